What follows belongs to an exercise in optimizing a design on an open flow for small area, a short achievable clock period and few clock cycles; a production flow would make more cautious choices.
At most, simulation tests tie the RTL to the original design; equivalence was not proved.
Order is by start time. A run may have started before the one above it ended, and the first run may already hold edits.
The series may have gaps, and a smaller design here may also do less where the tests do not look.
For runs 2, 10, 17, 18, 20, 22 and 25, only the layout was checked, not whether the RTL still works.
Power figures rest on the tool's default switching activity, not on a simulated workload.

<file path="flow/run.sh">
#!/bin/bash
# synth_recipe.tcl (not shown) runs the flow's synth.tcl, then flattens the netlist and writes it again
# the make line also repeats each setting of config.mk as NAME=value (left out here)
make -C /OpenROAD-flow-scripts/flow DESIGN_CONFIG=/design/flow/config.mk WORK_HOME=/design/flow/orfs CLKGATE_MAP_FILE= SYNTH_SCRIPT=/design/flow/synth_recipe.tcl finish
</file>
<file path="flow/config.mk">
export PLATFORM = sky130hd
export DESIGN_NAME = top
export DESIGN_NICKNAME = top
export VERILOG_FILES = /design/flow/design.v
export SDC_FILE = /design/flow/constraint.sdc
export NUM_CORES = 8
export LEC_CHECK = 0
export CAP_MARGIN = 20
export CORE_MARGIN = 2
export CORE_UTILIZATION = 40
export SLEW_MARGIN = 20
</file>
<file path="flow/constraint.sdc">
create_clock -name core_clock -period 6.5 [get_ports {clk_i}]
set_input_delay 1.3000 -clock core_clock [delete_from_list [all_inputs] [get_ports {clk_i}]]
set_output_delay 1.3000 -clock core_clock [all_outputs]
set_load 0.01 [all_outputs]
</file>
<file path="flow/design.v">
module PE #(
    parameter x_w = 9,
    parameter w_w = 9,
    parameter mac_w = 32 
)
(
    input clk_i,
    input rst_i,
    input signed [x_w-1:0] x_i, 
    input x_v_i, 
    input signed [mac_w-1:0] mac_i, 
    input mac_v_i, 
    input signed [w_w-1:0] w_i, 
    input wr_en_i,
    output reg [x_w-1:0] x_o,
    output reg x_v_o,
    output reg signed [mac_w-1:0] mac_o,
    output reg mac_v_o
);
reg signed [w_w-1:0] w_r;
always_ff @(posedge clk_i or negedge rst_i)begin
    if (!rst_i)begin
        w_r <= 0;
    end
    else if (wr_en_i) begin
        w_r <= w_i;
    end
end
always_ff @(posedge clk_i or negedge rst_i)
    if (!rst_i) begin
        x_o <= '0;
    end
    else begin
        if (x_v_i) x_o <= x_i;
    end
always_ff @(posedge clk_i or negedge rst_i) begin
     if (!rst_i) begin
        x_v_o <= 0;
        mac_v_o <= 0;
    end 
    else begin
        x_v_o <= x_v_i;
        mac_v_o <= mac_v_i && x_v_i;
    end
end
always_ff @(posedge clk_i or negedge rst_i) begin
     if (!rst_i) begin
       mac_o <= '0;
    end
    else begin
        if(x_v_i && mac_v_i) mac_o <= x_i*w_r + mac_i;
    end
end
endmodule
module read_buf#(
    parameter x_w = 9,
    parameter depth = 8
)(
    input clk_i,
    input rst_i,
    input start_vi,
    output reg [x_w-1:0] d_o,
    output reg v_vo,
    input [$clog2(depth)-1:0] addr_w_i,
    input [x_w-1:0] data_w_i,
    input w_vi
);
logic [$clog2(depth):0] cnt_n;
reg [$clog2(depth):0] cnt_r;
always_comb begin
    if(cnt_r != depth) begin
        cnt_n = cnt_r + 1; 
    end
    else if(start_vi) begin
        cnt_n = 0; 
    end
    else cnt_n = cnt_r; 
end
always_ff @(posedge clk_i or negedge rst_i) begin
    if (!rst_i) begin
        cnt_r <= depth;
    end
    else cnt_r <= cnt_n;
end
reg [depth-1:0][x_w-1:0] data_r;
always_ff @(posedge clk_i or negedge rst_i)
    if(!rst_i) d_o <= '0;
    else d_o <= data_r[cnt_n[$clog2(depth)-1:0]];
always_ff @(posedge clk_i or negedge rst_i)
    if(!rst_i) v_vo <= '0;
    else v_vo <= cnt_n != depth;
always_ff @(posedge clk_i) 
    if(w_vi) data_r[addr_w_i] <= data_w_i;
endmodule
module o_buf #(
  parameter width = 32,
  parameter depth = 8
)(
  input clk_i,
  input rst_i,
  input [width-1:0] wdata_i,
  input wdata_vi,
  input [$clog2(depth)-1:0] raddr_i,
  output reg [width-1:0] rdata_o, 
  input [width-1:0] cdata_i,  
  input cw_vi  
);
reg [$clog2(depth)-1:0] cnt_r;
always_ff @(posedge clk_i or negedge rst_i) begin
  if(!rst_i) cnt_r <= '0;
  else if(wdata_vi) cnt_r <= cnt_r + 1;
end
reg [depth-1:0][width-1:0] data_r; 
always_ff @(posedge clk_i or negedge rst_i) begin
  if(!rst_i) data_r <= '0;
  else begin
    if(wdata_vi) data_r[cnt_r] <= wdata_i + data_r[cnt_r];
    else if(cw_vi) data_r[raddr_i] <= cdata_i; 
    end
end
always_ff @(posedge clk_i or negedge rst_i) begin
  if(!rst_i) rdata_o <= '0;
  else rdata_o <= data_r[raddr_i]; 
end
endmodule
module pe_array #(
    parameter array_width = 8,
    parameter array_height = 8,
    parameter x_w = 9,
    parameter w_w = 9,
    parameter mac_w = 32,
    parameter rbuf_depth = 8
)
(
    input clk_i,
    input rst_i,
    input [w_w-1:0] w_i,
    input [$clog2(array_width*array_height)-1:0] w_addr_i,
    input w_en_i,
    input [$clog2(array_height) + $clog2(rbuf_depth)-1:0] rbuf_waddr_i,
    input [x_w-1:0] rbuf_wdata_i,
    input rbuf_w_vi,
    input start_vi,
    output [array_width-1:0][mac_w-1:0] mac_o,
    output [array_width-1:0] mac_v_o
);
wire [array_height:0] start_v;
wire [array_height:0][array_width-1:0][mac_w-1:0] pe_mac;
wire [array_height:0][array_width-1:0] pe_mac_v;
for(genvar i = 0; i < array_height; ++i) begin: pe_column
    wire cc_to_pe;
    wire [x_w-1:0] rdata;
    wire [array_width:0][x_w-1:0] pe_x;
    wire [array_width:0] pe_x_v;
    read_buf #(
        .x_w(x_w)
        ,.depth(rbuf_depth)
    ) rbuf (
        .clk_i(clk_i),
        .rst_i(rst_i),
        .start_vi(start_v[i]),
        .d_o(pe_x[0]), 
        .v_vo(pe_x_v[0]), 
        .addr_w_i(rbuf_waddr_i[$clog2(rbuf_depth)-1:0]),
        .data_w_i(rbuf_wdata_i),
        .w_vi(rbuf_waddr_i[$clog2(array_height) + $clog2(rbuf_depth)-1:$clog2(rbuf_depth)] == i && rbuf_w_vi)
    );
    assign start_v[i + 1] = pe_x_v[0]; 
    for(genvar j = 0; j < array_width; ++j) begin: pe_row
        PE #(
            .x_w(x_w)
            ,.w_w(w_w)
            ,.mac_w(mac_w)
        ) pe (
            .clk_i(clk_i)
            ,.rst_i(rst_i)
            ,.x_i(pe_x[j])
            ,.x_v_i(pe_x_v[j])
            ,.mac_i(pe_mac[i][j])
            ,.mac_v_i(pe_mac_v[i][j])
            ,.w_i(w_i)
            ,.wr_en_i(w_addr_i == j+i*array_width && w_en_i)
            ,.x_o(pe_x[j+1])
            ,.x_v_o(pe_x_v[j+1])
            ,.mac_o(pe_mac[i+1][j])
            ,.mac_v_o(pe_mac_v[i+1][j])
        );
    end
end
assign start_v[0] = start_vi;
assign pe_mac[0] = '0;
assign pe_mac_v[0] = '1;
assign mac_o = pe_mac[array_height];
assign mac_v_o = pe_mac_v[array_height];
endmodule
module top #(
    parameter mac_w = 32,
    parameter x_w = 9,
    parameter array_width = 4,
    parameter array_height = 4
)(
    input clk_i,
    input rst_i,
    input [7:0] addr_i,
    input [31:0] data_i,
    input wr_vi,
    output [mac_w-1:0] data_o 
);
localparam ib = $clog2(array_width);
localparam lat = array_height + 2 * array_width;
wire [array_width-1:0][mac_w-1:0] mac;
wire [array_width-1:0] mac_v;
reg [5:0] cnt_24_r;
always_ff @(posedge clk_i or negedge rst_i)begin
    if (!rst_i)begin
         cnt_24_r <= lat;
    end
    else if(cnt_24_r < lat) cnt_24_r <= cnt_24_r + 1;
    else if(addr_i[7:6] == 2'b11 && wr_vi) cnt_24_r <= 0; 
end
pe_array #(
    .array_width(array_width),
    .array_height(array_height),
    .rbuf_depth(array_width)
) i1(
    .clk_i(clk_i),
    .rst_i(rst_i),
    .w_i(data_i[x_w-1:0]),
    .w_addr_i(addr_i[2*ib-1:0]),
    .w_en_i(addr_i[7:6] == 0 && addr_i[5:2*ib] == 0 && wr_vi),
    .rbuf_waddr_i(addr_i[2*ib-1:0]),
    .rbuf_wdata_i(data_i[x_w-1:0]),
    .rbuf_w_vi(addr_i[7:6] == 2'b01 && addr_i[5:2*ib] == 0 && wr_vi),
    .start_vi(addr_i[7:6] == 2'b11 && wr_vi), 
    .mac_o(mac),
    .mac_v_o(mac_v)
);
wire [array_width-1:0][mac_w-1:0] rdata;
for(genvar i = 0; i < array_width; i++) begin: o_buf_gen
    o_buf #(
        .width(mac_w),
        .depth(array_width)
    ) obuf(
        .clk_i(clk_i),
        .rst_i(rst_i),
        .wdata_i(mac[i]),
        .wdata_vi(mac_v[i]),
        .raddr_i(addr_i[ib-1:0]),
        .rdata_o(rdata[i]), 
        .cdata_i(data_i[mac_w-1:0]),
        .cw_vi(addr_i[7:6] == 2'b10 && addr_i[5:2*ib] == 0 && addr_i[2*ib-1:ib] == i && wr_vi)
    );
end
reg [1:0] addr_76_r;
reg [ib-1:0] addr_53_r;
always_ff @(posedge clk_i)begin
    addr_76_r <= addr_i[7:6];
    addr_53_r <= addr_i[2*ib-1:ib];
end
assign data_o = addr_76_r == 2'b10 ? rdata[addr_53_r] : {31'b0, cnt_24_r == lat};
endmodule
</file>
==> results of run 1 <==
-- what timing repair did --
item,in CTS,in global routing
gates resized for setup,0,17
buffers inserted,0,4
setup endpoints to repair,0,37
-- per-layer routing --
metal  vias up  track usage  wire length, um
met3      1272      0.07799            54840
met4        32       0.1341            30210
met2      5711       0.3873           212500
li1      52234            -                -
met5         -            0              292
met1     59138       0.3449           201700
-- power by group through the flow --
stage	Clock (uW)	Sequential (uW)	Combinational [uW]
final	11700	19400	49700
after global routing	12100	19800	54800
after CTS	11800	19200	48700
after detailed placement	0	19400	48400
after global placement	0	19300	48000
after floorplan	0	15800	36100
-- path summary, 6_finish.rpt --
check / to / slack [ns]
setup / recovery: i1.pe_column[2].pe_row[3].pe.mac_o[23]$_DFFE_PN0P_ / 0.31
hold / removal: i1.pe_column[2].pe_row[3].pe.mac_o[31]$_DFFE_PN0P_ / 0.36
setup reg to reg: i1.pe_column[2].pe_row[3].pe.mac_o[23]$_DFFE_PN0P_ / 0.31
hold reg to reg: i1.pe_column[2].pe_row[1].pe.mac_o[8]$_DFFE_PN0P_ / 0.48
max in group asynchronous: i1.pe_column[0].pe_row[1].pe.mac_o[3]$_DFFE_PN0P_ / 4.40
min in group core_clock: i1.pe_column[2].pe_row[1].pe.mac_o[8]$_DFFE_PN0P_ / 0.48
-- cells by family after synthesis --
| family | count (synthesis) | synth area share |
|---|---|---|
| compound gates | 3313 | 0.1386 |
| simple gates | 3529 | 0.1061 |
| buf+inv | 3458 | 0.08573 |
| mux | 690 | 0.07376 |
| flops | 1587 | 0.2668 |
| xor+xnor | 478 | 0.02763 |
| fa+ha+maj | 2709 | 0.3014 |
-- cells in the mapped netlist (all sizes together), types with 60 or more instances --
library cell / number / area, um2
nor2: 554 / 2079
dfrtp: 1433 / 35860
o21a: 80 / 600.6
buf: 81 / 310.3
fa: 1568 / 31390
nand2: 1748 / 6561
xnor2: 315 / 2759
a21o: 220 / 1652
nand2b: 86 / 538.0
edfxtp: 144 / 4324
mux2: 352 / 3964
xor2: 163 / 1428
nor3: 115 / 575.6
nor2b: 89 / 556.8
mux4: 306 / 6892
clkbuf: 734 / 2758
ha: 1141 / 14280
and2: 521 / 3259
o31ai: 73 / 548.0
a31oi: 154 / 975.9
a211oi: 88 / 680.7
inv: 2619 / 9831
a22oi: 60 / 450.4
and3: 65 / 406.6
nand3: 165 / 825.8
a221oi: 224 / 1962
o21ai: 996 / 4992
o21bai: 82 / 615.6
a21oi: 857 / 4297
-- registers in the layout, indices dropped and copies added (netlist names) --
register and flops:
i1.pe_column.pe_row.pe.w_r 144, i1.pe_column.rbuf.data_r 144, cnt_24_r 6, addr_76_r 2, i1.pe_column.rbuf.v_vo 4, i1.pe_column.pe_row.pe.mac_o 456
i1.pe_column.pe_row.pe.x_v_o 12, o_buf_gen.obuf.data_r 512, i1.pe_column.pe_row.pe.mac_v_o 13, i1.pe_column.pe_row.pe.x_o 108, addr_53_r 2, o_buf_gen.obuf.cnt_r 8
i1.pe_column.rbuf.cnt_r 12, i1.pe_column.rbuf.d_o 36, o_buf_gen.obuf.rdata_o 128
-- through the flow --
| stage | cell area (um2) | cells |
|---|---|---|
| 5_1_grt | 165200 | 20761 |
| 3_3_place_gp | 158500 | 20394 |
| 4_1_cts | 165100 | 20745 |
| 6_report | 165300 | 20805 |
| 2_1_floorplan | 151500 | 15764 |
| 3_5_place_dp | 158500 | 20394 |
-- area by class of cell --
type / instances / share of cell area
repair buffers: 433 / 0.02200
well taps: 5016 / 0.03796
multi-input cells: 10719 / 0.5947
flip-flops and latches: 1587 / 0.2447
inverters: 2643 / 0.06004
clock inverters: 91 / 0.007637
diodes: 56 / 0.0008477
clock buffers: 260 / 0.03213
==> metrics.md, run 1 <==
| Metric | Value |
|---|---|
| Most frequent CP cell | `fa_1` |
| Max Cap Viol | `0` |
| Net Sw Frac | `0.5065` |
| Largest net degree at the start of global routing | `141` |
| Total wire length | `roughly 500 mm` |
| Number of primary I/O pins | `75` |
| Initial antenna violation count | `77` |
| Root buffer cell | `clkbuf_16` |
| VDD IR-drop max | `0.0003535 V` |
| Setup slack after layout | `0.3098 ns` |
| Clock Path Buffers | `4` |
| RePlAce Congestion | `around 0.99` |
| Port Buffers | `74` |
| DP HPWL | `~370 mm` |
| WP data required | `slightly above 7 ns` |
| WL per Instance | `around 24 um` |
| Yosys synthesis warning count | `4` |
| Area grow syn2layout | `9.110%` |
| Async set-reset flop share out of synthesis | `0.9067` |
| Cts bufs inserted | `around 190` |
| Core area | `0.3781 mm2` |
| Share of layout cells above drive strength 1 | `0.09401` |
| Internal power | `about 40000 uW` |
| Worst slew margin | `0.09973` |
| Hold buffers post-CTS | `0` |
| Total grt overflow | `0` |
| Clock period minus worst slack | `6.190 ns` |
| Area of the die | `0.3837 mm2` |
| DRC | `0` |
| Synthesized area | `~0.15 mm2` |
| CP Cell Sequence | `and2_1, fa_1, inv_1, fa_1, inv_1, fa_1, fa_1, inv_1, fa_1, inv_1, ha_1, a21o_1, a21oi_1, o21ai_0, or3_1, o221a_2, and4_1, a2111oi_0, nor3_1, o31ai_1` |
| Peak Freq | `161.5 MHz` |
| Most frequent cells in the layout | `inv_1 (2612), nand2_1 (1742), fa_1 (1566), dfrtp_1 (1418), ha_1 (1137)` |
| Antenna Nets Post-Route | `0` |
| WP depth | `20` |
| Starting Density | `0.4007` |
| CP top delay family | `adder cells` |
| First-pass GRT wire length | `roughly 760 mm` |
| CTS tree | `built` |
| Final nets | `about 18000` |
| HP Class | `primary input to async pin` |
| Mapped Cells | `15764` |
| Vias/cell | `5.690` |
| R2R cell count | `20` |
| Crit path DAT | `~6.9 ns` |
| Area of the multi-input gates | `0.09831 mm2` |
| Slew at the pin with the worst max-slew slack | `1.344 ns` |
| FF+latch count, synth | `1587` |
| Setup TNS | `0 ns` |
| First-pass DRT Iterations | `9` |
| Htree depth | `4` |
| Startpoint Class | `flip-flop` |
| Die Wd | `619.4 um` |
| Row count | `226` |
| Crit end category | `flip-flop` |
| Final Hold Fails | `0` |
| Hold slack | `0.3573 ns` |
| Synth cell types | `97` |
| DIE HEIGHT | `619.4 um` |
| EDFF count, synth | `144` |
| Crit path kind | `flip-flop to flip-flop` |
| Vias | `118387` |
| Sum of buffers and inverters on the critical path | `4` |
| RSZ-0062 raised after global routing | `false` |
| Dominant synthesized flop cell | `dfrtp_1` |
| Worst clock skew | `0.1318 ns` |
| Static Leakage | `0.07939 uW` |
| PwrDens | `488.6 mW/mm2` |
| Sequential power share | `0.241` |
| Switching pwr | `40910 uW` |
| Pre-CTS setup slack | `0.09542 ns` |
| Clock Sinks | `1587` |
| Critical path peak fanout | `10` |
| All-Layer GR Usage | `0.2612` |
| Max-slew violation count | `0` |
| Status | `timing/DRC/antenna clean` |
| Max stage delay cell, worst path | `a2111oi_0` |
| Filler instances | `36154` |
| Sequential area share after synthesis | `0.2668` |
| Commonest non-fill, non-tap cell in the layout | `inv_1` |
| Fin util | `0.4373` |
| Reg2Reg Launch Point | `i1.pe_column[2].pe_row[2].pe.x_o[5]$_DFFE_PN0P_` |
| Part of the power in the clock network | `0.144` |
| Clk Latency, worst-skew pair | `0.97 ns` |
| Clock Pin Slew Worst Setup and Hold Paths | `0.07 ns` |
| Crit. Startpoint | `i1.pe_column[2].pe_row[2].pe.x_o[5]$_DFFE_PN0P_` |
| Power share of the combinational group | `0.615` |
| Register area | `0.04045 mm2` |
| DRC violation total after the first TritonRoute iteration | `between 10000 and 15000` |
| Worst stage delay on the critical path | `between 0.7 and 0.8 ns` |
| Final Cycle Share | `0.9523` |
| Syn avg cell area | `9.611 um2` |
| Power, Total | `80770 uW` |
| Final setup vio count | `0` |
| Number of global-route vias before repair | `roughly 120k` |
Testbench counts, summed over its fixed seeds: cycles 14,136.
==> inputs of run 2 (changes only) <==
==> flow/design.v (replaced) <==
module top (
    input         clk_i,
    input         rst_i,
    input  [7:0]  addr_i,
    input  [31:0] data_i,
    input         wr_vi,
    output [31:0] data_o
);
reg        s0_wx;       
reg        s0_c;        
reg        s0_isx;      
reg        s0_rd;       
reg [3:0]  s0_idx;      
reg [31:0] s0_d;
always_ff @(posedge clk_i or negedge rst_i)
    if (!rst_i) begin
        s0_wx <= 1'b0;
        s0_c  <= 1'b0;
    end else begin
        s0_wx <= wr_vi & ~addr_i[7];
        s0_c  <= wr_vi & addr_i[7] & ~addr_i[6];
    end
always_ff @(posedge clk_i) begin
    s0_isx <= addr_i[6];
    s0_rd  <= addr_i[7] & ~addr_i[6];
    s0_idx <= addr_i[3:0];
    s0_d   <= data_i;
end
reg st0, st1, st2;
always_ff @(posedge clk_i or negedge rst_i)
    if (!rst_i) begin
        st0 <= 1'b0;
        st1 <= 1'b0;
        st2 <= 1'b0;
    end else begin
        st0 <= wr_vi & addr_i[7] & addr_i[6];
        st1 <= st0;
        st2 <= st1;
    end
wire idle = ~(st0 | st1);
reg [8:0] W [16];
reg [8:0] X [16];
always_ff @(posedge clk_i or negedge rst_i)
    if (!rst_i) begin
        for (int a = 0; a < 16; a++) begin
            W[a] <= '0;
            X[a] <= '0;
        end
    end else if (s0_wx) begin
        if (s0_isx) X[s0_idx] <= s0_d[8:0];
        else        W[s0_idx] <= s0_d[8:0];
    end
wire [1:0] row = s0_idx[3:2];
wire [8:0] oldv = s0_isx ? X[s0_idx] : W[s0_idx];
wire [9:0] delta = {s0_d[8], s0_d[8:0]} - {oldv[8], oldv};
reg        sa_v;
reg        sa_isx;
reg [1:0]  sa_sel;
reg [9:0]  sa_delta;
reg [8:0]  sa_b [4];
always_ff @(posedge clk_i or negedge rst_i)
    if (!rst_i) sa_v <= 1'b0;
    else        sa_v <= s0_wx;
always_ff @(posedge clk_i) begin
    sa_isx   <= s0_isx;
    sa_sel   <= s0_idx[1:0];
    sa_delta <= delta;
    for (int m = 0; m < 4; m++)
        sa_b[m] <= s0_isx ? W[{row, m[1:0]}] : X[{row, m[1:0]}];
end
reg        sb_v;
reg        sb_isx;
reg [1:0]  sb_sel;
reg [17:0] sb_p [4];
always_ff @(posedge clk_i or negedge rst_i)
    if (!rst_i) sb_v <= 1'b0;
    else        sb_v <= sa_v;
always_ff @(posedge clk_i) begin
    sb_isx <= sa_isx;
    sb_sel <= sa_sel;
    for (int m = 0; m < 4; m++)
        sb_p[m] <= 18'($signed(sa_delta) * $signed(sa_b[m]));
end
reg [19:0] P [16];
always_ff @(posedge clk_i or negedge rst_i)
    if (!rst_i) begin
        for (int a = 0; a < 16; a++) P[a] <= '0;
    end else begin
        for (int j = 0; j < 4; j++)
            for (int k = 0; k < 4; k++) begin
                logic [17:0] add;
                add = (sb_v &  sb_isx & (sb_sel == k[1:0])) ? sb_p[j] :
                      (sb_v & ~sb_isx & (sb_sel == j[1:0])) ? sb_p[k] : 18'd0;
                P[4*j+k] <= P[4*j+k] + {{2{add[17]}}, add};
            end
    end
reg [31:0] C [16];
always_ff @(posedge clk_i or negedge rst_i)
    if (!rst_i) begin
        for (int a = 0; a < 16; a++) C[a] <= '0;
    end else begin
        for (int a = 0; a < 16; a++) begin
            logic [31:0] base;
            logic [19:0] inc;
            base = (s0_c && s0_idx == a[3:0]) ? s0_d : C[a];
            inc  = st2 ? P[a] : 20'd0;
            C[a] <= base + {{12{inc[19]}}, inc};
        end
    end
assign data_o = s0_rd ? C[s0_idx] : {31'd0, idle};
endmodule
==> run 2 against run 1 <==
Effect of this change: core utilization increased by 0.86 points; wire length is 28% lower; largest cell class unchanged; combinational power down 59%; still clean; first-iteration DRC count decreased by 42%.
==> metrics.md, run 2 <==
| Metric | Value |
|---|---|
| Cell with the most instances after synthesis | `dfrtp_1` |
| Setup TNS | `0 ns (unchanged)` |
| Crit. Startpoint | `s0_idx[2]$_DFF_P_` |
| Post-Layout Inst Area | `0.1111 mm2 (-33%)` |
| Syn avg cell area | `9.837 um2 (+2.3%)` |
| Root buffer cell | `clkbuf_16` |
| Top flop regs | `C x512, P x320` |
| Antenna Nets Post-Route | `0 (unchanged)` |
| Largest net degree at the start of global routing | `148 (+5.0%)` |
| Net Sw Frac | `0.4263 (-0.08023)` |
| Cts bufs inserted | `155 (-19%)` |
| Static Leakage | `0.05310 uW (-33%)` |
| Worst clock skew | `0.05516 ns (-0.07666 ns)` |
| EDFF count, synth | `0 (-100%)` |
| DP Area | `0.1058 mm2 (-33%)` |
| Crit path DAT | `5.10 ns (-1.83 ns)` |
| Clk Latency, worst-skew pair | `0.87 ns (-0.10 ns)` |
| Slew at the pin with the worst max-slew slack | `1.216 ns (-0.1284 ns)` |
| Status | `timing/DRC/antenna clean` |
| Final Cycle Share | `0.9848 (+0.03249)` |
| Synth cell types | `90 (-7.2%)` |
| Critical path peak fanout | `24 (+14)` |
| Synthesized area | `0.1004 mm2 (-34%)` |
| Reg2Reg Launch Point | `s0_idx[2]$_DFF_P_` |
| Metal2 WL | `152.2 mm (-28%)` |
| Final Non-Filler Cells | `13690 (-34%)` |
| Worst stage delay on the critical path | `0.74 ns (+0.03 ns)` |
| Clock Sinks | `1289 (-19%)` |
| Dominant synthesized flop cell | `dfrtp_1` |
| Core area | `0.2491 mm2 (-34%)` |
| Top cell type's share of synthesized area | `0.2808 (+0.04412)` |
| Startpoint Class | `flip-flop` |
| Clock Path Buffers | `3 (-1)` |
| Most common library cells after synthesis | `dfrtp_1 (1127), ha_1 (957), mux2_2 (757)` |
| DRC | `0 (unchanged)` |
| Final nets | `11561 (-37%)` |
| All-Layer GR Usage | `0.2764 (+0.01526)` |
| Share of layout cells above drive strength 1 | `0.1344 (+0.04042)` |
| Max-slew violation count | `0 (unchanged)` |
| RSZ-0062 raised after global routing | `false` |
| Clock Pin Slew Worst Setup and Hold Paths | `0.06 ns (about the same)` |
| Max stage delay cell, worst path | `buf_4` |
| Internal power | `25630 uW (-36%)` |
| Switching pwr | `19040 uW (-53%)` |
| Vias/cell | `5.915 (+3.9%)` |
| Row count | `183 (-19%)` |
| Crit path kind | `flip-flop to primary output` |
| Total grt overflow | `0 (unchanged)` |
| Top post-synthesis cells by area | `dfrtp_1 (28%), ha_1 (12%), mux2_2 (8.5%)` |
| Commonest non-fill, non-tap cell in the layout | `dfrtp_1` |
| Part of the power in the clock network | `0.207 (+0.063)` |
| DIE HEIGHT | `505.1 um (-18%)` |
| Area grow syn2layout | `10.58%` |
| WL per Instance | `26.30 um (+9.5%)` |
| Number of global-route vias before repair | `79350 (-33%)` |
| Met1 wire length | `153.4 mm (-24%)` |
| Port Buffers | `72 (-2.7%)` |
| Number of primary I/O pins | `75 (unchanged)` |
| Metal3 WL | `27.63 mm (-50%)` |
| Dpl cells | `13405 (-34%)` |
| CTS tree | `built` |
| CP Cell Sequence | `inv_2, nand2_1, nor3_2, buf_4, buf_4, a21oi_1, and3_1, a31oi_1, clkdlybuf4s50_1` |
| First-pass GRT wire length | `529.0 mm (-30%)` |
| Sequential area share after synthesis | `0.3131 (+0.04630)` |
| VDD IR-drop max | `0.0003537 V (about the same)` |
| DP HPWL | `273.2 mm (-26%)` |
| Sequential power share | `0.341 (+0.100)` |
| Most flops, register | `C` |
| Max Cap Viol | `0 (unchanged)` |
| Hold Crit Start | `sa_sel[0]$_DFF_P_` |
| Max FFs per register | `512 (unchanged)` |
| First-pass DRT Iterations | `8 (-1)` |
| Worst slew margin | `0.1865 (+0.08682)` |
| HP Class | `flip-flop to flip-flop` |
| Htree depth | `4 (unchanged)` |
| Most frequent CP cell | `buf_4` |
| Vias | `80977 (-32%)` |
| WP data required | `5.20 ns (-2.04 ns)` |
| Power share of the combinational group | `0.453 (-0.162)` |
| Final setup vio count | `0 (unchanged)` |
| # resized after CTS | `0 (unchanged)` |
| RePlAce Congestion | `0.9735 (-2.1%)` |
| Async set-reset flop share out of synthesis | `0.8743 (-0.03242)` |
| Peak Freq | `156.2 MHz (-3.3%)` |
| Most frequent cells in the layout | `dfrtp_1 (1126), ha_1 (957), mux2_2 (757), a21oi_1 (642), xnor2_1 (621)` |
| DRC violation total after the first TritonRoute iteration | `7715 (-42%)` |
| Final Hold Fails | `0 (unchanged)` |
| Yosys synthesis warning count | `7 (+3)` |
| Total wire length | `360.1 mm (-28%)` |
| Setup bufs post-CTS | `0 (unchanged)` |
| FF+latch count, synth | `1289 (-19%)` |
| Starting Density | `0.4032 (+0.002413)` |
| Leading area contributor after synthesis | `dfrtp_1` |
| Mapped Cells | `10210 (-35%)` |
| Clock period minus worst slack | `6.401 ns (+0.2112 ns)` |
| Crit end category | `primary output` |
| Initial antenna violation count | `22 (-71%)` |
| Max Used Layer | `met5` |
| Die Wd | `505.1 um (-18%)` |
| PwrDens | `402.2 mW/mm2 (-18%)` |
| Hold buffers post-CTS | `0 (unchanged)` |
| Area of the die | `0.2551 mm2 (-34%)` |
==> run 2: path summary, 6_finish.rpt <==
kind	endpoint	slack (ns)	cells after the start
worst max-delay path	data_o[14]	0.1	9
worst min-delay path	sb_sel[0]$_DFF_P_	0.33	0
worst max register to register	C[8][31]$_DFF_PN0_	0.41	17
worst min register to register	sb_sel[0]$_DFF_P_	0.33	0
max in group asynchronous	P[2][5]$_DFF_PN0_	4.48	2
min in group asynchronous	X[14][3]$_DFFE_PN0P_	0.42	1
==> run 2: area by class of cell <==
cell class | count | area, um2
fillers | 23807 | 138100
clock buffers | 230 | 4566
flip-flops and latches | 1289 | 31470
repair buffers | 291 | 2537
clock inverters | 50 | 713.2
multi-input cells | 7968 | 65620
inverters | 527 | 1978
diodes | 5 | 12.51
well taps | 3330 | 4167
==> run 2: worst max-delay path: cells and delay by family, from the launching register on <==
| kind | cells | cell delay, ns |
|---|---|---|
| DFF | 1 | 0.48 |
| AOI/OAI and AO/OA | 2 | 0.82 |
| buffers and inverters | 4 | 1.96 |
| and+or+nand+nor | 3 | 0.93 |
==> run 2: kinds of logic after synthesis <==
group / Yosys count / share of synthesized area
flops: 1289 / 0.3131
buf+inv: 953 / 0.03573
simple gates: 2469 / 0.1225
fa+ha+maj: 1286 / 0.1848
mux: 865 / 0.09975
xor+xnor: 802 / 0.07062
compound gates: 2546 / 0.1735
==> run 2: through the flow <==
step	power, uW	hold WS (ns)	worst slack [ns]	util
2_1_floorplan	27960	0.3096	1.106	-
3_3_place_gp	34450	0.3134	0.5383	0.4246
3_5_place_dp	35120	0.3182	0.5655	0.4246
4_1_cts	44490	0.3325	0.2184	0.4458
5_1_grt	47470	0.3431	0.1764	0.4458
6_report	44670	0.3301	0.09856	0.4458
==> run 2: layer usage <==
| layer | vias to the layer above | global-route usage |
|---|---|---|
| li1 | 36653 | - |
| met1 | 40209 | 0.3693 |
| met2 | 3233 | 0.4103 |
| met3 | 870 | 0.05390 |
| met4 | 12 | 0.1725 |
| met5 | - | 0 |
==> run 2: power by group through the flow <==
| stage | sequential (uW) | clock (uW) | combinational (uW) |
|---|---|---|---|
| after floorplan | 12700 | 0 | 15300 |
| after global placement | 15200 | 0 | 19300 |
| after detailed placement | 15300 | 0 | 19800 |
| after CTS | 15100 | 9360 | 20000 |
| after global routing | 15300 | 9680 | 22400 |
| final | 15200 | 9230 | 20200 |
==> inputs of run 3 (changes only) <==
==> flow/design.v (replaced) <==
module top (
    input         clk_i,
    input         rst_i,
    input  [7:0]  addr_i,
    input  [31:0] data_i,
    input         wr_vi,
    output [31:0] data_o
);
wire       op_wx = wr_vi & ~addr_i[7];              
wire       op_c  = wr_vi &  addr_i[7] & ~addr_i[6];  
wire       op_st = wr_vi &  addr_i[7] &  addr_i[6];  
wire       op_rd = addr_i[7] & ~addr_i[6];           
wire       isx   = addr_i[6];
wire [3:0] a     = addr_i[3:0];
wire [1:0] sel   = a[1:0];                           
wire [1:0] row   = a[3:2];                           
wire [8:0] dnew  = data_i[8:0];
reg       b0;
reg [3:0] g;
always_ff @(posedge clk_i or negedge rst_i)
    if (!rst_i) begin
        b0 <= 1'b0;
        g  <= '0;
    end else begin
        b0 <= op_st;
        g  <= {g[2:0], b0};
    end
wire commit = |g;
wire idle_next = ~(op_st | b0 | g[0] | g[1] | g[2]);
reg [8:0] W [16];
reg [8:0] X [16];
always_ff @(posedge clk_i or negedge rst_i)
    if (!rst_i) begin
        for (int q = 0; q < 16; q++) begin
            W[q] <= '0;
            X[q] <= '0;
        end
    end else if (op_wx) begin
        if (isx) X[a] <= dnew;
        else     W[a] <= dnew;
    end
wire [8:0] oldv  = isx ? X[a] : W[a];
wire [9:0] delta = {dnew[8], dnew} - {oldv[8], oldv};
reg       sa_v;
reg [9:0] sa_d;
reg [8:0] sa_b  [4];
reg [3:0] sa_oh [4];      
always_ff @(posedge clk_i or negedge rst_i)
    if (!rst_i) sa_v <= 1'b0;
    else        sa_v <= op_wx;
always_ff @(posedge clk_i) begin
    sa_d <= delta;
    for (int m = 0; m < 4; m++) begin
        logic [1:0] r;
        r = 2'(m) - sel;
        sa_b[m]  <= isx ? W[{row, r}] : X[{row, r}];
        sa_oh[m] <= 4'b1 << (isx ? sel : r);
    end
end
function automatic logic [41:0] mul_cs(input logic [9:0] d, input logic [8:0] b);
    logic [10:0] bx;
    logic [20:0] rows [5];
    logic [20:0] nk;
    logic [20:0] s1, c1, s2, c2, s3, c3, s4, c4;
    bx = {b[8], b, 1'b0};                  
    nk = 21'h0AAC00 | 21'h100000;          
    for (int t = 0; t < 5; t++) begin
        logic neg, one, two;
        logic [10:0] xm, rw;
        neg = bx[2*t+2];
        one = bx[2*t+1] ^ bx[2*t];
        two = (bx[2*t+2] & ~bx[2*t+1] & ~bx[2*t]) | (~bx[2*t+2] & bx[2*t+1] & bx[2*t]);
        xm  = one ? {d[9], d} : two ? {d, 1'b0} : 11'd0;
        rw  = xm ^ {11{neg}};
        rw[10] = ~rw[10];
        rows[t] = 21'(rw) << (2*t);
        nk[2*t] = neg;
    end
    s1 = rows[0] ^ rows[1] ^ rows[2];
    c1 = ((rows[0] & rows[1]) | (rows[0] & rows[2]) | (rows[1] & rows[2])) << 1;
    s2 = rows[3] ^ rows[4] ^ nk;
    c2 = ((rows[3] & rows[4]) | (rows[3] & nk) | (rows[4] & nk)) << 1;
    s3 = s1 ^ c1 ^ s2;
    c3 = ((s1 & c1) | (s1 & s2) | (c1 & s2)) << 1;
    s4 = s3 ^ c3 ^ c2;
    c4 = ((s3 & c3) | (s3 & c2) | (c3 & c2)) << 1;
    mul_cs = {s4, c4};
endfunction
reg        sb_v;
reg [20:0] sb_s  [4];
reg [20:0] sb_c  [4];
reg [3:0]  sb_oh [4];
always_ff @(posedge clk_i or negedge rst_i)
    if (!rst_i) sb_v <= 1'b0;
    else        sb_v <= sa_v;
always_ff @(posedge clk_i)
    for (int m = 0; m < 4; m++) begin
        logic [41:0] sc;
        sc = mul_cs(sa_d, sa_b[m]);
        sb_s[m]  <= sc[41:21];
        sb_c[m]  <= sc[20:0];
        sb_oh[m] <= sa_oh[m];
    end
function automatic logic [3:0] lane_addr(input int m, input int e);
    lane_addr = 4'(4 * ((m - e) & 3) + e);
endfunction
reg [19:0] P [16];      
reg [31:0] C [16];
logic [19:0] lsum [4];   
logic [11:0] lhi  [4];   
logic [3:0]  lsel [4];   
always_comb
    for (int m = 0; m < 4; m++) begin
        logic [19:0] pv, cl;
        logic [11:0] ch;
        logic [20:0] x1, x2, x3, s, cc;
        logic [20:0] tot;
        lsel[m] = commit ? g : sb_oh[m];
        pv = '0; cl = '0; ch = '0;
        for (int e = 0; e < 4; e++)
            if (lsel[m][e]) begin
                pv = pv | P[lane_addr(m, e)];
                cl = cl | C[lane_addr(m, e)][19:0];
                ch = ch | C[lane_addr(m, e)][31:20];
            end
        x1 = {1'b0, pv};
        x2 = commit ? {1'b0, cl} : sb_s[m];
        x3 = commit ? 21'd0 : sb_c[m];
        s  = x1 ^ x2 ^ x3;
        cc = ((x1 & x2) | (x1 & x3) | (x2 & x3)) << 1;
        tot = s + cc;
        lsum[m] = tot[19:0];
        if (tot[20] & ~pv[19])      lhi[m] = ch + 12'd1;
        else if (~tot[20] & pv[19]) lhi[m] = ch - 12'd1;
        else                        lhi[m] = ch;
    end
always_ff @(posedge clk_i or negedge rst_i)
    if (!rst_i) begin
        for (int q = 0; q < 16; q++) P[q] <= '0;
    end else if (sb_v & ~commit) begin
        for (int m = 0; m < 4; m++)
            for (int e = 0; e < 4; e++)
                if (lsel[m][e]) P[lane_addr(m, e)] <= lsum[m];
    end
always_ff @(posedge clk_i or negedge rst_i)
    if (!rst_i) begin
        for (int q = 0; q < 16; q++) C[q] <= '0;
    end else begin
        for (int m = 0; m < 4; m++)
            for (int e = 0; e < 4; e++) begin
                if (commit & g[e])
                    C[lane_addr(m, e)] <= {lhi[m], lsum[m]};
                else if (op_c && a == lane_addr(m, e))
                    C[lane_addr(m, e)] <= data_i;
            end
    end
reg [31:0] dout;
always_ff @(posedge clk_i)
    dout <= op_rd ? C[a] : {31'd0, idle_next};
assign data_o = dout;
endmodule
--- a/flow/config.mk
+++ b/flow/config.mk
@@ -8,4 +8,5 @@
 export CAP_MARGIN = 20
 export CORE_MARGIN = 2
 export CORE_UTILIZATION = 40
+export SETUP_SLACK_MARGIN = 3.5
 export SLEW_MARGIN = 20
==> run 3 against run 2 <==
Effect of this change: clock power is 2% higher; synthesized cell count is 8.5% lower; clock-buffer cell count is 15 higher; global-route usage is 9.7 points higher; total power is 43% higher.
==> metrics.md, run 3 <==
| Metric | Value |
|---|---|
| PwrDens | `557.9 mW/mm2 (+39%)` |
| Root buffer cell | `clkbuf_16` |
| Synthesized area | `0.08585 mm2 (-15%)` |
| Crit path DAT | `6.03 ns (+0.93 ns)` |
| WL per Instance | `33.39 um (+27%)` |
| Yosys synthesis warning count | `17 (+10)` |
| Final Cycle Share | `0.8162 (-0.1687)` |
| Cell with the most instances after synthesis | `dfrtp_1` |
| Final setup vio count | `0 (unchanged)` |
| Crit end category | `flip-flop` |
| First-pass DRT Iterations | `19 (+11)` |
| HP Class | `flip-flop to flip-flop` |
| Max Cap Viol | `0 (unchanged)` |
| DIE HEIGHT | `467.3 um (-7.5%)` |
| VDD IR-drop max | `0.0005259 V (+49%)` |
| Static Leakage | `0.04563 uW (-14%)` |
| Cts bufs inserted | `160 (+3.2%)` |
| Top cell type's share of synthesized area | `0.3285 (+0.04772)` |
| CP Cell Sequence | `nor4b_4, or2_4, buf_12, buf_4, a22oi_1, a31oi_2, ha_1, ha_4, o21ai_1, o21ai_2, nand4_1, and3_1, buf_6, a211oi_4, buf_6, buf_12, mux2_4, buf_6, o22ai_2, nor3_2` |
| Clock period minus worst slack | `5.305 ns (-1.096 ns)` |
| Leading area contributor after synthesis | `dfrtp_1` |
| Clk Latency, worst-skew pair | `0.87 ns (about the same)` |
| Worst clock skew | `0.07874 ns (+0.02359 ns)` |
| Syn avg cell area | `9.184 um2 (-6.6%)` |
| Vias | `88388 (+9.2%)` |
| Vias/cell | `6.880 (+16%)` |
| Max-slew violation count | `0 (unchanged)` |
| Dominant synthesized flop cell | `dfrtp_1` |
| DP HPWL | `261.2 mm (-4.4%)` |
| Max stage delay cell, worst path | `dfxtp_1` |
| Starting Density | `0.4012 (-0.001968)` |
| DRC | `0 (unchanged)` |
| DRC violation total after the first TritonRoute iteration | `14696 (+90%)` |
| Power, Total | `64020 uW (+43%)` |
| Worst slew margin | `0.09967 (-0.08687)` |
| Core area | `0.2140 mm2 (-14%)` |
| Post-Layout Inst Area | `0.1147 mm2 (+3.3%)` |
| Startpoint Class | `flip-flop` |
| Clock Pin Slew Worst Setup and Hold Paths | `0.06 ns (about the same)` |
| All-Layer GR Usage | `0.3731 (+0.09672)` |
| Total grt overflow | `0 (unchanged)` |
| Top post-synthesis cells by area | `dfrtp_1 (33%), a22oi_1 (6.4%), dfxtp_1 (5.7%)` |
| RSZ-0062 raised after global routing | `true` |
| DP Area | `0.09207 mm2 (-13%)` |
| Status | `timing/DRC/antenna clean` |
| Area of the die | `0.2183 mm2 (-14%)` |
| Final Hold Fails | `0 (unchanged)` |
| Initial antenna violation count | `41 (+86%)` |
| Setup TNS | `0 ns (unchanged)` |
| Crit path kind | `flip-flop to flip-flop` |
| Final nets | `10269 (-11%)` |
| Clock Sinks | `1373 (+6.5%)` |
| Most flops, register | `C` |
| Die Wd | `467.3 um (-7.5%)` |
| Commonest non-fill, non-tap cell in the layout | `dfrtp_1` |
| Number of global-route vias before repair | `82911 (+4.5%)` |
| Critical path peak fanout | `8 (-67%)` |
| WP data required | `7.22 ns (+2.02 ns)` |
| Mapped Cells | `9347 (-8.5%)` |
| Row count | `170 (-7.1%)` |
| Peak Freq | `188.5 MHz (+21%)` |
| Number of primary I/O pins | `75 (unchanged)` |
| Most frequent cells in the layout | `dfrtp_1 (1123), nand2_1 (873), a22oi_1 (661), buf_4 (623), o21ai_0 (408)` |
| Slew at the pin with the worst max-slew slack | `1.346 ns (+0.1306 ns)` |
| First-pass GRT wire length | `599.4 mm (+13%)` |
| Area grow syn2layout | `33.66%` |
| Top flop regs | `C x512, P x320` |
| EDFF count, synth | `0 (unchanged)` |
| Clock Path Buffers | `3 (unchanged)` |
| Filler instances | `18318 (-23%)` |
| Htree depth | `4 (unchanged)` |
| Port Buffers | `72 (unchanged)` |
| Async set-reset flop share out of synthesis | `0.8208 (-0.05349)` |
| Pre-CTS setup slack | `0.4458 ns (-0.1197 ns)` |
| R2r setup slk | `1.19 ns (+0.78 ns)` |
| Largest net degree at the start of global routing | `135 (-8.8%)` |
| Max FFs per register | `512 (unchanged)` |
| Worst stage delay on the critical path | `0.75 ns (about the same)` |
| Setup slack after layout | `1.195 ns (+1.096 ns)` |
| Sequential area share after synthesis | `0.3859 (+0.07279)` |
| Most frequent CP cell | `buf_6` |
| Most common library cells after synthesis | `dfrtp_1 (1127), nand2_1 (919), o21ai_0 (833)` |
| Antenna Nets Post-Route | `0 (unchanged)` |
| FF+latch count, synth | `1373 (+6.5%)` |
| Synth cell types | `88 (-2.2%)` |
| RePlAce Congestion | `0.9851 (+1.2%)` |
| Share of layout cells above drive strength 1 | `0.3137 (+0.1792)` |
| Total wire length | `429.0 mm (+19%)` |
| CTS tree | `built` |
## run 3: cell count changes after synthesis, moves of 357 or more
cell,change
a22oi_1,+676
and2_1,-452
clkbuf_1,+357
ha_1,-739
mux2_2,-362
o21ai_0,+449
xnor2_1,-529
## run 3: critical path, delay by kind of cell (launching register included)
family	cells	cell delay [ns]
multiplexers	1	0.39
flip-flops	1	0.75
adder cells (fa/ha/maj)	2	0.73
AND/OR/NAND/NOR	5	1.05
AO/OA/AOI/OAI	6	1.30
buffers and inverters	6	0.90
## run 3: power by group
part / switching (uW) / internal [uW] / total (uW)
sequential: 3430 / 11700 / 15100
clock: 4070 / 5320 / 9390
combinational: 21800 / 17700 / 39500
total: 29300 / 34700 / 64000
## run 3: cell type report
class	count	area, um2	area share
clock inverter	53	680.7	0.005932
clock buffer	245	4668	0.04068
antenna	30	75.07	0.0006542
tap	2838	3551	0.03095
inverter	226	903.4	0.007873
timing repair buffer	1202	13340	0.1163
sequential	1373	33220	0.2895
multi-input combinational	6880	58310	0.5082
## run 3: cell families after synthesis
group	after synthesis	share of synthesized area
flops	1373	0.3859
mux	691	0.08676
buf+inv	1119	0.04929
simple gates	2206	0.1242
compound gates	3349	0.2598
xor+xnor	190	0.01960
fa+ha+maj	419	0.07445
## run 3: final timing paths
check	cells after the start	to	from
setup reg to reg	20	C[3][30]$_DFFE_PN0P_	sb_oh[3][1]$_DFF_P_
min in group asynchronous	1	C[7][25]$_DFFE_PN0P_	rst_i
setup / recovery	20	C[3][30]$_DFFE_PN0P_	sb_oh[3][1]$_DFF_P_
hold / removal	0	sb_oh[2][2]$_DFF_P_	sa_oh[2][2]$_SDFF_PN0_
hold reg to reg	0	sb_oh[2][2]$_DFF_P_	sa_oh[2][2]$_SDFF_PN0_
max in group asynchronous	2	W[12][1]$_DFFE_PN0P_	rst_i
## run 3: routing by layer
metal,vias up,global-route usage,part of all wire
met5,-,0,0.00038
met4,22,0.2541,0.089
met3,2029,0.1378,0.14
met2,7014,0.5277,0.41
met1,43340,0.4714,0.36
li1,35983,-,-
## run 3: repair_timing
action / in CTS / in global routing
gates resized for setup: 1321 / 809
endpoints found under the setup margin: 1316 / 999
hold buffers: 0 / 0
gates cloned: 44 / 9
endpoints found under the hold margin: 0 / 0
pin swaps: 511 / 478
buffers inserted: 564 / 187
## run 3: metrics by stage
step	cells	utilization	hold WS [ns]
after floorplan	9347	-	0.3096
after global placement	11712	0.4302	0.3125
after detailed placement	11714	0.4303	0.3121
after CTS	12620	0.5118	0.3193
after global routing	12839	0.5362	0.3259
final	12847	0.5362	0.3248
Testbench counts for the RTL of run 3, summed over its fixed seeds: cycles 12,624.
==> inputs of run 4 (changes only) <==
==> flow/design.v (replaced) <==
module top (
    input         clk_i,
    input         rst_i,
    input  [7:0]  addr_i,
    input  [31:0] data_i,
    input         wr_vi,
    output [31:0] data_o
);
wire       op_wx = wr_vi & ~addr_i[7];               
wire       op_c  = wr_vi &  addr_i[7] & ~addr_i[6];  
wire       op_st = wr_vi &  addr_i[7] &  addr_i[6];  
wire       op_rd = addr_i[7] & ~addr_i[6];           
wire [3:0] a     = addr_i[3:0];
wire       clr   = ~rst_i;                           
reg [7:1] q;
always_ff @(posedge clk_i or negedge rst_i)
    if (!rst_i) q <= '0;
    else        q <= {q[6:1], op_st};
wire [3:0] crd = q[6:3];    
wire [3:0] cwr = q[7:4];    
wire       crd_any = |crd;
wire       cwr_any = |cwr;
wire idle_next = ~(op_st | q[1] | q[2] | q[3] | q[4] | q[5] | q[6]);
reg        s0_v;
reg        s0_isx;
reg [3:0]  s0_a;
reg [15:0] s0_oh;
reg [8:0]  s0_new;
always_ff @(posedge clk_i or negedge rst_i)
    if (!rst_i) s0_v <= 1'b0;
    else        s0_v <= op_wx;
always_ff @(posedge clk_i) begin
    s0_isx <= addr_i[6];
    s0_a   <= a;
    s0_oh  <= 16'b1 << a;
    s0_new <= data_i[8:0];
end
wire [1:0] sel = s0_a[1:0];     
wire [1:0] row = s0_a[3:2];     
reg [8:0] W [16];
reg [8:0] X [16];
always_ff @(posedge clk_i)
    for (int n = 0; n < 16; n++) begin
        if (clr | (s0_v & ~s0_isx & s0_oh[n])) W[n] <= s0_new & {9{rst_i}};
        if (clr | (s0_v &  s0_isx & s0_oh[n])) X[n] <= s0_new & {9{rst_i}};
    end
logic [8:0] oldw, oldx;
always_comb begin
    oldw = '0;
    oldx = '0;
    for (int n = 0; n < 16; n++) begin
        oldw = oldw | (W[n] & {9{s0_oh[n]}});
        oldx = oldx | (X[n] & {9{s0_oh[n]}});
    end
end
wire [8:0] oldv  = s0_isx ? oldx : oldw;
wire [9:0] delta = {s0_new[8], s0_new} - {oldv[8], oldv};
function automatic logic [14:0] booth_enc(input logic [8:0] b);
    logic [10:0] bx;
    logic [14:0] r;
    bx = {b[8], b, 1'b0};
    for (int t = 0; t < 5; t++) begin
        r[3*t+2] = bx[2*t+2];
        r[3*t+1] = bx[2*t+1] ^ bx[2*t];
        r[3*t]   = (bx[2*t+2] & ~bx[2*t+1] & ~bx[2*t]) | (~bx[2*t+2] & bx[2*t+1] & bx[2*t]);
    end
    booth_enc = r;
endfunction
reg        sa_v;
reg [9:0]  sa_d;
reg [14:0] sa_bd [4];      
reg [3:0]  sa_oh [4];      
always_ff @(posedge clk_i or negedge rst_i)
    if (!rst_i) sa_v <= 1'b0;
    else        sa_v <= s0_v;
always_ff @(posedge clk_i) begin
    sa_d <= delta;
    for (int m = 0; m < 4; m++) begin
        logic [1:0] r;
        r = 2'(m) - sel;
        sa_bd[m] <= booth_enc(s0_isx ? W[{row, r}] : X[{row, r}]) & {15{s0_v}};
        sa_oh[m] <= 4'b1 << (s0_isx ? sel : r);
    end
end
function automatic logic [39:0] mul_cs(input logic [9:0] d, input logic [14:0] bd);
    logic [19:0] rows [5];
    logic [19:0] nk;
    logic [19:0] s1, c1, s2, c2, s3, c3, s4, c4;
    nk = 20'hAAC00;                        
    for (int t = 0; t < 5; t++) begin
        logic [10:0] xm, rw;
        xm = bd[3*t+1] ? {d[9], d} : bd[3*t] ? {d, 1'b0} : 11'd0;
        rw = xm ^ {11{bd[3*t+2]}};
        rw[10] = ~rw[10];
        rows[t] = 20'(rw) << (2*t);
        nk[2*t] = bd[3*t+2];
    end
    s1 = rows[0] ^ rows[1] ^ rows[2];
    c1 = ((rows[0] & rows[1]) | (rows[0] & rows[2]) | (rows[1] & rows[2])) << 1;
    s2 = rows[3] ^ rows[4] ^ nk;
    c2 = ((rows[3] & rows[4]) | (rows[3] & nk) | (rows[4] & nk)) << 1;
    s3 = s1 ^ c1 ^ s2;
    c3 = ((s1 & c1) | (s1 & s2) | (c1 & s2)) << 1;
    s4 = s3 ^ c3 ^ c2;
    c4 = ((s3 & c3) | (s3 & c2) | (c3 & c2)) << 1;
    mul_cs = {s4, c4};
endfunction
function automatic logic [3:0] lane_addr(input int m, input int e);
    lane_addr = 4'(4 * ((m - e) & 3) + e);
endfunction
reg [19:0] P [16];
reg [31:0] C [16];
reg        sb_v, sc_v;
reg [19:0] sb_s  [4];
reg [19:0] sb_c  [4];
reg [3:0]  sb_oh [4];
reg [31:0] sc_p  [4];     
reg [3:0]  sc_oh [4];
reg [19:0] pr    [4];     
logic [31:0] lsum [4];    
always_ff @(posedge clk_i or negedge rst_i)
    if (!rst_i) begin
        sb_v <= 1'b0;
        sc_v <= 1'b0;
    end else begin
        sb_v <= sa_v;
        sc_v <= sb_v;
    end
always_ff @(posedge clk_i)
    for (int m = 0; m < 4; m++) begin
        logic [39:0] sc;
        logic [3:0]  ri;
        logic [19:0] pv;
        logic [31:0] cv;
        sc = mul_cs(sa_d, sa_bd[m]);
        sb_s[m]  <= sc[39:20];
        sb_c[m]  <= sc[19:0];
        sb_oh[m] <= sa_oh[m];
        ri = crd_any ? crd : sb_oh[m];
        pv = '0;
        cv = '0;
        for (int e = 0; e < 4; e++) begin
            pv = pv | (P[lane_addr(m, e)] & {20{ri[e]}});
            cv = cv | (C[lane_addr(m, e)] & {32{crd[e]}});
        end
        sc_p[m]  <= crd_any ? cv : {12'd0, sb_s[m] + sb_c[m]};
        sc_oh[m] <= sb_oh[m];
        pr[m]    <= (sc_v && ri == sc_oh[m]) ? lsum[m][19:0] : pv;
    end
always_comb
    for (int m = 0; m < 4; m++)
        lsum[m] = {{12{pr[m][19]}}, pr[m]} + sc_p[m];
always_ff @(posedge clk_i or negedge rst_i)
    if (!rst_i) begin
        for (int n = 0; n < 16; n++) P[n] <= '0;
    end else if (sc_v) begin
        for (int m = 0; m < 4; m++)
            for (int e = 0; e < 4; e++)
                if (sc_oh[m][e]) P[lane_addr(m, e)] <= lsum[m][19:0];
    end
always_ff @(posedge clk_i)
    for (int m = 0; m < 4; m++) begin
        logic [31:0] din;
        din = cwr_any ? lsum[m] : data_i & {32{rst_i}};
        for (int e = 0; e < 4; e++)
            if (clr | cwr[e] | (op_c && a == lane_addr(m, e)))
                C[lane_addr(m, e)] <= din;
    end
reg [31:0] dout;
always_ff @(posedge clk_i)
    dout <= op_rd ? C[a] : {31'd0, idle_next};
assign data_o = dout;
endmodule
--- a/flow/config.mk
+++ b/flow/config.mk
@@ -8,5 +8,5 @@
 export CAP_MARGIN = 20
 export CORE_MARGIN = 2
 export CORE_UTILIZATION = 40
-export SETUP_SLACK_MARGIN = 3.5
+export SETUP_SLACK_MARGIN = 3.3
 export SLEW_MARGIN = 20
==> run 4 against run 3 <==
Effect of this change: now fails the layout checks on antenna violations; core utilization shrank 4.3 points; sequential share of layout area grew 13 points; maximum frequency grew 48%; clock power grew 17%; clock-buffer cell count shrank 5; wire length shrank 15%; first-iteration DRC count shrank 15%; non-clock buffer count shrank 516; critical path depth shrank 4; highest routed layer unchanged.
==> metrics.md, run 4 <==
| Metric | Value |
|---|---|
| Internal power | `27620 uW (-20%)` |
| Max Cap Viol | `0 (unchanged)` |
| R2R cell count | `16 (-20%)` |
| Fin util | `0.4934 (-0.04285)` |
| Layout Check Failures | `antenna violations` |
| Cell with the most instances after synthesis | `nand2_1` |
| Area of the multi-input gates | `0.04060 mm2 (-30%)` |
| RePlAce Congestion | `1.020 (+3.6%)` |
| Leading area contributor after synthesis | `edfxtp_1` |
| Peak Freq | `279.3 MHz (+48%)` |
| Share of layout cells above drive strength 1 | `0.1957 (-0.1179)` |
| Crit path kind | `flip-flop to flip-flop` |
| Setup TNS | `0 ns (unchanged)` |
| Top flop regs | `C x512, P x320` |
| FF-to-FF End | `sa_bd[0][6]$_DFF_P_` |
| Top post-synthesis cells by area | `edfxtp_1 (29%), dfxtp_1 (13%), dfrtp_1 (10%)` |
| RSZ-0062 raised after global routing | `true` |
| DRC | `0 (unchanged)` |
| Critical path peak fanout | `6 (-2)` |
| Worst clock skew | `0.1037 ns (+0.02499 ns)` |
| Top cell type's share of synthesized area | `0.2904 (-0.03812)` |
| Switching pwr | `18690 uW (-36%)` |
| R2r setup slk | `2.92 ns (+1.72 ns)` |
| Starting Density | `0.4035 (+0.002348)` |
| VDD IR-drop max | `0.0003311 V (-37%)` |
| Final Non-Filler Cells | `10889 (-15%)` |
| DRC violation total after the first TritonRoute iteration | `12420 (-15%)` |
| DIE HEIGHT | `458.8 um (-1.8%)` |
| Port Buffers | `72 (unchanged)` |
| Final Cycle Share | `0.5508 (-0.2654)` |
| Pre-CTS setup slack | `1.679 ns (+1.233 ns)` |
| Synth cell types | `92 (+4.5%)` |
| CP Cell Sequence | `buf_12, clkinvlp_4, buf_12, buf_6, ha_4, buf_16, and2_4, buf_12, a222oi_1, o2111ai_2, a211o_1, a21oi_4, buf_12, nand2_1, or2_0, a21oi_2` |
| Number of primary I/O pins | `75 (unchanged)` |
| PwrDens | `457.8 mW/mm2 (-18%)` |
| Crit end category | `flip-flop` |
| Slew at the pin with the worst max-slew slack | `1.226 ns (-0.1200 ns)` |
| HP Class | `primary input to async pin` |
| CTS tree | `built` |
| Async set-reset flop share out of synthesis | `0.2005 (-0.6203)` |
| Static Leakage | `0.04019 uW (-12%)` |
| Synthesized area | `0.08273 mm2 (-3.6%)` |
| EDFF count, synth | `800 (+800)` |
| Mapped Cells | `7694 (-18%)` |
| Most common library cells after synthesis | `nand2_1 (952), edfxtp_1 (800), o21ai_0 (656)` |
| Sequential power share | `0.371 (+0.135)` |
| Final Hold Fails | `0 (unchanged)` |
| Vias | `72765 (-18%)` |
| FF+latch count, synth | `1651 (+20%)` |
| Worst slew margin | `0.1797 (+0.08001)` |
| First-pass GRT wire length | `502.3 mm (-16%)` |
| Reg2Reg Launch Point | `s0_a[1]$_DFF_P_` |
| Clock Pin Slew Worst Setup and Hold Paths | `0.06 ns (about the same)` |
| Antenna Nets Post-Route | `1 (+1)` |
| Clk Latency, worst-skew pair | `0.89 ns (+0.02 ns)` |
| Dpl cells | `10140 (-13%)` |
| Clock Path Buffers | `3 (unchanged)` |
| Max stage delay cell, worst path | `a211o_1` |
| Final nets | `8470 (-18%)` |
| Max-slew violation count | `0 (unchanged)` |
| All-Layer GR Usage | `0.3307 (-0.04247)` |
| Setup slack after layout | `2.920 ns (+1.725 ns)` |
| Cts bufs inserted | `178 (+11%)` |
| Hold slack | `0.3164 ns (-0.008412 ns)` |
| Total wire length | `364.7 mm (-15%)` |
| Startpoint Class | `flip-flop` |
| Area grow syn2layout | `22.27%` |
| Sequential area share after synthesis | `0.5164 (+0.1305)` |
| Most frequent cells in the layout | `nand2_1 (936), edfxtp_1 (800), a22oi_1 (610), o21ai_0 (605), dfxtp_1 (458)` |
| Htree depth | `4 (unchanged)` |
| WL per Instance | `33.49 um (+0.30%)` |
| Vias/cell | `6.682 (-2.9%)` |
| CP top delay family | `compound AO/OA/AOI/OAI gates` |
| Status | `finished with violations` |
| Hold buffers post-CTS | `0 (unchanged)` |
| Yosys synthesis warning count | `18 (+1)` |
| Commonest non-fill, non-tap cell in the layout | `nand2_1` |
| Most frequent CP cell | `buf_12` |
| Part of the power in the clock network | `0.238 (+0.091)` |
| Sum of buffers and inverters on the critical path | `7 (+1)` |
| Root buffer cell | `clkbuf_16` |
| Net Sw Frac | `0.4036 (-0.05437)` |
| Filler instances | `18010 (-1.7%)` |
| Most flops, register | `C` |
| Number of global-route vias before repair | `67581 (-18%)` |
| Max FFs per register | `512 (unchanged)` |
| Crit path DAT | `4.33 ns (-1.70 ns)` |
| Dominant synthesized flop cell | `edfxtp_1` |
| Worst stage delay on the critical path | `0.47 ns (-0.28 ns)` |
| Row count | `166 (-2.4%)` |
| Core area | `0.2050 mm2 (-4.2%)` |
| Die Wd | `458.8 um (-1.8%)` |
| Clock Sinks | `1651 (+20%)` |
| Final setup vio count | `0 (unchanged)` |
| Area of the die | `0.2105 mm2 (-3.6%)` |
| Register area | `0.04287 mm2 (+29%)` |
| Power share of the combinational group | `0.390 (-0.227)` |
| WP data required | `7.25 ns (+0.03 ns)` |
| Syn avg cell area | `10.75 um2 (+17%)` |
| Total grt overflow | `0 (unchanged)` |
| Initial antenna violation count | `41 (unchanged)` |
| DP HPWL | `230.1 mm (-12%)` |
| First-pass DRT Iterations | `14 (-5)` |
| Largest net degree at the start of global routing | `105 (-22%)` |
| Clock period minus worst slack | `3.580 ns (-1.725 ns)` |
[run 4: cell count changes in the layout (fill, tap and decap cells not counted), moves of 145 or more]
cell,delta
edfxtp_1,+800
dfrtp_1,-796
mux2_2,-302
a211oi_1,-282
o21ai_1,-250
dfxtp_1,+243
nor2b_1,-241
buf_4,-207
o21ai_0,+197
mux2i_1,-164
buf_6,-163
a21oi_1,-145
xor2_1,+145
[run 4: cells by family (layout without fill, tap and decap cells)]
group,Yosys count,in the layout,synth area share
compound gates,2581,2581,0.2190
simple gates,1673,1680,0.08871
flops,1651,1651,0.5164
buf+inv,764,1238,0.03530
xor+xnor,414,414,0.04383
fa+ha+maj,408,408,0.07087
mux,203,203,0.02594
other cells,0,26,0
[run 4: repair_timing]
action                                  4_1_cts  5_1_grt
endpoints found under the setup margin      849      472
resized for setup                           498      377
gates cloned                                 11        9
setup buffers                               213      151
pin swaps                                   141      228
[run 4: power groups by stage]
stage          Sequential, uW  Clock (uW)  Combinational [uW]
6_report                17200       11000               18100
5_1_grt                 17500       11500               19200
4_1_cts                 17100       11100               16500
3_5_place_dp            17200           0               15200
3_3_place_gp            17100           0               14800
2_1_floorplan           16200           0                9350
[run 4: worst register-to-register path: stages (launching register included)]
cell	delay (ns)
dfxtp_2	0.35
buf_12	0.11
clkinvlp_4	0.11
buf_12	0.15
buf_6	0.12
ha_4	0.23
buf_16	0.19
and2_4	0.22
buf_12	0.16
a222oi_1	0.36
o2111ai_2	0.21
a211o_1	0.47
a21oi_4	0.26
buf_12	0.15
nand2_1	0.07
or2_0	0.21
a21oi_2	0.12
[run 4: metrics by stage]
stage,area [um2],total power (uW)
6_report,101100,46310
5_1_grt,101100,48130
4_1_cts,97720,44600
3_5_place_dp,87040,32410
3_3_place_gp,87010,31950
2_1_floorplan,82930,25590
[run 4: metal layers]
layer / global-route usage / wire length (um) / vias to the layer above
met3: 0.1318 / 53530 / 1648
met2: 0.4675 / 148000 / 5853
met5: 0.003904 / 359 / -
li1: - / - / 29818
met4: 0.2015 / 28690 / 22
met1: 0.4216 / 134000 / 35424
[run 4: how the worst max path moves through the flow]
stage	start	to	slack, ns	cells past startpoint
global route	s0_a[1]$_DFF_P_	sa_bd[0][6]$_DFF_P_	2.94	16
CTS	sc_p[0][0]$_DFF_P_	C[7][30]$_DFFE_PP_	3.03	13
floorplan	addr_i[1]	C[1][0]$_DFFE_PP_	3.00	7
detailed placement	addr_i[2]	C[4][24]$_DFFE_PP_	1.68	5
finish	s0_a[1]$_DFF_P_	sa_bd[0][6]$_DFF_P_	2.92	16
global placement	addr_i[2]	C[4][28]$_DFFE_PP_	1.70	5
[run 4: layout make-up]
type                            instances  area share
Inverter                              216    0.008127
Clock inverter                         96     0.01263
Multi-Input combinational cell       5286      0.4014
Timing Repair Buffer                  686     0.06867
Sequential cell                      1651      0.4239
Tap cell                             2688     0.03325
Clock buffer                          240     0.05140
Antenna cell                           26   0.0006433
Testbench counts for the RTL of run 4, summed over its fixed seeds: cycles 13,056.
==> inputs of run 5 (changes only) <==
--- a/flow/design.v
+++ b/flow/design.v
@@ -23,20 +23,20 @@
 wire idle_next = ~(op_st | q[1] | q[2] | q[3] | q[4] | q[5] | q[6]);
 reg        s0_v;
 reg        s0_isx;
-reg [3:0]  s0_a;
-reg [15:0] s0_oh;
+reg [15:0] s0_oh;       
+reg [3:0]  s0_row;      
+reg [3:0]  s0_sel;      
 reg [8:0]  s0_new;
 always_ff @(posedge clk_i or negedge rst_i)
     if (!rst_i) s0_v <= 1'b0;
     else        s0_v <= op_wx;
 always_ff @(posedge clk_i) begin
     s0_isx <= addr_i[6];
-    s0_a   <= a;
     s0_oh  <= 16'b1 << a;
+    s0_row <= 4'b1 << a[3:2];
+    s0_sel <= 4'b1 << a[1:0];
     s0_new <= data_i[8:0];
 end
-wire [1:0] sel = s0_a[1:0];     
-wire [1:0] row = s0_a[3:2];     
 reg [8:0] W [16];
 reg [8:0] X [16];
 always_ff @(posedge clk_i)
@@ -44,16 +44,24 @@
         if (clr | (s0_v & ~s0_isx & s0_oh[n])) W[n] <= s0_new & {9{rst_i}};
         if (clr | (s0_v &  s0_isx & s0_oh[n])) X[n] <= s0_new & {9{rst_i}};
     end
-logic [8:0] oldw, oldx;
+logic [8:0] rowv [4];
+logic [8:0] rowo [4];
+logic [8:0] oldv;
 always_comb begin
-    oldw = '0;
-    oldx = '0;
-    for (int n = 0; n < 16; n++) begin
-        oldw = oldw | (W[n] & {9{s0_oh[n]}});
-        oldx = oldx | (X[n] & {9{s0_oh[n]}});
+    oldv = '0;
+    for (int e = 0; e < 4; e++) begin
+        logic [8:0] rw, rx;
+        rw = '0;
+        rx = '0;
+        for (int r = 0; r < 4; r++) begin
+            rw = rw | (W[4*r+e] & {9{s0_row[r]}});
+            rx = rx | (X[4*r+e] & {9{s0_row[r]}});
+        end
+        rowv[e] = s0_isx ? rx : rw;
+        rowo[e] = s0_isx ? rw : rx;
+        oldv = oldv | (rowv[e] & {9{s0_sel[e]}});
     end
 end
-wire [8:0] oldv  = s0_isx ? oldx : oldw;
 wire [9:0] delta = {s0_new[8], s0_new} - {oldv[8], oldv};
 function automatic logic [14:0] booth_enc(input logic [8:0] b);
     logic [10:0] bx;
@@ -76,10 +84,15 @@
 always_ff @(posedge clk_i) begin
     sa_d <= delta;
     for (int m = 0; m < 4; m++) begin
-        logic [1:0] r;
-        r = 2'(m) - sel;
-        sa_bd[m] <= booth_enc(s0_isx ? W[{row, r}] : X[{row, r}]) & {15{s0_v}};
-        sa_oh[m] <= 4'b1 << (s0_isx ? sel : r);
+        logic [3:0] rot;
+        logic [8:0] b;
+        b = '0;
+        for (int e = 0; e < 4; e++) begin
+            rot[e] = s0_sel[(m - e) & 3];
+            b = b | (rowo[e] & {9{rot[e]}});
+        end
+        sa_bd[m] <= booth_enc(b) & {15{s0_v}};
+        sa_oh[m] <= s0_isx ? s0_sel : rot;
     end
 end
 function automatic logic [39:0] mul_cs(input logic [9:0] d, input logic [14:0] bd);
@@ -150,14 +163,11 @@
 always_comb
     for (int m = 0; m < 4; m++)
         lsum[m] = {{12{pr[m][19]}}, pr[m]} + sc_p[m];
-always_ff @(posedge clk_i or negedge rst_i)
-    if (!rst_i) begin
-        for (int n = 0; n < 16; n++) P[n] <= '0;
-    end else if (sc_v) begin
-        for (int m = 0; m < 4; m++)
-            for (int e = 0; e < 4; e++)
-                if (sc_oh[m][e]) P[lane_addr(m, e)] <= lsum[m][19:0];
-    end
+always_ff @(posedge clk_i)
+    for (int m = 0; m < 4; m++)
+        for (int e = 0; e < 4; e++)
+            if (clr | (sc_v & sc_oh[m][e]))
+                P[lane_addr(m, e)] <= lsum[m][19:0] & {20{rst_i}};
 always_ff @(posedge clk_i)
     for (int m = 0; m < 4; m++) begin
         logic [31:0] din;
--- a/flow/config.mk
+++ b/flow/config.mk
@@ -7,6 +7,6 @@
 export LEC_CHECK = 0
 export CAP_MARGIN = 20
 export CORE_MARGIN = 2
-export CORE_UTILIZATION = 40
-export SETUP_SLACK_MARGIN = 3.3
+export CORE_UTILIZATION = 30
+export SETUP_SLACK_MARGIN = 3.6
 export SLEW_MARGIN = 20
==> run 5 against run 4 <==
Effect of this change: the run now finishes clean; synthesized area fell by 7.4%; via count is 21% lower; maximum frequency grew 13%; highest routed layer unchanged; first-iteration DRC count is 33% lower; sequential power is 3% higher; critical endpoint is now C[5][28]$_DFFE_PP_; largest power group unchanged; clock power about the same; worst setup slack improved by 0.40 ns.
==> metrics.md, run 5 <==
| Metric | Value |
|---|---|
| Area grow syn2layout | `21.55%` |
| Htree depth | `4 (unchanged)` |
| Most frequent cells in the layout | `edfxtp_1 (1120), a22oi_1 (637), nand2_1 (621), dfxtp_1 (453), ha_1 (252)` |
| Syn avg cell area | `11.89 um2 (+11%)` |
| PwrDens | `511.6 mW/mm2 (+12%)` |
| Area of the multi-input gates | `0.03340 mm2 (-18%)` |
| Starting Density | `0.3017 (-0.1019)` |
| Area of the die | `0.2594 mm2 (+23%)` |
| FF-to-FF End | `C[5][28]$_DFFE_PP_` |
| Initial antenna violation count | `19 (-54%)` |
| Top post-synthesis cells by area | `edfxtp_1 (44%), dfxtp_1 (14%), a22oi_1 (6.4%)` |
| Pre-CTS setup slack | `1.987 ns (+0.3079 ns)` |
| CP Cell Sequence | `ha_4, fa_2, a21o_1, a21oi_4, o211ai_1, and4_4, o22ai_4, o21ai_4, a221oi_2, xor2_2, o21ai_2` |
| Hold path endpoint | `sb_oh[0][1]$_DFF_P_` |
| DP Area | `0.08139 mm2 (-6.5%)` |
| Synth cell types | `83 (-9.8%)` |
| Max stage delay cell, worst path | `xor2_2` |
| Worst clock skew | `0.05940 ns (-0.04434 ns)` |
| Power share of the combinational group | `0.401 (+0.011)` |
| Crit end category | `flip-flop` |
| Final Hold Fails | `0 (unchanged)` |
| Slew at the pin with the worst max-slew slack | `1.219 ns (-0.006908 ns)` |
| CTS tree | `built` |
| HP Class | `flip-flop to flip-flop` |
| WP data required | `7.06 ns (-0.19 ns)` |
| Setup TNS | `0 ns (unchanged)` |
| Worst slew margin | `0.1812 (+0.001536)` |
| Async set-reset flop share out of synthesis | `0.006647 (-0.1938)` |
| Total grt overflow | `0 (unchanged)` |
| Clock Sinks | `1655 (+0.24%)` |
| Sequential power share | `0.374 (+0.003)` |
| Status | `timing/DRC/antenna clean` |
| DRC | `0 (unchanged)` |
| Crit path kind | `flip-flop to flip-flop` |
| R2R cell count | `11 (-5)` |
| Max FFs per register | `512 (unchanged)` |
| Largest net degree at the start of global routing | `65 (-38%)` |
| DP HPWL | `193.0 mm (-16%)` |
| First-pass GRT wire length | `402.6 mm (-20%)` |
| RSZ-0062 raised after global routing | `true` |
| Number of primary I/O pins | `75 (unchanged)` |
| Crit path DAT | `3.74 ns (-0.59 ns)` |
| R2r setup slk | `3.32 ns (+0.40 ns)` |
| RePlAce Congestion | `0.9925 (-2.7%)` |
| Crit. Startpoint | `pr[2][0]$_DFF_P_` |
| Cts bufs inserted | `178 (unchanged)` |
| Critical path peak fanout | `4 (-2)` |
| Row count | `185 (+11%)` |
| Worst stage delay on the critical path | `0.34 ns (-0.13 ns)` |
| All-Layer GR Usage | `0.2150 (-0.1157)` |
| WL per Instance | `28.64 um (-14%)` |
| Sum of buffers and inverters on the critical path | `0 (-7)` |
| Yosys synthesis warning count | `20 (+2)` |
| Vias | `57822 (-21%)` |
| Internal power | `28820 uW (+4.4%)` |
| Dominant synthesized flop cell | `edfxtp_1` |
| Port Buffers | `72 (unchanged)` |
| Hold Crit Start | `sa_oh[0][1]$_DFF_P_` |
| Most common library cells after synthesis | `edfxtp_1 (1120), nand2_1 (653), a22oi_1 (650)` |
| Hold path cells | `0` |
| VDD IR-drop max | `0.0003326 V (+0.45%)` |
| Startpoint Class | `flip-flop` |
| Clock Path Buffers | `3 (unchanged)` |
| Cell with the most instances after synthesis | `edfxtp_1` |
| Net Sw Frac | `0.3950 (-0.008551)` |
| FF+latch count, synth | `1655 (+0.24%)` |
| Max-slew violation count | `0 (unchanged)` |
| Register area | `0.04454 mm2 (+3.9%)` |
| Commonest non-fill, non-tap cell in the layout | `edfxtp_1` |
| Setup slack after layout | `3.322 ns (+0.4016 ns)` |
| Mapped Cells | `6443 (-16%)` |
| Most flops, register | `C` |
| Die Wd | `509.3 um (+11%)` |
| CP top delay family | `compound AO/OA/AOI/OAI gates` |
| Post-Layout Inst Area | `0.09312 mm2 (-7.9%)` |
| Peak Freq | `314.6 MHz (+13%)` |
| Core area | `0.2539 mm2 (+24%)` |
| Final Cycle Share | `0.4890 (-0.06179)` |
| Vias/cell | `5.706 (-15%)` |
| Antenna Nets Post-Route | `0 (-1)` |
| Clk Latency, worst-skew pair | `0.85 ns (-0.04 ns)` |
| Clock period minus worst slack | `3.178 ns (-0.4016 ns)` |
| Switching pwr | `18820 uW (+0.70%)` |
| DIE HEIGHT | `509.3 um (+11%)` |
| Final nets | `7045 (-17%)` |
| Reg2Reg Launch Point | `pr[2][0]$_DFF_P_` |
| Total wire length | `290.2 mm (-20%)` |
| Number of global-route vias before repair | `54632 (-19%)` |
| First-pass DRT Iterations | `9 (-5)` |
| EDFF count, synth | `1120 (+40%)` |
| Top cell type's share of synthesized area | `0.4390 (+0.1486)` |
| Final setup vio count | `0 (unchanged)` |
| DRC violation total after the first TritonRoute iteration | `8357 (-33%)` |
| Top flop regs | `C x512, P x320` |
| Sequential area share after synthesis | `0.5796 (+0.06321)` |
| Part of the power in the clock network | `0.225 (-0.013)` |
| Clock Pin Slew Worst Setup and Hold Paths | `0.06 ns (about the same)` |
| Hold slack | `0.3225 ns (+0.006160 ns)` |
| Synthesized area | `0.07660 mm2 (-7.4%)` |
| Share of layout cells above drive strength 1 | `0.1764 (-0.01931)` |
| Filler instances | `24184 (+34%)` |
| Max Cap Viol | `0 (unchanged)` |
| Static Leakage | `0.03497 uW (-13%)` |
| Root buffer cell | `clkbuf_16` |
| Leading area contributor after synthesis | `edfxtp_1` |
-- run 5: cell count changes after synthesis, moves of 69 or more --
cell / change
nand4_1: -84
and2_1: +98
dfrtp_1: -320
edfxtp_1: +320
mux2i_1: -102
clkbuf_1: -115
a31oi_1: +69
nand2_1: -299
a222oi_1: -78
a221oi_1: -129
o21ai_0: -352
-- run 5: area by class of cell --
type / instances / area share
Tap cell: 3366 / 0.04523
Timing Repair Buffer: 385 / 0.04239
Clock buffer: 248 / 0.05519
Inverter: 188 / 0.007861
Clock inverter: 89 / 0.01209
Sequential cell: 1655 / 0.4783
Multi-Input combinational cell: 4192 / 0.3587
Antenna cell: 10 / 0.0002687
-- run 5: repair_timing --
action / CTS / global route
buffers inserted: 107 / 71
gates resized for setup: 421 / 396
gates cloned: 13 / 2
hold buffers: 0 / 0
endpoints found under the setup margin: 1048 / 730
pin swaps: 106 / 145
-- run 5: power by group through the flow --
stage          Clock, uW  Sequential [uW]  Combinational [uW]
2_1_floorplan          0            16900                9170
3_3_place_gp           0            17800               14900
3_5_place_dp           0            17900               15200
4_1_cts            10800            17700               16900
5_1_grt            11200            18100               20000
6_report           10700            17800               19100
-- run 5: worst reg2reg max path: cells and delay by family, from the launching register on --
family / cells / cell delay, ns
AO/OA/AOI/OAI: 7 / 1.47
XOR/XNOR: 1 / 0.34
AND/OR/NAND/NOR: 1 / 0.29
adder cells (fa/ha/maj): 2 / 0.49
flip-flops: 1 / 0.33
-- run 5: cell families after synthesis --
kind of cell / Yosys count / synth area share
fa+ha+maj: 402 / 0.07556
simple gates: 1327 / 0.07780
mux: 34 / 0.004835
buf+inv: 602 / 0.02991
compound gates: 1999 / 0.1839
flops: 1655 / 0.5796
xor+xnor: 424 / 0.04848
-- run 5: metal layers --
metal	vias up	track usage	share of wire
li1	24667	-	-
met4	14	0.1416	0.078
met1	28702	0.2815	0.38
met3	799	0.05349	0.11
met2	3640	0.3145	0.42
met5	-	0	0.00033
-- run 5: how the worst max path moves through the flow --
stage	to	slack, ns	cells past startpoint
after global placement	dout[17]$_SDFF_PN0_	1.99	9
after CTS	C[15][30]$_DFFE_PP_	3.23	10
after global routing	sa_d[9]$_DFF_P_	3.28	16
after floorplan	C[4][0]$_DFFE_PP_	3.35	4
after detailed placement	C[0][24]$_DFFE_PP_	1.99	7
final	C[5][28]$_DFFE_PP_	3.32	11
-- run 5: stage by stage --
stage | std cells | utilization | total power, uW
2_1_floorplan | 6443 | - | 26060
3_3_place_gp | 9591 | 0.3204 | 32720
3_5_place_dp | 9592 | 0.3205 | 33060
4_1_cts | 10049 | 0.3568 | 45390
5_1_grt | 10125 | 0.3666 | 49290
6_report | 10133 | 0.3667 | 47640
Testbench counts for the RTL of run 5, summed over its fixed seeds: cycles 13,056.
==> inputs of run 6 (changes only) <==
--- a/flow/design.v
+++ b/flow/design.v
@@ -23,7 +23,6 @@
 wire idle_next = ~(op_st | q[1] | q[2] | q[3] | q[4] | q[5] | q[6]);
 reg        s0_v;
 reg        s0_isx;
-reg [15:0] s0_oh;       
 reg [3:0]  s0_row;      
 reg [3:0]  s0_sel;      
 reg [8:0]  s0_new;
@@ -32,7 +31,6 @@
     else        s0_v <= op_wx;
 always_ff @(posedge clk_i) begin
     s0_isx <= addr_i[6];
-    s0_oh  <= 16'b1 << a;
     s0_row <= 4'b1 << a[3:2];
     s0_sel <= 4'b1 << a[1:0];
     s0_new <= data_i[8:0];
@@ -41,8 +39,8 @@
 reg [8:0] X [16];
 always_ff @(posedge clk_i)
     for (int n = 0; n < 16; n++) begin
-        if (clr | (s0_v & ~s0_isx & s0_oh[n])) W[n] <= s0_new & {9{rst_i}};
-        if (clr | (s0_v &  s0_isx & s0_oh[n])) X[n] <= s0_new & {9{rst_i}};
+        if (clr | (s0_v & ~s0_isx & s0_row[n/4] & s0_sel[n%4])) W[n] <= s0_new & {9{rst_i}};
+        if (clr | (s0_v &  s0_isx & s0_row[n/4] & s0_sel[n%4])) X[n] <= s0_new & {9{rst_i}};
     end
 logic [8:0] rowv [4];
 logic [8:0] rowo [4];
@@ -77,7 +75,14 @@
 reg        sa_v;
 reg [9:0]  sa_d;
 reg [14:0] sa_bd [4];      
-reg [3:0]  sa_oh [4];      
+reg        sa_isx;
+reg [3:0]  sa_sel;
+function automatic logic [3:0] lane_oh(input int m, input logic isx, input logic [3:0] sel);
+    logic [3:0] r;
+    for (int e = 0; e < 4; e++)
+        r[e] = isx ? sel[e] : sel[(m - e) & 3];
+    lane_oh = r;
+endfunction
 always_ff @(posedge clk_i or negedge rst_i)
     if (!rst_i) sa_v <= 1'b0;
     else        sa_v <= s0_v;
@@ -92,8 +97,9 @@
             b = b | (rowo[e] & {9{rot[e]}});
         end
         sa_bd[m] <= booth_enc(b) & {15{s0_v}};
-        sa_oh[m] <= s0_isx ? s0_sel : rot;
     end
+    sa_isx <= s0_isx;
+    sa_sel <= s0_sel;
 end
 function automatic logic [39:0] mul_cs(input logic [9:0] d, input logic [14:0] bd);
     logic [19:0] rows [5];
@@ -126,9 +132,9 @@
 reg        sb_v, sc_v;
 reg [19:0] sb_s  [4];
 reg [19:0] sb_c  [4];
-reg [3:0]  sb_oh [4];
+reg        sb_isx, sc_isx;
+reg [3:0]  sb_sel, sc_sel;
 reg [31:0] sc_p  [4];     
-reg [3:0]  sc_oh [4];
 reg [19:0] pr    [4];     
 logic [31:0] lsum [4];    
 always_ff @(posedge clk_i or negedge rst_i)
@@ -148,8 +154,7 @@
         sc = mul_cs(sa_d, sa_bd[m]);
         sb_s[m]  <= sc[39:20];
         sb_c[m]  <= sc[19:0];
-        sb_oh[m] <= sa_oh[m];
-        ri = crd_any ? crd : sb_oh[m];
+        ri = crd_any ? crd : lane_oh(m, sb_isx, sb_sel);
         pv = '0;
         cv = '0;
         for (int e = 0; e < 4; e++) begin
@@ -157,17 +162,25 @@
             cv = cv | (C[lane_addr(m, e)] & {32{crd[e]}});
         end
         sc_p[m]  <= crd_any ? cv : {12'd0, sb_s[m] + sb_c[m]};
-        sc_oh[m] <= sb_oh[m];
-        pr[m]    <= (sc_v && ri == sc_oh[m]) ? lsum[m][19:0] : pv;
+        pr[m]    <= (sc_v && ri == lane_oh(m, sc_isx, sc_sel)) ? lsum[m][19:0] : pv;
     end
+always_ff @(posedge clk_i) begin
+    sb_isx <= sa_isx;
+    sb_sel <= sa_sel;
+    sc_isx <= sb_isx;
+    sc_sel <= sb_sel;
+end
 always_comb
     for (int m = 0; m < 4; m++)
         lsum[m] = {{12{pr[m][19]}}, pr[m]} + sc_p[m];
 always_ff @(posedge clk_i)
-    for (int m = 0; m < 4; m++)
+    for (int m = 0; m < 4; m++) begin
+        logic [3:0] wo;
+        wo = lane_oh(m, sc_isx, sc_sel);
         for (int e = 0; e < 4; e++)
-            if (clr | (sc_v & sc_oh[m][e]))
+            if (clr | (sc_v & wo[e]))
                 P[lane_addr(m, e)] <= lsum[m][19:0] & {20{rst_i}};
+    end
 always_ff @(posedge clk_i)
     for (int m = 0; m < 4; m++) begin
         logic [31:0] din;
==> run 6 against run 5 <==
Effect of this change: still clean on timing, DRC and antenna; via count decreased by 2.4%; wire length shrank 5.2%; clock skew is 0.020 ns higher; clock-buffer cell count decreased by 39; global-route usage shrank 1.2 points; register-to-register slack lost 0.15 ns; clock power is 11% lower; total power decreased by 5.9%; core utilization decreased by 0.074 points; design area down 1.0%; critical path type unchanged; critical endpoint is now C[8][28]$_DFFE_PP_; largest cell class unchanged.
==> metrics.md, run 6 <==
| Metric | Value |
|---|---|
| Area grow syn2layout | `21.16%` |
| Final Hold Fails | `0 (unchanged)` |
| Starting Density | `0.3021 (+0.0003700)` |
| Slew at the pin with the worst max-slew slack | `1.155 ns (-0.06459 ns)` |
| Sequential power share | `0.394 (+0.020)` |
| Max-slew violation count | `0 (unchanged)` |
| DIE HEIGHT | `507.6 um (-0.34%)` |
| DRC violation total after the first TritonRoute iteration | `7295 (-13%)` |
| Share of layout cells above drive strength 1 | `0.1819 (+0.005462)` |
| Part of the power in the clock network | `0.213 (-0.012)` |
| FF+latch count, synth | `1606 (-3.0%)` |
| Switching pwr | `17250 uW (-8.3%)` |
| Pre-CTS setup slack | `1.885 ns (-0.1022 ns)` |
| CP top delay family | `compound AO/OA/AOI/OAI gates` |
| Yosys synthesis warning count | `17 (-15%)` |
| Hold slack | `0.3441 ns (+0.02152 ns)` |
| Status | `timing/DRC/antenna clean` |
| Htree depth | `4 (unchanged)` |
| XOR/XNOR Fraction of Synth Area | `0.04824 (-0.0002384)` |
| Complex-gate fraction of the synthesized area | `0.1785 (-0.005365)` |
| R2R cell count | `11 (unchanged)` |
| Crit. Startpoint | `sc_p[2][0]$_DFF_P_` |
| Async set-reset flop share out of synthesis | `0.006849 (+0.0002028)` |
| Sum of buffers and inverters on the critical path | `0 (unchanged)` |
| Clock period minus worst slack | `3.333 ns (+0.1548 ns)` |
| CTS tree | `built` |
| Number of primary I/O pins | `75 (unchanged)` |
| FF-to-FF End | `C[8][28]$_DFFE_PP_` |
| Hold buffers post-CTS | `0 (unchanged)` |
| Worst setup path end | `C[8][28]$_DFFE_PP_` |
| Syn avg cell area | `11.86 um2 (-0.24%)` |
| Synthesized area | `0.07608 mm2 (-0.69%)` |
| Final Non-Filler Cells | `10107 (-0.26%)` |
| Max stage delay cell, worst path | `a2111oi_4` |
| Final Cycle Share | `0.5128 (+0.02382)` |
| Net Sw Frac | `0.3849 (-0.01006)` |
| Vias | `56419 (-2.4%)` |
| Cts bufs inserted | `161 (-9.6%)` |
| Initial antenna violation count | `16 (-3)` |
| Port Buffers | `72 (unchanged)` |
| Top cell type's share of synthesized area | `0.4421 (+0.003054)` |
| Row count | `184 (-0.54%)` |
| Total wire length | `275.1 mm (-5.2%)` |
| Clock Path Buffers | `3 (unchanged)` |
| Post-Synth Simple-Gate Area | `0.08177 (+0.003979)` |
| Critical path peak fanout | `4 (unchanged)` |
| Area of the die | `0.2576 mm2 (-0.69%)` |
| Die Wd | `507.6 um (-0.34%)` |
| Setup slack after layout | `3.167 ns (-0.1548 ns)` |
| R2r setup slk | `3.17 ns (-0.15 ns)` |
| First-pass DRT Iterations | `7 (-2)` |
| Vias/cell | `5.582 (-2.2%)` |
| WP depth | `11 (unchanged)` |
| RSZ-0062 raised after global routing | `true` |
| RePlAce Congestion | `0.9678 (-2.5%)` |
| Sequential area share after synthesis | `0.5707 (-0.008862)` |
| Largest family of logic cells by synthesized area | `compound AO/OA/AOI/OAI gates` |
| Crit path DAT | `3.87 ns (+0.13 ns)` |
| Leading area contributor after synthesis | `edfxtp_1` |
| Adder-Cell Fraction of Synth Area | `0.07608 (+0.0005257)` |
| EDFF count, synth | `1120 (unchanged)` |
| Setup TNS | `0 ns (unchanged)` |
| Cell with the most instances after synthesis | `edfxtp_1` |
| Max FFs per register | `512 (unchanged)` |
| Total grt overflow | `0 (unchanged)` |
| Largest net degree at the start of global routing | `59 (-9.2%)` |
| HP Class | `flip-flop to flip-flop` |
| Filler instances | `24187 (+0.012%)` |
| Most common library cells after synthesis | `edfxtp_1 (1120), nand2_1 (664), a22oi_1 (610)` |
| Top flop regs | `C x512, P x320` |
| Peak Freq | `300.0 MHz (-4.6%)` |
| Static Leakage | `0.03477 uW (-0.56%)` |
| Commonest non-fill, non-tap cell in the layout | `edfxtp_1` |
| Internal power | `27560 uW (-4.4%)` |
| Worst clock skew | `0.07924 ns (+0.01984 ns)` |
| Synth cell types | `91 (+9.6%)` |
| Mapped Cells | `6414 (-0.45%)` |
| Most frequent cells in the layout | `edfxtp_1 (1120), nand2_1 (642), a22oi_1 (585), dfxtp_1 (422), o21ai_0 (285)` |
| Crit path kind | `flip-flop to flip-flop` |
| Worst slew margin | `0.2301 (+0.04890)` |
| Worst stage delay on the critical path | `0.39 ns (+0.05 ns)` |
| WL per Instance | `27.22 um (-5.0%)` |
| Clk Latency, worst-skew pair | `0.85 ns (about the same)` |
| Number of global-route vias before repair | `54165 (-0.85%)` |
| Reg2Reg Launch Point | `sc_p[2][0]$_DFF_P_` |
| Mux cell area share after synthesis | `0.01414 (+0.009310)` |
| All-Layer GR Usage | `0.2028 (-0.01217)` |
| DP HPWL | `177.8 mm (-7.9%)` |
| Dominant synthesized flop cell | `edfxtp_1` |
| PwrDens | `486.1 mW/mm2 (-5.0%)` |
| Antenna Nets Post-Route | `0 (unchanged)` |
| Power share of the combinational group | `0.393 (-0.008)` |
| Power, Total | `44810 uW (-5.9%)` |
| Top post-synthesis cells by area | `edfxtp_1 (44%), dfxtp_1 (12%), a22oi_1 (6.0%)` |
| Root buffer cell | `clkbuf_16` |
| Startpoint Class | `flip-flop` |
| Core area | `0.2519 mm2 (-0.81%)` |
| Crit end category | `flip-flop` |
| Final setup vio count | `0 (unchanged)` |
| Max Cap Viol | `0 (unchanged)` |
| DRC | `0 (unchanged)` |
| WP data required | `7.04 ns (-0.02 ns)` |
| First-pass GRT wire length | `383.1 mm (-4.8%)` |
| VDD IR-drop max | `0.0002745 V (-17%)` |
| Clock Pin Slew Worst Setup and Hold Paths | `0.06 ns (about the same)` |
| Most flops, register | `C` |
| Clock Sinks | `1606 (-3.0%)` |
| Final nets | `7061 (+0.23%)` |
| Dpl cells | `9568 (-0.25%)` |
| CP Cell Sequence | `ha_4, fa_2, a211o_1, a21oi_4, a22oi_2, o31a_4, a2111oi_4, nor2_2, a221oi_2, xor2_1, o21ai_2` |
==> run 6: cell count changes in the layout (fill, tap and decap cells not counted), moves of 20 or more <==
cell      change
xnor2_1      +24
a222oi_1     +33
nand3_1      +38
inv_1        +20
mux2_2       +67
a22oi_1      -52
buf_4        +28
dfxtp_1      -31
o21ai_0      +51
nand2_1      +21
nor2_1       -49
a31oi_1      -77
==> run 6: per-layer routing <==
| metal | up-vias | global-route usage | share of wire |
|---|---|---|---|
| li1 | 24607 | - | - |
| met1 | 27999 | 0.2576 | 0.39 |
| met2 | 3059 | 0.3169 | 0.45 |
| met3 | 744 | 0.04660 | 0.095 |
| met4 | 10 | 0.1163 | 0.066 |
| met5 | - | 0 | 0.00033 |
==> run 6: cell families after synthesis <==
kind of cell / Yosys count
AO/OA/AOI/OAI: 1921
XOR/XNOR: 419
adder cells (fa/ha/maj): 402
buffers and inverters: 609
flip-flops: 1606
multiplexers: 97
AND/OR/NAND/NOR: 1360
==> run 6: per-stage QoR <==
stage            util  area, um2
6_report       0.3660      92170
2_1_floorplan       -      76590
3_5_place_dp   0.3218      81060
3_3_place_gp   0.3217      81030
5_1_grt        0.3659      92160
4_1_cts        0.3568      89860
==> run 6: layout make-up <==
cell class                 instances  area (um2)  area share
antenna                            7       17.52   0.0001900
clock buffer                     209        4456     0.04834
clock inverter                    90       952.2     0.01033
inverter                         201       765.7    0.008308
multi-input combinational       4207       33460      0.3630
sequential                      1606       43530      0.4723
tap                             3348        4189     0.04545
timing repair buffer             439        4800     0.05207
==> run 6: worst register-to-register path: stages (launching register included) <==
cell       delay [ns]
dfxtp_2          0.34
ha_4             0.17
fa_2             0.36
a211o_1          0.32
a21oi_4          0.16
a22oi_2          0.10
o31a_4           0.33
a2111oi_4        0.39
nor2_2           0.09
a221oi_2         0.31
xor2_1           0.32
o21ai_2          0.14
==> run 6: power by group through the flow <==
stage	sequential, uW	clock, uW	combinational [uW]
5_1_grt	17800	10100	18800
4_1_cts	17600	9620	16000
3_5_place_dp	17700	0	14300
2_1_floorplan	16600	0	9300
6_report	17600	9550	17600
3_3_place_gp	17600	0	14000
==> run 6: repair_timing <==
action	4_1_cts	5_1_grt
setup buffers	128	69
endpoints found under the setup margin	1453	572
pin swaps	140	135
gates cloned	22	12
gates resized for setup	441	303
==> run 6: worst min-delay path by stage <==
stage | end | cells past startpoint | from
6_report | sb_isx$_DFF_P_ | 0 | sa_isx$_DFF_P_
2_1_floorplan | sb_isx$_DFF_P_ | 0 | sa_isx$_DFF_P_
3_5_place_dp | sb_sel[0]$_DFF_P_ | 0 | sa_sel[0]$_DFF_P_
4_1_cts | sb_sel[0]$_DFF_P_ | 0 | sa_sel[0]$_DFF_P_
5_1_grt | sb_isx$_DFF_P_ | 0 | sa_isx$_DFF_P_
3_3_place_gp | sb_isx$_DFF_P_ | 0 | sa_isx$_DFF_P_
Testbench counts for the RTL of run 6, summed over its fixed seeds: cycles 13,056.
==> inputs of run 7 (changes only) <==
==> flow/design.v (replaced) <==
module top (
    input         clk_i,
    input         rst_i,
    input  [7:0]  addr_i,
    input  [31:0] data_i,
    input         wr_vi,
    output [31:0] data_o
);
wire       op_wx = wr_vi & ~addr_i[7];               
wire       op_c  = wr_vi &  addr_i[7] & ~addr_i[6];  
wire       op_st = wr_vi &  addr_i[7] &  addr_i[6];  
wire       op_rd = addr_i[7] & ~addr_i[6];           
wire [3:0] a     = addr_i[3:0];
wire       clr   = ~rst_i;                           
reg [8:1] q;
always_ff @(posedge clk_i or negedge rst_i)
    if (!rst_i) q <= '0;
    else        q <= {q[7:1], op_st};
wire [3:0] cwr = q[7:4];    
wire [3:0] chi = q[8:5];    
wire idle_next = ~(op_st | q[1] | q[2] | q[3] | q[4] | q[5] | q[6] | q[7]);
reg [8:0] W [16];
reg [8:0] X [16];
reg        s0_v;
reg        s0_isx;
reg [3:0]  s0_row;      
reg [3:0]  s0_a;
reg [8:0]  s0_old;      
reg [3:0]  s0_sel;      
reg [8:0]  s0_new;
always_ff @(posedge clk_i or negedge rst_i)
    if (!rst_i) s0_v <= 1'b0;
    else        s0_v <= op_wx;
always_ff @(posedge clk_i) begin
    s0_isx <= addr_i[6];
    s0_row <= 4'b1 << a[3:2];
    s0_a   <= a;
    if (s0_v && s0_isx == addr_i[6] && s0_a == a) s0_old <= s0_new;
    else s0_old <= addr_i[6] ? X[a] : W[a];
    s0_sel <= 4'b1 << a[1:0];
    s0_new <= data_i[8:0];
end
always_ff @(posedge clk_i)
    for (int n = 0; n < 16; n++) begin
        if (clr | (s0_v & ~s0_isx & s0_row[n/4] & s0_sel[n%4])) W[n] <= s0_new & {9{rst_i}};
        if (clr | (s0_v &  s0_isx & s0_row[n/4] & s0_sel[n%4])) X[n] <= s0_new & {9{rst_i}};
    end
logic [8:0] rowo [4];
always_comb begin
    for (int e = 0; e < 4; e++) begin
        logic [8:0] rw, rx;
        rw = '0;
        rx = '0;
        for (int r = 0; r < 4; r++) begin
            rw = rw | (W[4*r+e] & {9{s0_row[r]}});
            rx = rx | (X[4*r+e] & {9{s0_row[r]}});
        end
        rowo[e] = s0_isx ? rw : rx;
    end
end
wire [9:0] delta = {s0_new[8], s0_new} - {s0_old[8], s0_old};
function automatic logic [14:0] booth_enc(input logic [8:0] b);
    logic [10:0] bx;
    logic [14:0] r;
    bx = {b[8], b, 1'b0};
    for (int t = 0; t < 5; t++) begin
        r[3*t+2] = bx[2*t+2];
        r[3*t+1] = bx[2*t+1] ^ bx[2*t];
        r[3*t]   = (bx[2*t+2] & ~bx[2*t+1] & ~bx[2*t]) | (~bx[2*t+2] & bx[2*t+1] & bx[2*t]);
    end
    booth_enc = r;
endfunction
reg        sa_v;
reg [9:0]  sa_d;
reg [14:0] sa_bd [4];      
reg [3:0]  sa_oh [4];      
always_ff @(posedge clk_i or negedge rst_i)
    if (!rst_i) sa_v <= 1'b0;
    else        sa_v <= s0_v;
always_ff @(posedge clk_i) begin
    sa_d <= delta;
    for (int m = 0; m < 4; m++) begin
        logic [3:0] rot;
        logic [8:0] b;
        b = '0;
        for (int e = 0; e < 4; e++) begin
            rot[e] = s0_sel[(m - e) & 3];
            b = b | (rowo[e] & {9{rot[e]}});
        end
        sa_bd[m] <= booth_enc(b) & {15{s0_v}};
        sa_oh[m] <= s0_isx ? s0_sel : rot;
    end
end
function automatic logic [39:0] mul_cs(input logic [9:0] d, input logic [14:0] bd);
    logic [19:0] rows [5];
    logic [19:0] nk;
    logic [19:0] s1, c1, s2, c2, s3, c3, s4, c4;
    nk = 20'hAAC00;                        
    for (int t = 0; t < 5; t++) begin
        logic [10:0] xm, rw;
        xm = bd[3*t+1] ? {d[9], d} : bd[3*t] ? {d, 1'b0} : 11'd0;
        rw = xm ^ {11{bd[3*t+2]}};
        rw[10] = ~rw[10];
        rows[t] = 20'(rw) << (2*t);
        nk[2*t] = bd[3*t+2];
    end
    s1 = rows[0] ^ rows[1] ^ rows[2];
    c1 = ((rows[0] & rows[1]) | (rows[0] & rows[2]) | (rows[1] & rows[2])) << 1;
    s2 = rows[3] ^ rows[4] ^ nk;
    c2 = ((rows[3] & rows[4]) | (rows[3] & nk) | (rows[4] & nk)) << 1;
    s3 = s1 ^ c1 ^ s2;
    c3 = ((s1 & c1) | (s1 & s2) | (c1 & s2)) << 1;
    s4 = s3 ^ c3 ^ c2;
    c4 = ((s3 & c3) | (s3 & c2) | (c3 & c2)) << 1;
    mul_cs = {s4, c4};
endfunction
function automatic logic [3:0] lane_addr(input int m, input int e);
    lane_addr = 4'(4 * ((m - e) & 3) + e);
endfunction
reg [19:0] P [16];
reg [31:0] C [16];
reg        sb_v, sc_v;
reg [19:0] sb_s  [4];
reg [19:0] sb_c  [4];
reg [3:0]  sb_oh [4];
reg [19:0] sc_p  [4];     
reg [3:0]  sc_oh [4];
reg [19:0] pr    [4];     
logic [20:0] lsum [4];    
reg   [1:0]  adj  [4];    
reg [3:0]  rsel  [4];
reg        fwd   [4];
reg        crdl  [4];
reg        cwrl  [4];
reg        chil  [4];
reg [3:0]  chiv  [4];
reg [3:0]  crdv  [4];
always_ff @(posedge clk_i or negedge rst_i)
    if (!rst_i) begin
        sb_v <= 1'b0;
        sc_v <= 1'b0;
    end else begin
        sb_v <= sa_v;
        sc_v <= sb_v;
    end
always_ff @(posedge clk_i)
    for (int m = 0; m < 4; m++) begin
        logic [39:0] sc;
        logic [3:0]  ri;
        logic [19:0] pv;
        logic [19:0] cv;
        sc = mul_cs(sa_d, sa_bd[m]);
        sb_s[m]  <= sc[39:20];
        sb_c[m]  <= sc[19:0];
        sb_oh[m] <= sa_oh[m];
        ri = |q[5:2] ? q[5:2] : sa_oh[m];
        rsel[m] <= ri;
        fwd[m]  <= sb_v && ri == sb_oh[m];
        crdl[m] <= |q[5:2];
        crdv[m] <= q[5:2];
        cwrl[m] <= |q[6:3];
        chil[m] <= |q[7:4];
        chiv[m] <= q[7:4];
        pv = '0;
        cv = '0;
        for (int e = 0; e < 4; e++) begin
            pv = pv | (P[lane_addr(m, e)] & {20{rsel[m][e]}});
            cv = cv | (C[lane_addr(m, e)][19:0] & {20{crdv[m][e]}});
        end
        sc_p[m]  <= crdl[m] ? cv : sb_s[m] + sb_c[m];
        sc_oh[m] <= sb_oh[m];
        pr[m]    <= fwd[m] ? lsum[m][19:0] : pv;
    end
always_comb
    for (int m = 0; m < 4; m++)
        lsum[m] = {1'b0, pr[m]} + {1'b0, sc_p[m]};
always_ff @(posedge clk_i)
    for (int m = 0; m < 4; m++)
        adj[m] <= {~lsum[m][20] & pr[m][19], lsum[m][20] & ~pr[m][19]};
always_ff @(posedge clk_i)
    for (int m = 0; m < 4; m++)
        for (int e = 0; e < 4; e++)
            if (clr | (sc_v & sc_oh[m][e]))
                P[lane_addr(m, e)] <= lsum[m][19:0] & {20{rst_i}};
always_ff @(posedge clk_i)
    for (int m = 0; m < 4; m++) begin
        logic [19:0] dlo;
        logic [11:0] dhi, ch;
        ch = '0;
        for (int e = 0; e < 4; e++)
            ch = ch | (C[lane_addr(m, e)][31:20] & {12{chiv[m][e]}});
        dlo = cwrl[m] ? lsum[m][19:0] : data_i[19:0] & {20{rst_i}};
        dhi = chil[m] ? (adj[m][1] ? ch - 12'd1 : adj[m][0] ? ch + 12'd1 : ch) : data_i[31:20] & {12{rst_i}};
        for (int e = 0; e < 4; e++) begin
            if (clr | cwr[e] | (op_c && a == lane_addr(m, e)))
                C[lane_addr(m, e)][19:0] <= dlo;
            if (clr | chi[e] | (op_c && a == lane_addr(m, e)))
                C[lane_addr(m, e)][31:20] <= dhi;
        end
    end
reg [31:0] dout;
always_ff @(posedge clk_i)
    dout <= op_rd ? C[a] : {31'd0, idle_next};
assign data_o = dout;
endmodule
--- a/flow/config.mk
+++ b/flow/config.mk
@@ -8,5 +8,7 @@
 export CAP_MARGIN = 20
 export CORE_MARGIN = 2
 export CORE_UTILIZATION = 30
-export SETUP_SLACK_MARGIN = 3.6
+export CTS_CLUSTER_DIAMETER = 80
+export CTS_CLUSTER_SIZE = 30
+export SETUP_SLACK_MARGIN = 3.7
 export SLEW_MARGIN = 20
==> run 7 against run 6 <==
Effect of this change: via count increased by 8.3%; register-to-register slack gained 0.33 ns; die area up 1.7%; synthesized cell count grew 2.8%; synthesized area is 1.7% higher; design area down 0.81%.
==> metrics.md, run 7 <==
| Metric | Value |
|---|---|
| Clock Path Buffers | `3 (unchanged)` |
| Number of global-route vias before repair | `57524 (+6.2%)` |
| Filler instances | `24651 (+1.9%)` |
| Hold path cells | `0 (unchanged)` |
| Sum of buffers and inverters on the critical path | `1 (+1)` |
| XOR/XNOR Fraction of Synth Area | `0.04662 (-0.001618)` |
| Final setup vio count | `0 (unchanged)` |
| Mux cell area share after synthesis | `0.01026 (-0.003879)` |
| R2R cell count | `11 (unchanged)` |
| Top post-synthesis cells by area | `edfxtp_1 (43%), dfxtp_1 (13%), a22oi_1 (6.6%)` |
| Area grow syn2layout | `18.12%` |
| Hold slack | `0.3581 ns (+0.01400 ns)` |
| Critical path peak fanout | `4 (unchanged)` |
| First-pass DRT Iterations | `7 (unchanged)` |
| First-pass GRT wire length | `435.9 mm (+14%)` |
| Final Cycle Share | `0.4621 (-0.05074)` |
| Crit end category | `flip-flop` |
| Most common library cells after synthesis | `edfxtp_1 (1120), a22oi_1 (681), nand2_1 (567)` |
| Top flop regs | `C x512, P x320` |
| Metal2 WL | `134.7 mm (+9.1%)` |
| Most flops, register | `C` |
| DRC | `0 (unchanged)` |
| DP HPWL | `206.9 mm (+16%)` |
| Largest family of logic cells by synthesized area | `compound AO/OA/AOI/OAI gates` |
| Max Cap Viol | `0 (unchanged)` |
| Adder-Cell Fraction of Synth Area | `0.06896 (-0.007122)` |
| Core area | `0.2567 mm2 (+1.9%)` |
| Setup TNS | `0 ns (unchanged)` |
| Max-slew violation count | `0 (unchanged)` |
| Worst stage delay on the critical path | `0.41 ns (+0.02 ns)` |
| Startpoint Class | `flip-flop` |
| RSZ-0062 raised after global routing | `true` |
| Cts bufs inserted | `89 (-45%)` |
| Total grt overflow | `0 (unchanged)` |
| Area of the multi-input gates | `0.03397 mm2 (+1.5%)` |
| Root buffer cell | `clkbuf_16` |
| Row count | `186 (+1.1%)` |
| Dominant synthesized flop cell | `edfxtp_1` |
| Fin util | `0.3562 (-0.009809)` |
| Slew at the pin with the worst max-slew slack | `1.233 ns (+0.07823 ns)` |
| CP top delay family | `compound AO/OA/AOI/OAI gates` |
| Syn avg cell area | `11.74 um2 (-0.99%)` |
| HP Class | `flip-flop to flip-flop` |
| DRC violation total after the first TritonRoute iteration | `9462 (+30%)` |
| Status | `timing/DRC/antenna clean` |
| Port Buffers | `72 (unchanged)` |
| Peak Freq | `333.0 MHz (+11%)` |
| Worst slew margin | `0.1771 (-0.05304)` |
| Complex-gate fraction of the synthesized area | `0.1902 (+0.01169)` |
| Final nets | `7108 (+0.67%)` |
| Vias | `61119 (+8.3%)` |
| R2r setup slk | `3.50 ns (+0.33 ns)` |
| Async set-reset flop share out of synthesis | `0.007308 (+0.0004588)` |
| Worst clock skew | `0.08011 ns (+0.0008757 ns)` |
| EDFF count, synth | `1120 (unchanged)` |
| All-Layer GR Usage | `0.2305 (+0.02763)` |
| Die Wd | `511.9 um (+0.86%)` |
| Synthesized area | `0.07740 mm2 (+1.7%)` |
| Area of the die | `0.2621 mm2 (+1.7%)` |
| Top cell type's share of synthesized area | `0.4345 (-0.007568)` |
| Share of layout cells above drive strength 1 | `0.1668 (-0.01511)` |
| WP depth | `11 (unchanged)` |
| WL per Instance | `31.20 um (+15%)` |
| Final Hold Fails | `0 (unchanged)` |
| Post-Layout Inst Area | `0.09142 mm2 (-0.81%)` |
| Final Non-Filler Cells | `10197 (+0.89%)` |
| Clock Pin Slew Worst Setup and Hold Paths | `0.12 ns (+0.06 ns)` |
| DIE HEIGHT | `511.9 um (+0.86%)` |
| Register area | `0.04434 mm2 (+1.9%)` |
| Clock Sinks | `1642 (+2.2%)` |
| Mapped Cells | `6591 (+2.8%)` |
| Htree depth | `3 (-1)` |
| Synth cell types | `93 (+2.2%)` |
| Number of primary I/O pins | `75 (unchanged)` |
| RePlAce Congestion | `0.9676 (about the same)` |
| CP Cell Sequence | `ha_4, fa_2, a211oi_2, o21a_1, o21ai_2, a211o_4, a2111o_1, a31oi_4, xor2_2, buf_6, o21ai_4` |
| Total wire length | `318.1 mm (+16%)` |
| Vias/cell | `5.994 (+7.4%)` |
| Leading area contributor after synthesis | `edfxtp_1` |
| Crit path kind | `flip-flop to flip-flop` |
| Initial antenna violation count | `52 (+36)` |
| Largest net degree at the start of global routing | `94 (+59%)` |
| Max FFs per register | `512 (unchanged)` |
| Dpl cells | `9753 (+1.9%)` |
| Max Used Layer | `met5` |
| VDD IR-drop max | `0.0003230 V (+18%)` |
| DP Area | `0.08240 mm2 (+1.7%)` |
| Static Leakage | `0.03348 uW (-3.7%)` |
| Crit path DAT | `3.58 ns (-0.29 ns)` |
| Commonest non-fill, non-tap cell in the layout | `edfxtp_1` |
| Yosys synthesis warning count | `27 (+10)` |
| Max stage delay cell, worst path | `a2111o_1` |
| FF+latch count, synth | `1642 (+2.2%)` |
| WP data required | `7.07 ns (+0.03 ns)` |
| Starting Density | `0.3015 (-0.0005241)` |
| Most frequent cells in the layout | `edfxtp_1 (1120), a22oi_1 (670), nand2_1 (521), dfxtp_1 (428), o21ai_0 (273)` |
| Cell with the most instances after synthesis | `edfxtp_1` |
| Clk Latency, worst-skew pair | `0.86 ns (about the same)` |
| Metal3 WL | `42.39 mm (+61%)` |
| Post-Synth Simple-Gate Area | `0.08265 (+0.0008794)` |
| CTS tree | `built` |
| Sequential area share after synthesis | `0.5703 (about the same)` |
| Antenna Nets Post-Route | `0 (unchanged)` |
| Clock period minus worst slack | `3.003 ns (-0.3298 ns)` |
| Met1 wire length | `113.8 mm (+6.3%)` |
| PwrDens | `441.5 mW/mm2 (-9.2%)` |
run 7: cell count changes in the layout (fill, tap and decap cells not counted), sizes merged, moves of 30 or more:
cell,delta
clkbuf,-115
diode,+30
dfxtp,+35
clkinv,-30
ha,-36
nand2,-102
a22oi,+70
a21oi,+44
mux2,-57
nor3,+52
a31oi,+111
o211ai,-40
a22o,+79
nor2,+84
run 7: cell type report:
cell class	instances	share of cell area
Sequential cell	1642	0.4850
Tap cell	3384	0.04631
Antenna cell	37	0.001013
Inverter	171	0.007650
Clock buffer	99	0.02511
Multi-Input combinational cell	4365	0.3716
Clock inverter	69	0.01099
Timing Repair Buffer	430	0.05232
run 7: worst register-to-register path, stage by stage, from the launching register on:
cell	delay [ns]
dfxtp_2	0.35
ha_4	0.16
fa_2	0.37
a211oi_2	0.22
o21a_1	0.17
o21ai_2	0.10
a211o_4	0.36
a2111o_1	0.41
a31oi_4	0.19
xor2_2	0.16
buf_6	0.18
o21ai_4	0.09
run 7: metal layers:
metal  GRT usage  vias up
li1            -    25283
met1      0.2824    30131
met2      0.3362     4551
met3     0.07713     1142
met4      0.1700       12
met5           0        -
run 7: what timing repair did:
item                        CTS  global route
resized for setup           469           315
pin swaps                    95            86
hold buffers                  0             0
hold endpoints to repair      0             0
cloned                       22             7
setup endpoints to repair  1198           773
buffers inserted            143            63
run 7: power by group:
| group | internal [uW] | switching, uW | leakage, uW | total [uW] |
|---|---|---|---|---|
| sequential | 15200 | 1890 | 0.0158 | 17100 |
| clock | 2920 | 4070 | 0.00157 | 6990 |
| combinational | 5740 | 10500 | 0.0161 | 16300 |
| total | 23900 | 16500 | 0.0335 | 40400 |
run 7: final timing paths:
kind	from	endpoint
setup / recovery	sc_p[1][0]$_DFF_P_	C[1][16]$_DFFE_PP_
hold / removal	sa_oh[2][3]$_DFF_P_	sb_oh[2][3]$_DFF_P_
setup reg to reg	sc_p[1][0]$_DFF_P_	C[1][16]$_DFFE_PP_
hold reg to reg	sa_oh[2][3]$_DFF_P_	sb_oh[2][3]$_DFF_P_
max in group asynchronous	rst_i	s0_v$_DFF_PN0_
min in group asynchronous	rst_i	q[5]$_DFF_PN0_
run 7: kinds of logic (layout without fill, tap and decap cells):
group / count (synthesis) / in the layout
AOI/OAI and AO/OA: 2105 / 2120
DFF: 1642 / 1642
xor gates and xnor gates: 412 / 412
other: 0 / 37
muxes: 71 / 71
and+or+nand+nor: 1392 / 1396
buffers and inverters: 603 / 769
adders and majority gates: 366 / 366
run 7: metrics by stage:
step / power (uW) / setup slack [ns]
after floorplan: 24490 / 3.545
after global placement: 30230 / 1.855
after detailed placement: 30500 / 1.857
after CTS: 38620 / 3.537
after global routing: 41860 / 3.387
final: 40370 / 3.497
Testbench counts for the RTL of run 7, summed over its fixed seeds: cycles 13,272.
==> inputs of run 8 (changes only) <==
--- a/flow/config.mk
+++ b/flow/config.mk
@@ -9,6 +9,7 @@
 export CORE_MARGIN = 2
 export CORE_UTILIZATION = 30
 export CTS_CLUSTER_DIAMETER = 80
-export CTS_CLUSTER_SIZE = 30
+export CTS_CLUSTER_SIZE = 25
+export PLACE_DENSITY = 0.7
 export SETUP_SLACK_MARGIN = 3.7
 export SLEW_MARGIN = 20
==> run 8 against run 7 <==
Effect of this change: non-clock buffer count decreased by 14; via count increased by 1.9%; clock-buffer cell count is 24 higher.
==> metrics.md, run 8 <==
| Metric | Value |
|---|---|
| Status | `timing/DRC/antenna clean` |
| Share of layout cells above drive strength 1 | `0.1515 (-0.01526)` |
| Crit path kind | `primary input to flip-flop` |
| RSZ-0062 raised after global routing | `true` |
| Max-slew violation count | `0 (unchanged)` |
| Crit path DAT | `3.74 ns (+0.16 ns)` |
| Clock Path Buffers | `3 (unchanged)` |
| Complex-gate fraction of the synthesized area | `0.1902 (unchanged)` |
| CP Cell Sequence | `buf_6, buf_6, and2_0, buf_4, a22oi_1, o22a_1, nand4_1, o221ai_1, o311ai_0` |
| Most flops, register | `C` |
| Most frequent CP cell | `buf_6` |
| XOR/XNOR Fraction of Synth Area | `0.04662 (unchanged)` |
| Max FFs per register | `512 (unchanged)` |
| Peak Freq | `329.8 MHz (-0.94%)` |
| VDD IR-drop max | `0.0004044 V (+25%)` |
| Top post-synthesis cells by area | `edfxtp_1 (43%), dfxtp_1 (13%), a22oi_1 (6.6%)` |
| Worst stage delay on the critical path | `0.70 ns (+0.29 ns)` |
| Total grt overflow | `0 (unchanged)` |
| Final Non-Filler Cells | `10175 (-0.22%)` |
| Setup TNS | `0 ns (unchanged)` |
| CTS tree | `built` |
| Clock period minus worst slack | `3.032 ns (+0.02858 ns)` |
| Clock Sinks | `1642 (unchanged)` |
| Total wire length | `310.2 mm (-2.5%)` |
| Crit end category | `flip-flop` |
| Synthesized area | `0.07740 mm2 (unchanged)` |
| HP Class | `flip-flop to flip-flop` |
| Max stage delay cell, worst path | `and2_0` |
| Number of global-route vias before repair | `57820 (+0.51%)` |
| Sequential area share after synthesis | `0.5703 (unchanged)` |
| DRC | `0 (unchanged)` |
| Clk Latency, worst-skew pair | `0.80 ns (-0.06 ns)` |
| Top flop regs | `C x512, P x320` |
| Slew at the pin with the worst max-slew slack | `1.174 ns (-0.05906 ns)` |
| Antenna Nets Post-Route | `0 (unchanged)` |
| Port Buffers | `72 (unchanged)` |
| Core area | `0.2567 mm2 (unchanged)` |
| Max Cap Viol | `0 (unchanged)` |
| Most frequent cells in the layout | `edfxtp_1 (1120), a22oi_1 (678), nand2_1 (533), dfxtp_1 (435), o21ai_0 (268)` |
| WP data required | `7.21 ns (+0.14 ns)` |
| Syn avg cell area | `11.74 um2 (unchanged)` |
| Async set-reset flop share out of synthesis | `0.007308 (unchanged)` |
| Area of the die | `0.2621 mm2 (unchanged)` |
| EDFF count, synth | `1120 (unchanged)` |
| Worst slew margin | `0.2173 (+0.04026)` |
| Die Wd | `511.9 um (unchanged)` |
| Clock Pin Slew Worst Setup and Hold Paths | `0.11 ns (about the same)` |
| Cell with the most instances after synthesis | `edfxtp_1` |
| First-pass GRT wire length | `427.1 mm (-2.0%)` |
| Hold buffers post-CTS | `0 (unchanged)` |
| Adder-Cell Fraction of Synth Area | `0.06896 (unchanged)` |
| Critical path peak fanout | `23 (+19)` |
| All-Layer GR Usage | `0.2232 (-0.007245)` |
| Largest net degree at the start of global routing | `73 (-22%)` |
| Static Leakage | `0.03317 uW (-0.93%)` |
| Most common library cells after synthesis | `edfxtp_1 (1120), a22oi_1 (681), nand2_1 (567)` |
| Startpoint Class | `primary input` |
| Commonest non-fill, non-tap cell in the layout | `edfxtp_1` |
| Dpl cells | `9751 (-0.021%)` |
| Vias | `62254 (+1.9%)` |
| Final Hold Fails | `0 (unchanged)` |
| Starting Density | `0.3015 (unchanged)` |
| Cts bufs inserted | `88 (-1.1%)` |
| Root buffer cell | `clkbuf_16` |
| Final setup vio count | `0 (unchanged)` |
| Htree depth | `3 (unchanged)` |
| Filler instances | `24560 (-0.37%)` |
| DIE HEIGHT | `511.9 um (unchanged)` |
| Largest family of logic cells by synthesized area | `compound AO/OA/AOI/OAI gates` |
| Post-Synth Simple-Gate Area | `0.08265 (unchanged)` |
| Dominant synthesized flop cell | `edfxtp_1` |
| Row count | `186 (unchanged)` |
| WL per Instance | `30.49 um (-2.3%)` |
| Number of primary I/O pins | `75 (unchanged)` |
| Final Cycle Share | `0.4665 (+0.004397)` |
| Final nets | `7092 (-0.23%)` |
| Vias/cell | `6.118 (+2.1%)` |
| DP HPWL | `202.3 mm (-2.3%)` |
| Yosys synthesis warning count | `27 (unchanged)` |
| Initial antenna violation count | `47 (-9.6%)` |
| Leading area contributor after synthesis | `edfxtp_1` |
| PwrDens | `443.0 mW/mm2 (+0.34%)` |
| Area grow syn2layout | `17.03%` |
| Top cell type's share of synthesized area | `0.4345 (unchanged)` |
| DRC violation total after the first TritonRoute iteration | `10328 (+9.2%)` |
| Mapped Cells | `6591 (unchanged)` |
| FF+latch count, synth | `1642 (unchanged)` |
| RePlAce Congestion | `1.033 (+6.7%)` |
| Synth cell types | `93 (unchanged)` |
| First-pass DRT Iterations | `11 (+4)` |
| Mux cell area share after synthesis | `0.01026 (unchanged)` |
| Worst clock skew | `0.05531 ns (-0.02481 ns)` |
## run 8: layout make-up
type / instances / area, um2 / area share
sequential: 1642 / 44340 / 0.4895
multi-input combinational: 4364 / 33740 / 0.3725
timing repair buffer: 416 / 4576 / 0.05052
tap: 3384 / 4234 / 0.04674
clock buffer: 123 / 2386 / 0.02634
inverter: 171 / 703.2 / 0.007763
clock inverter: 43 / 521.8 / 0.005760
antenna: 32 / 80.08 / 0.0008841
## run 8: final timing paths
check | from | to | slack [ns] | cells past startpoint
max | addr_i[1] | s0_old[0]$_DFF_P_ | 3.47 | 9
min | sa_oh[3][2]$_DFF_P_ | sb_oh[3][2]$_DFF_P_ | 0.33 | 0
max reg2reg | pr[1][0]$_DFF_P_ | C[11][16]$_DFFE_PP_ | 3.53 | 11
min reg2reg | sa_oh[3][2]$_DFF_P_ | sb_oh[3][2]$_DFF_P_ | 0.33 | 0
max in group asynchronous | rst_i | s0_v$_DFF_PN0_ | 5.12 | 2
min in group asynchronous | rst_i | q[5]$_DFF_PN0_ | 0.45 | 1
## run 8: metrics by stage
| stage | hold WS (ns) | instance area [um2] | total power, uW | util | worst slack, ns |
|---|---|---|---|---|---|
| after floorplan | 0.3312 | 78160 | 24490 | - | 3.545 |
| after global placement | 0.3378 | 82310 | 30020 | 0.3206 | 1.978 |
| after detailed placement | 0.3407 | 82380 | 30450 | 0.3209 | 1.950 |
| after CTS | 0.3376 | 88550 | 38030 | 0.3450 | 3.489 |
| after global routing | 0.3473 | 90540 | 41390 | 0.3527 | 3.472 |
| final | 0.3305 | 90580 | 40130 | 0.3529 | 3.468 |
## run 8: critical path: cells and delay by family
kind	cells	cell delay, ns
AO/OA/AOI/OAI	4	0.54
buffers and inverters	3	1.04
AND/OR/NAND/NOR	2	0.79
## run 8: power breakdown
| group | switching, uW | internal [uW] | leakage, uW | total, uW |
|---|---|---|---|---|
| Combinational | 10700 | 5780 | 0.0160 | 16400 |
| Clock | 3750 | 2790 | 0.00140 | 6540 |
| Sequential | 1920 | 15200 | 0.0158 | 17200 |
## run 8: timing repair
action	in CTS	in global routing
gates resized for setup	413	287
setup buffers	135	60
gates cloned	20	9
setup endpoints to repair	1570	673
pin swaps	91	76
## run 8: cells by family (layout without fill, tap and decap cells)
logic type      after synthesis  in the layout
mux                          71             71
fa+ha+maj                   366            366
xor+xnor                    412            412
simple gates               1392           1395
flops                      1642           1642
compound gates             2105           2120
other cells                   0             32
buf+inv                     603            753
## run 8: routing by layer
metal	up-vias	part of all wire	global-route usage
met5	-	0.0015	0.001644
met2	5229	0.41	0.3205
met3	1403	0.15	0.08584
li1	25231	-	-
met4	30	0.094	0.1721
met1	30361	0.34	0.2677
==> inputs of run 9 (changes only) <==
==> flow/design.v (replaced) <==
module top (
    input         clk_i,
    input         rst_i,
    input  [7:0]  addr_i,
    input  [31:0] data_i,
    input         wr_vi,
    output [31:0] data_o
);
wire       op_w  = wr_vi & ~addr_i[7] & ~addr_i[6];  
wire       op_x  = wr_vi & ~addr_i[7] &  addr_i[6];  
wire       op_c  = wr_vi &  addr_i[7] & ~addr_i[6];  
wire       op_st = wr_vi &  addr_i[7] &  addr_i[6];  
wire       op_rd = addr_i[7] & ~addr_i[6];           
wire [3:0] a     = addr_i[3:0];
wire       clr   = ~rst_i;                           
reg [8:0] W [16];
reg [8:0] X [16];
reg [15:0] xv;
reg        pok;
wire       fast = pok & (&xv);
reg        rc;
reg [4:0]  rn;
reg        rc_op;           
wire       rc_clr = rc & (rn == 5'd2);
wire       vst    = rc & (rn == 5'd19);
reg [7:1] q;
always_ff @(posedge clk_i or negedge rst_i)
    if (!rst_i) begin
        q   <= '0;
        rc  <= 1'b0;
        rn  <= '0;
        xv  <= '0;
        pok <= 1'b1;
    end else begin
        q <= {q[6:1], (op_st & fast) | vst};
        if (op_st & ~fast) begin
            rc <= 1'b1;
            rn <= '0;
        end else if (rc) begin
            rn <= rn + 5'd1;
            if (vst) rc <= 1'b0;
        end
        if (q[1]) begin
            xv  <= '0;
            pok <= 1'b1;
        end else if (op_x) begin
            xv[a] <= 1'b1;
            if (xv[a]) pok <= 1'b0;
        end else if (op_w) begin
            if (|(xv & (16'hF << {a[3:2], 2'b00}))) pok <= 1'b0;
        end
    end
wire idle_next = ~(op_st | rc | q[1] | q[2] | q[3] | q[4] | q[5] | q[6]);
always_ff @(posedge clk_i)
    for (int n = 0; n < 16; n++) begin
        if (clr | (op_w & a == n)) W[n] <= data_i[8:0] & {9{rst_i}};
        if (clr | (op_x & a == n)) X[n] <= data_i[8:0] & {9{rst_i}};
    end
reg [3:0] ri_oh, rk_oh;         
always_ff @(posedge clk_i or negedge rst_i)
    if (!rst_i) begin
        rc_op <= 1'b0;
        ri_oh <= '0;
        rk_oh <= '0;
    end else begin
        logic [3:0] n;
        logic       nx;
        n  = 4'(rn - 5'd2);         
        nx = rc & (rn >= 5'd2) & (rn <= 5'd17);
        rc_op <= nx;
        ri_oh <= nx ? 4'b1 << n[3:2] : 4'd0;
        rk_oh <= nx ? 4'b1 << n[1:0] : 4'd0;
    end
function automatic logic [14:0] booth_enc(input logic [8:0] b);
    logic [10:0] bx;
    logic [14:0] r;
    bx = {b[8], b, 1'b0};
    for (int t = 0; t < 5; t++) begin
        r[3*t+2] = bx[2*t+2];
        r[3*t+1] = bx[2*t+1] ^ bx[2*t];
        r[3*t]   = (bx[2*t+2] & ~bx[2*t+1] & ~bx[2*t]) | (~bx[2*t+2] & bx[2*t+1] & bx[2*t]);
    end
    booth_enc = r;
endfunction
wire [3:0] oh_i = (op_x ? 4'b1 << a[3:2] : 4'd0) | ri_oh;
wire [3:0] oh_k = (op_x ? 4'b1 << a[1:0] : 4'd0) | rk_oh;
logic [8:0] roww [4];
logic [8:0] xval;
always_comb begin
    xval = '0;
    for (int e = 0; e < 4; e++) begin
        logic [8:0] rx;
        roww[e] = '0;
        rx = '0;
        for (int r = 0; r < 4; r++) begin
            roww[e] = roww[e] | (W[4*r+e] & {9{oh_i[r]}});
            rx = rx | (X[4*r+e] & {9{ri_oh[r]}});
        end
        xval = xval | (rx & {9{rk_oh[e]}});
    end
end
reg        sa_v;
reg [9:0]  sa_d;
reg [14:0] sa_bd [4];      
reg [3:0]  sa_k;           
always_ff @(posedge clk_i or negedge rst_i)
    if (!rst_i) sa_v <= 1'b0;
    else        sa_v <= op_x | rc_op;
always_ff @(posedge clk_i) begin
    logic [8:0] d;
    d = rc_op ? xval : data_i[8:0];
    sa_d <= {d[8], d};
    sa_k <= oh_k;
    for (int m = 0; m < 4; m++) begin
        logic [8:0] b;
        b = '0;
        for (int e = 0; e < 4; e++)
            b = b | (roww[e] & {9{oh_k[(m - e) & 3]}});
        sa_bd[m] <= booth_enc(b);
    end
end
function automatic logic [39:0] mul_cs(input logic [9:0] d, input logic [14:0] bd);
    logic [19:0] rows [5];
    logic [19:0] nk;
    logic [19:0] s1, c1, s2, c2, s3, c3, s4, c4;
    nk = 20'hAAC00;                        
    for (int t = 0; t < 5; t++) begin
        logic [10:0] xm, rw;
        xm = bd[3*t+1] ? {d[9], d} : bd[3*t] ? {d, 1'b0} : 11'd0;
        rw = xm ^ {11{bd[3*t+2]}};
        rw[10] = ~rw[10];
        rows[t] = 20'(rw) << (2*t);
        nk[2*t] = bd[3*t+2];
    end
    s1 = rows[0] ^ rows[1] ^ rows[2];
    c1 = ((rows[0] & rows[1]) | (rows[0] & rows[2]) | (rows[1] & rows[2])) << 1;
    s2 = rows[3] ^ rows[4] ^ nk;
    c2 = ((rows[3] & rows[4]) | (rows[3] & nk) | (rows[4] & nk)) << 1;
    s3 = s1 ^ c1 ^ s2;
    c3 = ((s1 & c1) | (s1 & s2) | (c1 & s2)) << 1;
    s4 = s3 ^ c3 ^ c2;
    c4 = ((s3 & c3) | (s3 & c2) | (c3 & c2)) << 1;
    mul_cs = {s4, c4};
endfunction
function automatic logic [3:0] lane_addr(input int m, input int e);
    lane_addr = 4'(4 * ((m - e) & 3) + e);
endfunction
reg [19:0] P [16];
reg [31:0] C [16];
reg        sb_v, sc_v;
reg [19:0] sb_s  [4];
reg [19:0] sb_c  [4];
reg [3:0]  sb_k;
reg [19:0] sc_p  [4];     
reg [3:0]  sc_k;
reg [19:0] pr    [4];     
logic [20:0] lsum [4];    
reg   [1:0]  adj  [4];    
logic [11:0] chsel [4];   
reg [3:0]  rsel;
reg        fwd;
reg        crdl, cwrl, chil, pzl;
reg [3:0]  crdv, cwrv, chiv;
always_ff @(posedge clk_i or negedge rst_i)
    if (!rst_i) begin
        sb_v <= 1'b0;
        sc_v <= 1'b0;
    end else begin
        sb_v <= sa_v;
        sc_v <= sb_v;
    end
always_ff @(posedge clk_i) begin
    logic [3:0] ri;
    ri = |q[4:1] ? q[4:1] : sa_k;
    rsel <= ri;
    fwd  <= sb_v && ri == sb_k;
    crdl <= |q[4:1];
    crdv <= q[4:1];
    cwrl <= |q[5:2];
    cwrv <= q[5:2];
    chil <= |q[6:3];
    chiv <= q[6:3];
    pzl  <= |q[5:2] | rc_clr;
    sb_k <= sa_k;
    sc_k <= sb_k;
end
wire [39:0] msc [4];
wire [19:0] bsum [4];
wire [20:0] lsw [4];
wire [11:0] hiw [4];
for (genvar g = 0; g < 4; g++) begin : g_lane
    mul_cs_m u_mul (.d(sa_d), .bd(sa_bd[g]), .sc(msc[g]));
    add20_m  u_b2  (.a(sb_s[g]), .b(sb_c[g]), .s(bsum[g]));
    add21_m  u_l   (.a(pr[g]), .b(sc_p[g]), .s(lsw[g]));
    hiadj_m  u_h   (.ch(chsel[g]), .adj(adj[g]), .s(hiw[g]));
end
always_ff @(posedge clk_i)
    for (int m = 0; m < 4; m++) begin
        logic [39:0] sc;
        logic [19:0] pv, cv;
        sc = msc[m];
        sb_s[m] <= sc[39:20];
        sb_c[m] <= sc[19:0];
        pv = '0;
        cv = '0;
        for (int e = 0; e < 4; e++) begin
            pv = pv | (P[lane_addr(m, e)] & {20{rsel[e]}});
            cv = cv | (C[lane_addr(m, e)][19:0] & {20{crdv[e]}});
        end
        sc_p[m] <= crdl ? cv : bsum[m];
        pr[m]   <= fwd ? lsum[m][19:0] : pv;
    end
always_comb
    for (int m = 0; m < 4; m++)
        lsum[m] = lsw[m];
always_ff @(posedge clk_i)
    for (int m = 0; m < 4; m++)
        adj[m] <= {~lsum[m][20] & pr[m][19], lsum[m][20] & ~pr[m][19]};
always_ff @(posedge clk_i)
    for (int m = 0; m < 4; m++)
        for (int e = 0; e < 4; e++)
            if (clr | pzl & (cwrv[e] | ~cwrl) | (sc_v & sc_k[e]))
                P[lane_addr(m, e)] <= lsum[m][19:0] & {20{rst_i & ~pzl}};
always_ff @(posedge clk_i)
    for (int m = 0; m < 4; m++) begin
        logic [19:0] dlo;
        logic [11:0] dhi;
        dlo = cwrl ? lsum[m][19:0] : data_i[19:0] & {20{rst_i}};
        dhi = chil ? hiw[m] : data_i[31:20] & {12{rst_i}};
        for (int e = 0; e < 4; e++) begin
            if (clr | cwrv[e] | (op_c && a == lane_addr(m, e)))
                C[lane_addr(m, e)][19:0] <= dlo;
            if (clr | chiv[e] | (op_c && a == lane_addr(m, e)))
                C[lane_addr(m, e)][31:20] <= dhi;
        end
    end
always_comb
    for (int m = 0; m < 4; m++) begin
        chsel[m] = '0;
        for (int e = 0; e < 4; e++)
            chsel[m] = chsel[m] | (C[lane_addr(m, e)][31:20] & {12{chiv[e]}});
    end
reg [31:0] dout;
always_ff @(posedge clk_i)
    dout <= op_rd ? C[a] : {31'd0, idle_next};
assign data_o = dout;
endmodule
module mul_cs_m (input [9:0] d, input [14:0] bd, output [39:0] sc);
    logic [19:0] rows [5];
    logic [19:0] nk;
    logic [19:0] s1, c1, s2, c2, s3, c3, s4, c4;
    always_comb begin
        nk = 20'hAAC00;                    
        for (int t = 0; t < 5; t++) begin
            logic [10:0] xm, rw;
            xm = bd[3*t+1] ? {d[9], d} : bd[3*t] ? {d, 1'b0} : 11'd0;
            rw = xm ^ {11{bd[3*t+2]}};
            rw[10] = ~rw[10];
            rows[t] = 20'(rw) << (2*t);
            nk[2*t] = bd[3*t+2];
        end
        s1 = rows[0] ^ rows[1] ^ rows[2];
        c1 = ((rows[0] & rows[1]) | (rows[0] & rows[2]) | (rows[1] & rows[2])) << 1;
        s2 = rows[3] ^ rows[4] ^ nk;
        c2 = ((rows[3] & rows[4]) | (rows[3] & nk) | (rows[4] & nk)) << 1;
        s3 = s1 ^ c1 ^ s2;
        c3 = ((s1 & c1) | (s1 & s2) | (c1 & s2)) << 1;
        s4 = s3 ^ c3 ^ c2;
        c4 = ((s3 & c3) | (s3 & c2) | (c3 & c2)) << 1;
    end
    assign sc = {s4, c4};
endmodule
module add20_m (input [19:0] a, input [19:0] b, output [19:0] s);
    assign s = a + b;
endmodule
module add21_m (input [19:0] a, input [19:0] b, output [20:0] s);
    assign s = {1'b0, a} + {1'b0, b};
endmodule
module hiadj_m (input [11:0] ch, input [1:0] adj, output [11:0] s);
    assign s = adj[1] ? ch - 12'd1 : adj[0] ? ch + 12'd1 : ch;
endmodule
--- a/flow/config.mk
+++ b/flow/config.mk
@@ -13,3 +13,5 @@
 export PLACE_DENSITY = 0.7
 export SETUP_SLACK_MARGIN = 3.7
 export SLEW_MARGIN = 20
+export SYNTH_HIERARCHICAL = 1
+export SYNTH_MINIMUM_KEEP_SIZE = 0
==> run 9 against run 8 <==
Effect of this change: still clean on timing, DRC and antenna; register-to-register slack better by 0.17 ns; cell count up 0.19%; sequential share of layout area shrank 0.75 points; sequential cell count decreased by 29; maximum frequency increased by 0.80%; largest power group is now combinational logic; highest routed layer unchanged.
==> metrics.md, run 9 <==
| Metric | Value |
|---|---|
| Status | `timing/DRC/antenna clean` |
| Top post-synthesis cells by area | `edfxtp_1 (43%), dfxtp_1 (12%), a22oi_1 (7.3%)` |
| Final setup vio count | `0 (unchanged)` |
| Clock Pin Slew Worst Setup and Hold Paths | `0.10 ns (about the same)` |
| Starting Density | `0.3023 (+0.0007428)` |
| Root buffer cell | `clkbuf_16` |
| CTS tree | `built` |
| VDD IR-drop max | `0.0002904 V (-28%)` |
| Cts bufs inserted | `91 (+3.4%)` |
| GR Util met3 | `0.06679 (-0.01906)` |
| Initial antenna violation count | `19 (-60%)` |
| Cell with the most instances after synthesis | `edfxtp_1` |
| Critical path peak fanout | `46 (+100%)` |
| Largest net degree at the start of global routing | `68 (-6.8%)` |
| Row count | `187 (+0.54%)` |
| Clock Path Buffers | `3 (unchanged)` |
| Reg2Reg Launch Point | `sa_d[8]$_DFF_P_` |
| R2r setup slk | `3.70 ns (+0.17 ns)` |
| HP Class | `flip-flop to flip-flop` |
| M2 GR Usage | `0.3036 (-0.01698)` |
| DIE HEIGHT | `515.8 um (+0.75%)` |
| Share of layout cells above drive strength 1 | `0.1583 (+0.006818)` |
| Final nets | `7042 (-0.71%)` |
| Sequential area share after synthesis | `0.5563 (-0.01404)` |
| PwrDens | `546.2 mW/mm2 (+23%)` |
| Syn avg cell area | `11.96 um2 (+1.9%)` |
| Top cell type's share of synthesized area | `0.4280 (-0.006490)` |
| Synthesized area | `0.07857 mm2 (+1.5%)` |
| RePlAce Congestion | `0.9847 (-4.6%)` |
| Static Leakage | `0.03341 uW (+0.74%)` |
| Worst clock skew | `0.07755 ns (+0.02224 ns)` |
| Async set-reset flop share out of synthesis | `0.02542 (+0.01811)` |
| Max-slew violation count | `0 (unchanged)` |
| Fin util | `0.3504 (-0.002456)` |
| Area of the die | `0.2660 mm2 (+1.5%)` |
| Number of primary I/O pins | `75 (unchanged)` |
| EDFF count, synth | `1120 (unchanged)` |
| Total grt overflow | `0 (unchanged)` |
| FF-to-FF End | `sb_s[0][11]$_DFF_P_` |
| Clock period minus worst slack | `3.008 ns (-0.02414 ns)` |
| Vias | `59822 (-3.9%)` |
| Leading area contributor after synthesis | `edfxtp_1` |
| Htree depth | `3 (unchanged)` |
| Clk Latency, worst-skew pair | `0.79 ns (about the same)` |
| First-pass DRT Iterations | `9 (-2)` |
| Top flop regs | `C x512, P x320` |
| Hold path cells | `0 (unchanged)` |
| Peak Freq | `332.5 MHz (+0.80%)` |
| Crit path kind | `primary input to flip-flop` |
| First-pass GRT wire length | `399.3 mm (-6.5%)` |
| GRT busiest layer | `met2` |
| Antenna Nets Post-Route | `0 (unchanged)` |
| Most frequent cells in the layout | `edfxtp_1 (1120), a22oi_1 (746), nand2_1 (530), dfxtp_1 (380), ha_1 (270)` |
| Vias/cell | `5.868 (-4.1%)` |
| Hold path endpoint | `sc_k[0]$_DFF_P_` |
| DRC violation total after the first TritonRoute iteration | `8436 (-18%)` |
| Crit end category | `flip-flop` |
| Most flops, register | `C` |
| Mapped Cells | `6568 (-0.35%)` |
| Area grow syn2layout | `15.93%` |
| Final Cycle Share | `0.4627 (-0.003714)` |
| FF+latch count, synth | `1613 (-1.8%)` |
| Worst slew margin | `0.2001 (-0.01721)` |
| WL per Instance | `28.28 um (-7.2%)` |
| Core area | `0.2599 mm2 (+1.3%)` |
| All-Layer GR Usage | `0.2039 (-0.01934)` |
| Total wire length | `288.3 mm (-7.1%)` |
| Hold Crit Start | `sb_k[0]$_DFF_P_` |
| WP data required | `6.94 ns (-0.27 ns)` |
| Max FFs per register | `512 (unchanged)` |
| Startpoint Class | `primary input` |
| Met1 usage | `0.2508 (-0.01690)` |
| R2R cell count | `9 (-2)` |
| Die Wd | `515.8 um (+0.75%)` |
| Crit path DAT | `3.45 ns (-0.29 ns)` |
| Final Hold Fails | `0 (unchanged)` |
| DRC | `0 (unchanged)` |
| Dominant synthesized flop cell | `edfxtp_1` |
| RSZ-0062 raised after global routing | `true` |
| DP HPWL | `180.2 mm (-11%)` |
| Setup TNS | `0 ns (unchanged)` |
| Yosys synthesis warning count | `35 (+30%)` |
| Hold buffers post-CTS | `0 (unchanged)` |
| Slew at the pin with the worst max-slew slack | `1.197 ns (+0.02291 ns)` |
| Number of global-route vias before repair | `56493 (-2.3%)` |
| Synth cell types | `93 (unchanged)` |
| Commonest non-fill, non-tap cell in the layout | `edfxtp_1` |
| Max Cap Viol | `0 (unchanged)` |
| Most common library cells after synthesis | `edfxtp_1 (1120), a22oi_1 (759), nand2_1 (565)` |
| Clock Sinks | `1613 (-1.8%)` |
| Port Buffers | `72 (unchanged)` |
[run 9: cell types whose count changed after synthesis, sizes merged, moves of 58 or more]
cell	change
a22oi	+78
dfxtp	-58
mux2	+81
nor2	-64
nor3	-82
xnor2	+67
xor2	-74
[run 9: metrics by stage]
step	total power (uW)	instance area [um2]	setup slack (ns)	std cells	hold WS, ns
after floorplan	31950	80150	3.390	6595	0.3312
after global placement	39860	83680	1.294	9821	0.3465
after detailed placement	40480	83690	1.218	9821	0.3461
after CTS	48030	89380	3.695	10122	0.3665
after global routing	52330	91070	3.642	10188	0.3840
final	49750	91090	3.492	10194	0.3591
[run 9: final cells by class]
type,count,area (um2)
multi-input combinational,4368,34960
sequential,1613,43910
inverter,198,775.7
clock inverter,45,601.8
timing repair inverter,4,30.03
clock buffer,127,2495
timing repair buffer,334,3926
fill,24933,168900
tap,3496,4374
antenna,9,22.52
[run 9: worst max-delay path, cell delays in order]
cell,delay (ns)
buf_16,0.19
nor2_4,0.49
buf_4,0.35
nand2_2,0.38
o21ai_4,0.62
[run 9: worst max-delay path by stage]
stage / startpoint / to / cells past startpoint
floorplan: addr_i[2] / C[15][0]$_DFFE_PP_ / 9
global placement: addr_i[1] / sa_bd[2][3]$_DFF_P_ / 9
detailed placement: addr_i[1] / sa_bd[3][9]$_DFF_P_ / 10
CTS: pr[2][0]$_DFF_P_ / C[2][12]$_DFFE_PP_ / 9
global route: addr_i[2] / sa_bd[3][4]$_DFF_P_ / 9
finish: addr_i[3] / C[3][10]$_DFFE_PP_ / 5
[run 9: cells by family after synthesis]
| family | after synthesis | synth area share |
|---|---|---|
| and+or+nand+nor | 1269 | 0.07707 |
| AOI/OAI and AO/OA | 2058 | 0.1862 |
| DFF | 1613 | 0.5563 |
| muxes | 186 | 0.02908 |
| adders and majority gates | 389 | 0.07188 |
| xor gates and xnor gates | 405 | 0.04514 |
| other | 9 | 0.0004299 |
| buffers and inverters | 639 | 0.03389 |
[run 9: what timing repair did]
action / in CTS / in global routing
pin swaps: 58 / 51
setup endpoints to repair: 2125 / 584
cloned: 33 / 15
gates resized for setup: 391 / 202
setup buffers: 96 / 48
[run 9: modules after synthesis (local to each module, per instance)]
module | times used | cell area, um2 | cells | flops+latches
mul_cs_m | 4 | 2090 | 262 | 0
add21_m | 4 | 1012 | 142 | 0
top | 1 | 60560 | 4180 | 1613
hiadj_m | 4 | 400.4 | 61 | 0
add20_m | 4 | 1001 | 132 | 0
[run 9: metal layers]
metal	vias up	share of wire
met5	-	0.00075
met3	976	0.14
met2	4215	0.43
met4	16	0.078
li1	25147	-
met1	29468	0.36
[run 9: where the power goes]
part / internal, uW / switching [uW]
clock: 2880 / 3780
combinational: 9390 / 16000
sequential: 15200 / 2500
total: 27500 / 22300
Testbench counts for the RTL of run 9, summed over its fixed seeds: cycles 13,056.
==> inputs of run 10 (changes only) <==
--- a/flow/design.v
+++ b/flow/design.v
@@ -50,7 +50,8 @@
             if (|(xv & (16'hF << {a[3:2], 2'b00}))) pok <= 1'b0;
         end
     end
-wire idle_next = ~(op_st | rc | q[1] | q[2] | q[3] | q[4] | q[5] | q[6]);
+wire idle_next = ~(op_st | rc | q[1] | q[2] | q[3] | q[4] | q[5]);
+wire qin = (op_st & fast) | vst;
 always_ff @(posedge clk_i)
     for (int n = 0; n < 16; n++) begin
         if (clr | (op_w & a == n)) W[n] <= data_i[8:0] & {9{rst_i}};
@@ -100,7 +101,7 @@
     end
 end
 reg        sa_v;
-reg [9:0]  sa_d;
+reg [8:0]  sa_d;
 reg [14:0] sa_bd [4];      
 reg [3:0]  sa_k;           
 always_ff @(posedge clk_i or negedge rst_i)
@@ -109,105 +110,73 @@
 always_ff @(posedge clk_i) begin
     logic [8:0] d;
     d = rc_op ? xval : data_i[8:0];
-    sa_d <= {d[8], d};
+    sa_d <= d;
     sa_k <= oh_k;
     for (int m = 0; m < 4; m++) begin
         logic [8:0] b;
         b = '0;
         for (int e = 0; e < 4; e++)
             b = b | (roww[e] & {9{oh_k[(m - e) & 3]}});
-        sa_bd[m] <= booth_enc(b);
-    end
-end
-function automatic logic [39:0] mul_cs(input logic [9:0] d, input logic [14:0] bd);
-    logic [19:0] rows [5];
-    logic [19:0] nk;
-    logic [19:0] s1, c1, s2, c2, s3, c3, s4, c4;
-    nk = 20'hAAC00;                        
-    for (int t = 0; t < 5; t++) begin
-        logic [10:0] xm, rw;
-        xm = bd[3*t+1] ? {d[9], d} : bd[3*t] ? {d, 1'b0} : 11'd0;
-        rw = xm ^ {11{bd[3*t+2]}};
-        rw[10] = ~rw[10];
-        rows[t] = 20'(rw) << (2*t);
-        nk[2*t] = bd[3*t+2];
-    end
-    s1 = rows[0] ^ rows[1] ^ rows[2];
-    c1 = ((rows[0] & rows[1]) | (rows[0] & rows[2]) | (rows[1] & rows[2])) << 1;
-    s2 = rows[3] ^ rows[4] ^ nk;
-    c2 = ((rows[3] & rows[4]) | (rows[3] & nk) | (rows[4] & nk)) << 1;
-    s3 = s1 ^ c1 ^ s2;
-    c3 = ((s1 & c1) | (s1 & s2) | (c1 & s2)) << 1;
-    s4 = s3 ^ c3 ^ c2;
-    c4 = ((s3 & c3) | (s3 & c2) | (c3 & c2)) << 1;
-    mul_cs = {s4, c4};
-endfunction
+        sa_bd[m] <= booth_enc(b) & {15{op_x | rc_op}};
+    end
+end
 function automatic logic [3:0] lane_addr(input int m, input int e);
     lane_addr = 4'(4 * ((m - e) & 3) + e);
 endfunction
 reg [19:0] P [16];
 reg [31:0] C [16];
-reg        sb_v, sc_v;
-reg [19:0] sb_s  [4];
+reg        sb_v;
+reg [19:0] sb_s  [4];     
 reg [19:0] sb_c  [4];
 reg [3:0]  sb_k;
-reg [19:0] sc_p  [4];     
-reg [3:0]  sc_k;
 reg [19:0] pr    [4];     
 logic [20:0] lsum [4];    
 reg   [1:0]  adj  [4];    
 logic [11:0] chsel [4];   
 reg [3:0]  rsel;
 reg        fwd;
-reg        crdl, cwrl, chil, pzl;
+reg        cwrl, chil, pzl;
 reg [3:0]  crdv, cwrv, chiv;
 always_ff @(posedge clk_i or negedge rst_i)
-    if (!rst_i) begin
-        sb_v <= 1'b0;
-        sc_v <= 1'b0;
-    end else begin
-        sb_v <= sa_v;
-        sc_v <= sb_v;
-    end
+    if (!rst_i) sb_v <= 1'b0;
+    else        sb_v <= sa_v;
 always_ff @(posedge clk_i) begin
-    logic [3:0] ri;
-    ri = |q[4:1] ? q[4:1] : sa_k;
+    logic [3:0] ri, nq;
+    nq = {q[3:1], qin};       
+    ri = |nq ? nq : oh_k;
     rsel <= ri;
-    fwd  <= sb_v && ri == sb_k;
-    crdl <= |q[4:1];
-    crdv <= q[4:1];
-    cwrl <= |q[5:2];
-    cwrv <= q[5:2];
-    chil <= |q[6:3];
-    chiv <= q[6:3];
-    pzl  <= |q[5:2] | rc_clr;
+    fwd  <= sa_v && ri == sa_k;
+    crdv <= nq;
+    cwrl <= |q[4:1];
+    cwrv <= q[4:1];
+    chil <= |q[5:2];
+    chiv <= q[5:2];
+    pzl  <= |q[4:1] | rc_clr;
     sb_k <= sa_k;
-    sc_k <= sb_k;
 end
 wire [39:0] msc [4];
-wire [19:0] bsum [4];
 wire [20:0] lsw [4];
 wire [11:0] hiw [4];
+logic [19:0] cin [4];     
 for (genvar g = 0; g < 4; g++) begin : g_lane
-    mul_cs_m u_mul (.d(sa_d), .bd(sa_bd[g]), .sc(msc[g]));
-    add20_m  u_b2  (.a(sb_s[g]), .b(sb_c[g]), .s(bsum[g]));
-    add21_m  u_l   (.a(pr[g]), .b(sc_p[g]), .s(lsw[g]));
+    mul_cs_m u_mul (.d(sa_d), .bd(sa_bd[g]), .v(sa_v), .e(cin[g]), .sc(msc[g]));
+    add3_m   u_l   (.a(pr[g]), .b(sb_s[g]), .c(sb_c[g]), .s(lsw[g]));
     hiadj_m  u_h   (.ch(chsel[g]), .adj(adj[g]), .s(hiw[g]));
 end
-always_ff @(posedge clk_i)
-    for (int m = 0; m < 4; m++) begin
-        logic [39:0] sc;
-        logic [19:0] pv, cv;
-        sc = msc[m];
-        sb_s[m] <= sc[39:20];
-        sb_c[m] <= sc[19:0];
+always_comb
+    for (int m = 0; m < 4; m++) begin
+        cin[m] = '0;
+        for (int e = 0; e < 4; e++)
+            cin[m] = cin[m] | (C[lane_addr(m, e)][19:0] & {20{crdv[e]}});
+    end
+always_ff @(posedge clk_i)
+    for (int m = 0; m < 4; m++) begin
+        logic [19:0] pv;
+        sb_s[m] <= msc[m][39:20];
+        sb_c[m] <= msc[m][19:0];
         pv = '0;
-        cv = '0;
-        for (int e = 0; e < 4; e++) begin
+        for (int e = 0; e < 4; e++)
             pv = pv | (P[lane_addr(m, e)] & {20{rsel[e]}});
-            cv = cv | (C[lane_addr(m, e)][19:0] & {20{crdv[e]}});
-        end
-        sc_p[m] <= crdl ? cv : bsum[m];
         pr[m]   <= fwd ? lsum[m][19:0] : pv;
     end
 always_comb
@@ -219,7 +188,7 @@
 always_ff @(posedge clk_i)
     for (int m = 0; m < 4; m++)
         for (int e = 0; e < 4; e++)
-            if (clr | pzl & (cwrv[e] | ~cwrl) | (sc_v & sc_k[e]))
+            if (clr | pzl & (cwrv[e] | ~cwrl) | (sb_v & sb_k[e]))
                 P[lane_addr(m, e)] <= lsum[m][19:0] & {20{rst_i & ~pzl}};
 always_ff @(posedge clk_i)
     for (int m = 0; m < 4; m++) begin
@@ -245,17 +214,17 @@
     dout <= op_rd ? C[a] : {31'd0, idle_next};
 assign data_o = dout;
 endmodule
-module mul_cs_m (input [9:0] d, input [14:0] bd, output [39:0] sc);
+module mul_cs_m (input [8:0] d, input [14:0] bd, input v, input [19:0] e, output [39:0] sc);
     logic [19:0] rows [5];
     logic [19:0] nk;
     logic [19:0] s1, c1, s2, c2, s3, c3, s4, c4;
     always_comb begin
-        nk = 20'hAAC00;                    
+        nk = 20'hD5600 & {20{v}};          
         for (int t = 0; t < 5; t++) begin
-            logic [10:0] xm, rw;
-            xm = bd[3*t+1] ? {d[9], d} : bd[3*t] ? {d, 1'b0} : 11'd0;
-            rw = xm ^ {11{bd[3*t+2]}};
-            rw[10] = ~rw[10];
+            logic [9:0] xm, rw;
+            xm = bd[3*t+1] ? {d[8], d} : bd[3*t] ? {d, 1'b0} : 10'd0;
+            rw = xm ^ {10{bd[3*t+2]}};
+            rw[9] = rw[9] ^ v;
             rows[t] = 20'(rw) << (2*t);
             nk[2*t] = bd[3*t+2];
         end
@@ -265,16 +234,14 @@
         c2 = ((rows[3] & rows[4]) | (rows[3] & nk) | (rows[4] & nk)) << 1;
         s3 = s1 ^ c1 ^ s2;
         c3 = ((s1 & c1) | (s1 & s2) | (c1 & s2)) << 1;
+        c2 = v ? c2 : e;
         s4 = s3 ^ c3 ^ c2;
         c4 = ((s3 & c3) | (s3 & c2) | (c3 & c2)) << 1;
     end
     assign sc = {s4, c4};
 endmodule
-module add20_m (input [19:0] a, input [19:0] b, output [19:0] s);
-    assign s = a + b;
-endmodule
-module add21_m (input [19:0] a, input [19:0] b, output [20:0] s);
-    assign s = {1'b0, a} + {1'b0, b};
+module add3_m (input [19:0] a, input [19:0] b, input [19:0] c, output [20:0] s);
+    assign s = {1'b0, a} + {1'b0, b} + {1'b0, c};
 endmodule
 module hiadj_m (input [11:0] ch, input [1:0] adj, output [11:0] s);
     assign s = adj[1] ? ch - 12'd1 : adj[0] ? ch + 12'd1 : ch;
==> run 10 against run 9 <==
Effect of this change: still clean; wire length increased by 0.53%; via count shrank 4.2%; first-iteration DRC count up 7.0%; die area shrank 5.1%; clock-buffer cell count is 14 lower; sequential cell count shrank 87; design area about the same; total power rose by 16%; critical endpoint is now C[9][19]$_DFFE_PP_; largest power group unchanged; highest routed layer unchanged.
==> metrics.md, run 10 <==
| Metric | Value |
|---|---|
| Status | `timing/DRC/antenna clean` |
| Most frequent cells in the layout | `edfxtp_1 (1120), a22oi_1 (695), nand2_1 (503), dfxtp_1 (263), buf_4 (245)` |
| Startpoint Class | `flip-flop` |
| Max-slew violation count | `0 (unchanged)` |
| Starting Density | `0.3025 (about the same)` |
| VDD IR-drop max | `0.0004773 V (+64%)` |
| Largest net degree at the start of global routing | `82 (+21%)` |
| Crit path kind | `flip-flop to flip-flop` |
| WP data required | `7.02 ns (+0.08 ns)` |
| First-pass DRT Iterations | `14 (+5)` |
| Power, Total | `57850 uW (+16%)` |
| Peak Freq | `306.3 MHz (-7.9%)` |
| Row count | `182 (-2.7%)` |
| Clock Sinks | `1526 (-5.4%)` |
| Worst clock skew | `0.07085 ns (-0.006701 ns)` |
| DP HPWL | `167.2 mm (-7.2%)` |
| Max stage delay cell, worst path | `fa_2` |
| Top flop regs | `C x512, P x320` |
| CTS tree | `built` |
| Metal3 WL | `44.70 mm (+13%)` |
| PwrDens | `634.9 mW/mm2 (+16%)` |
| Clock Path Buffers | `3 (unchanged)` |
| FF+latch count, synth | `1526 (-5.4%)` |
| Root buffer cell | `clkbuf_16` |
| Final setup vio count | `0 (unchanged)` |
| Clk Latency, worst-skew pair | `0.80 ns (about the same)` |
| Vias | `57335 (-4.2%)` |
| EDFF count, synth | `1120 (unchanged)` |
| Max FFs per register | `512 (unchanged)` |
| Initial antenna violation count | `34 (+15)` |
| Clock Pin Slew Worst Setup and Hold Paths | `0.11 ns (about the same)` |
| Met1 wire length | `96.62 mm (-6.0%)` |
| Metal2 WL | `121.3 mm (-1.4%)` |
| R2r setup slk | `3.23 ns (-0.47 ns)` |
| Crit end category | `flip-flop` |
| Post-Layout Inst Area | `0.09111 mm2 (about the same)` |
| WL per Instance | `30.24 um (+6.9%)` |
| Commonest non-fill, non-tap cell in the layout | `edfxtp_1` |
| Mapped Cells | `5958 (-9.3%)` |
| Hold buffers post-CTS | `0 (unchanged)` |
| Die Wd | `502.4 um (-2.6%)` |
| Yosys synthesis warning count | `35 (unchanged)` |
| Top post-synthesis cells by area | `edfxtp_1 (45%), dfxtp_1 (9.9%), a22oi_1 (7.3%)` |
| Area grow syn2layout | `22.25%` |
| Core area | `0.2464 mm2 (-5.2%)` |
| RSZ-0062 raised after global routing | `true` |
| Critical path peak fanout | `4 (-91%)` |
| Synthesized area | `0.07453 mm2 (-5.1%)` |
| Hold path cells | `0 (unchanged)` |
| Syn avg cell area | `12.51 um2 (+4.6%)` |
| Crit path DAT | `3.78 ns (+0.33 ns)` |
| Htree depth | `3 (unchanged)` |
| Cell with the most instances after synthesis | `edfxtp_1` |
| Worst slew margin | `0.1127 (-0.08744)` |
| Number of primary I/O pins | `75 (unchanged)` |
| Hold Crit Start | `q[4]$_DFF_PN0_` |
| Sequential area share after synthesis | `0.5629 (+0.006679)` |
| Max Cap Viol | `0 (unchanged)` |
| R2R cell count | `11 (+2)` |
| DP Area | `0.07972 mm2 (-4.8%)` |
| All-Layer GR Usage | `0.2160 (+0.01206)` |
| Clock period minus worst slack | `3.265 ns (+0.2575 ns)` |
| CP Cell Sequence | `fa_2, ha_4, fa_2, a211oi_4, o21ai_4, a311oi_4, buf_6, nor2_4, mux2i_4, buf_12, a22o_1` |
| Async set-reset flop share out of synthesis | `0.02556 (+0.0001385)` |
| Reg2Reg Launch Point | `pr[3][1]$_DFF_P_` |
| Top cell type's share of synthesized area | `0.4513 (+0.02322)` |
| Antenna Nets Post-Route | `0 (unchanged)` |
| Cts bufs inserted | `80 (-12%)` |
| Port Buffers | `72 (unchanged)` |
| Final Hold Fails | `0 (unchanged)` |
| Total grt overflow | `0 (unchanged)` |
| Leading area contributor after synthesis | `edfxtp_1` |
| Vias/cell | `5.982 (+1.9%)` |
| Static Leakage | `0.03374 uW (+0.98%)` |
| Number of global-route vias before repair | `54285 (-3.9%)` |
| Hold path endpoint | `chiv[3]$_DFF_P_` |
| Synth cell types | `92 (-1.1%)` |
| Most flops, register | `C` |
| Area of the die | `0.2524 mm2 (-5.1%)` |
| Most frequent CP cell | `fa_2` |
| Final nets | `6601 (-6.3%)` |
| DRC violation total after the first TritonRoute iteration | `9025 (+7.0%)` |
| Dominant synthesized flop cell | `edfxtp_1` |
| DIE HEIGHT | `502.4 um (-2.6%)` |
| Slew at the pin with the worst max-slew slack | `1.331 ns (+0.1341 ns)` |
| Most common library cells after synthesis | `edfxtp_1 (1120), a22oi_1 (722), nand2_1 (564)` |
| Worst stage delay on the critical path | `0.51 ns (-0.11 ns)` |
| First-pass GRT wire length | `394.2 mm (-1.3%)` |
| Max Used Layer | `met5` |
| Setup TNS | `0 ns (unchanged)` |
| Share of layout cells above drive strength 1 | `0.2569 (+0.09856)` |
| HP Class | `flip-flop to flip-flop` |
| Total wire length | `289.8 mm (+0.53%)` |
| FF-to-FF End | `C[9][19]$_DFFE_PP_` |
| DRC | `0 (unchanged)` |
| Final Cycle Share | `0.5024 (+0.03961)` |
| RePlAce Congestion | `0.9530 (-3.2%)` |
run 10: cell count changes in the layout (fill, tap and decap cells not counted), sizes merged, moves of 61 or more:
cell | before | now
nor2 | 217 | 156
ha | 285 | 169
dfxtp | 452 | 367
o21ai | 362 | 262
a31oi | 125 | 31
buf | 257 | 437
fa | 104 | 208
run 10: timing repair:
action | 4_1_cts | 5_1_grt
cloned | 43 | 8
resized for setup | 706 | 476
buffers inserted | 194 | 113
setup endpoints to repair | 2000 | 726
pin swaps | 213 | 202
run 10: how the worst max path moves through the flow:
stage / cells past startpoint / startpoint / slack [ns] / to
detailed placement: 9 / addr_i[1] / 1.38 / dout[16]$_SDFF_PN0_
CTS: 10 / pr[1][1]$_DFF_P_ / 3.26 / C[11][17]$_DFFE_PP_
finish: 11 / pr[3][1]$_DFF_P_ / 3.23 / C[9][19]$_DFFE_PP_
global route: 10 / pr[1][1]$_DFF_P_ / 3.19 / C[4][19]$_DFFE_PP_
floorplan: 9 / addr_i[3] / 3.37 / sa_bd[0][3]$_DFF_P_
global placement: 9 / addr_i[1] / 1.44 / dout[16]$_SDFF_PN0_
run 10: modules after synthesis, one instance, submodules excluded:
| module | copies in the design | cell area, um2 | cells inside |
|---|---|---|---|
| top | 1 | 58210 | 4014 |
| hiadj_m | 4 | 400.4 | 61 |
| mul_cs_m | 4 | 2262 | 273 |
| add3_m | 4 | 1418 | 152 |
run 10: kinds of logic (layout without fill, tap and decap cells):
| kind of cell | after synthesis | count (layout) | share of synthesized area |
|---|---|---|---|
| buffers and inverters | 604 | 844 | 0.03403 |
| XOR/XNOR | 356 | 356 | 0.04184 |
| adder cells (fa/ha/maj) | 377 | 377 | 0.08424 |
| AO/OA/AOI/OAI | 1721 | 1740 | 0.1706 |
| multiplexers | 187 | 187 | 0.03052 |
| flip-flops | 1526 | 1526 | 0.5629 |
| other | 5 | 57 | 0.0002518 |
| AND/OR/NAND/NOR | 1182 | 1186 | 0.07555 |
run 10: layer usage:
layer,track usage,vias to the layer above
met5,0.02037,-
met1,0.2470,28212
met4,0.1525,29
li1,-,22976
met3,0.09849,1422
met2,0.3176,4696
run 10: cell type report:
cell class	count	area [um2]
Antenna cell	25	62.56
Clock buffer	113	2188
Clock inverter	36	489.2
Fill cell	23010	155300
Inverter	186	735.7
Multi-Input combinational cell	3878	35370
Sequential cell	1526	42190
Tap cell	3312	4144
Timing Repair Buffer	509	5926
run 10: worst max-delay path, delay by kind of cell (launching register included):
family / cells / cell delay (ns)
muxes: 1 / 0.20
buffers and inverters: 2 / 0.33
adders and majority gates: 3 / 1.12
DFF: 1 / 0.39
and+or+nand+nor: 1 / 0.06
AOI/OAI and AO/OA: 4 / 0.91
run 10: power breakdown:
part | switching, uW | internal (uW)
logic | 19900 | 14700
clock network | 3470 | 2580
registers | 2620 | 14600
run 10: stage by stage:
stage | setup WS, ns | utilization | cells | hold slack [ns]
2_1_floorplan | 3.373 | - | 5985 | 0.3481
3_3_place_gp | 1.439 | 0.3233 | 9051 | 0.3591
3_5_place_dp | 1.385 | 0.3235 | 9053 | 0.3750
4_1_cts | 3.265 | 0.3566 | 9439 | 0.3706
5_1_grt | 3.194 | 0.3696 | 9570 | 0.3814
6_report | 3.235 | 0.3698 | 9585 | 0.3588
==> inputs of run 11 (changes only) <==
==> flow/design.v: back to that of run 9 <==
--- a/flow/config.mk
+++ b/flow/config.mk
@@ -7,7 +7,7 @@
 export LEC_CHECK = 0
 export CAP_MARGIN = 20
 export CORE_MARGIN = 2
-export CORE_UTILIZATION = 30
+export CORE_UTILIZATION = 45
 export CTS_CLUSTER_DIAMETER = 80
 export CTS_CLUSTER_SIZE = 25
 export PLACE_DENSITY = 0.7
==> run 11 against run 10 <==
Effect of this change: still clean; core utilization rose by 14 points; cell count shrank 6.5%; synthesized area grew 5.4%; clock skew down 0.013 ns; wire length down 5.2%; non-clock buffer count shrank 205; register-to-register slack better by 0.41 ns; global-route usage grew 7.5 points; design area fell by 2.8%; total power fell by 15%; clock-buffer cell count rose by 9; critical endpoint is now C[0][13]$_DFFE_PP_.
==> metrics.md, run 11 <==
| Metric | Value |
|---|---|
| Status | `timing/DRC/antenna clean` |
| Max-slew violation count | `0 (unchanged)` |
| DIE HEIGHT | `421.9 um (-16%)` |
| WP data required | `6.84 ns (-0.18 ns)` |
| Final Cycle Share | `0.4504 (-0.05195)` |
| Final setup vio count | `0 (unchanged)` |
| Final nets | `6997 (+6.0%)` |
| Htree depth | `3 (unchanged)` |
| PwrDens | `553.9 mW/mm2 (-13%)` |
| Async set-reset flop share out of synthesis | `0.02542 (-0.0001385)` |
| All-Layer GR Usage | `0.2913 (+0.07536)` |
| FF+latch count, synth | `1613 (+5.7%)` |
| Hold buffers post-CTS | `0 (unchanged)` |
| Hold path cells | `0 (unchanged)` |
| Number of primary I/O pins | `75 (unchanged)` |
| Clk Latency, worst-skew pair | `0.75 ns (-0.05 ns)` |
| Crit end category | `flip-flop` |
| Clock period minus worst slack | `2.928 ns (-0.3377 ns)` |
| HP Class | `flip-flop to flip-flop` |
| Startpoint Class | `primary input` |
| R2R cell count | `7 (-4)` |
| Peak Freq | `341.6 MHz (+12%)` |
| Largest net degree at the start of global routing | `90 (+9.8%)` |
| Static Leakage | `0.03300 uW (-2.2%)` |
| Synthesized area | `0.07857 mm2 (+5.4%)` |
| Starting Density | `0.4525 (+0.1500)` |
| Cell with the most instances after synthesis | `edfxtp_1` |
| Pre-CTS setup slack | `1.448 ns (+0.06341 ns)` |
| Register area | `0.04388 mm2 (+4.0%)` |
| Mapped Cells | `6568 (+10%)` |
| DRC violation total after the first TritonRoute iteration | `8649 (-4.2%)` |
| Top cell type's share of synthesized area | `0.4280 (-0.02322)` |
| CTS tree | `built` |
| Die Wd | `421.9 um (-16%)` |
| Leading area contributor after synthesis | `edfxtp_1` |
| Slew at the pin with the worst max-slew slack | `1.219 ns (-0.1121 ns)` |
| Root buffer cell | `clkbuf_16` |
| Setup slack after layout | `3.572 ns (+0.3377 ns)` |
| Top post-synthesis cells by area | `edfxtp_1 (43%), dfxtp_1 (12%), a22oi_1 (7.3%)` |
| Crit path kind | `primary input to flip-flop` |
| Vias/cell | `6.587 (+10%)` |
| Max FFs per register | `512 (unchanged)` |
| First-pass DRT Iterations | `7 (-7)` |
| Final Hold Fails | `0 (unchanged)` |
| RePlAce Congestion | `0.9678 (+1.6%)` |
| Clock Pin Slew Worst Setup and Hold Paths | `0.11 ns (about the same)` |
| Total grt overflow | `0 (unchanged)` |
| Top flop regs | `C x512, P x320` |
| DP HPWL | `171.9 mm (+2.8%)` |
| Vias | `59053 (+3.0%)` |
| Port Buffers | `72 (unchanged)` |
| Core area | `0.1736 mm2 (-30%)` |
| Number of global-route vias before repair | `54733 (+0.83%)` |
| Area grow syn2layout | `12.72%` |
| Max Cap Viol | `0 (unchanged)` |
| Setup TNS | `0 ns (unchanged)` |
| Cts bufs inserted | `82 (+2.5%)` |
| Initial antenna violation count | `10 (-71%)` |
| Net Sw Frac | `0.4466 (-0.003358)` |
| Power share of the combinational group | `0.516 (-0.082)` |
| Crit path DAT | `3.27 ns (-0.51 ns)` |
| Clock Sinks | `1613 (+5.7%)` |
| Antenna Nets Post-Route | `0 (unchanged)` |
| WL per Instance | `30.65 um (+1.4%)` |
| Internal power | `27150 uW (-15%)` |
| Hold slack | `0.3688 ns (+0.01003 ns)` |
| Row count | `153 (-16%)` |
| Area of the multi-input gates | `0.03487 mm2 (-1.4%)` |
| EDFF count, synth | `1120 (unchanged)` |
| Sequential power share | `0.359 (+0.062)` |
| Most frequent cells in the layout | `edfxtp_1 (1120), a22oi_1 (738), nand2_1 (529), dfxtp_1 (379), ha_1 (277)` |
| Filler instances | `14640 (-36%)` |
| Worst slew margin | `0.1874 (+0.07470)` |
| Syn avg cell area | `11.96 um2 (-4.4%)` |
| Part of the power in the clock network | `0.125 (+0.020)` |
| Most common library cells after synthesis | `edfxtp_1 (1120), a22oi_1 (759), nand2_1 (565)` |
| Yosys synthesis warning count | `35 (unchanged)` |
| Sequential area share after synthesis | `0.5563 (-0.006679)` |
| Power, Total | `49060 uW (-15%)` |
| Total wire length | `274.8 mm (-5.2%)` |
| Switching pwr | `21910 uW (-16%)` |
| Synth cell types | `93 (+1.1%)` |
| Critical path peak fanout | `43 (+39)` |
| Area of the die | `0.1780 mm2 (-30%)` |
| Dominant synthesized flop cell | `edfxtp_1` |
| RSZ-0062 raised after global routing | `true` |
| Clock Path Buffers | `3 (unchanged)` |
| Commonest non-fill, non-tap cell in the layout | `edfxtp_1` |
| Worst clock skew | `0.05761 ns (-0.01324 ns)` |
| First-pass GRT wire length | `381.7 mm (-3.2%)` |
| VDD IR-drop max | `0.0003072 V (-36%)` |
| Share of layout cells above drive strength 1 | `0.1476 (-0.1092)` |
| DRC | `0 (unchanged)` |
| Most flops, register | `C` |
[run 11: timing repair]
item | CTS | global route
endpoints found under the setup margin | 1777 | 701
setup buffers | 75 | 50
cloned | 24 | 13
gates resized for setup | 335 | 184
pin swaps | 39 | 45
[run 11: final cells by class]
class / instances / share of cell area
flip-flops and latches: 1613 / 0.4954
multi-input cells: 4363 / 0.3938
repair buffers: 304 / 0.03836
well taps: 2325 / 0.03285
clock buffers: 122 / 0.02591
inverters: 198 / 0.008731
clock inverters: 28 / 0.004478
diodes: 9 / 0.0002543
repair inverters: 3 / 0.0002260
[run 11: path summary, 6_finish.rpt]
kind                                 start  slack [ns]            endpoint
max in group asynchronous            rst_i        5.32  ri_oh[3]$_DFF_PN0_
min reg2reg                 q[5]$_DFF_PN0_        0.37     chiv[3]$_DFF_P_
min in group asynchronous            rst_i        0.42      q[2]$_DFF_PN0_
max                              addr_i[3]        3.57  C[0][13]$_DFFE_PP_
min                         q[5]$_DFF_PN0_        0.37     chiv[3]$_DFF_P_
max reg2reg                chiv[0]$_DFF_P_        3.64  C[2][23]$_DFFE_PP_
[run 11: Yosys stat by module (local to each module, per instance)]
module | flops+latches | area [um2] | cells inside
hiadj_m | 0 | 400.4 | 61
mul_cs_m | 0 | 2090 | 262
add21_m | 0 | 1012 | 142
top | 1613 | 60560 | 4180
add20_m | 0 | 1001 | 132
[run 11: cell families after synthesis]
logic type	Yosys count	share of synthesized area
xor gates and xnor gates	405	0.04514
other	9	0.0004299
DFF	1613	0.5563
muxes	186	0.02908
buffers and inverters	639	0.03389
AOI/OAI and AO/OA	2058	0.1862
and+or+nand+nor	1269	0.07707
adders and majority gates	389	0.07188
[run 11: through the flow]
stage | cells | utilization | cell area [um2]
finish | 8965 | 0.5101 | 88570
CTS | 8893 | 0.5016 | 87090
floorplan | 6595 | - | 80150
global route | 8959 | 0.5100 | 88550
detailed placement | 8644 | 0.4734 | 82200
global placement | 8643 | 0.4732 | 82170
[run 11: worst max-delay path, stage by stage]
cell and delay (ns):
buf_16 0.18, buf_16 0.23, nor2_4 0.36, nand2_4 0.27
o21ai_4 0.82
[run 11: power groups by stage]
stage / Combinational, uW / Clock, uW / Sequential [uW]
final: 25300 / 6140 / 17600
after global routing: 27200 / 6490 / 17900
after CTS: 24000 / 6150 / 17400
after detailed placement: 22900 / 0 / 17600
after global placement: 22500 / 0 / 17500
after floorplan: 15700 / 0 / 16200
[run 11: routing by layer]
layer	vias to the layer above	global-route usage	wire length, um
li1	25001	-	-
met1	29037	0.3688	98400
met2	4123	0.4345	119100
met3	884	0.09085	37440
met4	8	0.1806	19660
met5	-	0	154
Testbench counts for the RTL of run 11, summed over its fixed seeds: cycles 13,056.
==> inputs of run 12 (changes only) <==
--- a/flow/config.mk
+++ b/flow/config.mk
@@ -12,6 +12,6 @@
 export CTS_CLUSTER_SIZE = 25
 export PLACE_DENSITY = 0.7
 export SETUP_SLACK_MARGIN = 3.7
-export SLEW_MARGIN = 20
+export SLEW_MARGIN = 60
 export SYNTH_HIERARCHICAL = 1
 export SYNTH_MINIMUM_KEEP_SIZE = 0
==> run 12 against run 11 <==
Effect of this change: largest cell class unchanged; non-clock buffer count up 95; synthesized area unchanged; clock skew down 0.0035 ns; synthesized cell count unchanged; highest routed layer unchanged; via count down 0.41%; worst hold slack better by 0.0070 ns; critical endpoint is now C[3][16]$_DFFE_PP_.
==> metrics.md, run 12 <==
| Metric | Value |
|---|---|
| Vias/cell | `6.503 (-1.3%)` |
| Sequential power share | `0.352 (-0.007)` |
| Clk Latency, worst-skew pair | `0.76 ns (about the same)` |
| CTS tree | `built` |
| Filler instances | `14511 (-0.88%)` |
| Port Buffers | `72 (unchanged)` |
| Most flops, register | `C` |
| Number of primary I/O pins | `75 (unchanged)` |
| Power share of the combinational group | `0.523 (+0.007)` |
| Syn avg cell area | `11.96 um2 (unchanged)` |
| Top cell type's share of synthesized area | `0.4280 (unchanged)` |
| Status | `timing/DRC/antenna clean` |
| Leading area contributor after synthesis | `edfxtp_1` |
| Htree depth | `3 (unchanged)` |
| Crit end category | `flip-flop` |
| Total grt overflow | `0 (unchanged)` |
| Critical path peak fanout | `43 (unchanged)` |
| Static Leakage | `0.03372 uW (+2.2%)` |
| VDD IR-drop max | `0.0003384 V (+10%)` |
| RePlAce Congestion | `0.9678 (unchanged)` |
| DP HPWL | `180.7 mm (+5.1%)` |
| Final nets | `7071 (+1.1%)` |
| Synthesized area | `0.07857 mm2 (unchanged)` |
| Cell with the most instances after synthesis | `edfxtp_1` |
| Register area | `0.04390 mm2 (about the same)` |
| Initial antenna violation count | `14 (+4)` |
| Startpoint Class | `primary input` |
| RSZ-0062 raised after global routing | `true` |
| WP data required | `6.96 ns (+0.12 ns)` |
| Area of the multi-input gates | `0.03501 mm2 (+0.40%)` |
| Area grow syn2layout | `14.61%` |
| First-pass GRT wire length | `371.4 mm (-2.7%)` |
| Crit path kind | `primary input to flip-flop` |
| Clock Pin Slew Worst Setup and Hold Paths | `0.11 ns (about the same)` |
| Antenna Nets Post-Route | `0 (unchanged)` |
| Starting Density | `0.4525 (unchanged)` |
| Crit path DAT | `3.34 ns (+0.07 ns)` |
| HP Class | `flip-flop to flip-flop` |
| Async set-reset flop share out of synthesis | `0.02542 (unchanged)` |
| WL per Instance | `29.50 um (-3.7%)` |
| Core area | `0.1736 mm2 (unchanged)` |
| Post-Layout Inst Area | `0.09005 mm2 (+1.7%)` |
| PwrDens | `548.1 mW/mm2 (-1.1%)` |
| Clock period minus worst slack | `2.883 ns (-0.04472 ns)` |
| Peak Freq | `346.9 MHz (+1.6%)` |
| EDFF count, synth | `1120 (unchanged)` |
| All-Layer GR Usage | `0.2808 (-0.01048)` |
| Clock Sinks | `1613 (unchanged)` |
| Max Cap Viol | `0 (unchanged)` |
| Final Cycle Share | `0.4435 (-0.006880)` |
| Most frequent cells in the layout | `edfxtp_1 (1120), a22oi_1 (732), nand2_1 (517), dfxtp_1 (371), ha_1 (276)` |
| Number of global-route vias before repair | `54461 (-0.50%)` |
| Yosys synthesis warning count | `35 (unchanged)` |
| Largest net degree at the start of global routing | `90 (unchanged)` |
| Vias | `58811 (-0.41%)` |
| Top flop regs | `C x512, P x320` |
| Worst clock skew | `0.05414 ns (-0.003466 ns)` |
| Power, Total | `49350 uW (+0.60%)` |
| Dominant synthesized flop cell | `edfxtp_1` |
| FF+latch count, synth | `1613 (unchanged)` |
| Top post-synthesis cells by area | `edfxtp_1 (43%), dfxtp_1 (12%), a22oi_1 (7.3%)` |
| DIE HEIGHT | `421.9 um (unchanged)` |
| Clock Path Buffers | `3 (unchanged)` |
| Most common library cells after synthesis | `edfxtp_1 (1120), a22oi_1 (759), nand2_1 (565)` |
| Part of the power in the clock network | `0.125 (about the same)` |
| Area of the die | `0.1780 mm2 (unchanged)` |
| Mapped Cells | `6568 (unchanged)` |
| Net Sw Frac | `0.4437 (-0.002909)` |
| Max-slew violation count | `0 (unchanged)` |
| Row count | `153 (unchanged)` |
| Total wire length | `266.8 mm (-2.9%)` |
| Sequential area share after synthesis | `0.5563 (unchanged)` |
| First-pass DRT Iterations | `8 (+1)` |
| Cts bufs inserted | `82 (unchanged)` |
| Setup TNS | `0 ns (unchanged)` |
| DRC violation total after the first TritonRoute iteration | `8753 (+1.2%)` |
| Internal power | `27450 uW (+1.1%)` |
| DRC | `0 (unchanged)` |
| Synth cell types | `93 (unchanged)` |
| Commonest non-fill, non-tap cell in the layout | `edfxtp_1` |
| Share of layout cells above drive strength 1 | `0.1680 (+0.02037)` |
| R2r setup slk | `3.67 ns (+0.03 ns)` |
| Final setup vio count | `0 (unchanged)` |
| Final Hold Fails | `0 (unchanged)` |
| Switching pwr | `21900 uW (about the same)` |
| Die Wd | `421.9 um (unchanged)` |
| Slew at the pin with the worst max-slew slack | `0.6313 ns (-0.5876 ns)` |
| DP Area | `0.08408 mm2 (+2.3%)` |
| Worst slew margin | `0.5791 (+0.3917)` |
| Root buffer cell | `clkbuf_16` |
| Max FFs per register | `512 (unchanged)` |
[run 12: through the flow]
| step | utilization | setup WS (ns) | instances | hold WS (ns) |
|---|---|---|---|---|
| after detailed placement | 0.4842 | 1.851 | 8733 | 0.3432 |
| after global placement | 0.4732 | 1.490 | 8643 | 0.3391 |
| after global routing | 0.5185 | 3.641 | 9034 | 0.3815 |
| after floorplan | - | 3.390 | 6595 | 0.3312 |
| final | 0.5186 | 3.617 | 9044 | 0.3758 |
| after CTS | 0.5077 | 3.664 | 8941 | 0.3727 |
[run 12: power groups by stage]
| stage | clock network (uW) | logic [uW] | registers, uW |
|---|---|---|---|
| after floorplan | 0 | 15700 | 16200 |
| after global placement | 0 | 22500 | 17500 |
| after detailed placement | 0 | 23800 | 17400 |
| after CTS | 6170 | 24500 | 17200 |
| after global routing | 6520 | 27800 | 17600 |
| final | 6180 | 25800 | 17400 |
[run 12: cells by family after synthesis]
family / Yosys count / share of synthesized area
AO/OA/AOI/OAI: 2058 / 0.1862
flip-flops: 1613 / 0.5563
AND/OR/NAND/NOR: 1269 / 0.07707
buffers and inverters: 639 / 0.03389
XOR/XNOR: 405 / 0.04514
adder cells (fa/ha/maj): 389 / 0.07188
multiplexers: 186 / 0.02908
other: 9 / 0.0004299
[run 12: worst paths after layout]
kind,cells past startpoint,to,start
worst max-delay path,7,C[3][16]$_DFFE_PP_,addr_i[3]
worst min-delay path,0,sb_v$_DFF_PN0_,sa_v$_DFF_PN0_
worst max register to register,8,sc_p[2][17]$_DFF_P_,sb_s[2][6]$_DFF_P_
worst min register to register,0,sb_v$_DFF_PN0_,sa_v$_DFF_PN0_
max in group asynchronous,2,ri_oh[1]$_DFF_PN0_,rst_i
min in group asynchronous,1,q[2]$_DFF_PN0_,rst_i
[run 12: timing repair]
item,in CTS,in global routing
resized for setup,252,169
endpoints found under the setup margin,1133,376
hold buffers,0,0
pin swaps,30,59
cloned,7,15
setup buffers,48,74
[run 12: metal layers]
layer	up-vias	part of all wire	track usage
li1	25107	-	-
met5	-	0.00027	0
met4	10	0.070	0.1692
met3	784	0.12	0.06825
met1	29007	0.37	0.3620
met2	3903	0.44	0.4285
[run 12: per-module statistics from Yosys (local to each module, per instance)]
module	times used	flops+latches	cell area, um2
add20_m	4	0	1001
top	1	1613	60560
mul_cs_m	4	0	2090
hiadj_m	4	0	400.4
add21_m	4	0	1012
[run 12: cell type report]
class | instances | share of cell area
inverters | 198 | 0.008503
well taps | 2325 | 0.03230
repair buffers | 399 | 0.05203
flip-flops and latches | 1613 | 0.4875
diodes | 11 | 0.0003057
clock buffers | 125 | 0.02586
clock inverters | 28 | 0.004710
multi-input cells | 4345 | 0.3888
[run 12: worst max-delay path, cell delays in order]
cell and delay, ns:
buf_16 0.17, buf_16 0.26, nor2_4 0.37, nand2_2 0.29, o21ai_4 0.44, buf_6 0.22, buf_6 0.18
==> inputs of run 13 (changes only) <==
--- a/flow/config.mk
+++ b/flow/config.mk
@@ -7,11 +7,11 @@
 export LEC_CHECK = 0
 export CAP_MARGIN = 20
 export CORE_MARGIN = 2
-export CORE_UTILIZATION = 45
+export CORE_UTILIZATION = 65
 export CTS_CLUSTER_DIAMETER = 80
 export CTS_CLUSTER_SIZE = 25
-export PLACE_DENSITY = 0.7
+export PLACE_DENSITY = 0.75
 export SETUP_SLACK_MARGIN = 3.7
-export SLEW_MARGIN = 60
+export SLEW_MARGIN = 20
 export SYNTH_HIERARCHICAL = 1
 export SYNTH_MINIMUM_KEEP_SIZE = 0
==> run 13 against run 12 <==
Effect of this change: still clean on timing, DRC and antenna; worst hold slack worse by 0.013 ns; synthesized cell count unchanged; cell count down 8.8%; first-iteration DRC count up 11%; wire length increased by 0.37%; critical path depth grew 3; sequential share of layout area grew 1.4 points; clock-buffer cell count rose by 1; critical path type unchanged; critical endpoint is now dout[6]$_SDFF_PN0_; largest power group unchanged; highest routed layer unchanged.
==> metrics.md, run 13 <==
| Metric | Value |
|---|---|
| Clk Latency, worst-skew pair | `0.73 ns (-0.03 ns)` |
| WP data required | `7.10 ns (+0.14 ns)` |
| Share of layout cells above drive strength 1 | `0.1457 (-0.02231)` |
| Vias/cell | `7.272 (+12%)` |
| RSZ-0062 raised after global routing | `true` |
| Clock period minus worst slack | `2.998 ns (+0.1151 ns)` |
| Cts bufs inserted | `79 (-3.7%)` |
| Antenna Nets Post-Route | `0 (unchanged)` |
| Largest net degree at the start of global routing | `82 (-8.9%)` |
| Row count | `127 (-17%)` |
| Number of primary I/O pins | `75 (unchanged)` |
| Leading area contributor after synthesis | `edfxtp_1` |
| Total grt overflow | `0 (unchanged)` |
| Max-slew violation count | `0 (unchanged)` |
| Static Leakage | `0.03293 uW (-2.3%)` |
| Hold Crit Start | `sb_k[3]$_DFF_P_` |
| Syn avg cell area | `11.96 um2 (unchanged)` |
| Filler instances | `8010 (-45%)` |
| Status | `timing/DRC/antenna clean` |
| Slew at the pin with the worst max-slew slack | `1.175 ns (+0.5441 ns)` |
| Initial antenna violation count | `15 (+1)` |
| DRC violation total after the first TritonRoute iteration | `9710 (+11%)` |
| Port Buffers | `72 (unchanged)` |
| Number of global-route vias before repair | `54803 (+0.63%)` |
| Top cell type's share of synthesized area | `0.4280 (unchanged)` |
| Crit path DAT | `3.60 ns (+0.26 ns)` |
| Crit. Startpoint | `addr_i[3]` |
| Area of the die | `0.1237 mm2 (-31%)` |
| Synth cell types | `93 (unchanged)` |
| Final setup vio count | `0 (unchanged)` |
| Crit end category | `flip-flop` |
| Synthesized area | `0.07857 mm2 (unchanged)` |
| DP HPWL | `167.5 mm (-7.3%)` |
| Worst slew margin | `0.2128 (-0.3663)` |
| DRC | `0 (unchanged)` |
| Die Wd | `351.7 um (-17%)` |
| Root buffer cell | `clkbuf_16` |
| Async set-reset flop share out of synthesis | `0.02542 (unchanged)` |
| Most flops, register | `C` |
| Hold buffers post-CTS | `0 (unchanged)` |
| Commonest non-fill, non-tap cell in the layout | `edfxtp_1` |
| Max Cap Viol | `0 (unchanged)` |
| First-pass GRT wire length | `370.9 mm (-0.14%)` |
| Final nets | `6996 (-1.1%)` |
| VDD IR-drop max | `0.0003361 V (-0.69%)` |
| Starting Density | `0.6549 (+0.2024)` |
| WL per Instance | `32.45 um (+10%)` |
| Setup TNS | `0 ns (unchanged)` |
| Worst clock skew | `0.04875 ns (-0.005387 ns)` |
| Mapped Cells | `6568 (unchanged)` |
| Crit path kind | `primary input to flip-flop` |
| Startpoint Class | `primary input` |
| Critical path peak fanout | `29 (-33%)` |
| Yosys synthesis warning count | `35 (unchanged)` |
| Total wire length | `267.8 mm (+0.37%)` |
| Htree depth | `3 (unchanged)` |
| Cell with the most instances after synthesis | `edfxtp_1` |
| Core area | `0.1200 mm2 (-31%)` |
| Top flop regs | `C x512, P x320` |
| First-pass DRT Iterations | `15 (+7)` |
| DIE HEIGHT | `351.7 um (-17%)` |
| Area grow syn2layout | `11.35%` |
| Most frequent cells in the layout | `edfxtp_1 (1120), a22oi_1 (749), nand2_1 (522), dfxtp_1 (384), ha_1 (277)` |
| Final Cycle Share | `0.4612 (+0.01771)` |
| Most common library cells after synthesis | `edfxtp_1 (1120), a22oi_1 (759), nand2_1 (565)` |
| CTS tree | `built` |
| PwrDens | `552.5 mW/mm2 (+0.80%)` |
| EDFF count, synth | `1120 (unchanged)` |
| HP Class | `flip-flop to flip-flop` |
| All-Layer GR Usage | `0.4166 (+0.1358)` |
| Max FFs per register | `512 (unchanged)` |
| Top post-synthesis cells by area | `edfxtp_1 (43%), dfxtp_1 (12%), a22oi_1 (7.3%)` |
| Clock Pin Slew Worst Setup and Hold Paths | `0.10 ns (about the same)` |
| Clock Sinks | `1613 (unchanged)` |
| FF+latch count, synth | `1613 (unchanged)` |
| RePlAce Congestion | `0.9912 (+2.4%)` |
| DP Area | `0.08125 mm2 (-3.4%)` |
| Peak Freq | `333.6 MHz (-3.8%)` |
| Dominant synthesized flop cell | `edfxtp_1` |
| Clock Path Buffers | `3 (unchanged)` |
| Final Hold Fails | `0 (unchanged)` |
| Vias | `59999 (+2.0%)` |
| Reg2Reg Launch Point | `pr[3][2]$_DFF_P_` |
| Sequential area share after synthesis | `0.5563 (unchanged)` |
| Post-Layout Inst Area | `0.08750 mm2 (-2.8%)` |
-- run 13: through the flow --
| stage | power [uW] | std cells | util | hold WS, ns | worst slack (ns) |
|---|---|---|---|---|---|
| 2_1_floorplan | 31950 | 6595 | - | 0.3312 | 3.390 |
| 3_3_place_gp | 39300 | 7924 | 0.6772 | 0.3338 | 1.550 |
| 3_5_place_dp | 40030 | 7924 | 0.6772 | 0.3508 | 1.496 |
| 4_1_cts | 46730 | 8177 | 0.7168 | 0.3562 | 3.538 |
| 5_1_grt | 50790 | 8245 | 0.7292 | 0.3704 | 3.505 |
| 6_report | 48340 | 8251 | 0.7293 | 0.3626 | 3.502 |
-- run 13: kinds of logic (layout without fill, tap and decap cells) --
kind of cell	Yosys count	after routing	share of synthesized area
simple gates	1269	1274	0.07707
compound gates	2058	2072	0.1862
flops	1613	1613	0.5563
fa+ha+maj	389	389	0.07188
xor+xnor	405	405	0.04514
mux	186	186	0.02908
buf+inv	639	655	0.03389
other cells	9	45	0.0004299
-- run 13: Yosys stat by module (local to each module, per instance) --
module / flops+latches / cells inside
top: 1613 / 4180
mul_cs_m: 0 / 262
add21_m: 0 / 142
add20_m: 0 / 132
hiadj_m: 0 / 61
-- run 13: report_power, final --
group / switching (uW) / total [uW] / internal [uW]
clock: 3360 / 5980 / 2620
combinational: 15700 / 24800 / 9110
sequential: 2370 / 17600 / 15200
total: 21400 / 48300 / 26900
-- run 13: final cells by class --
cell class,count,area [um2],share of cell area
Sequential cell,1613,43870,0.5014
Timing Repair Buffer,304,3493,0.03993
Antenna cell,9,22.52,0.0002574
Clock buffer,126,2311,0.02641
Clock inverter,21,240.2,0.002746
Inverter,198,770.7,0.008809
Timing Repair inverter,6,37.54,0.0004290
Multi-Input combinational cell,4362,34730,0.3969
Tap cell,1612,2017,0.02305
-- run 13: worst paths after layout --
kind                                       to  slack (ns)  depth (start not counted)
setup / recovery           dout[6]$_SDFF_PN0_        3.50                         10
setup reg to reg           C[3][13]$_DFFE_PP_        3.62                          7
hold / removal                sc_k[3]$_DFF_P_        0.36                          0
hold reg to reg               sc_k[3]$_DFF_P_        0.36                          0
min in group asynchronous      q[1]$_DFF_PN0_        0.59                          1
max in group asynchronous     pok$_DFFE_PN1P_        5.14                          2
-- run 13: critical path, cell delays in order --
cell	delay, ns
buf_12	0.18
buf_16	0.24
inv_4	0.22
buf_12	0.24
nor2_1	0.07
buf_4	0.26
a222oi_1	0.51
nand3_1	0.16
a2111oi_2	0.25
a21oi_1	0.12
-- run 13: per-layer routing --
metal  global-route usage  wire length, um  up-vias  share of wire
li1                     -                -    24992              -
met1               0.5500            94070    29146           0.35
met2               0.5948           112300     4745           0.42
met3               0.1471            41140     1100           0.15
met4               0.2461            19890       16          0.074
met5                    0              416        -         0.0016
-- run 13: repair_timing --
item / CTS / global route
pin swaps: 51 / 40
endpoints found under the hold margin: 0 / 0
cloned: 26 / 9
gates resized for setup: 323 / 194
endpoints found under the setup margin: 2100 / 798
buffers inserted: 80 / 56
==> inputs of run 14 (changes only) <==
--- a/flow/config.mk
+++ b/flow/config.mk
@@ -7,10 +7,10 @@
 export LEC_CHECK = 0
 export CAP_MARGIN = 20
 export CORE_MARGIN = 2
-export CORE_UTILIZATION = 65
+export CORE_UTILIZATION = 55
 export CTS_CLUSTER_DIAMETER = 80
 export CTS_CLUSTER_SIZE = 25
-export PLACE_DENSITY = 0.75
+export PLACE_DENSITY = 0.7
 export SETUP_SLACK_MARGIN = 3.7
 export SLEW_MARGIN = 20
 export SYNTH_HIERARCHICAL = 1
==> run 14 against run 13 <==
Effect of this change: combinational power fell by 2%; sequential cell count did not move; still clean on timing, DRC and antenna; first-iteration DRC count fell by 7.6%; sequential share of layout area fell by 0.11 points; largest power group unchanged; synthesized cell count did not move; highest routed layer unchanged.
==> metrics.md, run 14 <==
| Metric | Value |
|---|---|
| Htree depth | `3 (unchanged)` |
| Crit path kind | `primary input to flip-flop` |
| Sequential area share after synthesis | `0.5563 (unchanged)` |
| Top flop regs | `C x512, P x320` |
| CTS tree | `built` |
| Cts bufs inserted | `86 (+8.9%)` |
| Synth cell types | `93 (unchanged)` |
| Clk Latency, worst-skew pair | `0.76 ns (+0.03 ns)` |
| Peak Freq | `345.0 MHz (+3.4%)` |
| Antenna Nets Post-Route | `0 (unchanged)` |
| Most flops, register | `C` |
| Final nets | `6972 (-0.34%)` |
| First-pass GRT wire length | `374.1 mm (+0.87%)` |
| Total grt overflow | `0 (unchanged)` |
| Status | `timing/DRC/antenna clean` |
| EDFF count, synth | `1120 (unchanged)` |
| Vias | `59208 (-1.3%)` |
| Startpoint Class | `primary input` |
| Dpl cells | `8202 (+3.5%)` |
| Cell with the most instances after synthesis | `edfxtp_1` |
| Total wire length | `266.5 mm (-0.48%)` |
| Initial antenna violation count | `18 (+3)` |
| Synthesized area | `0.07857 mm2 (unchanged)` |
| Yosys synthesis warning count | `35 (unchanged)` |
| Dominant synthesized flop cell | `edfxtp_1` |
| Clock period minus worst slack | `2.899 ns (-0.09936 ns)` |
| Crit end category | `flip-flop` |
| Top cell type's share of synthesized area | `0.4280 (unchanged)` |
| Crit path DAT | `3.25 ns (-0.35 ns)` |
| Most frequent cells in the layout | `edfxtp_1 (1120), a22oi_1 (749), nand2_1 (529), dfxtp_1 (386), ha_1 (278)` |
| Crit. Startpoint | `addr_i[3]` |
| RePlAce Congestion | `0.9690 (-2.2%)` |
| R2r setup slk | `3.70 ns (+0.08 ns)` |
| First-pass DRT Iterations | `9 (-6)` |
| Share of layout cells above drive strength 1 | `0.1386 (-0.007144)` |
| Final Cycle Share | `0.4460 (-0.01529)` |
| Die Wd | `382.0 um (+8.6%)` |
| Hold path cells | `0 (unchanged)` |
| WL per Instance | `31.32 um (-3.5%)` |
| Power share of the combinational group | `0.505 (-0.007)` |
| Most common library cells after synthesis | `edfxtp_1 (1120), a22oi_1 (759), nand2_1 (565)` |
| Net Sw Frac | `0.4410 (-0.001634)` |
| Async set-reset flop share out of synthesis | `0.02542 (unchanged)` |
| Top post-synthesis cells by area | `edfxtp_1 (43%), dfxtp_1 (12%), a22oi_1 (7.3%)` |
| Commonest non-fill, non-tap cell in the layout | `edfxtp_1` |
| FF+latch count, synth | `1613 (unchanged)` |
| Static Leakage | `0.03289 uW (-0.12%)` |
| Clock Sinks | `1613 (unchanged)` |
| Area of the die | `0.1459 mm2 (+18%)` |
| Max-slew violation count | `0 (unchanged)` |
| HP Class | `flip-flop to flip-flop` |
| Mapped Cells | `6568 (unchanged)` |
| Setup TNS | `0 ns (unchanged)` |
| Final setup vio count | `0 (unchanged)` |
| DRC | `0 (unchanged)` |
| Number of global-route vias before repair | `54653 (-0.27%)` |
| FF-to-FF End | `C[15][14]$_DFFE_PP_` |
| RSZ-0062 raised after global routing | `true` |
| Row count | `138 (+8.7%)` |
| Hold buffers post-CTS | `0 (unchanged)` |
| Port Buffers | `72 (unchanged)` |
| Starting Density | `0.5543 (-0.1007)` |
| Number of primary I/O pins | `75 (unchanged)` |
| Worst clock skew | `0.07288 ns (+0.02412 ns)` |
| VDD IR-drop max | `0.0003070 V (-8.7%)` |
| Filler instances | `10847 (+35%)` |
| R2R cell count | `8 (+1)` |
| Reg2Reg Launch Point | `pr[2][0]$_DFF_P_` |
| Final Hold Fails | `0 (unchanged)` |
| Clock Pin Slew Worst Setup and Hold Paths | `0.10 ns (about the same)` |
| Worst setup path end | `C[4][0]$_DFFE_PP_` |
| Core area | `0.1418 mm2 (+18%)` |
| Leading area contributor after synthesis | `edfxtp_1` |
| WP data required | `6.85 ns (-0.25 ns)` |
| Syn avg cell area | `11.96 um2 (unchanged)` |
| Switching pwr | `21290 uW (-0.51%)` |
| Max Cap Viol | `0 (unchanged)` |
| Root buffer cell | `clkbuf_16` |
| Vias/cell | `6.957 (-4.3%)` |
| All-Layer GR Usage | `0.3490 (-0.06760)` |
| DRC violation total after the first TritonRoute iteration | `8971 (-7.6%)` |
| Sequential power share | `0.364 (about the same)` |
| Max FFs per register | `512 (unchanged)` |
| Largest net degree at the start of global routing | `84 (+2.4%)` |
| Internal power | `26980 uW (+0.15%)` |
| DIE HEIGHT | `382.0 um (+8.6%)` |
| Critical path peak fanout | `10 (-66%)` |
| Part of the power in the clock network | `0.131 (+0.007)` |
| PwrDens | `550.8 mW/mm2 (-0.31%)` |
| Clock Path Buffers | `3 (unchanged)` |
| Worst slew margin | `0.1787 (-0.03411)` |
| Slew at the pin with the worst max-slew slack | `1.232 ns (+0.05649 ns)` |
| DP HPWL | `170.3 mm (+1.7%)` |
| Area grow syn2layout | `11.55%` |
| Final Non-Filler Cells | `8510 (+3.1%)` |
## run 14: layer usage
layer,part of all wire,global-route usage,vias to the layer above
met5,0.00010,0.0003307,-
met4,0.065,0.1883,4
met3,0.14,0.1058,866
met2,0.43,0.5176,4435
met1,0.36,0.4602,28964
li1,-,-,24939
## run 14: Yosys stat by module, one instance, submodules excluded
module    area [um2]  flip-flops and latches  cells inside
add21_m         1012                       0           142
mul_cs_m        2090                       0           262
add20_m         1001                       0           132
hiadj_m        400.4                       0            61
top            60560                    1613          4180
## run 14: worst max-delay path, stage by stage
cell and delay, ns:
buf_8 0.16, buf_16 0.18, nor2b_4 0.42, buf_4 0.27
nand2_4 0.19, o21ai_4 0.68
## run 14: logic make-up (layout without fill, tap and decap cells)
| group | after synthesis | after routing | synth area share |
|---|---|---|---|
| compound gates | 2058 | 2071 | 0.1862 |
| flops | 1613 | 1613 | 0.5563 |
| simple gates | 1269 | 1274 | 0.07707 |
| buf+inv | 639 | 637 | 0.03389 |
| xor+xnor | 405 | 405 | 0.04514 |
| fa+ha+maj | 389 | 389 | 0.07188 |
| mux | 186 | 186 | 0.02908 |
| other cells | 9 | 45 | 0.0004299 |
## run 14: cell type report
| class | count | area [um2] | share of cell area |
|---|---|---|---|
| well taps | 1890 | 2365 | 0.02698 |
| clock buffers | 121 | 2376 | 0.02711 |
| repair inverters | 3 | 20.02 | 0.0002284 |
| clock inverters | 38 | 470.5 | 0.005368 |
| inverters | 198 | 773.2 | 0.008822 |
| multi-input cells | 4361 | 34590 | 0.3946 |
| repair buffers | 277 | 3174 | 0.03622 |
| diodes | 9 | 22.52 | 0.0002570 |
| flip-flops and latches | 1613 | 43860 | 0.5004 |
## run 14: worst min path at each step
stage | start | end | slack, ns
2_1_floorplan | sa_v$_DFF_PN0_ | sb_v$_DFF_PN0_ | 0.33
3_3_place_gp | sa_v$_DFF_PN0_ | sb_v$_DFF_PN0_ | 0.33
3_5_place_dp | sa_v$_DFF_PN0_ | sb_v$_DFF_PN0_ | 0.34
4_1_cts | sa_v$_DFF_PN0_ | sb_v$_DFF_PN0_ | 0.36
5_1_grt | q[5]$_DFF_PN0_ | chiv[3]$_DFF_P_ | 0.38
6_report | q[5]$_DFF_PN0_ | chiv[3]$_DFF_P_ | 0.37
## run 14: repair_timing
action | 4_1_cts | 5_1_grt
pin swaps | 43 | 23
gates cloned | 24 | 10
setup buffers | 67 | 39
gates resized for setup | 298 | 156
setup endpoints to repair | 1755 | 424
## run 14: power by group through the flow
stage,sequential [uW],clock [uW],combinational (uW)
2_1_floorplan,16200,0,15700
3_3_place_gp,17500,0,22100
3_5_place_dp,17600,0,22500
4_1_cts,17400,6340,23300
5_1_grt,17800,6680,26300
6_report,17600,6350,24400
## run 14: stage by stage
stage | util | hold slack [ns] | total power, uW | cell area [um2] | setup slack [ns]
2_1_floorplan | - | 0.3312 | 31950 | 80150 | 3.390
3_3_place_gp | 0.5755 | 0.3337 | 39630 | 81580 | 1.434
3_5_place_dp | 0.5755 | 0.3373 | 40170 | 81580 | 1.456
4_1_cts | 0.6096 | 0.3592 | 47090 | 86420 | 3.610
5_1_grt | 0.6181 | 0.3810 | 50840 | 87620 | 3.636
6_report | 0.6183 | 0.3688 | 48270 | 87650 | 3.601
==> inputs of run 15 (changes only) <==
--- a/flow/config.mk
+++ b/flow/config.mk
@@ -11,7 +11,7 @@
 export CTS_CLUSTER_DIAMETER = 80
 export CTS_CLUSTER_SIZE = 25
 export PLACE_DENSITY = 0.7
-export SETUP_SLACK_MARGIN = 3.7
+export SETUP_SLACK_MARGIN = 3.5
 export SLEW_MARGIN = 20
 export SYNTH_HIERARCHICAL = 1
 export SYNTH_MINIMUM_KEEP_SIZE = 0
==> run 15 against run 14 <==
Effect of this change: synthesized cell count stayed put; clock-buffer cell count decreased by 4; critical path type unchanged; global-route usage barely moved; sequential share of layout area grew 0.81 points; non-clock buffer count decreased by 30; worst hold slack better by 0.0073 ns; cell count fell by 0.45%; total power down 1.5%; still clean on timing, DRC and antenna; clock power is 2% lower; synthesized area is the same.
==> metrics.md, run 15 <==
| Metric | Value |
|---|---|
| Metal2 WL | `111.7 mm (-2.4%)` |
| Total grt overflow | `0 (unchanged)` |
| Synth cell types | `93 (unchanged)` |
| Final setup vio count | `0 (unchanged)` |
| Max Cap Viol | `0 (unchanged)` |
| R2R cell count | `4 (-4)` |
| Slew at the pin with the worst max-slew slack | `1.073 ns (-0.1584 ns)` |
| Root buffer cell | `clkbuf_16` |
| Reg2Reg Launch Point | `chiv[1]$_DFF_P_` |
| Setup TNS | `0 ns (unchanged)` |
| RSZ-0062 raised after global routing | `true` |
| Max stage delay cell, worst path | `and2_2` |
| Largest net degree at the start of global routing | `145 (+73%)` |
| Peak Freq | `321.7 MHz (-6.8%)` |
| Critical path peak fanout | `36 (+26)` |
| Clock Path Buffers | `3 (unchanged)` |
| Htree depth | `3 (unchanged)` |
| Yosys synthesis warning count | `35 (unchanged)` |
| Clock Pin Slew Worst Setup and Hold Paths | `0.10 ns (about the same)` |
| Status | `timing/DRC/antenna clean` |
| Top cell type's share of synthesized area | `0.4280 (unchanged)` |
| HP Class | `flip-flop to flip-flop` |
| Most frequent CP cell | `a22oi_1` |
| First-pass GRT wire length | `374.2 mm (about the same)` |
| PwrDens | `552.2 mW/mm2 (+0.27%)` |
| DIE HEIGHT | `382.0 um (unchanged)` |
| Filler instances | `11030 (+1.7%)` |
| Synthesized area | `0.07857 mm2 (unchanged)` |
| Syn avg cell area | `11.96 um2 (unchanged)` |
| Antenna Nets Post-Route | `0 (unchanged)` |
| FF-to-FF End | `sc_p[0][1]$_DFF_P_` |
| Clk Latency, worst-skew pair | `0.77 ns (about the same)` |
| Worst stage delay on the critical path | `0.49 ns (-0.19 ns)` |
| Starting Density | `0.5543 (unchanged)` |
| Clock period minus worst slack | `3.109 ns (+0.2103 ns)` |
| Worst slew margin | `0.2844 (+0.1056)` |
| Area of the die | `0.1459 mm2 (unchanged)` |
| Post-Layout Inst Area | `0.08614 mm2 (-1.7%)` |
| CTS tree | `built` |
| Crit path kind | `primary input to flip-flop` |
| FF+latch count, synth | `1613 (unchanged)` |
| Final Cycle Share | `0.4783 (+0.03235)` |
| Core area | `0.1418 mm2 (unchanged)` |
| Worst clock skew | `0.06161 ns (-0.01127 ns)` |
| Hold path cells | `0 (unchanged)` |
| Initial antenna violation count | `14 (-4)` |
| Max FFs per register | `512 (unchanged)` |
| Max Used Layer | `met5` |
| Sequential area share after synthesis | `0.5563 (unchanged)` |
| Top post-synthesis cells by area | `edfxtp_1 (43%), dfxtp_1 (12%), a22oi_1 (7.3%)` |
| Met1 wire length | `95.96 mm (-1.2%)` |
| Hold path endpoint | `sc_k[0]$_DFF_P_` |
| Port Buffers | `72 (unchanged)` |
| R2r setup slk | `3.44 ns (-0.26 ns)` |
| Most flops, register | `C` |
| Metal3 WL | `35.96 mm (-4.2%)` |
| Cell with the most instances after synthesis | `edfxtp_1` |
| Mapped Cells | `6568 (unchanged)` |
| DRC | `0 (unchanged)` |
| Die Wd | `382.0 um (unchanged)` |
| DP HPWL | `169.5 mm (-0.46%)` |
| Clock Sinks | `1613 (unchanged)` |
| Hold Crit Start | `sb_k[0]$_DFF_P_` |
| Crit path DAT | `3.74 ns (+0.49 ns)` |
| Final nets | `6941 (-0.44%)` |
| Top flop regs | `C x512, P x320` |
| DP Area | `0.08131 mm2 (-0.33%)` |
| Number of primary I/O pins | `75 (unchanged)` |
| Leading area contributor after synthesis | `edfxtp_1` |
| WP data required | `7.13 ns (+0.28 ns)` |
| EDFF count, synth | `1120 (unchanged)` |
| Total wire length | `261.5 mm (-1.9%)` |
| Vias | `58176 (-1.7%)` |
| First-pass DRT Iterations | `13 (+4)` |
| Dominant synthesized flop cell | `edfxtp_1` |
| Share of layout cells above drive strength 1 | `0.1180 (-0.02053)` |
| Crit end category | `flip-flop` |
| Final Hold Fails | `0 (unchanged)` |
| Startpoint Class | `primary input` |
| All-Layer GR Usage | `0.3487 (about the same)` |
| Vias/cell | `6.867 (-1.3%)` |
| Max-slew violation count | `0 (unchanged)` |
| Number of global-route vias before repair | `54937 (+0.52%)` |
| Most common library cells after synthesis | `edfxtp_1 (1120), a22oi_1 (759), nand2_1 (565)` |
| Area grow syn2layout | `9.631%` |
| CP Cell Sequence | `buf_8, and2_2, buf_4, a21o_1, a22oi_1, nand2_1, a22oi_1, and3_1` |
| Row count | `138 (unchanged)` |
| DRC violation total after the first TritonRoute iteration | `7916 (-12%)` |
| WL per Instance | `30.87 um (-1.4%)` |
| RePlAce Congestion | `0.9986 (+3.1%)` |
| Cts bufs inserted | `84 (-2.3%)` |
| Most frequent cells in the layout | `edfxtp_1 (1120), a22oi_1 (758), nand2_1 (546), dfxtp_1 (409), ha_1 (280)` |
| Static Leakage | `0.03231 uW (-1.8%)` |
| VDD IR-drop max | `0.0003075 V (+0.16%)` |
| Async set-reset flop share out of synthesis | `0.02542 (unchanged)` |
| Commonest non-fill, non-tap cell in the layout | `edfxtp_1` |
[run 15: cell types whose count changed in the layout (fill, tap and decap cells not counted), moves of 11 or more]
cell and delta:
nand2_1 +17, buf_4 -15, nor2b_4 -11, nand2_2 -13, clkdlybuf4s50_1 +12, o21ai_4 -11
dfxtp_1 +23, dfxtp_2 -14, dlygate4sd2_1 -12, o21ai_2 +11
[run 15: repair_timing]
item                       in CTS  in global routing
cloned                         19                  5
setup endpoints to repair    1329                514
pin swaps                      34                  8
hold buffers                    0                  0
buffers inserted               49                 25
resized for setup             183                 86
[run 15: report_power, final]
part,switching [uW],total (uW),leakage (uW),internal [uW]
clock network,3540,6200,0.00132,2660
logic,15400,24000,0.0153,8560
registers,2220,17400,0.0157,15200
[run 15: cell type report]
type                    count  area (um2)  area share
diodes                      7       17.52   0.0002033
clock buffers             117        2308     0.02680
clock inverters            35       440.4    0.005113
inverters                 198       762.0    0.008846
multi-input cells        4360       33850      0.3929
flip-flops and latches   1613       43800      0.5084
well taps                1890        2365     0.02745
repair buffers            247        2569     0.02982
repair inverters            5       37.54   0.0004357
[run 15: Yosys stat by module (local to each module, per instance)]
module,cell area [um2],cells inside
add20_m,1001,132
top,60560,4180
add21_m,1012,142
mul_cs_m,2090,262
hiadj_m,400.4,61
[run 15: cell families (layout without fill, tap and decap cells)]
family,after synthesis,count (layout),share of synthesized area
buf+inv,639,602,0.03389
mux,186,186,0.02908
compound gates,2058,2073,0.1862
simple gates,1269,1271,0.07707
xor+xnor,405,405,0.04514
fa+ha+maj,389,389,0.07188
flops,1613,1613,0.5563
other cells,9,43,0.0004299
[run 15: worst max path at each step]
stage | slack [ns] | startpoint | to | cells past startpoint
6_report | 3.39 | addr_i[2] | sa_bd[0][0]$_DFF_P_ | 8
5_1_grt | 3.44 | wr_vi | sa_bd[0][0]$_DFF_P_ | 8
4_1_cts | 3.38 | rst_i | P[7][13]$_DFFE_PP_ | 5
3_5_place_dp | 1.45 | addr_i[1] | dout[10]$_SDFF_PN0_ | 9
3_3_place_gp | 1.45 | addr_i[1] | dout[10]$_SDFF_PN0_ | 9
2_1_floorplan | 3.34 | addr_i[2] | C[7][0]$_DFFE_PP_ | 9
[run 15: metrics by stage]
stage	util	total power [uW]	setup slack [ns]	instances	hold WS, ns
floorplan	-	31900	3.340	6595	0.3312
global placement	0.5734	39790	1.455	8213	0.3328
detailed placement	0.5736	40350	1.448	8215	0.3450
CTS	0.6028	46790	3.384	8435	0.3671
global route	0.6076	50280	3.439	8466	0.3782
finish	0.6077	47570	3.391	8472	0.3760
[run 15: critical path, delay by kind of cell]
kind	cells	cell delay [ns]
compound gates	3	0.69
buf+inv	2	0.69
simple gates	3	0.94
[run 15: per-layer routing]
layer  vias to the layer above  global-route usage
met1                     28403              0.4550
met3                       829              0.1176
met5                         -                   0
met2                      4030              0.5104
met4                        14              0.1953
li1                      24900                   -
==> inputs of run 16 (changes only) <==
--- a/flow/config.mk
+++ b/flow/config.mk
@@ -11,7 +11,7 @@
 export CTS_CLUSTER_DIAMETER = 80
 export CTS_CLUSTER_SIZE = 25
 export PLACE_DENSITY = 0.7
-export SETUP_SLACK_MARGIN = 3.5
+export SETUP_SLACK_MARGIN = 3.9
 export SLEW_MARGIN = 20
 export SYNTH_HIERARCHICAL = 1
 export SYNTH_MINIMUM_KEEP_SIZE = 0
==> run 16 against run 15 <==
Effect of this change: still clean on timing, DRC and antenna; die area unchanged; sequential power increased by 2%; maximum frequency increased by 8.9%; combinational power increased by 17%; synthesized cell count unchanged; non-clock buffer count increased by 222; core utilization increased by 4.4 points; sequential share of layout area decreased by 3.2 points; first-iteration DRC count increased by 17%; synthesized area unchanged; wire length increased by 9.0%; critical path type is now flip-flop to flip-flop; largest cell class unchanged; largest power group unchanged.
==> metrics.md, run 16 <==
| Metric | Value |
|---|---|
| Number of global-route vias before repair | `56393 (+2.7%)` |
| First-pass DRT Iterations | `9 (-4)` |
| Status | `timing/DRC/antenna clean` |
| RePlAce Congestion | `1.041 (+4.3%)` |
| Sequential area share after synthesis | `0.5563 (unchanged)` |
| Htree depth | `3 (unchanged)` |
| Fin util | `0.6516 (+0.04394)` |
| Max FFs per register | `512 (unchanged)` |
| Area of the die | `0.1459 mm2 (unchanged)` |
| First-pass GRT wire length | `393.2 mm (+5.1%)` |
| PwrDens | `567.6 mW/mm2 (+2.8%)` |
| Max stage delay cell, worst path | `fa_2` |
| RSZ-0062 raised after global routing | `true` |
| Port Buffers | `72 (unchanged)` |
| Dominant synthesized flop cell | `edfxtp_1` |
| Top cell type's share of synthesized area | `0.4280 (unchanged)` |
| Setup TNS | `0 ns (unchanged)` |
| Crit path kind | `flip-flop to flip-flop` |
| Hold slack | `0.3414 ns (-0.03463 ns)` |
| Area of the multi-input gates | `0.03663 mm2 (+8.2%)` |
| Slew at the pin with the worst max-slew slack | `1.189 ns (+0.1160 ns)` |
| Async set-reset flop share out of synthesis | `0.02542 (unchanged)` |
| Most frequent cells in the layout | `edfxtp_1 (1120), a22oi_1 (679), nand2_1 (497), dfxtp_1 (352), ha_1 (250)` |
| Cts bufs inserted | `86 (+2.4%)` |
| Largest net degree at the start of global routing | `85 (-41%)` |
| FF-to-FF End | `sb_s[2][10]$_DFF_P_` |
| Core area | `0.1418 mm2 (unchanged)` |
| Die Wd | `382.0 um (unchanged)` |
| CTS tree | `built` |
| Final setup vio count | `0 (unchanged)` |
| Number of primary I/O pins | `75 (unchanged)` |
| Crit end category | `flip-flop` |
| Most flops, register | `C` |
| Total grt overflow | `0 (unchanged)` |
| Leading area contributor after synthesis | `edfxtp_1` |
| Final nets | `7163 (+3.2%)` |
| Peak Freq | `350.3 MHz (+8.9%)` |
| R2R cell count | `11 (+7)` |
| Worst slew margin | `0.2035 (-0.08089)` |
| Hold buffers post-CTS | `0 (unchanged)` |
| Worst stage delay on the critical path | `0.59 ns (+0.10 ns)` |
| Most frequent CP cell | `fa_2` |
| Crit path DAT | `3.56 ns (-0.18 ns)` |
| Max-slew violation count | `0 (unchanged)` |
| Commonest non-fill, non-tap cell in the layout | `edfxtp_1` |
| Starting Density | `0.5543 (unchanged)` |
| R2r setup slk | `3.65 ns (+0.21 ns)` |
| Row count | `138 (unchanged)` |
| DRC violation total after the first TritonRoute iteration | `9285 (+17%)` |
| DIE HEIGHT | `382.0 um (unchanged)` |
| EDFF count, synth | `1120 (unchanged)` |
| Clock Sinks | `1613 (unchanged)` |
| Filler instances | `10218 (-7.4%)` |
| Cell with the most instances after synthesis | `edfxtp_1` |
| Clk Latency, worst-skew pair | `0.78 ns (about the same)` |
| WP data required | `7.21 ns (+0.08 ns)` |
| Final Hold Fails | `0 (unchanged)` |
| Synth cell types | `93 (unchanged)` |
| HP Class | `flip-flop to flip-flop` |
| Vias | `60860 (+4.6%)` |
| Clock period minus worst slack | `2.855 ns (-0.2541 ns)` |
| Most common library cells after synthesis | `edfxtp_1 (1120), a22oi_1 (759), nand2_1 (565)` |
| Root buffer cell | `clkbuf_16` |
| Worst clock skew | `0.05934 ns (-0.002267 ns)` |
| Antenna Nets Post-Route | `0 (unchanged)` |
| Worst setup path end | `sb_s[2][10]$_DFF_P_` |
| Yosys synthesis warning count | `35 (unchanged)` |
| Crit. Startpoint | `sa_d[8]$_DFF_P_` |
| CP Cell Sequence | `buf_12, buf_12, buf_6, buf_6, o21ai_4, xor2_2, fa_2, inv_2, fa_2, inv_2, fa_2` |
| All-Layer GR Usage | `0.3699 (+0.02119)` |
| DP HPWL | `172.6 mm (+1.8%)` |
| DRC | `0 (unchanged)` |
| Max Cap Viol | `0 (unchanged)` |
| Clock Path Buffers | `3 (unchanged)` |
| Mapped Cells | `6568 (unchanged)` |
| Total wire length | `285.0 mm (+9.0%)` |
| Top post-synthesis cells by area | `edfxtp_1 (43%), dfxtp_1 (12%), a22oi_1 (7.3%)` |
| Register area | `0.04397 mm2 (+0.39%)` |
| Top flop regs | `C x512, P x320` |
| Share of layout cells above drive strength 1 | `0.2261 (+0.1081)` |
| Vias/cell | `6.994 (+1.8%)` |
| Reg2Reg Launch Point | `sa_d[8]$_DFF_P_` |
| VDD IR-drop max | `0.0003582 V (+16%)` |
| Static Leakage | `0.03451 uW (+6.8%)` |
| WL per Instance | `32.75 um (+6.1%)` |
| Critical path peak fanout | `4 (-89%)` |
| Final Cycle Share | `0.4392 (-0.03909)` |
| Synthesized area | `0.07857 mm2 (unchanged)` |
| FF+latch count, synth | `1613 (unchanged)` |
| Area grow syn2layout | `17.56%` |
| Syn avg cell area | `11.96 um2 (unchanged)` |
| Startpoint Class | `flip-flop` |
| Initial antenna violation count | `10 (-4)` |
| Clock Pin Slew Worst Setup and Hold Paths | `0.11 ns (about the same)` |
==> run 16: kinds of logic (layout without fill, tap and decap cells) <==
logic type	after synthesis	in the layout	synth area share
other	9	45	0.0004299
DFF	1613	1613	0.5563
xor gates and xnor gates	405	405	0.04514
and+or+nand+nor	1269	1274	0.07707
AOI/OAI and AO/OA	2058	2069	0.1862
adders and majority gates	389	389	0.07188
muxes	186	186	0.02908
buffers and inverters	639	831	0.03389
==> run 16: area by class of cell <==
class | instances | area share
tap | 1890 | 0.02560
multi-input combinational | 4359 | 0.3965
antenna | 9 | 0.0002438
clock buffer | 121 | 0.02575
timing repair inverter | 4 | 0.0003251
clock inverter | 39 | 0.006407
sequential | 1613 | 0.4760
inverter | 198 | 0.008507
timing repair buffer | 469 | 0.06067
==> run 16: power by group <==
part           internal (uW)  leakage [uW]  switching, uW
clock                   2870       0.00143           3660
sequential             15200        0.0157           2560
combinational          11000        0.0174          17100
==> run 16: per-module statistics from Yosys (local to each module, per instance) <==
module    area [um2]  copies in the design
add20_m         1001                     4
add21_m         1012                     4
hiadj_m        400.4                     4
mul_cs_m        2090                     4
top            60560                     1
==> run 16: worst min path at each step <==
stage | cells after the start | end | slack (ns) | startpoint
finish | 0 | chiv[3]$_DFF_P_ | 0.34 | q[5]$_DFF_PN0_
global route | 0 | sb_v$_DFF_PN0_ | 0.37 | sa_v$_DFF_PN0_
CTS | 0 | chiv[3]$_DFF_P_ | 0.36 | q[5]$_DFF_PN0_
detailed placement | 0 | sb_v$_DFF_PN0_ | 0.34 | sa_v$_DFF_PN0_
global placement | 0 | sb_v$_DFF_PN0_ | 0.33 | sa_v$_DFF_PN0_
floorplan | 0 | sb_v$_DFF_PN0_ | 0.33 | sa_v$_DFF_PN0_
==> run 16: routing by layer <==
metal / GRT usage / wire length, um / share of wire
met1: 0.4782 / 101100 / 0.35
met2: 0.5373 / 120300 / 0.42
met3: 0.1333 / 41770 / 0.15
met4: 0.2120 / 21640 / 0.076
met5: 0.003968 / 166 / 0.00058
==> run 16: what timing repair did <==
action / 4_1_cts / 5_1_grt
gates resized for setup: 759 / 394
setup buffers: 156 / 108
gates cloned: 45 / 13
endpoints found under the hold margin: 0 / 0
setup endpoints to repair: 2234 / 783
pin swaps: 168 / 180
==> run 16: critical path, delay by kind of cell (launching register included) <==
kind | cells | cell delay [ns]
AO/OA/AOI/OAI | 1 | 0.06
XOR/XNOR | 1 | 0.16
adder cells (fa/ha/maj) | 3 | 1.61
buffers and inverters | 6 | 0.52
flip-flops | 1 | 0.44
==> run 16: metrics by stage <==
stage / cell area [um2] / cells / total power (uW) / worst slack, ns
finish: 92370 / 8702 / 52430 / 3.645
global route: 92350 / 8693 / 54760 / 3.610
CTS: 89410 / 8571 / 49360 / 3.655
detailed placement: 81890 / 8210 / 40300 / 1.463
global placement: 81890 / 8210 / 39660 / 1.515
floorplan: 80570 / 6595 / 32000 / 3.390
==> inputs of run 17 (changes only) <==
--- a/flow/design.v
+++ b/flow/design.v
@@ -12,7 +12,27 @@
 wire       op_st = wr_vi &  addr_i[7] &  addr_i[6];  
 wire       op_rd = addr_i[7] & ~addr_i[6];           
 wire [3:0] a     = addr_i[3:0];
-wire       clr   = ~rst_i;                           
+reg        pw_w, pw_x, pw_c;
+reg [3:0]  pw_a;
+reg [15:0] pw_oh;
+reg [31:0] pw_d;
+reg        clr;                                      
+always_ff @(posedge clk_i or negedge rst_i)
+    if (!rst_i) begin
+        pw_w <= 1'b0;
+        pw_x <= 1'b0;
+        pw_c <= 1'b0;
+    end else begin
+        pw_w <= op_w;
+        pw_x <= op_x;
+        pw_c <= op_c;
+    end
+always_ff @(posedge clk_i) begin
+    pw_a  <= a;
+    pw_oh <= 16'b1 << a;
+    pw_d  <= data_i;
+    clr   <= ~rst_i;
+end
 reg [8:0] W [16];
 reg [8:0] X [16];
 reg [15:0] xv;
@@ -49,12 +69,13 @@
         end else if (op_w) begin
             if (|(xv & (16'hF << {a[3:2], 2'b00}))) pok <= 1'b0;
         end
+        if (op_x & pw_w & (pw_a[3:2] == a[3:2])) pok <= 1'b0;
     end
 wire idle_next = ~(op_st | rc | q[1] | q[2] | q[3] | q[4] | q[5] | q[6]);
 always_ff @(posedge clk_i)
     for (int n = 0; n < 16; n++) begin
-        if (clr | (op_w & a == n)) W[n] <= data_i[8:0] & {9{rst_i}};
-        if (clr | (op_x & a == n)) X[n] <= data_i[8:0] & {9{rst_i}};
+        if (clr | (pw_w & pw_oh[n])) W[n] <= pw_d[8:0] & {9{~clr}};
+        if (clr | (pw_x & pw_oh[n])) X[n] <= pw_d[8:0] & {9{~clr}};
     end
 reg [3:0] ri_oh, rk_oh;         
 always_ff @(posedge clk_i or negedge rst_i)
@@ -86,6 +107,11 @@
 wire [3:0] oh_k = (op_x ? 4'b1 << a[1:0] : 4'd0) | rk_oh;
 logic [8:0] roww [4];
 logic [8:0] xval;
+logic [143:0] wflat;
+wire  [59:0]  opd;
+always_comb
+    for (int n = 0; n < 16; n++) wflat[9*n +: 9] = W[n];
+opsel_m u_opsel (.w(wflat), .oh_i(oh_i), .oh_k(oh_k), .bd(opd));
 always_comb begin
     xval = '0;
     for (int e = 0; e < 4; e++) begin
@@ -111,13 +137,8 @@
     d = rc_op ? xval : data_i[8:0];
     sa_d <= {d[8], d};
     sa_k <= oh_k;
-    for (int m = 0; m < 4; m++) begin
-        logic [8:0] b;
-        b = '0;
-        for (int e = 0; e < 4; e++)
-            b = b | (roww[e] & {9{oh_k[(m - e) & 3]}});
-        sa_bd[m] <= booth_enc(b);
-    end
+    for (int m = 0; m < 4; m++)
+        sa_bd[m] <= opd[15*m +: 15];
 end
 function automatic logic [39:0] mul_cs(input logic [9:0] d, input logic [14:0] bd);
     logic [19:0] rows [5];
@@ -220,17 +241,17 @@
     for (int m = 0; m < 4; m++)
         for (int e = 0; e < 4; e++)
             if (clr | pzl & (cwrv[e] | ~cwrl) | (sc_v & sc_k[e]))
-                P[lane_addr(m, e)] <= lsum[m][19:0] & {20{rst_i & ~pzl}};
+                P[lane_addr(m, e)] <= lsum[m][19:0] & {20{~clr & ~pzl}};
 always_ff @(posedge clk_i)
     for (int m = 0; m < 4; m++) begin
         logic [19:0] dlo;
         logic [11:0] dhi;
-        dlo = cwrl ? lsum[m][19:0] : data_i[19:0] & {20{rst_i}};
-        dhi = chil ? hiw[m] : data_i[31:20] & {12{rst_i}};
+        dlo = cwrl ? lsum[m][19:0] : pw_d[19:0] & {20{~clr}};
+        dhi = chil ? hiw[m] : pw_d[31:20] & {12{~clr}};
         for (int e = 0; e < 4; e++) begin
-            if (clr | cwrv[e] | (op_c && a == lane_addr(m, e)))
+            if (clr | cwrv[e] | (pw_c & pw_oh[lane_addr(m, e)]))
                 C[lane_addr(m, e)][19:0] <= dlo;
-            if (clr | chiv[e] | (op_c && a == lane_addr(m, e)))
+            if (clr | chiv[e] | (pw_c & pw_oh[lane_addr(m, e)]))
                 C[lane_addr(m, e)][31:20] <= dhi;
         end
     end
@@ -241,8 +262,14 @@
             chsel[m] = chsel[m] | (C[lane_addr(m, e)][31:20] & {12{chiv[e]}});
     end
 reg [31:0] dout;
+logic [511:0] cflat;
+wire  [31:0]  dnext;
+always_comb
+    for (int n = 0; n < 16; n++) cflat[32*n +: 32] = C[n];
+rdmux_m u_rd (.c(cflat), .rd(op_rd), .a(a), .idle(idle_next),
+              .fw(pw_c), .fa(pw_a), .fd(pw_d), .d(dnext));
 always_ff @(posedge clk_i)
-    dout <= op_rd ? C[a] : {31'd0, idle_next};
+    dout <= dnext;
 assign data_o = dout;
 endmodule
 module mul_cs_m (input [9:0] d, input [14:0] bd, output [39:0] sc);
@@ -279,3 +306,44 @@
 module hiadj_m (input [11:0] ch, input [1:0] adj, output [11:0] s);
     assign s = adj[1] ? ch - 12'd1 : adj[0] ? ch + 12'd1 : ch;
 endmodule
+module opsel_m (input [143:0] w, input [3:0] oh_i, input [3:0] oh_k, output [59:0] bd);
+    function automatic logic [14:0] benc(input logic [8:0] b);
+        logic [10:0] bx;
+        logic [14:0] r;
+        bx = {b[8], b, 1'b0};
+        for (int t = 0; t < 5; t++) begin
+            r[3*t+2] = bx[2*t+2];
+            r[3*t+1] = bx[2*t+1] ^ bx[2*t];
+            r[3*t]   = (bx[2*t+2] & ~bx[2*t+1] & ~bx[2*t]) | (~bx[2*t+2] & bx[2*t+1] & bx[2*t]);
+        end
+        benc = r;
+    endfunction
+    logic [8:0]  roww [4];
+    logic [59:0] r;
+    always_comb begin
+        for (int e = 0; e < 4; e++) begin
+            roww[e] = '0;
+            for (int i = 0; i < 4; i++)
+                roww[e] = roww[e] | (w[9*(4*i+e) +: 9] & {9{oh_i[i]}});
+        end
+        for (int m = 0; m < 4; m++) begin
+            logic [8:0] b;
+            b = '0;
+            for (int e = 0; e < 4; e++)
+                b = b | (roww[e] & {9{oh_k[(m - e) & 3]}});
+            r[15*m +: 15] = benc(b);
+        end
+    end
+    assign bd = r;
+endmodule
+module rdmux_m (input [511:0] c, input rd, input [3:0] a, input idle,
+                input fw, input [3:0] fa, input [31:0] fd, output [31:0] d);
+    logic [31:0] v;
+    always_comb begin
+        if (rd && fw && fa == a) v = fd;
+        else v = {31'd0, idle & ~rd};
+        for (int n = 0; n < 16; n++)
+            v = v | (c[32*n +: 32] & {32{rd && a == n && !(fw && fa == a)}});
+    end
+    assign d = v;
+endmodule
--- a/flow/config.mk
+++ b/flow/config.mk
@@ -11,7 +11,7 @@
 export CTS_CLUSTER_DIAMETER = 80
 export CTS_CLUSTER_SIZE = 25
 export PLACE_DENSITY = 0.7
-export SETUP_SLACK_MARGIN = 3.9
+export SETUP_SLACK_MARGIN = 3.7
 export SLEW_MARGIN = 20
 export SYNTH_HIERARCHICAL = 1
 export SYNTH_MINIMUM_KEEP_SIZE = 0
==> run 17 against run 16 <==
Effect of this change: core utilization fell by 3.6 points; synthesized area rose by 2.1%; sequential cell count rose by 60; sequential power barely moved; critical path depth did not move; wire length fell by 5.8%; design area fell by 3.2%.
==> metrics.md, run 17 <==
| Metric | Value |
|---|---|
| Status | `timing/DRC/antenna clean` |
| First-pass DRT Iterations | `10 (+1)` |
| DRC | `0 (unchanged)` |
| Initial antenna violation count | `17 (+7)` |
| Synth cell types | `105 (+13%)` |
| Cell with the most instances after synthesis | `edfxtp_1` |
| Max stage delay cell, worst path | `or4b_1` |
| Hold Crit Start | `sa_v$_DFF_PN0_` |
| Antenna Nets Post-Route | `0 (unchanged)` |
| Max FFs per register | `512 (unchanged)` |
| WP depth | `11 (unchanged)` |
| Crit end category | `flip-flop` |
| Synthesized area | `0.08020 mm2 (+2.1%)` |
| Register area | `0.04511 mm2 (+2.6%)` |
| Top flop regs | `C x512, P x320` |
| Vias | `57829 (-5.0%)` |
| Critical path peak fanout | `4 (unchanged)` |
| Most frequent cells in the layout | `edfxtp_1 (1120), a22oi_1 (685), nand2_1 (562), dfxtp_1 (425), ha_1 (280)` |
| EDFF count, synth | `1120 (unchanged)` |
| Area of the multi-input gates | `0.03484 mm2 (-4.9%)` |
| Area grow syn2layout | `11.50%` |
| WP data required | `7.10 ns (-0.11 ns)` |
| Mapped Cells | `6623 (+0.84%)` |
| Peak Freq | `321.9 MHz (-8.1%)` |
| Max Cap Viol | `0 (unchanged)` |
| Area of the die | `0.1489 mm2 (+2.0%)` |
| Syn avg cell area | `12.11 um2 (+1.2%)` |
| Post-Layout Inst Area | `0.08942 mm2 (-3.2%)` |
| Setup TNS | `0 ns (unchanged)` |
| Hold path cells | `0 (unchanged)` |
| Commonest non-fill, non-tap cell in the layout | `edfxtp_1` |
| Dominant synthesized flop cell | `edfxtp_1` |
| Dpl cells | `8299 (+1.1%)` |
| Reg2Reg Launch Point | `sc_p[0][0]$_DFF_P_` |
| DP Area | `0.08259 mm2 (+0.85%)` |
| DP HPWL | `174.5 mm (+1.0%)` |
| CTS tree | `built` |
| Clock period minus worst slack | `3.107 ns (+0.2521 ns)` |
| WL per Instance | `31.08 um (-5.1%)` |
| VDD IR-drop max | `0.0003732 V (+4.2%)` |
| Largest net degree at the start of global routing | `112 (+32%)` |
| Worst stage delay on the critical path | `0.48 ns (-0.11 ns)` |
| HP Class | `flip-flop to flip-flop` |
| Final Hold Fails | `0 (unchanged)` |
| RePlAce Congestion | `1.022 (-1.9%)` |
| Top post-synthesis cells by area | `edfxtp_1 (42%), dfxtp_1 (13%), a22oi_1 (6.8%)` |
| Yosys synthesis warning count | `38 (+8.6%)` |
| Crit path DAT | `3.71 ns (+0.15 ns)` |
| Worst slew margin | `0.1850 (-0.01847)` |
| Most flops, register | `C` |
| Startpoint Class | `flip-flop` |
| Final Cycle Share | `0.4780 (+0.03878)` |
| Hold path endpoint | `sb_v$_DFF_PN0_` |
| Hold buffers post-CTS | `0 (unchanged)` |
| DRC violation total after the first TritonRoute iteration | `8024 (-14%)` |
| Share of layout cells above drive strength 1 | `0.1566 (-0.06948)` |
| R2R cell count | `11 (unchanged)` |
| Pre-CTS setup slack | `1.729 ns (+0.2669 ns)` |
| Fin util | `0.6158 (-0.03582)` |
| Starting Density | `0.5523 (-0.002024)` |
| DIE HEIGHT | `385.9 um (+1.0%)` |
| R2r setup slk | `3.39 ns (-0.25 ns)` |
| CP Cell Sequence | `ha_4, inv_2, fa_2, and2b_2, o2111ai_4, a311oi_4, buf_4, nor2_2, or4b_1, nand3b_1, a22o_4` |
| Worst clock skew | `0.05910 ns (-0.0002411 ns)` |
| Setup slack after layout | `3.393 ns (-0.2521 ns)` |
| Total wire length | `268.5 mm (-5.8%)` |
| Top cell type's share of synthesized area | `0.4194 (-0.008655)` |
| RSZ-0062 raised after global routing | `true` |
| Sequential area share after synthesis | `0.5602 (+0.003917)` |
| CP top delay family | `simple AND/OR/NAND/NOR gates` |
| Clock Pin Slew Worst Setup and Hold Paths | `0.10 ns (about the same)` |
| Max-slew violation count | `0 (unchanged)` |
| FF+latch count, synth | `1673 (+3.7%)` |
| First-pass GRT wire length | `375.6 mm (-4.5%)` |
| Die Wd | `385.9 um (+1.0%)` |
| Static Leakage | `0.03455 uW (+0.13%)` |
| Total grt overflow | `0 (unchanged)` |
| Slew at the pin with the worst max-slew slack | `1.220 ns (+0.03014 ns)` |
| Vias/cell | `6.692 (-4.3%)` |
| All-Layer GR Usage | `0.3481 (-0.02178)` |
| Filler instances | `11211 (+9.7%)` |
| PwrDens | `568.6 mW/mm2 (+0.18%)` |
| Final Non-Filler Cells | `8641 (-0.70%)` |
| Async set-reset flop share out of synthesis | `0.02630 (+0.0008816)` |
| Clock Path Buffers | `3 (unchanged)` |
| Htree depth | `3 (unchanged)` |
| Row count | `140 (+1.4%)` |
| Final nets | `7074 (-1.2%)` |
| Sum of buffers and inverters on the critical path | `2 (-4)` |
| FF-to-FF End | `C[0][18]$_DFFE_PP_` |
| Final setup vio count | `0 (unchanged)` |
| Number of primary I/O pins | `75 (unchanged)` |
| Core area | `0.1452 mm2 (+2.4%)` |
| Leading area contributor after synthesis | `edfxtp_1` |
| Port Buffers | `72 (unchanged)` |
| Most common library cells after synthesis | `edfxtp_1 (1120), a22oi_1 (726), nand2_1 (608)` |
| Crit path kind | `flip-flop to flip-flop` |
| Clock Sinks | `1673 (+3.7%)` |
| Root buffer cell | `clkbuf_16` |
| Clk Latency, worst-skew pair | `0.78 ns (about the same)` |
| Cts bufs inserted | `90 (+4.7%)` |
| Number of global-route vias before repair | `54660 (-3.1%)` |
==> run 17: cell count changes in the layout (fill, tap and decap cells not counted), moves of 50 or more <==
cell     previous run  this run
buf_6              66        16
a21o_1             43       126
o21ai_4            75         5
o21ai_0           192       135
a21oi_1           222       166
mux2i_1            54       138
buf_4             239       179
nand2_1           497       562
dfxtp_1           352       425
==> run 17: worst max path at each step <==
stage,from,end,slack (ns)
2_1_floorplan,addr_i[7],sa_bd[0][9]$_DFF_P_,3.50
3_3_place_gp,addr_i[2],dout[26]$_DFF_P_,1.78
3_5_place_dp,addr_i[2],dout[26]$_DFF_P_,1.73
4_1_cts,addr_i[1],dout[26]$_DFF_P_,3.56
5_1_grt,sc_p[0][0]$_DFF_P_,adj[0][0]$_DFF_P_,3.33
6_report,sc_p[0][0]$_DFF_P_,C[0][18]$_DFFE_PP_,3.39
==> run 17: area by class of cell <==
type,instances,area share
tap,1917,0.02682
clock inverter,44,0.005863
antenna,6,0.0001679
inverter,201,0.008689
clock buffer,125,0.02737
multi-input combinational,4359,0.3896
sequential,1673,0.5045
timing repair buffer,316,0.03705
==> run 17: repair_timing <==
action / in CTS / in global routing
cloned: 14 / 12
resized for setup: 345 / 289
buffers inserted: 66 / 75
pin swaps: 52 / 59
setup endpoints to repair: 820 / 523
==> run 17: modules after synthesis, one instance, submodules excluded <==
| module | cells | area [um2] |
|---|---|---|
| opsel_m | 310 | 2197 |
| add21_m | 140 | 998.5 |
| mul_cs_m | 270 | 2103 |
| add20_m | 132 | 1001 |
| top | 3305 | 55430 |
| rdmux_m | 596 | 4559 |
| hiadj_m | 61 | 400.4 |
==> run 17: logic make-up (layout without fill, tap and decap cells) <==
family / Yosys count / in the layout / synth area share
AOI/OAI and AO/OA: 1849 / 1860 / 0.1687
DFF: 1673 / 1673 / 0.5602
and+or+nand+nor: 1419 / 1419 / 0.08498
buffers and inverters: 613 / 686 / 0.03350
xor gates and xnor gates: 422 / 422 / 0.04637
adders and majority gates: 390 / 390 / 0.07058
muxes: 248 / 248 / 0.03528
other: 9 / 26 / 0.0004212
==> run 17: through the flow <==
stage | hold WS (ns) | power, uW
floorplan | 0.3233 | 32260
global route | 0.3635 | 53470
global placement | 0.3353 | 40510
detailed placement | 0.3363 | 41070
finish | 0.3582 | 50840
CTS | 0.3571 | 48740
==> run 17: routing by layer <==
layer / vias up / GRT usage / share of wire
met3: 814 / 0.1156 / 0.13
met5: - / 0 / 0.00040
met1: 28365 / 0.4502 / 0.37
met2: 3695 / 0.5143 / 0.43
met4: 16 / 0.1959 / 0.074
li1: 24939 / - / -
==> run 17: power breakdown <==
part	internal (uW)	total (uW)	leakage [uW]	switching (uW)
Combinational	9690	26300	0.0169	16600
Clock	2820	6600	0.00144	3780
Sequential	15600	17900	0.0162	2300
Total	28100	50800	0.0346	22700
==> inputs of run 18 (changes only) <==
--- a/flow/design.v
+++ b/flow/design.v
@@ -339,11 +339,12 @@
 module rdmux_m (input [511:0] c, input rd, input [3:0] a, input idle,
                 input fw, input [3:0] fa, input [31:0] fd, output [31:0] d);
     logic [31:0] v;
+    logic        hit;
     always_comb begin
-        if (rd && fw && fa == a) v = fd;
-        else v = {31'd0, idle & ~rd};
+        v = '0;
         for (int n = 0; n < 16; n++)
-            v = v | (c[32*n +: 32] & {32{rd && a == n && !(fw && fa == a)}});
+            v = v | (c[32*n +: 32] & {32{a == n}});
+        hit = fw && fa == a;
     end
-    assign d = v;
+    assign d = rd ? (hit ? fd : v) : {31'd0, idle};
 endmodule
==> run 18 against run 17 <==
Effect of this change: synthesized area up 0.37%; wire length down 0.98%; design area down 1.2%; critical path depth down 3; sequential cell count unchanged; maximum frequency up 6.1%; worst hold slack worse by 0.0010 ns; critical path type is now primary input to flip-flop; largest cell class unchanged; largest power group unchanged.
==> metrics.md, run 18 <==
| Metric | Value |
|---|---|
| DRC | `0 (unchanged)` |
| Commonest non-fill, non-tap cell in the layout | `edfxtp_1` |
| Final Cycle Share | `0.4506 (-0.02739)` |
| Most common library cells after synthesis | `edfxtp_1 (1120), a22oi_1 (757), nand2_1 (622)` |
| Setup TNS | `0 ns (unchanged)` |
| Vias | `58497 (+1.2%)` |
| R2r setup slk | `3.69 ns (+0.30 ns)` |
| Synthesized area | `0.08049 mm2 (+0.37%)` |
| Row count | `140 (unchanged)` |
| Dominant synthesized flop cell | `edfxtp_1` |
| PwrDens | `555.0 mW/mm2 (-2.4%)` |
| Root buffer cell | `clkbuf_16` |
| Starting Density | `0.5536 (+0.001357)` |
| VDD IR-drop max | `0.0003108 V (-17%)` |
| Most frequent cells in the layout | `edfxtp_1 (1120), a22oi_1 (731), nand2_1 (600), dfxtp_1 (441), ha_1 (274)` |
| Top cell type's share of synthesized area | `0.4178 (-0.001532)` |
| Final Hold Fails | `0 (unchanged)` |
| First-pass GRT wire length | `376.7 mm (+0.30%)` |
| Top post-synthesis cells by area | `edfxtp_1 (42%), dfxtp_1 (13%), a22oi_1 (7.1%)` |
| DRC violation total after the first TritonRoute iteration | `8646 (+7.8%)` |
| Async set-reset flop share out of synthesis | `0.02630 (unchanged)` |
| Mapped Cells | `6709 (+1.3%)` |
| Crit path kind | `primary input to flip-flop` |
| Clock Path Buffers | `3 (unchanged)` |
| RSZ-0062 raised after global routing | `true` |
| Yosys synthesis warning count | `38 (unchanged)` |
| WL per Instance | `30.68 um (-1.3%)` |
| Clock Pin Slew Worst Setup and Hold Paths | `0.09 ns (about the same)` |
| Hold path endpoint | `sb_v$_DFF_PN0_` |
| HP Class | `flip-flop to flip-flop` |
| Leading area contributor after synthesis | `edfxtp_1` |
| Htree depth | `3 (unchanged)` |
| Area of the die | `0.1494 mm2 (+0.36%)` |
| Worst clock skew | `0.04449 ns (-0.01461 ns)` |
| Core area | `0.1454 mm2 (+0.12%)` |
| First-pass DRT Iterations | `7 (-3)` |
| Cts bufs inserted | `89 (-1.1%)` |
| Clk Latency, worst-skew pair | `0.77 ns (about the same)` |
| RePlAce Congestion | `1.002 (-2.0%)` |
| Total grt overflow | `0 (unchanged)` |
| Port Buffers | `72 (unchanged)` |
| Die Wd | `386.6 um (+0.18%)` |
| Synth cell types | `104 (-0.95%)` |
| Reg2Reg Launch Point | `cwrv[0]$_DFF_P_` |
| Sequential area share after synthesis | `0.5581 (-0.002046)` |
| Startpoint Class | `primary input` |
| Area grow syn2layout | `9.751%` |
| Final nets | `7101 (+0.38%)` |
| Static Leakage | `0.03373 uW (-2.4%)` |
| Crit path DAT | `3.61 ns (-0.10 ns)` |
| Clock period minus worst slack | `2.929 ns (-0.1780 ns)` |
| R2R cell count | `3 (-8)` |
| DP HPWL | `177.3 mm (+1.6%)` |
| Hold slack | `0.3572 ns (-0.001032 ns)` |
| Critical path peak fanout | `43 (+39)` |
| Clock Sinks | `1673 (unchanged)` |
| Most flops, register | `C` |
| Hold path cells | `0 (unchanged)` |
| Share of layout cells above drive strength 1 | `0.1309 (-0.02566)` |
| All-Layer GR Usage | `0.3426 (-0.005509)` |
| CTS tree | `built` |
| DIE HEIGHT | `386.6 um (+0.18%)` |
| EDFF count, synth | `1120 (unchanged)` |
| Worst slew margin | `0.1800 (-0.004976)` |
| WP data required | `7.18 ns (+0.08 ns)` |
| Syn avg cell area | `12.00 um2 (-0.92%)` |
| Vias/cell | `6.749 (+0.84%)` |
| Total wire length | `265.9 mm (-0.98%)` |
| Number of global-route vias before repair | `55142 (+0.88%)` |
| Status | `timing/DRC/antenna clean` |
| Peak Freq | `341.4 MHz (+6.1%)` |
| Number of primary I/O pins | `75 (unchanged)` |
| Max-slew violation count | `0 (unchanged)` |
| Initial antenna violation count | `16 (-1)` |
| Antenna Nets Post-Route | `0 (unchanged)` |
| Crit. Startpoint | `addr_i[1]` |
| FF+latch count, synth | `1673 (unchanged)` |
| Max FFs per register | `512 (unchanged)` |
| Cell with the most instances after synthesis | `edfxtp_1` |
| Slew at the pin with the worst max-slew slack | `1.230 ns (+0.01042 ns)` |
| Top flop regs | `C x512, P x320` |
| FF-to-FF End | `sc_p[1][3]$_DFF_P_` |
| Crit end category | `flip-flop` |
| Largest net degree at the start of global routing | `76 (-32%)` |
| Max Cap Viol | `0 (unchanged)` |
| Hold Crit Start | `sa_v$_DFF_PN0_` |
| Final setup vio count | `0 (unchanged)` |
[run 18: Yosys stat by module (local to each module, per instance)]
module	cell area, um2	cells	copies in the design
opsel_m	2197	310	1
top	55430	3305	1
hiadj_m	400.4	61	4
mul_cs_m	2103	270	4
add21_m	1012	142	4
rdmux_m	4798	674	1
add20_m	1001	132	4
[run 18: cells by family (layout without fill, tap and decap cells)]
group,Yosys count,count (layout),share of synthesized area
AOI/OAI and AO/OA,2058,2062,0.1853
DFF,1673,1673,0.5581
and+or+nand+nor,1340,1340,0.07947
buffers and inverters,640,660,0.03540
xor gates and xnor gates,408,408,0.04440
adders and majority gates,390,390,0.07032
muxes,191,191,0.02652
other,9,27,0.0004197
[run 18: cell type report]
class	count	area, um2
Tap cell	1917	2399
Timing Repair Buffer	296	3020
Timing Repair inverter	1	7.507
Antenna cell	7	17.52
Multi-Input combinational cell	4411	34080
Sequential cell	1673	45090
Clock inverter	38	498.0
Fill cell	11440	57050
Inverter	196	757.0
Clock buffer	129	2472
[run 18: timing repair]
action | 4_1_cts | 5_1_grt
pin swaps | 20 | 36
buffers inserted | 58 | 52
setup endpoints to repair | 699 | 397
gates cloned | 6 | 7
hold buffers | 0 | 0
gates resized for setup | 227 | 235
[run 18: worst max path at each step]
stage                     cells after the start                   to
after detailed placement                     10  sa_bd[1][9]$_DFF_P_
after global routing                         12  sa_bd[2][9]$_DFF_P_
after global placement                       10  sa_bd[1][6]$_DFF_P_
after floorplan                              10  sa_bd[0][9]$_DFF_P_
final                                         8     dout[21]$_DFF_P_
after CTS                                     9  sc_p[2][14]$_DFF_P_
[run 18: layer usage]
| layer | GRT usage | up-vias | share of wire |
|---|---|---|---|
| met5 | 0 | - | 0.00029 |
| met4 | 0.1854 | 12 | 0.068 |
| met3 | 0.09677 | 851 | 0.12 |
| met2 | 0.5150 | 3758 | 0.44 |
| met1 | 0.4498 | 28571 | 0.37 |
| li1 | - | 25305 | - |
[run 18: worst max-delay path, stage by stage]
cell     delay (ns)
buf_12         0.15
buf_12         0.25
nor2_4         0.46
buf_4          0.36
a22oi_1        0.18
o32ai_1        0.53
nor4_2         0.13
a21oi_1        0.16
[run 18: power breakdown]
group	internal [uW]	total, uW	leakage (uW)	switching (uW)
clock	2830	6520	0.00144	3700
combinational	9100	24600	0.0161	15500
sequential	15600	17900	0.0162	2280
total	27500	49000	0.0337	21500
[run 18: per-stage QoR]
step             util  instances  setup WS, ns  total power, uW  area, um2
2_1_floorplan       -       6720         3.503            32270      80740
5_1_grt        0.6075       8663         3.633            51800      88330
3_5_place_dp   0.5682       8370         1.827            40470      82610
3_3_place_gp   0.5682       8370         1.885            39870      82610
4_1_cts        0.5975       8601         3.515            47540      86860
6_report       0.6076       8668         3.571            49030      88340
==> inputs of run 19 (changes only) <==
--- a/flow/design.v
+++ b/flow/design.v
@@ -12,27 +12,7 @@
 wire       op_st = wr_vi &  addr_i[7] &  addr_i[6];  
 wire       op_rd = addr_i[7] & ~addr_i[6];           
 wire [3:0] a     = addr_i[3:0];
-reg        pw_w, pw_x, pw_c;
-reg [3:0]  pw_a;
-reg [15:0] pw_oh;
-reg [31:0] pw_d;
-reg        clr;                                      
-always_ff @(posedge clk_i or negedge rst_i)
-    if (!rst_i) begin
-        pw_w <= 1'b0;
-        pw_x <= 1'b0;
-        pw_c <= 1'b0;
-    end else begin
-        pw_w <= op_w;
-        pw_x <= op_x;
-        pw_c <= op_c;
-    end
-always_ff @(posedge clk_i) begin
-    pw_a  <= a;
-    pw_oh <= 16'b1 << a;
-    pw_d  <= data_i;
-    clr   <= ~rst_i;
-end
+wire       clr   = ~rst_i;                           
 reg [8:0] W [16];
 reg [8:0] X [16];
 reg [15:0] xv;
@@ -69,13 +49,12 @@
         end else if (op_w) begin
             if (|(xv & (16'hF << {a[3:2], 2'b00}))) pok <= 1'b0;
         end
-        if (op_x & pw_w & (pw_a[3:2] == a[3:2])) pok <= 1'b0;
     end
 wire idle_next = ~(op_st | rc | q[1] | q[2] | q[3] | q[4] | q[5] | q[6]);
 always_ff @(posedge clk_i)
     for (int n = 0; n < 16; n++) begin
-        if (clr | (pw_w & pw_oh[n])) W[n] <= pw_d[8:0] & {9{~clr}};
-        if (clr | (pw_x & pw_oh[n])) X[n] <= pw_d[8:0] & {9{~clr}};
+        if (clr | (op_w & a == n)) W[n] <= data_i[8:0] & {9{rst_i}};
+        if (clr | (op_x & a == n)) X[n] <= data_i[8:0] & {9{rst_i}};
     end
 reg [3:0] ri_oh, rk_oh;         
 always_ff @(posedge clk_i or negedge rst_i)
@@ -241,17 +220,17 @@
     for (int m = 0; m < 4; m++)
         for (int e = 0; e < 4; e++)
             if (clr | pzl & (cwrv[e] | ~cwrl) | (sc_v & sc_k[e]))
-                P[lane_addr(m, e)] <= lsum[m][19:0] & {20{~clr & ~pzl}};
+                P[lane_addr(m, e)] <= lsum[m][19:0] & {20{rst_i & ~pzl}};
 always_ff @(posedge clk_i)
     for (int m = 0; m < 4; m++) begin
         logic [19:0] dlo;
         logic [11:0] dhi;
-        dlo = cwrl ? lsum[m][19:0] : pw_d[19:0] & {20{~clr}};
-        dhi = chil ? hiw[m] : pw_d[31:20] & {12{~clr}};
+        dlo = cwrl ? lsum[m][19:0] : data_i[19:0] & {20{rst_i}};
+        dhi = chil ? hiw[m] : data_i[31:20] & {12{rst_i}};
         for (int e = 0; e < 4; e++) begin
-            if (clr | cwrv[e] | (pw_c & pw_oh[lane_addr(m, e)]))
+            if (clr | cwrv[e] | (op_c && a == lane_addr(m, e)))
                 C[lane_addr(m, e)][19:0] <= dlo;
-            if (clr | chiv[e] | (pw_c & pw_oh[lane_addr(m, e)]))
+            if (clr | chiv[e] | (op_c && a == lane_addr(m, e)))
                 C[lane_addr(m, e)][31:20] <= dhi;
         end
     end
@@ -266,8 +245,7 @@
 wire  [31:0]  dnext;
 always_comb
     for (int n = 0; n < 16; n++) cflat[32*n +: 32] = C[n];
-rdmux_m u_rd (.c(cflat), .rd(op_rd), .a(a), .idle(idle_next),
-              .fw(pw_c), .fa(pw_a), .fd(pw_d), .d(dnext));
+rdmux_m u_rd (.c(cflat), .rd(op_rd), .a(a), .idle(idle_next), .d(dnext));
 always_ff @(posedge clk_i)
     dout <= dnext;
 assign data_o = dout;
@@ -336,15 +314,12 @@
     end
     assign bd = r;
 endmodule
-module rdmux_m (input [511:0] c, input rd, input [3:0] a, input idle,
-                input fw, input [3:0] fa, input [31:0] fd, output [31:0] d);
+module rdmux_m (input [511:0] c, input rd, input [3:0] a, input idle, output [31:0] d);
     logic [31:0] v;
-    logic        hit;
     always_comb begin
-        v = '0;
+        v = {31'd0, idle & ~rd};
         for (int n = 0; n < 16; n++)
-            v = v | (c[32*n +: 32] & {32{a == n}});
-        hit = fw && fa == a;
+            v = v | (c[32*n +: 32] & {32{rd && a == n}});
     end
-    assign d = rd ? (hit ? fd : v) : {31'd0, idle};
+    assign d = v;
 endmodule
==> run 19 against run 18 <==
Effect of this change: first-iteration DRC count shrank 15%; global-route usage shrank 0.060 points; synthesized area shrank 2.4%; synthesized cell count shrank 2.8%; clock power is essentially flat; cell count shrank 2.3%; sequential share of layout area shrank 0.46 points; clock-buffer cell count shrank 5; total power grew 0.16%; critical path depth is the same; largest power group unchanged.
==> metrics.md, run 19 <==
| Metric | Value |
|---|---|
| Power, Total | `49110 uW (+0.16%)` |
| Reg2Reg Launch Point | `sb_s[3][6]$_DFF_P_` |
| First-pass DRT Iterations | `7 (unchanged)` |
| Most flops, register | `C` |
| Worst setup path end | `dout[23]$_DFF_P_` |
| Number of primary I/O pins | `75 (unchanged)` |
| Top post-synthesis cells by area | `edfxtp_1 (43%), dfxtp_1 (12%), a22oi_1 (7.3%)` |
| Leading area contributor after synthesis | `edfxtp_1` |
| Largest net degree at the start of global routing | `77 (+1.3%)` |
| Htree depth | `3 (unchanged)` |
| Dominant synthesized flop cell | `edfxtp_1` |
| Max-slew violation count | `0 (unchanged)` |
| Max FFs per register | `512 (unchanged)` |
| RSZ-0062 raised after global routing | `true` |
| Final Hold Fails | `0 (unchanged)` |
| Area of the die | `0.1458 mm2 (-2.4%)` |
| Pre-CTS setup slack | `1.594 ns (-0.2329 ns)` |
| Synth cell types | `108 (+3.8%)` |
| Core area | `0.1416 mm2 (-2.6%)` |
| Total grt overflow | `0 (unchanged)` |
| Root buffer cell | `clkbuf_16` |
| HP Class | `flip-flop to flip-flop` |
| Vias | `56818 (-2.9%)` |
| R2R cell count | `8 (+5)` |
| Antenna Nets Post-Route | `0 (unchanged)` |
| Top flop regs | `C x512, P x320` |
| Critical path peak fanout | `20 (-53%)` |
| WL per Instance | `30.58 um (-0.31%)` |
| Clock Path Buffers | `3 (unchanged)` |
| Slew at the pin with the worst max-slew slack | `1.197 ns (-0.03272 ns)` |
| RePlAce Congestion | `0.9841 (-1.7%)` |
| Crit. Startpoint | `addr_i[7]` |
| Crit path DAT | `3.52 ns (-0.09 ns)` |
| Mapped Cells | `6518 (-2.8%)` |
| DP HPWL | `171.8 mm (-3.1%)` |
| Crit path kind | `primary input to flip-flop` |
| Dpl cells | `8162 (-2.5%)` |
| First-pass GRT wire length | `366.7 mm (-2.7%)` |
| CTS tree | `built` |
| Final Non-Filler Cells | `8465 (-2.3%)` |
| WP data required | `7.15 ns (-0.03 ns)` |
| Clock period minus worst slack | `2.877 ns (-0.05209 ns)` |
| Die Wd | `381.8 um (-1.2%)` |
| Vias/cell | `6.712 (-0.54%)` |
| FF-to-FF End | `sc_p[3][17]$_DFF_P_` |
| Cell with the most instances after synthesis | `edfxtp_1` |
| Sequential area share after synthesis | `0.5577 (about the same)` |
| VDD IR-drop max | `0.0002847 V (-8.4%)` |
| Final setup vio count | `0 (unchanged)` |
| Total wire length | `258.9 mm (-2.6%)` |
| Starting Density | `0.5546 (+0.0009455)` |
| Most common library cells after synthesis | `edfxtp_1 (1120), a22oi_1 (766), nand2_1 (614)` |
| Cts bufs inserted | `87 (-2.2%)` |
| Share of layout cells above drive strength 1 | `0.1444 (+0.01351)` |
| Initial antenna violation count | `19 (+3)` |
| Hold buffers post-CTS | `0 (unchanged)` |
| Clk Latency, worst-skew pair | `0.75 ns (-0.02 ns)` |
| Hold Crit Start | `sb_v$_DFF_PN0_` |
| Most frequent cells in the layout | `edfxtp_1 (1120), a22oi_1 (748), nand2_1 (566), dfxtp_1 (381), ha_1 (273)` |
| Port Buffers | `72 (unchanged)` |
| Setup TNS | `0 ns (unchanged)` |
| Top cell type's share of synthesized area | `0.4283 (+0.01049)` |
| Final Cycle Share | `0.4426 (-0.008014)` |
| DIE HEIGHT | `381.8 um (-1.2%)` |
| Synthesized area | `0.07852 mm2 (-2.4%)` |
| FF+latch count, synth | `1617 (-3.3%)` |
| Crit end category | `flip-flop` |
| Clock Sinks | `1617 (-3.3%)` |
| DRC | `0 (unchanged)` |
| Row count | `138 (-1.4%)` |
| Number of global-route vias before repair | `53162 (-3.6%)` |
| Worst slew margin | `0.2018 (+0.02182)` |
| Area grow syn2layout | `10.68%` |
| Startpoint Class | `primary input` |
| Syn avg cell area | `12.05 um2 (+0.41%)` |
| R2r setup slk | `3.66 ns (-0.03 ns)` |
| Peak Freq | `347.6 MHz (+1.8%)` |
| Commonest non-fill, non-tap cell in the layout | `edfxtp_1` |
| Yosys synthesis warning count | `38 (unchanged)` |
| Worst clock skew | `0.03642 ns (-0.008068 ns)` |
| Setup slack after layout | `3.623 ns (+0.05209 ns)` |
| Async set-reset flop share out of synthesis | `0.02536 (-0.0009445)` |
| Clock Pin Slew Worst Setup and Hold Paths | `0.10 ns (about the same)` |
| Final nets | `6924 (-2.5%)` |
| EDFF count, synth | `1120 (unchanged)` |
| DRC violation total after the first TritonRoute iteration | `7366 (-15%)` |
| PwrDens | `565.1 mW/mm2 (+1.8%)` |
| Status | `timing/DRC/antenna clean` |
| All-Layer GR Usage | `0.3420 (-0.0006002)` |
| Static Leakage | `0.03293 uW (-2.4%)` |
| Max Cap Viol | `0 (unchanged)` |
==> run 19: area by class of cell <==
type                       count  area [um2]
tap                         1890        2365
fill                       11108       54680
antenna                       12       30.03
timing repair buffer         297        3100
inverter                     190       728.2
sequential                  1617       43960
multi-input combinational   4299       33760
clock buffer                 124        2452
clock inverter                36       509.2
==> run 19: cells by family after synthesis <==
kind of cell / after synthesis / share of synthesized area
AOI/OAI and AO/OA: 1908 / 0.1759
xor gates and xnor gates: 405 / 0.04527
adders and majority gates: 389 / 0.07193
buffers and inverters: 622 / 0.03534
DFF: 1617 / 0.5577
muxes: 221 / 0.03147
other: 9 / 0.0004302
and+or+nand+nor: 1347 / 0.08194
==> run 19: per-module statistics from Yosys, one instance, submodules excluded <==
module    times used  cell area [um2]
rdmux_m            1             3924
hiadj_m            4            400.4
top                1            54330
add21_m            4             1012
mul_cs_m           4             2103
opsel_m            1             2197
add20_m            4             1001
==> run 19: how the worst min path moves through the flow <==
stage | end | slack (ns) | cells after the start
finish | sc_v$_DFF_PN0_ | 0.37 | 0
global route | sc_v$_DFF_PN0_ | 0.38 | 0
floorplan | sb_k[2]$_DFF_P_ | 0.32 | 0
detailed placement | sc_v$_DFF_PN0_ | 0.36 | 0
global placement | sc_k[0]$_DFF_P_ | 0.36 | 0
CTS | sc_v$_DFF_PN0_ | 0.37 | 0
==> run 19: timing repair <==
item,CTS,global route
pin swaps,25,40
resized for setup,321,224
cloned,12,8
endpoints found under the setup margin,1740,586
setup buffers,65,46
==> run 19: worst max-delay path, stage by stage <==
cell and delay (ns):
buf_2 0.16, nor2b_4 0.33, buf_8 0.24, nor2b_2 0.45
nand2_1 0.48, o22ai_1 0.31, a211oi_1 0.10, o211ai_1 0.13
==> run 19: metrics by stage <==
stage | area [um2] | hold WS, ns | utilization
floorplan | 78870 | 0.3229 | -
global placement | 80670 | 0.3574 | 0.5698
detailed placement | 80680 | 0.3579 | 0.5698
CTS | 85490 | 0.3684 | 0.6038
global route | 86890 | 0.3785 | 0.6137
finish | 86900 | 0.3695 | 0.6138
==> run 19: report_power, final <==
group | switching, uW | internal (uW) | total [uW]
logic | 16100 | 9170 | 25300
registers | 2110 | 15200 | 17300
clock network | 3590 | 2890 | 6490
==> run 19: per-layer routing <==
layer	wire, um	global-route usage
met1	94880	0.4423
met2	114800	0.5188
met3	28640	0.08217
met4	20420	0.2154
met5	112	0
Testbench counts for the RTL of run 19, summed over its fixed seeds: cycles 13,056.
==> inputs of run 20 (changes only) <==
--- a/flow/design.v
+++ b/flow/design.v
@@ -317,9 +317,9 @@
 module rdmux_m (input [511:0] c, input rd, input [3:0] a, input idle, output [31:0] d);
     logic [31:0] v;
     always_comb begin
-        v = {31'd0, idle & ~rd};
+        v = '0;
         for (int n = 0; n < 16; n++)
-            v = v | (c[32*n +: 32] & {32{rd && a == n}});
+            v = v | (c[32*n +: 32] & {32{a == n}});
     end
-    assign d = v;
+    assign d = rd ? v : {31'd0, idle};
 endmodule
==> run 20 against run 19 <==
Effect of this change: critical path depth decreased by 1; clock skew up 0.0090 ns; die area is 1.3% higher; synthesized cell count increased by 1.5%; sequential power about the same; sequential cell count did not move; global-route usage rose by 0.55 points; non-clock buffer count is 22 higher; sequential share of layout area fell by 0.86 points; clock power increased by 0.6%; clock-buffer cell count grew 2; total power increased by 1.5%; largest cell class unchanged.
==> metrics.md, run 20 <==
| Metric | Value |
|---|---|
| Most common library cells after synthesis | `edfxtp_1 (1120), a22oi_1 (744), nand2_1 (613)` |
| Setup TNS | `0 ns (unchanged)` |
| Mapped Cells | `6615 (+1.5%)` |
| Number of primary I/O pins | `75 (unchanged)` |
| Synthesized area | `0.07953 mm2 (+1.3%)` |
| Hold Crit Start | `sb_k[0]$_DFF_P_` |
| CP Cell Sequence | `buf_16, buf_6, nor2b_2, buf_4, a22oi_1, o22ai_1, o41a_1` |
| Async set-reset flop share out of synthesis | `0.02536 (unchanged)` |
| Clock Sinks | `1617 (unchanged)` |
| Initial antenna violation count | `21 (+2)` |
| Vias/cell | `6.853 (+2.1%)` |
| Dominant synthesized flop cell | `edfxtp_1` |
| Slew at the pin with the worst max-slew slack | `1.342 ns (+0.1447 ns)` |
| Clock Path Buffers | `3 (unchanged)` |
| Max stage delay cell, worst path | `nor2b_2` |
| Status | `timing/DRC/antenna clean` |
| VDD IR-drop max | `0.0003769 V (+32%)` |
| Most frequent cells in the layout | `edfxtp_1 (1120), a22oi_1 (710), nand2_1 (554), dfxtp_1 (382), ha_1 (277)` |
| Crit end category | `flip-flop` |
| DRC violation total after the first TritonRoute iteration | `8422 (+14%)` |
| M2 GR Usage | `0.5211 (+0.002330)` |
| Leading area contributor after synthesis | `edfxtp_1` |
| Most flops, register | `C` |
| Critical path peak fanout | `37 (+85%)` |
| Total grt overflow | `0 (unchanged)` |
| Clock Pin Slew Worst Setup and Hold Paths | `0.10 ns (about the same)` |
| GRT busiest layer | `met2` |
| Syn avg cell area | `12.02 um2 (-0.20%)` |
| WL per Instance | `31.67 um (+3.5%)` |
| DP HPWL | `176.1 mm (+2.5%)` |
| Hold buffers post-CTS | `0 (unchanged)` |
| Final nets | `7018 (+1.4%)` |
| PwrDens | `563.9 mW/mm2 (-0.22%)` |
| Crit path kind | `primary input to flip-flop` |
| Filler instances | `11160 (+0.47%)` |
| Number of global-route vias before repair | `54180 (+1.9%)` |
| Share of layout cells above drive strength 1 | `0.1564 (+0.01199)` |
| Yosys synthesis warning count | `38 (unchanged)` |
| Met1 usage | `0.4448 (+0.002483)` |
| Port Buffers | `72 (unchanged)` |
| Total wire length | `271.5 mm (+4.9%)` |
| Reg2Reg Launch Point | `sb_s[1][1]$_DFF_P_` |
| Htree depth | `3 (unchanged)` |
| DRC | `0 (unchanged)` |
| Crit path DAT | `3.59 ns (+0.07 ns)` |
| Area grow syn2layout | `11.16%` |
| WP data required | `7.15 ns (about the same)` |
| RSZ-0062 raised after global routing | `true` |
| Worst slew margin | `0.1005 (-0.1013)` |
| Synth cell types | `114 (+5.6%)` |
| Clk Latency, worst-skew pair | `0.77 ns (+0.02 ns)` |
| Final Hold Fails | `0 (unchanged)` |
| EDFF count, synth | `1120 (unchanged)` |
| Crit. Startpoint | `addr_i[3]` |
| Core area | `0.1435 mm2 (+1.3%)` |
| First-pass DRT Iterations | `9 (+2)` |
| Max Cap Viol | `0 (unchanged)` |
| Worst clock skew | `0.04544 ns (+0.009022 ns)` |
| Static Leakage | `0.03318 uW (+0.75%)` |
| Final Cycle Share | `0.4525 (+0.009898)` |
| Commonest non-fill, non-tap cell in the layout | `edfxtp_1` |
| CTS tree | `built` |
| Final setup vio count | `0 (unchanged)` |
| Final Non-Filler Cells | `8575 (+1.3%)` |
| Cell with the most instances after synthesis | `edfxtp_1` |
| Top flop regs | `C x512, P x320` |
| Root buffer cell | `clkbuf_16` |
| Top post-synthesis cells by area | `edfxtp_1 (42%), dfxtp_1 (11%), a22oi_1 (7.0%)` |
| Peak Freq | `340.0 MHz (-2.2%)` |
| DIE HEIGHT | `384.3 um (+0.63%)` |
| All-Layer GR Usage | `0.3475 (+0.005453)` |
| Sequential area share after synthesis | `0.5506 (-0.007063)` |
| Cts bufs inserted | `88 (+1.1%)` |
| Max-slew violation count | `0 (unchanged)` |
| Dpl cells | `8235 (+0.89%)` |
| Area of the die | `0.1476 mm2 (+1.3%)` |
| Antenna Nets Post-Route | `0 (unchanged)` |
| FF+latch count, synth | `1617 (unchanged)` |
| Clock period minus worst slack | `2.941 ns (+0.06434 ns)` |
| Startpoint Class | `primary input` |
| HP Class | `flip-flop to flip-flop` |
| First-pass GRT wire length | `374.6 mm (+2.1%)` |
| Max FFs per register | `512 (unchanged)` |
| Top cell type's share of synthesized area | `0.4229 (-0.005425)` |
| Die Wd | `384.3 um (+0.63%)` |
| CP top delay family | `simple AND/OR/NAND/NOR gates` |
| GR Util met3 | `0.1018 (+0.01958)` |
| RePlAce Congestion | `1.012 (+2.9%)` |
| Worst stage delay on the critical path | `0.82 ns (+0.34 ns)` |
| Vias | `58765 (+3.4%)` |
| Sum of buffers and inverters on the critical path | `3 (+1)` |
| Starting Density | `0.5543 (about the same)` |
| Largest net degree at the start of global routing | `80 (+3.9%)` |
| Row count | `139 (+0.72%)` |
==> run 20: cell types whose count changed in the layout (fill, tap and decap cells not counted), sizes merged, moves of 18 or more <==
cell and change:
a22oi -22, a32oi +22, mux2 +18, a31oi +21, mux2i -24, nor2 -23
==> run 20: report_power, final <==
| group | total (uW) | internal, uW | switching, uW |
|---|---|---|---|
| registers | 17400 | 15200 | 2200 |
| clock network | 6530 | 2870 | 3670 |
| logic | 25900 | 9440 | 16400 |
| total | 49800 | 27500 | 22300 |
==> run 20: cells by family (layout without fill, tap and decap cells) <==
kind of cell / Yosys count / after routing / synth area share
compound gates: 1973 / 1980 / 0.1806
xor+xnor: 405 / 405 / 0.04470
fa+ha+maj: 389 / 389 / 0.07102
buf+inv: 650 / 675 / 0.03762
flops: 1617 / 1617 / 0.5506
mux: 223 / 223 / 0.03296
other cells: 9 / 31 / 0.0004248
simple gates: 1349 / 1352 / 0.08210
==> run 20: timing repair <==
item	CTS	global route
cloned	8	23
endpoints found under the hold margin	0	0
endpoints found under the setup margin	1733	992
gates resized for setup	295	280
setup buffers	61	72
pin swaps	33	49
==> run 20: routing by layer <==
metal  vias up  part of all wire
met2      4019              0.43
met5         -           0.00048
met3      1041              0.13
li1      25073                 -
met1     28614              0.36
met4        18             0.080
==> run 20: layout make-up <==
class | instances | area [um2] | share of cell area
Inverter | 191 | 739.5 | 0.008365
Sequential cell | 1617 | 43960 | 0.4973
Clock inverter | 39 | 519.2 | 0.005874
Timing Repair Buffer | 319 | 3540 | 0.04004
Multi-Input combinational cell | 4369 | 34760 | 0.3933
Antenna cell | 11 | 27.53 | 0.0003114
Clock buffer | 126 | 2471 | 0.02795
Tap cell | 1903 | 2381 | 0.02693
==> run 20: through the flow <==
step	worst slack (ns)	hold slack [ns]	cell area, um2	power (uW)	utilization
global placement	1.761	0.3454	81460	40050	0.5677
detailed placement	1.721	0.3504	81470	40560	0.5678
floorplan	3.367	0.3229	79880	31960	-
finish	3.559	0.3439	88400	49850	0.6161
CTS	3.488	0.3509	86160	47860	0.6005
global route	3.595	0.3599	88370	52380	0.6159
==> run 20: worst paths after layout <==
path                                            end  slack (ns)  depth (start not counted)
max in group asynchronous        xv[15]$_DFFE_PN0N_        5.02                          2
worst max register to register  sc_p[1][13]$_DFF_P_        3.62                          7
worst max-delay path                dout[9]$_DFF_P_        3.56                          7
worst min-delay path                sc_k[0]$_DFF_P_        0.34                          0
worst min register to register      sc_k[0]$_DFF_P_        0.34                          0
min in group asynchronous            q[5]$_DFF_PN0_        0.47                          1
==> run 20: per-module statistics from Yosys (local to each module, per instance) <==
module | cells | times used
opsel_m | 310 | 1
mul_cs_m | 270 | 4
rdmux_m | 645 | 1
top | 3252 | 1
add21_m | 142 | 4
add20_m | 132 | 4
hiadj_m | 58 | 4
==> inputs of run 21 (changes only) <==
--- a/flow/design.v
+++ b/flow/design.v
@@ -84,23 +84,19 @@
 endfunction
 wire [3:0] oh_i = (op_x ? 4'b1 << a[3:2] : 4'd0) | ri_oh;
 wire [3:0] oh_k = (op_x ? 4'b1 << a[1:0] : 4'd0) | rk_oh;
-logic [8:0] roww [4];
 logic [8:0] xval;
 logic [143:0] wflat;
 wire  [59:0]  opd;
 always_comb
     for (int n = 0; n < 16; n++) wflat[9*n +: 9] = W[n];
-opsel_m u_opsel (.w(wflat), .oh_i(oh_i), .oh_k(oh_k), .bd(opd));
+opsel_m u_opsel (.w(wflat), .oh_i(oh_i), .bd(opd));
 always_comb begin
     xval = '0;
     for (int e = 0; e < 4; e++) begin
         logic [8:0] rx;
-        roww[e] = '0;
         rx = '0;
-        for (int r = 0; r < 4; r++) begin
-            roww[e] = roww[e] | (W[4*r+e] & {9{oh_i[r]}});
+        for (int r = 0; r < 4; r++)
             rx = rx | (X[4*r+e] & {9{ri_oh[r]}});
-        end
         xval = xval | (rx & {9{rk_oh[e]}});
     end
 end
@@ -143,7 +139,7 @@
     mul_cs = {s4, c4};
 endfunction
 function automatic logic [3:0] lane_addr(input int m, input int e);
-    lane_addr = 4'(4 * ((m - e) & 3) + e);
+    lane_addr = 4'(4 * m + e);
 endfunction
 reg [19:0] P [16];
 reg [31:0] C [16];
@@ -284,7 +280,7 @@
 module hiadj_m (input [11:0] ch, input [1:0] adj, output [11:0] s);
     assign s = adj[1] ? ch - 12'd1 : adj[0] ? ch + 12'd1 : ch;
 endmodule
-module opsel_m (input [143:0] w, input [3:0] oh_i, input [3:0] oh_k, output [59:0] bd);
+module opsel_m (input [143:0] w, input [3:0] oh_i, output [59:0] bd);
     function automatic logic [14:0] benc(input logic [8:0] b);
         logic [10:0] bx;
         logic [14:0] r;
@@ -296,30 +292,23 @@
         end
         benc = r;
     endfunction
-    logic [8:0]  roww [4];
     logic [59:0] r;
-    always_comb begin
-        for (int e = 0; e < 4; e++) begin
-            roww[e] = '0;
-            for (int i = 0; i < 4; i++)
-                roww[e] = roww[e] | (w[9*(4*i+e) +: 9] & {9{oh_i[i]}});
-        end
+    always_comb
         for (int m = 0; m < 4; m++) begin
             logic [8:0] b;
             b = '0;
-            for (int e = 0; e < 4; e++)
-                b = b | (roww[e] & {9{oh_k[(m - e) & 3]}});
+            for (int i = 0; i < 4; i++)
+                b = b | (w[9*(4*i+m) +: 9] & {9{oh_i[i]}});
             r[15*m +: 15] = benc(b);
         end
-    end
     assign bd = r;
 endmodule
 module rdmux_m (input [511:0] c, input rd, input [3:0] a, input idle, output [31:0] d);
     logic [31:0] v;
     always_comb begin
-        v = '0;
+        v = {31'd0, idle & ~rd};
         for (int n = 0; n < 16; n++)
-            v = v | (c[32*n +: 32] & {32{a == n}});
+            v = v | (c[32*n +: 32] & {32{rd && a == n}});
     end
-    assign d = rd ? v : {31'd0, idle};
+    assign d = v;
 endmodule
==> run 21 against run 20 <==
Effect of this change: via count down 6.3%; clock power down 8.0%; clock skew up 0.0056 ns; critical path depth unchanged; total power up 0.10%; wire length down 8.9%; synthesized area down 2.0%; cell count down 3.7%; synthesized cell count down 3.7%; worst hold slack better by 0.029 ns; global-route usage down 1.9 points; largest cell class unchanged.
==> metrics.md, run 21 <==
| Metric | Value |
|---|---|
| Critical path peak fanout | `45 (+22%)` |
| Top post-synthesis cells by area | `edfxtp_1 (43%), dfxtp_1 (12%), a22oi_1 (7.2%)` |
| DP Area | `0.07995 mm2 (-1.9%)` |
| Root buffer cell | `clkbuf_16` |
| Port Buffers | `72 (unchanged)` |
| Max Used Layer | `met5` |
| Async set-reset flop share out of synthesis | `0.02536 (unchanged)` |
| Complex-gate fraction of the synthesized area | `0.1741 (-0.006487)` |
| Slew at the pin with the worst max-slew slack | `1.115 ns (-0.2265 ns)` |
| Reg2Reg Launch Point | `sb_s[3][6]$_DFF_P_` |
| Sum of buffers and inverters on the critical path | `2 (-1)` |
| Final Hold Fails | `0 (unchanged)` |
| Largest net degree at the start of global routing | `122 (+53%)` |
| Syn avg cell area | `12.23 um2 (+1.7%)` |
| DIE HEIGHT | `380.4 um (-1.0%)` |
| Number of primary I/O pins | `75 (unchanged)` |
| Total grt overflow | `0 (unchanged)` |
| Initial antenna violation count | `16 (-24%)` |
| Internal power | `27670 uW (+0.48%)` |
| Clk Latency, worst-skew pair | `0.76 ns (about the same)` |
| Most frequent cells in the layout | `edfxtp_1 (1120), a22oi_1 (737), nand2_1 (524), dfxtp_1 (389), ha_1 (271)` |
| Vias/cell | `6.667 (-2.7%)` |
| Crit end category | `flip-flop` |
| Dominant synthesized flop cell | `edfxtp_1` |
| Leading area contributor after synthesis | `edfxtp_1` |
| PwrDens | `587.6 mW/mm2 (+4.2%)` |
| Top cell type's share of synthesized area | `0.4316 (+0.008727)` |
| Synth cell types | `108 (-5.3%)` |
| First-pass DRT Iterations | `10 (+1)` |
| EDFF count, synth | `1120 (unchanged)` |
| Sequential area share after synthesis | `0.5620 (+0.01136)` |
| Synthesized area | `0.07792 mm2 (-2.0%)` |
| DRC violation total after the first TritonRoute iteration | `8198 (-2.7%)` |
| Filler instances | `11026 (-1.2%)` |
| Clock Pin Slew Worst Setup and Hold Paths | `0.10 ns (about the same)` |
| Fin util | `0.6020 (-0.01412)` |
| Antenna Nets Post-Route | `0 (unchanged)` |
| Worst slew margin | `0.2564 (+0.1559)` |
| Hold buffers post-CTS | `0 (unchanged)` |
| Peak Freq | `346.5 MHz (+1.9%)` |
| Startpoint Class | `primary input` |
| Worst clock skew | `0.05103 ns (+0.005588 ns)` |
| Row count | `138 (-0.72%)` |
| Final nets | `6729 (-4.1%)` |
| FF+latch count, synth | `1617 (unchanged)` |
| Dpl cells | `8026 (-2.5%)` |
| WP depth | `7 (unchanged)` |
| CP top delay family | `simple AND/OR/NAND/NOR gates` |
| Part of the power in the clock network | `0.120 (-0.011)` |
| Worst setup path end | `dout[26]$_DFF_P_` |
| Vias | `55067 (-6.3%)` |
| FF-to-FF End | `sc_p[3][19]$_DFF_P_` |
| Area of the multi-input gates | `0.03283 mm2 (-5.6%)` |
| Area grow syn2layout | `8.989%` |
| Number of global-route vias before repair | `51962 (-4.1%)` |
| Share of layout cells above drive strength 1 | `0.1288 (-0.02760)` |
| Final setup vio count | `0 (unchanged)` |
| Total wire length | `247.3 mm (-8.9%)` |
| Net Sw Frac | `0.4455 (-0.002087)` |
| First-pass GRT wire length | `351.9 mm (-6.0%)` |
| Final Cycle Share | `0.4440 (-0.008523)` |
| RePlAce Congestion | `1.012 (about the same)` |
| Mux cell area share after synthesis | `0.03120 (-0.001761)` |
| Crit path DAT | `3.57 ns (-0.02 ns)` |
| Cts bufs inserted | `80 (-9.1%)` |
| WP data required | `7.18 ns (+0.03 ns)` |
| R2R cell count | `8 (+1)` |
| DP HPWL | `165.4 mm (-6.1%)` |
| Static Leakage | `0.03205 uW (-3.4%)` |
| Sequential power share | `0.353 (+0.003)` |
| Cell with the most instances after synthesis | `edfxtp_1` |
| Max Cap Viol | `0 (unchanged)` |
| Clock Path Buffers | `3 (unchanged)` |
| Most common library cells after synthesis | `edfxtp_1 (1120), a22oi_1 (747), nand2_1 (565)` |
| Htree depth | `3 (unchanged)` |
| All-Layer GR Usage | `0.3289 (-0.01852)` |
| Power share of the combinational group | `0.526 (+0.007)` |
| R2r setup slk | `3.64 ns (+0.02 ns)` |
| RSZ-0062 raised after global routing | `true` |
| Switching pwr | `22230 uW (-0.37%)` |
| WL per Instance | `29.94 um (-5.4%)` |
| Worst stage delay on the critical path | `0.41 ns (-0.41 ns)` |
| Post-Layout Inst Area | `0.08492 mm2 (-3.9%)` |
| Crit. Startpoint | `addr_i[2]` |
| Adder-Cell Fraction of Synth Area | `0.07249 (+0.001465)` |
| Max-slew violation count | `0 (unchanged)` |
| Core area | `0.1411 mm2 (-1.7%)` |
| Largest family of logic cells by synthesized area | `compound AO/OA/AOI/OAI gates` |
| Yosys synthesis warning count | `35 (-7.9%)` |
| Hold slack | `0.3731 ns (+0.02913 ns)` |
| DRC | `0 (unchanged)` |
| Status | `timing/DRC/antenna clean` |
| VDD IR-drop max | `0.0003814 V (+1.2%)` |
| Max FFs per register | `512 (unchanged)` |
| Final Non-Filler Cells | `8260 (-3.7%)` |
| Most flops, register | `C` |
| Metal2 WL | `111.3 mm (-5.1%)` |
| HP Class | `flip-flop to flip-flop` |
| Clock period minus worst slack | `2.886 ns (-0.05540 ns)` |
| Post-Synth Simple-Gate Area | `0.07823 (-0.003862)` |
| Met1 wire length | `92.70 mm (-5.5%)` |
| Max stage delay cell, worst path | `buf_6` |
| Area of the die | `0.1447 mm2 (-2.0%)` |
| Die Wd | `380.4 um (-1.0%)` |
| Setup TNS | `0 ns (unchanged)` |
| XOR/XNOR Fraction of Synth Area | `0.04562 (+0.0009223)` |
| CP Cell Sequence | `buf_6, buf_4, and2_2, nand3_2, o22ai_1, a21oi_1, nand4_1` |
| Register area | `0.04393 mm2 (about the same)` |
| Metal3 WL | `27.73 mm (-19%)` |
| Top flop regs | `C x512, P x320` |
| Clock Sinks | `1617 (unchanged)` |
| CTS tree | `built` |
| Starting Density | `0.5523 (-0.001914)` |
| Mapped Cells | `6373 (-3.7%)` |
| Commonest non-fill, non-tap cell in the layout | `edfxtp_1` |
| Crit path kind | `primary input to flip-flop` |
run 21: worst min path at each step:
stage / slack [ns] / cells after the start / startpoint / endpoint
3_3_place_gp: 0.35 / 0 / sa_k[2]$_DFF_P_ / sb_k[2]$_DFF_P_
2_1_floorplan: 0.32 / 0 / sa_k[2]$_DFF_P_ / sb_k[2]$_DFF_P_
6_report: 0.37 / 0 / sa_k[3]$_DFF_P_ / sb_k[3]$_DFF_P_
3_5_place_dp: 0.35 / 0 / sa_k[2]$_DFF_P_ / sb_k[2]$_DFF_P_
4_1_cts: 0.37 / 0 / sa_k[2]$_DFF_P_ / sb_k[2]$_DFF_P_
5_1_grt: 0.38 / 0 / sb_k[3]$_DFF_P_ / sc_k[3]$_DFF_P_
run 21: logic make-up (layout without fill, tap and decap cells):
logic type               after synthesis  in the layout
buffers and inverters                609            582
multiplexers                         217            217
XOR/XNOR                             405            405
other                                  9             25
flip-flops                          1617           1617
adder cells (fa/ha/maj)              389            389
AND/OR/NAND/NOR                     1275           1277
AO/OA/AOI/OAI                       1852           1858
run 21: power groups by stage:
stage	combinational (uW)	clock (uW)	sequential, uW
after global placement	23900	0	17600
after detailed placement	24400	0	17700
final	26300	6010	17600
after global routing	28700	6370	17900
after floorplan	16800	0	16400
after CTS	25200	6020	17500
run 21: what timing repair did:
item	4_1_cts	5_1_grt
gates resized for setup	289	176
buffers inserted	46	20
setup endpoints to repair	1831	659
gates cloned	5	8
pin swaps	23	28
run 21: final cells by class:
cell class	count	area share
flip-flops and latches	1617	0.5173
multi-input cells	4166	0.3866
repair buffers	247	0.02922
well taps	1890	0.02785
clock buffers	123	0.02670
inverters	185	0.008177
clock inverters	27	0.003993
diodes	5	0.0001473
run 21: through the flow:
stage          total power [uW]  setup slack (ns)
2_1_floorplan             33240             3.497
3_3_place_gp              41450             1.618
3_5_place_dp              42070             1.578
4_1_cts                   48680             3.638
5_1_grt                   52940             3.618
6_report                  49900             3.614
run 21: per-module statistics from Yosys (local to each module, per instance), excerpt:
module | area (um2) | cells | copies in the design
hiadj_m | 400.4 | 61 | 4
add21_m | 1012 | 142 | 4
rdmux_m | 3924 | 536 | 1
mul_cs_m | 2090 | 262 | 4
opsel_m | 1652 | 197 | 1
add20_m | 1001 | 132 | 4
run 21: worst reg2reg max path, delay by kind of cell (launching register included):
| kind | cells | cell delay, ns |
|---|---|---|
| adder cells (fa/ha/maj) | 1 | 0.38 |
| AO/OA/AOI/OAI | 5 | 1.65 |
| AND/OR/NAND/NOR | 2 | 0.37 |
| flip-flops | 1 | 0.31 |
run 21: routing by layer:
metal | global-route usage | vias up
li1 | - | 23978
met3 | 0.08278 | 654
met5 | 0 | -
met2 | 0.5082 | 3316
met1 | 0.4324 | 27113
met4 | 0.1643 | 6
Testbench counts for the RTL of run 21, summed over its fixed seeds: cycles 13,056.
==> inputs of run 22 (changes only) <==
--- a/flow/design.v
+++ b/flow/design.v
@@ -50,7 +50,7 @@
             if (|(xv & (16'hF << {a[3:2], 2'b00}))) pok <= 1'b0;
         end
     end
-wire idle_next = ~(op_st | rc | q[1] | q[2] | q[3] | q[4] | q[5] | q[6]);
+wire idle_next = ~(op_st | rc | q[1] | q[2] | q[3] | q[4] | q[5]);
 always_ff @(posedge clk_i)
     for (int n = 0; n < 16; n++) begin
         if (clr | (op_w & a == n)) W[n] <= data_i[8:0] & {9{rst_i}};
@@ -147,16 +147,14 @@
 reg [19:0] sb_s  [4];
 reg [19:0] sb_c  [4];
 reg [3:0]  sb_k;
-reg [19:0] sc_p  [4];     
+reg [31:0] sc_p  [4];     
 reg [3:0]  sc_k;
 reg [19:0] pr    [4];     
-logic [20:0] lsum [4];    
-reg   [1:0]  adj  [4];    
-logic [11:0] chsel [4];   
+logic [31:0] lsum [4];    
 reg [3:0]  rsel;
 reg        fwd;
-reg        crdl, cwrl, chil, pzl;
-reg [3:0]  crdv, cwrv, chiv;
+reg        crdl, cwrl, pzl;
+reg [3:0]  crdv, cwrv;
 always_ff @(posedge clk_i or negedge rst_i)
     if (!rst_i) begin
         sb_v <= 1'b0;
@@ -174,26 +172,23 @@
     crdv <= q[4:1];
     cwrl <= |q[5:2];
     cwrv <= q[5:2];
-    chil <= |q[6:3];
-    chiv <= q[6:3];
     pzl  <= |q[5:2] | rc_clr;
     sb_k <= sa_k;
     sc_k <= sb_k;
 end
 wire [39:0] msc [4];
 wire [19:0] bsum [4];
-wire [20:0] lsw [4];
-wire [11:0] hiw [4];
+wire [31:0] lsw [4];
 for (genvar g = 0; g < 4; g++) begin : g_lane
     mul_cs_m u_mul (.d(sa_d), .bd(sa_bd[g]), .sc(msc[g]));
     add20_m  u_b2  (.a(sb_s[g]), .b(sb_c[g]), .s(bsum[g]));
-    add21_m  u_l   (.a(pr[g]), .b(sc_p[g]), .s(lsw[g]));
-    hiadj_m  u_h   (.ch(chsel[g]), .adj(adj[g]), .s(hiw[g]));
+    add32_m  u_l   (.a(pr[g]), .b(sc_p[g]), .s(lsw[g]));
 end
 always_ff @(posedge clk_i)
     for (int m = 0; m < 4; m++) begin
         logic [39:0] sc;
-        logic [19:0] pv, cv;
+        logic [19:0] pv;
+        logic [31:0] cv;
         sc = msc[m];
         sb_s[m] <= sc[39:20];
         sb_c[m] <= sc[19:0];
@@ -201,9 +196,9 @@
         cv = '0;
         for (int e = 0; e < 4; e++) begin
             pv = pv | (P[lane_addr(m, e)] & {20{rsel[e]}});
-            cv = cv | (C[lane_addr(m, e)][19:0] & {20{crdv[e]}});
+            cv = cv | (C[lane_addr(m, e)] & {32{crdv[e]}});
         end
-        sc_p[m] <= crdl ? cv : bsum[m];
+        sc_p[m] <= crdl ? cv : {12'd0, bsum[m]};
         pr[m]   <= fwd ? lsum[m][19:0] : pv;
     end
 always_comb
@@ -211,30 +206,16 @@
         lsum[m] = lsw[m];
 always_ff @(posedge clk_i)
     for (int m = 0; m < 4; m++)
-        adj[m] <= {~lsum[m][20] & pr[m][19], lsum[m][20] & ~pr[m][19]};
-always_ff @(posedge clk_i)
-    for (int m = 0; m < 4; m++)
         for (int e = 0; e < 4; e++)
             if (clr | pzl & (cwrv[e] | ~cwrl) | (sc_v & sc_k[e]))
                 P[lane_addr(m, e)] <= lsum[m][19:0] & {20{rst_i & ~pzl}};
 always_ff @(posedge clk_i)
     for (int m = 0; m < 4; m++) begin
-        logic [19:0] dlo;
-        logic [11:0] dhi;
-        dlo = cwrl ? lsum[m][19:0] : data_i[19:0] & {20{rst_i}};
-        dhi = chil ? hiw[m] : data_i[31:20] & {12{rst_i}};
-        for (int e = 0; e < 4; e++) begin
-            if (clr | cwrv[e] | (op_c && a == lane_addr(m, e)))
-                C[lane_addr(m, e)][19:0] <= dlo;
-            if (clr | chiv[e] | (op_c && a == lane_addr(m, e)))
-                C[lane_addr(m, e)][31:20] <= dhi;
-        end
-    end
-always_comb
-    for (int m = 0; m < 4; m++) begin
-        chsel[m] = '0;
+        logic [31:0] din;
+        din = cwrl ? lsum[m] : data_i & {32{rst_i}};
         for (int e = 0; e < 4; e++)
-            chsel[m] = chsel[m] | (C[lane_addr(m, e)][31:20] & {12{chiv[e]}});
+            if (clr | cwrv[e] | (op_c && a == lane_addr(m, e)))
+                C[lane_addr(m, e)] <= din;
     end
 reg [31:0] dout;
 logic [511:0] cflat;
@@ -274,11 +255,8 @@
 module add20_m (input [19:0] a, input [19:0] b, output [19:0] s);
     assign s = a + b;
 endmodule
-module add21_m (input [19:0] a, input [19:0] b, output [20:0] s);
-    assign s = {1'b0, a} + {1'b0, b};
-endmodule
-module hiadj_m (input [11:0] ch, input [1:0] adj, output [11:0] s);
-    assign s = adj[1] ? ch - 12'd1 : adj[0] ? ch + 12'd1 : ch;
+module add32_m (input [19:0] a, input [31:0] b, output [31:0] s);
+    assign s = {{12{a[19]}}, a} + b;
 endmodule
 module opsel_m (input [143:0] w, input [3:0] oh_i, output [59:0] bd);
     function automatic logic [14:0] benc(input logic [8:0] b);
==> run 22 against run 21 <==
Effect of this change: maximum frequency shrank 5.0%; first-iteration DRC count up 4.6%; global-route usage up 3.0 points; design area increased by 7.1%; combinational power is 16% higher; clock-buffer cell count is the same; total power rose by 11%; synthesized area is 3.2% higher; non-clock buffer count is 101 higher; register-to-register slack lost 0.18 ns; worst hold slack worse by 0.020 ns; clock skew rose by 0.026 ns.
==> metrics.md, run 22 <==
| Metric | Value |
|---|---|
| All-Layer GR Usage | `0.3586 (+0.02969)` |
| Clock Sinks | `1654 (+2.3%)` |
| Sequential power share | `0.328 (-0.025)` |
| Reg2Reg Launch Point | `sc_p[3][0]$_DFF_P_` |
| Yosys synthesis warning count | `31 (-11%)` |
| Final nets | `7118 (+5.8%)` |
| Htree depth | `3 (unchanged)` |
| Sum of buffers and inverters on the critical path | `1 (-1)` |
| Number of global-route vias before repair | `55232 (+6.3%)` |
| Die Wd | `386.3 um (+1.6%)` |
| Total wire length | `278.7 mm (+13%)` |
| Synthesized area | `0.08039 mm2 (+3.2%)` |
| Top cell type's share of synthesized area | `0.4184 (-0.01329)` |
| Clock Path Buffers | `3 (unchanged)` |
| Crit. Startpoint | `sc_p[3][0]$_DFF_P_` |
| Top flop regs | `C x512, P x320` |
| Clock Pin Slew Worst Setup and Hold Paths | `0.10 ns (about the same)` |
| Max stage delay cell, worst path | `fa_2` |
| Most common library cells after synthesis | `edfxtp_1 (1120), a22oi_1 (751), dfxtp_1 (494)` |
| WL per Instance | `32.20 um (+7.5%)` |
| CP Cell Sequence | `ha_4, fa_2, a21oi_4, o211ai_1, a21o_2, a21oi_2, o21ai_2, a21boi_2, xnor2_4, buf_12, and2_4` |
| Cell with the most instances after synthesis | `edfxtp_1` |
| Part of the power in the clock network | `0.119 (about the same)` |
| RSZ-0062 raised after global routing | `true` |
| Final Cycle Share | `0.4672 (+0.02324)` |
| WP depth | `11 (+4)` |
| Area grow syn2layout | `13.12%` |
| Final setup vio count | `0 (unchanged)` |
| FF+latch count, synth | `1654 (+2.3%)` |
| Peak Freq | `329.3 MHz (-5.0%)` |
| Filler instances | `11069 (+0.39%)` |
| Net Sw Frac | `0.4587 (+0.01320)` |
| Crit end category | `flip-flop` |
| DP HPWL | `179.8 mm (+8.8%)` |
| Mapped Cells | `6635 (+4.1%)` |
| Most flops, register | `C` |
| Final Hold Fails | `0 (unchanged)` |
| CTS tree | `built` |
| Startpoint Class | `flip-flop` |
| Max FFs per register | `512 (unchanged)` |
| Crit path kind | `flip-flop to flip-flop` |
| Critical path peak fanout | `4 (-91%)` |
| Switching pwr | `25330 uW (+14%)` |
| Status | `timing/DRC/antenna clean` |
| Worst slew margin | `0.2598 (+0.003475)` |
| Leading area contributor after synthesis | `edfxtp_1` |
| Number of primary I/O pins | `75 (unchanged)` |
| Vias/cell | `6.887 (+3.3%)` |
| DRC violation total after the first TritonRoute iteration | `8577 (+4.6%)` |
| CP top delay family | `compound AO/OA/AOI/OAI gates` |
| HP Class | `flip-flop to flip-flop` |
| Cts bufs inserted | `89 (+11%)` |
| Static Leakage | `0.03411 uW (+6.4%)` |
| DIE HEIGHT | `386.3 um (+1.6%)` |
| PwrDens | `607.2 mW/mm2 (+3.3%)` |
| RePlAce Congestion | `1.053 (+4.0%)` |
| Commonest non-fill, non-tap cell in the layout | `edfxtp_1` |
| VDD IR-drop max | `0.0003178 V (-17%)` |
| Max Cap Viol | `0 (unchanged)` |
| Hold path endpoint | `sb_k[2]$_DFF_P_` |
| WP data required | `7.01 ns (-0.17 ns)` |
| Async set-reset flop share out of synthesis | `0.02418 (-0.001172)` |
| Clock period minus worst slack | `3.037 ns (+0.1511 ns)` |
| Row count | `140 (+1.4%)` |
| First-pass GRT wire length | `385.8 mm (+9.6%)` |
| Setup TNS | `0 ns (unchanged)` |
| Worst clock skew | `0.07731 ns (+0.02628 ns)` |
| Vias | `59601 (+8.2%)` |
| Starting Density | `0.5529 (+0.0006043)` |
| R2r setup slk | `3.46 ns (-0.18 ns)` |
| R2R cell count | `11 (+3)` |
| Dominant synthesized flop cell | `edfxtp_1` |
| Most frequent cells in the layout | `edfxtp_1 (1120), a22oi_1 (748), nand2_1 (455), dfxtp_1 (394), xnor2_1 (260)` |
| Worst stage delay on the critical path | `0.37 ns (-0.04 ns)` |
| Initial antenna violation count | `26 (+10)` |
| Internal power | `29890 uW (+8.0%)` |
| First-pass DRT Iterations | `17 (+7)` |
| Syn avg cell area | `12.12 um2 (-0.90%)` |
| Port Buffers | `72 (unchanged)` |
| Antenna Nets Post-Route | `0 (unchanged)` |
| Hold path cells | `0 (unchanged)` |
| Sequential area share after synthesis | `0.5538 (-0.008149)` |
| Hold Crit Start | `sa_k[2]$_DFF_P_` |
| Total grt overflow | `0 (unchanged)` |
| Root buffer cell | `clkbuf_16` |
| Slew at the pin with the worst max-slew slack | `1.110 ns (-0.005213 ns)` |
| EDFF count, synth | `1120 (unchanged)` |
| Top post-synthesis cells by area | `edfxtp_1 (42%), dfxtp_1 (12%), a22oi_1 (7.0%)` |
| Crit path DAT | `3.54 ns (-0.03 ns)` |
| Synth cell types | `109 (+0.93%)` |
| Hold slack | `0.3526 ns (-0.02041 ns)` |
| DRC | `0 (unchanged)` |
| Area of the die | `0.1492 mm2 (+3.1%)` |
| Largest net degree at the start of global routing | `129 (+5.7%)` |
| Max-slew violation count | `0 (unchanged)` |
| FF-to-FF End | `P[14][18]$_DFFE_PP_` |
| Power share of the combinational group | `0.553 (+0.027)` |
| Share of layout cells above drive strength 1 | `0.1688 (+0.03997)` |
| Clk Latency, worst-skew pair | `0.80 ns (+0.04 ns)` |
| Core area | `0.1454 mm2 (+3.1%)` |
run 22: changes by cell type after synthesis, sizes merged, moves of 32 or more:
| cell | delta |
|---|---|
| nand2 | -87 |
| a21oi | +60 |
| dfxtp | +38 |
| o21ai | +42 |
| a21o | +47 |
| xnor2 | +32 |
| a21boi | +56 |
| nor2 | +42 |
| ha | +36 |
run 22: final cells by class:
cell class              count  area, um2  share of cell area
flip-flops and latches   1654      44760              0.4922
multi-input cells        4358      36310              0.3993
repair buffers            348       3707             0.04077
clock buffers             123       2430             0.02672
well taps                1917       2399             0.02637
inverters                 199      747.0            0.008214
clock inverters            42      556.8            0.006122
diodes                     13      32.53           0.0003577
run 22: per-stage QoR:
step	setup slack, ns	std cells	util	total power [uW]	instance area [um2]
CTS	3.541	8563	0.6091	52420	88550
detailed placement	1.564	8293	0.5681	43860	82590
floorplan	3.317	6646	-	34100	80800
finish	3.463	8654	0.6255	55220	90940
global placement	1.599	8293	0.5680	43290	82590
global route	3.455	8645	0.6253	57880	90920
run 22: Yosys stat by module, one instance, submodules excluded:
module	copies in the design	area (um2)	cells inside
add20_m	4	1001	132
mul_cs_m	4	2090	262
rdmux_m	1	3924	536
opsel_m	1	1652	197
top	1	55010	3242
add32_m	4	1862	271
run 22: worst max-delay path by stage:
| stage | endpoint | slack (ns) |
|---|---|---|
| 4_1_cts | W[3][1]$_DFFE_PP_ | 3.54 |
| 5_1_grt | C[13][18]$_DFFE_PP_ | 3.45 |
| 3_3_place_gp | dout[31]$_DFF_P_ | 1.60 |
| 2_1_floorplan | C[0][0]$_DFFE_PP_ | 3.32 |
| 3_5_place_dp | dout[1]$_DFF_P_ | 1.56 |
| 6_report | P[14][18]$_DFFE_PP_ | 3.46 |
run 22: repair_timing:
item / 4_1_cts / 5_1_grt
endpoints found under the hold margin: 0 / 0
pin swaps: 85 / 109
resized for setup: 481 / 352
endpoints found under the setup margin: 1599 / 953
setup buffers: 94 / 70
hold buffers: 0 / 0
gates cloned: 11 / 8
run 22: layer usage:
layer,vias up,GRT usage,part of all wire
li1,25188,-,-
met1,29269,0.4609,0.36
met2,4154,0.5202,0.43
met3,970,0.1008,0.13
met4,20,0.2592,0.089
met5,-,0.003899,0.00095
run 22: power groups by stage:
stage | combinational [uW] | sequential, uW | clock, uW
3_3_place_gp | 25400 | 17900 | 0
6_report | 30500 | 18100 | 6560
2_1_floorplan | 17400 | 16700 | 0
3_5_place_dp | 25800 | 18000 | 0
5_1_grt | 32500 | 18400 | 6940
4_1_cts | 27900 | 17900 | 6590
run 22: logic make-up after synthesis:
group	synth area share
compound gates	0.1868
xor+xnor	0.04640
fa+ha+maj	0.07586
buf+inv	0.03603
flops	0.5538
mux	0.02918
other cells	0.0004202
simple gates	0.07147
==> inputs of run 23 (changes only) <==
==> flow/design.v: back to that of run 21 <==
--- a/flow/config.mk
+++ b/flow/config.mk
@@ -7,7 +7,7 @@
 export LEC_CHECK = 0
 export CAP_MARGIN = 20
 export CORE_MARGIN = 2
-export CORE_UTILIZATION = 55
+export CORE_UTILIZATION = 50
 export CTS_CLUSTER_DIAMETER = 80
 export CTS_CLUSTER_SIZE = 25
 export PLACE_DENSITY = 0.7
==> run 23 against run 22 <==
Effect of this change: clock skew down 0.021 ns; synthesized cell count shrank 3.9%; synthesized area down 3.1%; total power is 8.1% lower; register-to-register slack better by 0.21 ns; via count down 7.2%.
==> metrics.md, run 23 <==
| Metric | Value |
|---|---|
| Clock Sinks | `1617 (-2.2%)` |
| Dominant synthesized flop cell | `edfxtp_1` |
| Setup TNS | `0 ns (unchanged)` |
| Top post-synthesis cells by area | `edfxtp_1 (43%), dfxtp_1 (12%), a22oi_1 (7.2%)` |
| Clock Pin Slew Worst Setup and Hold Paths | `0.10 ns (about the same)` |
| RePlAce Congestion | `1.012 (-3.9%)` |
| Row count | `144 (+2.9%)` |
| Total grt overflow | `0 (unchanged)` |
| Most flops, register | `C` |
| Cell with the most instances after synthesis | `edfxtp_1` |
| Number of global-route vias before repair | `52233 (-5.4%)` |
| Total wire length | `250.2 mm (-10%)` |
| Max FFs per register | `512 (unchanged)` |
| WL per Instance | `29.68 um (-7.8%)` |
| Htree depth | `3 (unchanged)` |
| Clock period minus worst slack | `2.921 ns (-0.1155 ns)` |
| Antenna Nets Post-Route | `0 (unchanged)` |
| Peak Freq | `342.3 MHz (+4.0%)` |
| Static Leakage | `0.03238 uW (-5.1%)` |
| PwrDens | `590.0 mW/mm2 (-2.8%)` |
| Final nets | `6736 (-5.4%)` |
| Number of primary I/O pins | `75 (unchanged)` |
| Syn avg cell area | `12.23 um2 (+0.91%)` |
| Final Hold Fails | `0 (unchanged)` |
| Net Sw Frac | `0.4477 (-0.01096)` |
| EDFF count, synth | `1120 (unchanged)` |
| Crit path DAT | `3.62 ns (+0.08 ns)` |
| Sequential power share | `0.349 (+0.021)` |
| Sequential area share after synthesis | `0.5620 (+0.008149)` |
| Final Cycle Share | `0.4494 (-0.01777)` |
| Dpl cells | `8170 (-1.5%)` |
| Root buffer cell | `clkbuf_16` |
| DP Area | `0.08009 mm2 (-3.0%)` |
| HP Class | `flip-flop to flip-flop` |
| DIE HEIGHT | `398.8 um (+3.2%)` |
| Worst clock skew | `0.05640 ns (-0.02091 ns)` |
| Crit path kind | `primary input to flip-flop` |
| Startpoint Class | `primary input` |
| FF+latch count, synth | `1617 (-2.2%)` |
| All-Layer GR Usage | `0.3037 (-0.05489)` |
| Die Wd | `398.8 um (+3.2%)` |
| Area of the die | `0.1590 mm2 (+6.5%)` |
| Critical path peak fanout | `49 (+45)` |
| Crit end category | `flip-flop` |
| Final Non-Filler Cells | `8431 (-2.6%)` |
| Final setup vio count | `0 (unchanged)` |
| Cts bufs inserted | `91 (+2.2%)` |
| Status | `timing/DRC/antenna clean` |
| Top cell type's share of synthesized area | `0.4316 (+0.01329)` |
| Top flop regs | `C x512, P x320` |
| Core area | `0.1544 mm2 (+6.2%)` |
| RSZ-0062 raised after global routing | `true` |
| Power, Total | `50730 uW (-8.1%)` |
| Most common library cells after synthesis | `edfxtp_1 (1120), a22oi_1 (747), nand2_1 (565)` |
| Area grow syn2layout | `10.35%` |
| Max Cap Viol | `0 (unchanged)` |
| First-pass GRT wire length | `354.8 mm (-8.0%)` |
| WP data required | `7.20 ns (+0.19 ns)` |
| Vias/cell | `6.559 (-4.8%)` |
| Initial antenna violation count | `15 (-42%)` |
| Most frequent cells in the layout | `edfxtp_1 (1120), a22oi_1 (743), nand2_1 (521), dfxtp_1 (387), ha_1 (276)` |
| Part of the power in the clock network | `0.132 (+0.013)` |
| Slew at the pin with the worst max-slew slack | `1.273 ns (+0.1626 ns)` |
| DRC | `0 (unchanged)` |
| Port Buffers | `72 (unchanged)` |
| Vias | `55298 (-7.2%)` |
| Post-Layout Inst Area | `0.08598 mm2 (-5.5%)` |
| Switching pwr | `22710 uW (-10%)` |
| Async set-reset flop share out of synthesis | `0.02536 (+0.001172)` |
| Internal power | `28010 uW (-6.3%)` |
| Share of layout cells above drive strength 1 | `0.1341 (-0.03467)` |
| DP HPWL | `163.6 mm (-9.0%)` |
| Worst slew margin | `0.1497 (-0.1102)` |
| DRC violation total after the first TritonRoute iteration | `7023 (-18%)` |
| Filler instances | `12463 (+13%)` |
| Leading area contributor after synthesis | `edfxtp_1` |
| Power share of the combinational group | `0.519 (-0.034)` |
| Largest net degree at the start of global routing | `64 (-50%)` |
| Max-slew violation count | `0 (unchanged)` |
| Starting Density | `0.5046 (-0.04832)` |
| First-pass DRT Iterations | `11 (-6)` |
| Synth cell types | `108 (-0.92%)` |
| Commonest non-fill, non-tap cell in the layout | `edfxtp_1` |
| Synthesized area | `0.07792 mm2 (-3.1%)` |
| Mapped Cells | `6373 (-3.9%)` |
| VDD IR-drop max | `0.0002959 V (-6.9%)` |
| CTS tree | `built` |
| Yosys synthesis warning count | `35 (+13%)` |
| Clk Latency, worst-skew pair | `0.77 ns (-0.03 ns)` |
| Clock Path Buffers | `3 (unchanged)` |
run 23: logic make-up (layout without fill, tap and decap cells):
logic type               after synthesis  after routing  share of synthesized area
adder cells (fa/ha/maj)              389            389                    0.07249
other                                  9             25                  0.0004335
AO/OA/AOI/OAI                       1852           1860                     0.1741
multiplexers                         217            217                    0.03120
AND/OR/NAND/NOR                     1275           1278                    0.07823
XOR/XNOR                             405            405                    0.04562
buffers and inverters                609            596                    0.03597
flip-flops                          1617           1617                     0.5620
run 23: cell type report:
cell class / count / area, um2 / share of cell area
sequential: 1617 / 43940 / 0.5111
multi-input combinational: 4169 / 33080 / 0.3847
tap: 2044 / 2557 / 0.02974
timing repair buffer: 240 / 2516 / 0.02926
clock buffer: 123 / 2512 / 0.02922
inverter: 185 / 694.4 / 0.008076
clock inverter: 48 / 669.4 / 0.007785
antenna: 5 / 12.51 / 0.0001455
run 23: path summary, 6_finish.rpt:
check	start	end	slack, ns	depth (start not counted)
max in group asynchronous	rst_i	pok$_DFFE_PN1P_	5.06	2
max	addr_i[1]	dout[5]$_DFF_P_	3.58	6
min reg2reg	sa_k[1]$_DFF_P_	sb_k[1]$_DFF_P_	0.36	0
min	sa_k[1]$_DFF_P_	sb_k[1]$_DFF_P_	0.36	0
max reg2reg	cwrv[0]$_DFF_P_	sc_p[1][3]$_DFF_P_	3.67	3
min in group asynchronous	rst_i	xv[6]$_DFFE_PN0N_	0.54	1
run 23: critical path, cell delays in order:
cell       delay (ns)
buf_8            0.36
nor2b_4          1.13
a22oi_1          0.31
o22ai_1          0.24
nor3_1           0.07
o2111ai_1        0.08
run 23: power by group through the flow:
stage | combinational, uW | sequential, uW | clock [uW]
3_5_place_dp | 24300 | 17700 | 0
6_report | 26300 | 17700 | 6710
3_3_place_gp | 23900 | 17600 | 0
5_1_grt | 28700 | 18000 | 7090
4_1_cts | 25200 | 17500 | 6740
2_1_floorplan | 16800 | 16400 | 0
run 23: routing by layer:
metal,track usage,up-vias,routed length (um)
met5,0.002421,-,284
met3,0.09367,805,30320
met4,0.1739,20,18310
met1,0.3869,27036,92160
met2,0.4586,3415,109100
li1,-,24022,-
run 23: Yosys stat by module (local to each module, per instance):
module,flip-flops and latches,cell area [um2],cells,copies in the design
add21_m,0,1012,142,4
opsel_m,0,1652,197,1
top,1617,54330,3252,1
rdmux_m,0,3924,536,1
add20_m,0,1001,132,4
mul_cs_m,0,2090,262,4
hiadj_m,0,400.4,61,4
run 23: per-stage QoR:
| stage | utilization | worst slack (ns) | hold slack [ns] |
|---|---|---|---|
| floorplan | - | 3.497 | 0.3229 |
| global placement | 0.5185 | 1.801 | 0.3409 |
| detailed placement | 0.5187 | 1.769 | 0.3398 |
| CTS | 0.5495 | 3.590 | 0.3569 |
| global route | 0.5568 | 3.639 | 0.3706 |
| finish | 0.5568 | 3.579 | 0.3578 |
run 23: timing repair:
item / 4_1_cts / 5_1_grt
resized for setup: 326 / 198
gates cloned: 9 / 7
pin swaps: 21 / 30
hold buffers: 0 / 0
setup endpoints to repair: 1914 / 1122
setup buffers: 41 / 28
Testbench counts for the RTL of run 23, summed over its fixed seeds: cycles 13,056.
==> inputs of run 24 (changes only) <==
--- a/flow/config.mk
+++ b/flow/config.mk
@@ -7,7 +7,7 @@
 export LEC_CHECK = 0
 export CAP_MARGIN = 20
 export CORE_MARGIN = 2
-export CORE_UTILIZATION = 50
+export CORE_UTILIZATION = 60
 export CTS_CLUSTER_DIAMETER = 80
 export CTS_CLUSTER_SIZE = 25
 export PLACE_DENSITY = 0.7
==> run 24 against run 23 <==
Effect of this change: global-route usage increased by 6.3 points; cell count decreased by 3.6%; synthesized cell count unchanged; core utilization increased by 10 points; non-clock buffer count increased by 19; design area decreased by 1.3%; highest routed layer unchanged.
==> metrics.md, run 24 <==
| Metric | Value |
|---|---|
| Status | `timing/DRC/antenna clean` |
| Largest net degree at the start of global routing | `81 (+27%)` |
| Final Hold Fails | `0 (unchanged)` |
| Worst stage delay on the critical path | `0.91 ns (-0.22 ns)` |
| Commonest non-fill, non-tap cell in the layout | `edfxtp_1` |
| Area grow syn2layout | `8.960%` |
| Area of the die | `0.1328 mm2 (-17%)` |
| Switching pwr | `22540 uW (-0.75%)` |
| Filler instances | `9613 (-23%)` |
| CP Cell Sequence | `buf_6, nor2b_4, a21oi_4, a21o_2` |
| Slew at the pin with the worst max-slew slack | `1.169 ns (-0.1036 ns)` |
| First-pass DRT Iterations | `7 (-4)` |
| Synthesized area | `0.07792 mm2 (unchanged)` |
| Clock Pin Slew Worst Setup and Hold Paths | `0.10 ns (about the same)` |
| RePlAce Congestion | `1.021 (+0.90%)` |
| Fin util | `0.6573 (+0.1005)` |
| Top post-synthesis cells by area | `edfxtp_1 (43%), dfxtp_1 (12%), a22oi_1 (7.2%)` |
| Port Buffers | `72 (unchanged)` |
| Critical path peak fanout | `47 (-4.1%)` |
| Crit path kind | `primary input to flip-flop` |
| DP Area | `0.07981 mm2 (-0.34%)` |
| RSZ-0062 raised after global routing | `true` |
| Cell with the most instances after synthesis | `edfxtp_1` |
| Clock period minus worst slack | `2.932 ns (+0.01030 ns)` |
| Clock Path Buffers | `3 (unchanged)` |
| Final Non-Filler Cells | `8129 (-3.6%)` |
| Net Sw Frac | `0.4499 (+0.002202)` |
| DRC violation total after the first TritonRoute iteration | `8510 (+21%)` |
| Total wire length | `250.6 mm (+0.15%)` |
| Root buffer cell | `clkbuf_16` |
| Dominant synthesized flop cell | `edfxtp_1` |
| Top cell type's share of synthesized area | `0.4316 (unchanged)` |
| Share of layout cells above drive strength 1 | `0.1294 (-0.004756)` |
| Post-Layout Inst Area | `0.08490 mm2 (-1.3%)` |
| Met1 wire length | `90.02 mm (-2.3%)` |
| Most flops, register | `C` |
| Async set-reset flop share out of synthesis | `0.02536 (unchanged)` |
| Max stage delay cell, worst path | `a21o_2` |
| Max Used Layer | `met5` |
| Row count | `132 (-8.3%)` |
| Max Cap Viol | `0 (unchanged)` |
| CP top delay family | `compound AO/OA/AOI/OAI gates` |
| Final nets | `6744 (+0.12%)` |
| Vias/cell | `6.886 (+5.0%)` |
| Total grt overflow | `0 (unchanged)` |
| Sum of buffers and inverters on the critical path | `1 (unchanged)` |
| Most frequent cells in the layout | `edfxtp_1 (1120), a22oi_1 (740), nand2_1 (522), dfxtp_1 (396), ha_1 (273)` |
| Final setup vio count | `0 (unchanged)` |
| WP data required | `6.85 ns (-0.35 ns)` |
| Power share of the combinational group | `0.529 (+0.010)` |
| Crit end category | `flip-flop` |
| Metal2 WL | `109.3 mm (+0.18%)` |
| Dpl cells | `7883 (-3.5%)` |
| Starting Density | `0.6033 (+0.09867)` |
| Worst clock skew | `0.06193 ns (+0.005525 ns)` |
| Number of global-route vias before repair | `52299 (+0.13%)` |
| Top flop regs | `C x512, P x320` |
| DIE HEIGHT | `364.4 um (-8.6%)` |
| DP HPWL | `164.1 mm (+0.33%)` |
| Sequential area share after synthesis | `0.5620 (unchanged)` |
| PwrDens | `590.1 mW/mm2 (about the same)` |
| DRC | `0 (unchanged)` |
| Sequential power share | `0.353 (+0.004)` |
| Clk Latency, worst-skew pair | `0.76 ns (about the same)` |
| Antenna Nets Post-Route | `0 (unchanged)` |
| Static Leakage | `0.03210 uW (-0.85%)` |
| Htree depth | `3 (unchanged)` |
| Number of primary I/O pins | `75 (unchanged)` |
| Part of the power in the clock network | `0.118 (-0.014)` |
| First-pass GRT wire length | `354.2 mm (-0.15%)` |
| Internal power | `27560 uW (-1.6%)` |
| Startpoint Class | `primary input` |
| Worst slew margin | `0.2176 (+0.06797)` |
| Hold buffers post-CTS | `0 (unchanged)` |
| Setup TNS | `0 ns (unchanged)` |
| Mapped Cells | `6373 (unchanged)` |
| Max-slew violation count | `0 (unchanged)` |
| Die Wd | `364.4 um (-8.6%)` |
| Crit path DAT | `3.29 ns (-0.33 ns)` |
| Final Cycle Share | `0.4510 (+0.001585)` |
| Synth cell types | `108 (unchanged)` |
| Max FFs per register | `512 (unchanged)` |
| Core area | `0.1292 mm2 (-16%)` |
| Metal3 WL | `33.56 mm (+11%)` |
| VDD IR-drop max | `0.0003539 V (+20%)` |
| Initial antenna violation count | `25 (+10)` |
| FF+latch count, synth | `1617 (unchanged)` |
| Peak Freq | `341.1 MHz (-0.35%)` |
| WL per Instance | `30.83 um (+3.9%)` |
| All-Layer GR Usage | `0.3664 (+0.06269)` |
| HP Class | `flip-flop to flip-flop` |
| Cts bufs inserted | `81 (-11%)` |
| Clock Sinks | `1617 (unchanged)` |
| Yosys synthesis warning count | `35 (unchanged)` |
| CTS tree | `built` |
| Syn avg cell area | `12.23 um2 (unchanged)` |
| EDFF count, synth | `1120 (unchanged)` |
| Vias | `55975 (+1.2%)` |
| Leading area contributor after synthesis | `edfxtp_1` |
| Most common library cells after synthesis | `edfxtp_1 (1120), a22oi_1 (747), nand2_1 (565)` |
run 24: cell counts after synthesis:
Identical to the previous run, type by type.
run 24: cells by family (layout without fill, tap and decap cells):
family,after synthesis,count (layout),synth area share
buffers and inverters,609,592,0.03597
AND/OR/NAND/NOR,1275,1277,0.07823
flip-flops,1617,1617,0.5620
adder cells (fa/ha/maj),389,389,0.07249
AO/OA/AOI/OAI,1852,1860,0.1741
XOR/XNOR,405,405,0.04562
other,9,30,0.0004335
multiplexers,217,217,0.03120
run 24: power by group through the flow:
| stage | sequential, uW | combinational [uW] | clock (uW) |
|---|---|---|---|
| 2_1_floorplan | 16400 | 16800 | 0 |
| 3_3_place_gp | 17600 | 24000 | 0 |
| 3_5_place_dp | 17700 | 24500 | 0 |
| 4_1_cts | 17500 | 25300 | 5930 |
| 5_1_grt | 17900 | 28700 | 6270 |
| 6_report | 17700 | 26500 | 5920 |
run 24: what timing repair did:
action	4_1_cts	5_1_grt
setup endpoints to repair	1544	937
setup buffers	31	41
gates cloned	9	7
pin swaps	19	27
gates resized for setup	301	172
run 24: layer usage:
metal	global-route usage	vias to the layer above
met5	0	-
met4	0.2019	16
met3	0.1141	802
met2	0.5560	3733
met1	0.4698	27394
li1	-	24030
run 24: metrics by stage:
| step | setup WS, ns | hold slack (ns) | total power, uW |
|---|---|---|---|
| 3_5_place_dp | 1.829 | 0.3503 | 42180 |
| 6_report | 3.568 | 0.3715 | 50100 |
| 2_1_floorplan | 3.497 | 0.3229 | 33240 |
| 4_1_cts | 3.473 | 0.3722 | 48730 |
| 3_3_place_gp | 1.848 | 0.3363 | 41560 |
| 5_1_grt | 3.592 | 0.3812 | 52930 |
run 24: path summary, 6_finish.rpt:
check                           slack, ns            endpoint          startpoint  cells past startpoint
worst max-delay path                 3.57  P[1][11]$_DFFE_PP_               rst_i                      4
worst min-delay path                 0.37      sb_v$_DFF_PN0_      sa_v$_DFF_PN0_                      0
worst max register to register       3.61  sc_p[3][9]$_DFF_P_  sb_s[3][6]$_DFF_P_                      7
worst min register to register       0.37      sb_v$_DFF_PN0_      sa_v$_DFF_PN0_                      0
max in group asynchronous            4.83   xv[2]$_DFFE_PN0N_               rst_i                      2
min in group asynchronous            0.56   xv[9]$_DFFE_PN0N_               rst_i                      1
run 24: per-module statistics from Yosys (local to each module, per instance), excerpt:
module / flops+latches / times used / area (um2)
add20_m: 0 / 4 / 1001
hiadj_m: 0 / 4 / 400.4
mul_cs_m: 0 / 4 / 2090
opsel_m: 0 / 1 / 1652
rdmux_m: 0 / 1 / 3924
top: 1617 / 1 / 54330
run 24: final cells by class:
cell class                      count  area (um2)  share of cell area
Antenna cell                       10       25.02           0.0002948
Clock buffer                      127        2295             0.02703
Clock inverter                     21       241.5            0.002844
Inverter                          185       694.4            0.008179
Multi-Input combinational cell   4168       32950              0.3882
Sequential cell                  1617       43920              0.5173
Tap cell                         1742        2180             0.02567
Timing Repair Buffer              259        2587             0.03048
run 24: worst reg2reg max path, cell delays in order, from the launching register on:
cell	delay [ns]
dfxtp_1	0.31
ha_1	0.39
a2111oi_4	0.40
o21ai_2	0.15
a41oi_1	0.35
xnor2_1	0.11
nor2_1	0.88
a31oi_1	0.13
==> inputs of run 25 (changes only) <==
--- a/flow/design.v
+++ b/flow/design.v
@@ -86,7 +86,7 @@
 wire [3:0] oh_k = (op_x ? 4'b1 << a[1:0] : 4'd0) | rk_oh;
 logic [8:0] xval;
 logic [143:0] wflat;
-wire  [59:0]  opd;
+wire  [35:0]  opd;
 always_comb
     for (int n = 0; n < 16; n++) wflat[9*n +: 9] = W[n];
 opsel_m u_opsel (.w(wflat), .oh_i(oh_i), .bd(opd));
@@ -102,7 +102,7 @@
 end
 reg        sa_v;
 reg [9:0]  sa_d;
-reg [14:0] sa_bd [4];      
+reg [8:0]  sa_bd [4];      
 reg [3:0]  sa_k;           
 always_ff @(posedge clk_i or negedge rst_i)
     if (!rst_i) sa_v <= 1'b0;
@@ -113,7 +113,7 @@
     sa_d <= {d[8], d};
     sa_k <= oh_k;
     for (int m = 0; m < 4; m++)
-        sa_bd[m] <= opd[15*m +: 15];
+        sa_bd[m] <= opd[9*m +: 9];
 end
 function automatic logic [39:0] mul_cs(input logic [9:0] d, input logic [14:0] bd);
     logic [19:0] rows [5];
@@ -185,7 +185,7 @@
 wire [20:0] lsw [4];
 wire [11:0] hiw [4];
 for (genvar g = 0; g < 4; g++) begin : g_lane
-    mul_cs_m u_mul (.d(sa_d), .bd(sa_bd[g]), .sc(msc[g]));
+    mul_cs_m u_mul (.d(sa_d), .b(sa_bd[g]), .sc(msc[g]));
     add20_m  u_b2  (.a(sb_s[g]), .b(sb_c[g]), .s(bsum[g]));
     add21_m  u_l   (.a(pr[g]), .b(sc_p[g]), .s(lsw[g]));
     hiadj_m  u_h   (.ch(chsel[g]), .adj(adj[g]), .s(hiw[g]));
@@ -246,7 +246,17 @@
     dout <= dnext;
 assign data_o = dout;
 endmodule
-module mul_cs_m (input [9:0] d, input [14:0] bd, output [39:0] sc);
+module mul_cs_m (input [9:0] d, input [8:0] b, output [39:0] sc);
+    logic [10:0] bx;
+    logic [14:0] bd;
+    always_comb begin
+        bx = {b[8], b, 1'b0};
+        for (int t = 0; t < 5; t++) begin
+            bd[3*t+2] = bx[2*t+2];
+            bd[3*t+1] = bx[2*t+1] ^ bx[2*t];
+            bd[3*t]   = (bx[2*t+2] & ~bx[2*t+1] & ~bx[2*t]) | (~bx[2*t+2] & bx[2*t+1] & bx[2*t]);
+        end
+    end
     logic [19:0] rows [5];
     logic [19:0] nk;
     logic [19:0] s1, c1, s2, c2, s3, c3, s4, c4;
@@ -280,26 +290,13 @@
 module hiadj_m (input [11:0] ch, input [1:0] adj, output [11:0] s);
     assign s = adj[1] ? ch - 12'd1 : adj[0] ? ch + 12'd1 : ch;
 endmodule
-module opsel_m (input [143:0] w, input [3:0] oh_i, output [59:0] bd);
-    function automatic logic [14:0] benc(input logic [8:0] b);
-        logic [10:0] bx;
-        logic [14:0] r;
-        bx = {b[8], b, 1'b0};
-        for (int t = 0; t < 5; t++) begin
-            r[3*t+2] = bx[2*t+2];
-            r[3*t+1] = bx[2*t+1] ^ bx[2*t];
-            r[3*t]   = (bx[2*t+2] & ~bx[2*t+1] & ~bx[2*t]) | (~bx[2*t+2] & bx[2*t+1] & bx[2*t]);
-        end
-        benc = r;
-    endfunction
-    logic [59:0] r;
+module opsel_m (input [143:0] w, input [3:0] oh_i, output [35:0] bd);
+    logic [35:0] r;
     always_comb
         for (int m = 0; m < 4; m++) begin
-            logic [8:0] b;
-            b = '0;
+            r[9*m +: 9] = '0;
             for (int i = 0; i < 4; i++)
-                b = b | (w[9*(4*i+m) +: 9] & {9{oh_i[i]}});
-            r[15*m +: 15] = benc(b);
+                r[9*m +: 9] = r[9*m +: 9] | (w[9*(4*i+m) +: 9] & {9{oh_i[i]}});
         end
     assign bd = r;
 endmodule
--- a/flow/config.mk
+++ b/flow/config.mk
@@ -7,7 +7,7 @@
 export LEC_CHECK = 0
 export CAP_MARGIN = 20
 export CORE_MARGIN = 2
-export CORE_UTILIZATION = 60
+export CORE_UTILIZATION = 55
 export CTS_CLUSTER_DIAMETER = 80
 export CTS_CLUSTER_SIZE = 25
 export PLACE_DENSITY = 0.7
==> run 25 against run 24 <==
Effect of this change: still clean on timing, DRC and antenna; sequential cell count fell by 24; sequential share of layout area decreased by 3.2 points; via count is 6.1% higher; total power rose by 6.6%; first-iteration DRC count down 8.4%; cell count grew 7.1%; sequential power is 3% lower; critical path type is now flip-flop to flip-flop; largest power group unchanged; highest routed layer unchanged.
==> metrics.md, run 25 <==
| Metric | Value |
|---|---|
| Starting Density | `0.5534 (-0.04992)` |
| Die Wd | `383.7 um (+5.3%)` |
| Worst clock skew | `0.05605 ns (-0.005879 ns)` |
| Static Leakage | `0.03410 uW (+6.2%)` |
| Hold path cells | `0 (unchanged)` |
| Commonest non-fill, non-tap cell in the layout | `edfxtp_1` |
| Status | `timing/DRC/antenna clean` |
| WL per Instance | `30.52 um (-0.99%)` |
| Hold slack | `0.3421 ns (-0.02947 ns)` |
| Synthesized area | `0.07930 mm2 (+1.8%)` |
| WP data required | `7.17 ns (+0.32 ns)` |
| Setup TNS | `0 ns (unchanged)` |
| Worst slew margin | `0.2272 (+0.009598)` |
| Most common library cells after synthesis | `edfxtp_1 (1120), a22oi_1 (672), nand2_1 (501)` |
| DIE HEIGHT | `383.7 um (+5.3%)` |
| Startpoint Class | `flip-flop` |
| Hold buffers post-CTS | `0 (unchanged)` |
| Most frequent cells in the layout | `edfxtp_1 (1120), a22oi_1 (649), nand2_1 (442), a21oi_1 (360), dfxtp_1 (353)` |
| Max FFs per register | `512 (unchanged)` |
| Core area | `0.1433 mm2 (+11%)` |
| Number of primary I/O pins | `75 (unchanged)` |
| FF+latch count, synth | `1593 (-1.5%)` |
| Power, Total | `53420 uW (+6.6%)` |
| Share of layout cells above drive strength 1 | `0.1981 (+0.06875)` |
| First-pass GRT wire length | `372.1 mm (+5.1%)` |
| Final Cycle Share | `0.4657 (+0.01465)` |
| First-pass DRT Iterations | `7 (unchanged)` |
| Most flops, register | `C` |
| Cell with the most instances after synthesis | `edfxtp_1` |
| Total wire length | `265.7 mm (+6.0%)` |
| Sequential area share after synthesis | `0.5461 (-0.01587)` |
| Final nets | `7164 (+6.2%)` |
| Slew at the pin with the worst max-slew slack | `1.159 ns (-0.01008 ns)` |
| Adder-Cell Fraction of Synth Area | `0.07431 (+0.001826)` |
| R2R cell count | `12 (+5)` |
| RePlAce Congestion | `1.007 (-1.4%)` |
| RSZ-0062 raised after global routing | `true` |
| Max stage delay cell, worst path | `fa_2` |
| DP HPWL | `169.8 mm (+3.5%)` |
| Largest net degree at the start of global routing | `85 (+4.9%)` |
| Top cell type's share of synthesized area | `0.4241 (-0.007539)` |
| Vias/cell | `6.823 (-0.92%)` |
| Crit path kind | `flip-flop to flip-flop` |
| Complex-gate fraction of the synthesized area | `0.1894 (+0.01534)` |
| Crit path DAT | `3.70 ns (+0.41 ns)` |
| Dominant synthesized flop cell | `edfxtp_1` |
| All-Layer GR Usage | `0.3437 (-0.02273)` |
| Top flop regs | `C x512, P x320` |
| Worst stage delay on the critical path | `0.57 ns (-0.34 ns)` |
| Final Hold Fails | `0 (unchanged)` |
| Final setup vio count | `0 (unchanged)` |
| Clock Path Buffers | `3 (unchanged)` |
| Top post-synthesis cells by area | `edfxtp_1 (42%), dfxtp_1 (11%), a22oi_1 (6.4%)` |
| XOR/XNOR Fraction of Synth Area | `0.02573 (-0.01989)` |
| DRC violation total after the first TritonRoute iteration | `7791 (-8.4%)` |
| Synth cell types | `106 (-1.9%)` |
| Clock Sinks | `1593 (-1.5%)` |
| Largest family of logic cells by synthesized area | `compound AO/OA/AOI/OAI gates` |
| DRC | `0 (unchanged)` |
| CP Cell Sequence | `buf_12, buf_16, buf_8, buf_12, inv_6, nor3b_4, a21oi_2, fa_2, inv_2, fa_2, inv_2, fa_2` |
| Cts bufs inserted | `80 (-1.2%)` |
| Syn avg cell area | `11.87 um2 (-2.9%)` |
| Max Cap Viol | `0 (unchanged)` |
| Htree depth | `3 (unchanged)` |
| Clk Latency, worst-skew pair | `0.74 ns (-0.02 ns)` |
| Max-slew violation count | `0 (unchanged)` |
| Mapped Cells | `6683 (+4.9%)` |
| Area of the die | `0.1472 mm2 (+11%)` |
| Clock period minus worst slack | `3.027 ns (+0.09522 ns)` |
| Initial antenna violation count | `16 (-36%)` |
| Clock Pin Slew Worst Setup and Hold Paths | `0.10 ns (about the same)` |
| Leading area contributor after synthesis | `edfxtp_1` |
| Total grt overflow | `0 (unchanged)` |
| CTS tree | `built` |
| Async set-reset flop share out of synthesis | `0.02574 (+0.0003820)` |
| Crit end category | `flip-flop` |
| PwrDens | `595.8 mW/mm2 (+0.96%)` |
| VDD IR-drop max | `0.0003068 V (-13%)` |
| Vias | `59390 (+6.1%)` |
| Number of global-route vias before repair | `54913 (+5.0%)` |
| Post-Synth Simple-Gate Area | `0.08256 (+0.004329)` |
| HP Class | `flip-flop to flip-flop` |
| Mux cell area share after synthesis | `0.03700 (+0.005798)` |
| Critical path peak fanout | `4 (-91%)` |
| Root buffer cell | `clkbuf_16` |
| Area grow syn2layout | `13.05%` |
| EDFF count, synth | `1120 (unchanged)` |
| Most frequent CP cell | `fa_2` |
| Antenna Nets Post-Route | `0 (unchanged)` |
| Port Buffers | `72 (unchanged)` |
| Yosys synthesis warning count | `35 (unchanged)` |
| Row count | `139 (+5.3%)` |
| Peak Freq | `330.4 MHz (-3.1%)` |
==> run 25: cell families (layout without fill, tap and decap cells) <==
group	after synthesis	in the layout
AO/OA/AOI/OAI	2117	2118
XOR/XNOR	233	233
adder cells (fa/ha/maj)	413	413
buffers and inverters	724	820
flip-flops	1593	1593
multiplexers	264	264
other	8	27
AND/OR/NAND/NOR	1331	1334
==> run 25: worst paths after layout <==
check	start	endpoint	slack (ns)
setup / recovery	sa_d[8]$_DFF_P_	sb_s[0][10]$_DFF_P_	3.47
hold / removal	sb_k[0]$_DFF_P_	sc_k[0]$_DFF_P_	0.34
setup reg to reg	sa_d[8]$_DFF_P_	sb_s[0][10]$_DFF_P_	3.47
hold reg to reg	sb_k[0]$_DFF_P_	sc_k[0]$_DFF_P_	0.34
max in group asynchronous	rst_i	ri_oh[0]$_DFF_PN0_	4.82
min in group asynchronous	rst_i	xv[7]$_DFFE_PN0N_	0.56
==> run 25: final cells by class <==
type | instances | area (um2)
Antenna cell | 3 | 7.507
Clock buffer | 121 | 2251
Clock inverter | 24 | 302.8
Fill cell | 10963 | 53650
Inverter | 221 | 845.8
Multi-Input combinational cell | 4386 | 35090
Sequential cell | 1593 | 43530
Tap cell | 1903 | 2381
Timing Repair Buffer | 454 | 5244
==> run 25: power by group <==
part	switching (uW)	internal, uW	leakage (uW)
sequential	2100	15100	0.0155
combinational	18700	11700	0.0173
clock	3320	2570	0.00123
total	24100	29300	0.0341
==> run 25: stage by stage <==
step	setup WS (ns)	utilization	instances	area (um2)
2_1_floorplan	3.395	-	6699	79530
3_3_place_gp	2.026	0.5649	8289	80950
4_1_cts	3.480	0.6063	8570	86880
5_1_grt	3.424	0.6256	8703	89650
3_5_place_dp	2.027	0.5649	8289	80950
6_report	3.473	0.6256	8705	89650
==> run 25: Yosys stat by module, one instance, submodules excluded <==
module,flops+latches,cell area (um2),cells
rdmux_m,0,3924,536
opsel_m,0,855.8,124
mul_cs_m,0,2770,359
top,1593,53790,3247
hiadj_m,0,400.4,61
add21_m,0,1012,142
add20_m,0,1001,132
==> run 25: critical path, delay by kind of cell, from the launching register on <==
kind                     cells  cell delay, ns
adder cells (fa/ha/maj)      3            1.61
buffers and inverters        7            0.66
flip-flops                   1            0.49
AND/OR/NAND/NOR              1            0.17
AO/OA/AOI/OAI                1            0.06
==> run 25: routing by layer <==
metal  track usage  vias to the layer above  wire, um
li1              -                    25488         -
met1        0.4550                    29188     97540
met2        0.5100                     3849    115000
met3       0.08366                      849     32270
met4        0.2143                       16     20750
met5             0                        -       114
==> run 25: timing repair <==
action                                 in CTS  in global routing
gates resized for setup                   498                356
setup endpoints to repair                1729                745
gates cloned                               22                 14
pin swaps                                  97                147
buffers inserted                          114                118
endpoints found under the hold margin       0                  0
==> inputs of run 26 (changes only) <==
==> flow/design.v: back to that of run 21 <==
--- a/flow/config.mk
+++ b/flow/config.mk
@@ -10,7 +10,7 @@
 export CORE_UTILIZATION = 55
 export CTS_CLUSTER_DIAMETER = 80
 export CTS_CLUSTER_SIZE = 25
-export PLACE_DENSITY = 0.7
+export PLACE_DENSITY = 0.8
 export SETUP_SLACK_MARGIN = 3.7
 export SLEW_MARGIN = 20
 export SYNTH_HIERARCHICAL = 1
==> run 26 against run 25 <==
Effect of this change: maximum frequency fell by 4.6%; clock power rose by 5.4%; design area fell by 5.4%; largest power group unchanged.
==> metrics.md, run 26 <==
| Metric | Value |
|---|---|
| Area of the die | `0.1447 mm2 (-1.7%)` |
| All-Layer GR Usage | `0.3224 (-0.02127)` |
| VDD IR-drop max | `0.0003245 V (+5.8%)` |
| Final Hold Fails | `0 (unchanged)` |
| M2 GR Usage | `0.4897 (-0.02030)` |
| Clock Path Buffers | `3 (unchanged)` |
| EDFF count, synth | `1120 (unchanged)` |
| Complex-gate fraction of the synthesized area | `0.1741 (-0.01534)` |
| Vias | `55995 (-5.7%)` |
| First-pass GRT wire length | `348.0 mm (-6.5%)` |
| Die Wd | `380.4 um (-0.87%)` |
| XOR/XNOR Fraction of Synth Area | `0.04562 (+0.01989)` |
| Crit path DAT | `3.56 ns (-0.14 ns)` |
| Cell with the most instances after synthesis | `edfxtp_1` |
| Mapped Cells | `6373 (-4.6%)` |
| Worst slew margin | `0.2119 (-0.01535)` |
| Share of layout cells above drive strength 1 | `0.1227 (-0.07538)` |
| Commonest non-fill, non-tap cell in the layout | `edfxtp_1` |
| Crit path kind | `flip-flop to flip-flop` |
| Filler instances | `10657 (-2.8%)` |
| Top cell type's share of synthesized area | `0.4316 (+0.007539)` |
| Clk Latency, worst-skew pair | `0.76 ns (+0.02 ns)` |
| Most frequent cells in the layout | `edfxtp_1 (1120), a22oi_1 (740), nand2_1 (538), dfxtp_1 (390), ha_1 (272)` |
| GR Util met3 | `0.1093 (+0.02567)` |
| Total grt overflow | `0 (unchanged)` |
| CP top delay family | `flip-flops` |
| Worst stage delay on the critical path | `1.08 ns (+0.51 ns)` |
| Worst clock skew | `0.04612 ns (-0.009934 ns)` |
| RSZ-0062 raised after global routing | `true` |
| Top flop regs | `C x512, P x320` |
| Clock period minus worst slack | `3.173 ns (+0.1457 ns)` |
| Final nets | `6722 (-6.2%)` |
| Area of the multi-input gates | `0.03261 mm2 (-7.1%)` |
| DRC | `0 (unchanged)` |
| Root buffer cell | `clkbuf_16` |
| Max-slew violation count | `0 (unchanged)` |
| Hold slack | `0.3568 ns (+0.01471 ns)` |
| Peak Freq | `315.2 MHz (-4.6%)` |
| Cts bufs inserted | `85 (+6.3%)` |
| Port Buffers | `72 (unchanged)` |
| Adder-Cell Fraction of Synth Area | `0.07249 (-0.001826)` |
| DP HPWL | `158.3 mm (-6.8%)` |
| Setup TNS | `0 ns (unchanged)` |
| Sum of buffers and inverters on the critical path | `1 (-6)` |
| Most flops, register | `C` |
| Clock Pin Slew Worst Setup and Hold Paths | `0.10 ns (about the same)` |
| Initial antenna violation count | `22 (+6)` |
| Startpoint Class | `flip-flop` |
| Max stage delay cell, worst path | `dfrtp_1` |
| Status | `timing/DRC/antenna clean` |
| CTS tree | `built` |
| Number of primary I/O pins | `75 (unchanged)` |
| FF+latch count, synth | `1617 (+1.5%)` |
| WL per Instance | `29.55 um (-3.2%)` |
| DRC violation total after the first TritonRoute iteration | `8254 (+5.9%)` |
| Max Cap Viol | `0 (unchanged)` |
| Top post-synthesis cells by area | `edfxtp_1 (43%), dfxtp_1 (12%), a22oi_1 (7.2%)` |
| Post-Synth Simple-Gate Area | `0.07823 (-0.004329)` |
| Max FFs per register | `512 (unchanged)` |
| Leading area contributor after synthesis | `edfxtp_1` |
| Syn avg cell area | `12.23 um2 (+3.0%)` |
| Total wire length | `244.0 mm (-8.2%)` |
| Register area | `0.04392 mm2 (+0.88%)` |
| Synth cell types | `108 (+1.9%)` |
| Largest net degree at the start of global routing | `86 (+1.2%)` |
| Antenna Nets Post-Route | `0 (unchanged)` |
| RePlAce Congestion | `1.038 (+3.1%)` |
| Final Cycle Share | `0.4881 (+0.02241)` |
| Final setup vio count | `0 (unchanged)` |
| Row count | `138 (-0.72%)` |
| Htree depth | `3 (unchanged)` |
| Hold buffers post-CTS | `0 (unchanged)` |
| Core area | `0.1411 mm2 (-1.6%)` |
| CP Cell Sequence | `nand2_1, nand3_4, buf_4` |
| Mux cell area share after synthesis | `0.03120 (-0.005798)` |
| Area grow syn2layout | `8.882%` |
| Largest family of logic cells by synthesized area | `compound AO/OA/AOI/OAI gates` |
| First-pass DRT Iterations | `11 (+4)` |
| Vias/cell | `6.782 (-0.59%)` |
| Static Leakage | `0.03202 uW (-6.1%)` |
| DIE HEIGHT | `380.4 um (-0.87%)` |
| Sequential area share after synthesis | `0.5620 (+0.01587)` |
| Async set-reset flop share out of synthesis | `0.02536 (-0.0003820)` |
| Met1 usage | `0.4027 (-0.05227)` |
| Starting Density | `0.5523 (-0.001033)` |
| Clock Sinks | `1617 (+1.5%)` |
| HP Class | `flip-flop to flip-flop` |
| WP data required | `6.89 ns (-0.28 ns)` |
| Most common library cells after synthesis | `edfxtp_1 (1120), a22oi_1 (747), nand2_1 (565)` |
| Slew at the pin with the worst max-slew slack | `1.182 ns (+0.02302 ns)` |
| Number of global-route vias before repair | `53202 (-3.1%)` |
| GRT busiest layer | `met2` |
| Yosys synthesis warning count | `35 (unchanged)` |
| PwrDens | `590.9 mW/mm2 (-0.82%)` |
| Synthesized area | `0.07792 mm2 (-1.7%)` |
| Critical path peak fanout | `42 (+38)` |
| Crit end category | `flip-flop` |
| Dominant synthesized flop cell | `edfxtp_1` |
run 26: cell count changes after synthesis, sizes merged, moves of 28 or more:
cell / previous run / this run
a21oi: 417 / 203
a22o: 144 / 174
a22oi: 688 / 749
buf: 256 / 195
inv: 221 / 185
maj3: 28 / 0
nand2: 509 / 565
nor2: 263 / 221
o22ai: 95 / 39
xnor2: 136 / 254
xor2: 97 / 151
run 26: worst paths after layout:
check                               start  slack, ns  cells after the start                 end
min reg2reg                sa_v$_DFF_PN0_       0.36                      0      sb_v$_DFF_PN0_
max                        sc_v$_DFF_PN0_       3.33                      3  P[4][18]$_DFFE_PP_
max in group asynchronous           rst_i       5.02                      2   xv[3]$_DFFE_PN0N_
max reg2reg                sc_v$_DFF_PN0_       3.33                      3  P[4][18]$_DFFE_PP_
min in group asynchronous           rst_i       0.52                      1      sa_v$_DFF_PN0_
min                        sa_v$_DFF_PN0_       0.36                      0      sb_v$_DFF_PN0_
run 26: final cells by class:
class,instances,area share
antenna,3,0.00008849
clock buffer,125,0.02770
clock inverter,35,0.005560
inverter,185,0.008185
multi-input combinational,4166,0.3844
sequential,1617,0.5176
tap,1890,0.02787
timing repair buffer,235,0.02855
run 26: modules after synthesis (local to each module, per instance):
module / copies in the design / flip-flops and latches / area (um2) / cells inside
top: 1 / 1617 / 54330 / 3252
rdmux_m: 1 / 0 / 3924 / 536
mul_cs_m: 4 / 0 / 2090 / 262
opsel_m: 1 / 0 / 1652 / 197
add21_m: 4 / 0 / 1012 / 142
add20_m: 4 / 0 / 1001 / 132
hiadj_m: 4 / 0 / 400.4 / 61
run 26: through the flow:
stage	area, um2	power (uW)	instances	utilization	worst slack, ns
2_1_floorplan	78150	33240	6384	-	3.497
3_3_place_gp	79910	40850	8022	0.5664	1.641
3_5_place_dp	79910	41770	8022	0.5665	1.618
4_1_cts	83770	48470	8221	0.5938	3.477
5_1_grt	84830	52870	8253	0.6013	3.505
6_report	84840	50130	8256	0.6014	3.327
run 26: cells by family after synthesis:
family | Yosys count
AOI/OAI and AO/OA | 1852
xor gates and xnor gates | 405
adders and majority gates | 389
buffers and inverters | 609
DFF | 1617
muxes | 217
other | 9
and+or+nand+nor | 1275
run 26: repair_timing:
action                     4_1_cts  5_1_grt
hold endpoints to repair         0        0
gates cloned                     7        7
buffers inserted                32       25
setup endpoints to repair     1509      875
pin swaps                       14       28
gates resized for setup        225      178
run 26: power breakdown:
| part | switching, uW | internal, uW | total, uW |
|---|---|---|---|
| combinational | 16600 | 9630 | 26200 |
| clock | 3510 | 2700 | 6210 |
| sequential | 2350 | 15400 | 17700 |
run 26: per-layer routing:
layer / up-vias / share of wire
li1: 23972 / -
met1: 27069 / 0.35
met2: 4018 / 0.44
met3: 914 / 0.14
met4: 22 / 0.073
met5: - / 0.00058
Testbench counts for the RTL of run 26, summed over its fixed seeds: cycles 13,056.
==> inputs of run 27 (changes only) <==
--- a/flow/config.mk
+++ b/flow/config.mk
@@ -9,8 +9,8 @@
 export CORE_MARGIN = 2
 export CORE_UTILIZATION = 55
 export CTS_CLUSTER_DIAMETER = 80
-export CTS_CLUSTER_SIZE = 25
-export PLACE_DENSITY = 0.8
+export CTS_CLUSTER_SIZE = 30
+export PLACE_DENSITY = 0.7
 export SETUP_SLACK_MARGIN = 3.7
 export SLEW_MARGIN = 20
 export SYNTH_HIERARCHICAL = 1
==> run 27 against run 26 <==
Effect of this change: largest power group unchanged; sequential share of layout area about the same; first-iteration DRC count decreased by 4.2%; synthesized cell count unchanged; design area about the same; largest cell class unchanged; clock skew increased by 0.0059 ns.
==> metrics.md, run 27 <==
| Metric | Value |
|---|---|
| Top cell type's share of synthesized area | `0.4316 (unchanged)` |
| First-pass GRT wire length | `351.6 mm (+1.0%)` |
| Worst clock skew | `0.05206 ns (+0.005942 ns)` |
| Status | `timing/DRC/antenna clean` |
| Most frequent cells in the layout | `edfxtp_1 (1120), a22oi_1 (736), nand2_1 (522), dfxtp_1 (391), ha_1 (272)` |
| Antenna Nets Post-Route | `0 (unchanged)` |
| Power share of the combinational group | `0.528 (+0.005)` |
| Pre-CTS setup slack | `1.578 ns (-0.03982 ns)` |
| Fin util | `0.6016 (about the same)` |
| Commonest non-fill, non-tap cell in the layout | `edfxtp_1` |
| VDD IR-drop max | `0.0003986 V (+23%)` |
| DRC | `0 (unchanged)` |
| Net Sw Frac | `0.4491 (+0.001346)` |
| Mapped Cells | `6373 (unchanged)` |
| DRC violation total after the first TritonRoute iteration | `7910 (-4.2%)` |
| Sequential power share | `0.354 (about the same)` |
| Initial antenna violation count | `17 (-23%)` |
| WL per Instance | `29.90 um (+1.2%)` |
| Sum of buffers and inverters on the critical path | `4 (+3)` |
| Cell with the most instances after synthesis | `edfxtp_1` |
| Crit path DAT | `3.56 ns (about the same)` |
| Setup TNS | `0 ns (unchanged)` |
| Switching pwr | `22350 uW (-0.44%)` |
| HP Class | `flip-flop to flip-flop` |
| CP Cell Sequence | `dlygate4sd2_1, nor2b_4, buf_12, buf_4, buf_4, nand4bb_1, o22ai_1, a2111oi_0, nand3_1` |
| All-Layer GR Usage | `0.3289 (+0.006504)` |
| CTS tree | `built` |
| Crit path kind | `primary input to flip-flop` |
| Clock Pin Slew Worst Setup and Hold Paths | `0.12 ns (+0.02 ns)` |
| Crit end category | `flip-flop` |
| Peak Freq | `349.9 MHz (+11%)` |
| Area of the die | `0.1447 mm2 (unchanged)` |
| Max stage delay cell, worst path | `nand4bb_1` |
| Worst stage delay on the critical path | `0.59 ns (-0.49 ns)` |
| Slew at the pin with the worst max-slew slack | `1.113 ns (-0.06904 ns)` |
| PwrDens | `586.3 mW/mm2 (-0.77%)` |
| RSZ-0062 raised after global routing | `true` |
| Dominant synthesized flop cell | `edfxtp_1` |
| Port Buffers | `72 (unchanged)` |
| Final nets | `6728 (+0.089%)` |
| Clock Path Buffers | `3 (unchanged)` |
| Yosys synthesis warning count | `35 (unchanged)` |
| Synth cell types | `108 (unchanged)` |
| Syn avg cell area | `12.23 um2 (unchanged)` |
| Number of primary I/O pins | `75 (unchanged)` |
| Async set-reset flop share out of synthesis | `0.02536 (unchanged)` |
| Clock Sinks | `1617 (unchanged)` |
| Final Cycle Share | `0.4397 (-0.04838)` |
| RePlAce Congestion | `1.012 (-2.5%)` |
| Core area | `0.1411 mm2 (unchanged)` |
| Row count | `138 (unchanged)` |
| Static Leakage | `0.03203 uW (about the same)` |
| Total wire length | `246.7 mm (+1.1%)` |
| Total grt overflow | `0 (unchanged)` |
| Internal power | `27420 uW (-0.98%)` |
| Top flop regs | `C x512, P x320` |
| DIE HEIGHT | `380.4 um (unchanged)` |
| Clock period minus worst slack | `2.858 ns (-0.3145 ns)` |
| Most common library cells after synthesis | `edfxtp_1 (1120), a22oi_1 (747), nand2_1 (565)` |
| Htree depth | `3 (unchanged)` |
| DP HPWL | `165.4 mm (+4.4%)` |
| Root buffer cell | `clkbuf_16` |
| Leading area contributor after synthesis | `edfxtp_1` |
| Starting Density | `0.5523 (unchanged)` |
| Clk Latency, worst-skew pair | `0.75 ns (about the same)` |
| Final Hold Fails | `0 (unchanged)` |
| Max-slew violation count | `0 (unchanged)` |
| Largest net degree at the start of global routing | `122 (+42%)` |
| WP data required | `7.20 ns (+0.31 ns)` |
| CP top delay family | `simple AND/OR/NAND/NOR gates` |
| First-pass DRT Iterations | `9 (-2)` |
| Max Cap Viol | `0 (unchanged)` |
| FF+latch count, synth | `1617 (unchanged)` |
| Cts bufs inserted | `74 (-13%)` |
| Die Wd | `380.4 um (unchanged)` |
| Critical path peak fanout | `10 (-76%)` |
| Max FFs per register | `512 (unchanged)` |
| Final setup vio count | `0 (unchanged)` |
| Part of the power in the clock network | `0.118 (-0.006)` |
| Vias/cell | `6.688 (-1.4%)` |
| Vias | `55174 (-1.5%)` |
| Sequential area share after synthesis | `0.5620 (unchanged)` |
| Worst slew margin | `0.2579 (+0.04602)` |
| Top post-synthesis cells by area | `edfxtp_1 (43%), dfxtp_1 (12%), a22oi_1 (7.2%)` |
| Number of global-route vias before repair | `51935 (-2.4%)` |
| Setup slack after layout | `3.642 ns (+0.3145 ns)` |
| Most frequent CP cell | `buf_4` |
| Area grow syn2layout | `8.920% (about the same)` |
| EDFF count, synth | `1120 (unchanged)` |
| Share of layout cells above drive strength 1 | `0.1306 (+0.007824)` |
| Most flops, register | `C` |
| Startpoint Class | `primary input` |
| Synthesized area | `0.07792 mm2 (unchanged)` |
==> run 27: changes by cell type in the layout (fill, tap and decap cells not counted), sizes merged <==
cell	change
clkinvlp	-4
dlymetal6s2s	+1
clkbuf	-28
nor2b	+2
clkinv	-4
a31o	+1
nand3	-1
inv	+10
buf	+17
a21o	-1
clkdlybuf4s15	+1
==> run 27: kinds of logic (layout without fill, tap and decap cells) <==
group	after synthesis	count (layout)	synth area share
other	9	23	0.0004335
flip-flops	1617	1617	0.5620
AO/OA/AOI/OAI	1852	1859	0.1741
adder cells (fa/ha/maj)	389	389	0.07249
buffers and inverters	609	573	0.03597
multiplexers	217	217	0.03120
AND/OR/NAND/NOR	1275	1277	0.07823
XOR/XNOR	405	405	0.04562
==> run 27: metal layers <==
| layer | share of wire | vias to the layer above | global-route usage |
|---|---|---|---|
| met1 | 0.37 | 27118 | 0.4323 |
| li1 | - | 23969 | - |
| met3 | 0.11 | 692 | 0.08318 |
| met2 | 0.45 | 3375 | 0.5074 |
| met4 | 0.065 | 20 | 0.1655 |
| met5 | 0.00051 | - | 0 |
==> run 27: area by class of cell <==
cell class                      instances  area [um2]
Antenna cell                            3       7.507
Fill cell                           10999       56200
Clock inverter                         37       483.0
Inverter                              185       694.4
Tap cell                             1890        2365
Clock buffer                          100        1992
Sequential cell                      1617       43930
Timing Repair Buffer                  251        2519
Multi-Input combinational cell       4167       32880
==> run 27: final timing paths <==
| kind | start | endpoint | slack [ns] | cells past startpoint |
|---|---|---|---|---|
| max | addr_i[7] | dout[14]$_DFF_P_ | 3.64 | 9 |
| min | sb_k[1]$_DFF_P_ | sc_k[1]$_DFF_P_ | 0.36 | 0 |
| max reg2reg | sc_p[0][3]$_DFF_P_ | C[0][18]$_DFFE_PP_ | 3.67 | 7 |
| min reg2reg | sb_k[1]$_DFF_P_ | sc_k[1]$_DFF_P_ | 0.36 | 0 |
| max in group asynchronous | rst_i | xv[15]$_DFFE_PN0N_ | 5.00 | 2 |
| min in group asynchronous | rst_i | rn[2]$_DFFE_PN0P_ | 0.58 | 1 |
==> run 27: per-module statistics from Yosys (local to each module, per instance) <==
module | flops+latches | copies in the design | area, um2
top | 1617 | 1 | 54330
hiadj_m | 0 | 4 | 400.4
opsel_m | 0 | 1 | 1652
mul_cs_m | 0 | 4 | 2090
rdmux_m | 0 | 1 | 3924
add21_m | 0 | 4 | 1012
add20_m | 0 | 4 | 1001
==> run 27: timing repair <==
action,4_1_cts,5_1_grt
gates cloned,6,8
buffers inserted,45,25
resized for setup,289,181
pin swaps,21,32
setup endpoints to repair,1846,676
hold buffers,0,0
==> run 27: power groups by stage <==
stage / Clock, uW / Combinational, uW / Sequential, uW
final: 5860 / 26300 / 17600
after global routing: 6220 / 28700 / 17900
after CTS: 5870 / 25200 / 17500
after detailed placement: 0 / 24400 / 17700
after global placement: 0 / 23900 / 17600
after floorplan: 0 / 16800 / 16400
==> run 27: worst reg2reg max path: stages (launching register included) <==
cell and delay (ns):
dfxtp_2 0.39, ha_1 0.37, o211ai_1 0.10, o21a_2 0.27, a221o_2 0.49, o21a_1 0.25
o311a_1 0.42, a22o_4 0.31
==> run 27: metrics by stage <==
| step | cell area (um2) | hold slack (ns) | total power (uW) | instances |
|---|---|---|---|---|
| 2_1_floorplan | 78150 | 0.3229 | 33240 | 6384 |
| 3_3_place_gp | 79940 | 0.3486 | 41450 | 8026 |
| 3_5_place_dp | 79950 | 0.3537 | 42070 | 8026 |
| 4_1_cts | 83810 | 0.3685 | 48530 | 8214 |
| 5_1_grt | 84860 | 0.3671 | 52810 | 8247 |
| 6_report | 84870 | 0.3565 | 49760 | 8250 |

re-timing with driven ports:
The results above use ideal ports. As a check the final layouts listed here were re-extracted and re-timed, cells and wires unchanged. Step 1, drivers: a clkbuf_16 drives clk_i and a buf_2 each remaining input, both assumed. Step 2 adds t to the input delays and takes it off the output delays; t is the mean of the earliest and latest rising clock arrival at the registers after step 1. Input paths then give back, and output paths get back, about the clock's delay inside the block. a / b / c = no drivers / after step 1 / after step 2; a / b = the first two.
run | t (ns) | slack for setup (ns) | worst data-port slew with drivers (ns)
run 1 | 1.006 | 0.310 / 0.310 / 0.310 | 0.24
run 2 | 0.944 | 0.099 / -0.007 / 0.408 | 0.11
run 3 | 0.922 | 1.195 / 1.195 / 1.195 | 0.22
run 4 | 0.940 | 2.920 / 2.920 / 2.313 | 0.09
run 5 | 0.915 | 3.322 / 3.322 / 2.655 | 0.08
run 6 | 0.889 | 3.167 / 3.167 / 2.636 | 0.14
run 7 | 0.906 | 3.497 / 3.497 / 2.767 | 0.29
run 8 | 0.867 | 3.468 / 3.517 / 2.651 | 0.35
run 9 | 0.844 | 3.492 / 3.330 / 2.487 | 0.42
run 10 | 0.867 | 3.235 / 3.235 / 2.643 | 0.25
run 11 | 0.816 | 3.572 / 3.384 / 2.569 | 0.42
run 12 | 0.829 | 3.617 / 3.640 / 2.820 | 0.16
run 13 | 0.785 | 3.502 / 3.480 / 2.695 | 0.31
run 14 | 0.806 | 3.601 / 3.614 / 2.808 | 0.09
run 15 | 0.826 | 3.391 / 3.423 / 2.601 | 0.06
run 16 | 0.837 | 3.645 / 3.645 / 2.821 | 0.31
run 17 | 0.831 | 3.393 / 3.393 / 2.788 | 0.19
run 18 | 0.830 | 3.571 / 3.608 / 2.778 | 0.07
run 19 | 0.808 | 3.623 / 3.469 / 2.661 | 0.34
run 20 | 0.832 | 3.559 / 3.346 / 2.514 | 0.35
run 21 | 0.810 | 3.614 / 3.626 / 2.815 | 0.06
run 22 | 0.851 | 3.463 / 3.463 / 2.748 | 0.19
run 23 | 0.828 | 3.579 / 3.611 / 2.783 | 0.06
run 24 | 0.800 | 3.568 / 3.608 / 2.811 | 0.11
run 25 | 0.801 | 3.473 / 3.473 / 2.801 | 0.13
run 26 | 0.812 | 3.327 / 3.327 / 2.774 | 0.07
run 27 | 0.807 | 3.642 / 3.662 / 2.865 | 0.06
The setup slack of run 20, which loses most, moves by -0.213 ns with the drivers and by -1.045 ns with both steps.
